Background: an optimization exercise with open tools, aiming at small area, a short achievable clock period and few clock cycles per item. Do not read the settings as production practice. Where RTL was checked, it was by simulation tests only, not by an equivalence proof against the original. Runs are listed by start time; runs that overlapped did not see each other's results, and the first one shown may already differ from the original design. Some runs may be left out. An edit can pass the tests and still lose a function that they never use. The RTL of runs 2 to 9, 15 to 18, 21 and 22 was laid out without a check of its function. No activity file was given, so power comes from the tool's default toggle rates.

==> config.mk <==
export PLATFORM = sky130hd
export DESIGN_NAME = filter
export DESIGN_NICKNAME = filter
export VERILOG_FILES = /design/flow/design.v
export SDC_FILE = /design/flow/constraint.sdc
export NUM_CORES = 4
export LEC_CHECK = 0
export CAP_MARGIN = 20
export CORE_MARGIN = 2
export CORE_UTILIZATION = 40
export SLEW_MARGIN = 20
export SYNTH_MEMORY_MAX_BITS = 16384
==> constraint.sdc <==
create_clock -name core_clock -period 11.0 [get_ports {clk}]
set_input_delay 2.2000 -clock core_clock [delete_from_list [all_inputs] [get_ports {clk}]]
set_output_delay 2.2000 -clock core_clock [all_outputs]
set_load 0.01 [all_outputs]
==> design.v <==
`timescale 1ns / 1ps
module filter
	#(parameter DWIDTH = 16,
		parameter DDWIDTH = 2*DWIDTH,
		parameter L = 160,
		parameter L_LOG = 8,
		parameter M = 147,
		parameter M_LOG = 8,
		parameter CWIDTH = 4*L)
	(input clk,
		input rst,
		output req_in,
		input ack_in,
		input [0:DWIDTH-1] data_in,
		output req_out,
		input ack_out,
		output [0:DWIDTH-1] data_out);
	reg req_out_buf;
	assign req_out = req_out_buf;
	reg req_in_buf;
	assign req_in = req_in_buf;
	reg [0:L_LOG-1] l;
	reg signed [0:DWIDTH-1] in [0:3];
	reg signed [0:DWIDTH-1] h [0:2*L];
	reg signed [0:DDWIDTH-1] partial1;
	reg signed [0:DDWIDTH-1] partial2;
	reg signed [0:DDWIDTH-1] partial3;
	reg signed [0:DDWIDTH-1] partial4;
	reg signed [0:DDWIDTH-1] sum;
	assign data_out = sum >> 15;
	initial
	begin
		$readmemh("coefficients.hex", h);
	end
	always @(posedge clk)
	begin
		if (rst)
		begin
			req_in_buf <= 0;
			req_out_buf <= 0;
			sum <= 0;
			l <= 0;
			in[0] <= 0;
			in[1] <= 0;
			in[2] <= 0;
			in[3] <= 0;
			partial1 <= 0;
			partial2 <= 0;
			partial3 <= 0;
			partial4 <= 0;
		end
		else
		begin
			if (req_in && ack_in)
			begin
				in[0] <= data_in;
				in[1] <= in[0];
				in[2] <= in[1];
				in[3] <= in[2];
				req_in_buf <= 0;
			end
			if (req_out && ack_out)
			begin
				req_out_buf <= 0;
			end
			if (!req_in && !req_out && !ack_in && !ack_out)
			begin
				if( l < L - M )
				begin
					l <= l + M;
				end
				else
				begin
					l <= l - (L - M);
					req_in_buf <= 1;
				end
				req_out_buf <= 1;
				partial1 <= in[0] * h[l];       
				partial2 <= in[1] * h[l+L];     
				partial3 <= in[2] * h[L*2-l];   
				partial4 <= in[3] * h[L-l];     
				sum <= partial1 + partial2 + partial3 + partial4;
			end
		end
	end
endmodule
==> coefficients.hex <==
0000
0000
ffff
fffd
fffb
fff8
fff4
fff0
ffeb
ffe5
ffdf
ffd7
ffcf
ffc7
ffbd
ffb3
ffa8
ff9c
ff90
ff82
ff74
ff66
ff56
ff46
ff34
ff22
ff10
fefc
fee8
fed3
febd
fea7
fe8f
fe77
fe5f
fe45
fe2b
fe10
fdf4
fdd8
fdbb
fd9d
fd7f
fd60
fd40
fd20
fd00
fcde
fcbc
fc9a
fc77
fc53
fc30
fc0b
fbe6
fbc1
fb9c
fb76
fb4f
fb29
fb02
fadb
fab3
fa8c
fa64
fa3c
fa14
f9ec
f9c4
f99c
f974
f94c
f924
f8fd
f8d5
f8ae
f887
f860
f839
f813
f7ed
f7c8
f7a3
f77f
f75b
f738
f716
f6f4
f6d3
f6b3
f693
f675
f657
f63b
f61f
f604
f5eb
f5d2
f5bb
f5a5
f590
f57d
f56b
f55a
f54b
f53d
f531
f527
f51e
f516
f511
f50d
f50b
f50b
f50d
f511
f517
f51f
f528
f535
f543
f553
f566
f57b
f592
f5ac
f5c8
f5e6
f607
f62b
f651
f67a
f6a5
f6d3
f704
f737
f76d
f7a6
f7e2
f820
f862
f8a6
f8ee
f938
f985
f9d6
fa29
fa7f
fad9
fb35
fb95
fbf8
fc5e
fcc7
fd33
fda3
fe15
fe8b
ff04
ff81
0000
0083
0109
0192
021e
02ae
0341
03d7
0470
050d
05ad
064f
06f6
079f
084b
08fb
09ae
0a64
0b1c
0bd8
0c98
0d5a
0e1f
0ee7
0fb2
1080
1150
1224
12fa
13d4
14b0
158e
1670
1754
183a
1923
1a0f
1afd
1bed
1ce0
1dd5
1ecc
1fc6
20c1
21bf
22bf
23c0
24c4
25c9
26d1
27da
28e4
29f0
2afe
2c0d
2d1e
2e30
2f43
3057
316d
3283
339b
34b3
35cc
36e6
3800
391c
3a37
3b53
3c70
3d8c
3ea9
3fc6
40e3
4200
431c
4439
4555
4671
478c
48a7
49c1
4ada
4bf2
4d0a
4e21
4f36
504a
515d
526f
537f
548e
559b
56a7
57b0
58b8
59be
5ac2
5bc4
5cc4
5dc1
5ebc
5fb4
60ab
619e
628f
637d
6468
6550
6636
6718
67f7
68d3
69ab
6a81
6b52
6c21
6ceb
6db3
6e76
6f36
6ff1
70a9
715d
720d
72b9
7360
7404
74a3
753e
75d5
7667
76f4
777d
7802
7882
78fd
7974
79e6
7a53
7abb
7b1e
7b7d
7bd6
7c2b
7c7b
7cc5
7d0b
7d4c
7d87
7dbd
7def
7e1b
7e42
7e64
7e80
7e98
7eaa
7eb7
7ebf
7ec1
==> run.sh <==
#!/bin/bash
# synth_recipe.tcl (not shown) runs the flow's synth.tcl, then flattens the netlist and writes it again
# the make line also repeats each setting of config.mk as NAME=value (left out here)
make -C /OpenROAD-flow-scripts/flow DESIGN_CONFIG=/design/flow/config.mk WORK_HOME=/design/flow/orfs CLKGATE_MAP_FILE= SYNTH_SCRIPT=/design/flow/synth_recipe.tcl finish
==> impl_summary.txt, run 1 <==
----------------------------------------------------
[Power]
  Clock network power share ... 19.0%
  Net switching power ... ~0.0035 W
  Share of total power consumed by net switching ... 54.6%
  Worst IR drop on VDD ... 0.0000823 V
  P_int ... about 0.0029 W
  Reg power frac ... 16.5%
  Share of power burned in combinational logic ... roughly 65%
  Power density over cell area ... ~94 nW/µm²
  P_leak ... around 30 nW

[Critical path]
  Worst path slowest cell ... ha_1
  Most repeated library cell on the critical path ... fa_1
  CP max FO ... 37
  Highest cell delay on the worst timing path ... between 0.7 and 0.8 ns
  Crit path capture type ... flop
  Required time worst endpoint ... 11.45 ns
  Dominant delay contributor by cell family on the critical path ... adder cells
  Type of the setup path with the least slack ... reg2reg
  Arrival @ worst endpoint ... 10.89 ns
  Element type at the critical path start ... flop
  WP buf/inv ... 7

[Synthesis]
  Top_reg_cell synth ... dfxtp_1
  Post-synthesis cell count ... 7977
  Number of distinct library cells after synthesis ... 101
  Async S/R FF share, synth ... 0%
  Area share of the largest cell type after synthesis ... 33.8%
  Cell type with the highest aggregate area in the netlist ... fa_1
  Average cell area after synthesis ... 8.06 µm²
  Synth Warn # ... 2
  Synth Cell Area ... 64300 µm²
  Number of flops mapped to enable cells by yosys ... 0
  Yosys reg bits ... 230
  Largest cells by area after synthesis ... fa_1, ha_1, inv_1, dfxtp_1, nand2_1
  Sequential cell area fraction in the yosys report ... 7.16%

[Route]
  Detailed-route DRC error count ... 0
  Number of DRC violations after detailed-routing iteration 0 ... ~6300
  Aggregate routed wire length ... 246 mm
  Ratio of routed vias to standard cells ... slightly below 6
  Number of vias in the routed layout ... 58193
  Antenna-violating nets left ... 0
  Number of optimization iterations in the first detailed-route pass ... 9
  Per-cell routed wire length ... 25.1 µm

[Global routing]
  GR met2 Demand/Resource ... about half
  Wire length of the first global-routing pass ... between 300 and 400 mm
  Global routing usage on met1 ... 40.0%
  Total routing usage reported by global routing ... 30.3%
  Global route total overflow ... 0
  Vias in the first global route ... ~60000
  Antenna violations before repair ... 9
  Pin count of the biggest net entering global routing ... 127
  GR peak layer ... met2
  Met3 demand-to-capacity share in global routing ... 5.29%

[STA]
  Final cycle utilization of the critical path ... 94.9%
  Worst-case clock skew ... between 0.02 and 0.025 ns
  Remaining max-slew budget at the tightest pin ... 20.2%
  Setup repair after global routing missed its margin ... false
  Final Critical Period ... 10.44 ns
  Minimum hold slack ... 0.450 ns
  Achievable frequency ... 0.0958 GHz
  Final Hold Vio Count ... 0
  Actual slew at the worst max-slew pin ... 1.19 ns
  Slew Limit Fails ... 0
  Endpoints failing setup ... 0
  Accumulated negative setup slack ... 0 ns

[Job]
  Maximum Capacitance Violations ... 0

[Die]
  Overall die width ... 405 µm
  Initial cell density of the core ... 40.2%
  Ports placed on the boundary ... 38
  Core Rows ... 147
  Core Footprint ... 160000 µm²
  Die Outline Area ... 164000 µm²
  Vertical die dimension ... 405 µm

[Clock network]
  Maximum level of the CTS H-tree ... 2
  Number of buffers between clock root and the deepest sink ... 3
  Buffers inserted by post-CTS timing repair ... 0
  Cell chosen for the clock root ... clkbuf_16
  TritonCTS buffer count ... 34
  Clock edge transition at the registers on the reported setup and hold paths ... 0.06 ns
  Total clock sinks ... 230
  TritonCTS clock tree ... yes
  Latest clock arrival within the worst-skew pair ... approximately 0.59 ns

[Placement]
  DP Wirelength ... around 190 mm
  Number of buffers inserted by port buffering ... 37
  Final RePlAce weighted congestion ... 1.01

[Min path]
  Worst hold path class ... reg2reg

[Layout]
  Share of final-layout standard cells stronger than drive strength 1 ... roughly 5.5%
  Layout Nets ... roughly 9000
  End-of-flow core utilization ... 42.5%
  Number of inserted filler cells in the final layout ... 16241
  Layout overhead on the synthesized area ... 5.76%

[Status]
  Result of the run ... timing/DRC/antenna clean

----------------------------------------------------
[power by group through the flow]
stage	Sequential [W]	Clock (W)	Combinational [W]
floorplan	0.000941	0	0.00248
global placement	0.00107	0	0.00399
detailed placement	0.00107	0	0.00397
CTS	0.00105	0.00124	0.00399
global route	0.00106	0.00126	0.00435
finish	0.00106	0.00121	0.00412
[synthesized netlist by cell type, drive strengths merged, types with 12 or more instances]
library cell	number
a311oi	38
xnor2	128
nand2b	85
and3	39
a22o	12
xor2	58
dfxtp	230
nor4	14
o21ai	356
mux2i	43
nor2	369
o2111ai	13
buf	211
nand3	111
a21o	72
nand4	16
o221ai	33
nor2b	148
fa	1086
ha	401
o21a	18
o211ai	106
a2111oi	15
mux4	43
a31oi	95
nand2	1111
a22oi	20
o31ai	36
a211o	19
o22ai	42
a211oi	140
o311ai	47
or2	35
and2	385
inv	1236
or3	24
a221oi	31
a21boi	13
a21oi	487
clkbuf	358
nor3	92
[timing repair]
| action | in CTS | in global routing |
|---|---|---|
| gates resized for setup | 0 | 4 |
| hold buffers | 0 | 0 |
| hold endpoints to repair | 0 | 0 |
| endpoints found under the setup margin | 0 | 6 |
[per-stage QoR]
stage	area [µm²]	cells	power, W	worst slack (ns)
2_1_floorplan	64300	7977	0.00342	0.132
3_3_place_gp	66700	9737	0.00506	0.456
3_5_place_dp	66700	9737	0.00505	0.410
4_1_cts	68000	9799	0.00628	0.360
5_1_grt	68000	9800	0.00668	0.0884
6_report	68000	9802	0.00638	0.563
[final cells by class]
cell class	instances	area [µm²]	area share (%)
antenna	3	7.51	0.0110
multi-input combinational	5936	52800	77.6
inverter	1242	4660	6.86
timing repair buffer	243	2110	3.10
sequential	230	4620	6.80
tap	2086	2610	3.84
clock buffer	44	970	1.43
clock inverter	18	241	0.355
[metal layers]
layer  part of all wire (%)  up-vias
met1                     41    29491
li1                       -    25392
met5                  0.031        -
met3                    8.1      636
met2                     46     2662
met4                    5.2       12
[flip-flops by register name (all words and copies together) (netlist names), named ones only]
signal	flops
req_in_buf	1
sum	16
partial1	31
partial2	31
req_out_buf	1
l	8
partial3	31
in	64
partial4	31
[placed cells by master (no fill, tap or decap), types with 42 or more instances in the layout]
cell and n:
a21oi_1 483, buf_4 190, dfxtp_1 224, fa_1 1086
ha_1 397, xor2_1 58, nand2_1 1108, xnor2_1 121
mux4_2 43, and2_1 383, o311ai_0 44, o21ai_0 338
nor2_1 367, mux2i_1 43, inv_1 1232, nor2b_1 147
a21o_1 71, nand2b_1 85, nor3_1 91, nand3_1 111
o22ai_1 42, a211oi_1 134, a31oi_1 94, o211ai_1 106
[worst min-delay path, delay by kind of cell, from the launching register on]
family             cells  cell delay, ns
AOI/OAI and AO/OA      1            0.05
and+or+nand+nor        1            0.05
DFF                    1            0.31
[path summary, 6_finish.rpt]
| kind | slack [ns] | start | end | depth (start not counted) |
|---|---|---|---|---|
| setup / recovery | 0.56 | l[7] | partial2[23] | 33 |
| hold / removal | 0.45 | sum[17] | sum[17] | 2 |
| setup reg to reg | 0.56 | l[7] | partial2[23] | 33 |
| hold reg to reg | 0.45 | sum[17] | sum[17] | 2 |
[cell families after synthesis]
family                     count (synthesis)  share of synthesized area, %
and+or+nand+nor                         2457                          17.9
buffers and inverters                   1811                          11.0
AOI/OAI and AO/OA                       1706                          17.2
adders and majority gates               1492                          41.7
xor gates and xnor gates                 187                          2.65
DFF                                      230                          7.16
muxes                                     94                          2.32
Testbench counts, summed over its fixed seeds: cycles 63,992, items 32,000.
==> run 2: changes to the inputs <==
==> design.v (replaced) <==
`timescale 1ns / 1ps
module filter
	#(parameter DWIDTH = 16)
	(input clk,
		input rst,
		output req_in,
		input ack_in,
		input [0:DWIDTH-1] data_in,
		output req_out,
		input ack_out,
		output [0:DWIDTH-1] data_out);
	function [11:0] rom1;
		input [7:0] a;
		case (a)
			8'd0: rom1 = 12'd0;
			8'd1: rom1 = 12'd0;
			8'd2: rom1 = 12'd1;
			8'd3: rom1 = 12'd3;
			8'd4: rom1 = 12'd5;
			8'd5: rom1 = 12'd8;
			8'd6: rom1 = 12'd12;
			8'd7: rom1 = 12'd16;
			8'd8: rom1 = 12'd21;
			8'd9: rom1 = 12'd27;
			8'd10: rom1 = 12'd33;
			8'd11: rom1 = 12'd41;
			8'd12: rom1 = 12'd49;
			8'd13: rom1 = 12'd57;
			8'd14: rom1 = 12'd67;
			8'd15: rom1 = 12'd77;
			8'd16: rom1 = 12'd88;
			8'd17: rom1 = 12'd100;
			8'd18: rom1 = 12'd112;
			8'd19: rom1 = 12'd126;
			8'd20: rom1 = 12'd140;
			8'd21: rom1 = 12'd154;
			8'd22: rom1 = 12'd170;
			8'd23: rom1 = 12'd186;
			8'd24: rom1 = 12'd204;
			8'd25: rom1 = 12'd222;
			8'd26: rom1 = 12'd240;
			8'd27: rom1 = 12'd260;
			8'd28: rom1 = 12'd280;
			8'd29: rom1 = 12'd301;
			8'd30: rom1 = 12'd323;
			8'd31: rom1 = 12'd345;
			8'd32: rom1 = 12'd369;
			8'd33: rom1 = 12'd393;
			8'd34: rom1 = 12'd417;
			8'd35: rom1 = 12'd443;
			8'd36: rom1 = 12'd469;
			8'd37: rom1 = 12'd496;
			8'd38: rom1 = 12'd524;
			8'd39: rom1 = 12'd552;
			8'd40: rom1 = 12'd581;
			8'd41: rom1 = 12'd611;
			8'd42: rom1 = 12'd641;
			8'd43: rom1 = 12'd672;
			8'd44: rom1 = 12'd704;
			8'd45: rom1 = 12'd736;
			8'd46: rom1 = 12'd768;
			8'd47: rom1 = 12'd802;
			8'd48: rom1 = 12'd836;
			8'd49: rom1 = 12'd870;
			8'd50: rom1 = 12'd905;
			8'd51: rom1 = 12'd941;
			8'd52: rom1 = 12'd976;
			8'd53: rom1 = 12'd1013;
			8'd54: rom1 = 12'd1050;
			8'd55: rom1 = 12'd1087;
			8'd56: rom1 = 12'd1124;
			8'd57: rom1 = 12'd1162;
			8'd58: rom1 = 12'd1201;
			8'd59: rom1 = 12'd1239;
			8'd60: rom1 = 12'd1278;
			8'd61: rom1 = 12'd1317;
			8'd62: rom1 = 12'd1357;
			8'd63: rom1 = 12'd1396;
			8'd64: rom1 = 12'd1436;
			8'd65: rom1 = 12'd1476;
			8'd66: rom1 = 12'd1516;
			8'd67: rom1 = 12'd1556;
			8'd68: rom1 = 12'd1596;
			8'd69: rom1 = 12'd1636;
			8'd70: rom1 = 12'd1676;
			8'd71: rom1 = 12'd1716;
			8'd72: rom1 = 12'd1756;
			8'd73: rom1 = 12'd1795;
			8'd74: rom1 = 12'd1835;
			8'd75: rom1 = 12'd1874;
			8'd76: rom1 = 12'd1913;
			8'd77: rom1 = 12'd1952;
			8'd78: rom1 = 12'd1991;
			8'd79: rom1 = 12'd2029;
			8'd80: rom1 = 12'd2067;
			8'd81: rom1 = 12'd2104;
			8'd82: rom1 = 12'd2141;
			8'd83: rom1 = 12'd2177;
			8'd84: rom1 = 12'd2213;
			8'd85: rom1 = 12'd2248;
			8'd86: rom1 = 12'd2282;
			8'd87: rom1 = 12'd2316;
			8'd88: rom1 = 12'd2349;
			8'd89: rom1 = 12'd2381;
			8'd90: rom1 = 12'd2413;
			8'd91: rom1 = 12'd2443;
			8'd92: rom1 = 12'd2473;
			8'd93: rom1 = 12'd2501;
			8'd94: rom1 = 12'd2529;
			8'd95: rom1 = 12'd2556;
			8'd96: rom1 = 12'd2581;
			8'd97: rom1 = 12'd2606;
			8'd98: rom1 = 12'd2629;
			8'd99: rom1 = 12'd2651;
			8'd100: rom1 = 12'd2672;
			8'd101: rom1 = 12'd2691;
			8'd102: rom1 = 12'd2709;
			8'd103: rom1 = 12'd2726;
			8'd104: rom1 = 12'd2741;
			8'd105: rom1 = 12'd2755;
			8'd106: rom1 = 12'd2767;
			8'd107: rom1 = 12'd2777;
			8'd108: rom1 = 12'd2786;
			8'd109: rom1 = 12'd2794;
			8'd110: rom1 = 12'd2799;
			8'd111: rom1 = 12'd2803;
			8'd112: rom1 = 12'd2805;
			8'd113: rom1 = 12'd2805;
			8'd114: rom1 = 12'd2803;
			8'd115: rom1 = 12'd2799;
			8'd116: rom1 = 12'd2793;
			8'd117: rom1 = 12'd2785;
			8'd118: rom1 = 12'd2776;
			8'd119: rom1 = 12'd2763;
			8'd120: rom1 = 12'd2749;
			8'd121: rom1 = 12'd2733;
			8'd122: rom1 = 12'd2714;
			8'd123: rom1 = 12'd2693;
			8'd124: rom1 = 12'd2670;
			8'd125: rom1 = 12'd2644;
			8'd126: rom1 = 12'd2616;
			8'd127: rom1 = 12'd2586;
			8'd128: rom1 = 12'd2553;
			8'd129: rom1 = 12'd2517;
			8'd130: rom1 = 12'd2479;
			8'd131: rom1 = 12'd2438;
			8'd132: rom1 = 12'd2395;
			8'd133: rom1 = 12'd2349;
			8'd134: rom1 = 12'd2300;
			8'd135: rom1 = 12'd2249;
			8'd136: rom1 = 12'd2195;
			8'd137: rom1 = 12'd2138;
			8'd138: rom1 = 12'd2078;
			8'd139: rom1 = 12'd2016;
			8'd140: rom1 = 12'd1950;
			8'd141: rom1 = 12'd1882;
			8'd142: rom1 = 12'd1810;
			8'd143: rom1 = 12'd1736;
			8'd144: rom1 = 12'd1659;
			8'd145: rom1 = 12'd1578;
			8'd146: rom1 = 12'd1495;
			8'd147: rom1 = 12'd1409;
			8'd148: rom1 = 12'd1319;
			8'd149: rom1 = 12'd1227;
			8'd150: rom1 = 12'd1131;
			8'd151: rom1 = 12'd1032;
			8'd152: rom1 = 12'd930;
			8'd153: rom1 = 12'd825;
			8'd154: rom1 = 12'd717;
			8'd155: rom1 = 12'd605;
			8'd156: rom1 = 12'd491;
			8'd157: rom1 = 12'd373;
			8'd158: rom1 = 12'd252;
			8'd159: rom1 = 12'd127;
			8'd160: rom1 = 12'd0;
			default: rom1 = 12'd0;
		endcase
	endfunction
	function [14:0] rom2;
		input [7:0] a;
		case (a)
			8'd0: rom2 = 15'd0;
			8'd1: rom2 = 15'd131;
			8'd2: rom2 = 15'd265;
			8'd3: rom2 = 15'd402;
			8'd4: rom2 = 15'd542;
			8'd5: rom2 = 15'd686;
			8'd6: rom2 = 15'd833;
			8'd7: rom2 = 15'd983;
			8'd8: rom2 = 15'd1136;
			8'd9: rom2 = 15'd1293;
			8'd10: rom2 = 15'd1453;
			8'd11: rom2 = 15'd1615;
			8'd12: rom2 = 15'd1782;
			8'd13: rom2 = 15'd1951;
			8'd14: rom2 = 15'd2123;
			8'd15: rom2 = 15'd2299;
			8'd16: rom2 = 15'd2478;
			8'd17: rom2 = 15'd2660;
			8'd18: rom2 = 15'd2844;
			8'd19: rom2 = 15'd3032;
			8'd20: rom2 = 15'd3224;
			8'd21: rom2 = 15'd3418;
			8'd22: rom2 = 15'd3615;
			8'd23: rom2 = 15'd3815;
			8'd24: rom2 = 15'd4018;
			8'd25: rom2 = 15'd4224;
			8'd26: rom2 = 15'd4432;
			8'd27: rom2 = 15'd4644;
			8'd28: rom2 = 15'd4858;
			8'd29: rom2 = 15'd5076;
			8'd30: rom2 = 15'd5296;
			8'd31: rom2 = 15'd5518;
			8'd32: rom2 = 15'd5744;
			8'd33: rom2 = 15'd5972;
			8'd34: rom2 = 15'd6202;
			8'd35: rom2 = 15'd6435;
			8'd36: rom2 = 15'd6671;
			8'd37: rom2 = 15'd6909;
			8'd38: rom2 = 15'd7149;
			8'd39: rom2 = 15'd7392;
			8'd40: rom2 = 15'd7637;
			8'd41: rom2 = 15'd7884;
			8'd42: rom2 = 15'd8134;
			8'd43: rom2 = 15'd8385;
			8'd44: rom2 = 15'd8639;
			8'd45: rom2 = 15'd8895;
			8'd46: rom2 = 15'd9152;
			8'd47: rom2 = 15'd9412;
			8'd48: rom2 = 15'd9673;
			8'd49: rom2 = 15'd9937;
			8'd50: rom2 = 15'd10202;
			8'd51: rom2 = 15'd10468;
			8'd52: rom2 = 15'd10736;
			8'd53: rom2 = 15'd11006;
			8'd54: rom2 = 15'd11277;
			8'd55: rom2 = 15'd11550;
			8'd56: rom2 = 15'd11824;
			8'd57: rom2 = 15'd12099;
			8'd58: rom2 = 15'd12375;
			8'd59: rom2 = 15'd12653;
			8'd60: rom2 = 15'd12931;
			8'd61: rom2 = 15'd13211;
			8'd62: rom2 = 15'd13491;
			8'd63: rom2 = 15'd13772;
			8'd64: rom2 = 15'd14054;
			8'd65: rom2 = 15'd14336;
			8'd66: rom2 = 15'd14620;
			8'd67: rom2 = 15'd14903;
			8'd68: rom2 = 15'd15187;
			8'd69: rom2 = 15'd15472;
			8'd70: rom2 = 15'd15756;
			8'd71: rom2 = 15'd16041;
			8'd72: rom2 = 15'd16326;
			8'd73: rom2 = 15'd16611;
			8'd74: rom2 = 15'd16896;
			8'd75: rom2 = 15'd17180;
			8'd76: rom2 = 15'd17465;
			8'd77: rom2 = 15'd17749;
			8'd78: rom2 = 15'd18033;
			8'd79: rom2 = 15'd18316;
			8'd80: rom2 = 15'd18599;
			8'd81: rom2 = 15'd18881;
			8'd82: rom2 = 15'd19162;
			8'd83: rom2 = 15'd19442;
			8'd84: rom2 = 15'd19722;
			8'd85: rom2 = 15'd20001;
			8'd86: rom2 = 15'd20278;
			8'd87: rom2 = 15'd20554;
			8'd88: rom2 = 15'd20829;
			8'd89: rom2 = 15'd21103;
			8'd90: rom2 = 15'd21375;
			8'd91: rom2 = 15'd21646;
			8'd92: rom2 = 15'd21915;
			8'd93: rom2 = 15'd22183;
			8'd94: rom2 = 15'd22448;
			8'd95: rom2 = 15'd22712;
			8'd96: rom2 = 15'd22974;
			8'd97: rom2 = 15'd23234;
			8'd98: rom2 = 15'd23492;
			8'd99: rom2 = 15'd23748;
			8'd100: rom2 = 15'd24001;
			8'd101: rom2 = 15'd24252;
			8'd102: rom2 = 15'd24500;
			8'd103: rom2 = 15'd24747;
			8'd104: rom2 = 15'd24990;
			8'd105: rom2 = 15'd25231;
			8'd106: rom2 = 15'd25469;
			8'd107: rom2 = 15'd25704;
			8'd108: rom2 = 15'd25936;
			8'd109: rom2 = 15'd26166;
			8'd110: rom2 = 15'd26392;
			8'd111: rom2 = 15'd26615;
			8'd112: rom2 = 15'd26835;
			8'd113: rom2 = 15'd27051;
			8'd114: rom2 = 15'd27265;
			8'd115: rom2 = 15'd27474;
			8'd116: rom2 = 15'd27681;
			8'd117: rom2 = 15'd27883;
			8'd118: rom2 = 15'd28083;
			8'd119: rom2 = 15'd28278;
			8'd120: rom2 = 15'd28470;
			8'd121: rom2 = 15'd28657;
			8'd122: rom2 = 15'd28841;
			8'd123: rom2 = 15'd29021;
			8'd124: rom2 = 15'd29197;
			8'd125: rom2 = 15'd29369;
			8'd126: rom2 = 15'd29536;
			8'd127: rom2 = 15'd29700;
			8'd128: rom2 = 15'd29859;
			8'd129: rom2 = 15'd30014;
			8'd130: rom2 = 15'd30165;
			8'd131: rom2 = 15'd30311;
			8'd132: rom2 = 15'd30452;
			8'd133: rom2 = 15'd30589;
			8'd134: rom2 = 15'd30722;
			8'd135: rom2 = 15'd30850;
			8'd136: rom2 = 15'd30973;
			8'd137: rom2 = 15'd31092;
			8'd138: rom2 = 15'd31206;
			8'd139: rom2 = 15'd31315;
			8'd140: rom2 = 15'd31419;
			8'd141: rom2 = 15'd31518;
			8'd142: rom2 = 15'd31613;
			8'd143: rom2 = 15'd31702;
			8'd144: rom2 = 15'd31787;
			8'd145: rom2 = 15'd31867;
			8'd146: rom2 = 15'd31941;
			8'd147: rom2 = 15'd32011;
			8'd148: rom2 = 15'd32076;
			8'd149: rom2 = 15'd32135;
			8'd150: rom2 = 15'd32189;
			8'd151: rom2 = 15'd32239;
			8'd152: rom2 = 15'd32283;
			8'd153: rom2 = 15'd32322;
			8'd154: rom2 = 15'd32356;
			8'd155: rom2 = 15'd32384;
			8'd156: rom2 = 15'd32408;
			8'd157: rom2 = 15'd32426;
			8'd158: rom2 = 15'd32439;
			8'd159: rom2 = 15'd32447;
			8'd160: rom2 = 15'd32449;
			default: rom2 = 15'd0;
		endcase
	endfunction
	reg ph;                  
	reg [7:0] l;             
	reg shm;                 
	reg [11:0] c1;           
	reg [14:0] c2;           
	reg signed [30:0] m;     
	reg signed [15:0] x0, x1, x2, x3;
	reg [15:0] din;          
	reg dv;                  
	reg rqi, rqo, occ;       
	reg [15:0] out;
	assign req_in = rqi;
	assign req_out = rqo;
	assign data_out = out;
	wire mac_b = ~ph;
	wire en = ~(mac_b & (occ | (shm & ~dv)));
	wire consume = en & mac_b & shm;
	wire load = en & mac_b;
	wire [7:0] addr = ph ? (8'd160 - l) : l;
	wire signed [15:0] xa = ph ? x0 : x3;
	wire signed [15:0] xb = ph ? x1 : x2;
	wire signed [30:0] acc = mac_b ? m : 31'sd0;
	wire signed [30:0] res = acc + xb * $signed({1'b0, c2}) - xa * $signed({1'b0, c1});
	always @(posedge clk) begin
		if (rst | en) begin
			c1 <= rom1(addr);
			c2 <= rom2(addr);
		end
		if (rqi)
			din <= data_in;
		if (rst) begin
			ph <= 1'b0;
			l <= 8'd0;
			shm <= 1'b0;
			m <= 31'sd0;
			x0 <= 16'sd0;
			x1 <= 16'sd0;
			x2 <= 16'sd0;
			x3 <= 16'sd0;
			dv <= 1'b0;
			rqi <= 1'b0;
			rqo <= 1'b0;
			occ <= 1'b0;
			out <= 16'd0;
		end else begin
			if (en) begin
				ph <= ~ph;
				m <= res;
				if (ph) begin
					shm <= (l >= 8'd13);
					l <= (l < 8'd13) ? l + 8'd147 : l - 8'd13;
				end
			end
			if (load)
				out <= res[30:15];
			if (consume) begin
				x0 <= din;
				x1 <= x0;
				x2 <= x1;
				x3 <= x2;
			end
			if (rqi & ack_in)
				dv <= 1'b1;
			else if (consume)
				dv <= 1'b0;
			if (rqi)
				rqi <= ~ack_in;
			else
				rqi <= ~ack_in & (~dv | consume);
			if (load)
				occ <= 1'b1;
			else if (rqo & ack_out)
				occ <= 1'b0;
			if (rqo)
				rqo <= ~ack_out;
			else
				rqo <= ~ack_out & (occ | load);
		end
	end
endmodule
removed: coefficients.hex
==> run 2 against run 1 <==
Flip-flop and latch count down 62. Sequential share of layout area up 5.7 points. Utilization up 0.17 points. Final cell count down 57%. Largest cell class unchanged. First-iteration DRC count down 65%. Still clean on timing, DRC and antenna. Die area down 55%. Routed wire length down 62%. Clock-buffer cell count down 24.
==> impl_summary.txt, run 2 <==
----------------------------------------------------
[Placement]
  Placed standard-cell area ... 29900 µm² (-55%)
  Number of buffers inserted by port buffering ... 37 (unchanged)
  DP Wirelength ... 72.0 mm (-62%)
  Cell total after placement ... 4219 (-57%)
  Final RePlAce weighted congestion ... 1.04 (+2.4%)

[Clock network]
  TritonCTS clock tree ... yes
  Cts repair resizes ... 0 (unchanged)
  Clock edge transition at the registers on the reported setup and hold paths ... 0.07 ns (about the same)
  Maximum level of the CTS H-tree ... 4 (+2)
  Buffers inserted by post-CTS timing repair ... 0 (unchanged)
  TritonCTS buffer count ... 17 (-50%)
  Cell chosen for the clock root ... clkbuf_16
  Number of buffers between clock root and the deepest sink ... 2 (-1)
  Hold bufs inserted after CTS ... 0 (unchanged)
  Total clock sinks ... 168 (-27%)
  Latest clock arrival within the worst-skew pair ... 0.46 ns (-0.13 ns)

[Layout]
  Count of inserted antenna diode cells ... 0 (-3)
  Number of inserted filler cells in the final layout ... 7208 (-56%)
  Post-layout instance area ... 30500 µm² (-55%)
  End-of-flow core utilization ... 42.7% (+0.17 points)
  Largest reg by FF count ... m
  Layout Nets ... 3980 (-57%)
  Layout overhead on the synthesized area ... 5.60%
  Commonest cells after routing, fill and taps aside ... inv_1, nand2_1, fa_1
  Max reg flops ... 31 (-52%)
  Share of final-layout standard cells stronger than drive strength 1 ... 3.88% (-1.7 points)
  Non-filler cells, final ... 4251 (-57%)
  Most common cell after layout, fill and taps aside ... inv_1

[Route]
  Number of optimization iterations in the first detailed-route pass ... 7 (-2)
  Per-cell routed wire length ... 22.1 µm (-12%)
  Antenna-violating nets left ... 0 (unchanged)
  Number of DRC violations after detailed-routing iteration 0 ... 2209 (-65%)
  Ratio of routed vias to standard cells ... 5.62 (-5.3%)
  Aggregate routed wire length ... 93.9 mm (-62%)
  Detailed-route DRC error count ... 0 (unchanged)
  Number of vias in the routed layout ... 23891 (-59%)

[Critical path]
  CP max FO ... 37 (unchanged)
  Worst r2r dst ... m[29]
  Reg2reg path depth ... 23 (-30%)
  R2R Setup Slk ... 2.44 ns (+1.88 ns)
  Arrival @ worst endpoint ... 8.88 ns (-2.01 ns)
  Reg2reg start ... ph
  Element type at the critical path start ... flop
  Crit path capture type ... flop
  Type of the setup path with the least slack ... reg2reg
  Required time worst endpoint ... 11.32 ns (-0.13 ns)

[Synthesis]
  Sequential cell area fraction in the yosys report ... 13.1% (+6.0 points)
  Most numerous cell types in the synthesized netlist ... inv_1, nand2_1, fa_1, a21oi_1, and2_1
  Post-synthesis cell count ... 3407 (-57%)
  Cell type with the highest aggregate area in the netlist ... fa_1
  Async S/R FF share, synth ... 0% (unchanged)
  Most instantiated library cell after synthesis ... inv_1
  Number of distinct library cells after synthesis ... 82 (-19%)
  Number of flops mapped to enable cells by yosys ... 43 (+43)
  Synth Cell Area ... 28900 µm² (-55%)
  Synth Warn # ... 1 (-1)
  Top_reg_cell synth ... dfxtp_1
  Area share of the largest cell type after synthesis ... 35.7% (+1.9 points)
  Largest cells by area after synthesis ... fa_1, dfxtp_1, inv_1, nand2_1, ha_1
  Average cell area after synthesis ... 8.48 µm² (+5.2%)
  Yosys reg bits ... 168 (-27%)

[Global routing]
  Global route total overflow ... 0 (unchanged)
  Antenna violations before repair ... 0 (-9)
  Total routing usage reported by global routing ... 25.8% (-4.5 points)
  Vias in the first global route ... 24465 (-59%)
  Wire length of the first global-routing pass ... 147 mm (-61%)
  Pin count of the biggest net entering global routing ... 111 (-13%)

[STA]
  Final Hold Vio Count ... 0 (unchanged)
  Remaining max-slew budget at the tightest pin ... 16.4% (-3.9 points)
  Setup repair after global routing missed its margin ... false
  Endpoints failing setup ... 0 (unchanged)
  Achievable frequency ... 0.117 GHz (+22%)
  Final Critical Period ... 8.56 ns (-1.88 ns)
  Worst-case clock skew ... 0.0181 ns (-0.00629 ns)
  Final cycle utilization of the critical path ... 77.8% (-17 points)
  Accumulated negative setup slack ... 0 ns (unchanged)
  Slew Limit Fails ... 0 (unchanged)
  Actual slew at the worst max-slew pin ... 1.25 ns (+0.0641 ns)

[Status]
  Result of the run ... timing/DRC/antenna clean

[Die]
  Overall die width ... 273 µm (-33%)
  Ports placed on the boundary ... 38 (unchanged)
  Vertical die dimension ... 273 µm (-33%)
  Die Outline Area ... 74400 µm² (-55%)
  Core Footprint ... 71500 µm² (-55%)
  Core Rows ... 98 (-33%)
  Initial cell density of the core ... 40.4% (+0.23 points)

[Min path]
  Worst hold path class ... reg2reg
  End of the worst hold path ... m[26]
  Worst min-delay path startpoint ... m[26]
  Instance count along the most critical hold path ... 2 (unchanged)

[Job]
  Maximum Capacitance Violations ... 0 (unchanged)

----------------------------------------------------
-- run 2: cells by family after synthesis --
group                    count (synthesis)  share of synthesized area (%)
XOR/XNOR                                53                           1.75
multiplexers                            42                           1.65
AND/OR/NAND/NOR                       1082                           17.3
buffers and inverters                  781                           10.4
AO/OA/AOI/OAI                          609                           13.2
adder cells (fa/ha/maj)                672                           42.5
flip-flops                             168                           13.1
-- run 2: area by class of cell --
type	count	area, µm²	share of cell area [%]
multi-input combinational	2458	22200	72.6
sequential	168	3800	12.5
inverter	565	2120	6.95
tap	950	1190	3.90
timing repair buffer	78	679	2.23
clock buffer	20	447	1.46
clock inverter	12	114	0.373
-- run 2: stage by stage --
| stage | setup WS [ns] | hold slack [ns] |
|---|---|---|
| 4_1_cts | 2.40 | 0.453 |
| 2_1_floorplan | 2.90 | 0.427 |
| 3_3_place_gp | 2.51 | 0.435 |
| 5_1_grt | 1.98 | 0.473 |
| 6_report | 2.44 | 0.453 |
| 3_5_place_dp | 2.40 | 0.443 |
-- run 2: how the worst max path moves through the flow --
stage / from / end / slack (ns) / cells after the start
6_report: ph / m[29] / 2.44 / 23
5_1_grt: ph / out[14] / 1.98 / 25
4_1_cts: ph / m[29] / 2.40 / 23
3_5_place_dp: ph / m[29] / 2.40 / 23
3_3_place_gp: ph / m[29] / 2.51 / 25
2_1_floorplan: ph / m[29] / 2.90 / 28
-- run 2: per-layer routing --
metal,up-vias,part of all wire (%),global-route usage (%)
met2,1035,50,44.7
met5,-,0,0
met4,0,6.0,13.7
met3,288,6.1,2.84
li1,10613,-,-
met1,11955,38,31.6
-- run 2: critical path, cell delays in order, from the launching register on --
cell	delay, ns
dfxtp_4	0.69
mux2_2	0.54
and2_1	0.27
fa_1	0.75
inv_1	0.15
fa_1	0.49
inv_1	0.35
fa_1	0.52
fa_1	0.64
fa_1	0.45
fa_1	0.46
fa_1	0.49
inv_1	0.05
fa_1	0.47
inv_1	0.04
ha_1	0.38
nand4_1	0.14
nor2_1	0.08
a21o_1	0.18
a221oi_1	0.33
a21boi_1	0.17
o41ai_1	0.52
or3_1	0.20
a31oi_1	0.07
Power of run 2 is not shown: the default activity estimate is doubtful for this run.
==> run 3: changes to the inputs <==
--- a/design.v
+++ b/design.v
@@ -349,5 +349,5 @@
 	reg [11:0] c1;           
 	reg [14:0] c2;           
-	reg signed [30:0] m;     
+	reg [30:0] m;            
 	reg signed [15:0] x0, x1, x2, x3;
 	reg [15:0] din;          
@@ -363,8 +363,1332 @@
 	wire load = en & mac_b;
 	wire [7:0] addr = ph ? (8'd160 - l) : l;
-	wire signed [15:0] xa = ph ? x0 : x3;
-	wire signed [15:0] xb = ph ? x1 : x2;
-	wire signed [30:0] acc = mac_b ? m : 31'sd0;
-	wire signed [30:0] res = acc + xb * $signed({1'b0, c2}) - xa * $signed({1'b0, c1});
+	wire [15:0] u = ~(ph ? x0 : x3);
+	wire [15:0] xb = ph ? x1 : x2;
+	wire p0 = ~(xb[0] & c2[0]);
+	wire p1 = ~(xb[0] & c2[1]);
+	wire p2 = ~(xb[0] & c2[2]);
+	wire p3 = ~(xb[0] & c2[3]);
+	wire p4 = ~(xb[0] & c2[4]);
+	wire p5 = ~(xb[0] & c2[5]);
+	wire p6 = ~(xb[0] & c2[6]);
+	wire p7 = ~(xb[0] & c2[7]);
+	wire p8 = ~(xb[0] & c2[8]);
+	wire p9 = ~(xb[0] & c2[9]);
+	wire p10 = ~(xb[0] & c2[10]);
+	wire p11 = ~(xb[0] & c2[11]);
+	wire p12 = ~(xb[0] & c2[12]);
+	wire p13 = ~(xb[0] & c2[13]);
+	wire p14 = ~(xb[0] & c2[14]);
+	wire p15 = ~(xb[1] & c2[0]);
+	wire p16 = ~(xb[1] & c2[1]);
+	wire p17 = ~(xb[1] & c2[2]);
+	wire p18 = ~(xb[1] & c2[3]);
+	wire p19 = ~(xb[1] & c2[4]);
+	wire p20 = ~(xb[1] & c2[5]);
+	wire p21 = ~(xb[1] & c2[6]);
+	wire p22 = ~(xb[1] & c2[7]);
+	wire p23 = ~(xb[1] & c2[8]);
+	wire p24 = ~(xb[1] & c2[9]);
+	wire p25 = ~(xb[1] & c2[10]);
+	wire p26 = ~(xb[1] & c2[11]);
+	wire p27 = ~(xb[1] & c2[12]);
+	wire p28 = ~(xb[1] & c2[13]);
+	wire p29 = ~(xb[1] & c2[14]);
+	wire p30 = ~(xb[2] & c2[0]);
+	wire p31 = ~(xb[2] & c2[1]);
+	wire p32 = ~(xb[2] & c2[2]);
+	wire p33 = ~(xb[2] & c2[3]);
+	wire p34 = ~(xb[2] & c2[4]);
+	wire p35 = ~(xb[2] & c2[5]);
+	wire p36 = ~(xb[2] & c2[6]);
+	wire p37 = ~(xb[2] & c2[7]);
+	wire p38 = ~(xb[2] & c2[8]);
+	wire p39 = ~(xb[2] & c2[9]);
+	wire p40 = ~(xb[2] & c2[10]);
+	wire p41 = ~(xb[2] & c2[11]);
+	wire p42 = ~(xb[2] & c2[12]);
+	wire p43 = ~(xb[2] & c2[13]);
+	wire p44 = ~(xb[2] & c2[14]);
+	wire p45 = ~(xb[3] & c2[0]);
+	wire p46 = ~(xb[3] & c2[1]);
+	wire p47 = ~(xb[3] & c2[2]);
+	wire p48 = ~(xb[3] & c2[3]);
+	wire p49 = ~(xb[3] & c2[4]);
+	wire p50 = ~(xb[3] & c2[5]);
+	wire p51 = ~(xb[3] & c2[6]);
+	wire p52 = ~(xb[3] & c2[7]);
+	wire p53 = ~(xb[3] & c2[8]);
+	wire p54 = ~(xb[3] & c2[9]);
+	wire p55 = ~(xb[3] & c2[10]);
+	wire p56 = ~(xb[3] & c2[11]);
+	wire p57 = ~(xb[3] & c2[12]);
+	wire p58 = ~(xb[3] & c2[13]);
+	wire p59 = ~(xb[3] & c2[14]);
+	wire p60 = ~(xb[4] & c2[0]);
+	wire p61 = ~(xb[4] & c2[1]);
+	wire p62 = ~(xb[4] & c2[2]);
+	wire p63 = ~(xb[4] & c2[3]);
+	wire p64 = ~(xb[4] & c2[4]);
+	wire p65 = ~(xb[4] & c2[5]);
+	wire p66 = ~(xb[4] & c2[6]);
+	wire p67 = ~(xb[4] & c2[7]);
+	wire p68 = ~(xb[4] & c2[8]);
+	wire p69 = ~(xb[4] & c2[9]);
+	wire p70 = ~(xb[4] & c2[10]);
+	wire p71 = ~(xb[4] & c2[11]);
+	wire p72 = ~(xb[4] & c2[12]);
+	wire p73 = ~(xb[4] & c2[13]);
+	wire p74 = ~(xb[4] & c2[14]);
+	wire p75 = ~(xb[5] & c2[0]);
+	wire p76 = ~(xb[5] & c2[1]);
+	wire p77 = ~(xb[5] & c2[2]);
+	wire p78 = ~(xb[5] & c2[3]);
+	wire p79 = ~(xb[5] & c2[4]);
+	wire p80 = ~(xb[5] & c2[5]);
+	wire p81 = ~(xb[5] & c2[6]);
+	wire p82 = ~(xb[5] & c2[7]);
+	wire p83 = ~(xb[5] & c2[8]);
+	wire p84 = ~(xb[5] & c2[9]);
+	wire p85 = ~(xb[5] & c2[10]);
+	wire p86 = ~(xb[5] & c2[11]);
+	wire p87 = ~(xb[5] & c2[12]);
+	wire p88 = ~(xb[5] & c2[13]);
+	wire p89 = ~(xb[5] & c2[14]);
+	wire p90 = ~(xb[6] & c2[0]);
+	wire p91 = ~(xb[6] & c2[1]);
+	wire p92 = ~(xb[6] & c2[2]);
+	wire p93 = ~(xb[6] & c2[3]);
+	wire p94 = ~(xb[6] & c2[4]);
+	wire p95 = ~(xb[6] & c2[5]);
+	wire p96 = ~(xb[6] & c2[6]);
+	wire p97 = ~(xb[6] & c2[7]);
+	wire p98 = ~(xb[6] & c2[8]);
+	wire p99 = ~(xb[6] & c2[9]);
+	wire p100 = ~(xb[6] & c2[10]);
+	wire p101 = ~(xb[6] & c2[11]);
+	wire p102 = ~(xb[6] & c2[12]);
+	wire p103 = ~(xb[6] & c2[13]);
+	wire p104 = ~(xb[6] & c2[14]);
+	wire p105 = ~(xb[7] & c2[0]);
+	wire p106 = ~(xb[7] & c2[1]);
+	wire p107 = ~(xb[7] & c2[2]);
+	wire p108 = ~(xb[7] & c2[3]);
+	wire p109 = ~(xb[7] & c2[4]);
+	wire p110 = ~(xb[7] & c2[5]);
+	wire p111 = ~(xb[7] & c2[6]);
+	wire p112 = ~(xb[7] & c2[7]);
+	wire p113 = ~(xb[7] & c2[8]);
+	wire p114 = ~(xb[7] & c2[9]);
+	wire p115 = ~(xb[7] & c2[10]);
+	wire p116 = ~(xb[7] & c2[11]);
+	wire p117 = ~(xb[7] & c2[12]);
+	wire p118 = ~(xb[7] & c2[13]);
+	wire p119 = ~(xb[7] & c2[14]);
+	wire p120 = ~(xb[8] & c2[0]);
+	wire p121 = ~(xb[8] & c2[1]);
+	wire p122 = ~(xb[8] & c2[2]);
+	wire p123 = ~(xb[8] & c2[3]);
+	wire p124 = ~(xb[8] & c2[4]);
+	wire p125 = ~(xb[8] & c2[5]);
+	wire p126 = ~(xb[8] & c2[6]);
+	wire p127 = ~(xb[8] & c2[7]);
+	wire p128 = ~(xb[8] & c2[8]);
+	wire p129 = ~(xb[8] & c2[9]);
+	wire p130 = ~(xb[8] & c2[10]);
+	wire p131 = ~(xb[8] & c2[11]);
+	wire p132 = ~(xb[8] & c2[12]);
+	wire p133 = ~(xb[8] & c2[13]);
+	wire p134 = ~(xb[8] & c2[14]);
+	wire p135 = ~(xb[9] & c2[0]);
+	wire p136 = ~(xb[9] & c2[1]);
+	wire p137 = ~(xb[9] & c2[2]);
+	wire p138 = ~(xb[9] & c2[3]);
+	wire p139 = ~(xb[9] & c2[4]);
+	wire p140 = ~(xb[9] & c2[5]);
+	wire p141 = ~(xb[9] & c2[6]);
+	wire p142 = ~(xb[9] & c2[7]);
+	wire p143 = ~(xb[9] & c2[8]);
+	wire p144 = ~(xb[9] & c2[9]);
+	wire p145 = ~(xb[9] & c2[10]);
+	wire p146 = ~(xb[9] & c2[11]);
+	wire p147 = ~(xb[9] & c2[12]);
+	wire p148 = ~(xb[9] & c2[13]);
+	wire p149 = ~(xb[9] & c2[14]);
+	wire p150 = ~(xb[10] & c2[0]);
+	wire p151 = ~(xb[10] & c2[1]);
+	wire p152 = ~(xb[10] & c2[2]);
+	wire p153 = ~(xb[10] & c2[3]);
+	wire p154 = ~(xb[10] & c2[4]);
+	wire p155 = ~(xb[10] & c2[5]);
+	wire p156 = ~(xb[10] & c2[6]);
+	wire p157 = ~(xb[10] & c2[7]);
+	wire p158 = ~(xb[10] & c2[8]);
+	wire p159 = ~(xb[10] & c2[9]);
+	wire p160 = ~(xb[10] & c2[10]);
+	wire p161 = ~(xb[10] & c2[11]);
+	wire p162 = ~(xb[10] & c2[12]);
+	wire p163 = ~(xb[10] & c2[13]);
+	wire p164 = ~(xb[10] & c2[14]);
+	wire p165 = ~(xb[11] & c2[0]);
+	wire p166 = ~(xb[11] & c2[1]);
+	wire p167 = ~(xb[11] & c2[2]);
+	wire p168 = ~(xb[11] & c2[3]);
+	wire p169 = ~(xb[11] & c2[4]);
+	wire p170 = ~(xb[11] & c2[5]);
+	wire p171 = ~(xb[11] & c2[6]);
+	wire p172 = ~(xb[11] & c2[7]);
+	wire p173 = ~(xb[11] & c2[8]);
+	wire p174 = ~(xb[11] & c2[9]);
+	wire p175 = ~(xb[11] & c2[10]);
+	wire p176 = ~(xb[11] & c2[11]);
+	wire p177 = ~(xb[11] & c2[12]);
+	wire p178 = ~(xb[11] & c2[13]);
+	wire p179 = ~(xb[11] & c2[14]);
+	wire p180 = ~(xb[12] & c2[0]);
+	wire p181 = ~(xb[12] & c2[1]);
+	wire p182 = ~(xb[12] & c2[2]);
+	wire p183 = ~(xb[12] & c2[3]);
+	wire p184 = ~(xb[12] & c2[4]);
+	wire p185 = ~(xb[12] & c2[5]);
+	wire p186 = ~(xb[12] & c2[6]);
+	wire p187 = ~(xb[12] & c2[7]);
+	wire p188 = ~(xb[12] & c2[8]);
+	wire p189 = ~(xb[12] & c2[9]);
+	wire p190 = ~(xb[12] & c2[10]);
+	wire p191 = ~(xb[12] & c2[11]);
+	wire p192 = ~(xb[12] & c2[12]);
+	wire p193 = ~(xb[12] & c2[13]);
+	wire p194 = ~(xb[12] & c2[14]);
+	wire p195 = ~(xb[13] & c2[0]);
+	wire p196 = ~(xb[13] & c2[1]);
+	wire p197 = ~(xb[13] & c2[2]);
+	wire p198 = ~(xb[13] & c2[3]);
+	wire p199 = ~(xb[13] & c2[4]);
+	wire p200 = ~(xb[13] & c2[5]);
+	wire p201 = ~(xb[13] & c2[6]);
+	wire p202 = ~(xb[13] & c2[7]);
+	wire p203 = ~(xb[13] & c2[8]);
+	wire p204 = ~(xb[13] & c2[9]);
+	wire p205 = ~(xb[13] & c2[10]);
+	wire p206 = ~(xb[13] & c2[11]);
+	wire p207 = ~(xb[13] & c2[12]);
+	wire p208 = ~(xb[13] & c2[13]);
+	wire p209 = ~(xb[13] & c2[14]);
+	wire p210 = ~(xb[14] & c2[0]);
+	wire p211 = ~(xb[14] & c2[1]);
+	wire p212 = ~(xb[14] & c2[2]);
+	wire p213 = ~(xb[14] & c2[3]);
+	wire p214 = ~(xb[14] & c2[4]);
+	wire p215 = ~(xb[14] & c2[5]);
+	wire p216 = ~(xb[14] & c2[6]);
+	wire p217 = ~(xb[14] & c2[7]);
+	wire p218 = ~(xb[14] & c2[8]);
+	wire p219 = ~(xb[14] & c2[9]);
+	wire p220 = ~(xb[14] & c2[10]);
+	wire p221 = ~(xb[14] & c2[11]);
+	wire p222 = ~(xb[14] & c2[12]);
+	wire p223 = ~(xb[14] & c2[13]);
+	wire p224 = ~(xb[14] & c2[14]);
+	wire p225 = ~xb[15] | c2[0];
+	wire p226 = ~xb[15] | c2[1];
+	wire p227 = ~xb[15] | c2[2];
+	wire p228 = ~xb[15] | c2[3];
+	wire p229 = ~xb[15] | c2[4];
+	wire p230 = ~xb[15] | c2[5];
+	wire p231 = ~xb[15] | c2[6];
+	wire p232 = ~xb[15] | c2[7];
+	wire p233 = ~xb[15] | c2[8];
+	wire p234 = ~xb[15] | c2[9];
+	wire p235 = ~xb[15] | c2[10];
+	wire p236 = ~xb[15] | c2[11];
+	wire p237 = ~xb[15] | c2[12];
+	wire p238 = ~xb[15] | c2[13];
+	wire p239 = ~xb[15] | c2[14];
+	wire p240 = ~xb[15];
+	wire p241 = ~xb[15];
+	wire p242 = ~(u[0] & c1[0]);
+	wire p243 = ~(u[0] & c1[1]);
+	wire p244 = ~(u[0] & c1[2]);
+	wire p245 = ~(u[0] & c1[3]);
+	wire p246 = ~(u[0] & c1[4]);
+	wire p247 = ~(u[0] & c1[5]);
+	wire p248 = ~(u[0] & c1[6]);
+	wire p249 = ~(u[0] & c1[7]);
+	wire p250 = ~(u[0] & c1[8]);
+	wire p251 = ~(u[0] & c1[9]);
+	wire p252 = ~(u[0] & c1[10]);
+	wire p253 = ~(u[0] & c1[11]);
+	wire p254 = ~(u[1] & c1[0]);
+	wire p255 = ~(u[1] & c1[1]);
+	wire p256 = ~(u[1] & c1[2]);
+	wire p257 = ~(u[1] & c1[3]);
+	wire p258 = ~(u[1] & c1[4]);
+	wire p259 = ~(u[1] & c1[5]);
+	wire p260 = ~(u[1] & c1[6]);
+	wire p261 = ~(u[1] & c1[7]);
+	wire p262 = ~(u[1] & c1[8]);
+	wire p263 = ~(u[1] & c1[9]);
+	wire p264 = ~(u[1] & c1[10]);
+	wire p265 = ~(u[1] & c1[11]);
+	wire p266 = ~(u[2] & c1[0]);
+	wire p267 = ~(u[2] & c1[1]);
+	wire p268 = ~(u[2] & c1[2]);
+	wire p269 = ~(u[2] & c1[3]);
+	wire p270 = ~(u[2] & c1[4]);
+	wire p271 = ~(u[2] & c1[5]);
+	wire p272 = ~(u[2] & c1[6]);
+	wire p273 = ~(u[2] & c1[7]);
+	wire p274 = ~(u[2] & c1[8]);
+	wire p275 = ~(u[2] & c1[9]);
+	wire p276 = ~(u[2] & c1[10]);
+	wire p277 = ~(u[2] & c1[11]);
+	wire p278 = ~(u[3] & c1[0]);
+	wire p279 = ~(u[3] & c1[1]);
+	wire p280 = ~(u[3] & c1[2]);
+	wire p281 = ~(u[3] & c1[3]);
+	wire p282 = ~(u[3] & c1[4]);
+	wire p283 = ~(u[3] & c1[5]);
+	wire p284 = ~(u[3] & c1[6]);
+	wire p285 = ~(u[3] & c1[7]);
+	wire p286 = ~(u[3] & c1[8]);
+	wire p287 = ~(u[3] & c1[9]);
+	wire p288 = ~(u[3] & c1[10]);
+	wire p289 = ~(u[3] & c1[11]);
+	wire p290 = ~(u[4] & c1[0]);
+	wire p291 = ~(u[4] & c1[1]);
+	wire p292 = ~(u[4] & c1[2]);
+	wire p293 = ~(u[4] & c1[3]);
+	wire p294 = ~(u[4] & c1[4]);
+	wire p295 = ~(u[4] & c1[5]);
+	wire p296 = ~(u[4] & c1[6]);
+	wire p297 = ~(u[4] & c1[7]);
+	wire p298 = ~(u[4] & c1[8]);
+	wire p299 = ~(u[4] & c1[9]);
+	wire p300 = ~(u[4] & c1[10]);
+	wire p301 = ~(u[4] & c1[11]);
+	wire p302 = ~(u[5] & c1[0]);
+	wire p303 = ~(u[5] & c1[1]);
+	wire p304 = ~(u[5] & c1[2]);
+	wire p305 = ~(u[5] & c1[3]);
+	wire p306 = ~(u[5] & c1[4]);
+	wire p307 = ~(u[5] & c1[5]);
+	wire p308 = ~(u[5] & c1[6]);
+	wire p309 = ~(u[5] & c1[7]);
+	wire p310 = ~(u[5] & c1[8]);
+	wire p311 = ~(u[5] & c1[9]);
+	wire p312 = ~(u[5] & c1[10]);
+	wire p313 = ~(u[5] & c1[11]);
+	wire p314 = ~(u[6] & c1[0]);
+	wire p315 = ~(u[6] & c1[1]);
+	wire p316 = ~(u[6] & c1[2]);
+	wire p317 = ~(u[6] & c1[3]);
+	wire p318 = ~(u[6] & c1[4]);
+	wire p319 = ~(u[6] & c1[5]);
+	wire p320 = ~(u[6] & c1[6]);
+	wire p321 = ~(u[6] & c1[7]);
+	wire p322 = ~(u[6] & c1[8]);
+	wire p323 = ~(u[6] & c1[9]);
+	wire p324 = ~(u[6] & c1[10]);
+	wire p325 = ~(u[6] & c1[11]);
+	wire p326 = ~(u[7] & c1[0]);
+	wire p327 = ~(u[7] & c1[1]);
+	wire p328 = ~(u[7] & c1[2]);
+	wire p329 = ~(u[7] & c1[3]);
+	wire p330 = ~(u[7] & c1[4]);
+	wire p331 = ~(u[7] & c1[5]);
+	wire p332 = ~(u[7] & c1[6]);
+	wire p333 = ~(u[7] & c1[7]);
+	wire p334 = ~(u[7] & c1[8]);
+	wire p335 = ~(u[7] & c1[9]);
+	wire p336 = ~(u[7] & c1[10]);
+	wire p337 = ~(u[7] & c1[11]);
+	wire p338 = ~(u[8] & c1[0]);
+	wire p339 = ~(u[8] & c1[1]);
+	wire p340 = ~(u[8] & c1[2]);
+	wire p341 = ~(u[8] & c1[3]);
+	wire p342 = ~(u[8] & c1[4]);
+	wire p343 = ~(u[8] & c1[5]);
+	wire p344 = ~(u[8] & c1[6]);
+	wire p345 = ~(u[8] & c1[7]);
+	wire p346 = ~(u[8] & c1[8]);
+	wire p347 = ~(u[8] & c1[9]);
+	wire p348 = ~(u[8] & c1[10]);
+	wire p349 = ~(u[8] & c1[11]);
+	wire p350 = ~(u[9] & c1[0]);
+	wire p351 = ~(u[9] & c1[1]);
+	wire p352 = ~(u[9] & c1[2]);
+	wire p353 = ~(u[9] & c1[3]);
+	wire p354 = ~(u[9] & c1[4]);
+	wire p355 = ~(u[9] & c1[5]);
+	wire p356 = ~(u[9] & c1[6]);
+	wire p357 = ~(u[9] & c1[7]);
+	wire p358 = ~(u[9] & c1[8]);
+	wire p359 = ~(u[9] & c1[9]);
+	wire p360 = ~(u[9] & c1[10]);
+	wire p361 = ~(u[9] & c1[11]);
+	wire p362 = ~(u[10] & c1[0]);
+	wire p363 = ~(u[10] & c1[1]);
+	wire p364 = ~(u[10] & c1[2]);
+	wire p365 = ~(u[10] & c1[3]);
+	wire p366 = ~(u[10] & c1[4]);
+	wire p367 = ~(u[10] & c1[5]);
+	wire p368 = ~(u[10] & c1[6]);
+	wire p369 = ~(u[10] & c1[7]);
+	wire p370 = ~(u[10] & c1[8]);
+	wire p371 = ~(u[10] & c1[9]);
+	wire p372 = ~(u[10] & c1[10]);
+	wire p373 = ~(u[10] & c1[11]);
+	wire p374 = ~(u[11] & c1[0]);
+	wire p375 = ~(u[11] & c1[1]);
+	wire p376 = ~(u[11] & c1[2]);
+	wire p377 = ~(u[11] & c1[3]);
+	wire p378 = ~(u[11] & c1[4]);
+	wire p379 = ~(u[11] & c1[5]);
+	wire p380 = ~(u[11] & c1[6]);
+	wire p381 = ~(u[11] & c1[7]);
+	wire p382 = ~(u[11] & c1[8]);
+	wire p383 = ~(u[11] & c1[9]);
+	wire p384 = ~(u[11] & c1[10]);
+	wire p385 = ~(u[11] & c1[11]);
+	wire p386 = ~(u[12] & c1[0]);
+	wire p387 = ~(u[12] & c1[1]);
+	wire p388 = ~(u[12] & c1[2]);
+	wire p389 = ~(u[12] & c1[3]);
+	wire p390 = ~(u[12] & c1[4]);
+	wire p391 = ~(u[12] & c1[5]);
+	wire p392 = ~(u[12] & c1[6]);
+	wire p393 = ~(u[12] & c1[7]);
+	wire p394 = ~(u[12] & c1[8]);
+	wire p395 = ~(u[12] & c1[9]);
+	wire p396 = ~(u[12] & c1[10]);
+	wire p397 = ~(u[12] & c1[11]);
+	wire p398 = ~(u[13] & c1[0]);
+	wire p399 = ~(u[13] & c1[1]);
+	wire p400 = ~(u[13] & c1[2]);
+	wire p401 = ~(u[13] & c1[3]);
+	wire p402 = ~(u[13] & c1[4]);
+	wire p403 = ~(u[13] & c1[5]);
+	wire p404 = ~(u[13] & c1[6]);
+	wire p405 = ~(u[13] & c1[7]);
+	wire p406 = ~(u[13] & c1[8]);
+	wire p407 = ~(u[13] & c1[9]);
+	wire p408 = ~(u[13] & c1[10]);
+	wire p409 = ~(u[13] & c1[11]);
+	wire p410 = ~(u[14] & c1[0]);
+	wire p411 = ~(u[14] & c1[1]);
+	wire p412 = ~(u[14] & c1[2]);
+	wire p413 = ~(u[14] & c1[3]);
+	wire p414 = ~(u[14] & c1[4]);
+	wire p415 = ~(u[14] & c1[5]);
+	wire p416 = ~(u[14] & c1[6]);
+	wire p417 = ~(u[14] & c1[7]);
+	wire p418 = ~(u[14] & c1[8]);
+	wire p419 = ~(u[14] & c1[9]);
+	wire p420 = ~(u[14] & c1[10]);
+	wire p421 = ~(u[14] & c1[11]);
+	wire p422 = ~u[15] | c1[0];
+	wire p423 = ~u[15] | c1[1];
+	wire p424 = ~u[15] | c1[2];
+	wire p425 = ~u[15] | c1[3];
+	wire p426 = ~u[15] | c1[4];
+	wire p427 = ~u[15] | c1[5];
+	wire p428 = ~u[15] | c1[6];
+	wire p429 = ~u[15] | c1[7];
+	wire p430 = ~u[15] | c1[8];
+	wire p431 = ~u[15] | c1[9];
+	wire p432 = ~u[15] | c1[10];
+	wire p433 = ~u[15] | c1[11];
+	wire p434 = ~u[15];
+	wire p435 = ~u[15];
+	wire p436 = ~u[15];
+	wire p437 = ~u[15];
+	wire p438 = ~u[15];
+	wire p439 = ~c1[0];
+	wire p440 = ~c1[1];
+	wire p441 = ~c1[2];
+	wire p442 = ~c1[3];
+	wire p443 = ~c1[4];
+	wire p444 = ~c1[5];
+	wire p445 = ~c1[6];
+	wire p446 = ~c1[7];
+	wire p447 = ~c1[8];
+	wire p448 = ~c1[9];
+	wire p449 = ~c1[10];
+	wire p450 = ~c1[11];
+	wire fs0, fc0;
+	filter_fa u_fs0 (.a(m[0]), .b(p439), .ci(p0), .s(fs0), .co(fc0));
+	wire fs1, fc1;
+	filter_fa u_fs1 (.a(m[1]), .b(p440), .ci(p1), .s(fs1), .co(fc1));
+	wire fs2, fc2;
+	filter_fa u_fs2 (.a(p15), .b(p243), .ci(p254), .s(fs2), .co(fc2));
+	wire hs0, hc0;
+	filter_ha u_hs0 (.a(fc0), .b(fs1), .s(hs0), .c(hc0));
+	wire fs3, fc3;
+	filter_fa u_fs3 (.a(m[2]), .b(p441), .ci(p2), .s(fs3), .co(fc3));
+	wire fs4, fc4;
+	filter_fa u_fs4 (.a(p16), .b(p30), .ci(p244), .s(fs4), .co(fc4));
+	wire fs5, fc5;
+	filter_fa u_fs5 (.a(p255), .b(p266), .ci(fc1), .s(fs5), .co(fc5));
+	wire fs6, fc6;
+	filter_fa u_fs6 (.a(fc2), .b(fs3), .ci(fs4), .s(fs6), .co(fc6));
+	wire hs1, hc1;
+	filter_ha u_hs1 (.a(hc0), .b(fs5), .s(hs1), .c(hc1));
+	wire fs7, fc7;
+	filter_fa u_fs7 (.a(m[3]), .b(p442), .ci(p3), .s(fs7), .co(fc7));
+	wire fs8, fc8;
+	filter_fa u_fs8 (.a(p17), .b(p31), .ci(p45), .s(fs8), .co(fc8));
+	wire fs9, fc9;
+	filter_fa u_fs9 (.a(p245), .b(p256), .ci(p267), .s(fs9), .co(fc9));
+	wire fs10, fc10;
+	filter_fa u_fs10 (.a(p278), .b(fc3), .ci(fc4), .s(fs10), .co(fc10));
+	wire fs11, fc11;
+	filter_fa u_fs11 (.a(fs7), .b(fs8), .ci(fs9), .s(fs11), .co(fc11));
+	wire fs12, fc12;
+	filter_fa u_fs12 (.a(fc5), .b(fc6), .ci(fs10), .s(fs12), .co(fc12));
+	wire hs2, hc2;
+	filter_ha u_hs2 (.a(fs11), .b(hc1), .s(hs2), .c(hc2));
+	wire fs13, fc13;
+	filter_fa u_fs13 (.a(m[4]), .b(p443), .ci(p4), .s(fs13), .co(fc13));
+	wire fs14, fc14;
+	filter_fa u_fs14 (.a(p18), .b(p32), .ci(p46), .s(fs14), .co(fc14));
+	wire fs15, fc15;
+	filter_fa u_fs15 (.a(p60), .b(p246), .ci(p257), .s(fs15), .co(fc15));
+	wire fs16, fc16;
+	filter_fa u_fs16 (.a(p268), .b(p279), .ci(p290), .s(fs16), .co(fc16));
+	wire fs17, fc17;
+	filter_fa u_fs17 (.a(fc7), .b(fc8), .ci(fc9), .s(fs17), .co(fc17));
+	wire fs18, fc18;
+	filter_fa u_fs18 (.a(fs13), .b(fs14), .ci(fs15), .s(fs18), .co(fc18));
+	wire fs19, fc19;
+	filter_fa u_fs19 (.a(fs16), .b(fc10), .ci(fc11), .s(fs19), .co(fc19));
+	wire fs20, fc20;
+	filter_fa u_fs20 (.a(fs17), .b(fs18), .ci(hc2), .s(fs20), .co(fc20));
+	wire hs3, hc3;
+	filter_ha u_hs3 (.a(fc12), .b(fs19), .s(hs3), .c(hc3));
+	wire fs21, fc21;
+	filter_fa u_fs21 (.a(m[5]), .b(p444), .ci(p5), .s(fs21), .co(fc21));
+	wire fs22, fc22;
+	filter_fa u_fs22 (.a(p19), .b(p33), .ci(p47), .s(fs22), .co(fc22));
+	wire fs23, fc23;
+	filter_fa u_fs23 (.a(p61), .b(p75), .ci(p247), .s(fs23), .co(fc23));
+	wire fs24, fc24;
+	filter_fa u_fs24 (.a(p258), .b(p269), .ci(p280), .s(fs24), .co(fc24));
+	wire fs25, fc25;
+	filter_fa u_fs25 (.a(p291), .b(p302), .ci(fc13), .s(fs25), .co(fc25));
+	wire fs26, fc26;
+	filter_fa u_fs26 (.a(fc14), .b(fc15), .ci(fc16), .s(fs26), .co(fc26));
+	wire fs27, fc27;
+	filter_fa u_fs27 (.a(fs21), .b(fs22), .ci(fs23), .s(fs27), .co(fc27));
+	wire fs28, fc28;
+	filter_fa u_fs28 (.a(fs24), .b(fc17), .ci(fc18), .s(fs28), .co(fc28));
+	wire fs29, fc29;
+	filter_fa u_fs29 (.a(fs25), .b(fs26), .ci(fs27), .s(fs29), .co(fc29));
+	wire fs30, fc30;
+	filter_fa u_fs30 (.a(fc19), .b(fs28), .ci(fs29), .s(fs30), .co(fc30));
+	wire hs4, hc4;
+	filter_ha u_hs4 (.a(hc3), .b(fc20), .s(hs4), .c(hc4));
+	wire fs31, fc31;
+	filter_fa u_fs31 (.a(m[6]), .b(p445), .ci(p6), .s(fs31), .co(fc31));
+	wire fs32, fc32;
+	filter_fa u_fs32 (.a(p20), .b(p34), .ci(p48), .s(fs32), .co(fc32));
+	wire fs33, fc33;
+	filter_fa u_fs33 (.a(p62), .b(p76), .ci(p90), .s(fs33), .co(fc33));
+	wire fs34, fc34;
+	filter_fa u_fs34 (.a(p248), .b(p259), .ci(p270), .s(fs34), .co(fc34));
+	wire fs35, fc35;
+	filter_fa u_fs35 (.a(p281), .b(p292), .ci(p303), .s(fs35), .co(fc35));
+	wire fs36, fc36;
+	filter_fa u_fs36 (.a(p314), .b(fc21), .ci(fc22), .s(fs36), .co(fc36));
+	wire fs37, fc37;
+	filter_fa u_fs37 (.a(fc23), .b(fc24), .ci(fs31), .s(fs37), .co(fc37));
+	wire fs38, fc38;
+	filter_fa u_fs38 (.a(fs32), .b(fs33), .ci(fs34), .s(fs38), .co(fc38));
+	wire fs39, fc39;
+	filter_fa u_fs39 (.a(fs35), .b(fc25), .ci(fc26), .s(fs39), .co(fc39));
+	wire fs40, fc40;
+	filter_fa u_fs40 (.a(fc27), .b(fs36), .ci(fs37), .s(fs40), .co(fc40));
+	wire fs41, fc41;
+	filter_fa u_fs41 (.a(fs38), .b(fc28), .ci(fs39), .s(fs41), .co(fc41));
+	wire fs42, fc42;
+	filter_fa u_fs42 (.a(fc29), .b(fs40), .ci(fs41), .s(fs42), .co(fc42));
+	wire hs5, hc5;
+	filter_ha u_hs5 (.a(fc30), .b(hc4), .s(hs5), .c(hc5));
+	wire fs43, fc43;
+	filter_fa u_fs43 (.a(m[7]), .b(p446), .ci(p7), .s(fs43), .co(fc43));
+	wire fs44, fc44;
+	filter_fa u_fs44 (.a(p21), .b(p35), .ci(p49), .s(fs44), .co(fc44));
+	wire fs45, fc45;
+	filter_fa u_fs45 (.a(p63), .b(p77), .ci(p91), .s(fs45), .co(fc45));
+	wire fs46, fc46;
+	filter_fa u_fs46 (.a(p105), .b(p249), .ci(p260), .s(fs46), .co(fc46));
+	wire fs47, fc47;
+	filter_fa u_fs47 (.a(p271), .b(p282), .ci(p293), .s(fs47), .co(fc47));
+	wire fs48, fc48;
+	filter_fa u_fs48 (.a(p304), .b(p315), .ci(p326), .s(fs48), .co(fc48));
+	wire fs49, fc49;
+	filter_fa u_fs49 (.a(fc31), .b(fc32), .ci(fc33), .s(fs49), .co(fc49));
+	wire fs50, fc50;
+	filter_fa u_fs50 (.a(fc34), .b(fc35), .ci(fs43), .s(fs50), .co(fc50));
+	wire fs51, fc51;
+	filter_fa u_fs51 (.a(fs44), .b(fs45), .ci(fs46), .s(fs51), .co(fc51));
+	wire fs52, fc52;
+	filter_fa u_fs52 (.a(fs47), .b(fs48), .ci(fc36), .s(fs52), .co(fc52));
+	wire fs53, fc53;
+	filter_fa u_fs53 (.a(fc37), .b(fc38), .ci(fs49), .s(fs53), .co(fc53));
+	wire fs54, fc54;
+	filter_fa u_fs54 (.a(fs50), .b(fs51), .ci(fc39), .s(fs54), .co(fc54));
+	wire fs55, fc55;
+	filter_fa u_fs55 (.a(fs52), .b(fc40), .ci(fs53), .s(fs55), .co(fc55));
+	wire fs56, fc56;
+	filter_fa u_fs56 (.a(fs54), .b(fc41), .ci(fs55), .s(fs56), .co(fc56));
+	wire hs6, hc6;
+	filter_ha u_hs6 (.a(hc5), .b(fc42), .s(hs6), .c(hc6));
+	wire fs57, fc57;
+	filter_fa u_fs57 (.a(m[8]), .b(p447), .ci(p8), .s(fs57), .co(fc57));
+	wire fs58, fc58;
+	filter_fa u_fs58 (.a(p22), .b(p36), .ci(p50), .s(fs58), .co(fc58));
+	wire fs59, fc59;
+	filter_fa u_fs59 (.a(p64), .b(p78), .ci(p92), .s(fs59), .co(fc59));
+	wire fs60, fc60;
+	filter_fa u_fs60 (.a(p106), .b(p120), .ci(p250), .s(fs60), .co(fc60));
+	wire fs61, fc61;
+	filter_fa u_fs61 (.a(p261), .b(p272), .ci(p283), .s(fs61), .co(fc61));
+	wire fs62, fc62;
+	filter_fa u_fs62 (.a(p294), .b(p305), .ci(p316), .s(fs62), .co(fc62));
+	wire fs63, fc63;
+	filter_fa u_fs63 (.a(p327), .b(p338), .ci(fc43), .s(fs63), .co(fc63));
+	wire fs64, fc64;
+	filter_fa u_fs64 (.a(fc44), .b(fc45), .ci(fc46), .s(fs64), .co(fc64));
+	wire fs65, fc65;
+	filter_fa u_fs65 (.a(fc47), .b(fc48), .ci(fs57), .s(fs65), .co(fc65));
+	wire fs66, fc66;
+	filter_fa u_fs66 (.a(fs58), .b(fs59), .ci(fs60), .s(fs66), .co(fc66));
+	wire fs67, fc67;
+	filter_fa u_fs67 (.a(fs61), .b(fs62), .ci(fc49), .s(fs67), .co(fc67));
+	wire fs68, fc68;
+	filter_fa u_fs68 (.a(fc50), .b(fc51), .ci(fs63), .s(fs68), .co(fc68));
+	wire fs69, fc69;
+	filter_fa u_fs69 (.a(fs64), .b(fs65), .ci(fs66), .s(fs69), .co(fc69));
+	wire fs70, fc70;
+	filter_fa u_fs70 (.a(fc52), .b(fc53), .ci(fs67), .s(fs70), .co(fc70));
+	wire fs71, fc71;
+	filter_fa u_fs71 (.a(fs68), .b(fs69), .ci(fc54), .s(fs71), .co(fc71));
+	wire fs72, fc72;
+	filter_fa u_fs72 (.a(fc55), .b(fs70), .ci(fs71), .s(fs72), .co(fc72));
+	wire hs7, hc7;
+	filter_ha u_hs7 (.a(fc56), .b(hc6), .s(hs7), .c(hc7));
+	wire fs73, fc73;
+	filter_fa u_fs73 (.a(m[9]), .b(p448), .ci(p9), .s(fs73), .co(fc73));
+	wire fs74, fc74;
+	filter_fa u_fs74 (.a(p23), .b(p37), .ci(p51), .s(fs74), .co(fc74));
+	wire fs75, fc75;
+	filter_fa u_fs75 (.a(p65), .b(p79), .ci(p93), .s(fs75), .co(fc75));
+	wire fs76, fc76;
+	filter_fa u_fs76 (.a(p107), .b(p121), .ci(p135), .s(fs76), .co(fc76));
+	wire fs77, fc77;
+	filter_fa u_fs77 (.a(p251), .b(p262), .ci(p273), .s(fs77), .co(fc77));
+	wire fs78, fc78;
+	filter_fa u_fs78 (.a(p284), .b(p295), .ci(p306), .s(fs78), .co(fc78));
+	wire fs79, fc79;
+	filter_fa u_fs79 (.a(p317), .b(p328), .ci(p339), .s(fs79), .co(fc79));
+	wire fs80, fc80;
+	filter_fa u_fs80 (.a(p350), .b(fc57), .ci(fc58), .s(fs80), .co(fc80));
+	wire fs81, fc81;
+	filter_fa u_fs81 (.a(fc59), .b(fc60), .ci(fc61), .s(fs81), .co(fc81));
+	wire fs82, fc82;
+	filter_fa u_fs82 (.a(fc62), .b(fs73), .ci(fs74), .s(fs82), .co(fc82));
+	wire fs83, fc83;
+	filter_fa u_fs83 (.a(fs75), .b(fs76), .ci(fs77), .s(fs83), .co(fc83));
+	wire fs84, fc84;
+	filter_fa u_fs84 (.a(fs78), .b(fs79), .ci(fc63), .s(fs84), .co(fc84));
+	wire fs85, fc85;
+	filter_fa u_fs85 (.a(fc64), .b(fc65), .ci(fc66), .s(fs85), .co(fc85));
+	wire fs86, fc86;
+	filter_fa u_fs86 (.a(fs80), .b(fs81), .ci(fs82), .s(fs86), .co(fc86));
+	wire fs87, fc87;
+	filter_fa u_fs87 (.a(fs83), .b(fc67), .ci(fc68), .s(fs87), .co(fc87));
+	wire fs88, fc88;
+	filter_fa u_fs88 (.a(fs84), .b(fc69), .ci(fs85), .s(fs88), .co(fc88));
+	wire fs89, fc89;
+	filter_fa u_fs89 (.a(fs86), .b(fc70), .ci(fs87), .s(fs89), .co(fc89));
+	wire fs90, fc90;
+	filter_fa u_fs90 (.a(fs88), .b(fc71), .ci(fs89), .s(fs90), .co(fc90));
+	wire hs8, hc8;
+	filter_ha u_hs8 (.a(fc72), .b(hc7), .s(hs8), .c(hc8));
+	wire fs91, fc91;
+	filter_fa u_fs91 (.a(m[10]), .b(p449), .ci(p10), .s(fs91), .co(fc91));
+	wire fs92, fc92;
+	filter_fa u_fs92 (.a(p24), .b(p38), .ci(p52), .s(fs92), .co(fc92));
+	wire fs93, fc93;
+	filter_fa u_fs93 (.a(p66), .b(p80), .ci(p94), .s(fs93), .co(fc93));
+	wire fs94, fc94;
+	filter_fa u_fs94 (.a(p108), .b(p122), .ci(p136), .s(fs94), .co(fc94));
+	wire fs95, fc95;
+	filter_fa u_fs95 (.a(p150), .b(p252), .ci(p263), .s(fs95), .co(fc95));
+	wire fs96, fc96;
+	filter_fa u_fs96 (.a(p274), .b(p285), .ci(p296), .s(fs96), .co(fc96));
+	wire fs97, fc97;
+	filter_fa u_fs97 (.a(p307), .b(p318), .ci(p329), .s(fs97), .co(fc97));
+	wire fs98, fc98;
+	filter_fa u_fs98 (.a(p340), .b(p351), .ci(p362), .s(fs98), .co(fc98));
+	wire fs99, fc99;
+	filter_fa u_fs99 (.a(fc73), .b(fc74), .ci(fc75), .s(fs99), .co(fc99));
+	wire fs100, fc100;
+	filter_fa u_fs100 (.a(fc76), .b(fc77), .ci(fc78), .s(fs100), .co(fc100));
+	wire fs101, fc101;
+	filter_fa u_fs101 (.a(fc79), .b(fs91), .ci(fs92), .s(fs101), .co(fc101));
+	wire fs102, fc102;
+	filter_fa u_fs102 (.a(fs93), .b(fs94), .ci(fs95), .s(fs102), .co(fc102));
+	wire fs103, fc103;
+	filter_fa u_fs103 (.a(fs96), .b(fs97), .ci(fs98), .s(fs103), .co(fc103));
+	wire fs104, fc104;
+	filter_fa u_fs104 (.a(fc80), .b(fc81), .ci(fc82), .s(fs104), .co(fc104));
+	wire fs105, fc105;
+	filter_fa u_fs105 (.a(fc83), .b(fs99), .ci(fs100), .s(fs105), .co(fc105));
+	wire fs106, fc106;
+	filter_fa u_fs106 (.a(fs101), .b(fs102), .ci(fs103), .s(fs106), .co(fc106));
+	wire fs107, fc107;
+	filter_fa u_fs107 (.a(fc84), .b(fc85), .ci(fc86), .s(fs107), .co(fc107));
+	wire fs108, fc108;
+	filter_fa u_fs108 (.a(fs104), .b(fs105), .ci(fs106), .s(fs108), .co(fc108));
+	wire fs109, fc109;
+	filter_fa u_fs109 (.a(fc87), .b(fc88), .ci(fs107), .s(fs109), .co(fc109));
+	wire fs110, fc110;
+	filter_fa u_fs110 (.a(fs108), .b(fc89), .ci(fs109), .s(fs110), .co(fc110));
+	wire hs9, hc9;
+	filter_ha u_hs9 (.a(fc90), .b(fs110), .s(hs9), .c(hc9));
+	wire fs111, fc111;
+	filter_fa u_fs111 (.a(m[11]), .b(p450), .ci(p11), .s(fs111), .co(fc111));
+	wire fs112, fc112;
+	filter_fa u_fs112 (.a(p25), .b(p39), .ci(p53), .s(fs112), .co(fc112));
+	wire fs113, fc113;
+	filter_fa u_fs113 (.a(p67), .b(p81), .ci(p95), .s(fs113), .co(fc113));
+	wire fs114, fc114;
+	filter_fa u_fs114 (.a(p109), .b(p123), .ci(p137), .s(fs114), .co(fc114));
+	wire fs115, fc115;
+	filter_fa u_fs115 (.a(p151), .b(p165), .ci(p253), .s(fs115), .co(fc115));
+	wire fs116, fc116;
+	filter_fa u_fs116 (.a(p264), .b(p275), .ci(p286), .s(fs116), .co(fc116));
+	wire fs117, fc117;
+	filter_fa u_fs117 (.a(p297), .b(p308), .ci(p319), .s(fs117), .co(fc117));
+	wire fs118, fc118;
+	filter_fa u_fs118 (.a(p330), .b(p341), .ci(p352), .s(fs118), .co(fc118));
+	wire fs119, fc119;
+	filter_fa u_fs119 (.a(p363), .b(p374), .ci(fc91), .s(fs119), .co(fc119));
+	wire fs120, fc120;
+	filter_fa u_fs120 (.a(fc92), .b(fc93), .ci(fc94), .s(fs120), .co(fc120));
+	wire fs121, fc121;
+	filter_fa u_fs121 (.a(fc95), .b(fc96), .ci(fc97), .s(fs121), .co(fc121));
+	wire fs122, fc122;
+	filter_fa u_fs122 (.a(fc98), .b(fs111), .ci(fs112), .s(fs122), .co(fc122));
+	wire fs123, fc123;
+	filter_fa u_fs123 (.a(fs113), .b(fs114), .ci(fs115), .s(fs123), .co(fc123));
+	wire fs124, fc124;
+	filter_fa u_fs124 (.a(fs116), .b(fs117), .ci(fs118), .s(fs124), .co(fc124));
+	wire fs125, fc125;
+	filter_fa u_fs125 (.a(fc99), .b(fc100), .ci(fc101), .s(fs125), .co(fc125));
+	wire fs126, fc126;
+	filter_fa u_fs126 (.a(fc102), .b(fc103), .ci(fs119), .s(fs126), .co(fc126));
+	wire fs127, fc127;
+	filter_fa u_fs127 (.a(fs120), .b(fs121), .ci(fs122), .s(fs127), .co(fc127));
+	wire fs128, fc128;
+	filter_fa u_fs128 (.a(fs123), .b(fs124), .ci(fc104), .s(fs128), .co(fc128));
+	wire fs129, fc129;
+	filter_fa u_fs129 (.a(fc105), .b(fc106), .ci(fs125), .s(fs129), .co(fc129));
+	wire fs130, fc130;
+	filter_fa u_fs130 (.a(fs126), .b(fs127), .ci(fc107), .s(fs130), .co(fc130));
+	wire fs131, fc131;
+	filter_fa u_fs131 (.a(fs128), .b(fc108), .ci(fs129), .s(fs131), .co(fc131));
+	wire fs132, fc132;
+	filter_fa u_fs132 (.a(fs130), .b(fc109), .ci(fs131), .s(fs132), .co(fc132));
+	wire hs10, hc10;
+	filter_ha u_hs10 (.a(fc110), .b(fs132), .s(hs10), .c(hc10));
+	wire fs133, fc133;
+	filter_fa u_fs133 (.a(m[12]), .b(p12), .ci(p26), .s(fs133), .co(fc133));
+	wire fs134, fc134;
+	filter_fa u_fs134 (.a(p40), .b(p54), .ci(p68), .s(fs134), .co(fc134));
+	wire fs135, fc135;
+	filter_fa u_fs135 (.a(p82), .b(p96), .ci(p110), .s(fs135), .co(fc135));
+	wire fs136, fc136;
+	filter_fa u_fs136 (.a(p124), .b(p138), .ci(p152), .s(fs136), .co(fc136));
+	wire fs137, fc137;
+	filter_fa u_fs137 (.a(p166), .b(p180), .ci(p265), .s(fs137), .co(fc137));
+	wire fs138, fc138;
+	filter_fa u_fs138 (.a(p276), .b(p287), .ci(p298), .s(fs138), .co(fc138));
+	wire fs139, fc139;
+	filter_fa u_fs139 (.a(p309), .b(p320), .ci(p331), .s(fs139), .co(fc139));
+	wire fs140, fc140;
+	filter_fa u_fs140 (.a(p342), .b(p353), .ci(p364), .s(fs140), .co(fc140));
+	wire fs141, fc141;
+	filter_fa u_fs141 (.a(p375), .b(p386), .ci(fc111), .s(fs141), .co(fc141));
+	wire fs142, fc142;
+	filter_fa u_fs142 (.a(fc112), .b(fc113), .ci(fc114), .s(fs142), .co(fc142));
+	wire fs143, fc143;
+	filter_fa u_fs143 (.a(fc115), .b(fc116), .ci(fc117), .s(fs143), .co(fc143));
+	wire fs144, fc144;
+	filter_fa u_fs144 (.a(fc118), .b(fs133), .ci(fs134), .s(fs144), .co(fc144));
+	wire fs145, fc145;
+	filter_fa u_fs145 (.a(fs135), .b(fs136), .ci(fs137), .s(fs145), .co(fc145));
+	wire fs146, fc146;
+	filter_fa u_fs146 (.a(fs138), .b(fs139), .ci(fs140), .s(fs146), .co(fc146));
+	wire fs147, fc147;
+	filter_fa u_fs147 (.a(fc119), .b(fc120), .ci(fc121), .s(fs147), .co(fc147));
+	wire fs148, fc148;
+	filter_fa u_fs148 (.a(fc122), .b(fc123), .ci(fc124), .s(fs148), .co(fc148));
+	wire fs149, fc149;
+	filter_fa u_fs149 (.a(fs141), .b(fs142), .ci(fs143), .s(fs149), .co(fc149));
+	wire fs150, fc150;
+	filter_fa u_fs150 (.a(fs144), .b(fs145), .ci(fs146), .s(fs150), .co(fc150));
+	wire fs151, fc151;
+	filter_fa u_fs151 (.a(fc125), .b(fc126), .ci(fs147), .s(fs151), .co(fc151));
+	wire fs152, fc152;
+	filter_fa u_fs152 (.a(fc127), .b(fs148), .ci(fs149), .s(fs152), .co(fc152));
+	wire fs153, fc153;
+	filter_fa u_fs153 (.a(fs150), .b(fc128), .ci(fc129), .s(fs153), .co(fc153));
+	wire fs154, fc154;
+	filter_fa u_fs154 (.a(fs151), .b(fs152), .ci(fc130), .s(fs154), .co(fc154));
+	wire fs155, fc155;
+	filter_fa u_fs155 (.a(fs153), .b(fc131), .ci(fs154), .s(fs155), .co(fc155));
+	wire hs11, hc11;
+	filter_ha u_hs11 (.a(fc132), .b(hc10), .s(hs11), .c(hc11));
+	wire fs156, fc156;
+	filter_fa u_fs156 (.a(m[13]), .b(p13), .ci(p27), .s(fs156), .co(fc156));
+	wire fs157, fc157;
+	filter_fa u_fs157 (.a(p41), .b(p55), .ci(p69), .s(fs157), .co(fc157));
+	wire fs158, fc158;
+	filter_fa u_fs158 (.a(p83), .b(p97), .ci(p111), .s(fs158), .co(fc158));
+	wire fs159, fc159;
+	filter_fa u_fs159 (.a(p125), .b(p139), .ci(p153), .s(fs159), .co(fc159));
+	wire fs160, fc160;
+	filter_fa u_fs160 (.a(p167), .b(p181), .ci(p195), .s(fs160), .co(fc160));
+	wire fs161, fc161;
+	filter_fa u_fs161 (.a(p277), .b(p288), .ci(p299), .s(fs161), .co(fc161));
+	wire fs162, fc162;
+	filter_fa u_fs162 (.a(p310), .b(p321), .ci(p332), .s(fs162), .co(fc162));
+	wire fs163, fc163;
+	filter_fa u_fs163 (.a(p343), .b(p354), .ci(p365), .s(fs163), .co(fc163));
+	wire fs164, fc164;
+	filter_fa u_fs164 (.a(p376), .b(p387), .ci(p398), .s(fs164), .co(fc164));
+	wire fs165, fc165;
+	filter_fa u_fs165 (.a(fc133), .b(fc134), .ci(fc135), .s(fs165), .co(fc165));
+	wire fs166, fc166;
+	filter_fa u_fs166 (.a(fc136), .b(fc137), .ci(fc138), .s(fs166), .co(fc166));
+	wire fs167, fc167;
+	filter_fa u_fs167 (.a(fc139), .b(fc140), .ci(fs156), .s(fs167), .co(fc167));
+	wire fs168, fc168;
+	filter_fa u_fs168 (.a(fs157), .b(fs158), .ci(fs159), .s(fs168), .co(fc168));
+	wire fs169, fc169;
+	filter_fa u_fs169 (.a(fs160), .b(fs161), .ci(fs162), .s(fs169), .co(fc169));
+	wire fs170, fc170;
+	filter_fa u_fs170 (.a(fs163), .b(fs164), .ci(fc141), .s(fs170), .co(fc170));
+	wire fs171, fc171;
+	filter_fa u_fs171 (.a(fc142), .b(fc143), .ci(fc144), .s(fs171), .co(fc171));
+	wire fs172, fc172;
+	filter_fa u_fs172 (.a(fc145), .b(fc146), .ci(fs165), .s(fs172), .co(fc172));
+	wire fs173, fc173;
+	filter_fa u_fs173 (.a(fs166), .b(fs167), .ci(fs168), .s(fs173), .co(fc173));
+	wire fs174, fc174;
+	filter_fa u_fs174 (.a(fs169), .b(fc147), .ci(fc148), .s(fs174), .co(fc174));
+	wire fs175, fc175;
+	filter_fa u_fs175 (.a(fc149), .b(fs170), .ci(fc150), .s(fs175), .co(fc175));
+	wire fs176, fc176;
+	filter_fa u_fs176 (.a(fs171), .b(fs172), .ci(fs173), .s(fs176), .co(fc176));
+	wire fs177, fc177;
+	filter_fa u_fs177 (.a(fc151), .b(fc152), .ci(fs174), .s(fs177), .co(fc177));
+	wire fs178, fc178;
+	filter_fa u_fs178 (.a(fs175), .b(fs176), .ci(fc153), .s(fs178), .co(fc178));
+	wire fs179, fc179;
+	filter_fa u_fs179 (.a(fs177), .b(fc154), .ci(fs178), .s(fs179), .co(fc179));
+	wire hs12, hc12;
+	filter_ha u_hs12 (.a(fc155), .b(fs179), .s(hs12), .c(hc12));
+	wire fs180, fc180;
+	filter_fa u_fs180 (.a(m[14]), .b(p14), .ci(p28), .s(fs180), .co(fc180));
+	wire fs181, fc181;
+	filter_fa u_fs181 (.a(p42), .b(p56), .ci(p70), .s(fs181), .co(fc181));
+	wire fs182, fc182;
+	filter_fa u_fs182 (.a(p84), .b(p98), .ci(p112), .s(fs182), .co(fc182));
+	wire fs183, fc183;
+	filter_fa u_fs183 (.a(p126), .b(p140), .ci(p154), .s(fs183), .co(fc183));
+	wire fs184, fc184;
+	filter_fa u_fs184 (.a(p168), .b(p182), .ci(p196), .s(fs184), .co(fc184));
+	wire fs185, fc185;
+	filter_fa u_fs185 (.a(p210), .b(p289), .ci(p300), .s(fs185), .co(fc185));
+	wire fs186, fc186;
+	filter_fa u_fs186 (.a(p311), .b(p322), .ci(p333), .s(fs186), .co(fc186));
+	wire fs187, fc187;
+	filter_fa u_fs187 (.a(p344), .b(p355), .ci(p366), .s(fs187), .co(fc187));
+	wire fs188, fc188;
+	filter_fa u_fs188 (.a(p377), .b(p388), .ci(p399), .s(fs188), .co(fc188));
+	wire fs189, fc189;
+	filter_fa u_fs189 (.a(p410), .b(fc156), .ci(fc157), .s(fs189), .co(fc189));
+	wire fs190, fc190;
+	filter_fa u_fs190 (.a(fc158), .b(fc159), .ci(fc160), .s(fs190), .co(fc190));
+	wire fs191, fc191;
+	filter_fa u_fs191 (.a(fc161), .b(fc162), .ci(fc163), .s(fs191), .co(fc191));
+	wire fs192, fc192;
+	filter_fa u_fs192 (.a(fc164), .b(fs180), .ci(fs181), .s(fs192), .co(fc192));
+	wire fs193, fc193;
+	filter_fa u_fs193 (.a(fs182), .b(fs183), .ci(fs184), .s(fs193), .co(fc193));
+	wire fs194, fc194;
+	filter_fa u_fs194 (.a(fs185), .b(fs186), .ci(fs187), .s(fs194), .co(fc194));
+	wire fs195, fc195;
+	filter_fa u_fs195 (.a(fs188), .b(fc165), .ci(fc166), .s(fs195), .co(fc195));
+	wire fs196, fc196;
+	filter_fa u_fs196 (.a(fc167), .b(fc168), .ci(fc169), .s(fs196), .co(fc196));
+	wire fs197, fc197;
+	filter_fa u_fs197 (.a(fs189), .b(fs190), .ci(fs191), .s(fs197), .co(fc197));
+	wire fs198, fc198;
+	filter_fa u_fs198 (.a(fs192), .b(fs193), .ci(fs194), .s(fs198), .co(fc198));
+	wire fs199, fc199;
+	filter_fa u_fs199 (.a(fc170), .b(fc171), .ci(fc172), .s(fs199), .co(fc199));
+	wire fs200, fc200;
+	filter_fa u_fs200 (.a(fs195), .b(fc173), .ci(fs196), .s(fs200), .co(fc200));
+	wire fs201, fc201;
+	filter_fa u_fs201 (.a(fs197), .b(fs198), .ci(fc174), .s(fs201), .co(fc201));
+	wire fs202, fc202;
+	filter_fa u_fs202 (.a(fc175), .b(fs199), .ci(fc176), .s(fs202), .co(fc202));
+	wire fs203, fc203;
+	filter_fa u_fs203 (.a(fs200), .b(fc177), .ci(fs201), .s(fs203), .co(fc203));
+	wire fs204, fc204;
+	filter_fa u_fs204 (.a(fs202), .b(fc178), .ci(fs203), .s(fs204), .co(fc204));
+	wire hs13, hc13;
+	filter_ha u_hs13 (.a(fc179), .b(fs204), .s(hs13), .c(hc13));
+	wire fs205, fc205;
+	filter_fa u_fs205 (.a(m[15]), .b(p241), .ci(p438), .s(fs205), .co(fc205));
+	wire fs206, fc206;
+	filter_fa u_fs206 (.a(p29), .b(p43), .ci(p57), .s(fs206), .co(fc206));
+	wire fs207, fc207;
+	filter_fa u_fs207 (.a(p71), .b(p85), .ci(p99), .s(fs207), .co(fc207));
+	wire fs208, fc208;
+	filter_fa u_fs208 (.a(p113), .b(p127), .ci(p141), .s(fs208), .co(fc208));
+	wire fs209, fc209;
+	filter_fa u_fs209 (.a(p155), .b(p169), .ci(p183), .s(fs209), .co(fc209));
+	wire fs210, fc210;
+	filter_fa u_fs210 (.a(p197), .b(p211), .ci(p225), .s(fs210), .co(fc210));
+	wire fs211, fc211;
+	filter_fa u_fs211 (.a(p301), .b(p312), .ci(p323), .s(fs211), .co(fc211));
+	wire fs212, fc212;
+	filter_fa u_fs212 (.a(p334), .b(p345), .ci(p356), .s(fs212), .co(fc212));
+	wire fs213, fc213;
+	filter_fa u_fs213 (.a(p367), .b(p378), .ci(p389), .s(fs213), .co(fc213));
+	wire fs214, fc214;
+	filter_fa u_fs214 (.a(p400), .b(p411), .ci(p422), .s(fs214), .co(fc214));
+	wire fs215, fc215;
+	filter_fa u_fs215 (.a(fs205), .b(fc180), .ci(fc181), .s(fs215), .co(fc215));
+	wire fs216, fc216;
+	filter_fa u_fs216 (.a(fc182), .b(fc183), .ci(fc184), .s(fs216), .co(fc216));
+	wire fs217, fc217;
+	filter_fa u_fs217 (.a(fc185), .b(fc186), .ci(fc187), .s(fs217), .co(fc217));
+	wire fs218, fc218;
+	filter_fa u_fs218 (.a(fc188), .b(fs206), .ci(fs207), .s(fs218), .co(fc218));
+	wire fs219, fc219;
+	filter_fa u_fs219 (.a(fs208), .b(fs209), .ci(fs210), .s(fs219), .co(fc219));
+	wire fs220, fc220;
+	filter_fa u_fs220 (.a(fs211), .b(fs212), .ci(fs213), .s(fs220), .co(fc220));
+	wire fs221, fc221;
+	filter_fa u_fs221 (.a(fs214), .b(fc189), .ci(fc190), .s(fs221), .co(fc221));
+	wire fs222, fc222;
+	filter_fa u_fs222 (.a(fc191), .b(fc192), .ci(fc193), .s(fs222), .co(fc222));
+	wire fs223, fc223;
+	filter_fa u_fs223 (.a(fc194), .b(fs215), .ci(fs216), .s(fs223), .co(fc223));
+	wire fs224, fc224;
+	filter_fa u_fs224 (.a(fs217), .b(fs218), .ci(fs219), .s(fs224), .co(fc224));
+	wire fs225, fc225;
+	filter_fa u_fs225 (.a(fs220), .b(fc195), .ci(fc196), .s(fs225), .co(fc225));
+	wire fs226, fc226;
+	filter_fa u_fs226 (.a(fc197), .b(fs221), .ci(fc198), .s(fs226), .co(fc226));
+	wire fs227, fc227;
+	filter_fa u_fs227 (.a(fs222), .b(fs223), .ci(fs224), .s(fs227), .co(fc227));
+	wire fs228, fc228;
+	filter_fa u_fs228 (.a(fc199), .b(fc200), .ci(fs225), .s(fs228), .co(fc228));
+	wire fs229, fc229;
+	filter_fa u_fs229 (.a(fs226), .b(fs227), .ci(fc201), .s(fs229), .co(fc229));
+	wire fs230, fc230;
+	filter_fa u_fs230 (.a(fs228), .b(fc202), .ci(fc203), .s(fs230), .co(fc230));
+	wire fs231, fc231;
+	filter_fa u_fs231 (.a(fs229), .b(fc204), .ci(fs230), .s(fs231), .co(fc231));
+	wire fs232, fc232;
+	filter_fa u_fs232 (.a(m[16]), .b(p44), .ci(p58), .s(fs232), .co(fc232));
+	wire fs233, fc233;
+	filter_fa u_fs233 (.a(p72), .b(p86), .ci(p100), .s(fs233), .co(fc233));
+	wire fs234, fc234;
+	filter_fa u_fs234 (.a(p114), .b(p128), .ci(p142), .s(fs234), .co(fc234));
+	wire fs235, fc235;
+	filter_fa u_fs235 (.a(p156), .b(p170), .ci(p184), .s(fs235), .co(fc235));
+	wire fs236, fc236;
+	filter_fa u_fs236 (.a(p198), .b(p212), .ci(p226), .s(fs236), .co(fc236));
+	wire fs237, fc237;
+	filter_fa u_fs237 (.a(p313), .b(p324), .ci(p335), .s(fs237), .co(fc237));
+	wire fs238, fc238;
+	filter_fa u_fs238 (.a(p346), .b(p357), .ci(p368), .s(fs238), .co(fc238));
+	wire fs239, fc239;
+	filter_fa u_fs239 (.a(p379), .b(p390), .ci(p401), .s(fs239), .co(fc239));
+	wire fs240, fc240;
+	filter_fa u_fs240 (.a(p412), .b(p423), .ci(fc205), .s(fs240), .co(fc240));
+	wire fs241, fc241;
+	filter_fa u_fs241 (.a(fc206), .b(fc207), .ci(fc208), .s(fs241), .co(fc241));
+	wire fs242, fc242;
+	filter_fa u_fs242 (.a(fc209), .b(fc210), .ci(fc211), .s(fs242), .co(fc242));
+	wire fs243, fc243;
+	filter_fa u_fs243 (.a(fc212), .b(fc213), .ci(fc214), .s(fs243), .co(fc243));
+	wire fs244, fc244;
+	filter_fa u_fs244 (.a(fs232), .b(fs233), .ci(fs234), .s(fs244), .co(fc244));
+	wire fs245, fc245;
+	filter_fa u_fs245 (.a(fs235), .b(fs236), .ci(fs237), .s(fs245), .co(fc245));
+	wire fs246, fc246;
+	filter_fa u_fs246 (.a(fs238), .b(fs239), .ci(fs240), .s(fs246), .co(fc246));
+	wire fs247, fc247;
+	filter_fa u_fs247 (.a(fc215), .b(fc216), .ci(fc217), .s(fs247), .co(fc247));
+	wire fs248, fc248;
+	filter_fa u_fs248 (.a(fc218), .b(fc219), .ci(fc220), .s(fs248), .co(fc248));
+	wire fs249, fc249;
+	filter_fa u_fs249 (.a(fs241), .b(fs242), .ci(fs243), .s(fs249), .co(fc249));
+	wire fs250, fc250;
+	filter_fa u_fs250 (.a(fs244), .b(fs245), .ci(fs246), .s(fs250), .co(fc250));
+	wire fs251, fc251;
+	filter_fa u_fs251 (.a(fc221), .b(fc222), .ci(fc223), .s(fs251), .co(fc251));
+	wire fs252, fc252;
+	filter_fa u_fs252 (.a(fs247), .b(fc224), .ci(fs248), .s(fs252), .co(fc252));
+	wire fs253, fc253;
+	filter_fa u_fs253 (.a(fs249), .b(fs250), .ci(fc225), .s(fs253), .co(fc253));
+	wire fs254, fc254;
+	filter_fa u_fs254 (.a(fc226), .b(fs251), .ci(fc227), .s(fs254), .co(fc254));
+	wire fs255, fc255;
+	filter_fa u_fs255 (.a(fs252), .b(fc228), .ci(fs253), .s(fs255), .co(fc255));
+	wire fs256, fc256;
+	filter_fa u_fs256 (.a(fs254), .b(fc229), .ci(fs255), .s(fs256), .co(fc256));
+	wire hs14, hc14;
+	filter_ha u_hs14 (.a(fc230), .b(fs256), .s(hs14), .c(hc14));
+	wire fs257, fc257;
+	filter_fa u_fs257 (.a(m[17]), .b(p59), .ci(p73), .s(fs257), .co(fc257));
+	wire fs258, fc258;
+	filter_fa u_fs258 (.a(p87), .b(p101), .ci(p115), .s(fs258), .co(fc258));
+	wire fs259, fc259;
+	filter_fa u_fs259 (.a(p129), .b(p143), .ci(p157), .s(fs259), .co(fc259));
+	wire fs260, fc260;
+	filter_fa u_fs260 (.a(p171), .b(p185), .ci(p199), .s(fs260), .co(fc260));
+	wire fs261, fc261;
+	filter_fa u_fs261 (.a(p213), .b(p227), .ci(p325), .s(fs261), .co(fc261));
+	wire fs262, fc262;
+	filter_fa u_fs262 (.a(p336), .b(p347), .ci(p358), .s(fs262), .co(fc262));
+	wire fs263, fc263;
+	filter_fa u_fs263 (.a(p369), .b(p380), .ci(p391), .s(fs263), .co(fc263));
+	wire fs264, fc264;
+	filter_fa u_fs264 (.a(p402), .b(p413), .ci(p424), .s(fs264), .co(fc264));
+	wire fs265, fc265;
+	filter_fa u_fs265 (.a(fc232), .b(fc233), .ci(fc234), .s(fs265), .co(fc265));
+	wire fs266, fc266;
+	filter_fa u_fs266 (.a(fc235), .b(fc236), .ci(fc237), .s(fs266), .co(fc266));
+	wire fs267, fc267;
+	filter_fa u_fs267 (.a(fc238), .b(fc239), .ci(fs257), .s(fs267), .co(fc267));
+	wire fs268, fc268;
+	filter_fa u_fs268 (.a(fs258), .b(fs259), .ci(fs260), .s(fs268), .co(fc268));
+	wire fs269, fc269;
+	filter_fa u_fs269 (.a(fs261), .b(fs262), .ci(fs263), .s(fs269), .co(fc269));
+	wire fs270, fc270;
+	filter_fa u_fs270 (.a(fs264), .b(fc240), .ci(fc241), .s(fs270), .co(fc270));
+	wire fs271, fc271;
+	filter_fa u_fs271 (.a(fc242), .b(fc243), .ci(fc244), .s(fs271), .co(fc271));
+	wire fs272, fc272;
+	filter_fa u_fs272 (.a(fc245), .b(fs265), .ci(fs266), .s(fs272), .co(fc272));
+	wire fs273, fc273;
+	filter_fa u_fs273 (.a(fs267), .b(fs268), .ci(fs269), .s(fs273), .co(fc273));
+	wire fs274, fc274;
+	filter_fa u_fs274 (.a(fc246), .b(fc247), .ci(fc248), .s(fs274), .co(fc274));
+	wire fs275, fc275;
+	filter_fa u_fs275 (.a(fc249), .b(fs270), .ci(fs271), .s(fs275), .co(fc275));
+	wire fs276, fc276;
+	filter_fa u_fs276 (.a(fs272), .b(fs273), .ci(fc250), .s(fs276), .co(fc276));
+	wire fs277, fc277;
+	filter_fa u_fs277 (.a(fc251), .b(fc252), .ci(fs274), .s(fs277), .co(fc277));
+	wire fs278, fc278;
+	filter_fa u_fs278 (.a(fs275), .b(fs276), .ci(fc253), .s(fs278), .co(fc278));
+	wire fs279, fc279;
+	filter_fa u_fs279 (.a(fs277), .b(fc254), .ci(fc255), .s(fs279), .co(fc279));
+	wire fs280, fc280;
+	filter_fa u_fs280 (.a(fs278), .b(fc256), .ci(fs279), .s(fs280), .co(fc280));
+	wire fs281, fc281;
+	filter_fa u_fs281 (.a(m[18]), .b(p74), .ci(p88), .s(fs281), .co(fc281));
+	wire fs282, fc282;
+	filter_fa u_fs282 (.a(p102), .b(p116), .ci(p130), .s(fs282), .co(fc282));
+	wire fs283, fc283;
+	filter_fa u_fs283 (.a(p144), .b(p158), .ci(p172), .s(fs283), .co(fc283));
+	wire fs284, fc284;
+	filter_fa u_fs284 (.a(p186), .b(p200), .ci(p214), .s(fs284), .co(fc284));
+	wire fs285, fc285;
+	filter_fa u_fs285 (.a(p228), .b(p337), .ci(p348), .s(fs285), .co(fc285));
+	wire fs286, fc286;
+	filter_fa u_fs286 (.a(p359), .b(p370), .ci(p381), .s(fs286), .co(fc286));
+	wire fs287, fc287;
+	filter_fa u_fs287 (.a(p392), .b(p403), .ci(p414), .s(fs287), .co(fc287));
+	wire fs288, fc288;
+	filter_fa u_fs288 (.a(p425), .b(fc257), .ci(fc258), .s(fs288), .co(fc288));
+	wire fs289, fc289;
+	filter_fa u_fs289 (.a(fc259), .b(fc260), .ci(fc261), .s(fs289), .co(fc289));
+	wire fs290, fc290;
+	filter_fa u_fs290 (.a(fc262), .b(fc263), .ci(fc264), .s(fs290), .co(fc290));
+	wire fs291, fc291;
+	filter_fa u_fs291 (.a(fs281), .b(fs282), .ci(fs283), .s(fs291), .co(fc291));
+	wire fs292, fc292;
+	filter_fa u_fs292 (.a(fs284), .b(fs285), .ci(fs286), .s(fs292), .co(fc292));
+	wire fs293, fc293;
+	filter_fa u_fs293 (.a(fs287), .b(fc265), .ci(fc266), .s(fs293), .co(fc293));
+	wire fs294, fc294;
+	filter_fa u_fs294 (.a(fc267), .b(fc268), .ci(fc269), .s(fs294), .co(fc294));
+	wire fs295, fc295;
+	filter_fa u_fs295 (.a(fs288), .b(fs289), .ci(fs290), .s(fs295), .co(fc295));
+	wire fs296, fc296;
+	filter_fa u_fs296 (.a(fs291), .b(fs292), .ci(fc270), .s(fs296), .co(fc296));
+	wire fs297, fc297;
+	filter_fa u_fs297 (.a(fc271), .b(fc272), .ci(fs293), .s(fs297), .co(fc297));
+	wire fs298, fc298;
+	filter_fa u_fs298 (.a(fc273), .b(fs294), .ci(fs295), .s(fs298), .co(fc298));
+	wire fs299, fc299;
+	filter_fa u_fs299 (.a(fs296), .b(fc274), .ci(fc275), .s(fs299), .co(fc299));
+	wire fs300, fc300;
+	filter_fa u_fs300 (.a(fs297), .b(fs298), .ci(fc276), .s(fs300), .co(fc300));
+	wire fs301, fc301;
+	filter_fa u_fs301 (.a(fc277), .b(fs299), .ci(fs300), .s(fs301), .co(fc301));
+	wire fs302, fc302;
+	filter_fa u_fs302 (.a(fc278), .b(fs301), .ci(fc279), .s(fs302), .co(fc302));
+	wire fs303, fc303;
+	filter_fa u_fs303 (.a(m[19]), .b(p89), .ci(p103), .s(fs303), .co(fc303));
+	wire fs304, fc304;
+	filter_fa u_fs304 (.a(p117), .b(p131), .ci(p145), .s(fs304), .co(fc304));
+	wire fs305, fc305;
+	filter_fa u_fs305 (.a(p159), .b(p173), .ci(p187), .s(fs305), .co(fc305));
+	wire fs306, fc306;
+	filter_fa u_fs306 (.a(p201), .b(p215), .ci(p229), .s(fs306), .co(fc306));
+	wire fs307, fc307;
+	filter_fa u_fs307 (.a(p349), .b(p360), .ci(p371), .s(fs307), .co(fc307));
+	wire fs308, fc308;
+	filter_fa u_fs308 (.a(p382), .b(p393), .ci(p404), .s(fs308), .co(fc308));
+	wire fs309, fc309;
+	filter_fa u_fs309 (.a(p415), .b(p426), .ci(fc281), .s(fs309), .co(fc309));
+	wire fs310, fc310;
+	filter_fa u_fs310 (.a(fc282), .b(fc283), .ci(fc284), .s(fs310), .co(fc310));
+	wire fs311, fc311;
+	filter_fa u_fs311 (.a(fc285), .b(fc286), .ci(fc287), .s(fs311), .co(fc311));
+	wire fs312, fc312;
+	filter_fa u_fs312 (.a(fs303), .b(fs304), .ci(fs305), .s(fs312), .co(fc312));
+	wire fs313, fc313;
+	filter_fa u_fs313 (.a(fs306), .b(fs307), .ci(fs308), .s(fs313), .co(fc313));
+	wire fs314, fc314;
+	filter_fa u_fs314 (.a(fc288), .b(fc289), .ci(fc290), .s(fs314), .co(fc314));
+	wire fs315, fc315;
+	filter_fa u_fs315 (.a(fc291), .b(fc292), .ci(fs309), .s(fs315), .co(fc315));
+	wire fs316, fc316;
+	filter_fa u_fs316 (.a(fs310), .b(fs311), .ci(fs312), .s(fs316), .co(fc316));
+	wire fs317, fc317;
+	filter_fa u_fs317 (.a(fs313), .b(fc293), .ci(fc294), .s(fs317), .co(fc317));
+	wire fs318, fc318;
+	filter_fa u_fs318 (.a(fc295), .b(fs314), .ci(fs315), .s(fs318), .co(fc318));
+	wire fs319, fc319;
+	filter_fa u_fs319 (.a(fs316), .b(fc296), .ci(fc297), .s(fs319), .co(fc319));
+	wire fs320, fc320;
+	filter_fa u_fs320 (.a(fc298), .b(fs317), .ci(fs318), .s(fs320), .co(fc320));
+	wire fs321, fc321;
+	filter_fa u_fs321 (.a(fc299), .b(fs319), .ci(fs320), .s(fs321), .co(fc321));
+	wire fs322, fc322;
+	filter_fa u_fs322 (.a(fc300), .b(fs321), .ci(fc301), .s(fs322), .co(fc322));
+	wire fs323, fc323;
+	filter_fa u_fs323 (.a(m[20]), .b(p104), .ci(p118), .s(fs323), .co(fc323));
+	wire fs324, fc324;
+	filter_fa u_fs324 (.a(p132), .b(p146), .ci(p160), .s(fs324), .co(fc324));
+	wire fs325, fc325;
+	filter_fa u_fs325 (.a(p174), .b(p188), .ci(p202), .s(fs325), .co(fc325));
+	wire fs326, fc326;
+	filter_fa u_fs326 (.a(p216), .b(p230), .ci(p361), .s(fs326), .co(fc326));
+	wire fs327, fc327;
+	filter_fa u_fs327 (.a(p372), .b(p383), .ci(p394), .s(fs327), .co(fc327));
+	wire fs328, fc328;
+	filter_fa u_fs328 (.a(p405), .b(p416), .ci(p427), .s(fs328), .co(fc328));
+	wire fs329, fc329;
+	filter_fa u_fs329 (.a(fc303), .b(fc304), .ci(fc305), .s(fs329), .co(fc329));
+	wire fs330, fc330;
+	filter_fa u_fs330 (.a(fc306), .b(fc307), .ci(fc308), .s(fs330), .co(fc330));
+	wire fs331, fc331;
+	filter_fa u_fs331 (.a(fs323), .b(fs324), .ci(fs325), .s(fs331), .co(fc331));
+	wire fs332, fc332;
+	filter_fa u_fs332 (.a(fs326), .b(fs327), .ci(fs328), .s(fs332), .co(fc332));
+	wire fs333, fc333;
+	filter_fa u_fs333 (.a(fc309), .b(fc310), .ci(fc311), .s(fs333), .co(fc333));
+	wire fs334, fc334;
+	filter_fa u_fs334 (.a(fc312), .b(fc313), .ci(fs329), .s(fs334), .co(fc334));
+	wire fs335, fc335;
+	filter_fa u_fs335 (.a(fs330), .b(fs331), .ci(fs332), .s(fs335), .co(fc335));
+	wire fs336, fc336;
+	filter_fa u_fs336 (.a(fc314), .b(fc315), .ci(fs333), .s(fs336), .co(fc336));
+	wire fs337, fc337;
+	filter_fa u_fs337 (.a(fc316), .b(fs334), .ci(fs335), .s(fs337), .co(fc337));
+	wire fs338, fc338;
+	filter_fa u_fs338 (.a(fc317), .b(fc318), .ci(fs336), .s(fs338), .co(fc338));
+	wire fs339, fc339;
+	filter_fa u_fs339 (.a(fs337), .b(fc319), .ci(fs338), .s(fs339), .co(fc339));
+	wire fs340, fc340;
+	filter_fa u_fs340 (.a(fc320), .b(fs339), .ci(fc321), .s(fs340), .co(fc340));
+	wire fs341, fc341;
+	filter_fa u_fs341 (.a(m[21]), .b(p119), .ci(p133), .s(fs341), .co(fc341));
+	wire fs342, fc342;
+	filter_fa u_fs342 (.a(p147), .b(p161), .ci(p175), .s(fs342), .co(fc342));
+	wire fs343, fc343;
+	filter_fa u_fs343 (.a(p189), .b(p203), .ci(p217), .s(fs343), .co(fc343));
+	wire fs344, fc344;
+	filter_fa u_fs344 (.a(p231), .b(p373), .ci(p384), .s(fs344), .co(fc344));
+	wire fs345, fc345;
+	filter_fa u_fs345 (.a(p395), .b(p406), .ci(p417), .s(fs345), .co(fc345));
+	wire fs346, fc346;
+	filter_fa u_fs346 (.a(p428), .b(fc323), .ci(fc324), .s(fs346), .co(fc346));
+	wire fs347, fc347;
+	filter_fa u_fs347 (.a(fc325), .b(fc326), .ci(fc327), .s(fs347), .co(fc347));
+	wire fs348, fc348;
+	filter_fa u_fs348 (.a(fc328), .b(fs341), .ci(fs342), .s(fs348), .co(fc348));
+	wire fs349, fc349;
+	filter_fa u_fs349 (.a(fs343), .b(fs344), .ci(fs345), .s(fs349), .co(fc349));
+	wire fs350, fc350;
+	filter_fa u_fs350 (.a(fc329), .b(fc330), .ci(fc331), .s(fs350), .co(fc350));
+	wire fs351, fc351;
+	filter_fa u_fs351 (.a(fc332), .b(fs346), .ci(fs347), .s(fs351), .co(fc351));
+	wire fs352, fc352;
+	filter_fa u_fs352 (.a(fs348), .b(fs349), .ci(fc333), .s(fs352), .co(fc352));
+	wire fs353, fc353;
+	filter_fa u_fs353 (.a(fc334), .b(fc335), .ci(fs350), .s(fs353), .co(fc353));
+	wire fs354, fc354;
+	filter_fa u_fs354 (.a(fs351), .b(fs352), .ci(fc336), .s(fs354), .co(fc354));
+	wire fs355, fc355;
+	filter_fa u_fs355 (.a(fc337), .b(fs353), .ci(fc338), .s(fs355), .co(fc355));
+	wire fs356, fc356;
+	filter_fa u_fs356 (.a(fs354), .b(fc339), .ci(fs355), .s(fs356), .co(fc356));
+	wire fs357, fc357;
+	filter_fa u_fs357 (.a(m[22]), .b(p134), .ci(p148), .s(fs357), .co(fc357));
+	wire fs358, fc358;
+	filter_fa u_fs358 (.a(p162), .b(p176), .ci(p190), .s(fs358), .co(fc358));
+	wire fs359, fc359;
+	filter_fa u_fs359 (.a(p204), .b(p218), .ci(p232), .s(fs359), .co(fc359));
+	wire fs360, fc360;
+	filter_fa u_fs360 (.a(p385), .b(p396), .ci(p407), .s(fs360), .co(fc360));
+	wire fs361, fc361;
+	filter_fa u_fs361 (.a(p418), .b(p429), .ci(fc341), .s(fs361), .co(fc361));
+	wire fs362, fc362;
+	filter_fa u_fs362 (.a(fc342), .b(fc343), .ci(fc344), .s(fs362), .co(fc362));
+	wire fs363, fc363;
+	filter_fa u_fs363 (.a(fc345), .b(fs357), .ci(fs358), .s(fs363), .co(fc363));
+	wire fs364, fc364;
+	filter_fa u_fs364 (.a(fs359), .b(fs360), .ci(fc346), .s(fs364), .co(fc364));
+	wire fs365, fc365;
+	filter_fa u_fs365 (.a(fc347), .b(fc348), .ci(fc349), .s(fs365), .co(fc365));
+	wire fs366, fc366;
+	filter_fa u_fs366 (.a(fs361), .b(fs362), .ci(fs363), .s(fs366), .co(fc366));
+	wire fs367, fc367;
+	filter_fa u_fs367 (.a(fc350), .b(fc351), .ci(fs364), .s(fs367), .co(fc367));
+	wire fs368, fc368;
+	filter_fa u_fs368 (.a(fs365), .b(fs366), .ci(fc352), .s(fs368), .co(fc368));
+	wire fs369, fc369;
+	filter_fa u_fs369 (.a(fc353), .b(fs367), .ci(fs368), .s(fs369), .co(fc369));
+	wire fs370, fc370;
+	filter_fa u_fs370 (.a(fc354), .b(fs369), .ci(fc355), .s(fs370), .co(fc370));
+	wire fs371, fc371;
+	filter_fa u_fs371 (.a(m[23]), .b(p149), .ci(p163), .s(fs371), .co(fc371));
+	wire fs372, fc372;
+	filter_fa u_fs372 (.a(p177), .b(p191), .ci(p205), .s(fs372), .co(fc372));
+	wire fs373, fc373;
+	filter_fa u_fs373 (.a(p219), .b(p233), .ci(p397), .s(fs373), .co(fc373));
+	wire fs374, fc374;
+	filter_fa u_fs374 (.a(p408), .b(p419), .ci(p430), .s(fs374), .co(fc374));
+	wire fs375, fc375;
+	filter_fa u_fs375 (.a(fc357), .b(fc358), .ci(fc359), .s(fs375), .co(fc375));
+	wire fs376, fc376;
+	filter_fa u_fs376 (.a(fc360), .b(fs371), .ci(fs372), .s(fs376), .co(fc376));
+	wire fs377, fc377;
+	filter_fa u_fs377 (.a(fs373), .b(fs374), .ci(fc361), .s(fs377), .co(fc377));
+	wire fs378, fc378;
+	filter_fa u_fs378 (.a(fc362), .b(fc363), .ci(fs375), .s(fs378), .co(fc378));
+	wire fs379, fc379;
+	filter_fa u_fs379 (.a(fs376), .b(fc364), .ci(fc365), .s(fs379), .co(fc379));
+	wire fs380, fc380;
+	filter_fa u_fs380 (.a(fs377), .b(fc366), .ci(fs378), .s(fs380), .co(fc380));
+	wire fs381, fc381;
+	filter_fa u_fs381 (.a(fc367), .b(fs379), .ci(fs380), .s(fs381), .co(fc381));
+	wire fs382, fc382;
+	filter_fa u_fs382 (.a(fc368), .b(fs381), .ci(fc369), .s(fs382), .co(fc382));
+	wire fs383, fc383;
+	filter_fa u_fs383 (.a(m[24]), .b(p164), .ci(p178), .s(fs383), .co(fc383));
+	wire fs384, fc384;
+	filter_fa u_fs384 (.a(p192), .b(p206), .ci(p220), .s(fs384), .co(fc384));
+	wire fs385, fc385;
+	filter_fa u_fs385 (.a(p234), .b(p409), .ci(p420), .s(fs385), .co(fc385));
+	wire fs386, fc386;
+	filter_fa u_fs386 (.a(p431), .b(fc371), .ci(fc372), .s(fs386), .co(fc386));
+	wire fs387, fc387;
+	filter_fa u_fs387 (.a(fc373), .b(fc374), .ci(fs383), .s(fs387), .co(fc387));
+	wire fs388, fc388;
+	filter_fa u_fs388 (.a(fs384), .b(fs385), .ci(fc375), .s(fs388), .co(fc388));
+	wire fs389, fc389;
+	filter_fa u_fs389 (.a(fc376), .b(fs386), .ci(fs387), .s(fs389), .co(fc389));
+	wire fs390, fc390;
+	filter_fa u_fs390 (.a(fc377), .b(fc378), .ci(fs388), .s(fs390), .co(fc390));
+	wire fs391, fc391;
+	filter_fa u_fs391 (.a(fs389), .b(fc379), .ci(fc380), .s(fs391), .co(fc391));
+	wire fs392, fc392;
+	filter_fa u_fs392 (.a(fs390), .b(fs391), .ci(fc381), .s(fs392), .co(fc392));
+	wire fs393, fc393;
+	filter_fa u_fs393 (.a(m[25]), .b(p179), .ci(p193), .s(fs393), .co(fc393));
+	wire fs394, fc394;
+	filter_fa u_fs394 (.a(p207), .b(p221), .ci(p235), .s(fs394), .co(fc394));
+	wire fs395, fc395;
+	filter_fa u_fs395 (.a(p421), .b(p432), .ci(fc383), .s(fs395), .co(fc395));
+	wire fs396, fc396;
+	filter_fa u_fs396 (.a(fc384), .b(fc385), .ci(fs393), .s(fs396), .co(fc396));
+	wire fs397, fc397;
+	filter_fa u_fs397 (.a(fs394), .b(fc386), .ci(fc387), .s(fs397), .co(fc397));
+	wire fs398, fc398;
+	filter_fa u_fs398 (.a(fs395), .b(fs396), .ci(fc388), .s(fs398), .co(fc398));
+	wire fs399, fc399;
+	filter_fa u_fs399 (.a(fc389), .b(fs397), .ci(fs398), .s(fs399), .co(fc399));
+	wire fs400, fc400;
+	filter_fa u_fs400 (.a(fc390), .b(fs399), .ci(fc391), .s(fs400), .co(fc400));
+	wire fs401, fc401;
+	filter_fa u_fs401 (.a(m[26]), .b(p194), .ci(p208), .s(fs401), .co(fc401));
+	wire fs402, fc402;
+	filter_fa u_fs402 (.a(p222), .b(p236), .ci(p433), .s(fs402), .co(fc402));
+	wire fs403, fc403;
+	filter_fa u_fs403 (.a(fc393), .b(fc394), .ci(fs401), .s(fs403), .co(fc403));
+	wire fs404, fc404;
+	filter_fa u_fs404 (.a(fs402), .b(fc395), .ci(fc396), .s(fs404), .co(fc404));
+	wire fs405, fc405;
+	filter_fa u_fs405 (.a(fs403), .b(fc397), .ci(fs404), .s(fs405), .co(fc405));
+	wire fs406, fc406;
+	filter_fa u_fs406 (.a(fc398), .b(fs405), .ci(fc399), .s(fs406), .co(fc406));
+	wire fs407, fc407;
+	filter_fa u_fs407 (.a(m[27]), .b(p434), .ci(p209), .s(fs407), .co(fc407));
+	wire fs408, fc408;
+	filter_fa u_fs408 (.a(p223), .b(p237), .ci(fc401), .s(fs408), .co(fc408));
+	wire fs409, fc409;
+	filter_fa u_fs409 (.a(fc402), .b(fs407), .ci(fc403), .s(fs409), .co(fc409));
+	wire fs410, fc410;
+	filter_fa u_fs410 (.a(fs408), .b(fc404), .ci(fs409), .s(fs410), .co(fc410));
+	wire hs15, hc15;
+	filter_ha u_hs15 (.a(fc405), .b(fs410), .s(hs15), .c(hc15));
+	wire fs411, fc411;
+	filter_fa u_fs411 (.a(m[28]), .b(p435), .ci(p224), .s(fs411), .co(fc411));
+	wire fs412, fc412;
+	filter_fa u_fs412 (.a(p238), .b(fc407), .ci(fs411), .s(fs412), .co(fc412));
+	wire fs413, fc413;
+	filter_fa u_fs413 (.a(fc408), .b(fs412), .ci(fc409), .s(fs413), .co(fc413));
+	wire hs16, hc16;
+	filter_ha u_hs16 (.a(fc410), .b(fs413), .s(hs16), .c(hc16));
+	wire fs414, fc414;
+	filter_fa u_fs414 (.a(m[29]), .b(p436), .ci(p239), .s(fs414), .co(fc414));
+	wire fs415, fc415;
+	filter_fa u_fs415 (.a(fc411), .b(fs414), .ci(fc412), .s(fs415), .co(fc415));
+	wire hs17, hc17;
+	filter_ha u_hs17 (.a(fs415), .b(fc413), .s(hs17), .c(hc17));
+	wire fs416, fc416;
+	filter_fa u_fs416 (.a(m[30]), .b(p240), .ci(p437), .s(fs416), .co(fc416));
+	wire fs417, fc417;
+	filter_fa u_fs417 (.a(fs416), .b(fc414), .ci(fc415), .s(fs417), .co(fc417));
+	wire [30:0] rs = {hc17, hc16, hc15, fc406, fc400, fc392, fc382, fc370, fc356, fc340, fc322, fc302, fc280, hc14, fc231, hc13, hc12, hc11, fs155, hc9, hc8, fs90, fs72, fs56, fs42, fs30, fs20, fs12, fs6, fs2, p242};
+	wire [30:0] rc = {fs417, hs17, hs16, hs15, fs406, fs400, fs392, fs382, fs370, fs356, fs340, fs322, fs302, fs280, hs14, fs231, hs13, hs12, hs11, hs10, hs9, hs8, hs7, hs6, hs5, hs4, hs3, hs2, hs1, hs0, fs0};
+	wire [30:0] T = rs + rc;
 	always @(posedge clk) begin
 		if (rst | en) begin
@@ -378,5 +1702,5 @@
 			l <= 8'd0;
 			shm <= 1'b0;
-			m <= 31'sd0;
+			m <= 31'h38017ffe;
 			x0 <= 16'sd0;
 			x1 <= 16'sd0;
@@ -391,5 +1715,4 @@
 			if (en) begin
 				ph <= ~ph;
-				m <= res;
 				if (ph) begin
 					shm <= (l >= 8'd13);
@@ -397,6 +1720,10 @@
 				end
 			end
+			if (ph)
+				m <= T;
+			else if (en)
+				m <= 31'h7002fffd;
 			if (load)
-				out <= res[30:15];
+				out <= ~T[30:15];
 			if (consume) begin
 				x0 <= din;
@@ -424,2 +1751,10 @@
 	end
 endmodule
+module filter_fa(input a, input b, input ci, output s, output co);
+	assign s = a ^ b ^ ci;
+	assign co = (a & b) | (a & ci) | (b & ci);
+endmodule
+module filter_ha(input a, input b, output s, output c);
+	assign s = a ^ b;
+	assign c = a & b;
+endmodule
--- a/config.mk
+++ b/config.mk
@@ -10,3 +10,4 @@
 export CORE_UTILIZATION = 40
 export SLEW_MARGIN = 20
-export SYNTH_MEMORY_MAX_BITS = 16384
+export SYNTH_HIERARCHICAL = 1
+export SYNTH_MINIMUM_KEEP_SIZE = 0
==> run 3 against run 2 <==
Still clean. Clock-buffer cell count shrank 3. Final cell count down 20%. Global-route usage increased by 7.1 points. Flip-flop and latch count unchanged. Largest cell class unchanged.
==> impl_summary.txt, run 3 <==
----------------------------------------------------
[Synthesis]
  Compound-Gate Fraction of Synth Area ... 18.6% (+5.5 points)
  Xor and xnor fraction of the mapped netlist area ... 1.59% (-0.16 points)
  Number of distinct library cells after synthesis ... 98 (+20%)
  Async S/R FF share, synth ... 0% (unchanged)
  Synthesized-area fraction occupied by adder cells ... 38.4% (-4.1 points)
  Cell type with the highest aggregate area in the netlist ... fa_1
  Most numerous cell types in the synthesized netlist ... nand2_1, fa_1, a21oi_1, clkbuf_1, o21ai_0
  Number of flops mapped to enable cells by yosys ... 43 (unchanged)
  Post-synthesis cell count ... 2715 (-20%)
  Synth Warn # ... 7 (+6)
  Sequential cell area fraction in the yosys report ... 16.0% (+2.8 points)
  Simple-gate area share of the yosys netlist ... 18.7% (+1.3 points)
  Combinational family with the most area after synthesis ... adder cells
  Most instantiated library cell after synthesis ... nand2_1
  Area share of the largest cell type after synthesis ... 35.3% (-0.39 points)
  Synth Cell Area ... 23800 µm² (-18%)
  Top_reg_cell synth ... dfxtp_1
  Proportion of synthesized area in mux cells ... 2.08% (+0.43 points)
  Average cell area after synthesis ... 8.75 µm² (+3.2%)
  Yosys reg bits ... 168 (unchanged)
  Largest cells by area after synthesis ... fa_1, nand2_1, dfxtp_1, edfxtp_1, a21oi_1

[Route]
  Uppermost signal routing layer after detailed routing ... met4
  Number of vias in the routed layout ... 22075 (-7.6%)
  Detailed-route DRC error count ... 0 (unchanged)
  Ratio of routed vias to standard cells ... 6.51 (+16%)
  Aggregate routed wire length ... 100 mm (+6.7%)
  Number of optimization iterations in the first detailed-route pass ... 7 (unchanged)
  WL met1 ... 36.4 mm (+2.1%)
  Routed wl met2 ... 47.4 mm (+0.97%)
  Per-cell routed wire length ... 29.6 µm (+34%)
  Number of DRC violations after detailed-routing iteration 0 ... 2414 (+9.3%)
  Antenna-violating nets left ... 0 (unchanged)
  Met3 routed wirelength ... 9.01 mm (+58%)

[Die]
  Vertical die dimension ... 248 µm (-9.2%)
  Die Outline Area ... 61400 µm² (-18%)
  Core Footprint ... 58900 µm² (-18%)
  Ports placed on the boundary ... 38 (unchanged)
  Initial cell density of the core ... 40.3% (-0.077 points)
  Overall die width ... 248 µm (-9.2%)
  Core Rows ... 89 (-9.2%)

[Critical path]
  Type of the setup path with the least slack ... reg2reg
  Element type at the critical path start ... flop
  Worst path slowest cell ... buf_4
  Crit path capture type ... flop
  Startpoint of the worst setup timing path ... ph
  Required time worst endpoint ... 11.37 ns (+0.05 ns)
  Arrival @ worst endpoint ... 8.50 ns (-0.38 ns)
  Highest cell delay on the worst timing path ... 0.71 ns (-0.04 ns)
  Dominant delay contributor by cell family on the critical path ... adder cells
  WP buf/inv ... 3 (-1)
  Most repeated library cell on the critical path ... fa_1
  Reg2reg path depth ... 20 (-13%)
  Reg2reg start ... ph
  Number of stages on the worst setup path ... 20 (-13%)
  Cells along the critical path ... buf_4 -> mux2i_1 -> buf_4 -> inv_1 -> fa_1 -> fa_1 -> fa_1 -> fa_1 -> fa_1 -> fa_1 -> fa_1 -> fa_1 -> ha_1 -> nand2_1 -> nor3_1 -> nand3_1 -> a21oi_1 -> o21ai_0 -> a31o_2 -> a32o_1
  CP max FO ... 69 (+86%)

[Layout]
  Largest reg by FF count ... m
  Number of inserted filler cells in the final layout ... 5748 (-20%)
  Layout Nets ... 3105 (-22%)
  Layout overhead on the synthesized area ... 6.81%
  Max reg flops ... 31 (unchanged)
  Non-filler cells, final ... 3393 (-20%)
  Count of inserted antenna diode cells ... 0 (unchanged)
  Most common cell after layout, fill and taps aside ... nand2_1
  Share of final-layout standard cells stronger than drive strength 1 ... 7.25% (+3.4 points)
  Commonest cells after routing, fill and taps aside ... nand2_1, fa_1, a21oi_1

[STA]
  Achievable frequency ... 0.123 GHz (+5.2%)
  Final Hold Vio Count ... 0 (unchanged)
  Slew Limit Fails ... 0 (unchanged)
  Actual slew at the worst max-slew pin ... 1.13 ns (-0.122 ns)
  Worst-case clock skew ... 0.0150 ns (-0.00312 ns)
  Remaining max-slew budget at the tightest pin ... 24.7% (+8.3 points)
  Final Critical Period ... 8.13 ns (-0.426 ns)
  Setup repair after global routing missed its margin ... false
  Endpoints failing setup ... 0 (unchanged)
  Final cycle utilization of the critical path ... 73.9% (-3.9 points)
  Accumulated negative setup slack ... 0 ns (unchanged)

[Clock network]
  Clock edge transition at the registers on the reported setup and hold paths ... 0.08 ns (about the same)
  Cell chosen for the clock root ... clkbuf_16
  Number of buffers between clock root and the deepest sink ... 2 (unchanged)
  Buffers inserted by post-CTS timing repair ... 0 (unchanged)
  TritonCTS buffer count ... 17 (unchanged)
  Latest clock arrival within the worst-skew pair ... 0.47 ns (about the same)
  Cts repair resizes ... 0 (unchanged)
  Hold bufs inserted after CTS ... 0 (unchanged)
  TritonCTS clock tree ... yes
  Maximum level of the CTS H-tree ... 4 (unchanged)
  Total clock sinks ... 168 (unchanged)

[Placement]
  Final RePlAce weighted congestion ... 1.02 (-1.5%)
  Cell total after placement ... 3361 (-20%)
  DP Wirelength ... 73.6 mm (+2.2%)
  Number of buffers inserted by port buffering ... 37 (unchanged)

[Global routing]
  Vias in the first global route ... 22765 (-6.9%)
  Wire length of the first global-routing pass ... 149 mm (+1.2%)
  Total routing usage reported by global routing ... 32.9% (+7.1 points)
  Global route total overflow ... 0 (unchanged)
  Pin count of the biggest net entering global routing ... 85 (-23%)
  Antenna violations before repair ... 1 (+1)

[Min path]
  Worst hold path class ... reg2reg
  Instance count along the most critical hold path ... 2 (unchanged)
  Worst min-delay path startpoint ... out[3]

[Job]
  Maximum Capacitance Violations ... 0 (unchanged)

[Status]
  Result of the run ... timing/DRC/antenna clean

----------------------------------------------------
==> run 3: worst reg2reg max path: stages, from the launching register on <==
cell and delay (ns):
dfxtp_4 0.67, buf_4 0.75, mux2i_1 0.30, buf_4 0.23, inv_1 0.24, fa_1 0.45, fa_1 0.56, fa_1 0.46
fa_1 0.47, fa_1 0.54, fa_1 0.43, fa_1 0.40, fa_1 0.53, ha_1 0.45, nand2_1 0.14, nor3_1 0.28
nand3_1 0.11, a21oi_1 0.29, o21ai_0 0.23, a31o_2 0.28, a32o_1 0.23
==> run 3: cells by family after synthesis <==
group	after synthesis
AOI/OAI and AO/OA	682
xor gates and xnor gates	37
adders and majority gates	478
buffers and inverters	265
DFF	168
muxes	47
and+or+nand+nor	1038
==> run 3: final timing paths <==
| kind | to | slack [ns] |
|---|---|---|
| hold / removal | out[3] | 0.46 |
| setup / recovery | out[13] | 2.87 |
| hold reg to reg | out[3] | 0.46 |
| setup reg to reg | out[13] | 2.87 |
==> run 3: metrics by stage <==
| step | cell area, µm² | hold WS, ns | utilization, % | worst slack [ns] |
|---|---|---|---|---|
| floorplan | 23800 | 0.436 | - | 3.49 |
| global placement | 24600 | 0.438 | 41.8 | 2.74 |
| detailed placement | 24700 | 0.443 | 42.0 | 3.00 |
| CTS | 25400 | 0.459 | 43.1 | 2.94 |
| global route | 25400 | 0.472 | 43.1 | 2.53 |
| finish | 25400 | 0.460 | 43.1 | 2.87 |
==> run 3: cell type report <==
type	instances	area, µm²	share of cell area, %
repair buffers	99	857	3.38
flip-flops and latches	168	3800	15.0
multi-input cells	2282	19000	74.7
inverters	39	146	0.577
well taps	773	967	3.81
clock buffers	17	425	1.68
clock inverters	15	215	0.848
==> run 3: layer usage <==
layer,GRT usage [%],vias up
met5,0,-
met4,22.0,0
met3,6.09,412
met2,53.3,1506
met1,40.1,10995
li1,-,9162
==> run 3: Yosys stat by module, one instance, submodules excluded <==
module,cell area [µm²],times used,cells inside
filter,15200,1,2279
filter_fa,20.0,418,1
filter_ha,12.5,18,1
Power of run 3 is left out: the tool's default activity adds up to more than one toggle a clock period on the data nets, which glitch-free logic cannot reach.
## Run 4: large edit since run 3, in outline
design.v: 1760 -> 1266 lines; modules unchanged: 2
  filter: edited, 1751 -> 1257 lines, shown in part
==> module filter as of run 4, first 67 of 1257 lines <==
module filter
	#(parameter DWIDTH = 16)
	(input clk,
		input rst,
		output req_in,
		input ack_in,
		input [0:DWIDTH-1] data_in,
		output req_out,
		input ack_out,
		output [0:DWIDTH-1] data_out);
	function [20:0] rom1;
		input [7:0] a;
		case (a)
			8'd0: rom1 = 21'h0;
			8'd1: rom1 = 21'h0;
			8'd2: rom1 = 21'h124925;
			8'd3: rom1 = 21'h124929;
			8'd4: rom1 = 21'h12492d;
			8'd5: rom1 = 21'h124930;
			8'd6: rom1 = 21'h124948;
			8'd7: rom1 = 21'h124940;
			8'd8: rom1 = 21'h12496d;
			8'd9: rom1 = 21'h124989;
			8'd10: rom1 = 21'h124aa5;
			8'd11: rom1 = 21'h124a55;
			8'd12: rom1 = 21'h124a65;
			8'd13: rom1 = 21'h124a15;
			8'd14: rom1 = 21'h124b29;
			8'd15: rom1 = 21'h124b4d;
			8'd16: rom1 = 21'h124b70;
			8'd17: rom1 = 21'h124ca8;
			8'd18: rom1 = 21'h124c40;
			8'd19: rom1 = 21'h124c0e;
			8'd20: rom1 = 21'h125548;
			8'd21: rom1 = 21'h125596;
			8'd22: rom1 = 21'h125256;
			8'd23: rom1 = 21'h125216;
			8'd24: rom1 = 21'h125348;
			8'd25: rom1 = 21'h12538e;
			8'd26: rom1 = 21'h125040;
			8'd27: rom1 = 21'h125928;
			8'd28: rom1 = 21'h125970;
			8'd29: rom1 = 21'h125a4d;
			8'd30: rom1 = 21'h125b29;
			8'd31: rom1 = 21'h125b95;
			8'd32: rom1 = 21'h125c65;
			8'd33: rom1 = 21'h126555;
			8'd34: rom1 = 21'h1262a5;
			8'd35: rom1 = 21'h126209;
			8'd36: rom1 = 21'h12636d;
			8'd37: rom1 = 21'h126040;
			8'd38: rom1 = 21'h12a948;
			8'd39: rom1 = 21'h12aab0;
			8'd40: rom1 = 21'h12ab2d;
			8'd41: rom1 = 21'h12aca9;
			8'd42: rom1 = 21'h129525;
			8'd43: rom1 = 21'h129580;
			8'd44: rom1 = 21'h129200;
			8'd45: rom1 = 21'h129380;
			8'd46: rom1 = 21'h129000;
			8'd47: rom1 = 21'h129aa6;
			8'd48: rom1 = 21'h129b28;
			8'd49: rom1 = 21'h129cae;
			8'd50: rom1 = 21'h128555;
			8'd51: rom1 = 21'h12824d;
			8'd52: rom1 = 21'h128340;
			8'd53: rom1 = 21'h12806d;
==> run 4 against run 3 <==
The flow now stops in 1_2_yosys.
==> impl_summary.txt, run 4 <==
----------------------------------------------------
[Status]
  Last stage reached ... 1_2_yosys
  Tool error message ... ERROR: TCL interpreter returned an error: Source files actually used in the design:
  Result of the run ... stopped before the end

[Synthesis]
  Synth Warn # ... 1 (-6)

----------------------------------------------------
==> run 5: changes to the inputs <==
==> flow/run.sh (new file) <==
#!/bin/bash
# The standard layout (standard.sh: the standard flow's synthesis and ORFS flow, unchanged
# settings from config.mk), with repair_timing asked to leave more setup slack
# than config.mk's SETUP_SLACK_MARGIN may ask for.
set -euo pipefail
bash standard.sh SETUP_SLACK_MARGIN=${MARGIN:-7} finish > standard_flow.log 2>&1
==> standard.sh (new file) <==
#!/bin/bash
# synth_recipe.tcl (not shown) runs the flow's synth.tcl, then flattens the netlist and writes it again
# the make line also repeats each setting of config.mk as NAME=value (left out here)
make -C /OpenROAD-flow-scripts/flow DESIGN_CONFIG=/design/flow/config.mk WORK_HOME=/design/flow/orfs CLKGATE_MAP_FILE= SYNTH_SCRIPT=/design/flow/synth_recipe.tcl "${@:-finish}"
removed: run.sh
==> run 5 against run 4 <==
The run again fails in 1_2_yosys.
==> impl_summary.txt, run 5 <==
----------------------------------------------------
[Status]
  Result of the run ... stopped before the end
  Last stage reached ... 1_2_yosys
  Tool error message ... ERROR: TCL interpreter returned an error: Source files actually used in the design:

[Synthesis]
  Synth Warn # ... 1 (unchanged)

----------------------------------------------------
==> run 6: changes to the inputs <==
--- a/design.v
+++ b/design.v
@@ -10,338 +10,351 @@
 		input ack_out,
 		output [0:DWIDTH-1] data_out);
-	function [20:0] rom1;
+	function [13:0] rom1;
 		input [7:0] a;
 		case (a)
-			8'd0: rom1 = 21'h0;
-			8'd1: rom1 = 21'h0;
-			8'd2: rom1 = 21'h124925;
-			8'd3: rom1 = 21'h124929;
-			8'd4: rom1 = 21'h12492d;
-			8'd5: rom1 = 21'h124930;
-			8'd6: rom1 = 21'h124948;
-			8'd7: rom1 = 21'h124940;
-			8'd8: rom1 = 21'h12496d;
-			8'd9: rom1 = 21'h124989;
-			8'd10: rom1 = 21'h124aa5;
-			8'd11: rom1 = 21'h124a55;
-			8'd12: rom1 = 21'h124a65;
-			8'd13: rom1 = 21'h124a15;
-			8'd14: rom1 = 21'h124b29;
-			8'd15: rom1 = 21'h124b4d;
-			8'd16: rom1 = 21'h124b70;
-			8'd17: rom1 = 21'h124ca8;
-			8'd18: rom1 = 21'h124c40;
-			8'd19: rom1 = 21'h124c0e;
-			8'd20: rom1 = 21'h125548;
-			8'd21: rom1 = 21'h125596;
-			8'd22: rom1 = 21'h125256;
-			8'd23: rom1 = 21'h125216;
-			8'd24: rom1 = 21'h125348;
-			8'd25: rom1 = 21'h12538e;
-			8'd26: rom1 = 21'h125040;
-			8'd27: rom1 = 21'h125928;
-			8'd28: rom1 = 21'h125970;
-			8'd29: rom1 = 21'h125a4d;
-			8'd30: rom1 = 21'h125b29;
-			8'd31: rom1 = 21'h125b95;
-			8'd32: rom1 = 21'h125c65;
-			8'd33: rom1 = 21'h126555;
-			8'd34: rom1 = 21'h1262a5;
-			8'd35: rom1 = 21'h126209;
-			8'd36: rom1 = 21'h12636d;
-			8'd37: rom1 = 21'h126040;
-			8'd38: rom1 = 21'h12a948;
-			8'd39: rom1 = 21'h12aab0;
-			8'd40: rom1 = 21'h12ab2d;
-			8'd41: rom1 = 21'h12aca9;
-			8'd42: rom1 = 21'h129525;
-			8'd43: rom1 = 21'h129580;
-			8'd44: rom1 = 21'h129200;
-			8'd45: rom1 = 21'h129380;
-			8'd46: rom1 = 21'h129000;
-			8'd47: rom1 = 21'h129aa6;
-			8'd48: rom1 = 21'h129b28;
-			8'd49: rom1 = 21'h129cae;
-			8'd50: rom1 = 21'h128555;
-			8'd51: rom1 = 21'h12824d;
-			8'd52: rom1 = 21'h128340;
-			8'd53: rom1 = 21'h12806d;
-			8'd54: rom1 = 21'h12c996;
-			8'd55: rom1 = 21'h12ca01;
-			8'd56: rom1 = 21'h12cca8;
-			8'd57: rom1 = 21'h12d556;
-			8'd58: rom1 = 21'h12d265;
-			8'd59: rom1 = 21'h12d371;
-			8'd60: rom1 = 21'h12d00e;
-			8'd61: rom1 = 21'h12daad;
-			8'd62: rom1 = 21'h12db4d;
-			8'd63: rom1 = 21'h12dc68;
-			8'd64: rom1 = 21'h12e588;
-			8'd65: rom1 = 21'h12e328;
-			8'd66: rom1 = 21'h12e048;
-			8'd67: rom1 = 21'h132968;
-			8'd68: rom1 = 21'h132a08;
-			8'd69: rom1 = 21'h132ca8;
-			8'd70: rom1 = 21'h131548;
-			8'd71: rom1 = 21'h131268;
-			8'd72: rom1 = 21'h131388;
-			8'd73: rom1 = 21'h131929;
-			8'd74: rom1 = 21'h131a49;
-			8'd75: rom1 = 21'h131b66;
-			8'd76: rom1 = 21'h131c15;
-			8'd77: rom1 = 21'h130580;
-			8'd78: rom1 = 21'h130331;
-			8'd79: rom1 = 21'h13004d;
-			8'd80: rom1 = 21'h154969;
-			8'd81: rom1 = 21'h154a70;
-			8'd82: rom1 = 21'h154b8d;
-			8'd83: rom1 = 21'h155525;
-			8'd84: rom1 = 21'h1552ad;
-			8'd85: rom1 = 21'h155330;
-			8'd86: rom1 = 21'h155056;
-			8'd87: rom1 = 21'h155948;
-			8'd88: rom1 = 21'h155a4d;
-			8'd89: rom1 = 21'h155b4d;
-			8'd90: rom1 = 21'h155c4d;
-			8'd91: rom1 = 21'h156549;
-			8'd92: rom1 = 21'h156255;
-			8'd93: rom1 = 21'h15632d;
-			8'd94: rom1 = 21'h1560a5;
-			8'd95: rom1 = 21'h156008;
-			8'd96: rom1 = 21'h14a96d;
-			8'd97: rom1 = 21'h14aa4e;
-			8'd98: rom1 = 21'h14ab2d;
-			8'd99: rom1 = 21'h14ab89;
-			8'd100: rom1 = 21'h14ac40;
-			8'd101: rom1 = 21'h149529;
-			8'd102: rom1 = 21'h14956d;
-			8'd103: rom1 = 21'h1492ae;
-			8'd104: rom1 = 21'h14926d;
-			8'd105: rom1 = 21'h149329;
-			8'd106: rom1 = 21'h149341;
-			8'd107: rom1 = 21'h149395;
-			8'd108: rom1 = 21'h1490a6;
-			8'd109: rom1 = 21'h149056;
-			8'd110: rom1 = 21'h149041;
-			8'd111: rom1 = 21'h149069;
-			8'd112: rom1 = 21'h14906d;
-			8'd113: rom1 = 21'h14906d;
-			8'd114: rom1 = 21'h149069;
-			8'd115: rom1 = 21'h149041;
-			8'd116: rom1 = 21'h149055;
-			8'd117: rom1 = 21'h1490a5;
-			8'd118: rom1 = 21'h149370;
-			8'd119: rom1 = 21'h149349;
-			8'd120: rom1 = 21'h14920d;
-			8'd121: rom1 = 21'h14924d;
-			8'd122: rom1 = 21'h149596;
-			8'd123: rom1 = 21'h14952d;
-			8'd124: rom1 = 21'h14ac4e;
-			8'd125: rom1 = 21'h14ab68;
-			8'd126: rom1 = 21'h14aa70;
-			8'd127: rom1 = 21'h14a996;
-			8'd128: rom1 = 21'h156015;
-			8'd129: rom1 = 21'h15636d;
-			8'd130: rom1 = 21'h156241;
-			8'd131: rom1 = 21'h15652e;
-			8'd132: rom1 = 21'h155b89;
-			8'd133: rom1 = 21'h155a4d;
-			8'd134: rom1 = 21'h155008;
-			8'd135: rom1 = 21'h155355;
-			8'd136: rom1 = 21'h155569;
-			8'd137: rom1 = 21'h154b96;
-			8'd138: rom1 = 21'h15498e;
-			8'd139: rom1 = 21'h130380;
-			8'd140: rom1 = 21'h13058e;
-			8'd141: rom1 = 21'h131b96;
-			8'd142: rom1 = 21'h131966;
-			8'd143: rom1 = 21'h131330;
-			8'd144: rom1 = 21'h132c09;
-			8'd145: rom1 = 21'h132a56;
-			8'd146: rom1 = 21'h12e371;
-			8'd147: rom1 = 21'h12e525;
-			8'd148: rom1 = 21'h12dab1;
-			8'd149: rom1 = 21'h12d349;
-			8'd150: rom1 = 21'h12cc49;
-			8'd151: rom1 = 21'h12c930;
-			8'd152: rom1 = 21'h1282a6;
-			8'd153: rom1 = 21'h129a15;
-			8'd154: rom1 = 21'h12934d;
-			8'd155: rom1 = 21'h12ab8d;
-			8'd156: rom1 = 21'h126049;
-			8'd157: rom1 = 21'h125c6d;
-			8'd158: rom1 = 21'h125008;
-			8'd159: rom1 = 21'h124c01;
-			8'd160: rom1 = 21'h0;
-			default: rom1 = 21'h0;
+			8'd0: rom1 = 14'h0;
+			8'd1: rom1 = 14'h0;
+			8'd2: rom1 = 14'h3fff;
+			8'd3: rom1 = 14'h3ffd;
+			8'd4: rom1 = 14'h3ffb;
+			8'd5: rom1 = 14'h3ff8;
+			8'd6: rom1 = 14'h3ff4;
+			8'd7: rom1 = 14'h3ff0;
+			8'd8: rom1 = 14'h3feb;
+			8'd9: rom1 = 14'h3fe5;
+			8'd10: rom1 = 14'h3fdf;
+			8'd11: rom1 = 14'h3fd7;
+			8'd12: rom1 = 14'h3fcf;
+			8'd13: rom1 = 14'h3fc7;
+			8'd14: rom1 = 14'h3fbd;
+			8'd15: rom1 = 14'h3fb3;
+			8'd16: rom1 = 14'h3fa8;
+			8'd17: rom1 = 14'h3f9c;
+			8'd18: rom1 = 14'h3f90;
+			8'd19: rom1 = 14'h3f82;
+			8'd20: rom1 = 14'h3f74;
+			8'd21: rom1 = 14'h3f66;
+			8'd22: rom1 = 14'h3f56;
+			8'd23: rom1 = 14'h3f46;
+			8'd24: rom1 = 14'h3f34;
+			8'd25: rom1 = 14'h3f22;
+			8'd26: rom1 = 14'h3f10;
+			8'd27: rom1 = 14'h3efc;
+			8'd28: rom1 = 14'h3ee8;
+			8'd29: rom1 = 14'h3ed3;
+			8'd30: rom1 = 14'h3ebd;
+			8'd31: rom1 = 14'h3ea7;
+			8'd32: rom1 = 14'h3e8f;
+			8'd33: rom1 = 14'h3e77;
+			8'd34: rom1 = 14'h3e5f;
+			8'd35: rom1 = 14'h3e45;
+			8'd36: rom1 = 14'h3e2b;
+			8'd37: rom1 = 14'h3e10;
+			8'd38: rom1 = 14'h3df4;
+			8'd39: rom1 = 14'h3dd8;
+			8'd40: rom1 = 14'h3dbb;
+			8'd41: rom1 = 14'h3d9d;
+			8'd42: rom1 = 14'h3d7f;
+			8'd43: rom1 = 14'h3d60;
+			8'd44: rom1 = 14'h3d40;
+			8'd45: rom1 = 14'h3d20;
+			8'd46: rom1 = 14'h3d00;
+			8'd47: rom1 = 14'h3cde;
+			8'd48: rom1 = 14'h3cbc;
+			8'd49: rom1 = 14'h3c9a;
+			8'd50: rom1 = 14'h3c77;
+			8'd51: rom1 = 14'h3c53;
+			8'd52: rom1 = 14'h3c30;
+			8'd53: rom1 = 14'h3c0b;
+			8'd54: rom1 = 14'h3be6;
+			8'd55: rom1 = 14'h3bc1;
+			8'd56: rom1 = 14'h3b9c;
+			8'd57: rom1 = 14'h3b76;
+			8'd58: rom1 = 14'h3b4f;
+			8'd59: rom1 = 14'h3b29;
+			8'd60: rom1 = 14'h3b02;
+			8'd61: rom1 = 14'h3adb;
+			8'd62: rom1 = 14'h3ab3;
+			8'd63: rom1 = 14'h3a8c;
+			8'd64: rom1 = 14'h3a64;
+			8'd65: rom1 = 14'h3a3c;
+			8'd66: rom1 = 14'h3a14;
+			8'd67: rom1 = 14'h39ec;
+			8'd68: rom1 = 14'h39c4;
+			8'd69: rom1 = 14'h399c;
+			8'd70: rom1 = 14'h3974;
+			8'd71: rom1 = 14'h394c;
+			8'd72: rom1 = 14'h3924;
+			8'd73: rom1 = 14'h38fd;
+			8'd74: rom1 = 14'h38d5;
+			8'd75: rom1 = 14'h38ae;
+			8'd76: rom1 = 14'h3887;
+			8'd77: rom1 = 14'h3860;
+			8'd78: rom1 = 14'h3839;
+			8'd79: rom1 = 14'h3813;
+			8'd80: rom1 = 14'h37ed;
+			8'd81: rom1 = 14'h37c8;
+			8'd82: rom1 = 14'h37a3;
+			8'd83: rom1 = 14'h377f;
+			8'd84: rom1 = 14'h375b;
+			8'd85: rom1 = 14'h3738;
+			8'd86: rom1 = 14'h3716;
+			8'd87: rom1 = 14'h36f4;
+			8'd88: rom1 = 14'h36d3;
+			8'd89: rom1 = 14'h36b3;
+			8'd90: rom1 = 14'h3693;
+			8'd91: rom1 = 14'h3675;
+			8'd92: rom1 = 14'h3657;
+			8'd93: rom1 = 14'h363b;
+			8'd94: rom1 = 14'h361f;
+			8'd95: rom1 = 14'h3604;
+			8'd96: rom1 = 14'h35eb;
+			8'd97: rom1 = 14'h35d2;
+			8'd98: rom1 = 14'h35bb;
+			8'd99: rom1 = 14'h35a5;
+			8'd100: rom1 = 14'h3590;
+			8'd101: rom1 = 14'h357d;
+			8'd102: rom1 = 14'h356b;
+			8'd103: rom1 = 14'h355a;
+			8'd104: rom1 = 14'h354b;
+			8'd105: rom1 = 14'h353d;
+			8'd106: rom1 = 14'h3531;
+			8'd107: rom1 = 14'h3527;
+			8'd108: rom1 = 14'h351e;
+			8'd109: rom1 = 14'h3516;
+			8'd110: rom1 = 14'h3511;
+			8'd111: rom1 = 14'h350d;
+			8'd112: rom1 = 14'h350b;
+			8'd113: rom1 = 14'h350b;
+			8'd114: rom1 = 14'h350d;
+			8'd115: rom1 = 14'h3511;
+			8'd116: rom1 = 14'h3517;
+			8'd117: rom1 = 14'h351f;
+			8'd118: rom1 = 14'h3528;
+			8'd119: rom1 = 14'h3535;
+			8'd120: rom1 = 14'h3543;
+			8'd121: rom1 = 14'h3553;
+			8'd122: rom1 = 14'h3566;
+			8'd123: rom1 = 14'h357b;
+			8'd124: rom1 = 14'h3592;
+			8'd125: rom1 = 14'h35ac;
+			8'd126: rom1 = 14'h35c8;
+			8'd127: rom1 = 14'h35e6;
+			8'd128: rom1 = 14'h3607;
+			8'd129: rom1 = 14'h362b;
+			8'd130: rom1 = 14'h3651;
+			8'd131: rom1 = 14'h367a;
+			8'd132: rom1 = 14'h36a5;
+			8'd133: rom1 = 14'h36d3;
+			8'd134: rom1 = 14'h3704;
+			8'd135: rom1 = 14'h3737;
+			8'd136: rom1 = 14'h376d;
+			8'd137: rom1 = 14'h37a6;
+			8'd138: rom1 = 14'h37e2;
+			8'd139: rom1 = 14'h3820;
+			8'd140: rom1 = 14'h3862;
+			8'd141: rom1 = 14'h38a6;
+			8'd142: rom1 = 14'h38ee;
+			8'd143: rom1 = 14'h3938;
+			8'd144: rom1 = 14'h3985;
+			8'd145: rom1 = 14'h39d6;
+			8'd146: rom1 = 14'h3a29;
+			8'd147: rom1 = 14'h3a7f;
+			8'd148: rom1 = 14'h3ad9;
+			8'd149: rom1 = 14'h3b35;
+			8'd150: rom1 = 14'h3b95;
+			8'd151: rom1 = 14'h3bf8;
+			8'd152: rom1 = 14'h3c5e;
+			8'd153: rom1 = 14'h3cc7;
+			8'd154: rom1 = 14'h3d33;
+			8'd155: rom1 = 14'h3da3;
+			8'd156: rom1 = 14'h3e15;
+			8'd157: rom1 = 14'h3e8b;
+			8'd158: rom1 = 14'h3f04;
+			8'd159: rom1 = 14'h3f81;
+			8'd160: rom1 = 14'h0;
+			default: rom1 = 14'h0;
 		endcase
 	endfunction
-	function [23:0] rom2;
+	function [15:0] rom2;
 		input [7:0] a;
 		case (a)
-			8'd0: rom2 = 24'h0;
-			8'd1: rom2 = 24'h1c0d;
-			8'd2: rom2 = 24'h1071;
-			8'd3: rom2 = 24'h2c4e;
-			8'd4: rom2 = 24'he0a6;
-			8'd5: rom2 = 24'hdb66;
-			8'd6: rom2 = 24'hd201;
-			8'd7: rom2 = 24'hca55;
-			8'd8: rom2 = 24'h8540;
-			8'd9: rom2 = 24'h9069;
-			8'd10: rom2 = 24'hab69;
-			8'd11: rom2 = 24'h16265;
-			8'd12: rom2 = 24'h15956;
-			8'd13: rom2 = 24'h14ca5;
-			8'd14: rom2 = 24'h7026d;
-			8'd15: rom2 = 24'h7192d;
-			8'd16: rom2 = 24'h72b66;
-			8'd17: rom2 = 24'h6e588;
-			8'd18: rom2 = 24'h6d0a8;
-			8'd19: rom2 = 24'h6cab0;
-			8'd20: rom2 = 24'h69cb0;
-			8'd21: rom2 = 24'h692ae;
-			8'd22: rom2 = 24'h660a5;
-			8'd23: rom2 = 24'h65995;
-			8'd24: rom2 = 24'h64b4e;
-			8'd25: rom2 = 24'h41c00;
-			8'd26: rom2 = 24'h41240;
-			8'd27: rom2 = 24'h4e388;
-			8'd28: rom2 = 24'h4d92e;
-			8'd29: rom2 = 24'h4ca48;
-			8'd30: rom2 = 24'h49b40;
-			8'd31: rom2 = 24'h4ac66;
-			8'd32: rom2 = 24'h56540;
-			8'd33: rom2 = 24'h55248;
-			8'd34: rom2 = 24'hb032e;
-			8'd35: rom2 = 24'hb138d;
-			8'd36: rom2 = 24'hae065;
-			8'd37: rom2 = 24'had929;
-			8'd38: rom2 = 24'hac969;
-			8'd39: rom2 = 24'ha9980;
-			8'd40: rom2 = 24'haaa49;
-			8'd41: rom2 = 24'ha5a68;
-			8'd42: rom2 = 24'ha4a16;
-			8'd43: rom2 = 24'h381a01;
-			8'd44: rom2 = 24'h382b25;
-			8'd45: rom2 = 24'h38db25;
-			8'd46: rom2 = 24'h38ca00;
-			8'd47: rom2 = 24'h389a08;
-			8'd48: rom2 = 24'h38aa71;
-			8'd49: rom2 = 24'h395a41;
-			8'd50: rom2 = 24'h394aae;
-			8'd51: rom2 = 24'h371988;
-			8'd52: rom2 = 24'h372940;
-			8'd53: rom2 = 24'h36d926;
-			8'd54: rom2 = 24'h368069;
-			8'd55: rom2 = 24'h3690a6;
-			8'd56: rom2 = 24'h366340;
-			8'd57: rom2 = 24'h36520d;
-			8'd58: rom2 = 24'h340255;
-			8'd59: rom2 = 24'h341569;
-			8'd60: rom2 = 24'h34dc0d;
-			8'd61: rom2 = 24'h34ccad;
-			8'd62: rom2 = 24'h349b4d;
-			8'd63: rom2 = 24'h34aa68;
-			8'd64: rom2 = 24'h355996;
-			8'd65: rom2 = 24'h330000;
-			8'd66: rom2 = 24'h3310a8;
-			8'd67: rom2 = 24'h32e355;
-			8'd68: rom2 = 24'h32d24d;
-			8'd69: rom2 = 24'h328540;
-			8'd70: rom2 = 24'h32ac68;
-			8'd71: rom2 = 24'h325b71;
-			8'd72: rom2 = 24'h324a16;
-			8'd73: rom2 = 24'h20198d;
-			8'd74: rom2 = 24'h20e000;
-			8'd75: rom2 = 24'h20d0a8;
-			8'd76: rom2 = 24'h208331;
-			8'd77: rom2 = 24'h209249;
-			8'd78: rom2 = 24'h216541;
-			8'd79: rom2 = 24'h214c68;
-			8'd80: rom2 = 24'h271b95;
-			8'd81: rom2 = 24'h272a01;
-			8'd82: rom2 = 24'h26daae;
-			8'd83: rom2 = 24'h26c94e;
-			8'd84: rom2 = 24'h26906e;
-			8'd85: rom2 = 24'h266381;
-			8'd86: rom2 = 24'h265356;
-			8'd87: rom2 = 24'h24026e;
-			8'd88: rom2 = 24'h2412a9;
-			8'd89: rom2 = 24'h24e565;
-			8'd90: rom2 = 24'h24d525;
-			8'd91: rom2 = 24'h249c66;
-			8'd92: rom2 = 24'h24acad;
-			8'd93: rom2 = 24'h255b95;
-			8'd94: rom2 = 24'h254b40;
-			8'd95: rom2 = 24'h2b1b30;
-			8'd96: rom2 = 24'h2b2b26;
-			8'd97: rom2 = 24'h2ada0e;
-			8'd98: rom2 = 24'h2aca08;
-			8'd99: rom2 = 24'h2a9a08;
-			8'd100: rom2 = 24'h2aaa01;
-			8'd101: rom2 = 24'h2a5b28;
-			8'd102: rom2 = 24'h2a4b48;
-			8'd103: rom2 = 24'h581b6d;
-			8'd104: rom2 = 24'h582ca6;
-			8'd105: rom2 = 24'h58dc65;
-			8'd106: rom2 = 24'h58d529;
-			8'd107: rom2 = 24'h588570;
-			8'd108: rom2 = 24'h589240;
-			8'd109: rom2 = 24'h596356;
-			8'd110: rom2 = 24'h5950b0;
-			8'd111: rom2 = 24'h594955;
-			8'd112: rom2 = 24'h571a4d;
-			8'd113: rom2 = 24'h572b6d;
-			8'd114: rom2 = 24'h56dc01;
-			8'd115: rom2 = 24'h56d24e;
-			8'd116: rom2 = 24'h568381;
-			8'd117: rom2 = 24'h56996d;
-			8'd118: rom2 = 24'h56ab4d;
-			8'd119: rom2 = 24'h566556;
-			8'd120: rom2 = 24'h565356;
-			8'd121: rom2 = 24'h564941;
-			8'd122: rom2 = 24'h541b71;
-			8'd123: rom2 = 24'h5412a9;
-			8'd124: rom2 = 24'h54e069;
-			8'd125: rom2 = 24'h54db31;
-			8'd126: rom2 = 24'h54d580;
-			8'd127: rom2 = 24'h548008;
-			8'd128: rom2 = 24'h549b8d;
-			8'd129: rom2 = 24'h549326;
-			8'd130: rom2 = 24'h54aa49;
-			8'd131: rom2 = 24'h556595;
-			8'd132: rom2 = 24'h555948;
-			8'd133: rom2 = 24'h555529;
-			8'd134: rom2 = 24'h53000e;
-			8'd135: rom2 = 24'h531c0e;
-			8'd136: rom2 = 24'h531929;
-			8'd137: rom2 = 24'h531548;
-			8'd138: rom2 = 24'h532996;
-			8'd139: rom2 = 24'h52e24d;
-			8'd140: rom2 = 24'h52db2d;
-			8'd141: rom2 = 24'h52d0a6;
-			8'd142: rom2 = 24'h52d529;
-			8'd143: rom2 = 24'h52ca56;
-			8'd144: rom2 = 24'h52836d;
-			8'd145: rom2 = 24'h52852d;
-			8'd146: rom2 = 24'h529a09;
-			8'd147: rom2 = 24'h52906d;
-			8'd148: rom2 = 24'h529268;
-			8'd149: rom2 = 24'h52ac15;
-			8'd150: rom2 = 24'h52ab29;
-			8'd151: rom2 = 24'h52a965;
-			8'd152: rom2 = 24'h5260ad;
-			8'd153: rom2 = 24'h52620e;
-			8'd154: rom2 = 24'h526588;
-			8'd155: rom2 = 24'h525c00;
-			8'd156: rom2 = 24'h525cb0;
-			8'd157: rom2 = 24'h525b6e;
-			8'd158: rom2 = 24'h525b55;
-			8'd159: rom2 = 24'h525b25;
-			8'd160: rom2 = 24'h525a01;
-			default: rom2 = 24'h0;
+			8'd0: rom2 = 16'h0;
+			8'd1: rom2 = 16'h83;
+			8'd2: rom2 = 16'h109;
+			8'd3: rom2 = 16'h192;
+			8'd4: rom2 = 16'h21e;
+			8'd5: rom2 = 16'h2ae;
+			8'd6: rom2 = 16'h341;
+			8'd7: rom2 = 16'h3d7;
+			8'd8: rom2 = 16'h470;
+			8'd9: rom2 = 16'h50d;
+			8'd10: rom2 = 16'h5ad;
+			8'd11: rom2 = 16'h64f;
+			8'd12: rom2 = 16'h6f6;
+			8'd13: rom2 = 16'h79f;
+			8'd14: rom2 = 16'h84b;
+			8'd15: rom2 = 16'h8fb;
+			8'd16: rom2 = 16'h9ae;
+			8'd17: rom2 = 16'ha64;
+			8'd18: rom2 = 16'hb1c;
+			8'd19: rom2 = 16'hbd8;
+			8'd20: rom2 = 16'hc98;
+			8'd21: rom2 = 16'hd5a;
+			8'd22: rom2 = 16'he1f;
+			8'd23: rom2 = 16'hee7;
+			8'd24: rom2 = 16'hfb2;
+			8'd25: rom2 = 16'h1080;
+			8'd26: rom2 = 16'h1150;
+			8'd27: rom2 = 16'h1224;
+			8'd28: rom2 = 16'h12fa;
+			8'd29: rom2 = 16'h13d4;
+			8'd30: rom2 = 16'h14b0;
+			8'd31: rom2 = 16'h158e;
+			8'd32: rom2 = 16'h1670;
+			8'd33: rom2 = 16'h1754;
+			8'd34: rom2 = 16'h183a;
+			8'd35: rom2 = 16'h1923;
+			8'd36: rom2 = 16'h1a0f;
+			8'd37: rom2 = 16'h1afd;
+			8'd38: rom2 = 16'h1bed;
+			8'd39: rom2 = 16'h1ce0;
+			8'd40: rom2 = 16'h1dd5;
+			8'd41: rom2 = 16'h1ecc;
+			8'd42: rom2 = 16'h1fc6;
+			8'd43: rom2 = 16'h20c1;
+			8'd44: rom2 = 16'h21bf;
+			8'd45: rom2 = 16'h22bf;
+			8'd46: rom2 = 16'h23c0;
+			8'd47: rom2 = 16'h24c4;
+			8'd48: rom2 = 16'h25c9;
+			8'd49: rom2 = 16'h26d1;
+			8'd50: rom2 = 16'h27da;
+			8'd51: rom2 = 16'h28e4;
+			8'd52: rom2 = 16'h29f0;
+			8'd53: rom2 = 16'h2afe;
+			8'd54: rom2 = 16'h2c0d;
+			8'd55: rom2 = 16'h2d1e;
+			8'd56: rom2 = 16'h2e30;
+			8'd57: rom2 = 16'h2f43;
+			8'd58: rom2 = 16'h3057;
+			8'd59: rom2 = 16'h316d;
+			8'd60: rom2 = 16'h3283;
+			8'd61: rom2 = 16'h339b;
+			8'd62: rom2 = 16'h34b3;
+			8'd63: rom2 = 16'h35cc;
+			8'd64: rom2 = 16'h36e6;
+			8'd65: rom2 = 16'h3800;
+			8'd66: rom2 = 16'h391c;
+			8'd67: rom2 = 16'h3a37;
+			8'd68: rom2 = 16'h3b53;
+			8'd69: rom2 = 16'h3c70;
+			8'd70: rom2 = 16'h3d8c;
+			8'd71: rom2 = 16'h3ea9;
+			8'd72: rom2 = 16'h3fc6;
+			8'd73: rom2 = 16'h40e3;
+			8'd74: rom2 = 16'h4200;
+			8'd75: rom2 = 16'h431c;
+			8'd76: rom2 = 16'h4439;
+			8'd77: rom2 = 16'h4555;
+			8'd78: rom2 = 16'h4671;
+			8'd79: rom2 = 16'h478c;
+			8'd80: rom2 = 16'h48a7;
+			8'd81: rom2 = 16'h49c1;
+			8'd82: rom2 = 16'h4ada;
+			8'd83: rom2 = 16'h4bf2;
+			8'd84: rom2 = 16'h4d0a;
+			8'd85: rom2 = 16'h4e21;
+			8'd86: rom2 = 16'h4f36;
+			8'd87: rom2 = 16'h504a;
+			8'd88: rom2 = 16'h515d;
+			8'd89: rom2 = 16'h526f;
+			8'd90: rom2 = 16'h537f;
+			8'd91: rom2 = 16'h548e;
+			8'd92: rom2 = 16'h559b;
+			8'd93: rom2 = 16'h56a7;
+			8'd94: rom2 = 16'h57b0;
+			8'd95: rom2 = 16'h58b8;
+			8'd96: rom2 = 16'h59be;
+			8'd97: rom2 = 16'h5ac2;
+			8'd98: rom2 = 16'h5bc4;
+			8'd99: rom2 = 16'h5cc4;
+			8'd100: rom2 = 16'h5dc1;
+			8'd101: rom2 = 16'h5ebc;
+			8'd102: rom2 = 16'h5fb4;
+			8'd103: rom2 = 16'h60ab;
+			8'd104: rom2 = 16'h619e;
+			8'd105: rom2 = 16'h628f;
+			8'd106: rom2 = 16'h637d;
+			8'd107: rom2 = 16'h6468;
+			8'd108: rom2 = 16'h6550;
+			8'd109: rom2 = 16'h6636;
+			8'd110: rom2 = 16'h6718;
+			8'd111: rom2 = 16'h67f7;
+			8'd112: rom2 = 16'h68d3;
+			8'd113: rom2 = 16'h69ab;
+			8'd114: rom2 = 16'h6a81;
+			8'd115: rom2 = 16'h6b52;
+			8'd116: rom2 = 16'h6c21;
+			8'd117: rom2 = 16'h6ceb;
+			8'd118: rom2 = 16'h6db3;
+			8'd119: rom2 = 16'h6e76;
+			8'd120: rom2 = 16'h6f36;
+			8'd121: rom2 = 16'h6ff1;
+			8'd122: rom2 = 16'h70a9;
+			8'd123: rom2 = 16'h715d;
+			8'd124: rom2 = 16'h720d;
+			8'd125: rom2 = 16'h72b9;
+			8'd126: rom2 = 16'h7360;
+			8'd127: rom2 = 16'h7404;
+			8'd128: rom2 = 16'h74a3;
+			8'd129: rom2 = 16'h753e;
+			8'd130: rom2 = 16'h75d5;
+			8'd131: rom2 = 16'h7667;
+			8'd132: rom2 = 16'h76f4;
+			8'd133: rom2 = 16'h777d;
+			8'd134: rom2 = 16'h7802;
+			8'd135: rom2 = 16'h7882;
+			8'd136: rom2 = 16'h78fd;
+			8'd137: rom2 = 16'h7974;
+			8'd138: rom2 = 16'h79e6;
+			8'd139: rom2 = 16'h7a53;
+			8'd140: rom2 = 16'h7abb;
+			8'd141: rom2 = 16'h7b1e;
+			8'd142: rom2 = 16'h7b7d;
+			8'd143: rom2 = 16'h7bd6;
+			8'd144: rom2 = 16'h7c2b;
+			8'd145: rom2 = 16'h7c7b;
+			8'd146: rom2 = 16'h7cc5;
+			8'd147: rom2 = 16'h7d0b;
+			8'd148: rom2 = 16'h7d4c;
+			8'd149: rom2 = 16'h7d87;
+			8'd150: rom2 = 16'h7dbd;
+			8'd151: rom2 = 16'h7def;
+			8'd152: rom2 = 16'h7e1b;
+			8'd153: rom2 = 16'h7e42;
+			8'd154: rom2 = 16'h7e64;
+			8'd155: rom2 = 16'h7e80;
+			8'd156: rom2 = 16'h7e98;
+			8'd157: rom2 = 16'h7eaa;
+			8'd158: rom2 = 16'h7eb7;
+			8'd159: rom2 = 16'h7ebf;
+			8'd160: rom2 = 16'h7ec1;
+			default: rom2 = 16'h0;
 		endcase
 	endfunction
+	function [3*8-1:0] booth;
+		input [2*8-1:0] c;
+		integer k;
+		reg [2*8:0] b;
+		begin
+			b = {c, 1'b0};
+			for (k = 0; k < 8; k = k + 1) begin
+				booth[3*k] = b[2*k+1] ^ b[2*k];
+				booth[3*k+1] = (b[2*k+2] & ~b[2*k+1] & ~b[2*k]) | (~b[2*k+2] & b[2*k+1] & b[2*k]);
+				booth[3*k+2] = b[2*k+2];
+			end
+		end
+	endfunction
 	reg ph;                  
 	reg [7:0] l;             
@@ -362,4 +375,7 @@
 	wire shift = en & ~ph & sht;
 	wire [7:0] addr = ph ? (8'd160 - l) : l;
+	wire [13:0] c1 = rom1(addr);
+	wire [23:0] e1n = booth({c1[13], c1[13], c1});
+	wire [23:0] e2n = booth(rom2(addr));
 	wire [15:0] xa = r0;
 	wire [15:0] xb = r1;
@@ -652,5 +668,5 @@
 	filter_fa u_fs6 (.a(p128), .b(p144), .ci(fs4), .s(fs6), .co(fc6));
 	wire fs7, fc7;
-	filter_fa u_fs7 (.a(fc2), .b(fs5), .ci(fs6), .s(fs7), .co(fc7));
+	filter_fa u_fs7 (.a(fc2), .b(fs5), .ci(fc3), .s(fs7), .co(fc7));
 	wire fs8, fc8;
 	filter_fa u_fs8 (.a(fs[3]), .b(fc[3]), .ci(p3), .s(fs8), .co(fc8));
@@ -732,5 +748,5 @@
 	filter_fa u_fs46 (.a(fs41), .b(fs42), .ci(fs43), .s(fs46), .co(fc46));
 	wire fs47, fc47;
-	filter_fa u_fs47 (.a(fs44), .b(fc35), .ci(fc36), .s(fs47), .co(fc47));
+	filter_fa u_fs47 (.a(fc35), .b(fs44), .ci(fc36), .s(fs47), .co(fc47));
 	wire fs48, fc48;
 	filter_fa u_fs48 (.a(fs45), .b(fs46), .ci(fc37), .s(fs48), .co(fc48));
@@ -1187,11 +1203,11 @@
 	wire fs267, fc267;
 	filter_fa u_fs267 (.a(fc264), .b(fs266), .ci(fc265), .s(fs267), .co(fc267));
-	assign ts = {hc6, fc263, hc5, fc255, hc4, fc243, hc3, fc227, hc2, fc207, hc1, hc0, fs183, fc156, fc141, fc126, fc111, fc97, fc83, fc71, fc59, fc49, fc39, fc31, fc23, fc17, fc11, fc7, fc3, fs2, fs0};
+	assign ts = {hc6, fc263, hc5, fc255, hc4, fc243, hc3, fc227, hc2, fc207, hc1, hc0, fs183, fc156, fc141, fc126, fc111, fc97, fc83, fc71, fc59, fc49, fc39, fc31, fc23, fc17, fc11, fc7, fs6, fs2, fs0};
 	assign tc = {fs267, hs6, fs263, hs5, fs255, hs4, fs243, hs3, fs227, hs2, fs207, hs1, hs0, fs170, fs156, fs141, fs126, fs111, fs97, fs83, fs71, fs59, fs49, fs39, fs31, fs23, fs17, fs11, fs7, fs3, fs1};
 	wire [30:0] sum = cs_s + cs_c;
 	always @(posedge clk) begin
 		if (rst | en) begin
-			e1 <= rom1(addr);
-			e2 <= rom2(addr);
+			e1 <= e1n[21-1:0];
+			e2 <= e2n;
 		end
 		if (rqi)
==> run.sh (new file) <==
#!/bin/bash
# synth_recipe.tcl (not shown) runs the flow's synth.tcl, then flattens the netlist and writes it again
# the make line also repeats each setting of config.mk as NAME=value (left out here)
make -C /OpenROAD-flow-scripts/flow DESIGN_CONFIG=/design/flow/config.mk WORK_HOME=/design/flow/orfs CLKGATE_MAP_FILE= SYNTH_SCRIPT=/design/flow/synth_recipe.tcl finish
--- a/config.mk
+++ b/config.mk
@@ -11,3 +11,4 @@
 export SLEW_MARGIN = 20
 export SYNTH_HIERARCHICAL = 1
+export SYNTH_MEMORY_MAX_BITS = 16384
 export SYNTH_MINIMUM_KEEP_SIZE = 0
removed: flow/run.sh
removed: standard.sh
==> run 6 against run 5 <==
The run now finishes clean.
==> impl_summary.txt, run 6 <==
----------------------------------------------------
[Status]
  Result of the run ... timing/DRC/antenna clean

[STA]
  Final cycle utilization of the critical path ... 57.3%
  Final Hold Vio Count ... 0
  Worst-case clock skew ... 0.0236 ns
  Final Critical Period ... 6.31 ns
  Endpoints failing setup ... 0
  Setup repair after global routing missed its margin ... false
  Achievable frequency ... 0.159 GHz
  Actual slew at the worst max-slew pin ... ~1.2 ns
  Accumulated negative setup slack ... 0 ns
  Minimum hold slack ... 0.453 ns
  Remaining max-slew budget at the tightest pin ... 19.7%
  Slew Limit Fails ... 0

[Synthesis]
  Largest cells by area after synthesis ... fa_1, dfxtp_1, xnor2_1, edfxtp_1, nand2_1
  Async S/R FF share, synth ... 0%
  Synth Warn # ... 7 (+6)
  Top_reg_cell synth ... dfxtp_1
  Yosys reg bits ... 215
  Sequential cell area fraction in the yosys report ... about a fifth
  Number of flops mapped to enable cells by yosys ... 59
  Cell type with the highest aggregate area in the netlist ... fa_1
  Synth Cell Area ... 25500 µm²
  Number of distinct library cells after synthesis ... between 100 and 150
  Post-synthesis cell count ... around 3000
  Most numerous cell types in the synthesized netlist ... nand2_1, fa_1, xnor2_1, clkbuf_1, a21oi_1
  Area share of the largest cell type after synthesis ... 21.1%
  Most instantiated library cell after synthesis ... nand2_1
  Average cell area after synthesis ... roughly 8.6 µm²

[Clock network]
  Total clock sinks ... 215
  TritonCTS buffer count ... 27
  Cts repair resizes ... 0
  Hold bufs inserted after CTS ... 0
  Buffers inserted by post-CTS timing repair ... 0
  Cell chosen for the clock root ... clkbuf_16
  Maximum level of the CTS H-tree ... 1
  Latest clock arrival within the worst-skew pair ... about 0.59 ns
  TritonCTS clock tree ... yes
  Number of buffers between clock root and the deepest sink ... 3
  Clock edge transition at the registers on the reported setup and hold paths ... ~0.06 ns

[Job]
  Maximum Capacitance Violations ... 0

[Global routing]
  Global route total overflow ... 0
  Pin count of the biggest net entering global routing ... 167
  Wire length of the first global-routing pass ... roughly 150 mm
  Antenna violations before repair ... 1
  Total routing usage reported by global routing ... 30.2%
  Vias in the first global route ... 22574

[Critical path]
  Cells along the critical path ... buf_4 -> clkinv_1 -> ha_1 -> nor2b_1 -> xnor2_4 -> buf_4 -> inv_2 -> nor2_2 -> nand2_1 -> and3_1 -> o311ai_0 -> o311ai_1 -> nor2b_1 -> a21o_1
  CP max FO ... 51
  Highest cell delay on the worst timing path ... 0.67 ns
  Type of the setup path with the least slack ... reg2reg
  WP buf/inv ... 4
  Dominant delay contributor by cell family on the critical path ... simple AND/OR/NAND/NOR gates
  Crit path capture type ... flop
  Arrival @ worst endpoint ... 6.63 ns
  Element type at the critical path start ... flop
  Worst path slowest cell ... nor2_2
  Required time worst endpoint ... 11.32 ns

[Layout]
  Non-filler cells, final ... 3634
  Most common cell after layout, fill and taps aside ... nand2_1
  Layout Nets ... 3107
  Layout overhead on the synthesized area ... 5.80%
  Number of inserted filler cells in the final layout ... 6163
  Share of final-layout standard cells stronger than drive strength 1 ... 6.24%
  Registers with the highest flip-flop counts ... cs_c: 31 flops, cs_s: 31 flops, e2: 23 flops
  Commonest cells after routing, fill and taps aside ... nand2_1, fa_1, xnor2_1

[Die]
  Die Outline Area ... 65700 µm²
  Ports placed on the boundary ... 38
  Vertical die dimension ... between 200 and 300 µm
  Initial cell density of the core ... approximately two fifths
  Core Rows ... 92
  Core Footprint ... 63000 µm²
  Overall die width ... 256 µm

[Route]
  Number of optimization iterations in the first detailed-route pass ... 6
  Per-cell routed wire length ... ~28 µm
  Number of DRC violations after detailed-routing iteration 0 ... approximately 3000
  Aggregate routed wire length ... roughly 100 mm
  Antenna-violating nets left ... 0
  Number of vias in the routed layout ... around 23000
  Detailed-route DRC error count ... 0
  Ratio of routed vias to standard cells ... 6.44

[Min path]
  Worst hold path class ... reg2reg

[Placement]
  Final RePlAce weighted congestion ... 1.05
  Number of buffers inserted by port buffering ... 37
  DP Wirelength ... 71.1 mm
  Cell total after placement ... 3584

----------------------------------------------------
==> run 6: final cells by class <==
cell class              instances  area [µm²]  area share, %
flip-flops and latches        215        4900           18.2
clock buffers                  32         726           2.69
repair buffers                 99         858           3.19
diodes                          1        2.50        0.00929
inverters                      18        67.6          0.251
well taps                     846        1060           3.93
multi-input cells            2406       19100           71.0
clock inverters                17         203          0.752
==> run 6: kinds of logic after synthesis <==
| kind of cell | after synthesis | share of synthesized area (%) |
|---|---|---|
| AO/OA/AOI/OAI | 917 | 24.4 |
| AND/OR/NAND/NOR | 843 | 15.2 |
| buffers and inverters | 345 | 5.99 |
| adder cells (fa/ha/maj) | 320 | 23.6 |
| XOR/XNOR | 278 | 9.69 |
| flip-flops | 215 | 19.2 |
| multiplexers | 47 | 1.91 |
| other | 1 | 0.0147 |
==> run 6: worst paths after layout <==
check               from      to  slack [ns]  depth (start not counted)
setup / recovery    l[0]  e2[16]        4.69                         14
hold / removal    out[7]  out[7]        0.45                          2
setup reg to reg    l[0]  e2[16]        4.69                         14
hold reg to reg   out[7]  out[7]        0.45                          2
==> run 6: metal layers <==
layer  track usage, %  routed length, µm  vias to the layer above
li1                 -                  -                    10112
met2             48.8              47100                     1308
met5                0                  0                        -
met4             15.4               6010                        0
met1             38.9              40200                    11661
met3             4.89               8230                      322
==> run 6: stage by stage <==
step | instance area, µm² | worst slack, ns | util, %
CTS | 26900 | 5.03 | 42.8
global placement | 26000 | 4.98 | 41.3
global route | 26900 | 4.68 | 42.8
finish | 26900 | 4.69 | 42.8
detailed placement | 26000 | 5.06 | 41.3
floorplan | 25500 | 5.67 | -
==> run 6: tightest hold or removal path: stages, from the launching register on <==
cell	delay [ns]
dfxtp_1	0.31
nand2_1	0.05
a21oi_1	0.05
==> run 6: modules after synthesis, one instance, submodules excluded <==
module     flip-flops and latches  copies in the design  area (µm²)
filter                        215                     1       20000
filter_fa                       0                   268        20.0
filter_ha                       0                     7        12.5
Power of run 6 is left out for the same reason.
==> run 7: changes to the inputs <==
==> flow/run.sh (new file) <==
#!/bin/bash
# The standard layout (standard.sh: the standard flow's synthesis and ORFS flow, unchanged
# settings from config.mk), with repair_timing asked to leave more setup slack
# than config.mk's SETUP_SLACK_MARGIN may ask for.
set -euo pipefail
bash standard.sh SETUP_SLACK_MARGIN=${MARGIN:-7} finish > standard_flow.log 2>&1
==> standard.sh (new file) <==
#!/bin/bash
# synth_recipe.tcl (not shown) runs the flow's synth.tcl, then flattens the netlist and writes it again
# the make line also repeats each setting of config.mk as NAME=value (left out here)
make -C /OpenROAD-flow-scripts/flow DESIGN_CONFIG=/design/flow/config.mk WORK_HOME=/design/flow/orfs CLKGATE_MAP_FILE= SYNTH_SCRIPT=/design/flow/synth_recipe.tcl "${@:-finish}"
removed: run.sh
==> run 7 against run 6 <==
First-iteration DRC count grew 5.5%. Largest cell class unchanged. Routed wire length increased by 5.0%. Flip-flop and latch count unchanged.
==> impl_summary.txt, run 7 <==
----------------------------------------------------
[Status]
  Result of the run ... timing/DRC/antenna clean

[Global routing]
  Vias in the first global route ... 24176 (+7.1%)
  Antenna violations before repair ... 0 (-1)
  Pin count of the biggest net entering global routing ... 114 (-32%)
  Global route total overflow ... 0 (unchanged)
  Wire length of the first global-routing pass ... 159 mm (+5.1%)
  Total routing usage reported by global routing ... 31.7% (+1.5 points)

[Route]
  Per-cell routed wire length ... 28.2 µm (+0.78%)
  Aggregate routed wire length ... 107 mm (+5.0%)
  Number of optimization iterations in the first detailed-route pass ... 6 (unchanged)
  Number of DRC violations after detailed-routing iteration 0 ... 3152 (+5.5%)
  Number of vias in the routed layout ... 24525 (+4.8%)
  Antenna-violating nets left ... 0 (unchanged)
  Detailed-route DRC error count ... 0 (unchanged)
  Ratio of routed vias to standard cells ... 6.47 (+0.53%)

[Critical path]
  Required time worst endpoint ... 11.49 ns (+0.17 ns)
  Worst r2r dst ... cs_c[20]
  Reg2reg path depth ... 12 (-2)
  R2R Setup Slk ... 6.77 ns (+2.08 ns)
  Type of the setup path with the least slack ... reg2reg
  Reg2reg start ... e1[12]
  Crit path capture type ... flop
  Element type at the critical path start ... flop
  Arrival @ worst endpoint ... 4.72 ns (-1.91 ns)
  CP max FO ... 6 (-88%)

[STA]
  Final Critical Period ... 4.23 ns (-2.08 ns)
  Setup repair after global routing missed its margin ... true
  Actual slew at the worst max-slew pin ... 1.06 ns (-0.140 ns)
  Final cycle utilization of the critical path ... 38.4% (-19 points)
  Achievable frequency ... 0.236 GHz (+49%)
  Worst-case clock skew ... 0.0568 ns (+0.0332 ns)
  Endpoints failing setup ... 0 (unchanged)
  Slew Limit Fails ... 0 (unchanged)
  Remaining max-slew budget at the tightest pin ... 29.3% (+9.6 points)
  Final Hold Vio Count ... 0 (unchanged)
  Accumulated negative setup slack ... 0 ns (unchanged)

[Die]
  Overall die width ... 256 µm (unchanged)
  Vertical die dimension ... 256 µm (unchanged)
  Core Rows ... 92 (unchanged)
  Core Footprint ... 63000 µm² (unchanged)
  Initial cell density of the core ... 40.4% (unchanged)
  Die Outline Area ... 65700 µm² (unchanged)
  Ports placed on the boundary ... 38 (unchanged)

[Synthesis]
  Post-synthesis cell count ... 2966 (unchanged)
  Largest cells by area after synthesis ... fa_1, dfxtp_1, xnor2_1, edfxtp_1, nand2_1
  Area share of the largest cell type after synthesis ... 21.1% (unchanged)
  Synth Warn # ... 7 (unchanged)
  Number of distinct library cells after synthesis ... 106 (unchanged)
  Sequential cell area fraction in the yosys report ... 19.2% (unchanged)
  Synth Cell Area ... 25500 µm² (unchanged)
  Cell type with the highest aggregate area in the netlist ... fa_1
  Average cell area after synthesis ... 8.59 µm² (unchanged)
  Most instantiated library cell after synthesis ... nand2_1
  Number of flops mapped to enable cells by yosys ... 59 (unchanged)
  Most numerous cell types in the synthesized netlist ... nand2_1, fa_1, xnor2_1, clkbuf_1, a21oi_1
  Top_reg_cell synth ... dfxtp_1
  Yosys reg bits ... 215 (unchanged)
  Async S/R FF share, synth ... 0% (unchanged)

[Clock network]
  Number of buffers between clock root and the deepest sink ... 3 (unchanged)
  Hold bufs inserted after CTS ... 0 (unchanged)
  Maximum level of the CTS H-tree ... 1 (unchanged)
  Clock edge transition at the registers on the reported setup and hold paths ... 0.07 ns (about the same)
  Total clock sinks ... 215 (unchanged)
  Latest clock arrival within the worst-skew pair ... 0.62 ns (+0.03 ns)
  TritonCTS clock tree ... yes
  TritonCTS buffer count ... 29 (+7.4%)
  Cell chosen for the clock root ... clkbuf_16

[Min path]
  End of the worst hold path ... out[1]
  Worst hold path class ... reg2reg
  Worst min-delay path startpoint ... out[1]
  Instance count along the most critical hold path ... 2 (unchanged)

[Layout]
  Count of inserted antenna diode cells ... 0 (-1)
  Share of final-layout standard cells stronger than drive strength 1 ... 19.9% (+14 points)
  Layout overhead on the synthesized area ... 17.2%
  Registers with the highest flip-flop counts ... cs_c: 31 flops, cs_s: 31 flops, e2: 23 flops
  Number of inserted filler cells in the final layout ... 5915 (-4.0%)
  Most common cell after layout, fill and taps aside ... nand2_1
  Commonest cells after routing, fill and taps aside ... nand2_1, xnor2_1, a21oi_1
  Layout Nets ... 3259 (+4.9%)

[Placement]
  Number of buffers inserted by port buffering ... 37 (unchanged)
  Final RePlAce weighted congestion ... 1.05 (+0.23%)
  DP Wirelength ... 70.6 mm (-0.69%)

[Job]
  Maximum Capacitance Violations ... 0 (unchanged)

----------------------------------------------------
## run 7: cell counts after synthesis
No cell type changed its count.
## run 7: critical path, stage by stage, from the launching register on
cell,delay (ns)
edfxtp_1,0.42
buf_12,0.16
a22oi_2,0.23
xnor2_2,0.10
fa_2,0.40
fa_1,0.52
fa_2,0.40
fa_2,0.34
fa_1,0.47
fa_2,0.36
fa_1,0.53
nand2_1,0.06
a21oi_1,0.16
## run 7: how the worst max path moves through the flow
stage	from	end	slack [ns]	cells past startpoint
floorplan	ph	cs_c[20]	6.41	18
global placement	l[0]	e2[7]	4.95	14
detailed placement	l[0]	e2[4]	4.97	14
CTS	e2[9]	cs_c[20]	6.78	12
global route	r0[4]	cs_c[20]	6.68	11
finish	e1[12]	cs_c[20]	6.77	12
## run 7: kinds of logic (layout without fill, tap and decap cells)
kind of cell    count (synthesis)  in the layout  synth area share [%]
mux                            47             48                  1.91
fa+ha+maj                     320            320                  23.6
buf+inv                       345            319                  5.99
compound gates                917            918                  24.4
simple gates                  843            843                  15.2
flops                         215            215                  19.2
xor+xnor                      278            278                  9.69
other cells                     1              1                0.0147
## run 7: layout make-up
cell class / instances / area, µm² / area share [%]
Tap cell: 846 / 1060 / 3.55
Multi-Input combinational cell: 2408 / 20100 / 67.4
Sequential cell: 215 / 4990 / 16.7
Inverter: 18 / 86.3 / 0.289
Clock buffer: 38 / 769 / 2.58
Clock inverter: 16 / 220 / 0.738
Timing Repair Buffer: 247 / 2590 / 8.67
## run 7: per-stage QoR
stage	worst slack, ns	hold slack [ns]	utilization, %	std cells	cell area, µm²
2_1_floorplan	6.41	0.445	-	2966	25600
3_3_place_gp	4.95	0.440	41.5	3591	26100
3_5_place_dp	4.97	0.446	41.5	3592	26100
4_1_cts	6.78	0.456	46.2	3768	29100
5_1_grt	6.68	0.489	47.4	3788	29800
6_report	6.77	0.458	47.4	3788	29800
## run 7: metal layers
layer  vias up  track usage, %  wire [µm]
li1      10418               -          -
met1     12249            43.1      43000
met2      1536            47.5      46300
met3       322            6.86      11100
met4         0            15.5       6310
met5         -               0          0
## run 7: timing repair
item | 4_1_cts | 5_1_grt
setup endpoints to repair | 107 | 54
resized for setup | 210 | 144
buffers inserted | 117 | 18
cloned | 5 | 1
pin swaps | 64 | 52
endpoints found under the hold margin | 0 | 0
## run 7: modules after synthesis (local to each module, per instance)
module | cell area (µm²) | copies in the design | cells | flops+latches
filter_ha | 12.5 | 7 | 1 | 0
filter_fa | 20.0 | 268 | 1 | 0
filter | 20000 | 1 | 2691 | 215
Power of run 7 is left out for the same reason.
==> run 8: too many edits to list; what changed since run 7 <==
design.v: 1282 -> 1214 lines; modules unchanged: 2
  filter: edited, 1273 -> 1205 lines, shown in part
==> module filter, changes in run 8, first 54 of 951 lines <==
@@ -357,5 +357,8 @@
 	endfunction
 	reg ph;                  
+	reg first;               
 	reg [7:0] l;             
+	reg [7:0] a1, a2_n;      
+	reg rst_r;               
 	reg sht;                 
 	reg [21-1:0] e1;
@@ -363,22 +366,24 @@
 	reg [15:0] r0, r1, r2, r3;
 	reg [30:0] cs_s, cs_c;
+	reg [30:0] acc;
 	reg [15:0] din;          
 	reg dv;                  
-	reg rqi, rqo, occ;       
+	reg rqi, rqo;            
+	reg rqi_n, rqo_n;        
+	reg occ;                 
 	reg [15:0] out;
 	assign req_in = rqi;
 	assign req_out = rqo;
 	assign data_out = out;
-	wire en = ~(ph ? occ : (sht & ~dv));
-	wire load = en & ph;
+	wire en = ~(ph ? (occ & ~first) : (sht & ~dv));
+	wire load = en & ph & ~first;
 	wire shift = en & ~ph & sht;
-	wire [7:0] addr = ph ? (8'd160 - l) : l;
-	wire [13:0] c1 = rom1(addr);
+	wire [7:0] l_next = (l < 8'd13) ? l + 8'd147 : l - 8'd13;
+	wire [7:0] a_next = ph ? l_next : 8'd160 - l;
+	wire [13:0] c1 = rom1(a1);
 	wire [23:0] e1n = booth({c1[13], c1[13], c1});
-	wire [23:0] e2n = booth(rom2(addr));
+	wire [23:0] e2n = booth(rom2(~a2_n));
 	wire [15:0] xa = r0;
 	wire [15:0] xb = r1;
-	wire [30:0] fs = ph ? 31'h2aac0000 : cs_s;
-	wire [30:0] fc = ph ? 31'h0 : cs_c;
 	wire [30:0] ts, tc;
 	wire p0 = (e1[0] & xa[0]) ^ e1[2];
@@ -653,586 +658,495 @@
 	wire p269 = e2[23];
 	wire fs0, fc0;
-	filter_fa u_fs0 (.a(p17), .b(p143), .ci(fs[0]), .s(fs0), .co(fc0));
+	filter_fa u_fs0 (.a(p17), .b(p143), .ci(p0), .s(fs0), .co(fc0));
+	wire hs0, hc0;
+	filter_ha u_hs0 (.a(p1), .b(p127), .s(hs0), .c(hc0));
 	wire fs1, fc1;
-	filter_fa u_fs1 (.a(fc[0]), .b(p0), .ci(p126), .s(fs1), .co(fc1));
+	filter_fa u_fs1 (.a(p35), .b(p161), .ci(p2), .s(fs1), .co(fc1));
 	wire fs2, fc2;
-	filter_fa u_fs2 (.a(fs[1]), .b(fc[1]), .ci(p1), .s(fs2), .co(fc2));
==> flow/run.sh (replaced) <==
#!/bin/bash
# The standard layout (standard.sh: the standard flow's synthesis and ORFS flow with the
# settings of config.mk), with repair_timing asked for more setup slack than
# config.mk's SETUP_SLACK_MARGIN may ask for. The make output goes to
# standard_flow.log; ORFS's own logs stay under orfs/logs.
set -euo pipefail
MARGIN=$(cat flow/margin)
bash standard.sh SETUP_SLACK_MARGIN=$MARGIN finish > standard_flow.log 2>&1
==> flow/margin (new file) <==
7.5
==> run 8 against run 7 <==
Routed wire length is 7.9% lower. Non-clock buffer count increased by 89. Global-route usage shrank 4.7 points. Flip-flop and latch count is 64 higher. Synthesized cell count up 3.5%. Area after synthesis increased by 8.0%. Final area rose by 16%.
==> impl_summary.txt, run 8 <==
----------------------------------------------------
[Critical path]
  Arrival @ worst endpoint ... 4.47 ns (-0.25 ns)
  Highest cell delay on the worst timing path ... 0.53 ns (about the same)
  Cells along the critical path ... buf_6 -> a22oi_2 -> xnor2_2 -> fa_2 -> fa_2 -> fa_2 -> fa_2 -> fa_1 -> fa_1 -> ha_2
  Worst path slowest cell ... fa_1
  Type of the setup path with the least slack ... reg2reg
  Element type at the critical path start ... flop
  CP max FO ... 4 (-2)
  Required time worst endpoint ... 11.29 ns (-0.20 ns)
  Most repeated library cell on the critical path ... fa_2
  Crit path capture type ... flop

[Clock network]
  Hold bufs inserted after CTS ... 0 (unchanged)
  Cell chosen for the clock root ... clkbuf_16
  Latest clock arrival within the worst-skew pair ... 0.57 ns (-0.05 ns)
  TritonCTS clock tree ... yes
  Number of buffers between clock root and the deepest sink ... 3 (unchanged)
  Total clock sinks ... 279 (+30%)
  Clock edge transition at the registers on the reported setup and hold paths ... 0.06 ns (about the same)
  TritonCTS buffer count ... 36 (+24%)
  Maximum level of the CTS H-tree ... 2 (+1)

[Synthesis]
  Most numerous cell types in the synthesized netlist ... nand2_1, xnor2_1, clkbuf_1, fa_1, a22oi_1
  Largest cells by area after synthesis ... fa_1, edfxtp_1, dfxtp_1, xnor2_1, a22oi_1
  Number of flops mapped to enable cells by yosys ... 152 (+160%)
  Number of distinct library cells after synthesis ... 95 (-10%)
  Yosys reg bits ... 279 (+30%)
  Top_reg_cell synth ... edfxtp_1
  Synth Warn # ... 7 (unchanged)
  Async S/R FF share, synth ... 0% (unchanged)
  Synth Cell Area ... 27500 µm² (+8.0%)
  Average cell area after synthesis ... 8.97 µm² (+4.4%)
  Most instantiated library cell after synthesis ... nand2_1
  Post-synthesis cell count ... 3069 (+3.5%)
  Cell type with the highest aggregate area in the netlist ... fa_1
  Sequential cell area fraction in the yosys report ... 25.8% (+6.6 points)
  Area share of the largest cell type after synthesis ... 17.4% (-3.7 points)

[STA]
  Final Hold Vio Count ... 0 (unchanged)
  Actual slew at the worst max-slew pin ... 1.03 ns (-0.0255 ns)
  Worst-case clock skew ... 0.0288 ns (-0.0280 ns)
  Accumulated negative setup slack ... 0 ns (unchanged)
  Slew Limit Fails ... 0 (unchanged)
  Achievable frequency ... 0.239 GHz (+1.2%)
  Final cycle utilization of the critical path ... 38.0% (-0.45 points)
  Remaining max-slew budget at the tightest pin ... 30.6% (+1.3 points)
  Final Critical Period ... 4.18 ns (-0.0490 ns)
  Endpoints failing setup ... 0 (unchanged)
  Setup repair after global routing missed its margin ... true

[Layout]
  Number of inserted filler cells in the final layout ... 6102 (+3.2%)
  Non-filler cells, final ... 4040 (+6.7%)
  End-of-flow core utilization ... 50.7% (+3.3 points)
  Registers with the highest flip-flop counts ... acc: 31 flops, cs_c: 31 flops, cs_s: 31 flops
  Layout Nets ... 3485 (+6.9%)
  Layout overhead on the synthesized area ... 25.9%
  Commonest cells after routing, fill and taps aside ... nand2_1, xnor2_1, buf_4
  Most common cell after layout, fill and taps aside ... nand2_1
  Share of final-layout standard cells stronger than drive strength 1 ... 27.2% (+7.3 points)
  Post-layout instance area ... 34600 µm² (+16%)
  Count of inserted antenna diode cells ... 0 (unchanged)

[Die]
  Core Rows ... 96 (+4.3%)
  Ports placed on the boundary ... 38 (unchanged)
  Core Footprint ... 68300 µm² (+8.5%)
  Vertical die dimension ... 266 µm (+3.9%)
  Die Outline Area ... 70900 µm² (+7.9%)
  Overall die width ... 266 µm (+3.9%)
  Initial cell density of the core ... 40.3% (-0.19 points)

[Job]
  Maximum Capacitance Violations ... 0 (unchanged)

[Global routing]
  Pin count of the biggest net entering global routing ... 111 (-2.6%)
  Vias in the first global route ... 24781 (+2.5%)
  Antenna violations before repair ... 1 (+1)
  Global route total overflow ... 0 (unchanged)
  Total routing usage reported by global routing ... 27.0% (-4.7 points)
  Wire length of the first global-routing pass ... 149 mm (-6.6%)

[Placement]
  Cell total after placement ... 3709 (+3.3%)
  Final RePlAce weighted congestion ... 0.965 (-7.9%)
  DP Wirelength ... 62.3 mm (-12%)
  Placed standard-cell area ... 28700 µm² (+9.6%)
  Number of buffers inserted by port buffering ... 37 (unchanged)

[Route]
  Number of vias in the routed layout ... 25176 (+2.7%)
  Per-cell routed wire length ... 24.3 µm (-14%)
  Detailed-route DRC error count ... 0 (unchanged)
  Number of DRC violations after detailed-routing iteration 0 ... 3238 (+2.7%)
  Ratio of routed vias to standard cells ... 6.23 (-3.7%)
  Antenna-violating nets left ... 0 (unchanged)
  Number of optimization iterations in the first detailed-route pass ... 6 (unchanged)
  Aggregate routed wire length ... 98.3 mm (-7.9%)

[Min path]
  Worst hold path class ... reg2reg

[Status]
  Result of the run ... timing/DRC/antenna clean

----------------------------------------------------
[run 8: cell types whose count changed in the layout (fill, tap and decap cells not counted), moves of 43 or more]
| cell | change |
|---|---|
| nand2_1 | -90 |
| nor2b_1 | -50 |
| edfxtp_1 | +93 |
| inv_1 | +131 |
| buf_6 | +43 |
[run 8: repair_timing]
item	4_1_cts	5_1_grt
buffers inserted	210	38
gates resized for setup	379	189
pin swaps	167	171
endpoints found under the hold margin	0	0
setup endpoints to repair	134	85
gates cloned	13	4
[run 8: kinds of logic after synthesis]
| logic type | synth area share (%) |
|---|---|
| buffers and inverters | 6.88 |
| and+or+nand+nor | 11.9 |
| adders and majority gates | 21.8 |
| AOI/OAI and AO/OA | 22.2 |
| muxes | 2.23 |
| DFF | 25.8 |
| xor gates and xnor gates | 9.16 |
| other | 0.0136 |
[run 8: per-module statistics from Yosys (local to each module, per instance)]
module | times used | cells inside | flip-flops and latches | area (µm²)
filter | 1 | 2838 | 279 | 23100
filter_fa | 208 | 1 | 0 | 20.0
filter_ha | 23 | 1 | 0 | 12.5
[run 8: cell type report]
class / count / area [µm²] / area share, %
multi-input combinational: 2311 / 20700 / 59.9
sequential: 279 / 7220 / 20.9
timing repair buffer: 336 / 3610 / 10.4
tap: 882 / 1100 / 3.19
clock buffer: 48 / 1030 / 2.97
inverter: 162 / 679 / 1.96
clock inverter: 18 / 186 / 0.538
timing repair inverter: 4 / 52.6 / 0.152
[run 8: worst max-delay path, delay by kind of cell (launching register included)]
family / cells / cell delay [ns]
xor+xnor: 1 / 0.16
buf+inv: 1 / 0.19
fa+ha+maj: 7 / 2.85
compound gates: 1 / 0.23
flops: 1 / 0.50
[run 8: routing by layer]
metal	wire length, µm	vias up	share of wire (%)	global-route usage (%)
li1	-	10994	-	-
met1	39500	12317	40	35.9
met2	44500	1565	45	42.2
met3	10300	300	10	6.25
met4	4060	0	4.1	11.2
met5	0	-	0	0
[run 8: per-stage QoR]
step / hold slack, ns / worst slack (ns)
after floorplan: 0.409 / 6.52
after global placement: 0.436 / 5.26
after detailed placement: 0.440 / 5.33
after CTS: 0.451 / 6.85
after global routing: 0.469 / 6.76
final: 0.450 / 6.82
[run 8: path summary, 6_finish.rpt]
path / to / cells after the start / slack [ns] / startpoint
max: cs_c[16] / 10 / 6.82 / e1[0]
min: out[0] / 2 / 0.45 / out[0]
max reg2reg: cs_c[16] / 10 / 6.82 / e1[0]
min reg2reg: out[0] / 2 / 0.45 / out[0]
Power of run 8 is left out for the same reason.
==> run 9: changes to the inputs <==
==> run.sh (new file) <==
#!/bin/bash
# synth_recipe.tcl (not shown) runs the flow's synth.tcl, then flattens the netlist and writes it again
# the make line also repeats each setting of config.mk as NAME=value (left out here)
make -C /OpenROAD-flow-scripts/flow DESIGN_CONFIG=/design/flow/config.mk WORK_HOME=/design/flow/orfs CLKGATE_MAP_FILE= SYNTH_SCRIPT=/design/flow/synth_recipe.tcl finish
--- a/config.mk
+++ b/config.mk
@@ -9,4 +9,5 @@
 export CORE_MARGIN = 2
 export CORE_UTILIZATION = 40
+export SETUP_SLACK_MARGIN = 5
 export SLEW_MARGIN = 20
 export SYNTH_HIERARCHICAL = 1
removed: flow/run.sh
removed: flow/margin
removed: standard.sh
==> run 9 against run 8 <==
Still clean on timing, DRC and antenna. Area after synthesis unchanged. Final cell count decreased by 6.5%. Utilization decreased by 7.9 points. Via count decreased by 7.4%. Synthesized cell count unchanged. Setup slack got worse by 1.7 ns. Die area unchanged. Clock skew increased by 0.00098 ns. Sequential share of layout area increased by 3.5 points. Critical endpoint is now c1[6]. Largest cell class unchanged.
==> impl_summary.txt, run 9 <==
----------------------------------------------------
[Critical path]
  Dominant delay contributor by cell family on the critical path ... simple AND/OR/NAND/NOR gates
  CP max FO ... 51 (+47)
  Arrival @ worst endpoint ... 6.27 ns (+1.80 ns)
  Worst path slowest cell ... nor2_1
  Worst r2r dst ... out[14]
  Crit path to ... c1[6]
  Type of the setup path with the least slack ... in2reg
  WP buf/inv ... 4 (+3)
  Number of stages on the worst setup path ... 12 (+2)
  Reg2reg path depth ... 14 (+4)
  R2R Setup Slk ... 5.87 ns (-0.95 ns)
  Required time worst endpoint ... 11.43 ns (+0.14 ns)
  Element type at the critical path start ... input port
  Reg2reg start ... ph
  Crit path capture type ... flop
  Highest cell delay on the worst timing path ... 0.61 ns (+0.08 ns)
  Most repeated library cell on the critical path ... buf_4
  Startpoint of the worst setup timing path ... rst
  Cells along the critical path ... clkdlybuf4s50_1 -> buf_4 -> a31o_2 -> nor3_2 -> buf_4 -> inv_1 -> ha_1 -> nor2_1 -> o21ai_0 -> a221o_1 -> a21o_1 -> or4_1

[Synthesis]
  Synth Cell Area ... 27500 µm² (unchanged)
  Top_reg_cell synth ... edfxtp_1
  Post-synthesis cell count ... 3069 (unchanged)
  Yosys reg bits ... 279 (unchanged)
  Async S/R FF share, synth ... 0% (unchanged)
  Average cell area after synthesis ... 8.97 µm² (unchanged)
  Cell type with the highest aggregate area in the netlist ... fa_1
  Number of distinct library cells after synthesis ... 95 (unchanged)
  Number of flops mapped to enable cells by yosys ... 152 (unchanged)
  Synth Warn # ... 7 (unchanged)
  Most instantiated library cell after synthesis ... nand2_1
  Sequential cell area fraction in the yosys report ... 25.8% (unchanged)
  Largest cells by area after synthesis ... fa_1, edfxtp_1, dfxtp_1, xnor2_1, a22oi_1
  Area share of the largest cell type after synthesis ... 17.4% (unchanged)
  Most numerous cell types in the synthesized netlist ... nand2_1, xnor2_1, clkbuf_1, fa_1, a22oi_1

[STA]
  Achievable frequency ... 0.171 GHz (-28%)
  Endpoints failing setup ... 0 (unchanged)
  Final Critical Period ... 5.84 ns (+1.66 ns)
  Final cycle utilization of the critical path ... 53.1% (+15 points)
  Worst-case clock skew ... 0.0298 ns (+0.000984 ns)
  Accumulated negative setup slack ... 0 ns (unchanged)
  Final Hold Vio Count ... 0 (unchanged)
  Remaining max-slew budget at the tightest pin ... 25.5% (-5.1 points)
  Slew Limit Fails ... 0 (unchanged)
  Setup repair after global routing missed its margin ... false
  Actual slew at the worst max-slew pin ... 1.12 ns (+0.0829 ns)

[Global routing]
  Met3 demand-to-capacity share in global routing ... 3.07% (-3.2 points)
  GR met2 Demand/Resource ... 38.4% (-3.8 points)
  Global routing usage on met1 ... 30.4% (-5.5 points)
  Total routing usage reported by global routing ... 23.2% (-3.7 points)
  GR peak layer ... met2
  Vias in the first global route ... 22976 (-7.3%)
  Global route total overflow ... 0 (unchanged)
  Pin count of the biggest net entering global routing ... 95 (-14%)
  Wire length of the first global-routing pass ... 131 mm (-12%)
  Antenna violations before repair ... 0 (-1)

[Die]
  Die Outline Area ... 70900 µm² (unchanged)
  Core Rows ... 96 (unchanged)
  Vertical die dimension ... 266 µm (unchanged)
  Initial cell density of the core ... 40.3% (unchanged)
  Overall die width ... 266 µm (unchanged)
  Core Footprint ... 68300 µm² (unchanged)
  Ports placed on the boundary ... 38 (unchanged)

[Clock network]
  Clock edge transition at the registers on the reported setup and hold paths ... 0.06 ns (about the same)
  Cts repair resizes ... 0 (-100%)
  Maximum level of the CTS H-tree ... 2 (unchanged)
  Latest clock arrival within the worst-skew pair ... 0.56 ns (about the same)
  Total clock sinks ... 279 (unchanged)
  Number of buffers between clock root and the deepest sink ... 3 (unchanged)
  TritonCTS buffer count ... 36 (unchanged)
  Buffers inserted by post-CTS timing repair ... 0 (-100%)
  Hold bufs inserted after CTS ... 0 (unchanged)
  Cell chosen for the clock root ... clkbuf_16
  TritonCTS clock tree ... yes

[Route]
  Number of DRC violations after detailed-routing iteration 0 ... 2355 (-27%)
  Per-cell routed wire length ... 22.3 µm (-8.4%)
  Detailed-route DRC error count ... 0 (unchanged)
  Antenna-violating nets left ... 0 (unchanged)
  Number of optimization iterations in the first detailed-route pass ... 6 (unchanged)
  Number of vias in the routed layout ... 23313 (-7.4%)
  Ratio of routed vias to standard cells ... 6.17 (-1.0%)
  Aggregate routed wire length ... 84.2 mm (-14%)

[Layout]
  Layout Nets ... 3224 (-7.5%)
  Share of final-layout standard cells stronger than drive strength 1 ... 5.18% (-22 points)
  Commonest cells after routing, fill and taps aside ... nand2_1, xnor2_1, fa_1
  End-of-flow core utilization ... 42.8% (-7.9 points)
  Most common cell after layout, fill and taps aside ... nand2_1
  Layout overhead on the synthesized area ... 6.33%
  Count of inserted antenna diode cells ... 0 (unchanged)
  Registers with the highest flip-flop counts ... acc: 31 flops, cs_c: 31 flops, cs_s: 31 flops

[Placement]
  Number of buffers inserted by port buffering ... 37 (unchanged)
  Final RePlAce weighted congestion ... 0.963 (-0.24%)
  DP Wirelength ... 59.3 mm (-4.9%)

[Job]
  Maximum Capacitance Violations ... 0 (unchanged)

[Status]
  Result of the run ... timing/DRC/antenna clean

[Min path]
  Worst hold path class ... reg2reg

----------------------------------------------------
## run 9: worst min-delay path by stage
stage | from | endpoint | slack (ns) | cells past startpoint
after global routing | c1[12] | e1[20] | 0.46 | 0
after floorplan | c1[0] | e1[0] | 0.41 | 0
after global placement | c1[12] | e1[20] | 0.44 | 0
after CTS | c1[12] | e1[20] | 0.46 | 0
final | c1[12] | e1[20] | 0.45 | 0
after detailed placement | c1[12] | e1[20] | 0.44 | 0
## run 9: cell families (layout without fill, tap and decap cells)
| family | Yosys count | count (layout) | share of synthesized area, % |
|---|---|---|---|
| AOI/OAI and AO/OA | 913 | 913 | 22.2 |
| and+or+nand+nor | 721 | 721 | 11.9 |
| buffers and inverters | 480 | 308 | 6.88 |
| adders and majority gates | 337 | 337 | 21.8 |
| xor gates and xnor gates | 287 | 287 | 9.16 |
| DFF | 279 | 279 | 25.8 |
| muxes | 51 | 51 | 2.23 |
| other | 1 | 1 | 0.0136 |
## run 9: area by class of cell
class                           instances  area (µm²)
Clock buffer                           47         995
Clock inverter                         19         191
Fill cell                            6559       39100
Inverter                              162         618
Multi-Input combinational cell       2310       18500
Sequential cell                       279        7120
Tap cell                              882        1100
Timing Repair Buffer                   80         701
## run 9: per-stage QoR
step,instances,cell area (µm²),hold WS [ns],setup slack [ns]
2_1_floorplan,3069,27500,0.409,6.03
3_3_place_gp,3712,28100,0.442,4.77
3_5_place_dp,3712,28100,0.443,4.76
4_1_cts,3778,29200,0.456,5.36
5_1_grt,3779,29300,0.457,5.13
6_report,3779,29300,0.454,5.16
## run 9: metal layers
metal  vias to the layer above  share of wire, %
met3                       226               6.2
met4                         0               4.2
met1                     11552                42
li1                      10459                 -
met2                      1076                48
met5                         -                 0
## run 9: per-module statistics from Yosys (local to each module, per instance)
module,cell area (µm²),times used,cells inside,flops+latches
filter_ha,12.5,23,1,0
filter,23100,1,2838,279
filter_fa,20.0,208,1,0
Power of run 9 is left out for the same reason.
==> run 10: changes to the inputs <==
--- a/design.v
+++ b/design.v
@@ -360,5 +360,5 @@
 	reg first;               
 	reg [7:0] l;             
-	reg [7:0] a1, a2_n;      
+	reg [7:0] a1_n, a2_n;    
 	reg rst_r;               
 	reg sht;                 
@@ -382,5 +382,5 @@
 	wire [7:0] l_next = (l < 8'd13) ? l + 8'd147 : l - 8'd13;
 	wire [7:0] a_next = ph ? l_next : 8'd160 - l;
-	wire [13:0] c1 = rom1(a1);
+	wire [13:0] c1 = rom1(~a1_n);
 	wire [23:0] e1n = booth({c1[13], c1[13], c1});
 	wire [23:0] e2n = booth(rom2(~a2_n));
@@ -1173,5 +1173,5 @@
 			first <= 1'b1;
 			l <= 8'd0;
-			a1 <= 8'd0;
+			a1_n <= 8'hff;
 			a2_n <= 8'hff;
 			sht <= 1'b0;
@@ -1185,5 +1185,5 @@
 			if (en) begin
 				ph <= ~ph;
-				a1 <= a_next;
+				a1_n <= ~a_next;
 				a2_n <= ~a_next;
 				if (ph) begin
==> flow/run.sh (new file) <==
#!/bin/bash
# The standard layout (standard.sh: the standard flow's synthesis and ORFS flow with the
# settings of config.mk), with repair_timing asked for more setup slack than
# config.mk's SETUP_SLACK_MARGIN may ask for. The make output goes to
# standard_flow.log; ORFS's own logs stay under orfs/logs.
set -euo pipefail
MARGIN=$(cat flow/margin)
bash standard.sh SETUP_SLACK_MARGIN=$MARGIN finish > standard_flow.log 2>&1
==> flow/margin (new file) <==
7.5
==> standard.sh (new file) <==
#!/bin/bash
# synth_recipe.tcl (not shown) runs the flow's synth.tcl, then flattens the netlist and writes it again
# the make line also repeats each setting of config.mk as NAME=value (left out here)
make -C /OpenROAD-flow-scripts/flow DESIGN_CONFIG=/design/flow/config.mk WORK_HOME=/design/flow/orfs CLKGATE_MAP_FILE= SYNTH_SCRIPT=/design/flow/synth_recipe.tcl "${@:-finish}"
--- a/config.mk
+++ b/config.mk
@@ -9,5 +9,4 @@
 export CORE_MARGIN = 2
 export CORE_UTILIZATION = 40
-export SETUP_SLACK_MARGIN = 5
 export SLEW_MARGIN = 20
 export SYNTH_HIERARCHICAL = 1
removed: run.sh
==> run 10 against run 9 <==
Clock-buffer cell count fell by 10. Via count fell by 2.3%. Die area fell by 6.3%. Critical path depth fell by 2. Non-clock buffer count rose by 147. Setup slack improved by 1.7 ns. Fmax rose by 41%. Synthesized cell count fell by 8.7%. Utilization rose by 4.9 points. Sequential share of layout area fell by 2.1 points. Clock skew rose by 0.0081 ns.
==> impl_summary.txt, run 10 <==
----------------------------------------------------
[Global routing]
  Pin count of the biggest net entering global routing ... 107 (+13%)
  Wire length of the first global-routing pass ... 142 mm (+8.2%)
  Antenna violations before repair ... 3 (+3)
  Total routing usage reported by global routing ... 27.8% (+4.5 points)
  Global route total overflow ... 0 (unchanged)
  Vias in the first global route ... 22169 (-3.5%)

[STA]
  Actual slew at the worst max-slew pin ... 1.05 ns (-0.0655 ns)
  Slew Limit Fails ... 0 (unchanged)
  Endpoints failing setup ... 0 (unchanged)
  Accumulated negative setup slack ... 0 ns (unchanged)
  Achievable frequency ... 0.242 GHz (+41%)
  Final Critical Period ... 4.13 ns (-1.71 ns)
  Remaining max-slew budget at the tightest pin ... 29.8% (+4.4 points)
  Final cycle utilization of the critical path ... 37.5% (-16 points)
  Worst-case clock skew ... 0.0378 ns (+0.00807 ns)
  Final Hold Vio Count ... 0 (unchanged)
  Setup repair after global routing missed its margin ... true
  Minimum hold slack ... 0.452 ns (-0.00205 ns)

[Critical path]
  WP buf/inv ... 1 (-3)
  Arrival @ worst endpoint ... 4.45 ns (-1.82 ns)
  Startpoint of the worst setup timing path ... e1[6]
  Worst path slowest cell ... fa_1
  Dominant delay contributor by cell family on the critical path ... adder cells
  Most repeated library cell on the critical path ... fa_2
  Worst r2r dst ... cs_c[18]
  Reg2reg path depth ... 10 (-4)
  Element type at the critical path start ... flop
  Cells along the critical path ... buf_12 -> a22oi_2 -> xnor2_2 -> fa_1 -> fa_1 -> fa_2 -> fa_2 -> fa_1 -> fa_2 -> fa_2
  Type of the setup path with the least slack ... reg2reg
  Required time worst endpoint ... 11.32 ns (-0.11 ns)
  R2R Setup Slk ... 6.87 ns (+1.00 ns)
  Reg2reg start ... e1[6]
  Highest cell delay on the worst timing path ... 0.60 ns (about the same)
  CP max FO ... 9 (-82%)
  Crit path capture type ... flop

[Layout]
  Number of inserted filler cells in the final layout ... 5915 (-9.8%)
  Layout overhead on the synthesized area ... 18.6%
  Layout Nets ... 3106 (-3.7%)
  Commonest cells after routing, fill and taps aside ... nand2_1, xnor2_1, nor2_1
  Area occupied by registers ... 6800 µm² (-4.4%)
  Total area of multi-input combinational cells ... 18800 µm² (+1.2%)
  Registers with the highest flip-flop counts ... acc: 31 flops, cs_c: 31 flops, cs_s: 31 flops
  Share of final-layout standard cells stronger than drive strength 1 ... 21.9% (+17 points)
  Most common cell after layout, fill and taps aside ... nand2_1
  Post-layout instance area ... 30500 µm² (+4.4%)
  End-of-flow core utilization ... 47.7% (+4.9 points)

[Route]
  Per-cell routed wire length ... 26.1 µm (+17%)
  Aggregate routed wire length ... 95.0 mm (+13%)
  Number of DRC violations after detailed-routing iteration 0 ... 2850 (+21%)
  Met3 routed wirelength ... 10.8 mm (+110%)
  WL met1 ... 40.3 mm (+15%)
  Detailed-route DRC error count ... 0 (unchanged)
  Number of optimization iterations in the first detailed-route pass ... 6 (unchanged)
  Routed wl met2 ... 40.1 mm (-0.83%)
  Number of vias in the routed layout ... 22770 (-2.3%)
  Uppermost signal routing layer after detailed routing ... met5
  Antenna-violating nets left ... 0 (unchanged)
  Ratio of routed vias to standard cells ... 6.24 (+1.2%)

[Synthesis]
  Average cell area after synthesis ... 9.19 µm² (+2.5%)
  Area share of the largest cell type after synthesis ... 18.6% (+1.2 points)
  Number of flops mapped to enable cells by yosys ... 152 (unchanged)
  Async S/R FF share, synth ... 0% (unchanged)
  Cell type with the highest aggregate area in the netlist ... fa_1
  Post-synthesis cell count ... 2802 (-8.7%)
  Sequential cell area fraction in the yosys report ... 26.0% (+0.13 points)
  Number of distinct library cells after synthesis ... 85 (-11%)
  Yosys reg bits ... 258 (-7.5%)
  Synth Warn # ... 7 (unchanged)
  Top_reg_cell synth ... edfxtp_1
  Most numerous cell types in the synthesized netlist ... xnor2_1, fa_1, nand2_1, clkbuf_1, nor2_1
  Synth Cell Area ... 25800 µm² (-6.4%)
  Most instantiated library cell after synthesis ... xnor2_1
  Largest cells by area after synthesis ... fa_1, edfxtp_1, xnor2_1, dfxtp_1, a22oi_1

[Die]
  Overall die width ... 258 µm (-3.2%)
  Vertical die dimension ... 258 µm (-3.2%)
  Ports placed on the boundary ... 38 (unchanged)
  Initial cell density of the core ... 40.2% (about the same)
  Core Rows ... 93 (-3.1%)
  Core Footprint ... 64000 µm² (-6.4%)
  Die Outline Area ... 66400 µm² (-6.3%)

[Clock network]
  TritonCTS buffer count ... 29 (-19%)
  Clock edge transition at the registers on the reported setup and hold paths ... 0.06 ns (about the same)
  Total clock sinks ... 258 (-7.5%)
  TritonCTS clock tree ... yes
  Latest clock arrival within the worst-skew pair ... 0.58 ns (+0.02 ns)
  Maximum level of the CTS H-tree ... 1 (-1)
  Cell chosen for the clock root ... clkbuf_16
  Number of buffers between clock root and the deepest sink ... 3 (unchanged)

[Status]
  Result of the run ... timing/DRC/antenna clean

[Min path]
  Worst min-delay path startpoint ... out[4]
  End of the worst hold path ... out[4]
  Worst hold path class ... reg2reg
  Instance count along the most critical hold path ... 2 (+2)

[Placement]
  Number of buffers inserted by port buffering ... 37 (unchanged)
  Placed standard-cell area ... 26800 µm² (-4.6%)
  Final RePlAce weighted congestion ... 0.952 (-1.1%)
  DP Wirelength ... 65.0 mm (+9.6%)

[Job]
  Maximum Capacitance Violations ... 0 (unchanged)

----------------------------------------------------
## run 10: cell count changes after synthesis, sizes merged, moves of 11 or more
cell and change:
nand2 -99, a21oi -51, nor2 +47, o21ai -43, a221oi +26, dfxtp -21
ha -17, a211oi -16, clkbuf -15, a22o +12, nand3 -12, buf -11
## run 10: routing by layer
layer / up-vias / global-route usage, %
met5: - / 0
met4: 4 / 9.09
met3: 257 / 6.66
met2: 1420 / 41.2
met1: 11263 / 39.6
li1: 9826 / -
## run 10: area by class of cell
type / count / area share, %
multi-input combinational: 2102 / 61.4
sequential: 258 / 22.3
timing repair buffer: 227 / 7.69
tap: 855 / 3.50
clock buffer: 37 / 2.51
inverter: 150 / 1.95
clock inverter: 17 / 0.639
antenna: 1 / 0.00819
## run 10: kinds of logic after synthesis
group	count (synthesis)	share of synthesized area [%]
AO/OA/AOI/OAI	811	21.7
XOR/XNOR	289	9.86
adder cells (fa/ha/maj)	319	22.5
buffers and inverters	442	6.90
flip-flops	258	26.0
multiplexers	53	2.35
other	1	0.0146
AND/OR/NAND/NOR	629	10.7
## run 10: how the worst max path moves through the flow
| stage | endpoint | slack (ns) | cells past startpoint |
|---|---|---|---|
| after global placement | cs_c[17] | 6.44 | 9 |
| after global routing | cs_c[18] | 6.78 | 10 |
| final | cs_c[18] | 6.87 | 10 |
| after detailed placement | cs_c[18] | 6.41 | 7 |
| after CTS | cs_c[18] | 6.89 | 9 |
| after floorplan | cs_c[17] | 6.93 | 11 |
## run 10: repair_timing
action / in CTS / in global routing
gates resized for setup: 228 / 121
gates cloned: 2 / 0
hold buffers: 0 / 0
setup endpoints to repair: 142 / 74
pin swaps: 98 / 77
setup buffers: 121 / 16
## run 10: per-stage QoR
stage | std cells | setup slack, ns
2_1_floorplan | 2802 | 6.93
3_3_place_gp | 3453 | 6.44
3_5_place_dp | 3453 | 6.41
4_1_cts | 3630 | 6.89
5_1_grt | 3646 | 6.78
6_report | 3647 | 6.87
## run 10: tightest hold or removal path, delay by kind of cell, from the launching register on
| kind | cells | cell delay, ns |
|---|---|---|
| AO/OA/AOI/OAI | 1 | 0.05 |
| flip-flops | 1 | 0.31 |
| AND/OR/NAND/NOR | 1 | 0.05 |
## run 10: per-module statistics from Yosys, one instance, submodules excluded
module | area [µm²] | cells
filter | 21300 | 2571
filter_ha | 12.5 | 1
filter_fa | 20.0 | 1
Testbench counts for the RTL of run 10, summed over its fixed seeds: cycles 64,000, items 32,000.
Power of run 10 is left out for the same reason.
==> run 11: changes to the inputs <==
==> flow/margin (replaced) <==
7
==> run 11 against run 10 <==
Critical path depth up 1. First-iteration DRC count shrank 12%. Global-route usage decreased by 2.2 points. Largest cell class unchanged. Critical endpoint is now cs_c[16]. Sequential share of layout area grew 0.88 points. Highest routed layer is now met4. Critical path type unchanged. Utilization shrank 1.8 points. Clock-buffer cell count grew 12. Non-clock buffer count fell by 28. Final cell count decreased by 0.69%.
==> impl_summary.txt, run 11 <==
----------------------------------------------------
[Min path]
  Worst min-delay path startpoint ... out[2]
  Worst hold path class ... reg2reg
  End of the worst hold path ... out[2]
  Instance count along the most critical hold path ... 2 (unchanged)

[Route]
  Antenna-violating nets left ... 0 (unchanged)
  Number of DRC violations after detailed-routing iteration 0 ... 2511 (-12%)
  Number of optimization iterations in the first detailed-route pass ... 6 (unchanged)
  Detailed-route DRC error count ... 0 (unchanged)
  Aggregate routed wire length ... 87.6 mm (-7.8%)
  Number of vias in the routed layout ... 22203 (-2.5%)
  Per-cell routed wire length ... 24.2 µm (-7.2%)
  Ratio of routed vias to standard cells ... 6.13 (-1.8%)

[Global routing]
  Global route total overflow ... 0 (unchanged)
  Antenna violations before repair ... 2 (-1)
  Wire length of the first global-routing pass ... 133 mm (-6.2%)
  Vias in the first global route ... 21760 (-1.8%)
  Pin count of the biggest net entering global routing ... 93 (-13%)
  Total routing usage reported by global routing ... 25.6% (-2.2 points)

[Die]
  Die Outline Area ... 66400 µm² (unchanged)
  Initial cell density of the core ... 40.2% (unchanged)
  Core Footprint ... 64000 µm² (unchanged)
  Core Rows ... 93 (unchanged)
  Ports placed on the boundary ... 38 (unchanged)
  Overall die width ... 258 µm (unchanged)
  Vertical die dimension ... 258 µm (unchanged)

[Clock network]
  Total clock sinks ... 258 (unchanged)
  TritonCTS clock tree ... yes
  TritonCTS buffer count ... 30 (+3.4%)
  Maximum level of the CTS H-tree ... 1 (unchanged)
  Number of buffers between clock root and the deepest sink ... 3 (unchanged)
  Cell chosen for the clock root ... clkbuf_16
  Clock edge transition at the registers on the reported setup and hold paths ... 0.06 ns (about the same)
  Hold bufs inserted after CTS ... 0 (unchanged)
  Latest clock arrival within the worst-skew pair ... 0.62 ns (+0.04 ns)

[Layout]
  Number of inserted filler cells in the final layout ... 6056 (+2.4%)
  Layout Nets ... 3079 (-0.87%)
  Non-filler cells, final ... 3622 (-0.69%)
  Share of final-layout standard cells stronger than drive strength 1 ... 15.5% (-6.4 points)
  Layout overhead on the synthesized area ... 14.0%
  Registers with the highest flip-flop counts ... acc: 31 flops, cs_c: 31 flops, cs_s: 31 flops
  Post-layout instance area ... 29400 µm² (-3.9%)
  Commonest cells after routing, fill and taps aside ... nand2_1, xnor2_1, nor2_1

[Critical path]
  Required time worst endpoint ... 11.33 ns (about the same)
  Type of the setup path with the least slack ... reg2reg
  Highest cell delay on the worst timing path ... 0.53 ns (-0.07 ns)
  CP max FO ... 9 (unchanged)
  Arrival @ worst endpoint ... 4.59 ns (+0.14 ns)
  Reg2reg start ... e1[9]
  Reg2reg path depth ... 11 (+1)
  Most repeated library cell on the critical path ... fa_2
  Element type at the critical path start ... flop
  Cells along the critical path ... buf_12 -> buf_4 -> a22oi_2 -> xnor2_2 -> fa_2 -> fa_2 -> fa_2 -> fa_2 -> fa_1 -> fa_1 -> ha_2
  Crit path capture type ... flop
  Worst r2r dst ... cs_c[16]
  Worst path slowest cell ... fa_1
  R2R Setup Slk ... 6.74 ns (-0.13 ns)

[Synthesis]
  Average cell area after synthesis ... 9.19 µm² (unchanged)
  Async S/R FF share, synth ... 0% (unchanged)
  Number of flops mapped to enable cells by yosys ... 152 (unchanged)
  Synth Warn # ... 7 (unchanged)
  Sequential cell area fraction in the yosys report ... 26.0% (unchanged)
  Synth Cell Area ... 25800 µm² (unchanged)
  Area share of the largest cell type after synthesis ... 18.6% (unchanged)
  Number of distinct library cells after synthesis ... 85 (unchanged)
  Cell type with the highest aggregate area in the netlist ... fa_1
  Most instantiated library cell after synthesis ... xnor2_1
  Top_reg_cell synth ... edfxtp_1
  Yosys reg bits ... 258 (unchanged)
  Post-synthesis cell count ... 2802 (unchanged)
  Most numerous cell types in the synthesized netlist ... xnor2_1, fa_1, nand2_1, clkbuf_1, nor2_1
  Largest cells by area after synthesis ... fa_1, edfxtp_1, xnor2_1, dfxtp_1, a22oi_1

[STA]
  Final Hold Vio Count ... 0 (unchanged)
  Setup repair after global routing missed its margin ... true
  Accumulated negative setup slack ... 0 ns (unchanged)
  Final cycle utilization of the critical path ... 38.7% (+1.1 points)
  Slew Limit Fails ... 0 (unchanged)
  Final Critical Period ... 4.26 ns (+0.126 ns)
  Endpoints failing setup ... 0 (unchanged)
  Remaining max-slew budget at the tightest pin ... 30.1% (+0.29 points)
  Achievable frequency ... 0.235 GHz (-3.0%)
  Worst-case clock skew ... 0.0500 ns (+0.0122 ns)
  Actual slew at the worst max-slew pin ... 1.03 ns (-0.0175 ns)

[Placement]
  Number of buffers inserted by port buffering ... 37 (unchanged)
  Cell total after placement ... 3435 (-0.52%)
  Placed standard-cell area ... 26400 µm² (-1.2%)
  DP Wirelength ... 61.5 mm (-5.3%)
  Final RePlAce weighted congestion ... 1.05 (+10%)

[Job]
  Maximum Capacitance Violations ... 0 (unchanged)

[Status]
  Result of the run ... timing/DRC/antenna clean

----------------------------------------------------
==> run 11: cell counts after synthesis <==
No cell type changed its count.
==> run 11: worst max-delay path by stage <==
stage / from / end
after floorplan: e1[17] / cs_c[18]
after global placement: e1[5] / cs_c[16]
after detailed placement: e1[2] / cs_c[16]
after CTS: e1[9] / cs_c[18]
after global routing: e1[1] / cs_c[18]
final: e1[9] / cs_c[16]
==> run 11: stage by stage <==
step	utilization, %	setup WS (ns)	hold slack [ns]
2_1_floorplan	-	6.93	0.440
3_3_place_gp	41.3	6.42	0.445
3_5_place_dp	41.3	6.39	0.449
4_1_cts	45.4	6.82	0.458
5_1_grt	45.9	6.65	0.473
6_report	45.9	6.74	0.454
==> run 11: Yosys stat by module (local to each module, per instance) <==
module,area [µm²],flops+latches,cells
filter,21300,258,2571
filter_fa,20.0,0,1
filter_ha,12.5,0,1
==> run 11: routing by layer <==
metal  global-route usage [%]  wire length, µm  up-vias
met5                        0                0        -
met4                     10.8             4180        0
li1                         -                -     9763
met2                     40.4            39200     1221
met1                     34.3            35800    10962
met3                     4.96             8440      257
==> run 11: final cells by class <==
class                   count  area, µm²  area share [%]
repair buffers            199       2010            6.86
multi-input cells        2102      17900            61.1
well taps                 855       1070            3.64
flip-flops and latches    258       6800            23.2
clock buffers              49        905            3.08
diodes                      2       5.00          0.0170
inverters                 150        571            1.94
clock inverters             7       67.6           0.230
==> run 11: logic make-up after synthesis <==
family / synth area share, %
flip-flops: 26.0
adder cells (fa/ha/maj): 22.5
other: 0.0146
buffers and inverters: 6.90
AND/OR/NAND/NOR: 10.7
XOR/XNOR: 9.86
multiplexers: 2.35
AO/OA/AOI/OAI: 21.7
==> run 11: what timing repair did <==
item                                    in CTS  in global routing
gates resized for setup                    121                 58
pin swaps                                   22                 33
endpoints found under the hold margin        0                  0
setup buffers                              123                  6
endpoints found under the setup margin      55                 59
==> run 11: critical path: cells and delay by family, from the launching register on <==
| family | cells | cell delay (ns) |
|---|---|---|
| AO/OA/AOI/OAI | 1 | 0.20 |
| XOR/XNOR | 1 | 0.16 |
| adder cells (fa/ha/maj) | 7 | 2.86 |
| buffers and inverters | 2 | 0.31 |
| flip-flops | 1 | 0.44 |
Power of run 11 is left out for the same reason.
==> run 12: changes to the inputs <==
--- a/design.v
+++ b/design.v
@@ -366,5 +366,5 @@
 	reg [24-1:0] e2;
 	reg [15:0] r0, r1, r2, r3;
-	reg [30:0] cs_s, cs_c;
+	reg [30:0] cs0, cs1, cs2;
 	reg [30:0] acc;
 	reg [15:0] din;          
@@ -387,5 +387,5 @@
 	wire [15:0] xa = r0;
 	wire [15:0] xb = r1;
-	wire [30:0] ts, tc;
+	wire [30:0] t0, t1, t2;
 	wire p0 = (e1[0] & xa[0]) ^ e1[2];
 	wire p1 = ((e1[0] & xa[1]) | (e1[1] & xa[0])) ^ e1[2];
@@ -658,472 +658,417 @@
 	wire p268 = ~(((e2[21] & xb[15]) | (e2[22] & xb[15])) ^ e2[23]);
 	wire p269 = e2[23];
-	wire fs0, fc0;
-	filter_fa u_fs0 (.a(p17), .b(p143), .ci(p0), .s(fs0), .co(fc0));
 	wire hs0, hc0;
-	filter_ha u_hs0 (.a(p1), .b(p127), .s(hs0), .c(hc0));
+	filter_ha u_hs0 (.a(p17), .b(p143), .s(hs0), .c(hc0));
+	wire fs0, fc0;
+	filter_fa u_fs0 (.a(p35), .b(p161), .ci(p2), .s(fs0), .co(fc0));
+	wire hs1, hc1;
+	filter_ha u_hs1 (.a(p18), .b(p128), .s(hs1), .c(hc1));
 	wire fs1, fc1;
-	filter_fa u_fs1 (.a(p35), .b(p161), .ci(p2), .s(fs1), .co(fc1));
+	filter_fa u_fs1 (.a(p3), .b(p19), .ci(p129), .s(fs1), .co(fc1));
+	wire hs2, hc2;
+	filter_ha u_hs2 (.a(p145), .b(hc1), .s(hs2), .c(hc2));
 	wire fs2, fc2;
-	filter_fa u_fs2 (.a(p18), .b(p128), .ci(p144), .s(fs2), .co(fc2));
-	wire hs1, hc1;
-	filter_ha u_hs1 (.a(hc0), .b(fs1), .s(hs1), .c(hc1));
+	filter_fa u_fs2 (.a(p53), .b(p179), .ci(p4), .s(fs2), .co(fc2));
 	wire fs3, fc3;
-	filter_fa u_fs3 (.a(p3), .b(p19), .ci(p129), .s(fs3), .co(fc3));
+	filter_fa u_fs3 (.a(p20), .b(p36), .ci(p130), .s(fs3), .co(fc3));
 	wire fs4, fc4;
-	filter_fa u_fs4 (.a(p145), .b(fc1), .ci(fc2), .s(fs4), .co(fc4));
-	wire hs2, hc2;
-	filter_ha u_hs2 (.a(fs3), .b(hc1), .s(hs2), .c(hc2));
+	filter_fa u_fs4 (.a(p146), .b(p162), .ci(hc2), .s(fs4), .co(fc4));
+	wire hs3, hc3;
+	filter_ha u_hs3 (.a(fc1), .b(fs2), .s(hs3), .c(hc3));
 	wire fs5, fc5;
-	filter_fa u_fs5 (.a(p53), .b(p179), .ci(p4), .s(fs5), .co(fc5));
+	filter_fa u_fs5 (.a(p5), .b(p21), .ci(p37), .s(fs5), .co(fc5));
 	wire fs6, fc6;
-	filter_fa u_fs6 (.a(p20), .b(p36), .ci(p130), .s(fs6), .co(fc6));
+	filter_fa u_fs6 (.a(p131), .b(p147), .ci(p163), .s(fs6), .co(fc6));
 	wire fs7, fc7;
-	filter_fa u_fs7 (.a(p146), .b(p162), .ci(fc3), .s(fs7), .co(fc7));
+	filter_fa u_fs7 (.a(fc2), .b(fc3), .ci(fs5), .s(fs7), .co(fc7));
+	wire hs4, hc4;
+	filter_ha u_hs4 (.a(fs6), .b(hc3), .s(hs4), .c(hc4));
 	wire fs8, fc8;
-	filter_fa u_fs8 (.a(fs5), .b(fs6), .ci(fc4), .s(fs8), .co(fc8));
-	wire hs3, hc3;
-	filter_ha u_hs3 (.a(hc2), .b(fs7), .s(hs3), .c(hc3));
+	filter_fa u_fs8 (.a(p71), .b(p197), .ci(p6), .s(fs8), .co(fc8));
 	wire fs9, fc9;
-	filter_fa u_fs9 (.a(p5), .b(p21), .ci(p37), .s(fs9), .co(fc9));
+	filter_fa u_fs9 (.a(p22), .b(p38), .ci(p54), .s(fs9), .co(fc9));
 	wire fs10, fc10;
-	filter_fa u_fs10 (.a(p131), .b(p147), .ci(p163), .s(fs10), .co(fc10));
+	filter_fa u_fs10 (.a(p132), .b(p148), .ci(p164), .s(fs10), .co(fc10));
 	wire fs11, fc11;
-	filter_fa u_fs11 (.a(fc5), .b(fc6), .ci(fs9), .s(fs11), .co(fc11));
+	filter_fa u_fs11 (.a(p180), .b(fc5), .ci(fc6), .s(fs11), .co(fc11));
 	wire fs12, fc12;
-	filter_fa u_fs12 (.a(fs10), .b(fc7), .ci(fs11), .s(fs12), .co(fc12));
-	wire hs4, hc4;
-	filter_ha u_hs4 (.a(hc3), .b(fc8), .s(hs4), .c(hc4));
+	filter_fa u_fs12 (.a(fs8), .b(fs9), .ci(fs10), .s(fs12), .co(fc12));
+	wire hs5, hc5;
+	filter_ha u_hs5 (.a(hc4), .b(fc7), .s(hs5), .c(hc5));
 	wire fs13, fc13;
-	filter_fa u_fs13 (.a(p71), .b(p197), .ci(p6), .s(fs13), .co(fc13));
+	filter_fa u_fs13 (.a(p7), .b(p23), .ci(p39), .s(fs13), .co(fc13));
 	wire fs14, fc14;
-	filter_fa u_fs14 (.a(p22), .b(p38), .ci(p54), .s(fs14), .co(fc14));
+	filter_fa u_fs14 (.a(p55), .b(p133), .ci(p149), .s(fs14), .co(fc14));
 	wire fs15, fc15;
-	filter_fa u_fs15 (.a(p132), .b(p148), .ci(p164), .s(fs15), .co(fc15));
+	filter_fa u_fs15 (.a(p165), .b(p181), .ci(fc8), .s(fs15), .co(fc15));
 	wire fs16, fc16;
-	filter_fa u_fs16 (.a(p180), .b(fc9), .ci(fc10), .s(fs16), .co(fc16));
+	filter_fa u_fs16 (.a(fc9), .b(fc10), .ci(fs13), .s(fs16), .co(fc16));
 	wire fs17, fc17;
-	filter_fa u_fs17 (.a(fs13), .b(fs14), .ci(fs15), .s(fs17), .co(fc17));
+	filter_fa u_fs17 (.a(fs14), .b(fc11), .ci(fc12), .s(fs17), .co(fc17));
+	wire hs6, hc6;
+	filter_ha u_hs6 (.a(fs15), .b(fs16), .s(hs6), .c(hc6));
 	wire fs18, fc18;
-	filter_fa u_fs18 (.a(fc11), .b(fs16), .ci(fs17), .s(fs18), .co(fc18));
-	wire hs5, hc5;
-	filter_ha u_hs5 (.a(fc12), .b(fs18), .s(hs5), .c(hc5));
+	filter_fa u_fs18 (.a(p89), .b(p215), .ci(p8), .s(fs18), .co(fc18));
 	wire fs19, fc19;
-	filter_fa u_fs19 (.a(p7), .b(p23), .ci(p39), .s(fs19), .co(fc19));
+	filter_fa u_fs19 (.a(p24), .b(p40), .ci(p56), .s(fs19), .co(fc19));
 	wire fs20, fc20;
-	filter_fa u_fs20 (.a(p55), .b(p133), .ci(p149), .s(fs20), .co(fc20));
+	filter_fa u_fs20 (.a(p72), .b(p134), .ci(p150), .s(fs20), .co(fc20));
 	wire fs21, fc21;
-	filter_fa u_fs21 (.a(p165), .b(p181), .ci(fc13), .s(fs21), .co(fc21));
+	filter_fa u_fs21 (.a(p166), .b(p182), .ci(p198), .s(fs21), .co(fc21));
 	wire fs22, fc22;
-	filter_fa u_fs22 (.a(fc14), .b(fc15), .ci(fs19), .s(fs22), .co(fc22));
+	filter_fa u_fs22 (.a(fc13), .b(fc14), .ci(fs18), .s(fs22), .co(fc22));
 	wire fs23, fc23;
-	filter_fa u_fs23 (.a(fs20), .b(fc16), .ci(fc17), .s(fs23), .co(fc23));
+	filter_fa u_fs23 (.a(fs19), .b(fs20), .ci(fs21), .s(fs23), .co(fc23));
 	wire fs24, fc24;
-	filter_fa u_fs24 (.a(fs21), .b(fs22), .ci(fc18), .s(fs24), .co(fc24));
-	wire hs6, hc6;
-	filter_ha u_hs6 (.a(fs23), .b(hc5), .s(hs6), .c(hc6));
+	filter_fa u_fs24 (.a(fc15), .b(fc16), .ci(fs22), .s(fs24), .co(fc24));
+	wire hs7, hc7;
+	filter_ha u_hs7 (.a(fs23), .b(hc6), .s(hs7), .c(hc7));
 	wire fs25, fc25;
-	filter_fa u_fs25 (.a(p89), .b(p215), .ci(p8), .s(fs25), .co(fc25));
+	filter_fa u_fs25 (.a(p9), .b(p25), .ci(p41), .s(fs25), .co(fc25));
 	wire fs26, fc26;
-	filter_fa u_fs26 (.a(p24), .b(p40), .ci(p56), .s(fs26), .co(fc26));
+	filter_fa u_fs26 (.a(p57), .b(p73), .ci(p135), .s(fs26), .co(fc26));
 	wire fs27, fc27;
-	filter_fa u_fs27 (.a(p72), .b(p134), .ci(p150), .s(fs27), .co(fc27));
+	filter_fa u_fs27 (.a(p151), .b(p167), .ci(p183), .s(fs27), .co(fc27));
 	wire fs28, fc28;
-	filter_fa u_fs28 (.a(p166), .b(p182), .ci(p198), .s(fs28), .co(fc28));
+	filter_fa u_fs28 (.a(p199), .b(fc18), .ci(fc19), .s(fs28), .co(fc28));
 	wire fs29, fc29;
-	filter_fa u_fs29 (.a(fc19), .b(fc20), .ci(fs25), .s(fs29), .co(fc29));
+	filter_fa u_fs29 (.a(fc20), .b(fc21), .ci(fs25), .s(fs29), .co(fc29));
 	wire fs30, fc30;
-	filter_fa u_fs30 (.a(fs26), .b(fs27), .ci(fs28), .s(fs30), .co(fc30));
+	filter_fa u_fs30 (.a(fs26), .b(fs27), .ci(fc22), .s(fs30), .co(fc30));
 	wire fs31, fc31;
-	filter_fa u_fs31 (.a(fc21), .b(fc22), .ci(fs29), .s(fs31), .co(fc31));
+	filter_fa u_fs31 (.a(fc23), .b(fs28), .ci(fs29), .s(fs31), .co(fc31));
+	wire hs8, hc8;
+	filter_ha u_hs8 (.a(hc7), .b(fc24), .s(hs8), .c(hc8));
 	wire fs32, fc32;
-	filter_fa u_fs32 (.a(fs30), .b(fc23), .ci(fs31), .s(fs32), .co(fc32));
-	wire hs7, hc7;
-	filter_ha u_hs7 (.a(fc24), .b(hc6), .s(hs7), .c(hc7));
+	filter_fa u_fs32 (.a(p107), .b(p233), .ci(p10), .s(fs32), .co(fc32));
 	wire fs33, fc33;
-	filter_fa u_fs33 (.a(p9), .b(p25), .ci(p41), .s(fs33), .co(fc33));
+	filter_fa u_fs33 (.a(p26), .b(p42), .ci(p58), .s(fs33), .co(fc33));
 	wire fs34, fc34;
-	filter_fa u_fs34 (.a(p57), .b(p73), .ci(p135), .s(fs34), .co(fc34));
+	filter_fa u_fs34 (.a(p74), .b(p90), .ci(p136), .s(fs34), .co(fc34));
 	wire fs35, fc35;
-	filter_fa u_fs35 (.a(p151), .b(p167), .ci(p183), .s(fs35), .co(fc35));
+	filter_fa u_fs35 (.a(p152), .b(p168), .ci(p184), .s(fs35), .co(fc35));
 	wire fs36, fc36;
-	filter_fa u_fs36 (.a(p199), .b(fc25), .ci(fc26), .s(fs36), .co(fc36));
+	filter_fa u_fs36 (.a(p200), .b(p216), .ci(fc25), .s(fs36), .co(fc36));
 	wire fs37, fc37;
-	filter_fa u_fs37 (.a(fc27), .b(fc28), .ci(fs33), .s(fs37), .co(fc37));
+	filter_fa u_fs37 (.a(fc26), .b(fc27), .ci(fs32), .s(fs37), .co(fc37));
 	wire fs38, fc38;
-	filter_fa u_fs38 (.a(fs34), .b(fs35), .ci(fc29), .s(fs38), .co(fc38));
+	filter_fa u_fs38 (.a(fs33), .b(fs34), .ci(fs35), .s(fs38), .co(fc38));
 	wire fs39, fc39;
-	filter_fa u_fs39 (.a(fc30), .b(fs36), .ci(fs37), .s(fs39), .co(fc39));
+	filter_fa u_fs39 (.a(fc28), .b(fc29), .ci(fs36), .s(fs39), .co(fc39));
 	wire fs40, fc40;
-	filter_fa u_fs40 (.a(fc31), .b(fs38), .ci(fs39), .s(fs40), .co(fc40));
-	wire hs8, hc8;
-	filter_ha u_hs8 (.a(fc32), .b(fs40), .s(hs8), .c(hc8));
+	filter_fa u_fs40 (.a(fs37), .b(fs38), .ci(fc30), .s(fs40), .co(fc40));
+	wire hs9, hc9;
+	filter_ha u_hs9 (.a(fc31), .b(fs39), .s(hs9), .c(hc9));
 	wire fs41, fc41;
-	filter_fa u_fs41 (.a(p107), .b(p233), .ci(p10), .s(fs41), .co(fc41));
+	filter_fa u_fs41 (.a(p11), .b(p27), .ci(p43), .s(fs41), .co(fc41));
 	wire fs42, fc42;
-	filter_fa u_fs42 (.a(p26), .b(p42), .ci(p58), .s(fs42), .co(fc42));
+	filter_fa u_fs42 (.a(p59), .b(p75), .ci(p91), .s(fs42), .co(fc42));
 	wire fs43, fc43;
-	filter_fa u_fs43 (.a(p74), .b(p90), .ci(p136), .s(fs43), .co(fc43));
+	filter_fa u_fs43 (.a(p137), .b(p153), .ci(p169), .s(fs43), .co(fc43));
 	wire fs44, fc44;
-	filter_fa u_fs44 (.a(p152), .b(p168), .ci(p184), .s(fs44), .co(fc44));
+	filter_fa u_fs44 (.a(p185), .b(p201), .ci(p217), .s(fs44), .co(fc44));
 	wire fs45, fc45;
-	filter_fa u_fs45 (.a(p200), .b(p216), .ci(fc33), .s(fs45), .co(fc45));
+	filter_fa u_fs45 (.a(fc32), .b(fc33), .ci(fc34), .s(fs45), .co(fc45));
 	wire fs46, fc46;
-	filter_fa u_fs46 (.a(fc34), .b(fc35), .ci(fs41), .s(fs46), .co(fc46));
+	filter_fa u_fs46 (.a(fc35), .b(fs41), .ci(fs42), .s(fs46), .co(fc46));
 	wire fs47, fc47;
-	filter_fa u_fs47 (.a(fs42), .b(fs43), .ci(fs44), .s(fs47), .co(fc47));
+	filter_fa u_fs47 (.a(fs43), .b(fs44), .ci(fc36), .s(fs47), .co(fc47));
 	wire fs48, fc48;
-	filter_fa u_fs48 (.a(fc36), .b(fc37), .ci(fs45), .s(fs48), .co(fc48));
+	filter_fa u_fs48 (.a(fc37), .b(fc38), .ci(fs45), .s(fs48), .co(fc48));
 	wire fs49, fc49;
-	filter_fa u_fs49 (.a(fs46), .b(fs47), .ci(fc38), .s(fs49), .co(fc49));
+	filter_fa u_fs49 (.a(fs46), .b(fc39), .ci(fs47), .s(fs49), .co(fc49));
+	wire hs10, hc10;
+	filter_ha u_hs10 (.a(fs48), .b(hc9), .s(hs10), .c(hc10));
 	wire fs50, fc50;
-	filter_fa u_fs50 (.a(fc39), .b(fs48), .ci(fs49), .s(fs50), .co(fc50));
-	wire hs9, hc9;
-	filter_ha u_hs9 (.a(fc40), .b(hc8), .s(hs9), .c(hc9));
+	filter_fa u_fs50 (.a(p125), .b(p251), .ci(p12), .s(fs50), .co(fc50));
 	wire fs51, fc51;
-	filter_fa u_fs51 (.a(p11), .b(p27), .ci(p43), .s(fs51), .co(fc51));
+	filter_fa u_fs51 (.a(p28), .b(p44), .ci(p60), .s(fs51), .co(fc51));
 	wire fs52, fc52;
-	filter_fa u_fs52 (.a(p59), .b(p75), .ci(p91), .s(fs52), .co(fc52));
+	filter_fa u_fs52 (.a(p76), .b(p92), .ci(p108), .s(fs52), .co(fc52));
 	wire fs53, fc53;
-	filter_fa u_fs53 (.a(p137), .b(p153), .ci(p169), .s(fs53), .co(fc53));
+	filter_fa u_fs53 (.a(p138), .b(p154), .ci(p170), .s(fs53), .co(fc53));
 	wire fs54, fc54;
-	filter_fa u_fs54 (.a(p185), .b(p201), .ci(p217), .s(fs54), .co(fc54));
+	filter_fa u_fs54 (.a(p186), .b(p202), .ci(p218), .s(fs54), .co(fc54));
 	wire fs55, fc55;
-	filter_fa u_fs55 (.a(fc41), .b(fc42), .ci(fc43), .s(fs55), .co(fc55));
+	filter_fa u_fs55 (.a(p234), .b(fc41), .ci(fc42), .s(fs55), .co(fc55));
 	wire fs56, fc56;
-	filter_fa u_fs56 (.a(fc44), .b(fs51), .ci(fs52), .s(fs56), .co(fc56));
+	filter_fa u_fs56 (.a(fc43), .b(fc44), .ci(fs50), .s(fs56), .co(fc56));
 	wire fs57, fc57;
-	filter_fa u_fs57 (.a(fs53), .b(fs54), .ci(fc45), .s(fs57), .co(fc57));
+	filter_fa u_fs57 (.a(fs51), .b(fs52), .ci(fs53), .s(fs57), .co(fc57));
 	wire fs58, fc58;
-	filter_fa u_fs58 (.a(fc46), .b(fc47), .ci(fs55), .s(fs58), .co(fc58));
+	filter_fa u_fs58 (.a(fs54), .b(fc45), .ci(fc46), .s(fs58), .co(fc58));
 	wire fs59, fc59;
-	filter_fa u_fs59 (.a(fs56), .b(fc48), .ci(fs57), .s(fs59), .co(fc59));
+	filter_fa u_fs59 (.a(fs55), .b(fs56), .ci(fs57), .s(fs59), .co(fc59));
 	wire fs60, fc60;
-	filter_fa u_fs60 (.a(fs58), .b(fc49), .ci(fs59), .s(fs60), .co(fc60));
-	wire hs10, hc10;
-	filter_ha u_hs10 (.a(fc50), .b(fs60), .s(hs10), .c(hc10));
+	filter_fa u_fs60 (.a(fc47), .b(fc48), .ci(fs58), .s(fs60), .co(fc60));
+	wire hs11, hc11;
+	filter_ha u_hs11 (.a(fs59), .b(fc49), .s(hs11), .c(hc11));
 	wire fs61, fc61;
-	filter_fa u_fs61 (.a(p125), .b(p251), .ci(p12), .s(fs61), .co(fc61));
+	filter_fa u_fs61 (.a(p13), .b(p29), .ci(p45), .s(fs61), .co(fc61));
 	wire fs62, fc62;
-	filter_fa u_fs62 (.a(p28), .b(p44), .ci(p60), .s(fs62), .co(fc62));
+	filter_fa u_fs62 (.a(p61), .b(p77), .ci(p93), .s(fs62), .co(fc62));
 	wire fs63, fc63;
-	filter_fa u_fs63 (.a(p76), .b(p92), .ci(p108), .s(fs63), .co(fc63));
+	filter_fa u_fs63 (.a(p109), .b(p139), .ci(p155), .s(fs63), .co(fc63));
 	wire fs64, fc64;
-	filter_fa u_fs64 (.a(p138), .b(p154), .ci(p170), .s(fs64), .co(fc64));
+	filter_fa u_fs64 (.a(p171), .b(p187), .ci(p203), .s(fs64), .co(fc64));
 	wire fs65, fc65;
-	filter_fa u_fs65 (.a(p186), .b(p202), .ci(p218), .s(fs65), .co(fc65));
+	filter_fa u_fs65 (.a(p219), .b(p235), .ci(fc50), .s(fs65), .co(fc65));
 	wire fs66, fc66;
-	filter_fa u_fs66 (.a(p234), .b(fc51), .ci(fc52), .s(fs66), .co(fc66));
+	filter_fa u_fs66 (.a(fc51), .b(fc52), .ci(fc53), .s(fs66), .co(fc66));
 	wire fs67, fc67;
-	filter_fa u_fs67 (.a(fc53), .b(fc54), .ci(fs61), .s(fs67), .co(fc67));
+	filter_fa u_fs67 (.a(fc54), .b(fs61), .ci(fs62), .s(fs67), .co(fc67));
 	wire fs68, fc68;
-	filter_fa u_fs68 (.a(fs62), .b(fs63), .ci(fs64), .s(fs68), .co(fc68));
+	filter_fa u_fs68 (.a(fs63), .b(fs64), .ci(fc55), .s(fs68), .co(fc68));
 	wire fs69, fc69;
-	filter_fa u_fs69 (.a(fs65), .b(fc55), .ci(fc56), .s(fs69), .co(fc69));
+	filter_fa u_fs69 (.a(fc56), .b(fc57), .ci(fs65), .s(fs69), .co(fc69));
 	wire fs70, fc70;
-	filter_fa u_fs70 (.a(fs66), .b(fs67), .ci(fs68), .s(fs70), .co(fc70));
+	filter_fa u_fs70 (.a(fs66), .b(fs67), .ci(fc58), .s(fs70), .co(fc70));
 	wire fs71, fc71;
-	filter_fa u_fs71 (.a(fc57), .b(fc58), .ci(fs69), .s(fs71), .co(fc71));
+	filter_fa u_fs71 (.a(fs68), .b(fc59), .ci(fs69), .s(fs71), .co(fc71));
+	wire hs12, hc12;
+	filter_ha u_hs12 (.a(fc60), .b(fs70), .s(hs12), .c(hc12));
 	wire fs72, fc72;
-	filter_fa u_fs72 (.a(fs70), .b(fc59), .ci(fs71), .s(fs72), .co(fc72));
-	wire hs11, hc11;
-	filter_ha u_hs11 (.a(fc60), .b(fs72), .s(hs11), .c(hc11));
+	filter_fa u_fs72 (.a(p269), .b(p14), .ci(p30), .s(fs72), .co(fc72));
 	wire fs73, fc73;
-	filter_fa u_fs73 (.a(p13), .b(p29), .ci(p45), .s(fs73), .co(fc73));
+	filter_fa u_fs73 (.a(p46), .b(p62), .ci(p78), .s(fs73), .co(fc73));
 	wire fs74, fc74;
-	filter_fa u_fs74 (.a(p61), .b(p77), .ci(p93), .s(fs74), .co(fc74));
+	filter_fa u_fs74 (.a(p94), .b(p110), .ci(p140), .s(fs74), .co(fc74));
 	wire fs75, fc75;
-	filter_fa u_fs75 (.a(p109), .b(p139), .ci(p155), .s(fs75), .co(fc75));
+	filter_fa u_fs75 (.a(p156), .b(p172), .ci(p188), .s(fs75), .co(fc75));
 	wire fs76, fc76;
-	filter_fa u_fs76 (.a(p171), .b(p187), .ci(p203), .s(fs76), .co(fc76));
+	filter_fa u_fs76 (.a(p204), .b(p220), .ci(p236), .s(fs76), .co(fc76));
 	wire fs77, fc77;
-	filter_fa u_fs77 (.a(p219), .b(p235), .ci(fc61), .s(fs77), .co(fc77));
+	filter_fa u_fs77 (.a(p252), .b(fc61), .ci(fc62), .s(fs77), .co(fc77));
 	wire fs78, fc78;
-	filter_fa u_fs78 (.a(fc62), .b(fc63), .ci(fc64), .s(fs78), .co(fc78));
+	filter_fa u_fs78 (.a(fc63), .b(fc64), .ci(fs72), .s(fs78), .co(fc78));
 	wire fs79, fc79;
-	filter_fa u_fs79 (.a(fc65), .b(fs73), .ci(fs74), .s(fs79), .co(fc79));
+	filter_fa u_fs79 (.a(fs73), .b(fs74), .ci(fs75), .s(fs79), .co(fc79));
 	wire fs80, fc80;
-	filter_fa u_fs80 (.a(fs75), .b(fs76), .ci(fc66), .s(fs80), .co(fc80));
+	filter_fa u_fs80 (.a(fs76), .b(fc65), .ci(fc66), .s(fs80), .co(fc80));
 	wire fs81, fc81;
-	filter_fa u_fs81 (.a(fc67), .b(fc68), .ci(fs77), .s(fs81), .co(fc81));
+	filter_fa u_fs81 (.a(fc67), .b(fs77), .ci(fs78), .s(fs81), .co(fc81));
 	wire fs82, fc82;
-	filter_fa u_fs82 (.a(fs78), .b(fs79), .ci(fc69), .s(fs82), .co(fc82));
+	filter_fa u_fs82 (.a(fs79), .b(fc68), .ci(fc69), .s(fs82), .co(fc82));
 	wire fs83, fc83;
-	filter_fa u_fs83 (.a(fs80), .b(fc70), .ci(fs81), .s(fs83), .co(fc83));
+	filter_fa u_fs83 (.a(fs80), .b(fs81), .ci(fc70), .s(fs83), .co(fc83));
+	wire hs13, hc13;
+	filter_ha u_hs13 (.a(fc71), .b(fs82), .s(hs13), .c(hc13));
 	wire fs84, fc84;
-	filter_fa u_fs84 (.a(fc71), .b(fs82), .ci(fs83), .s(fs84), .co(fc84));
-	wire hs12, hc12;
-	filter_ha u_hs12 (.a(fc72), .b(fs84), .s(hs12), .c(hc12));
+	filter_fa u_fs84 (.a(p15), .b(p31), .ci(p47), .s(fs84), .co(fc84));
 	wire fs85, fc85;
-	filter_fa u_fs85 (.a(p269), .b(p14), .ci(p30), .s(fs85), .co(fc85));
+	filter_fa u_fs85 (.a(p63), .b(p79), .ci(p95), .s(fs85), .co(fc85));
 	wire fs86, fc86;
-	filter_fa u_fs86 (.a(p46), .b(p62), .ci(p78), .s(fs86), .co(fc86));
+	filter_fa u_fs86 (.a(p111), .b(p141), .ci(p157), .s(fs86), .co(fc86));
 	wire fs87, fc87;
-	filter_fa u_fs87 (.a(p94), .b(p110), .ci(p140), .s(fs87), .co(fc87));
+	filter_fa u_fs87 (.a(p173), .b(p189), .ci(p205), .s(fs87), .co(fc87));
 	wire fs88, fc88;
-	filter_fa u_fs88 (.a(p156), .b(p172), .ci(p188), .s(fs88), .co(fc88));
+	filter_fa u_fs88 (.a(p221), .b(p237), .ci(p253), .s(fs88), .co(fc88));
 	wire fs89, fc89;
-	filter_fa u_fs89 (.a(p204), .b(p220), .ci(p236), .s(fs89), .co(fc89));
+	filter_fa u_fs89 (.a(fc72), .b(fc73), .ci(fc74), .s(fs89), .co(fc89));
 	wire fs90, fc90;
-	filter_fa u_fs90 (.a(p252), .b(fc73), .ci(fc74), .s(fs90), .co(fc90));
+	filter_fa u_fs90 (.a(fc75), .b(fc76), .ci(fs84), .s(fs90), .co(fc90));
 	wire fs91, fc91;
-	filter_fa u_fs91 (.a(fc75), .b(fc76), .ci(fs85), .s(fs91), .co(fc91));
+	filter_fa u_fs91 (.a(fs85), .b(fs86), .ci(fs87), .s(fs91), .co(fc91));
 	wire fs92, fc92;
-	filter_fa u_fs92 (.a(fs86), .b(fs87), .ci(fs88), .s(fs92), .co(fc92));
+	filter_fa u_fs92 (.a(fs88), .b(fc77), .ci(fc78), .s(fs92), .co(fc92));
 	wire fs93, fc93;
-	filter_fa u_fs93 (.a(fs89), .b(fc77), .ci(fc78), .s(fs93), .co(fc93));
+	filter_fa u_fs93 (.a(fc79), .b(fs89), .ci(fs90), .s(fs93), .co(fc93));
 	wire fs94, fc94;
-	filter_fa u_fs94 (.a(fc79), .b(fs90), .ci(fs91), .s(fs94), .co(fc94));
+	filter_fa u_fs94 (.a(fs91), .b(fc80), .ci(fc81), .s(fs94), .co(fc94));
 	wire fs95, fc95;
-	filter_fa u_fs95 (.a(fs92), .b(fc80), .ci(fc81), .s(fs95), .co(fc95));
+	filter_fa u_fs95 (.a(fs92), .b(fs93), .ci(fc82), .s(fs95), .co(fc95));
+	wire hs14, hc14;
+	filter_ha u_hs14 (.a(fs94), .b(hc13), .s(hs14), .c(hc14));
 	wire fs96, fc96;
-	filter_fa u_fs96 (.a(fs93), .b(fs94), .ci(fc82), .s(fs96), .co(fc96));
+	filter_fa u_fs96 (.a(p16), .b(p32), .ci(p48), .s(fs96), .co(fc96));
 	wire fs97, fc97;
-	filter_fa u_fs97 (.a(fc83), .b(fs95), .ci(fs96), .s(fs97), .co(fc97));
-	wire hs13, hc13;
-	filter_ha u_hs13 (.a(fc84), .b(hc12), .s(hs13), .c(hc13));
+	filter_fa u_fs97 (.a(p64), .b(p80), .ci(p96), .s(fs97), .co(fc97));
 	wire fs98, fc98;
-	filter_fa u_fs98 (.a(p15), .b(p31), .ci(p47), .s(fs98), .co(fc98));
+	filter_fa u_fs98 (.a(p112), .b(p142), .ci(p158), .s(fs98), .co(fc98));
 	wire fs99, fc99;
-	filter_fa u_fs99 (.a(p63), .b(p79), .ci(p95), .s(fs99), .co(fc99));
+	filter_fa u_fs99 (.a(p174), .b(p190), .ci(p206), .s(fs99), .co(fc99));
 	wire fs100, fc100;
-	filter_fa u_fs100 (.a(p111), .b(p141), .ci(p157), .s(fs100), .co(fc100));
+	filter_fa u_fs100 (.a(p222), .b(p238), .ci(p254), .s(fs100), .co(fc100));
 	wire fs101, fc101;
-	filter_fa u_fs101 (.a(p173), .b(p189), .ci(p205), .s(fs101), .co(fc101));
+	filter_fa u_fs101 (.a(fc84), .b(fc85), .ci(fc86), .s(fs101), .co(fc101));
 	wire fs102, fc102;
-	filter_fa u_fs102 (.a(p221), .b(p237), .ci(p253), .s(fs102), .co(fc102));
+	filter_fa u_fs102 (.a(fc87), .b(fc88), .ci(fs96), .s(fs102), .co(fc102));
 	wire fs103, fc103;
-	filter_fa u_fs103 (.a(fc85), .b(fc86), .ci(fc87), .s(fs103), .co(fc103));
+	filter_fa u_fs103 (.a(fs97), .b(fs98), .ci(fs99), .s(fs103), .co(fc103));
 	wire fs104, fc104;
-	filter_fa u_fs104 (.a(fc88), .b(fc89), .ci(fs98), .s(fs104), .co(fc104));
+	filter_fa u_fs104 (.a(fs100), .b(fc89), .ci(fc90), .s(fs104), .co(fc104));
 	wire fs105, fc105;
-	filter_fa u_fs105 (.a(fs99), .b(fs100), .ci(fs101), .s(fs105), .co(fc105));
+	filter_fa u_fs105 (.a(fc91), .b(fs101), .ci(fs102), .s(fs105), .co(fc105));
 	wire fs106, fc106;
-	filter_fa u_fs106 (.a(fs102), .b(fc90), .ci(fc91), .s(fs106), .co(fc106));
+	filter_fa u_fs106 (.a(fs103), .b(fc92), .ci(fc93), .s(fs106), .co(fc106));
 	wire fs107, fc107;
-	filter_fa u_fs107 (.a(fc92), .b(fs103), .ci(fs104), .s(fs107), .co(fc107));
+	filter_fa u_fs107 (.a(fs104), .b(fs105), .ci(fc94), .s(fs107), .co(fc107));
+	wire hs15, hc15;
+	filter_ha u_hs15 (.a(fs106), .b(fc95), .s(hs15), .c(hc15));
 	wire fs108, fc108;
-	filter_fa u_fs108 (.a(fs105), .b(fc93), .ci(fc94), .s(fs108), .co(fc108));
+	filter_fa u_fs108 (.a(p33), .b(p49), .ci(p65), .s(fs108), .co(fc108));
 	wire fs109, fc109;
-	filter_fa u_fs109 (.a(fs106), .b(fs107), .ci(fc95), .s(fs109), .co(fc109));
+	filter_fa u_fs109 (.a(p81), .b(p97), .ci(p113), .s(fs109), .co(fc109));
 	wire fs110, fc110;
-	filter_fa u_fs110 (.a(fs108), .b(fc96), .ci(fs109), .s(fs110), .co(fc110));
-	wire hs14, hc14;
-	filter_ha u_hs14 (.a(fc97), .b(fs110), .s(hs14), .c(hc14));
+	filter_fa u_fs110 (.a(p159), .b(p175), .ci(p191), .s(fs110), .co(fc110));
 	wire fs111, fc111;
-	filter_fa u_fs111 (.a(p16), .b(p32), .ci(p48), .s(fs111), .co(fc111));
+	filter_fa u_fs111 (.a(p207), .b(p223), .ci(p239), .s(fs111), .co(fc111));
 	wire fs112, fc112;
-	filter_fa u_fs112 (.a(p64), .b(p80), .ci(p96), .s(fs112), .co(fc112));
+	filter_fa u_fs112 (.a(p255), .b(fc96), .ci(fc97), .s(fs112), .co(fc112));
 	wire fs113, fc113;
-	filter_fa u_fs113 (.a(p112), .b(p142), .ci(p158), .s(fs113), .co(fc113));
+	filter_fa u_fs113 (.a(fc98), .b(fc99), .ci(fc100), .s(fs113), .co(fc113));
 	wire fs114, fc114;
-	filter_fa u_fs114 (.a(p174), .b(p190), .ci(p206), .s(fs114), .co(fc114));
+	filter_fa u_fs114 (.a(fs108), .b(fs109), .ci(fs110), .s(fs114), .co(fc114));
 	wire fs115, fc115;
-	filter_fa u_fs115 (.a(p222), .b(p238), .ci(p254), .s(fs115), .co(fc115));
+	filter_fa u_fs115 (.a(fs111), .b(fc101), .ci(fc102), .s(fs115), .co(fc115));
 	wire fs116, fc116;
-	filter_fa u_fs116 (.a(fc98), .b(fc99), .ci(fc100), .s(fs116), .co(fc116));
+	filter_fa u_fs116 (.a(fc103), .b(fs112), .ci(fs113), .s(fs116), .co(fc116));
 	wire fs117, fc117;
-	filter_fa u_fs117 (.a(fc101), .b(fc102), .ci(fs111), .s(fs117), .co(fc117));
+	filter_fa u_fs117 (.a(fs114), .b(fc104), .ci(fc105), .s(fs117), .co(fc117));
 	wire fs118, fc118;
-	filter_fa u_fs118 (.a(fs112), .b(fs113), .ci(fs114), .s(fs118), .co(fc118));
+	filter_fa u_fs118 (.a(fs115), .b(fs116), .ci(fc106), .s(fs118), .co(fc118));
+	wire hs16, hc16;
+	filter_ha u_hs16 (.a(fs117), .b(fc107), .s(hs16), .c(hc16));
 	wire fs119, fc119;
-	filter_fa u_fs119 (.a(fs115), .b(fc103), .ci(fc104), .s(fs119), .co(fc119));
+	filter_fa u_fs119 (.a(p34), .b(p50), .ci(p66), .s(fs119), .co(fc119));
 	wire fs120, fc120;
-	filter_fa u_fs120 (.a(fc105), .b(fs116), .ci(fs117), .s(fs120), .co(fc120));
+	filter_fa u_fs120 (.a(p82), .b(p98), .ci(p114), .s(fs120), .co(fc120));
 	wire fs121, fc121;
-	filter_fa u_fs121 (.a(fs118), .b(fc106), .ci(fc107), .s(fs121), .co(fc121));
+	filter_fa u_fs121 (.a(p160), .b(p176), .ci(p192), .s(fs121), .co(fc121));
 	wire fs122, fc122;
-	filter_fa u_fs122 (.a(fs119), .b(fs120), .ci(fc108), .s(fs122), .co(fc122));
+	filter_fa u_fs122 (.a(p208), .b(p224), .ci(p240), .s(fs122), .co(fc122));
 	wire fs123, fc123;
-	filter_fa u_fs123 (.a(fs121), .b(fc109), .ci(fs122), .s(fs123), .co(fc123));
-	wire hs15, hc15;
-	filter_ha u_hs15 (.a(fc110), .b(fs123), .s(hs15), .c(hc15));
+	filter_fa u_fs123 (.a(p256), .b(fc108), .ci(fc109), .s(fs123), .co(fc123));
 	wire fs124, fc124;
-	filter_fa u_fs124 (.a(p33), .b(p49), .ci(p65), .s(fs124), .co(fc124));
+	filter_fa u_fs124 (.a(fc110), .b(fc111), .ci(fs119), .s(fs124), .co(fc124));
 	wire fs125, fc125;
-	filter_fa u_fs125 (.a(p81), .b(p97), .ci(p113), .s(fs125), .co(fc125));
+	filter_fa u_fs125 (.a(fs120), .b(fs121), .ci(fs122), .s(fs125), .co(fc125));
 	wire fs126, fc126;
-	filter_fa u_fs126 (.a(p159), .b(p175), .ci(p191), .s(fs126), .co(fc126));
+	filter_fa u_fs126 (.a(fc112), .b(fc113), .ci(fc114), .s(fs126), .co(fc126));
 	wire fs127, fc127;
-	filter_fa u_fs127 (.a(p207), .b(p223), .ci(p239), .s(fs127), .co(fc127));
+	filter_fa u_fs127 (.a(fs123), .b(fs124), .ci(fs125), .s(fs127), .co(fc127));
 	wire fs128, fc128;
-	filter_fa u_fs128 (.a(p255), .b(fc111), .ci(fc112), .s(fs128), .co(fc128));
+	filter_fa u_fs128 (.a(fc115), .b(fc116), .ci(fs126), .s(fs128), .co(fc128));
 	wire fs129, fc129;
-	filter_fa u_fs129 (.a(fc113), .b(fc114), .ci(fc115), .s(fs129), .co(fc129));
+	filter_fa u_fs129 (.a(fs127), .b(fc117), .ci(fs128), .s(fs129), .co(fc129));
 	wire fs130, fc130;
-	filter_fa u_fs130 (.a(fs124), .b(fs125), .ci(fs126), .s(fs130), .co(fc130));
+	filter_fa u_fs130 (.a(p51), .b(p67), .ci(p83), .s(fs130), .co(fc130));
 	wire fs131, fc131;
-	filter_fa u_fs131 (.a(fs127), .b(fc116), .ci(fc117), .s(fs131), .co(fc131));
+	filter_fa u_fs131 (.a(p99), .b(p115), .ci(p177), .s(fs131), .co(fc131));
 	wire fs132, fc132;
-	filter_fa u_fs132 (.a(fc118), .b(fs128), .ci(fs129), .s(fs132), .co(fc132));
+	filter_fa u_fs132 (.a(p193), .b(p209), .ci(p225), .s(fs132), .co(fc132));
 	wire fs133, fc133;
-	filter_fa u_fs133 (.a(fs130), .b(fc119), .ci(fc120), .s(fs133), .co(fc133));
+	filter_fa u_fs133 (.a(p241), .b(p257), .ci(fc119), .s(fs133), .co(fc133));
 	wire fs134, fc134;
-	filter_fa u_fs134 (.a(fs131), .b(fs132), .ci(fc121), .s(fs134), .co(fc134));
+	filter_fa u_fs134 (.a(fc120), .b(fc121), .ci(fc122), .s(fs134), .co(fc134));
 	wire fs135, fc135;
-	filter_fa u_fs135 (.a(fs133), .b(fc122), .ci(fs134), .s(fs135), .co(fc135));
-	wire hs16, hc16;
-	filter_ha u_hs16 (.a(fc123), .b(fs135), .s(hs16), .c(hc16));
+	filter_fa u_fs135 (.a(fs130), .b(fs131), .ci(fs132), .s(fs135), .co(fc135));
 	wire fs136, fc136;
-	filter_fa u_fs136 (.a(p34), .b(p50), .ci(p66), .s(fs136), .co(fc136));
+	filter_fa u_fs136 (.a(fc123), .b(fc124), .ci(fc125), .s(fs136), .co(fc136));
 	wire fs137, fc137;
-	filter_fa u_fs137 (.a(p82), .b(p98), .ci(p114), .s(fs137), .co(fc137));
+	filter_fa u_fs137 (.a(fs133), .b(fs134), .ci(fs135), .s(fs137), .co(fc137));
 	wire fs138, fc138;
-	filter_fa u_fs138 (.a(p160), .b(p176), .ci(p192), .s(fs138), .co(fc138));
+	filter_fa u_fs138 (.a(fc126), .b(fc127), .ci(fs136), .s(fs138), .co(fc138));
+	wire hs17, hc17;
+	filter_ha u_hs17 (.a(fs137), .b(fc128), .s(hs17), .c(hc17));
 	wire fs139, fc139;
-	filter_fa u_fs139 (.a(p208), .b(p224), .ci(p240), .s(fs139), .co(fc139));
+	filter_fa u_fs139 (.a(p52), .b(p68), .ci(p84), .s(fs139), .co(fc139));
 	wire fs140, fc140;
-	filter_fa u_fs140 (.a(p256), .b(fc124), .ci(fc125), .s(fs140), .co(fc140));
+	filter_fa u_fs140 (.a(p100), .b(p116), .ci(p178), .s(fs140), .co(fc140));
 	wire fs141, fc141;
-	filter_fa u_fs141 (.a(fc126), .b(fc127), .ci(fs136), .s(fs141), .co(fc141));
+	filter_fa u_fs141 (.a(p194), .b(p210), .ci(p226), .s(fs141), .co(fc141));
 	wire fs142, fc142;
-	filter_fa u_fs142 (.a(fs137), .b(fs138), .ci(fs139), .s(fs142), .co(fc142));
+	filter_fa u_fs142 (.a(p242), .b(p258), .ci(fc130), .s(fs142), .co(fc142));
 	wire fs143, fc143;
-	filter_fa u_fs143 (.a(fc128), .b(fc129), .ci(fc130), .s(fs143), .co(fc143));
+	filter_fa u_fs143 (.a(fc131), .b(fc132), .ci(fs139), .s(fs143), .co(fc143));
 	wire fs144, fc144;
-	filter_fa u_fs144 (.a(fs140), .b(fs141), .ci(fs142), .s(fs144), .co(fc144));
+	filter_fa u_fs144 (.a(fs140), .b(fs141), .ci(fc133), .s(fs144), .co(fc144));
 	wire fs145, fc145;
-	filter_fa u_fs145 (.a(fc131), .b(fc132), .ci(fs143), .s(fs145), .co(fc145));
+	filter_fa u_fs145 (.a(fc134), .b(fc135), .ci(fs142), .s(fs145), .co(fc145));
 	wire fs146, fc146;
-	filter_fa u_fs146 (.a(fs144), .b(fc133), .ci(fs145), .s(fs146), .co(fc146));
+	filter_fa u_fs146 (.a(fs143), .b(fc136), .ci(fs144), .s(fs146), .co(fc146));
 	wire fs147, fc147;
-	filter_fa u_fs147 (.a(fc134), .b(fs146), .ci(fc135), .s(fs147), .co(fc147));
+	filter_fa u_fs147 (.a(fc137), .b(fs145), .ci(fc138), .s(fs147), .co(fc147));
 	wire fs148, fc148;
-	filter_fa u_fs148 (.a(p51), .b(p67), .ci(p83), .s(fs148), .co(fc148));
+	filter_fa u_fs148 (.a(p69), .b(p85), .ci(p101), .s(fs148), .co(fc148));
 	wire fs149, fc149;
-	filter_fa u_fs149 (.a(p99), .b(p115), .ci(p177), .s(fs149), .co(fc149));
+	filter_fa u_fs149 (.a(p117), .b(p195), .ci(p211), .s(fs149), .co(fc149));
 	wire fs150, fc150;
-	filter_fa u_fs150 (.a(p193), .b(p209), .ci(p225), .s(fs150), .co(fc150));
+	filter_fa u_fs150 (.a(p227), .b(p243), .ci(p259), .s(fs150), .co(fc150));
 	wire fs151, fc151;
-	filter_fa u_fs151 (.a(p241), .b(p257), .ci(fc136), .s(fs151), .co(fc151));
+	filter_fa u_fs151 (.a(fc139), .b(fc140), .ci(fc141), .s(fs151), .co(fc151));
 	wire fs152, fc152;
-	filter_fa u_fs152 (.a(fc137), .b(fc138), .ci(fc139), .s(fs152), .co(fc152));
+	filter_fa u_fs152 (.a(fs148), .b(fs149), .ci(fs150), .s(fs152), .co(fc152));
 	wire fs153, fc153;
-	filter_fa u_fs153 (.a(fs148), .b(fs149), .ci(fs150), .s(fs153), .co(fc153));
+	filter_fa u_fs153 (.a(fc142), .b(fc143), .ci(fs151), .s(fs153), .co(fc153));
 	wire fs154, fc154;
-	filter_fa u_fs154 (.a(fc140), .b(fc141), .ci(fc142), .s(fs154), .co(fc154));
+	filter_fa u_fs154 (.a(fs152), .b(fc144), .ci(fc145), .s(fs154), .co(fc154));
+	wire hs18, hc18;
+	filter_ha u_hs18 (.a(fs153), .b(fc146), .s(hs18), .c(hc18));
 	wire fs155, fc155;
-	filter_fa u_fs155 (.a(fs151), .b(fs152), .ci(fs153), .s(fs155), .co(fc155));
+	filter_fa u_fs155 (.a(p70), .b(p86), .ci(p102), .s(fs155), .co(fc155));
 	wire fs156, fc156;
-	filter_fa u_fs156 (.a(fc143), .b(fc144), .ci(fs154), .s(fs156), .co(fc156));
+	filter_fa u_fs156 (.a(p118), .b(p196), .ci(p212), .s(fs156), .co(fc156));
 	wire fs157, fc157;
-	filter_fa u_fs157 (.a(fs155), .b(fc145), .ci(fs156), .s(fs157), .co(fc157));
-	wire hs17, hc17;
-	filter_ha u_hs17 (.a(fc146), .b(fs157), .s(hs17), .c(hc17));
+	filter_fa u_fs157 (.a(p228), .b(p244), .ci(p260), .s(fs157), .co(fc157));
 	wire fs158, fc158;
-	filter_fa u_fs158 (.a(p52), .b(p68), .ci(p84), .s(fs158), .co(fc158));
+	filter_fa u_fs158 (.a(fc148), .b(fc149), .ci(fc150), .s(fs158), .co(fc158));
 	wire fs159, fc159;
-	filter_fa u_fs159 (.a(p100), .b(p116), .ci(p178), .s(fs159), .co(fc159));
+	filter_fa u_fs159 (.a(fs155), .b(fs156), .ci(fs157), .s(fs159), .co(fc159));
 	wire fs160, fc160;
-	filter_fa u_fs160 (.a(p194), .b(p210), .ci(p226), .s(fs160), .co(fc160));
+	filter_fa u_fs160 (.a(fc151), .b(fc152), .ci(fs158), .s(fs160), .co(fc160));
 	wire fs161, fc161;
-	filter_fa u_fs161 (.a(p242), .b(p258), .ci(fc148), .s(fs161), .co(fc161));
+	filter_fa u_fs161 (.a(fs159), .b(fc153), .ci(fs160), .s(fs161), .co(fc161));
 	wire fs162, fc162;
-	filter_fa u_fs162 (.a(fc149), .b(fc150), .ci(fs158), .s(fs162), .co(fc162));
+	filter_fa u_fs162 (.a(p87), .b(p103), .ci(p119), .s(fs162), .co(fc162));
 	wire fs163, fc163;
-	filter_fa u_fs163 (.a(fs159), .b(fs160), .ci(fc151), .s(fs163), .co(fc163));
+	filter_fa u_fs163 (.a(p213), .b(p229), .ci(p245), .s(fs163), .co(fc163));
 	wire fs164, fc164;
-	filter_fa u_fs164 (.a(fc152), .b(fc153), .ci(fs161), .s(fs164), .co(fc164));
+	filter_fa u_fs164 (.a(p261), .b(fc155), .ci(fc156), .s(fs164), .co(fc164));
 	wire fs165, fc165;
-	filter_fa u_fs165 (.a(fs162), .b(fc154), .ci(fs163), .s(fs165), .co(fc165));
+	filter_fa u_fs165 (.a(fc157), .b(fs162), .ci(fs163), .s(fs165), .co(fc165));
 	wire fs166, fc166;
-	filter_fa u_fs166 (.a(fc155), .b(fs164), .ci(fc156), .s(fs166), .co(fc166));
+	filter_fa u_fs166 (.a(fc158), .b(fc159), .ci(fs164), .s(fs166), .co(fc166));
+	wire hs19, hc19;
+	filter_ha u_hs19 (.a(fs165), .b(fc160), .s(hs19), .c(hc19));
 	wire fs167, fc167;
-	filter_fa u_fs167 (.a(fs165), .b(fs166), .ci(fc157), .s(fs167), .co(fc167));
+	filter_fa u_fs167 (.a(p88), .b(p104), .ci(p120), .s(fs167), .co(fc167));
 	wire fs168, fc168;
-	filter_fa u_fs168 (.a(p69), .b(p85), .ci(p101), .s(fs168), .co(fc168));
+	filter_fa u_fs168 (.a(p214), .b(p230), .ci(p246), .s(fs168), .co(fc168));
 	wire fs169, fc169;
-	filter_fa u_fs169 (.a(p117), .b(p195), .ci(p211), .s(fs169), .co(fc169));
+	filter_fa u_fs169 (.a(p262), .b(fc162), .ci(fc163), .s(fs169), .co(fc169));
 	wire fs170, fc170;
-	filter_fa u_fs170 (.a(p227), .b(p243), .ci(p259), .s(fs170), .co(fc170));
+	filter_fa u_fs170 (.a(fs167), .b(fs168), .ci(fc164), .s(fs170), .co(fc170));
 	wire fs171, fc171;
-	filter_fa u_fs171 (.a(fc158), .b(fc159), .ci(fc160), .s(fs171), .co(fc171));
+	filter_fa u_fs171 (.a(fc165), .b(fs169), .ci(fc166), .s(fs171), .co(fc171));
 	wire fs172, fc172;
-	filter_fa u_fs172 (.a(fs168), .b(fs169), .ci(fs170), .s(fs172), .co(fc172));
+	filter_fa u_fs172 (.a(p105), .b(p121), .ci(p231), .s(fs172), .co(fc172));
 	wire fs173, fc173;
-	filter_fa u_fs173 (.a(fc161), .b(fc162), .ci(fs171), .s(fs173), .co(fc173));
+	filter_fa u_fs173 (.a(p247), .b(p263), .ci(fc167), .s(fs173), .co(fc173));
 	wire fs174, fc174;
-	filter_fa u_fs174 (.a(fs172), .b(fc163), .ci(fc164), .s(fs174), .co(fc174));
+	filter_fa u_fs174 (.a(fc168), .b(fs172), .ci(fc169), .s(fs174), .co(fc174));
+	wire hs20, hc20;
+	filter_ha u_hs20 (.a(fs173), .b(fc170), .s(hs20), .c(hc20));
 	wire fs175, fc175;
-	filter_fa u_fs175 (.a(fs173), .b(fc165), .ci(fs174), .s(fs175), .co(fc175));
-	wire hs18, hc18;
-	filter_ha u_hs18 (.a(fc166), .b(fs175), .s(hs18), .c(hc18));
+	filter_fa u_fs175 (.a(p106), .b(p122), .ci(p232), .s(fs175), .co(fc175));
 	wire fs176, fc176;
-	filter_fa u_fs176 (.a(p70), .b(p86), .ci(p102), .s(fs176), .co(fc176));
+	filter_fa u_fs176 (.a(p248), .b(p264), .ci(fc172), .s(fs176), .co(fc176));
 	wire fs177, fc177;
-	filter_fa u_fs177 (.a(p118), .b(p196), .ci(p212), .s(fs177), .co(fc177));
+	filter_fa u_fs177 (.a(fs175), .b(fc173), .ci(fs176), .s(fs177), .co(fc177));
 	wire fs178, fc178;
-	filter_fa u_fs178 (.a(p228), .b(p244), .ci(p260), .s(fs178), .co(fc178));
-	wire fs179, fc179;
-	filter_fa u_fs179 (.a(fc168), .b(fc169), .ci(fc170), .s(fs179), .co(fc179));
-	wire fs180, fc180;
-	filter_fa u_fs180 (.a(fs176), .b(fs177), .ci(fs178), .s(fs180), .co(fc180));
-	wire fs181, fc181;
-	filter_fa u_fs181 (.a(fc171), .b(fc172), .ci(fs179), .s(fs181), .co(fc181));
-	wire fs182, fc182;
-	filter_fa u_fs182 (.a(fs180), .b(fc173), .ci(fs181), .s(fs182), .co(fc182));
-	wire fs183, fc183;
-	filter_fa u_fs183 (.a(fc174), .b(fs182), .ci(fc175), .s(fs183), .co(fc183));
-	wire fs184, fc184;
-	filter_fa u_fs184 (.a(p87), .b(p103), .ci(p119), .s(fs184), .co(fc184));
-	wire fs185, fc185;
-	filter_fa u_fs185 (.a(p213), .b(p229), .ci(p245), .s(fs185), .co(fc185));
-	wire fs186, fc186;
-	filter_fa u_fs186 (.a(p261), .b(fc176), .ci(fc177), .s(fs186), .co(fc186));
-	wire fs187, fc187;
-	filter_fa u_fs187 (.a(fc178), .b(fs184), .ci(fs185), .s(fs187), .co(fc187));
-	wire fs188, fc188;
-	filter_fa u_fs188 (.a(fc179), .b(fc180), .ci(fs186), .s(fs188), .co(fc188));
-	wire fs189, fc189;
-	filter_fa u_fs189 (.a(fs187), .b(fc181), .ci(fs188), .s(fs189), .co(fc189));
-	wire hs19, hc19;
-	filter_ha u_hs19 (.a(fc182), .b(fs189), .s(hs19), .c(hc19));
-	wire fs190, fc190;
-	filter_fa u_fs190 (.a(p88), .b(p104), .ci(p120), .s(fs190), .co(fc190));
-	wire fs191, fc191;
-	filter_fa u_fs191 (.a(p214), .b(p230), .ci(p246), .s(fs191), .co(fc191));
-	wire fs192, fc192;
-	filter_fa u_fs192 (.a(p262), .b(fc184), .ci(fc185), .s(fs192), .co(fc192));
-	wire fs193, fc193;
-	filter_fa u_fs193 (.a(fs190), .b(fs191), .ci(fc186), .s(fs193), .co(fc193));
-	wire fs194, fc194;
-	filter_fa u_fs194 (.a(fc187), .b(fs192), .ci(fc188), .s(fs194), .co(fc194));
-	wire fs195, fc195;
-	filter_fa u_fs195 (.a(fs193), .b(fc189), .ci(fs194), .s(fs195), .co(fc195));
-	wire fs196, fc196;
-	filter_fa u_fs196 (.a(p105), .b(p121), .ci(p231), .s(fs196), .co(fc196));
-	wire fs197, fc197;
-	filter_fa u_fs197 (.a(p247), .b(p263), .ci(fc190), .s(fs197), .co(fc197));
-	wire fs198, fc198;
-	filter_fa u_fs198 (.a(fc191), .b(fs196), .ci(fc192), .s(fs198), .co(fc198));
-	wire fs199, fc199;
-	filter_fa u_fs199 (.a(fs197), .b(fc193), .ci(fs198), .s(fs199), .co(fc199));
-	wire hs20, hc20;
-	filter_ha u_hs20 (.a(fc194), .b(fs199), .s(hs20), .c(hc20));
-	wire fs200, fc200;
-	filter_fa u_fs200 (.a(p106), .b(p122), .ci(p232), .s(fs200), .co(fc200));
-	wire fs201, fc201;
-	filter_fa u_fs201 (.a(p248), .b(p264), .ci(fc196), .s(fs201), .co(fc201));
-	wire fs202, fc202;
-	filter_fa u_fs202 (.a(fs200), .b(fc197), .ci(fs201), .s(fs202), .co(fc202));
-	wire fs203, fc203;
-	filter_fa u_fs203 (.a(fc198), .b(fs202), .ci(fc199), .s(fs203), .co(fc203));
-	wire fs204, fc204;
-	filter_fa u_fs204 (.a(p123), .b(p249), .ci(p265), .s(fs204), .co(fc204));
-	wire fs205, fc205;
-	filter_fa u_fs205 (.a(fc200), .b(fs204), .ci(fc201), .s(fs205), .co(fc205));
+	filter_fa u_fs178 (.a(p123), .b(p249), .ci(p265), .s(fs178), .co(fc178));
 	wire hs21, hc21;
-	filter_ha u_hs21 (.a(fc202), .b(fs205), .s(hs21), .c(hc21));
-	wire fs206, fc206;
-	filter_fa u_fs206 (.a(p124), .b(p250), .ci(p266), .s(fs206), .co(fc206));
-	wire fs207, fc207;
-	filter_fa u_fs207 (.a(fc204), .b(fs206), .ci(fc205), .s(fs207), .co(fc207));
-	wire hs22, hc22;
-	filter_ha u_hs22 (.a(p267), .b(fc206), .s(hs22), .c(hc22));
-	assign ts = {p268, fc207, hc21, fc203, hc20, fc195, hc19, fc183, hc18, fc167, hc17, fc147, hc16, hc15, hc14, hc13, fs97, hc11, hc10, hc9, fs50, hc7, fs32, fs24, hc4, fs12, fs8, fs4, fs2, fc0, p126};
-	assign tc = {hc22, hs22, fs207, hs21, fs203, hs20, fs195, hs19, fs183, hs18, fs167, hs17, fs147, hs16, hs15, hs14, hs13, hs12, hs11, hs10, hs9, hs8, hs7, hs6, hs5, hs4, hs3, hs2, hs1, hs0, fs0};
+	filter_ha u_hs21 (.a(fc175), .b(fs178), .s(hs21), .c(hc21));
+	wire fs179, fc179;
+	filter_fa u_fs179 (.a(p124), .b(p250), .ci(p266), .s(fs179), .co(fc179));
+	assign t0 = {p268, p267, fc178, fc176, fc174, fs174, fs170, fs166, fc154, fs154, fs146, fs138, fc118, fs118, hc14, fc83, hc12, fs71, hc10, fc40, hc8, fs30, fc17, hc5, fs11, fc4, fs3, fc0, p144, p1, p0};
+	assign t1 = {1'b0, fc179, hc21, fc177, hc20, fc171, hc19, fc161, hc18, fc147, hc17, fc129, hc16, hc15, fs107, fs95, fs83, hc11, fs60, fs49, fs40, fs31, fs24, fs17, fs12, fs7, fs4, fs1, fs0, p127, p126};
+	assign t2 = {1'b0, 1'b0, fs179, hs21, fs177, hs20, fs171, hs19, fs161, hs18, fs147, hs17, fs129, hs16, hs15, hs14, hs13, hs12, hs11, hs10, hs9, hs8, hs7, hs6, hs5, hs4, hs3, hs2, hs1, hc0, hs0};
 	wire [30:0] ag = ph ? acc : 31'h2aac0000;
-	wire [30:0] as = ag ^ cs_s ^ cs_c;
-	wire [30:0] ac = (ag & cs_s) | (ag & cs_c) | (cs_s & cs_c);
-	wire [30:0] sum = as + {ac[29:0], 1'b0};
+	wire [30:0] as = cs0 ^ cs1 ^ cs2;
+	wire [30:0] ac = {(cs0[29:0] & cs1[29:0]) | (cs0[29:0] & cs2[29:0]) | (cs1[29:0] & cs2[29:0]), 1'b0};
+	wire [30:0] bs = ag ^ as ^ ac;
+	wire [30:0] bc = {(ag[29:0] & as[29:0]) | (ag[29:0] & ac[29:0]) | (as[29:0] & ac[29:0]), 1'b0};
+	wire [30:0] sum = bs + bc;
 	wire rqi_next = ~rqi_n ? ~ack_in : (~ack_in & (~dv | shift));
 	wire occ_next = load | (occ & ~(~rqo_n & ack_out));
@@ -1133,6 +1078,7 @@
 			e1 <= e1n[21-1:0];
 			e2 <= e2n;
-			cs_s <= ts;
-			cs_c <= tc;
+			cs0 <= t0;
+			cs1 <= t1;
+			cs2 <= t2;
 		end
 		if (~ph)
==> flow/margin (replaced) <==
7.5
--- a/config.mk
+++ b/config.mk
@@ -6,4 +6,5 @@
 export NUM_CORES = 4
 export LEC_CHECK = 0
+export ABC_AREA = 1
 export CAP_MARGIN = 20
 export CORE_MARGIN = 2
==> run 12 against run 11 <==
Sequential share of layout area increased by 0.97 points. Largest cell class unchanged. Critical path depth down 1. First-iteration DRC count is 22% higher.
==> impl_summary.txt, run 12 <==
----------------------------------------------------
[Status]
  Result of the run ... timing/DRC/antenna clean

[Die]
  Overall die width ... 263 µm (+2.1%)
  Die Outline Area ... 69300 µm² (+4.3%)
  Core Rows ... 95 (+2.2%)
  Initial cell density of the core ... 40.2% (about the same)
  Core Footprint ... 66800 µm² (+4.4%)
  Ports placed on the boundary ... 38 (unchanged)
  Vertical die dimension ... 263 µm (+2.1%)

[Global routing]
  Antenna violations before repair ... 0 (-2)
  Wire length of the first global-routing pass ... 145 mm (+9.4%)
  Vias in the first global route ... 24380 (+12%)
  Global route total overflow ... 0 (unchanged)
  Total routing usage reported by global routing ... 27.1% (+1.5 points)
  Pin count of the biggest net entering global routing ... 183 (+97%)

[Job]
  Maximum Capacitance Violations ... 0 (unchanged)

[STA]
  Slew Limit Fails ... 0 (unchanged)
  Setup repair after global routing missed its margin ... true
  Worst-case setup margin in the final layout ... 7.21 ns (+0.465 ns)
  Accumulated negative setup slack ... 0 ns (unchanged)
  Final Critical Period ... 3.79 ns (-0.465 ns)
  Remaining max-slew budget at the tightest pin ... 31.7% (+1.6 points)
  Final cycle utilization of the critical path ... 34.5% (-4.2 points)
  Final Hold Vio Count ... 0 (unchanged)
  Worst-case clock skew ... 0.0269 ns (-0.0231 ns)
  Endpoints failing setup ... 0 (unchanged)
  Achievable frequency ... 0.264 GHz (+12%)
  Actual slew at the worst max-slew pin ... 1.02 ns (-0.0128 ns)

[Critical path]
  Element type at the critical path start ... flop
  Startpoint of the worst setup timing path ... e1[3]
  Crit path capture type ... flop
  Reg2reg start ... e1[3]
  Crit path to ... cs2[17]
  Reg2reg path depth ... 10 (-1)
  CP max FO ... 5 (-4)
  Type of the setup path with the least slack ... reg2reg
  R2R Setup Slk ... 7.21 ns (+0.46 ns)
  Worst r2r dst ... cs2[17]
  Arrival @ worst endpoint ... 4.11 ns (-0.48 ns)
  Required time worst endpoint ... 11.32 ns (about the same)

[Route]
  Number of vias in the routed layout ... 25233 (+14%)
  Detailed-route DRC error count ... 0 (unchanged)
  Per-cell routed wire length ... 22.6 µm (-6.7%)
  Antenna-violating nets left ... 0 (unchanged)
  Aggregate routed wire length ... 97.7 mm (+12%)
  Number of DRC violations after detailed-routing iteration 0 ... 3055 (+22%)
  Ratio of routed vias to standard cells ... 5.83 (-4.9%)
  Number of optimization iterations in the first detailed-route pass ... 6 (unchanged)

[Placement]
  Cell total after placement ... 4075 (+19%)
  Setup Slack @ Placement ... 6.85 ns (+0.456 ns)
  DP Wirelength ... 69.1 mm (+12%)
  Number of buffers inserted by port buffering ... 37 (unchanged)
  Final RePlAce weighted congestion ... 1.02 (-2.4%)

[Clock network]
  Hold bufs inserted after CTS ... 0 (unchanged)
  Clock edge transition at the registers on the reported setup and hold paths ... 0.06 ns (about the same)
  Maximum level of the CTS H-tree ... 1 (unchanged)
  TritonCTS clock tree ... yes
  Latest clock arrival within the worst-skew pair ... 0.59 ns (-0.03 ns)
  TritonCTS buffer count ... 31 (+3.3%)
  Cell chosen for the clock root ... clkbuf_16
  Number of buffers between clock root and the deepest sink ... 3 (unchanged)
  Total clock sinks ... 286 (+11%)

[Synthesis]
  Async S/R FF share, synth ... 0% (unchanged)
  Number of distinct library cells after synthesis ... 49 (-42%)
  Yosys reg bits ... 286 (+11%)
  Most numerous cell types in the synthesized netlist ... nand2_1, inv_1, xor2_1, fa_1, o22ai_1
  Synth Cell Area ... 26900 µm² (+4.3%)
  Most instantiated library cell after synthesis ... nand2_1
  Largest cells by area after synthesis ... edfxtp_1, fa_1, nand2_1, xor2_1, dfxtp_1
  Post-synthesis cell count ... 3335 (+19%)
  Area share of the largest cell type after synthesis ... 20.1% (+1.5 points)
  Sequential cell area fraction in the yosys report ... 28.0% (+2.1 points)
  Cell type with the highest aggregate area in the netlist ... edfxtp_1
  Synth Warn # ... 7 (unchanged)
  Top_reg_cell synth ... edfxtp_1
  Number of flops mapped to enable cells by yosys ... 180 (+18%)
  Average cell area after synthesis ... 8.06 µm² (-12%)

[Layout]
  Count of inserted antenna diode cells ... 0 (-2)
  End-of-flow core utilization ... 47.0% (+1.2 points)
  Commonest cells after routing, fill and taps aside ... nand2_1, inv_1, xor2_1
  Layout overhead on the synthesized area ... 17.0%
  Most common cell after layout, fill and taps aside ... nand2_1
  Non-filler cells, final ... 4329 (+20%)
  Layout Nets ... 3773 (+23%)
  Registers with the highest flip-flop counts ... acc: 31 flops, cs0: 31 flops, cs1: 30 flops
  Share of final-layout standard cells stronger than drive strength 1 ... 15.6% (+0.12 points)

[Min path]
  Worst hold path class ... reg2reg

----------------------------------------------------
## run 12: cell count changes after synthesis, sizes merged, moves of 47 or more
cell	before	now
xnor2	254	21
a311oi	50	0
clkbuf	227	86
nand3	39	211
xor2	35	243
a22oi	199	5
o22ai	12	215
mux2i	47	0
inv	150	378
nand2	236	792
## run 12: per-stage QoR
step	cell area (µm²)	hold WS [ns]
5_1_grt	31400	0.517
6_report	31400	0.484
3_5_place_dp	27700	0.470
4_1_cts	30500	0.483
2_1_floorplan	27100	0.441
3_3_place_gp	27700	0.468
## run 12: how the worst min path moves through the flow
stage,cells after the start,endpoint,from,slack [ns]
after detailed placement,2,rqo_n,rqo_n,0.47
final,2,rqo_n,rqo_n,0.48
after CTS,2,rqo_n,rqo_n,0.48
after global routing,2,r1[11],r2[11],0.52
after floorplan,2,rqo_n,rqo_n,0.44
after global placement,2,rqo_n,rqo_n,0.47
## run 12: logic make-up after synthesis
kind of cell / after synthesis / synth area share [%]
simple gates: 1241 / 18.8
buf+inv: 591 / 8.94
xor+xnor: 264 / 8.61
fa+ha+maj: 322 / 21.7
other cells: 1 / 0.0140
flops: 286 / 28.0
compound gates: 630 / 14.0
## run 12: critical path, cell delays in order (launching register included)
cell        delay, ns
edfxtp_1         0.45
clkinvlp_4       0.22
buf_4            0.18
o22ai_2          0.16
xor2_1           0.11
fa_1             0.60
fa_2             0.49
fa_2             0.36
fa_2             0.36
fa_2             0.34
ha_2             0.26
## run 12: cell type report
type	instances	area, µm²
timing repair inverter	5	37.5
fill	6411	35400
clock inverter	16	115
timing repair buffer	254	2260
tap	873	1090
multi-input combinational	2458	17800
inverter	395	1710
clock buffer	42	858
sequential	286	7580
## run 12: Yosys stat by module (local to each module, per instance)
module | cell area, µm² | cells inside | copies in the design
filter_fa | 20.0 | 1 | 180
filter_ha | 12.5 | 1 | 22
filter | 23000 | 3133 | 1
## run 12: repair_timing
action	in CTS	in global routing
pin swaps	60	71
buffers inserted	153	38
setup endpoints to repair	168	142
gates resized for setup	187	120
gates cloned	4	1
## run 12: per-layer routing
metal,global-route usage [%],up-vias,part of all wire [%]
met1,34.2,11952,38
met4,16.0,0,7.6
met5,0,-,0
met3,3.77,467,8.9
li1,-,11192,-
met2,44.4,1622,46
Testbench counts for the RTL of run 12, summed over its fixed seeds: cycles 64,000, items 32,000.
Power of run 12 is left out for the same reason.
==> run 13: changes to the inputs <==
==> flow/margin (replaced) <==
7
==> run 13 against run 12 <==
Still clean. Setup slack worse by 0.12 ns. Utilization fell by 2.0 points. Final cell count fell by 1.1%. Clock skew down 0.013 ns. Routed wire length rose by 1.5%. Sequential share of layout area up 0.94 points. Fmax decreased by 3.1%. Global-route usage is 0.68 points higher. Via count down 2.5%. Die area unchanged. First-iteration DRC count decreased by 1.9%.
==> impl_summary.txt, run 13 <==
----------------------------------------------------
[Status]
  Result of the run ... timing/DRC/antenna clean

[Die]
  Overall die width ... 263 µm (unchanged)
  Core Rows ... 95 (unchanged)
  Die Outline Area ... 69300 µm² (unchanged)
  Core Footprint ... 66800 µm² (unchanged)
  Vertical die dimension ... 263 µm (unchanged)
  Ports placed on the boundary ... 38 (unchanged)
  Initial cell density of the core ... 40.2% (unchanged)

[Synthesis]
  Yosys reg bits ... 286 (unchanged)
  Number of distinct library cells after synthesis ... 49 (unchanged)
  Post-synthesis cell count ... 3335 (unchanged)
  Xor and xnor fraction of the mapped netlist area ... 8.61% (unchanged)
  Number of flops mapped to enable cells by yosys ... 180 (unchanged)
  Top_reg_cell synth ... edfxtp_1
  Cell type with the highest aggregate area in the netlist ... edfxtp_1
  Largest cells by area after synthesis ... edfxtp_1, fa_1, nand2_1, xor2_1, dfxtp_1
  Synth Cell Area ... 26900 µm² (unchanged)
  Sequential cell area fraction in the yosys report ... 28.0% (unchanged)
  Async S/R FF share, synth ... 0% (unchanged)
  Synth Warn # ... 7 (unchanged)
  Average cell area after synthesis ... 8.06 µm² (unchanged)
  Compound-Gate Fraction of Synth Area ... 14.0% (unchanged)
  Most instantiated library cell after synthesis ... nand2_1
  Simple-gate area share of the yosys netlist ... 18.8% (unchanged)
  Combinational family with the most area after synthesis ... adder cells
  Proportion of synthesized area in mux cells ... 0% (unchanged)
  Area share of the largest cell type after synthesis ... 20.1% (unchanged)
  Synthesized-area fraction occupied by adder cells ... 21.7% (unchanged)
  Most numerous cell types in the synthesized netlist ... nand2_1, inv_1, xor2_1, fa_1, o22ai_1

[Min path]
  End of the worst hold path ... rqo_n
  Instance count along the most critical hold path ... 2 (unchanged)
  Worst hold path class ... reg2reg
  Worst min-delay path startpoint ... rqo_n

[Placement]
  Setup Slack @ Placement ... 6.84 ns (-0.00805 ns)
  Final RePlAce weighted congestion ... 1.01 (-1.6%)
  Number of buffers inserted by port buffering ... 37 (unchanged)
  DP Wirelength ... 72.7 mm (+5.3%)
  Cell total after placement ... 4076 (+0.025%)

[Critical path]
  R2R Setup Slk ... 7.09 ns (-0.12 ns)
  Arrival @ worst endpoint ... 4.24 ns (+0.13 ns)
  Element type at the critical path start ... flop
  Worst r2r dst ... cs2[16]
  Type of the setup path with the least slack ... reg2reg
  Required time worst endpoint ... 11.33 ns (about the same)
  CP max FO ... 13 (+8)
  Reg2reg path depth ... 9 (-1)
  Reg2reg start ... r0[3]
  Crit path capture type ... flop

[Clock network]
  Total clock sinks ... 286 (unchanged)
  Hold bufs inserted after CTS ... 0 (unchanged)
  Maximum level of the CTS H-tree ... 1 (unchanged)
  Clock edge transition at the registers on the reported setup and hold paths ... 0.06 ns (about the same)
  TritonCTS clock tree ... yes
  TritonCTS buffer count ... 29 (-6.5%)
  Cell chosen for the clock root ... clkbuf_16
  Number of buffers between clock root and the deepest sink ... 3 (unchanged)
  Latest clock arrival within the worst-skew pair ... 0.59 ns (about the same)

[STA]
  Endpoints failing setup ... 0 (unchanged)
  Actual slew at the worst max-slew pin ... 1.01 ns (-0.00738 ns)
  Final Hold Vio Count ... 0 (unchanged)
  Final Critical Period ... 3.91 ns (+0.120 ns)
  Accumulated negative setup slack ... 0 ns (unchanged)
  Achievable frequency ... 0.256 GHz (-3.1%)
  Remaining max-slew budget at the tightest pin ... 32.4% (+0.66 points)
  Worst-case setup margin in the final layout ... 7.09 ns (-0.120 ns)
  Final cycle utilization of the critical path ... 35.6% (+1.1 points)
  Setup repair after global routing missed its margin ... true
  Slew Limit Fails ... 0 (unchanged)
  Worst-case clock skew ... 0.0144 ns (-0.0125 ns)

[Route]
  Per-cell routed wire length ... 23.2 µm (+2.6%)
  Ratio of routed vias to standard cells ... 5.75 (-1.4%)
  Number of optimization iterations in the first detailed-route pass ... 7 (+1)
  Antenna-violating nets left ... 0 (unchanged)
  Number of DRC violations after detailed-routing iteration 0 ... 2998 (-1.9%)
  Detailed-route DRC error count ... 0 (unchanged)
  Number of vias in the routed layout ... 24608 (-2.5%)
  Aggregate routed wire length ... 99.1 mm (+1.5%)

[Layout]
  Registers with the highest flip-flop counts ... acc: 31 flops, cs0: 31 flops, cs1: 30 flops
  Most common cell after layout, fill and taps aside ... nand2_1
  Commonest cells after routing, fill and taps aside ... nand2_1, inv_1, xor2_1
  Count of inserted antenna diode cells ... 0 (unchanged)
  Share of final-layout standard cells stronger than drive strength 1 ... 9.71% (-5.9 points)
  Layout Nets ... 3727 (-1.2%)
  Layout overhead on the synthesized area ... 12.0%
  Number of inserted filler cells in the final layout ... 6679 (+4.2%)
  Non-filler cells, final ... 4281 (-1.1%)

[Global routing]
  Vias in the first global route ... 23577 (-3.3%)
  Pin count of the biggest net entering global routing ... 171 (-6.6%)
  Total routing usage reported by global routing ... 27.8% (+0.68 points)
  Antenna violations before repair ... 0 (unchanged)
  Wire length of the first global-routing pass ... 147 mm (+1.2%)
  Global route total overflow ... 0 (unchanged)

[Job]
  Maximum Capacitance Violations ... 0 (unchanged)

----------------------------------------------------
==> run 13: cell types whose count changed in the layout (fill, tap and decap cells not counted), sizes merged, moves of 2 or more <==
cell / delta
clkbuf: -4
clkinv: -5
dlygate4sd2: -18
inv: +5
clkinvlp: -2
buf: -43
clkdlybuf4s50: +18
==> run 13: worst max-delay path, cell delays in order (launching register included) <==
cell and delay [ns]:
dfxtp_1 0.42, inv_1 0.29, o22ai_1 0.31, xor2_1 0.27, fa_1 0.46, fa_2 0.41, fa_1 0.41, fa_1 0.42
fa_1 0.38, ha_1 0.27
==> run 13: worst max-delay path by stage <==
stage,from,to,cells past startpoint
after floorplan,e1[8],cs2[16],9
after global placement,r1[0],cs2[16],9
after detailed placement,r1[11],cs2[16],9
after CTS,e1[17],cs2[16],7
after global routing,r0[3],cs2[16],9
final,r0[3],cs2[16],9
==> run 13: metrics by stage <==
stage / util [%] / hold slack, ns / cell area [µm²]
after global routing: 45.1 / 0.528 / 30100
after floorplan: - / 0.441 / 26900
final: 45.1 / 0.490 / 30100
after detailed placement: 41.4 / 0.483 / 27600
after CTS: 43.4 / 0.495 / 29000
after global placement: 41.4 / 0.484 / 27600
==> run 13: logic make-up after synthesis <==
| group | after synthesis |
|---|---|
| AOI/OAI and AO/OA | 630 |
| other | 1 |
| xor gates and xnor gates | 264 |
| and+or+nand+nor | 1241 |
| DFF | 286 |
| buffers and inverters | 591 |
| adders and majority gates | 322 |
==> run 13: metal layers <==
| metal | track usage [%] | part of all wire, % | wire length, µm | vias up |
|---|---|---|---|---|
| met5 | 0 | 0 | 0 | - |
| met4 | 16.3 | 7.0 | 6970 | 0 |
| met3 | 3.32 | 8.0 | 7900 | 361 |
| met2 | 45.3 | 46 | 45400 | 1358 |
| met1 | 35.6 | 39 | 38800 | 11787 |
| li1 | - | - | - | 11102 |
==> run 13: final cells by class <==
| class | count | area [µm²] | share of cell area (%) |
|---|---|---|---|
| clock buffer | 38 | 801 | 2.66 |
| clock inverter | 16 | 153 | 0.507 |
| inverter | 395 | 1650 | 5.48 |
| multi-input combinational | 2458 | 17000 | 56.4 |
| sequential | 286 | 7540 | 25.1 |
| tap | 873 | 1090 | 3.63 |
| timing repair buffer | 211 | 1850 | 6.15 |
| timing repair inverter | 4 | 27.5 | 0.0915 |
==> run 13: what timing repair did <==
action | 4_1_cts | 5_1_grt
endpoints found under the setup margin | 9 | 40
buffers inserted | 33 | 114
resized for setup | 16 | 57
cloned | 0 | 4
pin swaps | 0 | 7
==> run 13: per-module statistics from Yosys, one instance, submodules excluded <==
module | copies in the design | cells | cell area (µm²)
filter_ha | 22 | 1 | 12.5
filter | 1 | 3133 | 23000
filter_fa | 180 | 1 | 20.0
Power of run 13 is left out for the same reason.
==> run 14: changes to the inputs <==
--- a/config.mk
+++ b/config.mk
@@ -6,5 +6,4 @@
 export NUM_CORES = 4
 export LEC_CHECK = 0
-export ABC_AREA = 1
 export CAP_MARGIN = 20
 export CORE_MARGIN = 2
==> run 14 against run 13 <==
Final cell count fell by 14%. Utilization is 0.61 points lower. Final area fell by 1.2%. Clock skew grew 0.017 ns. Setup slack got worse by 0.065 ns. Global-route usage is 2.2 points lower. Sequential share of layout area is 0.41 points higher. Register-to-register slack got worse by 0.07 ns. Area after synthesis rose by 0.15%. Fmax is 1.6% lower. Critical path type unchanged. Critical endpoint is now out[14].
==> impl_summary.txt, run 14 <==
----------------------------------------------------
[Status]
  Result of the run ... timing/DRC/antenna clean

[Critical path]
  Type of the setup path with the least slack ... reg2reg
  CP max FO ... 3 (-10)
  Reg2reg path depth ... 16 (+7)
  Element type at the critical path start ... flop
  Reg2reg start ... cs2[1]
  Worst r2r dst ... out[14]
  Cells along the critical path ... inv_2 -> fa_1 -> fa_1 -> inv_1 -> ha_2 -> inv_2 -> fa_2 -> and2b_1 -> o2111ai_2 -> a2111oi_4 -> buf_4 -> o21ai_2 -> or2_1 -> a31oi_1 -> xor2_1 -> a22o_1
  Required time worst endpoint ... 11.44 ns (+0.11 ns)
  Worst path slowest cell ... fa_1
  R2R Setup Slk ... 7.02 ns (-0.07 ns)
  Arrival @ worst endpoint ... 4.41 ns (+0.17 ns)
  Highest cell delay on the worst timing path ... 0.54 ns (+0.08 ns)
  Crit path capture type ... flop

[Placement]
  Number of buffers inserted by port buffering ... 37 (unchanged)
  Final RePlAce weighted congestion ... 1.02 (+1.7%)
  DP Wirelength ... 63.3 mm (-13%)
  Cell total after placement ... 3535 (-13%)

[Layout]
  End-of-flow core utilization ... 44.4% (-0.61 points)
  Share of final-layout standard cells stronger than drive strength 1 ... 10.5% (+0.82 points)
  Most common cell after layout, fill and taps aside ... nand2_1
  Non-filler cells, final ... 3702 (-14%)
  Commonest cells after routing, fill and taps aside ... nand2_1, xnor2_1, fa_1
  Layout overhead on the synthesized area ... 10.5%
  Number of inserted filler cells in the final layout ... 6398 (-4.2%)
  Count of inserted antenna diode cells ... 0 (unchanged)
  Layout Nets ... 3146 (-16%)
  Registers with the highest flip-flop counts ... acc: 31 flops, cs0: 31 flops, cs1: 30 flops

[Synthesis]
  Number of distinct library cells after synthesis ... 89 (+82%)
  Largest cells by area after synthesis ... edfxtp_1, fa_1, xnor2_1, dfxtp_1, a22oi_1
  Synth Cell Area ... 26900 µm² (+0.15%)
  Top_reg_cell synth ... edfxtp_1
  Yosys reg bits ... 286 (unchanged)
  Sequential cell area fraction in the yosys report ... 28.0% (-0.043 points)
  Average cell area after synthesis ... 9.35 µm² (+16%)
  Cell type with the highest aggregate area in the netlist ... edfxtp_1
  Async S/R FF share, synth ... 0% (unchanged)
  Synth Warn # ... 7 (unchanged)
  Number of flops mapped to enable cells by yosys ... 180 (unchanged)
  Most numerous cell types in the synthesized netlist ... nand2_1, xnor2_1, fa_1, clkbuf_1, a22oi_1
  Area share of the largest cell type after synthesis ... 20.1% (-0.031 points)
  Most instantiated library cell after synthesis ... nand2_1
  Post-synthesis cell count ... 2878 (-14%)

[Route]
  Number of vias in the routed layout ... 22690 (-7.8%)
  Number of DRC violations after detailed-routing iteration 0 ... 2790 (-6.9%)
  Detailed-route DRC error count ... 0 (unchanged)
  Ratio of routed vias to standard cells ... 6.13 (+6.6%)
  Aggregate routed wire length ... 90.3 mm (-8.9%)
  Per-cell routed wire length ... 24.4 µm (+5.4%)
  Antenna-violating nets left ... 0 (unchanged)
  Number of optimization iterations in the first detailed-route pass ... 6 (-1)

[Clock network]
  TritonCTS buffer count ... 34 (+17%)
  Total clock sinks ... 286 (unchanged)
  Cell chosen for the clock root ... clkbuf_16
  Latest clock arrival within the worst-skew pair ... 0.56 ns (-0.03 ns)
  TritonCTS clock tree ... yes
  Number of buffers between clock root and the deepest sink ... 3 (unchanged)
  Hold bufs inserted after CTS ... 0 (unchanged)
  Clock edge transition at the registers on the reported setup and hold paths ... 0.06 ns (about the same)
  Maximum level of the CTS H-tree ... 2 (+1)

[Global routing]
  GR peak layer ... met2
  Antenna violations before repair ... 1 (+1)
  Global route total overflow ... 0 (unchanged)
  Pin count of the biggest net entering global routing ... 142 (-17%)
  GR met2 Demand/Resource ... 39.7% (-5.5 points)
  Wire length of the first global-routing pass ... 138 mm (-6.3%)
  Total routing usage reported by global routing ... 25.6% (-2.2 points)
  Met3 demand-to-capacity share in global routing ... 5.39% (+2.1 points)
  Vias in the first global route ... 22342 (-5.2%)
  Global routing usage on met1 ... 33.3% (-2.3 points)

[STA]
  Setup repair after global routing missed its margin ... true
  Minimum hold slack ... 0.455 ns (-0.0350 ns)
  Remaining max-slew budget at the tightest pin ... 23.8% (-8.6 points)
  Achievable frequency ... 0.251 GHz (-1.6%)
  Final Hold Vio Count ... 0 (unchanged)
  Final Critical Period ... 3.98 ns (+0.0654 ns)
  Worst-case clock skew ... 0.0314 ns (+0.0170 ns)
  Endpoints failing setup ... 0 (unchanged)
  Actual slew at the worst max-slew pin ... 1.13 ns (+0.117 ns)
  Final cycle utilization of the critical path ... 36.2% (+0.59 points)
  Slew Limit Fails ... 0 (unchanged)
  Accumulated negative setup slack ... 0 ns (unchanged)

[Min path]
  Worst min-delay path startpoint ... out[0]
  Instance count along the most critical hold path ... 2 (unchanged)
  End of the worst hold path ... out[0]
  Worst hold path class ... reg2reg

[Die]
  Core Rows ... 95 (unchanged)
  Die Outline Area ... 69400 µm² (+0.15%)
  Initial cell density of the core ... 40.2% (about the same)
  Core Footprint ... 66900 µm² (+0.18%)
  Vertical die dimension ... 263 µm (about the same)
  Ports placed on the boundary ... 38 (unchanged)
  Overall die width ... 263 µm (about the same)

[Job]
  Maximum Capacitance Violations ... 0 (unchanged)

----------------------------------------------------
run 14: cell count changes after synthesis, moves of 177 or more:
| cell | previous run | this run |
|---|---|---|
| o22ai_1 | 215 | 8 |
| xor2_1 | 243 | 40 |
| nand3_1 | 211 | 34 |
| a22oi_1 | 5 | 205 |
| xnor2_1 | 21 | 250 |
| inv_1 | 368 | 165 |
| nand2_1 | 787 | 259 |
run 14: area by class of cell:
type	count	area [µm²]	share of cell area, %
multi-input cells	2129	17600	59.2
repair buffers	183	1790	6.00
clock buffers	41	888	2.99
flip-flops and latches	286	7580	25.5
well taps	873	1090	3.67
clock inverters	20	153	0.513
inverters	170	651	2.19
run 14: worst max-delay path by stage:
stage	start	endpoint
2_1_floorplan	e1[8]	cs2[16]
3_3_place_gp	ph	out[15]
3_5_place_dp	ph	out[15]
4_1_cts	a1_n[0]	e2[13]
5_1_grt	ph	out[10]
6_report	cs2[1]	out[14]
run 14: timing repair:
item	CTS	global route
resized for setup	26	27
buffers inserted	62	44
endpoints found under the setup margin	135	124
pin swaps	2	9
run 14: metrics by stage:
| step | instance area, µm² | setup WS, ns |
|---|---|---|
| after detailed placement | 27500 | 6.57 |
| after CTS | 29200 | 7.00 |
| after global placement | 27500 | 6.58 |
| final | 29700 | 7.02 |
| after floorplan | 26900 | 7.02 |
| after global routing | 29700 | 6.91 |
run 14: worst max-delay path, delay by kind of cell (launching register included):
| kind | cells | cell delay, ns |
|---|---|---|
| fa+ha+maj | 4 | 1.51 |
| compound gates | 5 | 1.06 |
| simple gates | 2 | 0.48 |
| buf+inv | 4 | 0.36 |
| flops | 1 | 0.34 |
| xor+xnor | 1 | 0.10 |
run 14: logic make-up (layout without fill, tap and decap cells):
logic type | after synthesis | in the layout | synth area share, %
AO/OA/AOI/OAI | 830 | 830 | 21.1
AND/OR/NAND/NOR | 629 | 629 | 10.4
buffers and inverters | 463 | 414 | 6.97
adder cells (fa/ha/maj) | 322 | 322 | 21.6
XOR/XNOR | 290 | 290 | 9.44
flip-flops | 286 | 286 | 28.0
multiplexers | 57 | 57 | 2.52
other | 1 | 1 | 0.0139
run 14: Yosys stat by module (local to each module, per instance):
module	cells inside	copies in the design	cell area, µm²	flops+latches
filter_ha	1	22	12.5	0
filter	2676	1	23000	286
filter_fa	1	180	20.0	0
run 14: metal layers:
layer / share of wire, % / up-vias
met3: 9.7 / 348
met5: 0.014 / -
met2: 44 / 1311
met4: 6.0 / 2
met1: 40 / 11065
li1: - / 9964
Power of run 14 is left out for the same reason.
==> run 15: changes to the inputs <==
--- a/design.v
+++ b/design.v
@@ -366,5 +366,6 @@
 	reg [24-1:0] e2;
 	reg [15:0] r0, r1, r2, r3;
-	reg [30:0] cs0, cs1, cs2;
+	reg [30:0] cs0, cs1;
+	reg [20:11] cs2;       
 	reg [30:0] acc;
 	reg [15:0] din;          
@@ -387,5 +388,8 @@
 	wire [15:0] xa = r0;
 	wire [15:0] xb = r1;
-	wire [30:0] t0, t1, t2;
+	wire [30:0] t0, t1;
+	wire [20:11] t2;
+	wire [30:0] ag;
+	wire [30:0] as, ac, bs, bc;
 	wire p0 = (e1[0] & xa[0]) ^ e1[2];
 	wire p1 = ((e1[0] & xa[1]) | (e1[1] & xa[0])) ^ e1[2];
@@ -658,416 +662,512 @@
 	wire p268 = ~(((e2[21] & xb[15]) | (e2[22] & xb[15])) ^ e2[23]);
 	wire p269 = e2[23];
-	wire hs0, hc0;
-	filter_ha u_hs0 (.a(p17), .b(p143), .s(hs0), .c(hc0));
 	wire fs0, fc0;
-	filter_fa u_fs0 (.a(p35), .b(p161), .ci(p2), .s(fs0), .co(fc0));
-	wire hs1, hc1;
-	filter_ha u_hs1 (.a(p18), .b(p128), .s(hs1), .c(hc1));
+	filter_fa u_fs0 (.a(p17), .b(p143), .ci(p0), .s(fs0), .co(fc0));
+	wire hs0, hc0;
+	filter_ha u_hs0 (.a(p1), .b(p127), .s(hs0), .c(hc0));
 	wire fs1, fc1;
-	filter_fa u_fs1 (.a(p3), .b(p19), .ci(p129), .s(fs1), .co(fc1));
-	wire hs2, hc2;
-	filter_ha u_hs2 (.a(p145), .b(hc1), .s(hs2), .c(hc2));
+	filter_fa u_fs1 (.a(p35), .b(p161), .ci(p2), .s(fs1), .co(fc1));
 	wire fs2, fc2;
-	filter_fa u_fs2 (.a(p53), .b(p179), .ci(p4), .s(fs2), .co(fc2));
+	filter_fa u_fs2 (.a(p18), .b(p128), .ci(p144), .s(fs2), .co(fc2));
+	wire hs1, hc1;
+	filter_ha u_hs1 (.a(hc0), .b(fs1), .s(hs1), .c(hc1));
 	wire fs3, fc3;
-	filter_fa u_fs3 (.a(p20), .b(p36), .ci(p130), .s(fs3), .co(fc3));
+	filter_fa u_fs3 (.a(p3), .b(p19), .ci(p129), .s(fs3), .co(fc3));
 	wire fs4, fc4;
-	filter_fa u_fs4 (.a(p146), .b(p162), .ci(hc2), .s(fs4), .co(fc4));
-	wire hs3, hc3;
-	filter_ha u_hs3 (.a(fc1), .b(fs2), .s(hs3), .c(hc3));
+	filter_fa u_fs4 (.a(p145), .b(fc1), .ci(fc2), .s(fs4), .co(fc4));
+	wire hs2, hc2;
+	filter_ha u_hs2 (.a(fs3), .b(hc1), .s(hs2), .c(hc2));
 	wire fs5, fc5;
-	filter_fa u_fs5 (.a(p5), .b(p21), .ci(p37), .s(fs5), .co(fc5));
+	filter_fa u_fs5 (.a(p53), .b(p179), .ci(p4), .s(fs5), .co(fc5));
 	wire fs6, fc6;
-	filter_fa u_fs6 (.a(p131), .b(p147), .ci(p163), .s(fs6), .co(fc6));
+	filter_fa u_fs6 (.a(p20), .b(p36), .ci(p130), .s(fs6), .co(fc6));
 	wire fs7, fc7;
-	filter_fa u_fs7 (.a(fc2), .b(fc3), .ci(fs5), .s(fs7), .co(fc7));
-	wire hs4, hc4;
-	filter_ha u_hs4 (.a(fs6), .b(hc3), .s(hs4), .c(hc4));
+	filter_fa u_fs7 (.a(p146), .b(p162), .ci(fc3), .s(fs7), .co(fc7));
 	wire fs8, fc8;
-	filter_fa u_fs8 (.a(p71), .b(p197), .ci(p6), .s(fs8), .co(fc8));
+	filter_fa u_fs8 (.a(fs5), .b(fs6), .ci(fc4), .s(fs8), .co(fc8));
+	wire hs3, hc3;
+	filter_ha u_hs3 (.a(hc2), .b(fs7), .s(hs3), .c(hc3));
 	wire fs9, fc9;
-	filter_fa u_fs9 (.a(p22), .b(p38), .ci(p54), .s(fs9), .co(fc9));
+	filter_fa u_fs9 (.a(p5), .b(p21), .ci(p37), .s(fs9), .co(fc9));
 	wire fs10, fc10;
-	filter_fa u_fs10 (.a(p132), .b(p148), .ci(p164), .s(fs10), .co(fc10));
+	filter_fa u_fs10 (.a(p131), .b(p147), .ci(p163), .s(fs10), .co(fc10));
 	wire fs11, fc11;
-	filter_fa u_fs11 (.a(p180), .b(fc5), .ci(fc6), .s(fs11), .co(fc11));
+	filter_fa u_fs11 (.a(fc5), .b(fc6), .ci(fs9), .s(fs11), .co(fc11));
 	wire fs12, fc12;
-	filter_fa u_fs12 (.a(fs8), .b(fs9), .ci(fs10), .s(fs12), .co(fc12));
-	wire hs5, hc5;
-	filter_ha u_hs5 (.a(hc4), .b(fc7), .s(hs5), .c(hc5));
+	filter_fa u_fs12 (.a(fs10), .b(fc7), .ci(fs11), .s(fs12), .co(fc12));
+	wire hs4, hc4;
+	filter_ha u_hs4 (.a(hc3), .b(fc8), .s(hs4), .c(hc4));
 	wire fs13, fc13;
-	filter_fa u_fs13 (.a(p7), .b(p23), .ci(p39), .s(fs13), .co(fc13));
+	filter_fa u_fs13 (.a(p71), .b(p197), .ci(p6), .s(fs13), .co(fc13));
 	wire fs14, fc14;
-	filter_fa u_fs14 (.a(p55), .b(p133), .ci(p149), .s(fs14), .co(fc14));
+	filter_fa u_fs14 (.a(p22), .b(p38), .ci(p54), .s(fs14), .co(fc14));
 	wire fs15, fc15;
-	filter_fa u_fs15 (.a(p165), .b(p181), .ci(fc8), .s(fs15), .co(fc15));
+	filter_fa u_fs15 (.a(p132), .b(p148), .ci(p164), .s(fs15), .co(fc15));
 	wire fs16, fc16;
-	filter_fa u_fs16 (.a(fc9), .b(fc10), .ci(fs13), .s(fs16), .co(fc16));
+	filter_fa u_fs16 (.a(p180), .b(fc9), .ci(fc10), .s(fs16), .co(fc16));
 	wire fs17, fc17;
-	filter_fa u_fs17 (.a(fs14), .b(fc11), .ci(fc12), .s(fs17), .co(fc17));
-	wire hs6, hc6;
-	filter_ha u_hs6 (.a(fs15), .b(fs16), .s(hs6), .c(hc6));
+	filter_fa u_fs17 (.a(fs13), .b(fs14), .ci(fs15), .s(fs17), .co(fc17));
 	wire fs18, fc18;
-	filter_fa u_fs18 (.a(p89), .b(p215), .ci(p8), .s(fs18), .co(fc18));
+	filter_fa u_fs18 (.a(fc11), .b(fs16), .ci(fs17), .s(fs18), .co(fc18));
+	wire hs5, hc5;
+	filter_ha u_hs5 (.a(fc12), .b(fs18), .s(hs5), .c(hc5));
 	wire fs19, fc19;
-	filter_fa u_fs19 (.a(p24), .b(p40), .ci(p56), .s(fs19), .co(fc19));
+	filter_fa u_fs19 (.a(p7), .b(p23), .ci(p39), .s(fs19), .co(fc19));
 	wire fs20, fc20;
-	filter_fa u_fs20 (.a(p72), .b(p134), .ci(p150), .s(fs20), .co(fc20));
+	filter_fa u_fs20 (.a(p55), .b(p133), .ci(p149), .s(fs20), .co(fc20));
 	wire fs21, fc21;
-	filter_fa u_fs21 (.a(p166), .b(p182), .ci(p198), .s(fs21), .co(fc21));
+	filter_fa u_fs21 (.a(p165), .b(p181), .ci(fc13), .s(fs21), .co(fc21));
 	wire fs22, fc22;
-	filter_fa u_fs22 (.a(fc13), .b(fc14), .ci(fs18), .s(fs22), .co(fc22));
+	filter_fa u_fs22 (.a(fc14), .b(fc15), .ci(fs19), .s(fs22), .co(fc22));
 	wire fs23, fc23;
-	filter_fa u_fs23 (.a(fs19), .b(fs20), .ci(fs21), .s(fs23), .co(fc23));
+	filter_fa u_fs23 (.a(fs20), .b(fc16), .ci(fc17), .s(fs23), .co(fc23));
 	wire fs24, fc24;
-	filter_fa u_fs24 (.a(fc15), .b(fc16), .ci(fs22), .s(fs24), .co(fc24));
-	wire hs7, hc7;
-	filter_ha u_hs7 (.a(fs23), .b(hc6), .s(hs7), .c(hc7));
+	filter_fa u_fs24 (.a(fs21), .b(fs22), .ci(fc18), .s(fs24), .co(fc24));
+	wire hs6, hc6;
+	filter_ha u_hs6 (.a(fs23), .b(hc5), .s(hs6), .c(hc6));
 	wire fs25, fc25;
-	filter_fa u_fs25 (.a(p9), .b(p25), .ci(p41), .s(fs25), .co(fc25));
+	filter_fa u_fs25 (.a(p89), .b(p215), .ci(p8), .s(fs25), .co(fc25));
 	wire fs26, fc26;
-	filter_fa u_fs26 (.a(p57), .b(p73), .ci(p135), .s(fs26), .co(fc26));
+	filter_fa u_fs26 (.a(p24), .b(p40), .ci(p56), .s(fs26), .co(fc26));
 	wire fs27, fc27;
-	filter_fa u_fs27 (.a(p151), .b(p167), .ci(p183), .s(fs27), .co(fc27));
+	filter_fa u_fs27 (.a(p72), .b(p134), .ci(p150), .s(fs27), .co(fc27));
 	wire fs28, fc28;
-	filter_fa u_fs28 (.a(p199), .b(fc18), .ci(fc19), .s(fs28), .co(fc28));
+	filter_fa u_fs28 (.a(p166), .b(p182), .ci(p198), .s(fs28), .co(fc28));
 	wire fs29, fc29;
-	filter_fa u_fs29 (.a(fc20), .b(fc21), .ci(fs25), .s(fs29), .co(fc29));
+	filter_fa u_fs29 (.a(fc19), .b(fc20), .ci(fs25), .s(fs29), .co(fc29));
 	wire fs30, fc30;
-	filter_fa u_fs30 (.a(fs26), .b(fs27), .ci(fc22), .s(fs30), .co(fc30));
+	filter_fa u_fs30 (.a(fs26), .b(fs27), .ci(fs28), .s(fs30), .co(fc30));
 	wire fs31, fc31;
-	filter_fa u_fs31 (.a(fc23), .b(fs28), .ci(fs29), .s(fs31), .co(fc31));
-	wire hs8, hc8;
-	filter_ha u_hs8 (.a(hc7), .b(fc24), .s(hs8), .c(hc8));
+	filter_fa u_fs31 (.a(fc21), .b(fc22), .ci(fs29), .s(fs31), .co(fc31));
 	wire fs32, fc32;
-	filter_fa u_fs32 (.a(p107), .b(p233), .ci(p10), .s(fs32), .co(fc32));
+	filter_fa u_fs32 (.a(fs30), .b(fc23), .ci(fs31), .s(fs32), .co(fc32));
+	wire hs7, hc7;
+	filter_ha u_hs7 (.a(fc24), .b(hc6), .s(hs7), .c(hc7));
 	wire fs33, fc33;
-	filter_fa u_fs33 (.a(p26), .b(p42), .ci(p58), .s(fs33), .co(fc33));
+	filter_fa u_fs33 (.a(p9), .b(p25), .ci(p41), .s(fs33), .co(fc33));
 	wire fs34, fc34;
-	filter_fa u_fs34 (.a(p74), .b(p90), .ci(p136), .s(fs34), .co(fc34));
+	filter_fa u_fs34 (.a(p57), .b(p73), .ci(p135), .s(fs34), .co(fc34));
 	wire fs35, fc35;
-	filter_fa u_fs35 (.a(p152), .b(p168), .ci(p184), .s(fs35), .co(fc35));
+	filter_fa u_fs35 (.a(p151), .b(p167), .ci(p183), .s(fs35), .co(fc35));
 	wire fs36, fc36;
-	filter_fa u_fs36 (.a(p200), .b(p216), .ci(fc25), .s(fs36), .co(fc36));
+	filter_fa u_fs36 (.a(p199), .b(fc25), .ci(fc26), .s(fs36), .co(fc36));
 	wire fs37, fc37;
-	filter_fa u_fs37 (.a(fc26), .b(fc27), .ci(fs32), .s(fs37), .co(fc37));
+	filter_fa u_fs37 (.a(fc27), .b(fc28), .ci(fs33), .s(fs37), .co(fc37));
 	wire fs38, fc38;
-	filter_fa u_fs38 (.a(fs33), .b(fs34), .ci(fs35), .s(fs38), .co(fc38));
+	filter_fa u_fs38 (.a(fs34), .b(fs35), .ci(fc29), .s(fs38), .co(fc38));
 	wire fs39, fc39;
-	filter_fa u_fs39 (.a(fc28), .b(fc29), .ci(fs36), .s(fs39), .co(fc39));
+	filter_fa u_fs39 (.a(fc30), .b(fs36), .ci(fs37), .s(fs39), .co(fc39));
 	wire fs40, fc40;
-	filter_fa u_fs40 (.a(fs37), .b(fs38), .ci(fc30), .s(fs40), .co(fc40));
-	wire hs9, hc9;
-	filter_ha u_hs9 (.a(fc31), .b(fs39), .s(hs9), .c(hc9));
+	filter_fa u_fs40 (.a(fc31), .b(fs38), .ci(fs39), .s(fs40), .co(fc40));
+	wire hs8, hc8;
+	filter_ha u_hs8 (.a(fc32), .b(fs40), .s(hs8), .c(hc8));
 	wire fs41, fc41;
-	filter_fa u_fs41 (.a(p11), .b(p27), .ci(p43), .s(fs41), .co(fc41));
+	filter_fa u_fs41 (.a(p107), .b(p233), .ci(p10), .s(fs41), .co(fc41));
 	wire fs42, fc42;
-	filter_fa u_fs42 (.a(p59), .b(p75), .ci(p91), .s(fs42), .co(fc42));
+	filter_fa u_fs42 (.a(p26), .b(p42), .ci(p58), .s(fs42), .co(fc42));
 	wire fs43, fc43;
-	filter_fa u_fs43 (.a(p137), .b(p153), .ci(p169), .s(fs43), .co(fc43));
+	filter_fa u_fs43 (.a(p74), .b(p90), .ci(p136), .s(fs43), .co(fc43));
 	wire fs44, fc44;
-	filter_fa u_fs44 (.a(p185), .b(p201), .ci(p217), .s(fs44), .co(fc44));
+	filter_fa u_fs44 (.a(p152), .b(p168), .ci(p184), .s(fs44), .co(fc44));
 	wire fs45, fc45;
-	filter_fa u_fs45 (.a(fc32), .b(fc33), .ci(fc34), .s(fs45), .co(fc45));
+	filter_fa u_fs45 (.a(p200), .b(p216), .ci(fc33), .s(fs45), .co(fc45));
 	wire fs46, fc46;
-	filter_fa u_fs46 (.a(fc35), .b(fs41), .ci(fs42), .s(fs46), .co(fc46));
+	filter_fa u_fs46 (.a(fc34), .b(fc35), .ci(fs41), .s(fs46), .co(fc46));
 	wire fs47, fc47;
-	filter_fa u_fs47 (.a(fs43), .b(fs44), .ci(fc36), .s(fs47), .co(fc47));
+	filter_fa u_fs47 (.a(fs42), .b(fs43), .ci(fs44), .s(fs47), .co(fc47));
 	wire fs48, fc48;
-	filter_fa u_fs48 (.a(fc37), .b(fc38), .ci(fs45), .s(fs48), .co(fc48));
+	filter_fa u_fs48 (.a(fc36), .b(fc37), .ci(fs45), .s(fs48), .co(fc48));
 	wire fs49, fc49;
-	filter_fa u_fs49 (.a(fs46), .b(fc39), .ci(fs47), .s(fs49), .co(fc49));
-	wire hs10, hc10;
-	filter_ha u_hs10 (.a(fs48), .b(hc9), .s(hs10), .c(hc10));
+	filter_fa u_fs49 (.a(fs46), .b(fs47), .ci(fc38), .s(fs49), .co(fc49));
 	wire fs50, fc50;
-	filter_fa u_fs50 (.a(p125), .b(p251), .ci(p12), .s(fs50), .co(fc50));
+	filter_fa u_fs50 (.a(fc39), .b(fs48), .ci(fs49), .s(fs50), .co(fc50));
+	wire hs9, hc9;
+	filter_ha u_hs9 (.a(fc40), .b(hc8), .s(hs9), .c(hc9));
 	wire fs51, fc51;
-	filter_fa u_fs51 (.a(p28), .b(p44), .ci(p60), .s(fs51), .co(fc51));
+	filter_fa u_fs51 (.a(p11), .b(p27), .ci(p43), .s(fs51), .co(fc51));
 	wire fs52, fc52;
-	filter_fa u_fs52 (.a(p76), .b(p92), .ci(p108), .s(fs52), .co(fc52));
+	filter_fa u_fs52 (.a(p59), .b(p75), .ci(p91), .s(fs52), .co(fc52));
 	wire fs53, fc53;
-	filter_fa u_fs53 (.a(p138), .b(p154), .ci(p170), .s(fs53), .co(fc53));
+	filter_fa u_fs53 (.a(p137), .b(p153), .ci(p169), .s(fs53), .co(fc53));
 	wire fs54, fc54;
-	filter_fa u_fs54 (.a(p186), .b(p202), .ci(p218), .s(fs54), .co(fc54));
+	filter_fa u_fs54 (.a(p185), .b(p201), .ci(p217), .s(fs54), .co(fc54));
 	wire fs55, fc55;
-	filter_fa u_fs55 (.a(p234), .b(fc41), .ci(fc42), .s(fs55), .co(fc55));
+	filter_fa u_fs55 (.a(fc41), .b(fc42), .ci(fc43), .s(fs55), .co(fc55));
 	wire fs56, fc56;
-	filter_fa u_fs56 (.a(fc43), .b(fc44), .ci(fs50), .s(fs56), .co(fc56));
+	filter_fa u_fs56 (.a(fc44), .b(fs51), .ci(fs52), .s(fs56), .co(fc56));
 	wire fs57, fc57;
-	filter_fa u_fs57 (.a(fs51), .b(fs52), .ci(fs53), .s(fs57), .co(fc57));
+	filter_fa u_fs57 (.a(fs53), .b(fs54), .ci(fc45), .s(fs57), .co(fc57));
 	wire fs58, fc58;
-	filter_fa u_fs58 (.a(fs54), .b(fc45), .ci(fc46), .s(fs58), .co(fc58));
+	filter_fa u_fs58 (.a(fc46), .b(fc47), .ci(fs55), .s(fs58), .co(fc58));
 	wire fs59, fc59;
-	filter_fa u_fs59 (.a(fs55), .b(fs56), .ci(fs57), .s(fs59), .co(fc59));
+	filter_fa u_fs59 (.a(fs56), .b(fc48), .ci(fs57), .s(fs59), .co(fc59));
 	wire fs60, fc60;
-	filter_fa u_fs60 (.a(fc47), .b(fc48), .ci(fs58), .s(fs60), .co(fc60));
-	wire hs11, hc11;
-	filter_ha u_hs11 (.a(fs59), .b(fc49), .s(hs11), .c(hc11));
+	filter_fa u_fs60 (.a(fs58), .b(fc49), .ci(fs59), .s(fs60), .co(fc60));
 	wire fs61, fc61;
-	filter_fa u_fs61 (.a(p13), .b(p29), .ci(p45), .s(fs61), .co(fc61));
+	filter_fa u_fs61 (.a(p125), .b(p251), .ci(p12), .s(fs61), .co(fc61));
 	wire fs62, fc62;
-	filter_fa u_fs62 (.a(p61), .b(p77), .ci(p93), .s(fs62), .co(fc62));
+	filter_fa u_fs62 (.a(p28), .b(p44), .ci(p60), .s(fs62), .co(fc62));
 	wire fs63, fc63;
-	filter_fa u_fs63 (.a(p109), .b(p139), .ci(p155), .s(fs63), .co(fc63));
+	filter_fa u_fs63 (.a(p76), .b(p92), .ci(p108), .s(fs63), .co(fc63));
 	wire fs64, fc64;
-	filter_fa u_fs64 (.a(p171), .b(p187), .ci(p203), .s(fs64), .co(fc64));
+	filter_fa u_fs64 (.a(p138), .b(p154), .ci(p170), .s(fs64), .co(fc64));
 	wire fs65, fc65;
-	filter_fa u_fs65 (.a(p219), .b(p235), .ci(fc50), .s(fs65), .co(fc65));
+	filter_fa u_fs65 (.a(p186), .b(p202), .ci(p218), .s(fs65), .co(fc65));
 	wire fs66, fc66;
-	filter_fa u_fs66 (.a(fc51), .b(fc52), .ci(fc53), .s(fs66), .co(fc66));
+	filter_fa u_fs66 (.a(p234), .b(fc51), .ci(fc52), .s(fs66), .co(fc66));
 	wire fs67, fc67;
-	filter_fa u_fs67 (.a(fc54), .b(fs61), .ci(fs62), .s(fs67), .co(fc67));
+	filter_fa u_fs67 (.a(fc53), .b(fc54), .ci(fs61), .s(fs67), .co(fc67));
 	wire fs68, fc68;
-	filter_fa u_fs68 (.a(fs63), .b(fs64), .ci(fc55), .s(fs68), .co(fc68));
+	filter_fa u_fs68 (.a(fs62), .b(fs63), .ci(fs64), .s(fs68), .co(fc68));
 	wire fs69, fc69;
-	filter_fa u_fs69 (.a(fc56), .b(fc57), .ci(fs65), .s(fs69), .co(fc69));
+	filter_fa u_fs69 (.a(fs65), .b(fc55), .ci(fc56), .s(fs69), .co(fc69));
 	wire fs70, fc70;
-	filter_fa u_fs70 (.a(fs66), .b(fs67), .ci(fc58), .s(fs70), .co(fc70));
+	filter_fa u_fs70 (.a(fs66), .b(fs67), .ci(fs68), .s(fs70), .co(fc70));
 	wire fs71, fc71;
-	filter_fa u_fs71 (.a(fs68), .b(fc59), .ci(fs69), .s(fs71), .co(fc71));
-	wire hs12, hc12;
-	filter_ha u_hs12 (.a(fc60), .b(fs70), .s(hs12), .c(hc12));
+	filter_fa u_fs71 (.a(fc57), .b(fc58), .ci(fs69), .s(fs71), .co(fc71));
+	wire hs10, hc10;
+	filter_ha u_hs10 (.a(fs70), .b(fc59), .s(hs10), .c(hc10));
 	wire fs72, fc72;
-	filter_fa u_fs72 (.a(p269), .b(p14), .ci(p30), .s(fs72), .co(fc72));
+	filter_fa u_fs72 (.a(p13), .b(p29), .ci(p45), .s(fs72), .co(fc72));
 	wire fs73, fc73;
-	filter_fa u_fs73 (.a(p46), .b(p62), .ci(p78), .s(fs73), .co(fc73));
+	filter_fa u_fs73 (.a(p61), .b(p77), .ci(p93), .s(fs73), .co(fc73));
 	wire fs74, fc74;
-	filter_fa u_fs74 (.a(p94), .b(p110), .ci(p140), .s(fs74), .co(fc74));
+	filter_fa u_fs74 (.a(p109), .b(p139), .ci(p155), .s(fs74), .co(fc74));
 	wire fs75, fc75;
-	filter_fa u_fs75 (.a(p156), .b(p172), .ci(p188), .s(fs75), .co(fc75));
+	filter_fa u_fs75 (.a(p171), .b(p187), .ci(p203), .s(fs75), .co(fc75));
 	wire fs76, fc76;
-	filter_fa u_fs76 (.a(p204), .b(p220), .ci(p236), .s(fs76), .co(fc76));
+	filter_fa u_fs76 (.a(p219), .b(p235), .ci(fc61), .s(fs76), .co(fc76));
 	wire fs77, fc77;
-	filter_fa u_fs77 (.a(p252), .b(fc61), .ci(fc62), .s(fs77), .co(fc77));
+	filter_fa u_fs77 (.a(fc62), .b(fc63), .ci(fc64), .s(fs77), .co(fc77));
 	wire fs78, fc78;
-	filter_fa u_fs78 (.a(fc63), .b(fc64), .ci(fs72), .s(fs78), .co(fc78));
+	filter_fa u_fs78 (.a(fc65), .b(fs72), .ci(fs73), .s(fs78), .co(fc78));
 	wire fs79, fc79;
-	filter_fa u_fs79 (.a(fs73), .b(fs74), .ci(fs75), .s(fs79), .co(fc79));
+	filter_fa u_fs79 (.a(fs74), .b(fs75), .ci(fc66), .s(fs79), .co(fc79));
 	wire fs80, fc80;
-	filter_fa u_fs80 (.a(fs76), .b(fc65), .ci(fc66), .s(fs80), .co(fc80));
+	filter_fa u_fs80 (.a(fc67), .b(fc68), .ci(fs76), .s(fs80), .co(fc80));
 	wire fs81, fc81;
-	filter_fa u_fs81 (.a(fc67), .b(fs77), .ci(fs78), .s(fs81), .co(fc81));
+	filter_fa u_fs81 (.a(fs77), .b(fs78), .ci(fc69), .s(fs81), .co(fc81));
 	wire fs82, fc82;
-	filter_fa u_fs82 (.a(fs79), .b(fc68), .ci(fc69), .s(fs82), .co(fc82));
+	filter_fa u_fs82 (.a(fs79), .b(fc70), .ci(fs80), .s(fs82), .co(fc82));
+	wire hs11, hc11;
+	filter_ha u_hs11 (.a(fc71), .b(fs81), .s(hs11), .c(hc11));
 	wire fs83, fc83;
-	filter_fa u_fs83 (.a(fs80), .b(fs81), .ci(fc70), .s(fs83), .co(fc83));
-	wire hs13, hc13;
-	filter_ha u_hs13 (.a(fc71), .b(fs82), .s(hs13), .c(hc13));
+	filter_fa u_fs83 (.a(p269), .b(p14), .ci(p30), .s(fs83), .co(fc83));
 	wire fs84, fc84;
-	filter_fa u_fs84 (.a(p15), .b(p31), .ci(p47), .s(fs84), .co(fc84));
+	filter_fa u_fs84 (.a(p46), .b(p62), .ci(p78), .s(fs84), .co(fc84));
 	wire fs85, fc85;
-	filter_fa u_fs85 (.a(p63), .b(p79), .ci(p95), .s(fs85), .co(fc85));
+	filter_fa u_fs85 (.a(p94), .b(p110), .ci(p140), .s(fs85), .co(fc85));
 	wire fs86, fc86;
-	filter_fa u_fs86 (.a(p111), .b(p141), .ci(p157), .s(fs86), .co(fc86));
+	filter_fa u_fs86 (.a(p156), .b(p172), .ci(p188), .s(fs86), .co(fc86));
 	wire fs87, fc87;
-	filter_fa u_fs87 (.a(p173), .b(p189), .ci(p205), .s(fs87), .co(fc87));
+	filter_fa u_fs87 (.a(p204), .b(p220), .ci(p236), .s(fs87), .co(fc87));
 	wire fs88, fc88;
-	filter_fa u_fs88 (.a(p221), .b(p237), .ci(p253), .s(fs88), .co(fc88));
+	filter_fa u_fs88 (.a(p252), .b(fc72), .ci(fc73), .s(fs88), .co(fc88));
 	wire fs89, fc89;
-	filter_fa u_fs89 (.a(fc72), .b(fc73), .ci(fc74), .s(fs89), .co(fc89));
+	filter_fa u_fs89 (.a(fc74), .b(fc75), .ci(fs83), .s(fs89), .co(fc89));
 	wire fs90, fc90;
-	filter_fa u_fs90 (.a(fc75), .b(fc76), .ci(fs84), .s(fs90), .co(fc90));
+	filter_fa u_fs90 (.a(fs84), .b(fs85), .ci(fs86), .s(fs90), .co(fc90));
 	wire fs91, fc91;
-	filter_fa u_fs91 (.a(fs85), .b(fs86), .ci(fs87), .s(fs91), .co(fc91));
+	filter_fa u_fs91 (.a(fs87), .b(fc76), .ci(fc77), .s(fs91), .co(fc91));
 	wire fs92, fc92;
-	filter_fa u_fs92 (.a(fs88), .b(fc77), .ci(fc78), .s(fs92), .co(fc92));
+	filter_fa u_fs92 (.a(fc78), .b(fs88), .ci(fs89), .s(fs92), .co(fc92));
 	wire fs93, fc93;
-	filter_fa u_fs93 (.a(fc79), .b(fs89), .ci(fs90), .s(fs93), .co(fc93));
+	filter_fa u_fs93 (.a(fs90), .b(fc79), .ci(fc80), .s(fs93), .co(fc93));
 	wire fs94, fc94;
-	filter_fa u_fs94 (.a(fs91), .b(fc80), .ci(fc81), .s(fs94), .co(fc94));
+	filter_fa u_fs94 (.a(fs91), .b(fs92), .ci(fc81), .s(fs94), .co(fc94));
+	wire hs12, hc12;
+	filter_ha u_hs12 (.a(fc82), .b(fs93), .s(hs12), .c(hc12));
 	wire fs95, fc95;
-	filter_fa u_fs95 (.a(fs92), .b(fs93), .ci(fc82), .s(fs95), .co(fc95));
-	wire hs14, hc14;
-	filter_ha u_hs14 (.a(fs94), .b(hc13), .s(hs14), .c(hc14));
+	filter_fa u_fs95 (.a(p15), .b(p31), .ci(p47), .s(fs95), .co(fc95));
 	wire fs96, fc96;
-	filter_fa u_fs96 (.a(p16), .b(p32), .ci(p48), .s(fs96), .co(fc96));
+	filter_fa u_fs96 (.a(p63), .b(p79), .ci(p95), .s(fs96), .co(fc96));
 	wire fs97, fc97;
-	filter_fa u_fs97 (.a(p64), .b(p80), .ci(p96), .s(fs97), .co(fc97));
+	filter_fa u_fs97 (.a(p111), .b(p141), .ci(p157), .s(fs97), .co(fc97));
 	wire fs98, fc98;
-	filter_fa u_fs98 (.a(p112), .b(p142), .ci(p158), .s(fs98), .co(fc98));
+	filter_fa u_fs98 (.a(p173), .b(p189), .ci(p205), .s(fs98), .co(fc98));
 	wire fs99, fc99;
-	filter_fa u_fs99 (.a(p174), .b(p190), .ci(p206), .s(fs99), .co(fc99));
+	filter_fa u_fs99 (.a(p221), .b(p237), .ci(p253), .s(fs99), .co(fc99));
 	wire fs100, fc100;
-	filter_fa u_fs100 (.a(p222), .b(p238), .ci(p254), .s(fs100), .co(fc100));
+	filter_fa u_fs100 (.a(fc83), .b(fc84), .ci(fc85), .s(fs100), .co(fc100));
 	wire fs101, fc101;
-	filter_fa u_fs101 (.a(fc84), .b(fc85), .ci(fc86), .s(fs101), .co(fc101));
+	filter_fa u_fs101 (.a(fc86), .b(fc87), .ci(fs95), .s(fs101), .co(fc101));
 	wire fs102, fc102;
-	filter_fa u_fs102 (.a(fc87), .b(fc88), .ci(fs96), .s(fs102), .co(fc102));
+	filter_fa u_fs102 (.a(fs96), .b(fs97), .ci(fs98), .s(fs102), .co(fc102));
 	wire fs103, fc103;
-	filter_fa u_fs103 (.a(fs97), .b(fs98), .ci(fs99), .s(fs103), .co(fc103));
+	filter_fa u_fs103 (.a(fs99), .b(fc88), .ci(fc89), .s(fs103), .co(fc103));
 	wire fs104, fc104;
-	filter_fa u_fs104 (.a(fs100), .b(fc89), .ci(fc90), .s(fs104), .co(fc104));
+	filter_fa u_fs104 (.a(fc90), .b(fs100), .ci(fs101), .s(fs104), .co(fc104));
 	wire fs105, fc105;
-	filter_fa u_fs105 (.a(fc91), .b(fs101), .ci(fs102), .s(fs105), .co(fc105));
+	filter_fa u_fs105 (.a(fs102), .b(fc91), .ci(fc92), .s(fs105), .co(fc105));
 	wire fs106, fc106;
-	filter_fa u_fs106 (.a(fs103), .b(fc92), .ci(fc93), .s(fs106), .co(fc106));
+	filter_fa u_fs106 (.a(fs103), .b(fs104), .ci(fc93), .s(fs106), .co(fc106));
+	wire hs13, hc13;
+	filter_ha u_hs13 (.a(fs105), .b(hc12), .s(hs13), .c(hc13));
 	wire fs107, fc107;
-	filter_fa u_fs107 (.a(fs104), .b(fs105), .ci(fc94), .s(fs107), .co(fc107));
-	wire hs15, hc15;
-	filter_ha u_hs15 (.a(fs106), .b(fc95), .s(hs15), .c(hc15));
+	filter_fa u_fs107 (.a(p16), .b(p32), .ci(p48), .s(fs107), .co(fc107));
 	wire fs108, fc108;
-	filter_fa u_fs108 (.a(p33), .b(p49), .ci(p65), .s(fs108), .co(fc108));
+	filter_fa u_fs108 (.a(p64), .b(p80), .ci(p96), .s(fs108), .co(fc108));
 	wire fs109, fc109;
-	filter_fa u_fs109 (.a(p81), .b(p97), .ci(p113), .s(fs109), .co(fc109));
+	filter_fa u_fs109 (.a(p112), .b(p142), .ci(p158), .s(fs109), .co(fc109));
 	wire fs110, fc110;
-	filter_fa u_fs110 (.a(p159), .b(p175), .ci(p191), .s(fs110), .co(fc110));
+	filter_fa u_fs110 (.a(p174), .b(p190), .ci(p206), .s(fs110), .co(fc110));
 	wire fs111, fc111;
-	filter_fa u_fs111 (.a(p207), .b(p223), .ci(p239), .s(fs111), .co(fc111));
+	filter_fa u_fs111 (.a(p222), .b(p238), .ci(p254), .s(fs111), .co(fc111));
 	wire fs112, fc112;
-	filter_fa u_fs112 (.a(p255), .b(fc96), .ci(fc97), .s(fs112), .co(fc112));
+	filter_fa u_fs112 (.a(fc95), .b(fc96), .ci(fc97), .s(fs112), .co(fc112));
 	wire fs113, fc113;
-	filter_fa u_fs113 (.a(fc98), .b(fc99), .ci(fc100), .s(fs113), .co(fc113));
+	filter_fa u_fs113 (.a(fc98), .b(fc99), .ci(fs107), .s(fs113), .co(fc113));
 	wire fs114, fc114;
 	filter_fa u_fs114 (.a(fs108), .b(fs109), .ci(fs110), .s(fs114), .co(fc114));
 	wire fs115, fc115;
-	filter_fa u_fs115 (.a(fs111), .b(fc101), .ci(fc102), .s(fs115), .co(fc115));
+	filter_fa u_fs115 (.a(fs111), .b(fc100), .ci(fc101), .s(fs115), .co(fc115));
 	wire fs116, fc116;
-	filter_fa u_fs116 (.a(fc103), .b(fs112), .ci(fs113), .s(fs116), .co(fc116));
+	filter_fa u_fs116 (.a(fc102), .b(fs112), .ci(fs113), .s(fs116), .co(fc116));
 	wire fs117, fc117;
-	filter_fa u_fs117 (.a(fs114), .b(fc104), .ci(fc105), .s(fs117), .co(fc117));
+	filter_fa u_fs117 (.a(fs114), .b(fc103), .ci(fc104), .s(fs117), .co(fc117));
 	wire fs118, fc118;
-	filter_fa u_fs118 (.a(fs115), .b(fs116), .ci(fc106), .s(fs118), .co(fc118));
-	wire hs16, hc16;
-	filter_ha u_hs16 (.a(fs117), .b(fc107), .s(hs16), .c(hc16));
+	filter_fa u_fs118 (.a(fs115), .b(fs116), .ci(fc105), .s(fs118), .co(fc118));
+	wire hs14, hc14;
+	filter_ha u_hs14 (.a(fs117), .b(fc106), .s(hs14), .c(hc14));
 	wire fs119, fc119;
-	filter_fa u_fs119 (.a(p34), .b(p50), .ci(p66), .s(fs119), .co(fc119));
+	filter_fa u_fs119 (.a(p33), .b(p49), .ci(p65), .s(fs119), .co(fc119));
 	wire fs120, fc120;
-	filter_fa u_fs120 (.a(p82), .b(p98), .ci(p114), .s(fs120), .co(fc120));
+	filter_fa u_fs120 (.a(p81), .b(p97), .ci(p113), .s(fs120), .co(fc120));
 	wire fs121, fc121;
-	filter_fa u_fs121 (.a(p160), .b(p176), .ci(p192), .s(fs121), .co(fc121));
+	filter_fa u_fs121 (.a(p159), .b(p175), .ci(p191), .s(fs121), .co(fc121));
 	wire fs122, fc122;
-	filter_fa u_fs122 (.a(p208), .b(p224), .ci(p240), .s(fs122), .co(fc122));
+	filter_fa u_fs122 (.a(p207), .b(p223), .ci(p239), .s(fs122), .co(fc122));
 	wire fs123, fc123;
-	filter_fa u_fs123 (.a(p256), .b(fc108), .ci(fc109), .s(fs123), .co(fc123));
+	filter_fa u_fs123 (.a(p255), .b(fc107), .ci(fc108), .s(fs123), .co(fc123));
 	wire fs124, fc124;
-	filter_fa u_fs124 (.a(fc110), .b(fc111), .ci(fs119), .s(fs124), .co(fc124));
+	filter_fa u_fs124 (.a(fc109), .b(fc110), .ci(fc111), .s(fs124), .co(fc124));
 	wire fs125, fc125;
-	filter_fa u_fs125 (.a(fs120), .b(fs121), .ci(fs122), .s(fs125), .co(fc125));
+	filter_fa u_fs125 (.a(fs119), .b(fs120), .ci(fs121), .s(fs125), .co(fc125));
 	wire fs126, fc126;
-	filter_fa u_fs126 (.a(fc112), .b(fc113), .ci(fc114), .s(fs126), .co(fc126));
+	filter_fa u_fs126 (.a(fs122), .b(fc112), .ci(fc113), .s(fs126), .co(fc126));
 	wire fs127, fc127;
-	filter_fa u_fs127 (.a(fs123), .b(fs124), .ci(fs125), .s(fs127), .co(fc127));
+	filter_fa u_fs127 (.a(fc114), .b(fs123), .ci(fs124), .s(fs127), .co(fc127));
 	wire fs128, fc128;
-	filter_fa u_fs128 (.a(fc115), .b(fc116), .ci(fs126), .s(fs128), .co(fc128));
+	filter_fa u_fs128 (.a(fs125), .b(fc115), .ci(fc116), .s(fs128), .co(fc128));
 	wire fs129, fc129;
-	filter_fa u_fs129 (.a(fs127), .b(fc117), .ci(fs128), .s(fs129), .co(fc129));
+	filter_fa u_fs129 (.a(fs126), .b(fs127), .ci(fc117), .s(fs129), .co(fc129));
+	wire hs15, hc15;
+	filter_ha u_hs15 (.a(fs128), .b(fc118), .s(hs15), .c(hc15));
 	wire fs130, fc130;
-	filter_fa u_fs130 (.a(p51), .b(p67), .ci(p83), .s(fs130), .co(fc130));
+	filter_fa u_fs130 (.a(p34), .b(p50), .ci(p66), .s(fs130), .co(fc130));
 	wire fs131, fc131;
-	filter_fa u_fs131 (.a(p99), .b(p115), .ci(p177), .s(fs131), .co(fc131));
+	filter_fa u_fs131 (.a(p82), .b(p98), .ci(p114), .s(fs131), .co(fc131));
 	wire fs132, fc132;
-	filter_fa u_fs132 (.a(p193), .b(p209), .ci(p225), .s(fs132), .co(fc132));
+	filter_fa u_fs132 (.a(p160), .b(p176), .ci(p192), .s(fs132), .co(fc132));
 	wire fs133, fc133;
-	filter_fa u_fs133 (.a(p241), .b(p257), .ci(fc119), .s(fs133), .co(fc133));
+	filter_fa u_fs133 (.a(p208), .b(p224), .ci(p240), .s(fs133), .co(fc133));
 	wire fs134, fc134;
-	filter_fa u_fs134 (.a(fc120), .b(fc121), .ci(fc122), .s(fs134), .co(fc134));
+	filter_fa u_fs134 (.a(p256), .b(fc119), .ci(fc120), .s(fs134), .co(fc134));
 	wire fs135, fc135;
-	filter_fa u_fs135 (.a(fs130), .b(fs131), .ci(fs132), .s(fs135), .co(fc135));
+	filter_fa u_fs135 (.a(fc121), .b(fc122), .ci(fs130), .s(fs135), .co(fc135));
 	wire fs136, fc136;
-	filter_fa u_fs136 (.a(fc123), .b(fc124), .ci(fc125), .s(fs136), .co(fc136));
+	filter_fa u_fs136 (.a(fs131), .b(fs132), .ci(fs133), .s(fs136), .co(fc136));
 	wire fs137, fc137;
-	filter_fa u_fs137 (.a(fs133), .b(fs134), .ci(fs135), .s(fs137), .co(fc137));
+	filter_fa u_fs137 (.a(fc123), .b(fc124), .ci(fc125), .s(fs137), .co(fc137));
 	wire fs138, fc138;
-	filter_fa u_fs138 (.a(fc126), .b(fc127), .ci(fs136), .s(fs138), .co(fc138));
-	wire hs17, hc17;
-	filter_ha u_hs17 (.a(fs137), .b(fc128), .s(hs17), .c(hc17));
+	filter_fa u_fs138 (.a(fs134), .b(fs135), .ci(fs136), .s(fs138), .co(fc138));
 	wire fs139, fc139;
-	filter_fa u_fs139 (.a(p52), .b(p68), .ci(p84), .s(fs139), .co(fc139));
+	filter_fa u_fs139 (.a(fc126), .b(fc127), .ci(fs137), .s(fs139), .co(fc139));
 	wire fs140, fc140;
-	filter_fa u_fs140 (.a(p100), .b(p116), .ci(p178), .s(fs140), .co(fc140));
+	filter_fa u_fs140 (.a(fs138), .b(fc128), .ci(fs139), .s(fs140), .co(fc140));
 	wire fs141, fc141;
-	filter_fa u_fs141 (.a(p194), .b(p210), .ci(p226), .s(fs141), .co(fc141));
+	filter_fa u_fs141 (.a(p51), .b(p67), .ci(p83), .s(fs141), .co(fc141));
 	wire fs142, fc142;
-	filter_fa u_fs142 (.a(p242), .b(p258), .ci(fc130), .s(fs142), .co(fc142));
+	filter_fa u_fs142 (.a(p99), .b(p115), .ci(p177), .s(fs142), .co(fc142));
 	wire fs143, fc143;
-	filter_fa u_fs143 (.a(fc131), .b(fc132), .ci(fs139), .s(fs143), .co(fc143));
+	filter_fa u_fs143 (.a(p193), .b(p209), .ci(p225), .s(fs143), .co(fc143));
 	wire fs144, fc144;
-	filter_fa u_fs144 (.a(fs140), .b(fs141), .ci(fc133), .s(fs144), .co(fc144));
+	filter_fa u_fs144 (.a(p241), .b(p257), .ci(fc130), .s(fs144), .co(fc144));
 	wire fs145, fc145;
-	filter_fa u_fs145 (.a(fc134), .b(fc135), .ci(fs142), .s(fs145), .co(fc145));
+	filter_fa u_fs145 (.a(fc131), .b(fc132), .ci(fc133), .s(fs145), .co(fc145));
 	wire fs146, fc146;
-	filter_fa u_fs146 (.a(fs143), .b(fc136), .ci(fs144), .s(fs146), .co(fc146));
+	filter_fa u_fs146 (.a(fs141), .b(fs142), .ci(fs143), .s(fs146), .co(fc146));
 	wire fs147, fc147;
-	filter_fa u_fs147 (.a(fc137), .b(fs145), .ci(fc138), .s(fs147), .co(fc147));
+	filter_fa u_fs147 (.a(fc134), .b(fc135), .ci(fc136), .s(fs147), .co(fc147));
 	wire fs148, fc148;
-	filter_fa u_fs148 (.a(p69), .b(p85), .ci(p101), .s(fs148), .co(fc148));
+	filter_fa u_fs148 (.a(fs144), .b(fs145), .ci(fs146), .s(fs148), .co(fc148));
 	wire fs149, fc149;
-	filter_fa u_fs149 (.a(p117), .b(p195), .ci(p211), .s(fs149), .co(fc149));
+	filter_fa u_fs149 (.a(fc137), .b(fc138), .ci(fs147), .s(fs149), .co(fc149));
+	wire hs16, hc16;
+	filter_ha u_hs16 (.a(fs148), .b(fc139), .s(hs16), .c(hc16));
 	wire fs150, fc150;
-	filter_fa u_fs150 (.a(p227), .b(p243), .ci(p259), .s(fs150), .co(fc150));
+	filter_fa u_fs150 (.a(p52), .b(p68), .ci(p84), .s(fs150), .co(fc150));
 	wire fs151, fc151;
-	filter_fa u_fs151 (.a(fc139), .b(fc140), .ci(fc141), .s(fs151), .co(fc151));
+	filter_fa u_fs151 (.a(p100), .b(p116), .ci(p178), .s(fs151), .co(fc151));
 	wire fs152, fc152;
-	filter_fa u_fs152 (.a(fs148), .b(fs149), .ci(fs150), .s(fs152), .co(fc152));
+	filter_fa u_fs152 (.a(p194), .b(p210), .ci(p226), .s(fs152), .co(fc152));
 	wire fs153, fc153;
-	filter_fa u_fs153 (.a(fc142), .b(fc143), .ci(fs151), .s(fs153), .co(fc153));
+	filter_fa u_fs153 (.a(p242), .b(p258), .ci(fc141), .s(fs153), .co(fc153));
 	wire fs154, fc154;
-	filter_fa u_fs154 (.a(fs152), .b(fc144), .ci(fc145), .s(fs154), .co(fc154));
-	wire hs18, hc18;
-	filter_ha u_hs18 (.a(fs153), .b(fc146), .s(hs18), .c(hc18));
+	filter_fa u_fs154 (.a(fc142), .b(fc143), .ci(fs150), .s(fs154), .co(fc154));
 	wire fs155, fc155;
-	filter_fa u_fs155 (.a(p70), .b(p86), .ci(p102), .s(fs155), .co(fc155));
+	filter_fa u_fs155 (.a(fs151), .b(fs152), .ci(fc144), .s(fs155), .co(fc155));
 	wire fs156, fc156;
-	filter_fa u_fs156 (.a(p118), .b(p196), .ci(p212), .s(fs156), .co(fc156));
+	filter_fa u_fs156 (.a(fc145), .b(fc146), .ci(fs153), .s(fs156), .co(fc156));
 	wire fs157, fc157;
-	filter_fa u_fs157 (.a(p228), .b(p244), .ci(p260), .s(fs157), .co(fc157));
+	filter_fa u_fs157 (.a(fs154), .b(fc147), .ci(fs155), .s(fs157), .co(fc157));
 	wire fs158, fc158;
-	filter_fa u_fs158 (.a(fc148), .b(fc149), .ci(fc150), .s(fs158), .co(fc158));
+	filter_fa u_fs158 (.a(fc148), .b(fs156), .ci(fc149), .s(fs158), .co(fc158));
 	wire fs159, fc159;
-	filter_fa u_fs159 (.a(fs155), .b(fs156), .ci(fs157), .s(fs159), .co(fc159));
+	filter_fa u_fs159 (.a(p69), .b(p85), .ci(p101), .s(fs159), .co(fc159));
 	wire fs160, fc160;
-	filter_fa u_fs160 (.a(fc151), .b(fc152), .ci(fs158), .s(fs160), .co(fc160));
+	filter_fa u_fs160 (.a(p117), .b(p195), .ci(p211), .s(fs160), .co(fc160));
 	wire fs161, fc161;
-	filter_fa u_fs161 (.a(fs159), .b(fc153), .ci(fs160), .s(fs161), .co(fc161));
+	filter_fa u_fs161 (.a(p227), .b(p243), .ci(p259), .s(fs161), .co(fc161));
 	wire fs162, fc162;
-	filter_fa u_fs162 (.a(p87), .b(p103), .ci(p119), .s(fs162), .co(fc162));
+	filter_fa u_fs162 (.a(fc150), .b(fc151), .ci(fc152), .s(fs162), .co(fc162));
 	wire fs163, fc163;
-	filter_fa u_fs163 (.a(p213), .b(p229), .ci(p245), .s(fs163), .co(fc163));
+	filter_fa u_fs163 (.a(fs159), .b(fs160), .ci(fs161), .s(fs163), .co(fc163));
 	wire fs164, fc164;
-	filter_fa u_fs164 (.a(p261), .b(fc155), .ci(fc156), .s(fs164), .co(fc164));
+	filter_fa u_fs164 (.a(fc153), .b(fc154), .ci(fs162), .s(fs164), .co(fc164));
 	wire fs165, fc165;
-	filter_fa u_fs165 (.a(fc157), .b(fs162), .ci(fs163), .s(fs165), .co(fc165));
+	filter_fa u_fs165 (.a(fs163), .b(fc155), .ci(fc156), .s(fs165), .co(fc165));
 	wire fs166, fc166;
-	filter_fa u_fs166 (.a(fc158), .b(fc159), .ci(fs164), .s(fs166), .co(fc166));
-	wire hs19, hc19;
-	filter_ha u_hs19 (.a(fs165), .b(fc160), .s(hs19), .c(hc19));
+	filter_fa u_fs166 (.a(fs164), .b(fc157), .ci(fs165), .s(fs166), .co(fc166));
 	wire fs167, fc167;
-	filter_fa u_fs167 (.a(p88), .b(p104), .ci(p120), .s(fs167), .co(fc167));
+	filter_fa u_fs167 (.a(p70), .b(p86), .ci(p102), .s(fs167), .co(fc167));
 	wire fs168, fc168;
-	filter_fa u_fs168 (.a(p214), .b(p230), .ci(p246), .s(fs168), .co(fc168));
+	filter_fa u_fs168 (.a(p118), .b(p196), .ci(p212), .s(fs168), .co(fc168));
 	wire fs169, fc169;
-	filter_fa u_fs169 (.a(p262), .b(fc162), .ci(fc163), .s(fs169), .co(fc169));
+	filter_fa u_fs169 (.a(p228), .b(p244), .ci(p260), .s(fs169), .co(fc169));
 	wire fs170, fc170;
-	filter_fa u_fs170 (.a(fs167), .b(fs168), .ci(fc164), .s(fs170), .co(fc170));
+	filter_fa u_fs170 (.a(fc159), .b(fc160), .ci(fc161), .s(fs170), .co(fc170));
 	wire fs171, fc171;
-	filter_fa u_fs171 (.a(fc165), .b(fs169), .ci(fc166), .s(fs171), .co(fc171));
+	filter_fa u_fs171 (.a(fs167), .b(fs168), .ci(fs169), .s(fs171), .co(fc171));
 	wire fs172, fc172;
-	filter_fa u_fs172 (.a(p105), .b(p121), .ci(p231), .s(fs172), .co(fc172));
+	filter_fa u_fs172 (.a(fc162), .b(fc163), .ci(fs170), .s(fs172), .co(fc172));
 	wire fs173, fc173;
-	filter_fa u_fs173 (.a(p247), .b(p263), .ci(fc167), .s(fs173), .co(fc173));
+	filter_fa u_fs173 (.a(fs171), .b(fc164), .ci(fs172), .s(fs173), .co(fc173));
+	wire hs17, hc17;
+	filter_ha u_hs17 (.a(fc165), .b(fs173), .s(hs17), .c(hc17));
 	wire fs174, fc174;
-	filter_fa u_fs174 (.a(fc168), .b(fs172), .ci(fc169), .s(fs174), .co(fc174));
-	wire hs20, hc20;
-	filter_ha u_hs20 (.a(fs173), .b(fc170), .s(hs20), .c(hc20));
+	filter_fa u_fs174 (.a(p87), .b(p103), .ci(p119), .s(fs174), .co(fc174));
 	wire fs175, fc175;
-	filter_fa u_fs175 (.a(p106), .b(p122), .ci(p232), .s(fs175), .co(fc175));
+	filter_fa u_fs175 (.a(p213), .b(p229), .ci(p245), .s(fs175), .co(fc175));
 	wire fs176, fc176;
-	filter_fa u_fs176 (.a(p248), .b(p264), .ci(fc172), .s(fs176), .co(fc176));
+	filter_fa u_fs176 (.a(p261), .b(fc167), .ci(fc168), .s(fs176), .co(fc176));
 	wire fs177, fc177;
-	filter_fa u_fs177 (.a(fs175), .b(fc173), .ci(fs176), .s(fs177), .co(fc177));
+	filter_fa u_fs177 (.a(fc169), .b(fs174), .ci(fs175), .s(fs177), .co(fc177));
 	wire fs178, fc178;
-	filter_fa u_fs178 (.a(p123), .b(p249), .ci(p265), .s(fs178), .co(fc178));
-	wire hs21, hc21;
-	filter_ha u_hs21 (.a(fc175), .b(fs178), .s(hs21), .c(hc21));
+	filter_fa u_fs178 (.a(fc170), .b(fc171), .ci(fs176), .s(fs178), .co(fc178));
 	wire fs179, fc179;
-	filter_fa u_fs179 (.a(p124), .b(p250), .ci(p266), .s(fs179), .co(fc179));
-	assign t0 = {p268, p267, fc178, fc176, fc174, fs174, fs170, fs166, fc154, fs154, fs146, fs138, fc118, fs118, hc14, fc83, hc12, fs71, hc10, fc40, hc8, fs30, fc17, hc5, fs11, fc4, fs3, fc0, p144, p1, p0};
-	assign t1 = {1'b0, fc179, hc21, fc177, hc20, fc171, hc19, fc161, hc18, fc147, hc17, fc129, hc16, hc15, fs107, fs95, fs83, hc11, fs60, fs49, fs40, fs31, fs24, fs17, fs12, fs7, fs4, fs1, fs0, p127, p126};
-	assign t2 = {1'b0, 1'b0, fs179, hs21, fs177, hs20, fs171, hs19, fs161, hs18, fs147, hs17, fs129, hs16, hs15, hs14, hs13, hs12, hs11, hs10, hs9, hs8, hs7, hs6, hs5, hs4, hs3, hs2, hs1, hc0, hs0};
-	wire [30:0] ag = ph ? acc : 31'h2aac0000;
-	wire [30:0] as = cs0 ^ cs1 ^ cs2;
-	wire [30:0] ac = {(cs0[29:0] & cs1[29:0]) | (cs0[29:0] & cs2[29:0]) | (cs1[29:0] & cs2[29:0]), 1'b0};
-	wire [30:0] bs = ag ^ as ^ ac;
-	wire [30:0] bc = {(ag[29:0] & as[29:0]) | (ag[29:0] & ac[29:0]) | (as[29:0] & ac[29:0]), 1'b0};
+	filter_fa u_fs179 (.a(fs177), .b(fc172), .ci(fs178), .s(fs179), .co(fc179));
+	wire hs18, hc18;
+	filter_ha u_hs18 (.a(fc173), .b(fs179), .s(hs18), .c(hc18));
+	wire fs180, fc180;
+	filter_fa u_fs180 (.a(p88), .b(p104), .ci(p120), .s(fs180), .co(fc180));
+	wire fs181, fc181;
+	filter_fa u_fs181 (.a(p214), .b(p230), .ci(p246), .s(fs181), .co(fc181));
+	wire fs182, fc182;
+	filter_fa u_fs182 (.a(p262), .b(fc174), .ci(fc175), .s(fs182), .co(fc182));
+	wire fs183, fc183;
+	filter_fa u_fs183 (.a(fs180), .b(fs181), .ci(fc176), .s(fs183), .co(fc183));
+	wire fs184, fc184;
+	filter_fa u_fs184 (.a(fc177), .b(fs182), .ci(fc178), .s(fs184), .co(fc184));
+	wire fs185, fc185;
+	filter_fa u_fs185 (.a(fs183), .b(fc179), .ci(fs184), .s(fs185), .co(fc185));
+	wire fs186, fc186;
+	filter_fa u_fs186 (.a(p105), .b(p121), .ci(p231), .s(fs186), .co(fc186));
+	wire fs187, fc187;
+	filter_fa u_fs187 (.a(p247), .b(p263), .ci(fc180), .s(fs187), .co(fc187));
+	wire fs188, fc188;
+	filter_fa u_fs188 (.a(fc181), .b(fs186), .ci(fc182), .s(fs188), .co(fc188));
+	wire fs189, fc189;
+	filter_fa u_fs189 (.a(fs187), .b(fc183), .ci(fs188), .s(fs189), .co(fc189));
+	wire hs19, hc19;
+	filter_ha u_hs19 (.a(fc184), .b(fs189), .s(hs19), .c(hc19));
+	wire fs190, fc190;
+	filter_fa u_fs190 (.a(p106), .b(p122), .ci(p232), .s(fs190), .co(fc190));
+	wire fs191, fc191;
+	filter_fa u_fs191 (.a(p248), .b(p264), .ci(fc186), .s(fs191), .co(fc191));
+	wire fs192, fc192;
+	filter_fa u_fs192 (.a(fs190), .b(fc187), .ci(fs191), .s(fs192), .co(fc192));
+	wire fs193, fc193;
+	filter_fa u_fs193 (.a(fc188), .b(fs192), .ci(fc189), .s(fs193), .co(fc193));
+	wire fs194, fc194;
+	filter_fa u_fs194 (.a(p123), .b(p249), .ci(p265), .s(fs194), .co(fc194));
+	wire fs195, fc195;
+	filter_fa u_fs195 (.a(fc190), .b(fs194), .ci(fc191), .s(fs195), .co(fc195));
+	wire hs20, hc20;
+	filter_ha u_hs20 (.a(fc192), .b(fs195), .s(hs20), .c(hc20));
+	wire fs196, fc196;
+	filter_fa u_fs196 (.a(p124), .b(p250), .ci(p266), .s(fs196), .co(fc196));
+	wire fs197, fc197;
+	filter_fa u_fs197 (.a(fc194), .b(fs196), .ci(fc195), .s(fs197), .co(fc197));
+	wire hs21, hc21;
+	filter_ha u_hs21 (.a(p267), .b(fc196), .s(hs21), .c(hc21));
+	assign t0 = {p268, fc197, hc20, fc193, hc19, fc185, hc18, hc17, fc166, fc158, fs157, fs149, fc129, fs129, hc13, fc94, hc11, fs82, fs71, fc50, fs50, hc7, fs32, fs24, hc4, fs12, fs8, fs4, fs2, fc0, p126};
+	assign t1 = {hc21, hs21, fs197, hs20, fs193, hs19, fs185, hs18, hs17, fs166, hc16, fc140, hc15, hc14, fs118, fs106, fs94, hc10, fc60, hc9, hs9, hs8, hs7, hs6, hs5, hs4, hs3, hs2, hs1, hs0, fs0};
+	assign t2 = {fs158, hs16, fs140, hs15, hs14, hs13, hs12, hs11, hs10, fs60};
+	filter_ha u_a0 (.a(cs0[0]), .b(cs1[0]), .s(as[0]), .c(ac[1]));
+	filter_ha u_a1 (.a(cs0[1]), .b(cs1[1]), .s(as[1]), .c(ac[2]));
+	filter_ha u_a2 (.a(cs0[2]), .b(cs1[2]), .s(as[2]), .c(ac[3]));
+	filter_ha u_a3 (.a(cs0[3]), .b(cs1[3]), .s(as[3]), .c(ac[4]));
+	filter_ha u_a4 (.a(cs0[4]), .b(cs1[4]), .s(as[4]), .c(ac[5]));
+	filter_ha u_a5 (.a(cs0[5]), .b(cs1[5]), .s(as[5]), .c(ac[6]));
+	filter_ha u_a6 (.a(cs0[6]), .b(cs1[6]), .s(as[6]), .c(ac[7]));
+	filter_ha u_a7 (.a(cs0[7]), .b(cs1[7]), .s(as[7]), .c(ac[8]));
+	filter_ha u_a8 (.a(cs0[8]), .b(cs1[8]), .s(as[8]), .c(ac[9]));
+	filter_ha u_a9 (.a(cs0[9]), .b(cs1[9]), .s(as[9]), .c(ac[10]));
+	filter_ha u_a10 (.a(cs0[10]), .b(cs1[10]), .s(as[10]), .c(ac[11]));
+	filter_fa u_a11 (.a(cs0[11]), .b(cs1[11]), .ci(cs2[11]), .s(as[11]), .co(ac[12]));
+	filter_fa u_a12 (.a(cs0[12]), .b(cs1[12]), .ci(cs2[12]), .s(as[12]), .co(ac[13]));
+	filter_fa u_a13 (.a(cs0[13]), .b(cs1[13]), .ci(cs2[13]), .s(as[13]), .co(ac[14]));
+	filter_fa u_a14 (.a(cs0[14]), .b(cs1[14]), .ci(cs2[14]), .s(as[14]), .co(ac[15]));
+	filter_fa u_a15 (.a(cs0[15]), .b(cs1[15]), .ci(cs2[15]), .s(as[15]), .co(ac[16]));
+	filter_fa u_a16 (.a(cs0[16]), .b(cs1[16]), .ci(cs2[16]), .s(as[16]), .co(ac[17]));
+	filter_fa u_a17 (.a(cs0[17]), .b(cs1[17]), .ci(cs2[17]), .s(as[17]), .co(ac[18]));
+	filter_fa u_a18 (.a(cs0[18]), .b(cs1[18]), .ci(cs2[18]), .s(as[18]), .co(ac[19]));
+	filter_fa u_a19 (.a(cs0[19]), .b(cs1[19]), .ci(cs2[19]), .s(as[19]), .co(ac[20]));
+	filter_fa u_a20 (.a(cs0[20]), .b(cs1[20]), .ci(cs2[20]), .s(as[20]), .co(ac[21]));
+	filter_ha u_a21 (.a(cs0[21]), .b(cs1[21]), .s(as[21]), .c(ac[22]));
+	filter_ha u_a22 (.a(cs0[22]), .b(cs1[22]), .s(as[22]), .c(ac[23]));
+	filter_ha u_a23 (.a(cs0[23]), .b(cs1[23]), .s(as[23]), .c(ac[24]));
+	filter_ha u_a24 (.a(cs0[24]), .b(cs1[24]), .s(as[24]), .c(ac[25]));
+	filter_ha u_a25 (.a(cs0[25]), .b(cs1[25]), .s(as[25]), .c(ac[26]));
+	filter_ha u_a26 (.a(cs0[26]), .b(cs1[26]), .s(as[26]), .c(ac[27]));
+	filter_ha u_a27 (.a(cs0[27]), .b(cs1[27]), .s(as[27]), .c(ac[28]));
+	filter_ha u_a28 (.a(cs0[28]), .b(cs1[28]), .s(as[28]), .c(ac[29]));
+	filter_ha u_a29 (.a(cs0[29]), .b(cs1[29]), .s(as[29]), .c(ac[30]));
+	assign as[30] = cs0[30] ^ cs1[30];
+	assign ac[0] = 1'b0;
+	filter_fa u_b0 (.a(ag[0]), .b(as[0]), .ci(ac[0]), .s(bs[0]), .co(bc[1]));
+	filter_fa u_b1 (.a(ag[1]), .b(as[1]), .ci(ac[1]), .s(bs[1]), .co(bc[2]));
+	filter_fa u_b2 (.a(ag[2]), .b(as[2]), .ci(ac[2]), .s(bs[2]), .co(bc[3]));
+	filter_fa u_b3 (.a(ag[3]), .b(as[3]), .ci(ac[3]), .s(bs[3]), .co(bc[4]));
+	filter_fa u_b4 (.a(ag[4]), .b(as[4]), .ci(ac[4]), .s(bs[4]), .co(bc[5]));
+	filter_fa u_b5 (.a(ag[5]), .b(as[5]), .ci(ac[5]), .s(bs[5]), .co(bc[6]));
+	filter_fa u_b6 (.a(ag[6]), .b(as[6]), .ci(ac[6]), .s(bs[6]), .co(bc[7]));
+	filter_fa u_b7 (.a(ag[7]), .b(as[7]), .ci(ac[7]), .s(bs[7]), .co(bc[8]));
+	filter_fa u_b8 (.a(ag[8]), .b(as[8]), .ci(ac[8]), .s(bs[8]), .co(bc[9]));
+	filter_fa u_b9 (.a(ag[9]), .b(as[9]), .ci(ac[9]), .s(bs[9]), .co(bc[10]));
+	filter_fa u_b10 (.a(ag[10]), .b(as[10]), .ci(ac[10]), .s(bs[10]), .co(bc[11]));
+	filter_fa u_b11 (.a(ag[11]), .b(as[11]), .ci(ac[11]), .s(bs[11]), .co(bc[12]));
+	filter_fa u_b12 (.a(ag[12]), .b(as[12]), .ci(ac[12]), .s(bs[12]), .co(bc[13]));
+	filter_fa u_b13 (.a(ag[13]), .b(as[13]), .ci(ac[13]), .s(bs[13]), .co(bc[14]));
+	filter_fa u_b14 (.a(ag[14]), .b(as[14]), .ci(ac[14]), .s(bs[14]), .co(bc[15]));
+	filter_fa u_b15 (.a(ag[15]), .b(as[15]), .ci(ac[15]), .s(bs[15]), .co(bc[16]));
+	filter_fa u_b16 (.a(ag[16]), .b(as[16]), .ci(ac[16]), .s(bs[16]), .co(bc[17]));
+	filter_fa u_b17 (.a(ag[17]), .b(as[17]), .ci(ac[17]), .s(bs[17]), .co(bc[18]));
+	filter_fa u_b18 (.a(ag[18]), .b(as[18]), .ci(ac[18]), .s(bs[18]), .co(bc[19]));
+	filter_fa u_b19 (.a(ag[19]), .b(as[19]), .ci(ac[19]), .s(bs[19]), .co(bc[20]));
+	filter_fa u_b20 (.a(ag[20]), .b(as[20]), .ci(ac[20]), .s(bs[20]), .co(bc[21]));
+	filter_fa u_b21 (.a(ag[21]), .b(as[21]), .ci(ac[21]), .s(bs[21]), .co(bc[22]));
+	filter_fa u_b22 (.a(ag[22]), .b(as[22]), .ci(ac[22]), .s(bs[22]), .co(bc[23]));
+	filter_fa u_b23 (.a(ag[23]), .b(as[23]), .ci(ac[23]), .s(bs[23]), .co(bc[24]));
+	filter_fa u_b24 (.a(ag[24]), .b(as[24]), .ci(ac[24]), .s(bs[24]), .co(bc[25]));
+	filter_fa u_b25 (.a(ag[25]), .b(as[25]), .ci(ac[25]), .s(bs[25]), .co(bc[26]));
+	filter_fa u_b26 (.a(ag[26]), .b(as[26]), .ci(ac[26]), .s(bs[26]), .co(bc[27]));
+	filter_fa u_b27 (.a(ag[27]), .b(as[27]), .ci(ac[27]), .s(bs[27]), .co(bc[28]));
+	filter_fa u_b28 (.a(ag[28]), .b(as[28]), .ci(ac[28]), .s(bs[28]), .co(bc[29]));
+	filter_fa u_b29 (.a(ag[29]), .b(as[29]), .ci(ac[29]), .s(bs[29]), .co(bc[30]));
+	assign bs[30] = ag[30] ^ as[30] ^ ac[30];
+	assign bc[0] = 1'b0;
+	assign ag = ph ? acc : 31'h2aac0000;
 	wire [30:0] sum = bs + bc;
 	wire rqi_next = ~rqi_n ? ~ack_in : (~ack_in & (~dv | shift));
--- a/config.mk
+++ b/config.mk
@@ -6,4 +6,5 @@
 export NUM_CORES = 4
 export LEC_CHECK = 0
+export ABC_AREA = 1
 export CAP_MARGIN = 20
 export CORE_MARGIN = 2
==> run 15 against run 14 <==
Routed wire length grew 11%. Utilization grew 0.97 points. Synthesized cell count grew 13%. Hold slack gained 0.043 ns. First-iteration DRC count grew 6.7%. Sequential share of layout area shrank 1.6 points. Clock-buffer cell count grew 1. Die area shrank 3.1%. Area after synthesis shrank 3.2%. Global-route usage grew 3.5 points. Final cell count grew 12%.
==> impl_summary.txt, run 15 <==
----------------------------------------------------
[Status]
  Result of the run ... timing/DRC/antenna clean

[Layout]
  Share of final-layout standard cells stronger than drive strength 1 ... 9.41% (-1.1 points)
  Number of inserted filler cells in the final layout ... 6449 (+0.80%)
  Layout Nets ... 3618 (+15%)
  Most common cell after layout, fill and taps aside ... nand2_1
  Count of inserted antenna diode cells ... 0 (unchanged)
  Layout overhead on the synthesized area ... 12.4%
  Commonest cells after routing, fill and taps aside ... nand2_1, xor2_1, inv_1
  Registers with the highest flip-flop counts ... acc: 31 flops, cs0: 31 flops, cs1: 31 flops

[Global routing]
  Pin count of the biggest net entering global routing ... 141 (-0.70%)
  Global route total overflow ... 0 (unchanged)
  Vias in the first global route ... 23305 (+4.3%)
  Total routing usage reported by global routing ... 29.1% (+3.5 points)
  Wire length of the first global-routing pass ... 148 mm (+7.1%)
  Antenna violations before repair ... 1 (unchanged)

[Route]
  Antenna-violating nets left ... 0 (unchanged)
  Per-cell routed wire length ... 24.1 µm (-1.4%)
  Aggregate routed wire length ... 99.8 mm (+11%)
  Number of vias in the routed layout ... 24317 (+7.2%)
  Number of DRC violations after detailed-routing iteration 0 ... 2976 (+6.7%)
  Detailed-route DRC error count ... 0 (unchanged)
  Number of optimization iterations in the first detailed-route pass ... 7 (+1)
  Ratio of routed vias to standard cells ... 5.86 (-4.4%)

[Synthesis]
  Sequential cell area fraction in the yosys report ... 26.8% (-1.2 points)
  Most numerous cell types in the synthesized netlist ... nand2_1, inv_1, xor2_1, fa_1
  Cell type with the highest aggregate area in the netlist ... edfxtp_1
  Area share of the largest cell type after synthesis ... 18.7% (-1.4 points)
  Yosys reg bits ... 268 (-6.3%)
  Synth Warn # ... 7 (unchanged)
  Number of flops mapped to enable cells by yosys ... 162 (-10%)
  Async S/R FF share, synth ... 0% (unchanged)
  Most instantiated library cell after synthesis ... nand2_1
  Average cell area after synthesis ... 8.04 µm² (-14%)
  Number of distinct library cells after synthesis ... 51 (-43%)
  Largest cells by area after synthesis ... edfxtp_1, fa_1, nand2_1, xor2_1, dfxtp_1
  Post-synthesis cell count ... 3242 (+13%)
  Synth Cell Area ... 26100 µm² (-3.2%)
  Top_reg_cell synth ... edfxtp_1

[Die]
  Core Rows ... 93 (-2.1%)
  Core Footprint ... 64500 µm² (-3.7%)
  Die Outline Area ... 67200 µm² (-3.1%)
  Ports placed on the boundary ... 38 (unchanged)
  Overall die width ... 259 µm (-1.6%)
  Vertical die dimension ... 259 µm (-1.6%)
  Initial cell density of the core ... 40.4% (+0.20 points)

[STA]
  Slew Limit Fails ... 0 (unchanged)
  Accumulated negative setup slack ... 0 ns (unchanged)
  Achievable frequency ... 0.248 GHz (-1.2%)
  Actual slew at the worst max-slew pin ... 1.01 ns (-0.123 ns)
  Final cycle utilization of the critical path ... 36.6% (+0.45 points)
  Final Hold Vio Count ... 0 (unchanged)
  Worst-case clock skew ... 0.0353 ns (+0.00387 ns)
  Setup repair after global routing missed its margin ... true
  Final Critical Period ... 4.03 ns (+0.0492 ns)
  Remaining max-slew budget at the tightest pin ... 32.5% (+8.7 points)
  Endpoints failing setup ... 0 (unchanged)

[Clock network]
  Total clock sinks ... 268 (-6.3%)
  TritonCTS buffer count ... 30 (-12%)
  Latest clock arrival within the worst-skew pair ... 0.59 ns (+0.03 ns)
  Maximum level of the CTS H-tree ... 1 (-1)
  Clock edge transition at the registers on the reported setup and hold paths ... 0.07 ns (about the same)
  TritonCTS clock tree ... yes
  Cell chosen for the clock root ... clkbuf_16
  Number of buffers between clock root and the deepest sink ... 3 (unchanged)

[Placement]
  DP Wirelength ... 72.3 mm (+14%)
  Final RePlAce weighted congestion ... 1.02 (-0.96%)
  Number of buffers inserted by port buffering ... 37 (unchanged)

[Job]
  Maximum Capacitance Violations ... 0 (unchanged)

[Critical path]
  Element type at the critical path start ... flop
  Crit path capture type ... flop
  Reg2reg start ... e1[12]
  Type of the setup path with the least slack ... reg2reg
  Arrival @ worst endpoint ... 4.33 ns (-0.08 ns)
  CP max FO ... 7 (+4)
  Startpoint of the worst setup timing path ... e1[12]
  Required time worst endpoint ... 11.31 ns (-0.13 ns)

[Min path]
  Worst min-delay path startpoint ... l[7]
  Worst hold path class ... reg2reg

----------------------------------------------------
## run 15: changes by cell type after synthesis, moves of 98 or more
cell	previous run	this run
xor2_1	40	247
nand2_1	259	787
a22oi_1	205	6
o22ai_1	8	212
nand3_1	34	212
clkbuf_1	208	88
inv_1	165	263
xnor2_1	250	17
## run 15: worst max-delay path, cell delays in order (launching register included)
cell and delay [ns]:
edfxtp_1 0.51, clkinvlp_4 0.29, o22ai_1 0.26, xor2_1 0.26, fa_1 0.50, fa_2 0.40
fa_1 0.57, fa_1 0.47, fa_1 0.47
## run 15: stage by stage
stage	setup WS, ns	cells	hold WS, ns	utilization, %	instance area [µm²]
detailed placement	6.86	3967	0.479	41.7	26900
global placement	6.86	3967	0.467	41.7	26900
floorplan	7.19	3243	0.441	-	26100
finish	6.97	4148	0.498	45.4	29300
CTS	7.00	4066	0.497	44.0	28400
global route	6.89	4148	0.530	45.4	29300
## run 15: worst paths after layout
path                            endpoint  slack, ns  cells past startpoint
worst min register to register      l[7]       0.50                      2
worst max-delay path             cs2[18]       6.97                      8
worst max register to register   cs2[18]       6.97                      8
worst min-delay path                l[7]       0.50                      2
## run 15: Yosys stat by module (local to each module, per instance)
module	copies in the design	flip-flops and latches	cell area, µm²	cells
filter_ha	42	0	12.5	1
filter_fa	238	0	20.0	1
filter	1	268	20800	2962
## run 15: area by class of cell
cell class / instances / area [µm²] / area share [%]
Clock buffer: 42 / 898 / 3.07
Tap cell: 855 / 1070 / 3.65
Timing Repair Buffer: 187 / 1710 / 5.86
Timing Repair inverter: 5 / 37.5 / 0.128
Sequential cell: 268 / 7000 / 23.9
Multi-Input combinational cell: 2489 / 17200 / 58.9
Inverter: 288 / 1220 / 4.16
Clock inverter: 14 / 103 / 0.350
## run 15: kinds of logic (layout without fill, tap and decap cells)
group	Yosys count	count (layout)	synth area share (%)
other cells	1	2	0.0144
simple gates	1238	1238	19.4
buf+inv	486	536	7.41
flops	268	268	26.8
fa+ha+maj	329	329	22.7
compound gates	656	656	14.8
xor+xnor	264	264	8.88
## run 15: repair_timing
item | 4_1_cts | 5_1_grt
hold buffers | 0 | 0
gates resized for setup | 18 | 61
gates cloned | 0 | 5
buffers inserted | 43 | 76
pin swaps | 0 | 19
setup endpoints to repair | 15 | 19
## run 15: routing by layer
metal / GRT usage [%] / share of wire, % / up-vias
li1: - / - / 10888
met1: 36.7 / 38 / 11613
met2: 46.8 / 45 / 1437
met3: 4.23 / 8.7 / 377
met4: 18.9 / 8.0 / 2
met5: 0 / 0.010 / -
Power of run 15 is left out for the same reason.
==> run 16: changes to the inputs <==
--- a/design.v
+++ b/design.v
@@ -358,9 +358,9 @@
 	endfunction
 	reg ph;                  
-	reg first;               
+	reg vr, vt, vd;          
 	reg [7:0] l;             
+	reg pend;                
 	reg [7:0] a1_n, a2_n;    
 	reg rst_r;               
-	reg sht;                 
 	reg [21-1:0] e1;
 	reg [24-1:0] e2;
@@ -373,14 +373,16 @@
 	reg rqi, rqo;            
 	reg rqi_n, rqo_n;        
-	reg occ;                 
-	reg [15:0] out;
+	reg [15:0] q0, q1, q2;   
+	reg [1:0] cnt;           
 	assign req_in = rqi;
 	assign req_out = rqo;
-	assign data_out = out;
-	wire en = ~(ph ? (occ & ~first) : (sht & ~dv));
-	wire load = en & ph & ~first;
-	wire shift = en & ~ph & sht;
+	assign data_out = q0;
+	wire take = ~rqi_n & ack_in;
+	wire go = ({1'b0, cnt} + vd + vt <= 3'd2) & (~pend | dv | take);
+	wire shift = ~ph & vr & pend;
+	wire push = ph & vd;
+	wire pop = ~rqo_n & ack_out;
 	wire [7:0] l_next = (l < 8'd13) ? l + 8'd147 : l - 8'd13;
-	wire [7:0] a_next = ph ? l_next : 8'd160 - l;
+	wire [7:0] a_next = ph ? l : 8'd160 - l;
 	wire [13:0] c1 = rom1(~a1_n);
 	wire [23:0] e1n = booth({c1[13], c1[13], c1});
@@ -1171,19 +1173,19 @@
 	assign ag = ph ? acc : 31'h2aac0000;
 	wire [30:0] sum = bs + bc;
+	wire [15:0] y = sum[30:15];
 	wire rqi_next = ~rqi_n ? ~ack_in : (~ack_in & (~dv | shift));
-	wire occ_next = load | (occ & ~(~rqo_n & ack_out));
-	wire rqo_next = ~rqo_n ? ~ack_out : (~ack_out & (occ | load));
+	wire rqo_next = ~rqo_n ? ~ack_out : (~ack_out & ((cnt != 2'd0) | push));
 	always @(posedge clk) begin
-		if (en) begin
-			e1 <= e1n[21-1:0];
-			e2 <= e2n;
-			cs0 <= t0;
-			cs1 <= t1;
-			cs2 <= t2;
-		end
+		e1 <= e1n[21-1:0];
+		e2 <= e2n;
+		cs0 <= t0;
+		cs1 <= t1;
+		cs2 <= t2;
 		if (~ph)
 			acc <= sum;
 		if (~rqi_n)
 			din <= data_in;
+		a1_n <= ~a_next;
+		a2_n <= ~a_next;
 		rst_r <= rst;
 		if (rst_r) begin
@@ -1192,34 +1194,51 @@
 			r2 <= 16'd0;
 			r3 <= 16'd0;
-			out <= 16'd0;
-		end else begin
-			if (en) begin
-				if (ph) begin
-					r0 <= r3;
-					r1 <= r2;
-					r2 <= r0;
-					r3 <= r1;
-				end else if (sht) begin
-					r0 <= din;
-					r1 <= r2;
-					r2 <= r3;
-					r3 <= r1;
-				end else begin
-					r0 <= r2;
-					r1 <= r3;
-					r2 <= r1;
-					r3 <= r0;
-				end
+		end else if (ph) begin
+			if (vt) begin
+				r0 <= r3;
+				r1 <= r2;
+				r2 <= r0;
+				r3 <= r1;
 			end
-			if (load)
-				out <= sum[30:15];
+		end else if (vt) begin
+			if (shift) begin
+				r0 <= din;
+				r1 <= r2;
+				r2 <= r3;
+				r3 <= r1;
+			end else begin
+				r0 <= r2;
+				r1 <= r3;
+				r2 <= r1;
+				r3 <= r0;
+			end
+		end else if (shift) begin
+			r0 <= din;
+			r1 <= r0;
+			r2 <= r1;
+			r3 <= r2;
+		end
+		if (pop) begin
+			q0 <= (cnt[1] | ~push) ? q1 : y;
+			q1 <= (cnt == 2'd3 | ~push) ? q2 : y;
+			if (cnt == 2'd3)
+				q2 <= y;
+		end else if (push) begin
+			if (cnt == 2'd0)
+				q0 <= y;
+			if (cnt == 2'd1)
+				q1 <= y;
+			if (cnt == 2'd2)
+				q2 <= y;
 		end
 		if (rst) begin
 			ph <= 1'b0;
-			first <= 1'b1;
+			vr <= 1'b1;
+			vt <= 1'b0;
+			vd <= 1'b0;
 			l <= 8'd0;
+			pend <= 1'b0;
 			a1_n <= 8'hff;
 			a2_n <= 8'hff;
-			sht <= 1'b0;
 			dv <= 1'b0;
 			rqi <= 1'b0;
@@ -1227,17 +1246,19 @@
 			rqo <= 1'b0;
 			rqo_n <= 1'b1;
-			occ <= 1'b1;
+			q0 <= 16'd0;
+			cnt <= 2'd1;
 		end else begin
-			if (en) begin
-				ph <= ~ph;
-				a1_n <= ~a_next;
-				a2_n <= ~a_next;
-				if (ph) begin
-					first <= 1'b0;
-					sht <= (l >= 8'd13);
+			ph <= ~ph;
+			if (ph) begin
+				vr <= go;
+				vd <= vt;
+			end else begin
+				vt <= vr;
+				if (vr) begin
 					l <= l_next;
+					pend <= (l >= 8'd13);
 				end
 			end
-			if (~rqi_n & ack_in)
+			if (take)
 				dv <= 1'b1;
 			else if (shift)
@@ -1245,5 +1266,5 @@
 			rqi <= rqi_next;
 			rqi_n <= ~rqi_next;
-			occ <= occ_next;
+			cnt <= cnt + push - pop;
 			rqo <= rqo_next;
 			rqo_n <= ~rqo_next;
==> run 16 against run 15 <==
Area after synthesis increased by 2.6%. Register-to-register slack improved by 0.05 ns. Critical endpoint is now cs2[16]. Routed wire length decreased by 3.0%. Non-clock buffer count decreased by 102. Final cell count increased by 1.3%. Via count increased by 1.2%.
==> impl_summary.txt, run 16 <==
----------------------------------------------------
[Die]
  Initial cell density of the core ... 40.5% (+0.11 points)
  Ports placed on the boundary ... 38 (unchanged)
  Die Outline Area ... 68900 µm² (+2.6%)
  Core Rows ... 94 (+1.1%)
  Core Footprint ... 66000 µm² (+2.4%)
  Vertical die dimension ... 263 µm (+1.3%)
  Overall die width ... 263 µm (+1.3%)

[Critical path]
  Element type at the critical path start ... flop
  Required time worst endpoint ... 11.43 ns (+0.12 ns)
  Most repeated library cell on the critical path ... fa_1
  Crit path capture type ... flop
  Arrival @ worst endpoint ... 4.40 ns (+0.07 ns)
  Type of the setup path with the least slack ... reg2reg
  Worst path slowest cell ... dfxtp_1
  CP max FO ... 11 (+4)
  Cells along the critical path ... clkinv_2 -> o22ai_1 -> xor2_1 -> fa_1 -> fa_1 -> fa_1 -> fa_1 -> fa_1 -> ha_1
  Highest cell delay on the worst timing path ... 0.69 ns (+0.12 ns)

[STA]
  Accumulated negative setup slack ... 0 ns (unchanged)
  Remaining max-slew budget at the tightest pin ... 26.8% (-5.7 points)
  Final cycle utilization of the critical path ... 36.1% (-0.48 points)
  Actual slew at the worst max-slew pin ... 1.10 ns (+0.0876 ns)
  Final Hold Vio Count ... 0 (unchanged)
  Minimum hold slack ... 0.450 ns (-0.0482 ns)
  Slew Limit Fails ... 0 (unchanged)
  Endpoints failing setup ... 0 (unchanged)
  Final Critical Period ... 3.97 ns (-0.0532 ns)
  Achievable frequency ... 0.252 GHz (+1.3%)
  Worst-case clock skew ... 0.0272 ns (-0.00806 ns)
  Setup repair after global routing missed its margin ... true

[Layout]
  Layout Nets ... 3667 (+1.4%)
  Commonest cells after routing, fill and taps aside ... nand2_1, inv_1, xor2_1
  Most common cell after layout, fill and taps aside ... nand2_1
  Share of final-layout standard cells stronger than drive strength 1 ... 6.32% (-3.1 points)
  End-of-flow core utilization ... 43.9% (-1.5 points)
  Non-filler cells, final ... 4203 (+1.3%)
  Registers with the highest flip-flop counts ... acc: 31 flops, cs0: 31 flops, cs1: 31 flops
  Layout overhead on the synthesized area ... 8.40%
  Number of inserted filler cells in the final layout ... 6745 (+4.6%)
  Count of inserted antenna diode cells ... 0 (unchanged)

[Route]
  Number of optimization iterations in the first detailed-route pass ... 6 (-1)
  Ratio of routed vias to standard cells ... 5.86 (-0.12%)
  Number of vias in the routed layout ... 24610 (+1.2%)
  Aggregate routed wire length ... 96.9 mm (-3.0%)
  Detailed-route DRC error count ... 0 (unchanged)
  Antenna-violating nets left ... 0 (unchanged)
  Number of DRC violations after detailed-routing iteration 0 ... 2912 (-2.2%)
  Per-cell routed wire length ... 23.0 µm (-4.2%)

[Clock network]
  Latest clock arrival within the worst-skew pair ... 0.56 ns (-0.03 ns)
  TritonCTS clock tree ... yes
  TritonCTS buffer count ... 37 (+23%)
  Number of buffers between clock root and the deepest sink ... 3 (unchanged)
  Total clock sinks ... 303 (+13%)
  Maximum level of the CTS H-tree ... 2 (+1)
  Cell chosen for the clock root ... clkbuf_16
  Clock edge transition at the registers on the reported setup and hold paths ... 0.06 ns (about the same)

[Placement]
  Final RePlAce weighted congestion ... 1.07 (+5.3%)
  DP Wirelength ... 71.5 mm (-1.0%)
  Number of buffers inserted by port buffering ... 37 (unchanged)
  Cell total after placement ... 4122 (+3.9%)

[Synthesis]
  Post-synthesis cell count ... 3388 (+4.5%)
  Async S/R FF share, synth ... 0% (unchanged)
  Synth Cell Area ... 26700 µm² (+2.6%)
  Simple-gate area share of the yosys netlist ... 18.4% (-0.98 points)
  Xor and xnor fraction of the mapped netlist area ... 8.65% (-0.23 points)
  Synthesized-area fraction occupied by adder cells ... 22.4% (-0.27 points)
  Combinational family with the most area after synthesis ... adder cells
  Yosys reg bits ... 303 (+13%)
  Largest cells by area after synthesis ... fa_1, dfxtp_1, nand2_1, edfxtp_1, xor2_1
  Top_reg_cell synth ... dfxtp_1
  Most numerous cell types in the synthesized netlist ... nand2_1, inv_1, xor2_1, fa_1, o22ai_1
  Cell type with the highest aggregate area in the netlist ... fa_1
  Average cell area after synthesis ... 7.89 µm² (-1.8%)
  Most instantiated library cell after synthesis ... nand2_1
  Synth Warn # ... 7 (unchanged)
  Number of flops mapped to enable cells by yosys ... 79 (-51%)
  Area share of the largest cell type after synthesis ... 18.0% (-0.70 points)
  Sequential cell area fraction in the yosys report ... 25.6% (-1.2 points)
  Proportion of synthesized area in mux cells ... 0.0842% (+0.084 points)
  Number of distinct library cells after synthesis ... 55 (+7.8%)
  Compound-Gate Fraction of Synth Area ... 16.6% (+1.8 points)

[Global routing]
  Total routing usage reported by global routing ... 27.4% (-1.7 points)
  Pin count of the biggest net entering global routing ... 75 (-47%)
  Wire length of the first global-routing pass ... 147 mm (-0.44%)
  Antenna violations before repair ... 0 (-1)
  Global route total overflow ... 0 (unchanged)
  Vias in the first global route ... 24003 (+3.0%)

[Job]
  Maximum Capacitance Violations ... 0 (unchanged)

[Status]
  Result of the run ... timing/DRC/antenna clean

[Min path]
  Worst hold path class ... reg2reg

----------------------------------------------------
==> run 16: per-module statistics from Yosys, one instance, submodules excluded <==
module	flops+latches	copies in the design
filter_fa	0	238
filter	303	1
filter_ha	0	42
==> run 16: critical path, delay by kind of cell (launching register included) <==
family | cells | cell delay (ns)
compound gates | 1 | 0.29
buf+inv | 1 | 0.39
flops | 1 | 0.69
xor+xnor | 1 | 0.12
fa+ha+maj | 6 | 2.37
==> run 16: layout make-up <==
class                      instances  area (µm²)  area share (%)
multi-input combinational       2547       17800            61.4
sequential                       303        6870            23.7
inverter                         338        1330            4.57
tap                              864        1080            3.73
clock buffer                      47         993            3.43
timing repair buffer              85         758            2.62
clock inverter                    19         165           0.570
==> run 16: path summary, 6_finish.rpt <==
check	startpoint	end	slack (ns)	cells after the start
setup / recovery	r1[0]	cs2[16]	7.03	9
hold / removal	l[0]	a1_n[0]	0.45	1
setup reg to reg	r1[0]	cs2[16]	7.03	9
hold reg to reg	l[0]	a1_n[0]	0.45	1
==> run 16: metrics by stage <==
step	instance area [µm²]	worst slack [ns]
finish	29000	7.03
global placement	27600	6.44
global route	29000	6.94
floorplan	26700	7.03
detailed placement	27600	6.21
CTS	28800	7.00
==> run 16: metal layers <==
metal | vias up | global-route usage (%) | part of all wire, %
met5 | - | 0 | 0
met4 | 0 | 15.6 | 6.6
met3 | 368 | 5.68 | 10
met2 | 1455 | 42.1 | 43
met1 | 11653 | 35.9 | 41
li1 | 11134 | - | -
==> run 16: cells by family after synthesis <==
group | Yosys count
other | 1
and+or+nand+nor | 1207
adders and majority gates | 335
AOI/OAI and AO/OA | 736
buffers and inverters | 540
muxes | 2
DFF | 303
xor gates and xnor gates | 264
==> run 16: what timing repair did <==
action                     in CTS  in global routing
buffers inserted                0                 14
setup endpoints to repair      55                103
pin swaps                       1                  0
gates resized for setup        15                 19
hold endpoints to repair        0                  0
hold buffers                    0                  0
cloned                          1                  0
Power of run 16 is left out for the same reason.
==> run 17: changes to the inputs <==
==> flow/margin (replaced) <==
8
==> run 17 against run 16 <==
Synthesized cell count stayed put. Sequential share of layout area decreased by 2.8 points. Via count rose by 5.0%. Critical path depth is 1 higher. Utilization increased by 7.3 points. Hold slack worse by 0.0057 ns. Die area did not move. Clock-buffer cell count shrank 2. Critical path type unchanged. Largest cell class unchanged. Fmax rose by 14%. Register-to-register slack better by 0.49 ns.
==> impl_summary.txt, run 17 <==
----------------------------------------------------
[Placement]
  Final RePlAce weighted congestion ... 1.04 (-2.4%)
  Number of buffers inserted by port buffering ... 37 (unchanged)
  DP Wirelength ... 71.8 mm (+0.35%)
  Placed standard-cell area ... 28400 µm² (+2.9%)

[STA]
  Setup repair after global routing missed its margin ... true
  Final cycle utilization of the critical path ... 31.6% (-4.5 points)
  Achievable frequency ... 0.287 GHz (+14%)
  Remaining max-slew budget at the tightest pin ... 22.7% (-4.1 points)
  Final Critical Period ... 3.48 ns (-0.492 ns)
  Slew Limit Fails ... 0 (unchanged)
  Endpoints failing setup ... 0 (unchanged)
  Actual slew at the worst max-slew pin ... 1.16 ns (+0.0614 ns)
  Worst-case clock skew ... 0.0439 ns (+0.0167 ns)
  Accumulated negative setup slack ... 0 ns (unchanged)
  Final Hold Vio Count ... 0 (unchanged)
  Minimum hold slack ... 0.444 ns (-0.00568 ns)

[Min path]
  Worst hold path class ... reg2reg
  End of the worst hold path ... l[7]
  Instance count along the most critical hold path ... 1 (unchanged)
  Worst min-delay path startpoint ... l[7]

[Route]
  Antenna-violating nets left ... 0 (unchanged)
  Number of optimization iterations in the first detailed-route pass ... 8 (+2)
  Number of vias in the routed layout ... 25834 (+5.0%)
  Number of DRC violations after detailed-routing iteration 0 ... 3043 (+4.5%)
  Ratio of routed vias to standard cells ... 5.93 (+1.4%)
  Detailed-route DRC error count ... 0 (unchanged)
  Aggregate routed wire length ... 106 mm (+9.2%)
  Per-cell routed wire length ... 24.3 µm (+5.5%)

[Clock network]
  Total clock sinks ... 303 (unchanged)
  Clock edge transition at the registers on the reported setup and hold paths ... 0.06 ns (about the same)
  Cell chosen for the clock root ... clkbuf_16
  Maximum level of the CTS H-tree ... 2 (unchanged)
  Hold bufs inserted after CTS ... 0 (unchanged)
  TritonCTS clock tree ... yes
  TritonCTS buffer count ... 35 (-5.4%)
  Latest clock arrival within the worst-skew pair ... 0.57 ns (about the same)
  Number of buffers between clock root and the deepest sink ... 3 (unchanged)

[Critical path]
  Reg2reg path depth ... 10 (+1)
  Crit path capture type ... flop
  Element type at the critical path start ... flop
  R2R Setup Slk ... 7.52 ns (+0.49 ns)
  CP max FO ... 6 (-5)
  Type of the setup path with the least slack ... reg2reg
  Required time worst endpoint ... 11.49 ns (+0.06 ns)
  Worst r2r dst ... cs2[17]
  Reg2reg start ... r0[8]
  Arrival @ worst endpoint ... 3.97 ns (-0.43 ns)

[Synthesis]
  Sequential cell area fraction in the yosys report ... 25.6% (unchanged)
  Post-synthesis cell count ... 3388 (unchanged)
  Cell type with the highest aggregate area in the netlist ... fa_1
  Async S/R FF share, synth ... 0% (unchanged)
  Number of flops mapped to enable cells by yosys ... 79 (unchanged)
  Top_reg_cell synth ... dfxtp_1
  Number of distinct library cells after synthesis ... 55 (unchanged)
  Average cell area after synthesis ... 7.89 µm² (unchanged)
  Synth Warn # ... 7 (unchanged)
  Synth Cell Area ... 26700 µm² (unchanged)
  Area share of the largest cell type after synthesis ... 18.0% (unchanged)
  Most numerous cell types in the synthesized netlist ... nand2_1, inv_1, xor2_1, fa_1, o22ai_1
  Yosys reg bits ... 303 (unchanged)
  Largest cells by area after synthesis ... fa_1, dfxtp_1, nand2_1, edfxtp_1, xor2_1
  Most instantiated library cell after synthesis ... nand2_1

[Layout]
  Registers with the highest flip-flop counts ... acc: 31 flops, cs0: 31 flops, cs1: 31 flops
  Number of inserted filler cells in the final layout ... 6120 (-9.3%)
  Share of final-layout standard cells stronger than drive strength 1 ... 28.0% (+22 points)
  Most common cell after layout, fill and taps aside ... nand2_1
  Post-layout instance area ... 33800 µm² (+17%)
  Commonest cells after routing, fill and taps aside ... nand2_1, inv_1, xor2_1
  Layout Nets ... 3819 (+4.1%)
  Layout overhead on the synthesized area ... 26.4%
  End-of-flow core utilization ... 51.2% (+7.3 points)
  Count of inserted antenna diode cells ... 0 (unchanged)

[Die]
  Vertical die dimension ... 263 µm (unchanged)
  Ports placed on the boundary ... 38 (unchanged)
  Initial cell density of the core ... 40.5% (unchanged)
  Die Outline Area ... 68900 µm² (unchanged)
  Core Footprint ... 66000 µm² (unchanged)
  Overall die width ... 263 µm (unchanged)
  Core Rows ... 94 (unchanged)

[Global routing]
  Vias in the first global route ... 24765 (+3.2%)
  Antenna violations before repair ... 1 (+1)
  Global route total overflow ... 0 (unchanged)
  Pin count of the biggest net entering global routing ... 74 (-1.3%)
  Total routing usage reported by global routing ... 29.1% (+1.7 points)
  Wire length of the first global-routing pass ... 155 mm (+5.6%)

[Status]
  Result of the run ... timing/DRC/antenna clean

[Job]
  Maximum Capacitance Violations ... 0 (unchanged)

----------------------------------------------------
[run 17: cell count changes in the layout (fill, tap and decap cells not counted), sizes merged]
cell | previous run | this run
clkinvlp | 11 | 16
buf | 48 | 209
o21bai | 6 | 8
clkdlybuf4s50 | 37 | 18
bufinv | 2 | 1
clkbuf | 47 | 46
clkinv | 22 | 30
inv | 322 | 315
o21ai | 153 | 155
[run 17: cell type report]
class                   instances  area (µm²)  area share (%)
inverters                     338        1720            5.10
multi-input cells            2551       20600            61.0
flip-flops and latches        303        7050            20.9
repair buffers                228        2180            6.45
clock inverters                17         140           0.415
well taps                     864        1080            3.20
repair inverters                7        63.8           0.189
clock buffers                  45         933            2.76
[run 17: cell families after synthesis]
family / count (synthesis) / synth area share (%)
AO/OA/AOI/OAI: 736 / 16.6
XOR/XNOR: 264 / 8.65
adder cells (fa/ha/maj): 335 / 22.4
buffers and inverters: 540 / 8.14
flip-flops: 303 / 25.6
multiplexers: 2 / 0.0842
other: 1 / 0.0140
AND/OR/NAND/NOR: 1207 / 18.4
[run 17: stage by stage]
| step | setup slack (ns) | instances |
|---|---|---|
| detailed placement | 6.79 | 4115 |
| global placement | 6.82 | 4115 |
| CTS | 7.62 | 4311 |
| finish | 7.52 | 4353 |
| floorplan | 7.67 | 3389 |
| global route | 7.48 | 4353 |
[run 17: repair_timing]
item,CTS,global route
setup buffers,126,37
resized for setup,545,236
setup endpoints to repair,295,210
pin swaps,101,151
gates cloned,8,5
[run 17: worst max-delay path by stage]
stage	start	endpoint	cells past startpoint
after detailed placement	ack_out	q1[2]	6
after global routing	r0[8]	cs2[17]	10
after global placement	ack_out	q2[1]	6
after floorplan	ack_out	q1[0]	5
after CTS	r0[7]	cs2[18]	10
final	r0[8]	cs2[17]	10
[run 17: worst max-delay path: stages (launching register included)]
cell and delay (ns):
dfxtp_4 0.37, inv_8 0.06, buf_4 0.17, o22ai_2 0.21
xor2_1 0.25, fa_1 0.54, fa_2 0.39, fa_2 0.40
fa_2 0.36, fa_2 0.34, ha_2 0.32
[run 17: per-module statistics from Yosys (local to each module, per instance)]
module / times used / cells inside
filter: 1 / 3108
filter_fa: 238 / 1
filter_ha: 42 / 1
[run 17: per-layer routing]
layer	global-route usage, %	wire, µm	vias to the layer above
li1	-	-	11439
met1	40.2	43500	12496
met2	44.2	45900	1587
met3	6.11	11400	310
met4	12.0	4950	2
met5	0	3	-
Power of run 17 is left out for the same reason.
==> run 18: changes to the inputs <==
==> flow/margin (replaced) <==
7.5
==> run 18 against run 17 <==
Utilization is 3.2 points lower. Critical path type unchanged. Sequential share of layout area rose by 1.2 points. Synthesized cell count did not move. Hold slack improved by 0.00083 ns.
==> impl_summary.txt, run 18 <==
----------------------------------------------------
[Status]
  Result of the run ... timing/DRC/antenna clean

[Critical path]
  Reg2reg start ... r0[8]
  R2R Setup Slk ... 7.36 ns (-0.16 ns)
  Worst r2r dst ... cs2[17]
  Reg2reg path depth ... 11 (+1)
  Arrival @ worst endpoint ... 4.09 ns (+0.12 ns)
  Crit path capture type ... flop
  Element type at the critical path start ... flop
  CP max FO ... 7 (+1)
  Type of the setup path with the least slack ... reg2reg
  Required time worst endpoint ... 11.45 ns (-0.04 ns)

[Synthesis]
  Average cell area after synthesis ... 7.89 µm² (unchanged)
  Synth Warn # ... 7 (unchanged)
  Yosys reg bits ... 303 (unchanged)
  Cell type with the highest aggregate area in the netlist ... fa_1
  Sequential cell area fraction in the yosys report ... 25.6% (unchanged)
  Async S/R FF share, synth ... 0% (unchanged)
  Largest cells by area after synthesis ... fa_1, dfxtp_1, nand2_1, edfxtp_1, xor2_1
  Post-synthesis cell count ... 3388 (unchanged)
  Area share of the largest cell type after synthesis ... 18.0% (unchanged)
  Number of distinct library cells after synthesis ... 55 (unchanged)
  Most instantiated library cell after synthesis ... nand2_1
  Top_reg_cell synth ... dfxtp_1
  Number of flops mapped to enable cells by yosys ... 79 (unchanged)
  Synth Cell Area ... 26700 µm² (unchanged)
  Most numerous cell types in the synthesized netlist ... nand2_1, inv_1, xor2_1, fa_1, o22ai_1

[STA]
  Worst-case clock skew ... 0.0318 ns (-0.0121 ns)
  Achievable frequency ... 0.275 GHz (-4.4%)
  Accumulated negative setup slack ... 0 ns (unchanged)
  Slew Limit Fails ... 0 (unchanged)
  Final Hold Vio Count ... 0 (unchanged)
  Minimum hold slack ... 0.445 ns (+0.000831 ns)
  Actual slew at the worst max-slew pin ... 0.975 ns (-0.183 ns)
  Remaining max-slew budget at the tightest pin ... 35.0% (+12 points)
  Worst-case setup margin in the final layout ... 7.36 ns (-0.159 ns)
  Final Critical Period ... 3.64 ns (+0.159 ns)
  Final cycle utilization of the critical path ... 33.1% (+1.4 points)
  Endpoints failing setup ... 0 (unchanged)
  Setup repair after global routing missed its margin ... true

[Clock network]
  Maximum level of the CTS H-tree ... 2 (unchanged)
  TritonCTS clock tree ... yes
  Total clock sinks ... 303 (unchanged)
  Hold bufs inserted after CTS ... 0 (unchanged)
  TritonCTS buffer count ... 36 (+2.9%)
  Clock edge transition at the registers on the reported setup and hold paths ... 0.06 ns (about the same)
  Number of buffers between clock root and the deepest sink ... 3 (unchanged)
  Cell chosen for the clock root ... clkbuf_16
  Latest clock arrival within the worst-skew pair ... 0.57 ns (about the same)

[Global routing]
  Pin count of the biggest net entering global routing ... 75 (+1.4%)
  Total routing usage reported by global routing ... 28.9% (-0.24 points)
  Wire length of the first global-routing pass ... 154 mm (-0.92%)
  Vias in the first global route ... 25103 (+1.4%)
  Global route total overflow ... 0 (unchanged)
  Antenna violations before repair ... 2 (+1)

[Layout]
  Share of final-layout standard cells stronger than drive strength 1 ... 17.4% (-11 points)
  Most common cell after layout, fill and taps aside ... nand2_1
  Layout overhead on the synthesized area ... 18.5%
  Registers with the highest flip-flop counts ... acc: 31 flops, cs0: 31 flops, cs1: 31 flops
  Commonest cells after routing, fill and taps aside ... nand2_1, inv_1, xor2_1
  Total area of multi-input combinational cells ... 18500 µm² (-10%)
  Number of inserted filler cells in the final layout ... 6361 (+3.9%)
  Area occupied by registers ... 7000 µm² (-0.80%)
  Layout Nets ... 3841 (+0.58%)

[Placement]
  Number of buffers inserted by port buffering ... 37 (unchanged)
  DP Wirelength ... 72.9 mm (+1.5%)
  Setup Slack @ Placement ... 6.42 ns (-0.367 ns)
  Final RePlAce weighted congestion ... 1.03 (-1.6%)

[Route]
  Ratio of routed vias to standard cells ... 5.86 (-1.2%)
  Aggregate routed wire length ... 104 mm (-1.5%)
  Per-cell routed wire length ... 23.8 µm (-2.1%)
  Detailed-route DRC error count ... 0 (unchanged)
  Antenna-violating nets left ... 0 (unchanged)
  Number of optimization iterations in the first detailed-route pass ... 7 (-1)
  Number of DRC violations after detailed-routing iteration 0 ... 3167 (+4.1%)
  Number of vias in the routed layout ... 25671 (-0.63%)

[Die]
  Die Outline Area ... 68900 µm² (unchanged)
  Core Rows ... 94 (unchanged)
  Core Footprint ... 66000 µm² (unchanged)
  Overall die width ... 263 µm (unchanged)
  Ports placed on the boundary ... 38 (unchanged)
  Vertical die dimension ... 263 µm (unchanged)
  Initial cell density of the core ... 40.5% (unchanged)

[Min path]
  Worst hold path class ... reg2reg
  Worst min-delay path startpoint ... e2[22]
  End of the worst hold path ... cs0[30]
  Instance count along the most critical hold path ... 1 (unchanged)

[Job]
  Maximum Capacitance Violations ... 0 (unchanged)

----------------------------------------------------
run 18: cell counts after synthesis:
Identical to the previous run, type by type.
run 18: final cells by class:
| cell class | count | share of cell area (%) |
|---|---|---|
| clock buffer | 48 | 3.25 |
| sequential | 303 | 22.1 |
| multi-input combinational | 2548 | 58.3 |
| clock inverter | 18 | 0.561 |
| antenna | 1 | 0.00790 |
| inverter | 338 | 4.75 |
| timing repair inverter | 8 | 0.174 |
| timing repair buffer | 251 | 7.50 |
| tap | 864 | 3.41 |
run 18: metal layers:
layer	vias up	wire length [µm]	GRT usage [%]
met5	-	0	0
met4	0	7820	18.2
met3	520	10500	5.92
met2	1645	46500	46.1
met1	12010	39400	35.7
li1	11496	-	-
run 18: critical path, stage by stage, from the launching register on:
cell and delay [ns]:
dfxtp_4 0.37, clkinvlp_4 0.25, buf_6 0.21, buf_6 0.11, o22ai_4 0.17, xor2_2 0.18
fa_2 0.50, fa_2 0.37, fa_2 0.40, fa_2 0.38, fa_2 0.37, ha_4 0.22
run 18: how the worst max path moves through the flow:
stage / cells after the start / to / startpoint
floorplan: 9 / q0[11] / ack_out
global placement: 9 / q0[2] / ack_out
detailed placement: 9 / q0[2] / ack_out
CTS: 10 / cs2[16] / e1[7]
global route: 8 / cs2[18] / r1[15]
finish: 11 / cs2[17] / r0[8]
run 18: timing repair:
item | 4_1_cts | 5_1_grt
hold endpoints to repair | 0 | 0
cloned | 8 | 2
setup endpoints to repair | 176 | 101
pin swaps | 31 | 44
buffers inserted | 136 | 43
resized for setup | 218 | 135
run 18: kinds of logic after synthesis:
group	count (synthesis)	synth area share (%)
compound gates	736	16.6
xor+xnor	264	8.65
fa+ha+maj	335	22.4
buf+inv	540	8.14
flops	303	25.6
mux	2	0.0842
other cells	1	0.0140
simple gates	1207	18.4
run 18: stage by stage:
step           instances  util (%)  instance area (µm²)
5_1_grt             4378      48.0                31700
3_5_place_dp        4123      41.8                27600
3_3_place_gp        4123      41.8                27600
6_report            4379      48.0                31700
2_1_floorplan       3389         -                26800
4_1_cts             4333      46.5                30700
run 18: modules after synthesis, one instance, submodules excluded:
module     cells  area [µm²]  flops+latches
filter      3108       21400            303
filter_ha      1        12.5              0
filter_fa      1        20.0              0
Power of run 18 is left out for the same reason.
==> run 19: too many edits to list; what changed since run 18 <==
design.v: 1281 -> 1325 lines; modules unchanged: 2
  filter: edited, 1272 -> 1316 lines, shown in part
==> module filter, changes in run 19, first 56 of 813 lines <==
@@ -360,11 +360,13 @@
 	reg [7:0] l;             
 	reg pend;                
-	reg [7:0] a1_n, a2_n;    
+	reg [7:0] a1_n, a2_x;    
 	reg rst_r;               
 	reg [21-1:0] e1;
 	reg [24-1:0] e2;
 	reg [15:0] r0, r1, r2, r3;
-	reg [30:0] cs0, cs1;
-	reg [20:11] cs2;       
+	reg [30:0] cs0;
+	reg [30:0] cs1;
+	reg [16:0] cs2;
+	reg [5:0] cs3;
 	reg [30:0] acc;
 	reg [15:0] din;          
@@ -386,11 +388,13 @@
 	wire [13:0] c1 = rom1(~a1_n);
 	wire [23:0] e1n = booth({c1[13], c1[13], c1});
-	wire [23:0] e2n = booth(rom2(~a2_n));
+	wire [23:0] e2n = booth(rom2(a2_x ^ 8'ha5));
 	wire [15:0] xa = r0;
 	wire [15:0] xb = r1;
-	wire [30:0] t0, t1;
-	wire [20:11] t2;
+	wire [30:0] t0;
+	wire [30:0] t1;
+	wire [16:0] t2;
+	wire [5:0] t3;
 	wire [30:0] ag;
-	wire [30:0] as, ac, bs, bc;
+	wire [30:0] bs, bc;
 	wire p0 = (e1[0] & xa[0]) ^ e1[2];
 	wire p1 = ((e1[0] & xa[1]) | (e1[1] & xa[0])) ^ e1[2];
@@ -725,6 +729,4 @@
 	wire fs24, fc24;
 	filter_fa u_fs24 (.a(fs21), .b(fs22), .ci(fc18), .s(fs24), .co(fc24));
-	wire hs6, hc6;
-	filter_ha u_hs6 (.a(fs23), .b(hc5), .s(hs6), .c(hc6));
 	wire fs25, fc25;
 	filter_fa u_fs25 (.a(p89), .b(p215), .ci(p8), .s(fs25), .co(fc25));
@@ -741,433 +743,474 @@
 	wire fs31, fc31;
 	filter_fa u_fs31 (.a(fc21), .b(fc22), .ci(fs29), .s(fs31), .co(fc31));
+	wire hs6, hc6;
+	filter_ha u_hs6 (.a(fs30), .b(fc23), .s(hs6), .c(hc6));
 	wire fs32, fc32;
-	filter_fa u_fs32 (.a(fs30), .b(fc23), .ci(fs31), .s(fs32), .co(fc32));
-	wire hs7, hc7;
-	filter_ha u_hs7 (.a(fc24), .b(hc6), .s(hs7), .c(hc7));
+	filter_fa u_fs32 (.a(p9), .b(p25), .ci(p41), .s(fs32), .co(fc32));
 	wire fs33, fc33;
-	filter_fa u_fs33 (.a(p9), .b(p25), .ci(p41), .s(fs33), .co(fc33));
+	filter_fa u_fs33 (.a(p57), .b(p73), .ci(p135), .s(fs33), .co(fc33));
 	wire fs34, fc34;
==> flow/margin (replaced) <==
8
==> run 19 against run 18 <==
Flip-flop and latch count increased by 17. Register-to-register slack improved by 0.37 ns. Fmax increased by 11%. Sequential share of layout area decreased by 1.1 points. Setup slack improved by 0.37 ns. Still clean. Clock skew decreased by 0.014 ns. Via count increased by 5.8%. Final area increased by 11%. Final cell count increased by 6.6%. Area after synthesis increased by 3.6%. Largest cell class unchanged.
==> impl_summary.txt, run 19 <==
----------------------------------------------------
[Synthesis]
  Synth Warn # ... 7 (unchanged)
  Number of flops mapped to enable cells by yosys ... 79 (unchanged)
  Number of distinct library cells after synthesis ... 48 (-13%)
  Area share of the largest cell type after synthesis ... 17.4% (-0.56 points)
  Async S/R FF share, synth ... 0% (unchanged)
  Most numerous cell types in the synthesized netlist ... nand2_1, inv_1, xor2_1, dfxtp_1, fa_1
  Post-synthesis cell count ... 3540 (+4.5%)
  Sequential cell area fraction in the yosys report ... 26.0% (+0.33 points)
  Yosys reg bits ... 320 (+5.6%)
  Top_reg_cell synth ... dfxtp_1
  Synth Cell Area ... 27700 µm² (+3.6%)
  Largest cells by area after synthesis ... dfxtp_1, fa_1, nand2_1, edfxtp_1, xor2_1
  Most instantiated library cell after synthesis ... nand2_1
  Average cell area after synthesis ... 7.83 µm² (-0.83%)
  Cell type with the highest aggregate area in the netlist ... dfxtp_1

[STA]
  Remaining max-slew budget at the tightest pin ... 32.2% (-2.8 points)
  Accumulated negative setup slack ... 0 ns (unchanged)
  Endpoints failing setup ... 0 (unchanged)
  Achievable frequency ... 0.306 GHz (+11%)
  Minimum hold slack ... 0.467 ns (+0.0224 ns)
  Worst-case clock skew ... 0.0175 ns (-0.0143 ns)
  Final Hold Vio Count ... 0 (unchanged)
  Final Critical Period ... 3.27 ns (-0.372 ns)
  Setup repair after global routing missed its margin ... true
  Final cycle utilization of the critical path ... 29.7% (-3.4 points)
  Actual slew at the worst max-slew pin ... 1.02 ns (+0.0425 ns)
  Slew Limit Fails ... 0 (unchanged)

[Global routing]
  Vias in the first global route ... 25885 (+3.1%)
  Global route total overflow ... 0 (unchanged)
  Wire length of the first global-routing pass ... 157 mm (+2.2%)
  Total routing usage reported by global routing ... 28.6% (-0.29 points)
  Antenna violations before repair ... 0 (-2)
  Pin count of the biggest net entering global routing ... 77 (+2.7%)

[Layout]
  Count of inserted antenna diode cells ... 0 (-1)
  Layout Nets ... 4073 (+6.0%)
  Area occupied by registers ... 7410 µm² (+5.9%)
  Most common cell after layout, fill and taps aside ... nand2_1
  Number of inserted filler cells in the final layout ... 6298 (-0.99%)
  Registers with the highest flip-flop counts ... acc: 31 flops, cs0: 31 flops, cs1: 31 flops
  Total area of multi-input combinational cells ... 20500 µm² (+11%)
  Layout overhead on the synthesized area ... 27.5%
  Commonest cells after routing, fill and taps aside ... nand2_1, inv_1, buf_4
  Share of final-layout standard cells stronger than drive strength 1 ... 27.3% (+10 points)

[Clock network]
  Latest clock arrival within the worst-skew pair ... 0.58 ns (about the same)
  TritonCTS buffer count ... 38 (+5.6%)
  Total clock sinks ... 320 (+5.6%)
  Clock edge transition at the registers on the reported setup and hold paths ... 0.06 ns (about the same)
  Cell chosen for the clock root ... clkbuf_16
  TritonCTS clock tree ... yes
  Maximum level of the CTS H-tree ... 2 (unchanged)
  Number of buffers between clock root and the deepest sink ... 3 (unchanged)
  Hold bufs inserted after CTS ... 0 (unchanged)

[Die]
  Core Footprint ... 68600 µm² (+3.9%)
  Ports placed on the boundary ... 38 (unchanged)
  Initial cell density of the core ... 40.4% (-0.13 points)
  Overall die width ... 267 µm (+1.8%)
  Core Rows ... 96 (+2.1%)
  Die Outline Area ... 71400 µm² (+3.6%)
  Vertical die dimension ... 267 µm (+1.8%)

[Route]
  Number of vias in the routed layout ... 27156 (+5.8%)
  Per-cell routed wire length ... 22.8 µm (-4.0%)
  Number of DRC violations after detailed-routing iteration 0 ... 3455 (+9.1%)
  Ratio of routed vias to standard cells ... 5.82 (-0.76%)
  Aggregate routed wire length ... 107 mm (+2.3%)
  Detailed-route DRC error count ... 0 (unchanged)
  Antenna-violating nets left ... 0 (unchanged)
  Number of optimization iterations in the first detailed-route pass ... 10 (+3)

[Critical path]
  Type of the setup path with the least slack ... reg2reg
  R2R Setup Slk ... 7.73 ns (+0.37 ns)
  CP max FO ... 6 (-1)
  Crit path capture type ... flop
  Required time worst endpoint ... 11.33 ns (-0.12 ns)
  Arrival @ worst endpoint ... 3.60 ns (-0.49 ns)
  Element type at the critical path start ... flop

[Min path]
  Worst hold path class ... reg2reg

[Placement]
  DP Wirelength ... 68.4 mm (-6.1%)
  Number of buffers inserted by port buffering ... 37 (unchanged)
  Final RePlAce weighted congestion ... 0.983 (-4.3%)

[Job]
  Maximum Capacitance Violations ... 0 (unchanged)

[Status]
  Result of the run ... timing/DRC/antenna clean

----------------------------------------------------
run 19: cell types whose count changed after synthesis, sizes merged, moves of 5 or more:
cell | before | now
nand3 | 169 | 197
dfxtp | 224 | 241
nor2 | 233 | 223
buf | 107 | 122
a21oi | 183 | 170
o211ai | 69 | 63
a221oi | 31 | 48
inv | 321 | 329
ha | 95 | 107
a22oi | 16 | 21
nand2 | 768 | 844
nand4 | 12 | 22
run 19: kinds of logic (layout without fill, tap and decap cells):
family,Yosys count,after routing,share of synthesized area (%)
mux,2,2,0.0813
simple gates,1313,1313,19.3
flops,320,320,26.0
compound gates,731,731,16.0
fa+ha+maj,346,346,22.1
buf+inv,561,758,8.12
xor+xnor,266,266,8.41
other cells,1,1,0.0135
run 19: layout make-up:
type,instances,share of cell area (%)
multi-input cells,2659,58.1
repair buffers,326,9.09
flip-flops and latches,320,21.0
repair inverters,15,0.283
clock inverters,20,0.489
well taps,931,3.30
inverters,347,4.54
clock buffers,50,3.20
run 19: worst paths after layout:
| kind | start | endpoint | depth (start not counted) |
|---|---|---|---|
| worst max-delay path | ph | acc[16] | 16 |
| worst min-delay path | l[0] | a2_x[0] | 1 |
| worst max register to register | ph | acc[16] | 16 |
| worst min register to register | l[0] | a2_x[0] | 1 |
run 19: per-layer routing:
| metal | up-vias | track usage (%) | part of all wire (%) |
|---|---|---|---|
| met3 | 387 | 5.95 | 11 |
| met4 | 0 | 11.8 | 4.9 |
| li1 | 12097 | - | - |
| met2 | 1697 | 43.4 | 43 |
| met5 | - | 0 | 0 |
| met1 | 12975 | 39.5 | 41 |
run 19: stage by stage:
step | cells | area [µm²] | worst slack [ns] | util [%]
3_5_place_dp | 4328 | 28900 | 6.61 | 42.1
3_3_place_gp | 4328 | 28900 | 6.66 | 42.1
6_report | 4668 | 35300 | 7.73 | 51.5
2_1_floorplan | 3540 | 28100 | 7.71 | -
4_1_cts | 4606 | 33400 | 7.72 | 48.7
5_1_grt | 4668 | 35300 | 7.61 | 51.5
run 19: modules after synthesis, one instance, submodules excluded:
| module | cells inside | flip-flops and latches |
|---|---|---|
| filter_fa | 1 | 0 |
| filter | 3270 | 320 |
| filter_ha | 1 | 0 |
run 19: critical path, cell delays in order, from the launching register on:
cell and delay [ns]:
dfxtp_4 0.35, buf_12 0.14, buf_8 0.13, nand2_4 0.05, inv_2 0.04, fa_1 0.56, fa_2 0.47, ha_4 0.33
nand2_4 0.08, inv_4 0.06, nand2_4 0.06, nor3_4 0.19, nand2_1 0.09, nand2_2 0.11, xor2_4 0.10, buf_4 0.14
buf_6 0.11
run 19: timing repair:
item                       CTS  global route
setup endpoints to repair  301           216
hold endpoints to repair     0             0
gates cloned                15             4
buffers inserted           193            58
resized for setup          529           309
pin swaps                  122           116
Testbench counts for the RTL of run 19, summed over its fixed seeds: cycles 64,000, items 32,000.
Power of run 19 is left out for the same reason.
==> run 20: changes to the inputs <==
==> flow/margin (replaced) <==
7.5
==> run 20 against run 19 <==
Setup slack lost 0.17 ns. Highest routed layer is now met5. First-iteration DRC count down 17%. Global-route usage fell by 2.2 points. Register-to-register slack got worse by 0.16 ns. Clock skew increased by 0.0020 ns. Critical endpoint is now q0[14]. Critical path type is now in2reg. Final cell count down 5.6%. Critical path depth fell by 4.
==> impl_summary.txt, run 20 <==
----------------------------------------------------
[Synthesis]
  Area share of the largest cell type after synthesis ... 17.4% (unchanged)
  Number of distinct library cells after synthesis ... 48 (unchanged)
  Number of flops mapped to enable cells by yosys ... 79 (unchanged)
  Sequential cell area fraction in the yosys report ... 26.0% (unchanged)
  Cell type with the highest aggregate area in the netlist ... dfxtp_1
  Average cell area after synthesis ... 7.83 µm² (unchanged)
  Yosys reg bits ... 320 (unchanged)
  Async S/R FF share, synth ... 0% (unchanged)
  Most instantiated library cell after synthesis ... nand2_1
  Top_reg_cell synth ... dfxtp_1
  Post-synthesis cell count ... 3540 (unchanged)
  Most numerous cell types in the synthesized netlist ... nand2_1, inv_1, xor2_1, dfxtp_1, fa_1
  Synth Cell Area ... 27700 µm² (unchanged)
  Largest cells by area after synthesis ... dfxtp_1, fa_1, nand2_1, edfxtp_1, xor2_1
  Synth Warn # ... 7 (unchanged)

[Layout]
  Share of final-layout standard cells stronger than drive strength 1 ... 6.71% (-21 points)
  Number of inserted filler cells in the final layout ... 6925 (+10%)
  Layout Nets ... 3814 (-6.4%)
  Most common cell after layout, fill and taps aside ... nand2_1
  Commonest cells after routing, fill and taps aside ... nand2_1, inv_1, xor2_1
  Layout overhead on the synthesized area ... 9.32%
  Registers with the highest flip-flop counts ... acc: 31 flops, cs0: 31 flops, cs1: 31 flops

[Placement]
  DP Wirelength ... 68.7 mm (+0.40%)
  Final RePlAce weighted congestion ... 0.988 (+0.55%)
  Number of buffers inserted by port buffering ... 37 (unchanged)

[STA]
  Final cycle utilization of the critical path ... 31.3% (+1.6 points)
  Final Hold Vio Count ... 0 (unchanged)
  Remaining max-slew budget at the tightest pin ... 23.9% (-8.3 points)
  Final Critical Period ... 3.44 ns (+0.172 ns)
  Actual slew at the worst max-slew pin ... 1.14 ns (+0.121 ns)
  Accumulated negative setup slack ... 0 ns (unchanged)
  Slew Limit Fails ... 0 (unchanged)
  Endpoints failing setup ... 0 (unchanged)
  Setup repair after global routing missed its margin ... true
  Achievable frequency ... 0.291 GHz (-5.0%)
  Worst-case clock skew ... 0.0195 ns (+0.00199 ns)

[Status]
  Result of the run ... timing/DRC/antenna clean

[Critical path]
  Dominant delay contributor by cell family on the critical path ... buffers and inverters
  Highest cell delay on the worst timing path ... 0.48 ns (-0.08 ns)
  Crit path capture type ... flop
  WP buf/inv ... 7 (+1)
  Element type at the critical path start ... input port
  Cells along the critical path ... clkdlybuf4s50_1 -> inv_1 -> nor2_4 -> inv_2 -> ha_4 -> nor2_4 -> buf_4 -> buf_12 -> clkinvlp_4 -> buf_4 -> nand2_1 -> a21oi_1
  Required time worst endpoint ... 11.42 ns (+0.09 ns)
  Worst path slowest cell ... clkdlybuf4s50_1
  CP max FO ... 7 (+1)
  Arrival @ worst endpoint ... 3.86 ns (+0.26 ns)
  Type of the setup path with the least slack ... in2reg

[Route]
  Aggregate routed wire length ... 94.7 mm (-11%)
  Antenna-violating nets left ... 0 (unchanged)
  Number of vias in the routed layout ... 25205 (-7.2%)
  Number of optimization iterations in the first detailed-route pass ... 6 (-4)
  Detailed-route DRC error count ... 0 (unchanged)
  Per-cell routed wire length ... 21.5 µm (-6.0%)
  Ratio of routed vias to standard cells ... 5.72 (-1.7%)
  Number of DRC violations after detailed-routing iteration 0 ... 2883 (-17%)

[Die]
  Core Footprint ... 68600 µm² (unchanged)
  Overall die width ... 267 µm (unchanged)
  Die Outline Area ... 71400 µm² (unchanged)
  Core Rows ... 96 (unchanged)
  Vertical die dimension ... 267 µm (unchanged)
  Ports placed on the boundary ... 38 (unchanged)
  Initial cell density of the core ... 40.4% (unchanged)

[Job]
  Maximum Capacitance Violations ... 0 (unchanged)

[Global routing]
  Total routing usage reported by global routing ... 26.4% (-2.2 points)
  Wire length of the first global-routing pass ... 146 mm (-7.2%)
  Pin count of the biggest net entering global routing ... 96 (+25%)
  Vias in the first global route ... 24622 (-4.9%)
  Global route total overflow ... 0 (unchanged)
  Antenna violations before repair ... 3 (+3)

[Clock network]
  Number of buffers between clock root and the deepest sink ... 3 (unchanged)
  Latest clock arrival within the worst-skew pair ... 0.56 ns (-0.02 ns)
  Clock edge transition at the registers on the reported setup and hold paths ... 0.06 ns (about the same)
  Hold bufs inserted after CTS ... 0 (unchanged)
  TritonCTS clock tree ... yes
  TritonCTS buffer count ... 35 (-7.9%)
  Cell chosen for the clock root ... clkbuf_16
  Total clock sinks ... 320 (unchanged)
  Maximum level of the CTS H-tree ... 2 (unchanged)

[Min path]
  Worst hold path class ... reg2reg

----------------------------------------------------
-- run 20: final cells by class --
type                            instances  area [µm²]  share of cell area [%]
Multi-Input combinational cell       2659       18500                    61.1
Sequential cell                       320        7220                    23.8
Inverter                              347        1350                    4.46
Tap cell                              931        1160                    3.85
Clock buffer                           47        1000                    3.32
Timing Repair Buffer                   84         736                    2.43
Clock inverter                         17         292                   0.963
Timing Repair inverter                  1        7.51                  0.0248
Antenna cell                            2        5.00                  0.0165
-- run 20: metrics by stage --
stage / utilization, % / instance area, µm² / setup slack, ns / hold slack (ns) / cells
after floorplan: - / 27700 / 7.54 / 0.408 / 3540
after global placement: 41.7 / 28600 / 6.55 / 0.441 / 4324
after detailed placement: 41.7 / 28600 / 6.51 / 0.440 / 4324
after CTS: 43.8 / 30000 / 7.20 / 0.460 / 4399
after global routing: 44.2 / 30300 / 7.49 / 0.478 / 4407
final: 44.2 / 30300 / 7.56 / 0.459 / 4408
-- run 20: worst paths after layout --
path	from	to	slack [ns]	depth (start not counted)
hold reg to reg	q0[12]	q0[12]	0.46	2
hold / removal	q0[12]	q0[12]	0.46	2
setup / recovery	ack_out	q0[14]	7.56	12
setup reg to reg	e2[0]	cs2[9]	7.57	7
-- run 20: logic make-up after synthesis --
group	count (synthesis)	share of synthesized area, %
simple gates	1313	19.3
compound gates	731	16.0
buf+inv	561	8.12
fa+ha+maj	346	22.1
flops	320	26.0
xor+xnor	266	8.41
mux	2	0.0813
other cells	1	0.0135
-- run 20: per-module statistics from Yosys, one instance, submodules excluded --
module,copies in the design,flip-flops and latches,cells inside
filter_ha,33,0,1
filter_fa,237,0,1
filter,1,320,3270
-- run 20: tightest hold or removal path: stages (launching register included) --
cell	delay [ns]
dfxtp_1	0.30
nand2_1	0.06
a21oi_1	0.05
-- run 20: metal layers --
layer	part of all wire (%)	track usage, %
met2	45	42.3
met3	8.1	4.30
met1	41	34.3
met4	5.7	13.4
met5	0.014	0
-- run 20: repair_timing --
| action | in CTS | in global routing |
|---|---|---|
| cloned | 1 | 0 |
| pin swaps | 2 | 9 |
| setup endpoints to repair | 182 | 121 |
| gates resized for setup | 43 | 58 |
| buffers inserted | 10 | 7 |
Power of run 20 is left out for the same reason.
==> run 21: changes to the inputs <==
--- a/design.v
+++ b/design.v
@@ -377,9 +377,10 @@
 	reg [15:0] q0, q1, q2;   
 	reg [1:0] cnt;           
+	reg popd;                
 	assign req_in = rqi;
 	assign req_out = rqo;
 	assign data_out = q0;
 	wire take = ~rqi_n & ack_in;
-	wire go = ({1'b0, cnt} + vd + vt <= 3'd2) & (~pend | dv | take);
+	wire go = ({1'b0, cnt} - popd + vd + vt <= 3'd2) & (~pend | dv | take);
 	wire shift = ~ph & vr & pend;
 	wire push = ph & vd;
@@ -1218,5 +1219,6 @@
 	wire [15:0] y = sum[30:15];
 	wire rqi_next = ~rqi_n ? ~ack_in : (~ack_in & (~dv | shift));
-	wire rqo_next = ~rqo_n ? ~ack_out : (~ack_out & ((cnt != 2'd0) | push));
+	wire [1:0] left = cnt - popd;    
+	wire rqo_next = ~rqo_n ? ~ack_out : (~ack_out & ((left != 2'd0) | push));
 	always @(posedge clk) begin
 		e1 <= e1n[21-1:0];
@@ -1263,5 +1265,5 @@
 			r3 <= r2;
 		end
-		if (pop) begin
+		if (popd) begin
 			q0 <= (cnt[1] | ~push) ? q1 : y;
 			q1 <= (cnt == 2'd3 | ~push) ? q2 : y;
@@ -1292,4 +1294,5 @@
 			q0 <= 16'd0;
 			cnt <= 2'd1;
+			popd <= 1'b0;
 		end else begin
 			ph <= ~ph;
@@ -1310,5 +1313,6 @@
 			rqi <= rqi_next;
 			rqi_n <= ~rqi_next;
-			cnt <= cnt + push - pop;
+			cnt <= cnt + push - popd;
+			popd <= pop;
 			rqo <= rqo_next;
 			rqo_n <= ~rqo_next;
==> run 21 against run 20 <==
Final cell count is 0.32% higher. Routed wire length rose by 2.5%. Via count decreased by 0.14%. Hold slack worse by 0.016 ns. Clock-buffer cell count grew 1. Critical path type is now reg2out. Sequential share of layout area is 0.053 points lower. Flip-flop and latch count grew 1. Setup slack worse by 0.011 ns. Clock skew is 0.018 ns higher. Utilization up 0.066 points. Global-route usage increased by 0.49 points. Final area rose by 0.50%. Still clean.
==> impl_summary.txt, run 21 <==
----------------------------------------------------
[Status]
  Result of the run ... timing/DRC/antenna clean

[Clock network]
  Latest clock arrival within the worst-skew pair ... 0.58 ns (+0.02 ns)
  Clock edge transition at the registers on the reported setup and hold paths ... 0.06 ns (about the same)
  TritonCTS buffer count ... 37 (+5.7%)
  TritonCTS clock tree ... yes
  Total clock sinks ... 321 (+0.31%)
  Number of buffers between clock root and the deepest sink ... 3 (unchanged)
  Cell chosen for the clock root ... clkbuf_16
  Maximum level of the CTS H-tree ... 2 (unchanged)

[Critical path]
  CP max FO ... 2 (-5)
  Cells along the critical path ... clkdlybuf4s15_2
  Type of the setup path with the least slack ... reg2out
  Crit path capture type ... primary output
  Reg2reg start ... e2[8]
  Required time worst endpoint ... 8.80 ns (-2.62 ns)
  Dominant delay contributor by cell family on the critical path ... flip-flops
  Worst path slowest cell ... dfxtp_1
  Highest cell delay on the worst timing path ... 0.39 ns (-0.09 ns)
  Element type at the critical path start ... flop
  WP buf/inv ... 1 (-6)
  Startpoint of the worst setup timing path ... q0[10]
  Arrival @ worst endpoint ... 1.25 ns (-2.61 ns)

[Synthesis]
  Synth Warn # ... 7 (unchanged)
  Number of flops mapped to enable cells by yosys ... 79 (unchanged)
  Cell type with the highest aggregate area in the netlist ... dfxtp_1
  Most numerous cell types in the synthesized netlist ... nand2_1, inv_1, xor2_1, dfxtp_1, fa_1
  Top_reg_cell synth ... dfxtp_1
  Synth Cell Area ... 27900 µm² (+0.61%)
  Async S/R FF share, synth ... 0% (unchanged)
  Largest cells by area after synthesis ... dfxtp_1, fa_1, nand2_1, edfxtp_1, xor2_1
  Average cell area after synthesis ... 7.85 µm² (+0.36%)
  Sequential cell area fraction in the yosys report ... 25.9% (-0.087 points)
  Yosys reg bits ... 321 (+0.31%)
  Post-synthesis cell count ... 3549 (+0.25%)
  Most instantiated library cell after synthesis ... nand2_1
  Area share of the largest cell type after synthesis ... 17.4% (-0.034 points)
  Number of distinct library cells after synthesis ... 57 (+19%)

[Route]
  Antenna-violating nets left ... 0 (unchanged)
  Per-cell routed wire length ... 21.9 µm (+2.2%)
  Number of DRC violations after detailed-routing iteration 0 ... 2606 (-9.6%)
  Number of optimization iterations in the first detailed-route pass ... 6 (unchanged)
  Aggregate routed wire length ... 97.1 mm (+2.5%)
  Detailed-route DRC error count ... 0 (unchanged)
  Number of vias in the routed layout ... 25170 (-0.14%)
  Ratio of routed vias to standard cells ... 5.69 (-0.46%)

[Global routing]
  Vias in the first global route ... 24446 (-0.71%)
  Antenna violations before repair ... 1 (-2)
  Wire length of the first global-routing pass ... 148 mm (+1.7%)
  Global route total overflow ... 0 (unchanged)
  Total routing usage reported by global routing ... 26.8% (+0.49 points)
  Pin count of the biggest net entering global routing ... 78 (-19%)

[Placement]
  Final RePlAce weighted congestion ... 0.982 (-0.69%)
  Number of buffers inserted by port buffering ... 37 (unchanged)
  Cell total after placement ... 4338 (+0.32%)
  Setup Slack @ Placement ... 6.29 ns (-0.219 ns)
  DP Wirelength ... 70.1 mm (+2.1%)

[STA]
  Setup repair after global routing missed its margin ... true
  Remaining max-slew budget at the tightest pin ... 22.2% (-1.6 points)
  Slew Limit Fails ... 0 (unchanged)
  Final Critical Period ... 3.45 ns (+0.0111 ns)
  Endpoints failing setup ... 0 (unchanged)
  Worst-case setup margin in the final layout ... 7.55 ns (-0.0111 ns)
  Final Hold Vio Count ... 0 (unchanged)
  Final cycle utilization of the critical path ... 31.4% (+0.10 points)
  Worst-case clock skew ... 0.0375 ns (+0.0180 ns)
  Accumulated negative setup slack ... 0 ns (unchanged)
  Achievable frequency ... 0.290 GHz (-0.32%)
  Actual slew at the worst max-slew pin ... 1.17 ns (+0.0272 ns)

[Layout]
  Layout Nets ... 3827 (+0.34%)
  Non-filler cells, final ... 4422 (+0.32%)
  Share of final-layout standard cells stronger than drive strength 1 ... 7.22% (+0.52 points)
  Registers with the highest flip-flop counts ... acc: 31 flops, cs0: 31 flops, cs1: 31 flops
  Most common cell after layout, fill and taps aside ... nand2_1
  Layout overhead on the synthesized area ... 9.20%
  Commonest cells after routing, fill and taps aside ... nand2_1, inv_1, xor2_1

[Die]
  Core Rows ... 96 (unchanged)
  Ports placed on the boundary ... 38 (unchanged)
  Die Outline Area ... 71800 µm² (+0.60%)
  Overall die width ... 268 µm (+0.30%)
  Initial cell density of the core ... 40.5% (+0.11 points)
  Vertical die dimension ... 268 µm (+0.30%)
  Core Footprint ... 68800 µm² (+0.35%)

[Min path]
  Worst min-delay path startpoint ... rqo_n
  Worst hold path class ... reg2reg

[Job]
  Maximum Capacitance Violations ... 0 (unchanged)

----------------------------------------------------
==> run 21: cell types whose count changed after synthesis, moves of 4 or more <==
| cell | before | now |
|---|---|---|
| a221oi_1 | 47 | 43 |
| a22oi_1 | 21 | 17 |
| buf_1 | 56 | 50 |
| buf_2 | 54 | 60 |
| buf_4 | 5 | 10 |
| buf_6 | 7 | 11 |
| clkbuf_1 | 91 | 80 |
| inv_1 | 318 | 333 |
| nor2_1 | 212 | 173 |
| nor3_1 | 9 | 16 |
| o211ai_1 | 63 | 58 |
| o21ai_0 | 144 | 160 |
==> run 21: worst paths after layout <==
path,endpoint,slack [ns],cells past startpoint
worst max-delay path,data_out[5],7.55,1
worst min-delay path,popd,0.44,1
worst max register to register,cs3[0],7.60,5
worst min register to register,popd,0.44,1
==> run 21: kinds of logic (layout without fill, tap and decap cells) <==
logic type / Yosys count / count (layout) / synth area share [%]
fa+ha+maj: 346 / 346 / 22.0
buf+inv: 574 / 515 / 8.43
simple gates: 1298 / 1298 / 19.2
mux: 2 / 2 / 0.0808
xor+xnor: 265 / 265 / 8.33
other cells: 1 / 2 / 0.0135
flops: 321 / 321 / 25.9
compound gates: 742 / 742 / 16.1
==> run 21: modules after synthesis, one instance, submodules excluded <==
module	times used	area [µm²]	flops+latches
filter	1	22700	321
filter_ha	33	12.5	0
filter_fa	237	20.0	0
==> run 21: worst reg2reg max path, stage by stage (launching register included) <==
cell and delay [ns]:
dfxtp_1 1.09, xor2_1 0.23, fa_1 0.55, fa_1 0.41, fa_1 0.49, fa_1 0.53
==> run 21: per-stage QoR <==
step | utilization (%) | hold WS (ns) | cell area, µm²
CTS | 43.8 | 0.444 | 30100
global route | 44.2 | 0.456 | 30400
floorplan | - | 0.399 | 27900
detailed placement | 41.7 | 0.435 | 28700
global placement | 41.7 | 0.437 | 28700
finish | 44.2 | 0.443 | 30400
==> run 21: repair_timing <==
action | CTS | global route
gates cloned | 2 | 2
hold buffers | 0 | 0
buffers inserted | 4 | 7
gates resized for setup | 66 | 60
pin swaps | 1 | 16
endpoints found under the setup margin | 113 | 85
==> run 21: layout make-up <==
cell class              count  area (µm²)
fillers                  6970       38400
flip-flops and latches    321        7240
clock inverters            20         164
repair inverters            2        22.5
well taps                 931        1160
multi-input cells        2654       18600
inverters                 362        1420
diodes                      1        2.50
repair buffers             83         807
clock buffers              48        1030
==> run 21: routing by layer <==
layer  wire, µm  vias up  track usage (%)
met2      41800     1273             40.7
met3       9050      205             5.15
met5          0        -                0
met1      43300    12042             38.6
li1           -    11650                -
met4       2870        0             8.17
Power of run 21 is left out for the same reason.
==> run 22: changes to the inputs <==
--- a/design.v
+++ b/design.v
@@ -361,5 +361,5 @@
 	reg [7:0] l;             
 	reg pend;                
-	reg [7:0] a1_n, a2_x;    
+	reg [7:0] a_n;           
 	reg rst_r;               
 	reg [21-1:0] e1;
@@ -388,7 +388,7 @@
 	wire [7:0] l_next = (l < 8'd13) ? l + 8'd147 : l - 8'd13;
 	wire [7:0] a_next = ph ? l : 8'd160 - l;
-	wire [13:0] c1 = rom1(~a1_n);
+	wire [13:0] c1 = rom1(~a_n);
 	wire [23:0] e1n = booth({c1[13], c1[13], c1});
-	wire [23:0] e2n = booth(rom2(a2_x ^ 8'ha5));
+	wire [23:0] e2n = booth(rom2(~a_n));
 	wire [15:0] xa = r0;
 	wire [15:0] xb = r1;
@@ -1232,6 +1232,5 @@
 		if (~rqi_n)
 			din <= data_in;
-		a1_n <= ~a_next;
-		a2_x <= a_next ^ 8'ha5;
+		a_n <= ~a_next;
 		rst_r <= rst;
 		if (rst_r) begin
@@ -1285,6 +1284,5 @@
 			l <= 8'd0;
 			pend <= 1'b0;
-			a1_n <= 8'hff;
-			a2_x <= 8'ha5;
+			a_n <= 8'hff;
 			dv <= 1'b0;
 			rqi <= 1'b0;
==> run 22 against run 21 <==
Non-clock buffer count is 4 higher. First-iteration DRC count is 7.1% higher. Global-route usage is 2.0 points higher. Via count is 2.0% lower. Die area is 3.1% lower. Clock skew is 0.012 ns lower. Highest routed layer unchanged.
==> impl_summary.txt, run 22 <==
----------------------------------------------------
[STA]
  Setup repair after global routing missed its margin ... true
  Actual slew at the worst max-slew pin ... 1.18 ns (+0.0198 ns)
  Worst-case clock skew ... 0.0252 ns (-0.0124 ns)
  Slew Limit Fails ... 0 (unchanged)
  Endpoints failing setup ... 0 (unchanged)
  Remaining max-slew budget at the tightest pin ... 20.7% (-1.5 points)
  Achievable frequency ... 0.289 GHz (-0.23%)
  Final Hold Vio Count ... 0 (unchanged)
  Accumulated negative setup slack ... 0 ns (unchanged)
  Final cycle utilization of the critical path ... 31.4% (+0.072 points)
  Final Critical Period ... 3.46 ns (+0.00797 ns)

[Min path]
  Worst hold path class ... reg2reg
  Instance count along the most critical hold path ... 1 (unchanged)
  Worst min-delay path startpoint ... rqo_n
  End of the worst hold path ... popd

[Status]
  Result of the run ... timing/DRC/antenna clean

[Critical path]
  Cells along the critical path ... clkdlybuf4s15_1
  Crit path capture type ... primary output
  Worst r2r dst ... cs2[9]
  Required time worst endpoint ... 8.80 ns (about the same)
  Element type at the critical path start ... flop
  Type of the setup path with the least slack ... reg2out
  Reg2reg start ... e1[17]
  R2R Setup Slk ... 7.57 ns (-0.03 ns)
  Arrival @ worst endpoint ... 1.26 ns (about the same)
  Worst path slowest cell ... dfxtp_1
  Reg2reg path depth ... 5 (unchanged)
  Highest cell delay on the worst timing path ... 0.36 ns (-0.03 ns)
  CP max FO ... 2 (unchanged)
  WP buf/inv ... 1 (unchanged)
  Dominant delay contributor by cell family on the critical path ... flip-flops

[Layout]
  Count of inserted antenna diode cells ... 0 (-1)
  Most common cell after layout, fill and taps aside ... nand2_1
  Layout Nets ... 3665 (-4.2%)
  Layout overhead on the synthesized area ... 8.41%
  Commonest cells after routing, fill and taps aside ... nand2_1, inv_1, xor2_1
  Share of final-layout standard cells stronger than drive strength 1 ... 7.15% (-0.071 points)
  Registers with the highest flip-flop counts ... acc: 31 flops, cs0: 31 flops, cs1: 31 flops

[Die]
  Core Rows ... 95 (-1.0%)
  Vertical die dimension ... 264 µm (-1.6%)
  Core Footprint ... 67000 µm² (-2.6%)
  Ports placed on the boundary ... 38 (unchanged)
  Initial cell density of the core ... 40.3% (-0.25 points)
  Die Outline Area ... 69600 µm² (-3.1%)
  Overall die width ... 264 µm (-1.6%)

[Placement]
  Number of buffers inserted by port buffering ... 37 (unchanged)
  Final RePlAce weighted congestion ... 1.07 (+8.8%)
  DP Wirelength ... 74.1 mm (+5.7%)

[Synthesis]
  Largest cells by area after synthesis ... fa_1, dfxtp_1, nand2_1, edfxtp_1, xor2_1
  Synth Warn # ... 7 (unchanged)
  Top_reg_cell synth ... dfxtp_1
  Synth Cell Area ... 27000 µm² (-3.2%)
  Number of flops mapped to enable cells by yosys ... 79 (unchanged)
  Sequential cell area fraction in the yosys report ... 26.4% (+0.56 points)
  Yosys reg bits ... 317 (-1.2%)
  Area share of the largest cell type after synthesis ... 17.8% (+0.42 points)
  Number of distinct library cells after synthesis ... 55 (-3.5%)
  Cell type with the highest aggregate area in the netlist ... fa_1
  Async S/R FF share, synth ... 0% (unchanged)
  Post-synthesis cell count ... 3396 (-4.3%)
  Most numerous cell types in the synthesized netlist ... nand2_1, inv_1, xor2_1, fa_1, dfxtp_1
  Average cell area after synthesis ... 7.95 µm² (+1.2%)
  Most instantiated library cell after synthesis ... nand2_1

[Job]
  Maximum Capacitance Violations ... 0 (unchanged)

[Route]
  Aggregate routed wire length ... 101 mm (+4.1%)
  Number of vias in the routed layout ... 24673 (-2.0%)
  Number of DRC violations after detailed-routing iteration 0 ... 2792 (+7.1%)
  Ratio of routed vias to standard cells ... 5.85 (+2.8%)
  Number of optimization iterations in the first detailed-route pass ... 6 (unchanged)
  Per-cell routed wire length ... 24.0 µm (+9.2%)
  Detailed-route DRC error count ... 0 (unchanged)
  Antenna-violating nets left ... 0 (unchanged)

[Clock network]
  Number of buffers between clock root and the deepest sink ... 3 (unchanged)
  Cell chosen for the clock root ... clkbuf_16
  Clock edge transition at the registers on the reported setup and hold paths ... 0.06 ns (about the same)
  Hold bufs inserted after CTS ... 0 (unchanged)
  Maximum level of the CTS H-tree ... 2 (unchanged)
  TritonCTS clock tree ... yes
  Latest clock arrival within the worst-skew pair ... 0.56 ns (-0.02 ns)
  Total clock sinks ... 317 (-1.2%)
  TritonCTS buffer count ... 35 (-5.4%)

[Global routing]
  Met3 demand-to-capacity share in global routing ... 4.30% (-0.85 points)
  GR peak layer ... met2
  Vias in the first global route ... 23976 (-1.9%)
  GR met2 Demand/Resource ... 46.0% (+5.3 points)
  Wire length of the first global-routing pass ... 153 mm (+3.0%)
  Antenna violations before repair ... 0 (-1)
  Global routing usage on met1 ... 36.8% (-1.8 points)
  Global route total overflow ... 0 (unchanged)
  Total routing usage reported by global routing ... 28.8% (+2.0 points)
  Pin count of the biggest net entering global routing ... 63 (-19%)

----------------------------------------------------
-- run 22: cell types whose count changed after synthesis, sizes merged, moves of 4 or more --
| cell | previous run | this run |
|---|---|---|
| a21oi | 172 | 182 |
| ha | 106 | 88 |
| o211ai | 59 | 55 |
| or2 | 14 | 9 |
| nand3 | 200 | 172 |
| nand2 | 850 | 772 |
| xor2 | 246 | 242 |
| nand4 | 22 | 15 |
| o21ai | 171 | 164 |
| clkbuf | 81 | 85 |
| buf | 131 | 118 |
| dfxtp | 242 | 238 |
-- run 22: stage by stage --
stage / instance area (µm²) / hold slack, ns / cells / utilization, % / setup slack (ns)
4_1_cts: 29000 / 0.434 / 4204 / 43.2 / 7.50
3_5_place_dp: 27800 / 0.426 / 4136 / 41.5 / 7.07
5_1_grt: 29300 / 0.454 / 4216 / 43.6 / 7.45
3_3_place_gp: 27800 / 0.423 / 4136 / 41.5 / 7.10
6_report: 29300 / 0.435 / 4216 / 43.6 / 7.54
2_1_floorplan: 27000 / 0.396 / 3396 / - / 7.53
-- run 22: Yosys stat by module, one instance, submodules excluded --
module | cells | flip-flops and latches | cell area (µm²) | times used
filter | 3126 | 317 | 21800 | 1
filter_ha | 1 | 0 | 12.5 | 33
filter_fa | 1 | 0 | 20.0 | 237
-- run 22: kinds of logic (layout without fill, tap and decap cells) --
family,count (synthesis),after routing,share of synthesized area [%]
AOI/OAI and AO/OA,744,744,16.6
DFF,317,317,26.4
and+or+nand+nor,1179,1179,18.0
other,1,1,0.0139
adders and majority gates,328,328,21.9
muxes,1,1,0.0417
xor gates and xnor gates,263,263,8.54
buffers and inverters,563,510,8.45
-- run 22: repair_timing --
action                     CTS  global route
cloned                       0             0
hold endpoints to repair     0             0
pin swaps                    0             1
setup buffers                5            12
setup endpoints to repair  120           113
gates resized for setup     31            50
-- run 22: how the worst max path moves through the flow --
stage | from | to | depth (start not counted)
finish | q0[15] | data_out[0] | 1
global route | cs0[16] | q0[11] | 14
CTS | cs0[14] | q1[1] | 12
detailed placement | ph | q1[13] | 13
global placement | ph | q1[13] | 13
floorplan | ph | q1[1] | 16
-- run 22: routing by layer --
layer / wire [µm] / up-vias
li1: - / 11143
met1: 39800 / 11776
met2: 45600 / 1394
met3: 8000 / 360
met4: 7580 / 0
met5: 0 / -
-- run 22: cell type report --
type                       instances  area, µm²
sequential                       317       7160
fill                            6884      37800
tap                              873       1090
timing repair buffer              87        761
clock inverter                    17        128
clock buffer                      46        991
inverter                         360       1400
multi-input combinational       2516      17700
Power of run 22 is left out for the same reason.
==> run 23: changes to the inputs <==
--- a/design.v
+++ b/design.v
@@ -1228,6 +1228,5 @@
 		cs2 <= t2;
 		cs3 <= t3;
-		if (~ph)
-			acc <= sum;
+		acc <= sum;              
 		if (~rqi_n)
 			din <= data_in;
==> flow/margin (replaced) <==
7.75
==> run 23 against run 22 <==
Still clean. Synthesized cell count increased by 0.62%. Register-to-register slack improved by 0.16 ns. Non-clock buffer count increased by 97. Utilization increased by 3.2 points. Hold slack improved by 0.0048 ns. Final area increased by 5.4%. Critical endpoint is now cs2[9]. Largest cell class unchanged.
==> impl_summary.txt, run 23 <==
----------------------------------------------------
[Status]
  Result of the run ... timing/DRC/antenna clean

[STA]
  Final Critical Period ... 3.27 ns (-0.189 ns)
  Final Hold Vio Count ... 0 (unchanged)
  Actual slew at the worst max-slew pin ... 1.19 ns (+0.00288 ns)
  Endpoints failing setup ... 0 (unchanged)
  Final cycle utilization of the critical path ... 29.7% (-1.7 points)
  Setup repair after global routing missed its margin ... true
  Achievable frequency ... 0.306 GHz (+5.8%)
  Remaining max-slew budget at the tightest pin ... 20.5% (-0.19 points)
  Slew Limit Fails ... 0 (unchanged)
  Worst-case clock skew ... 0.0295 ns (+0.00430 ns)
  Accumulated negative setup slack ... 0 ns (unchanged)

[Layout]
  End-of-flow core utilization ... 46.8% (+3.2 points)
  Count of inserted antenna diode cells ... 0 (unchanged)
  Registers with the highest flip-flop counts ... acc: 31 flops, cs0: 31 flops, cs1: 31 flops
  Most common cell after layout, fill and taps aside ... nand2_1
  Total area of multi-input combinational cells ... 18300 µm² (+3.5%)
  Share of final-layout standard cells stronger than drive strength 1 ... 16.2% (+9.1 points)
  Non-filler cells, final ... 4326 (+2.6%)
  Layout Nets ... 3782 (+3.2%)
  Commonest cells after routing, fill and taps aside ... nand2_1, inv_1, xor2_1
  Number of inserted filler cells in the final layout ... 6593 (-4.2%)
  Area occupied by registers ... 6940 µm² (-3.1%)
  Layout overhead on the synthesized area ... 15.5%
  Post-layout instance area ... 30800 µm² (+5.4%)

[Placement]
  DP Wirelength ... 74.6 mm (+0.67%)
  Number of buffers inserted by port buffering ... 37 (unchanged)
  Placed standard-cell area ... 27500 µm² (-0.98%)
  Final RePlAce weighted congestion ... 1.07 (-0.14%)
  Cell total after placement ... 4150 (+0.34%)

[Critical path]
  WP buf/inv ... 3 (+2)
  CP max FO ... 6 (+4)
  Arrival @ worst endpoint ... 3.70 ns (+2.44 ns)
  R2R Setup Slk ... 7.73 ns (+0.16 ns)
  Number of stages on the worst setup path ... 9 (+8)
  Highest cell delay on the worst timing path ... 0.52 ns (+0.16 ns)
  Worst path slowest cell ... fa_1
  Cells along the critical path ... clkinvlp_4 -> buf_4 -> buf_4 -> o22ai_1 -> xor2_1 -> fa_1 -> fa_1 -> fa_1 -> fa_1
  Most repeated library cell on the critical path ... fa_1
  Required time worst endpoint ... 11.43 ns (+2.63 ns)
  Reg2reg start ... e1[4]
  Worst r2r dst ... cs2[9]
  Dominant delay contributor by cell family on the critical path ... adder cells
  Element type at the critical path start ... flop
  Crit path capture type ... flop
  Reg2reg path depth ... 9 (+4)
  Type of the setup path with the least slack ... reg2reg
  Startpoint of the worst setup timing path ... e1[4]

[Synthesis]
  Number of distinct library cells after synthesis ... 56 (+1.8%)
  Average cell area after synthesis ... 7.81 µm² (-1.7%)
  Synth Cell Area ... 26700 µm² (-1.1%)
  Synth Warn # ... 7 (unchanged)
  Post-synthesis cell count ... 3417 (+0.62%)
  Most instantiated library cell after synthesis ... nand2_1
  Cell type with the highest aggregate area in the netlist ... dfxtp_1
  Most numerous cell types in the synthesized netlist ... nand2_1, inv_1, dfxtp_1, xor2_1, o22ai_1
  Number of flops mapped to enable cells by yosys ... 48 (-39%)
  Async S/R FF share, synth ... 0% (unchanged)
  Top_reg_cell synth ... dfxtp_1
  Sequential cell area fraction in the yosys report ... 25.6% (-0.86 points)
  Yosys reg bits ... 317 (unchanged)
  Largest cells by area after synthesis ... dfxtp_1, fa_1, nand2_1, xor2_1, o22ai_1
  Area share of the largest cell type after synthesis ... 20.2% (+2.4 points)

[Global routing]
  Vias in the first global route ... 24255 (+1.2%)
  Total routing usage reported by global routing ... 29.0% (+0.14 points)
  Global route total overflow ... 0 (unchanged)
  Antenna violations before repair ... 0 (unchanged)
  Pin count of the biggest net entering global routing ... 97 (+54%)
  Wire length of the first global-routing pass ... 153 mm (about the same)

[Clock network]
  TritonCTS clock tree ... yes
  TritonCTS buffer count ... 36 (+2.9%)
  Latest clock arrival within the worst-skew pair ... 0.56 ns (about the same)
  Number of buffers between clock root and the deepest sink ... 3 (unchanged)
  Clock edge transition at the registers on the reported setup and hold paths ... 0.06 ns (about the same)
  Total clock sinks ... 317 (unchanged)
  Cell chosen for the clock root ... clkbuf_16
  Maximum level of the CTS H-tree ... 2 (unchanged)

[Die]
  Die Outline Area ... 68800 µm² (-1.1%)
  Core Rows ... 94 (-1.1%)
  Overall die width ... 262 µm (-0.56%)
  Core Footprint ... 65900 µm² (-1.8%)
  Vertical die dimension ... 262 µm (-0.56%)
  Initial cell density of the core ... 40.5% (+0.25 points)
  Ports placed on the boundary ... 38 (unchanged)

[Route]
  Detailed-route DRC error count ... 0 (unchanged)
  Met3 routed wirelength ... 8.60 mm (+7.5%)
  Antenna-violating nets left ... 0 (unchanged)
  Per-cell routed wire length ... 23.9 µm (-0.36%)
  WL met1 ... 40.2 mm (+0.88%)
  Number of optimization iterations in the first detailed-route pass ... 10 (+4)
  Number of DRC violations after detailed-routing iteration 0 ... 2991 (+7.1%)
  Number of vias in the routed layout ... 25121 (+1.8%)
  Aggregate routed wire length ... 103 mm (+2.2%)
  Uppermost signal routing layer after detailed routing ... met4
  Routed wl met2 ... 47.3 mm (+3.6%)
  Ratio of routed vias to standard cells ... 5.81 (-0.77%)

[Min path]
  Worst min-delay path startpoint ... rqo_n
  Worst hold path class ... reg2reg
  End of the worst hold path ... popd
  Instance count along the most critical hold path ... 1 (unchanged)

[Job]
  Maximum Capacitance Violations ... 0 (unchanged)

----------------------------------------------------
-- run 23: cell count changes after synthesis, moves of 12 or more --
cell	delta
a221oi_1	-44
a22oi_1	-12
dfxtp_1	+31
edfxtp_1	-31
o21ai_0	+28
a21oi_1	-59
a31oi_1	+42
nand2_1	+14
o22ai_1	+13
o211ai_1	+14
-- run 23: per-layer routing --
metal,up-vias,GRT usage (%)
met5,-,0
met4,0,17.5
met3,372,3.89
met2,1453,46.8
met1,11937,36.9
li1,11359,-
-- run 23: what timing repair did --
action | in CTS | in global routing
gates resized for setup | 221 | 198
hold endpoints to repair | 0 | 0
setup endpoints to repair | 166 | 115
pin swaps | 19 | 51
hold buffers | 0 | 0
buffers inserted | 38 | 72
-- run 23: modules after synthesis, one instance, submodules excluded --
module / flops+latches / cells inside / area, µm² / copies in the design
filter: 317 / 3147 / 21500 / 1
filter_fa: 0 / 1 / 20.0 / 237
filter_ha: 0 / 1 / 12.5 / 33
-- run 23: cell families (layout without fill, tap and decap cells) --
| group | after synthesis | count (layout) | share of synthesized area [%] |
|---|---|---|---|
| mux | 1 | 1 | 0.0422 |
| simple gates | 1205 | 1205 | 18.7 |
| flops | 317 | 317 | 25.6 |
| other cells | 1 | 1 | 0.0141 |
| compound gates | 737 | 737 | 16.4 |
| xor+xnor | 266 | 266 | 8.73 |
| buf+inv | 562 | 607 | 8.39 |
| fa+ha+maj | 328 | 328 | 22.1 |
-- run 23: final cells by class --
type | count | area share, %
Multi-Input combinational cell | 2538 | 59.5
Sequential cell | 317 | 22.5
Timing Repair Buffer | 184 | 5.45
Inverter | 357 | 5.01
Clock buffer | 53 | 3.57
Tap cell | 864 | 3.51
Clock inverter | 13 | 0.442
-- run 23: how the worst max path moves through the flow --
stage | end | slack, ns
finish | cs2[9] | 7.73
CTS | cs1[23] | 7.71
detailed placement | q1[12] | 7.06
floorplan | q1[1] | 7.77
global route | q0[1] | 7.64
global placement | q0[12] | 7.10
-- run 23: stage by stage --
| step | hold slack (ns) | worst slack (ns) |
|---|---|---|
| 5_1_grt | 0.447 | 7.64 |
| 3_3_place_gp | 0.421 | 7.10 |
| 6_report | 0.440 | 7.73 |
| 3_5_place_dp | 0.427 | 7.06 |
| 2_1_floorplan | 0.396 | 7.77 |
| 4_1_cts | 0.438 | 7.71 |
Testbench counts for the RTL of run 23, summed over its fixed seeds: cycles 64,000, items 32,000.
Power of run 23 is left out for the same reason.
==> run 24: changes to the inputs <==
==> flow/margin (replaced) <==
7.5
==> run 24 against run 23 <==
Hold slack about the same. Critical path type is now reg2out. Critical endpoint is now data_out[5]. Critical path depth shrank 8. Via count shrank 2.0%.
==> impl_summary.txt, run 24 <==
----------------------------------------------------
[Die]
  Vertical die dimension ... 262 µm (unchanged)
  Core Rows ... 94 (unchanged)
  Initial cell density of the core ... 40.5% (unchanged)
  Die Outline Area ... 68800 µm² (unchanged)
  Overall die width ... 262 µm (unchanged)
  Ports placed on the boundary ... 38 (unchanged)
  Core Footprint ... 65900 µm² (unchanged)

[Critical path]
  Cells along the critical path ... dlygate4sd2_1
  Reg2reg path depth ... 7 (-2)
  Arrival @ worst endpoint ... 1.25 ns (-2.45 ns)
  Type of the setup path with the least slack ... reg2out
  WP buf/inv ... 1 (-2)
  Required time worst endpoint ... 8.80 ns (-2.63 ns)
  Worst path slowest cell ... dfxtp_1
  Element type at the critical path start ... flop
  CP max FO ... 2 (-4)
  Number of stages on the worst setup path ... 1 (-8)
  Dominant delay contributor by cell family on the critical path ... flip-flops
  Crit path capture type ... primary output
  Highest cell delay on the worst timing path ... 0.40 ns (-0.12 ns)

[Synthesis]
  Xor and xnor fraction of the mapped netlist area ... 8.73% (unchanged)
  Synth Cell Area ... 26700 µm² (unchanged)
  Synth Warn # ... 7 (unchanged)
  Number of distinct library cells after synthesis ... 56 (unchanged)
  Combinational family with the most area after synthesis ... adder cells
  Largest cells by area after synthesis ... dfxtp_1, fa_1, nand2_1, xor2_1, o22ai_1
  Sequential cell area fraction in the yosys report ... 25.6% (unchanged)
  Proportion of synthesized area in mux cells ... 0.0422% (unchanged)
  Average cell area after synthesis ... 7.81 µm² (unchanged)
  Top_reg_cell synth ... dfxtp_1
  Async S/R FF share, synth ... 0% (unchanged)
  Simple-gate area share of the yosys netlist ... 18.7% (unchanged)
  Cell type with the highest aggregate area in the netlist ... dfxtp_1
  Area share of the largest cell type after synthesis ... 20.2% (unchanged)
  Most numerous cell types in the synthesized netlist ... nand2_1, inv_1, dfxtp_1, xor2_1, o22ai_1
  Yosys reg bits ... 317 (unchanged)
  Compound-Gate Fraction of Synth Area ... 16.4% (unchanged)
  Post-synthesis cell count ... 3417 (unchanged)
  Number of flops mapped to enable cells by yosys ... 48 (unchanged)
  Synthesized-area fraction occupied by adder cells ... 22.1% (unchanged)
  Most instantiated library cell after synthesis ... nand2_1

[Route]
  Detailed-route DRC error count ... 0 (unchanged)
  Antenna-violating nets left ... 0 (unchanged)
  Number of optimization iterations in the first detailed-route pass ... 9 (-1)
  Number of DRC violations after detailed-routing iteration 0 ... 3102 (+3.7%)
  Aggregate routed wire length ... 98.9 mm (-4.3%)
  Per-cell routed wire length ... 23.4 µm (-2.0%)
  Ratio of routed vias to standard cells ... 5.83 (+0.40%)
  Number of vias in the routed layout ... 24616 (-2.0%)

[Layout]
  Commonest cells after routing, fill and taps aside ... nand2_1, inv_1, dfxtp_1
  Layout Nets ... 3678 (-2.7%)
  Share of final-layout standard cells stronger than drive strength 1 ... 7.45% (-8.8 points)
  Most common cell after layout, fill and taps aside ... nand2_1
  Layout overhead on the synthesized area ... 8.72%
  Number of inserted filler cells in the final layout ... 6692 (+1.5%)
  Post-layout instance area ... 29000 µm² (-5.9%)
  End-of-flow core utilization ... 44.0% (-2.8 points)
  Registers with the highest flip-flop counts ... acc: 31 flops, cs0: 31 flops, cs1: 31 flops

[Clock network]
  TritonCTS clock tree ... yes
  TritonCTS buffer count ... 35 (-2.8%)
  Total clock sinks ... 317 (unchanged)
  Maximum level of the CTS H-tree ... 2 (unchanged)
  Cell chosen for the clock root ... clkbuf_16
  Hold bufs inserted after CTS ... 0 (unchanged)
  Clock edge transition at the registers on the reported setup and hold paths ... 0.06 ns (about the same)
  Number of buffers between clock root and the deepest sink ... 3 (unchanged)
  Latest clock arrival within the worst-skew pair ... 0.56 ns (about the same)

[Global routing]
  Global route total overflow ... 0 (unchanged)
  Vias in the first global route ... 23944 (-1.3%)
  Wire length of the first global-routing pass ... 149 mm (-2.5%)
  Antenna violations before repair ... 1 (+1)
  Pin count of the biggest net entering global routing ... 79 (-19%)
  Total routing usage reported by global routing ... 28.0% (-0.93 points)

[STA]
  Achievable frequency ... 0.290 GHz (-5.3%)
  Worst-case clock skew ... 0.0248 ns (-0.00462 ns)
  Remaining max-slew budget at the tightest pin ... 24.9% (+4.3 points)
  Slew Limit Fails ... 0 (unchanged)
  Final Hold Vio Count ... 0 (unchanged)
  Accumulated negative setup slack ... 0 ns (unchanged)
  Setup repair after global routing missed its margin ... true
  Endpoints failing setup ... 0 (unchanged)
  Final cycle utilization of the critical path ... 31.4% (+1.7 points)
  Worst-case setup margin in the final layout ... 7.55 ns (-0.184 ns)
  Final Critical Period ... 3.45 ns (+0.184 ns)
  Actual slew at the worst max-slew pin ... 1.12 ns (-0.0649 ns)

[Placement]
  Final RePlAce weighted congestion ... 1.10 (+3.4%)
  Setup Slack @ Placement ... 7.09 ns (+0.0262 ns)
  Placed standard-cell area ... 27500 µm² (-0.15%)
  DP Wirelength ... 72.6 mm (-2.8%)
  Number of buffers inserted by port buffering ... 37 (unchanged)

[Min path]
  Instance count along the most critical hold path ... 1 (unchanged)
  Worst hold path class ... reg2reg

[Job]
  Maximum Capacitance Violations ... 0 (unchanged)

[Status]
  Result of the run ... timing/DRC/antenna clean

----------------------------------------------------
run 24: cell counts after synthesis:
No cell type changed its count.
run 24: kinds of logic after synthesis:
| group | count (synthesis) |
|---|---|
| flops | 317 |
| other cells | 1 |
| buf+inv | 562 |
| simple gates | 1205 |
| xor+xnor | 266 |
| compound gates | 737 |
| fa+ha+maj | 328 |
| mux | 1 |
run 24: final timing paths:
| check | from | to | slack (ns) |
|---|---|---|---|
| max | q0[10] | data_out[5] | 7.55 |
| min | rqo_n | popd | 0.44 |
| max reg2reg | r0[11] | cs2[6] | 7.56 |
| min reg2reg | rqo_n | popd | 0.44 |
run 24: what timing repair did:
action                     CTS  global route
setup buffers                5             8
gates resized for setup     28            60
pin swaps                    0             2
setup endpoints to repair   98            99
run 24: metrics by stage:
step	hold slack [ns]	std cells
finish	0.440	4222
global route	0.479	4221
CTS	0.439	4213
detailed placement	0.430	4144
global placement	0.418	4144
floorplan	0.396	3417
run 24: metal layers:
metal	GRT usage, %	wire, µm	up-vias
met3	5.51	8770	371
met1	35.6	39000	11655
met2	44.0	43900	1439
li1	-	-	11151
met5	0	0	-
met4	17.3	7240	0
run 24: per-module statistics from Yosys, one instance, submodules excluded:
module / cell area, µm² / flops+latches / copies in the design
filter_fa: 20.0 / 0 / 237
filter_ha: 12.5 / 0 / 33
filter: 21500 / 317 / 1
run 24: cell type report:
class | count | area, µm² | share of cell area (%)
multi-input combinational | 2538 | 17800 | 61.4
sequential | 317 | 6850 | 23.6
inverter | 357 | 1400 | 4.82
tap | 864 | 1080 | 3.73
clock buffer | 45 | 1020 | 3.51
timing repair buffer | 81 | 706 | 2.43
clock inverter | 19 | 155 | 0.535
antenna | 1 | 2.50 | 0.00863
Power of run 24 is left out for the same reason.
==> run 25: changes to the inputs <==
--- a/config.mk
+++ b/config.mk
@@ -7,8 +7,10 @@
 export LEC_CHECK = 0
 export ABC_AREA = 1
-export CAP_MARGIN = 20
+export CAP_MARGIN = 10
 export CORE_MARGIN = 2
 export CORE_UTILIZATION = 40
-export SLEW_MARGIN = 20
+export CTS_CLUSTER_DIAMETER = 80
+export CTS_CLUSTER_SIZE = 20
+export SLEW_MARGIN = 10
 export SYNTH_HIERARCHICAL = 1
 export SYNTH_MEMORY_MAX_BITS = 16384
==> run 25 against run 24 <==
Flip-flop and latch count stayed put. Critical path type is now reg2reg. Final area is 1.7% lower. Largest cell class unchanged. Register-to-register slack lost 0.04 ns.
==> impl_summary.txt, run 25 <==
----------------------------------------------------
[Synthesis]
  Number of distinct library cells after synthesis ... 56 (unchanged)
  Number of flops mapped to enable cells by yosys ... 48 (unchanged)
  Most numerous cell types in the synthesized netlist ... nand2_1, inv_1, dfxtp_1, xor2_1, o22ai_1
  Post-synthesis cell count ... 3417 (unchanged)
  Yosys reg bits ... 317 (unchanged)
  Sequential cell area fraction in the yosys report ... 25.6% (unchanged)
  Synth Warn # ... 7 (unchanged)
  Async S/R FF share, synth ... 0% (unchanged)
  Synth Cell Area ... 26700 µm² (unchanged)
  Largest cells by area after synthesis ... dfxtp_1, fa_1, nand2_1, xor2_1, o22ai_1
  Top_reg_cell synth ... dfxtp_1
  Cell type with the highest aggregate area in the netlist ... dfxtp_1
  Area share of the largest cell type after synthesis ... 20.2% (unchanged)
  Average cell area after synthesis ... 7.81 µm² (unchanged)
  Most instantiated library cell after synthesis ... nand2_1

[Die]
  Vertical die dimension ... 262 µm (unchanged)
  Ports placed on the boundary ... 38 (unchanged)
  Overall die width ... 262 µm (unchanged)
  Core Footprint ... 65900 µm² (unchanged)
  Core Rows ... 94 (unchanged)
  Initial cell density of the core ... 40.5% (unchanged)
  Die Outline Area ... 68800 µm² (unchanged)

[Critical path]
  CP max FO ... 11 (+9)
  Crit path capture type ... flop
  Type of the setup path with the least slack ... reg2reg
  Reg2reg start ... r0[0]
  Worst r2r dst ... cs3[0]
  Arrival @ worst endpoint ... 3.89 ns (+2.64 ns)
  Element type at the critical path start ... flop
  R2R Setup Slk ... 7.52 ns (-0.04 ns)
  Required time worst endpoint ... 11.42 ns (+2.62 ns)
  Reg2reg path depth ... 7 (unchanged)

[Min path]
  Worst min-delay path startpoint ... rqo_n
  Instance count along the most critical hold path ... 1 (unchanged)
  Worst hold path class ... reg2reg
  End of the worst hold path ... popd

[Layout]
  Layout overhead on the synthesized area ... 6.87%
  Commonest cells after routing, fill and taps aside ... nand2_1, inv_1, dfxtp_1
  Number of inserted filler cells in the final layout ... 6786 (+1.4%)
  Count of inserted antenna diode cells ... 0 (-1)
  Registers with the highest flip-flop counts ... acc: 31 flops, cs0: 31 flops, cs1: 31 flops
  Layout Nets ... 3668 (-0.27%)
  End-of-flow core utilization ... 43.3% (-0.75 points)
  Share of final-layout standard cells stronger than drive strength 1 ... 6.45% (-1.0 points)
  Non-filler cells, final ... 4199 (-0.54%)
  Most common cell after layout, fill and taps aside ... nand2_1

[Clock network]
  TritonCTS clock tree ... yes
  TritonCTS buffer count ... 22 (-37%)
  Latest clock arrival within the worst-skew pair ... 0.57 ns (about the same)
  Cell chosen for the clock root ... clkbuf_16
  Number of buffers between clock root and the deepest sink ... 3 (unchanged)
  Hold bufs inserted after CTS ... 0 (unchanged)
  Maximum level of the CTS H-tree ... 1 (-1)
  Clock edge transition at the registers on the reported setup and hold paths ... 0.09 ns (+0.03 ns)
  Total clock sinks ... 317 (unchanged)

[STA]
  Final Hold Vio Count ... 0 (unchanged)
  Accumulated negative setup slack ... 0 ns (unchanged)
  Minimum hold slack ... 0.446 ns (+0.00617 ns)
  Setup repair after global routing missed its margin ... true
  Worst-case clock skew ... 0.0305 ns (+0.00561 ns)
  Achievable frequency ... 0.288 GHz (-0.62%)
  Slew Limit Fails ... 0 (unchanged)
  Actual slew at the worst max-slew pin ... 1.17 ns (+0.0441 ns)
  Remaining max-slew budget at the tightest pin ... 22.1% (-2.8 points)
  Final Critical Period ... 3.48 ns (+0.0215 ns)
  Endpoints failing setup ... 0 (unchanged)
  Final cycle utilization of the critical path ... 31.6% (+0.20 points)

[Route]
  Aggregate routed wire length ... 98.3 mm (-0.58%)
  Ratio of routed vias to standard cells ... 5.82 (-0.20%)
  Antenna-violating nets left ... 0 (unchanged)
  Detailed-route DRC error count ... 0 (unchanged)
  Number of DRC violations after detailed-routing iteration 0 ... 2979 (-4.0%)
  Per-cell routed wire length ... 23.4 µm (about the same)
  Number of optimization iterations in the first detailed-route pass ... 8 (-1)
  Number of vias in the routed layout ... 24432 (-0.75%)

[Global routing]
  Antenna violations before repair ... 1 (unchanged)
  Global route total overflow ... 0 (unchanged)
  Total routing usage reported by global routing ... 27.9% (-0.14 points)
  Wire length of the first global-routing pass ... 149 mm (-0.19%)
  Vias in the first global route ... 23962 (+0.075%)
  Pin count of the biggest net entering global routing ... 79 (unchanged)

[Status]
  Result of the run ... timing/DRC/antenna clean

[Placement]
  Final RePlAce weighted congestion ... 1.10 (unchanged)
  DP Wirelength ... 72.5 mm (about the same)
  Cell total after placement ... 4144 (unchanged)
  Number of buffers inserted by port buffering ... 37 (unchanged)

[Job]
  Maximum Capacitance Violations ... 0 (unchanged)

----------------------------------------------------
## run 25: cell counts after synthesis
Identical to the previous run, type by type.
## run 25: kinds of logic after synthesis
logic type               count (synthesis)  synth area share (%)
buffers and inverters                  562                  8.39
multiplexers                             1                0.0422
AND/OR/NAND/NOR                       1205                  18.7
flip-flops                             317                  25.6
XOR/XNOR                               266                  8.73
AO/OA/AOI/OAI                          737                  16.4
adder cells (fa/ha/maj)                328                  22.1
other                                    1                0.0141
## run 25: how the worst max path moves through the flow
stage	start	endpoint	slack, ns	cells after the start
finish	r0[0]	cs3[0]	7.52	7
global route	cs0[15]	q0[10]	7.44	16
CTS	r1[12]	cs3[5]	7.51	7
detailed placement	rst	vd	7.07	5
global placement	rst	vd	7.12	5
floorplan	ph	q1[1]	7.50	16
## run 25: Yosys stat by module (local to each module, per instance)
| module | cells | area [µm²] | flip-flops and latches | copies in the design |
|---|---|---|---|---|
| filter_fa | 1 | 20.0 | 0 | 237 |
| filter_ha | 1 | 12.5 | 0 | 33 |
| filter | 3147 | 21500 | 317 | 1 |
## run 25: layer usage
metal  track usage (%)  share of wire, %  up-vias
met4              17.6               7.5        0
met5                 0                 0        -
li1                  -                 -    11118
met3              4.89               8.8      359
met1              35.7                39    11632
met2              43.6                44     1323
## run 25: final cells by class
cell class / instances / area [µm²] / area share [%]
multi-input cells: 2538 / 17800 / 62.3
clock buffers: 30 / 612 / 2.15
repair buffers: 84 / 741 / 2.60
clock inverters: 9 / 82.6 / 0.290
flip-flops and latches: 317 / 6850 / 24.0
well taps: 864 / 1080 / 3.79
inverters: 357 / 1390 / 4.86
## run 25: through the flow
stage               cell area (µm²)  worst slack (ns)
global route                  28500              7.44
finish                        28500              7.52
detailed placement            27500              7.07
global placement              27500              7.12
CTS                           28200              7.51
floorplan                     26700              7.50
## run 25: timing repair
action | in CTS | in global routing
pin swaps | 0 | 1
setup endpoints to repair | 103 | 96
resized for setup | 36 | 42
buffers inserted | 5 | 11
## run 25: worst max-delay path, cell delays in order (launching register included)
cell and delay (ns):
dfxtp_1 0.66, inv_1 0.31, o22ai_1 0.26, xor2_1 0.22
fa_1 0.47, fa_1 0.41, fa_1 0.55, fa_1 0.44
Power of run 25 is left out for the same reason.
==> run 26: changes to the inputs <==
--- a/config.mk
+++ b/config.mk
@@ -10,6 +10,4 @@
 export CORE_MARGIN = 2
 export CORE_UTILIZATION = 40
-export CTS_CLUSTER_DIAMETER = 80
-export CTS_CLUSTER_SIZE = 20
 export SLEW_MARGIN = 10
 export SYNTH_HIERARCHICAL = 1
==> run 26 against run 25 <==
Critical path depth shrank 6. Clock skew shrank 0.0036 ns. Final area rose by 1.4%. Final cell count up 0.48%. Fmax rose by 0.40%. Setup slack better by 0.014 ns. Flip-flop and latch count unchanged. Hold slack worse by 0.0011 ns. Area after synthesis did not move. Via count about the same. Routed wire length rose by 0.61%. First-iteration DRC count decreased by 4.7%.
==> impl_summary.txt, run 26 <==
----------------------------------------------------
[Status]
  Result of the run ... timing/DRC/antenna clean

[STA]
  Slew Limit Fails ... 0 (unchanged)
  Endpoints failing setup ... 0 (unchanged)
  Final Critical Period ... 3.46 ns (-0.0137 ns)
  Remaining max-slew budget at the tightest pin ... 22.5% (+0.36 points)
  Achievable frequency ... 0.289 GHz (+0.40%)
  Accumulated negative setup slack ... 0 ns (unchanged)
  Final Hold Vio Count ... 0 (unchanged)
  Setup repair after global routing missed its margin ... true
  Final cycle utilization of the critical path ... 31.5% (-0.12 points)
  Actual slew at the worst max-slew pin ... 1.16 ns (-0.00806 ns)
  Worst-case clock skew ... 0.0269 ns (-0.00357 ns)

[Clock network]
  Hold bufs inserted after CTS ... 0 (unchanged)
  Cell chosen for the clock root ... clkbuf_16
  TritonCTS buffer count ... 35 (+59%)
  Maximum level of the CTS H-tree ... 2 (+1)
  Latest clock arrival within the worst-skew pair ... 0.56 ns (about the same)
  Total clock sinks ... 317 (unchanged)
  TritonCTS clock tree ... yes
  Number of buffers between clock root and the deepest sink ... 3 (unchanged)
  Clock edge transition at the registers on the reported setup and hold paths ... 0.06 ns (-0.03 ns)

[Synthesis]
  Yosys reg bits ... 317 (unchanged)
  Async S/R FF share, synth ... 0% (unchanged)
  Average cell area after synthesis ... 7.81 µm² (unchanged)
  Area share of the largest cell type after synthesis ... 20.2% (unchanged)
  Cell type with the highest aggregate area in the netlist ... dfxtp_1
  Largest cells by area after synthesis ... dfxtp_1, fa_1, nand2_1, xor2_1, o22ai_1
  Most instantiated library cell after synthesis ... nand2_1
  Most numerous cell types in the synthesized netlist ... nand2_1, inv_1, dfxtp_1, xor2_1, o22ai_1
  Synth Warn # ... 7 (unchanged)
  Sequential cell area fraction in the yosys report ... 25.6% (unchanged)
  Number of distinct library cells after synthesis ... 56 (unchanged)
  Top_reg_cell synth ... dfxtp_1
  Number of flops mapped to enable cells by yosys ... 48 (unchanged)
  Synth Cell Area ... 26700 µm² (unchanged)
  Post-synthesis cell count ... 3417 (unchanged)

[Die]
  Overall die width ... 262 µm (unchanged)
  Die Outline Area ... 68800 µm² (unchanged)
  Ports placed on the boundary ... 38 (unchanged)
  Initial cell density of the core ... 40.5% (unchanged)
  Vertical die dimension ... 262 µm (unchanged)
  Core Rows ... 94 (unchanged)
  Core Footprint ... 65900 µm² (unchanged)

[Route]
  Aggregate routed wire length ... 98.9 mm (+0.61%)
  Number of DRC violations after detailed-routing iteration 0 ... 2839 (-4.7%)
  Antenna-violating nets left ... 0 (unchanged)
  Number of optimization iterations in the first detailed-route pass ... 6 (-2)
  Per-cell routed wire length ... 23.4 µm (+0.13%)
  Number of vias in the routed layout ... 24431 (-0.0041%)
  Detailed-route DRC error count ... 0 (unchanged)
  Ratio of routed vias to standard cells ... 5.79 (-0.48%)

[Global routing]
  Total routing usage reported by global routing ... 28.2% (+0.26 points)
  Antenna violations before repair ... 1 (unchanged)
  Wire length of the first global-routing pass ... 149 mm (+0.53%)
  Global route total overflow ... 0 (unchanged)
  Pin count of the biggest net entering global routing ... 79 (unchanged)
  Vias in the first global route ... 24093 (+0.55%)

[Placement]
  Number of buffers inserted by port buffering ... 37 (unchanged)
  DP Wirelength ... 72.5 mm (unchanged)
  Placed standard-cell area ... 27500 µm² (unchanged)
  Final RePlAce weighted congestion ... 1.10 (unchanged)

[Critical path]
  Type of the setup path with the least slack ... reg2out
  Dominant delay contributor by cell family on the critical path ... flip-flops
  CP max FO ... 2 (-9)
  Cells along the critical path ... dlygate4sd2_1
  Number of stages on the worst setup path ... 1 (-6)
  Reg2reg path depth ... 5 (-2)
  Worst path slowest cell ... dfxtp_1
  Element type at the critical path start ... flop
  Required time worst endpoint ... 8.80 ns (-2.62 ns)
  WP buf/inv ... 1 (unchanged)
  Highest cell delay on the worst timing path ... 0.41 ns (-0.25 ns)
  Arrival @ worst endpoint ... 1.26 ns (-2.63 ns)
  Crit path capture type ... primary output

[Layout]
  Share of final-layout standard cells stronger than drive strength 1 ... 6.89% (+0.44 points)
  Commonest cells after routing, fill and taps aside ... nand2_1, inv_1, dfxtp_1
  Number of inserted filler cells in the final layout ... 6741 (-0.66%)
  Most common cell after layout, fill and taps aside ... nand2_1
  Layout Nets ... 3676 (+0.22%)
  Post-layout instance area ... 28900 µm² (+1.4%)
  Registers with the highest flip-flop counts ... acc: 31 flops, cs0: 31 flops, cs1: 31 flops
  Layout overhead on the synthesized area ... 8.40%

[Job]
  Maximum Capacitance Violations ... 0 (unchanged)

[Min path]
  Worst hold path class ... reg2reg
  Instance count along the most critical hold path ... 1 (unchanged)

----------------------------------------------------
-- run 26: timing repair --
item	CTS	global route
endpoints found under the hold margin	0	0
resized for setup	28	53
endpoints found under the setup margin	99	108
pin swaps	0	3
cloned	0	0
buffers inserted	5	6
-- run 26: stage by stage --
step / cells / hold slack, ns / setup slack (ns) / util, %
after global placement: 4144 / 0.418 / 7.12 / 41.7
final: 4219 / 0.445 / 7.54 / 43.9
after global routing: 4218 / 0.476 / 7.46 / 43.9
after CTS: 4212 / 0.442 / 7.50 / 43.5
after detailed placement: 4144 / 0.433 / 7.07 / 41.7
after floorplan: 3417 / 0.396 / 7.50 / -
-- run 26: final timing paths --
| check | from | to | slack [ns] |
|---|---|---|---|
| worst max register to register | e1[14] | cs2[12] | 7.56 |
| worst min-delay path | rqo_n | popd | 0.45 |
| worst min register to register | rqo_n | popd | 0.45 |
| worst max-delay path | q0[10] | data_out[5] | 7.54 |
-- run 26: logic make-up (layout without fill, tap and decap cells) --
family | count (synthesis) | in the layout | share of synthesized area (%)
AOI/OAI and AO/OA | 737 | 737 | 16.4
DFF | 317 | 317 | 25.6
adders and majority gates | 328 | 328 | 22.1
other | 1 | 2 | 0.0141
buffers and inverters | 562 | 499 | 8.39
xor gates and xnor gates | 266 | 266 | 8.73
muxes | 1 | 1 | 0.0422
and+or+nand+nor | 1205 | 1205 | 18.7
-- run 26: metal layers --
metal | track usage [%] | routed length (µm) | vias to the layer above
li1 | - | - | 11141
met1 | 35.7 | 39300 | 11639
met2 | 43.8 | 43800 | 1281
met3 | 5.64 | 8380 | 370
met4 | 18.0 | 7480 | 0
met5 | 0 | 0 | -
-- run 26: final cells by class --
class                   count  area [µm²]  share of cell area, %
flip-flops and latches    317        6840                   23.7
repair buffers             79         691                   2.39
diodes                      1        2.50                0.00865
multi-input cells        2538       17800                   61.5
clock buffers              49         992                   3.43
inverters                 357        1400                   4.83
well taps                 864        1080                   3.74
clock inverters            14         125                  0.433
-- run 26: Yosys stat by module, one instance, submodules excluded --
module     flip-flops and latches  times used
filter                        317           1
filter_fa                       0         237
filter_ha                       0          33
Power of run 26 is left out for the same reason.

==> static timing again, ports no longer ideal <==
Ports are ideal in the flow. The routed layouts listed here were re-timed in OpenROAD.
Step 1: set_driving_cell puts a clkbuf_16 on clk and a buf_2 on each other input, an assumption about the parent block.
Step 2 adds t to the input delays and takes it off the output delays; t is the mean of the earliest and latest rising clock arrival at the registers after step 1. Input paths then give back, and output paths get back, about the clock's delay inside the block.
Slacks: ideal / step 1 / step 2; pairs: ideal / step 1.
run	shift t [ns]	slack for setup (ns)	worst setup path at the end	latest minus earliest clock arrival (ns)	worst slew at a driven data input, ns
run 1	0.666	0.563 / 0.563 / 0.563	register to register	0.027 / 0.026	0.18
run 2	0.500	2.440 / 2.440 / 2.440	register to register	0.018 / 0.018	0.04
run 3	0.510	2.866 / 2.866 / 2.866	register to register	0.015 / 0.015	0.05
run 6	0.642	4.692 / 4.692 / 4.692	register to register	0.023 / 0.024	0.06
run 7	0.647	6.771 / 6.771 / 6.760	input to register	0.060 / 0.061	0.06
run 8	0.617	6.820 / 6.820 / 6.237	input to register	0.032 / 0.031	0.06
run 9	0.609	5.162 / 5.202 / 4.592	input to register	0.030 / 0.031	0.04
run 10	0.619	6.870 / 6.870 / 6.870	register to register	0.038 / 0.038	0.08
run 11	0.653	6.744 / 6.744 / 6.744	register to register	0.051 / 0.051	0.05
run 12	0.635	7.209 / 7.209 / 7.119	input to register	0.028 / 0.027	0.05
run 13	0.639	7.089 / 7.089 / 7.089	register to register	0.015 / 0.015	0.04
run 14	0.607	7.023 / 7.023 / 7.023	register to register	0.032 / 0.032	0.07
run 15	0.641	6.974 / 6.974 / 6.974	register to register	0.036 / 0.035	0.07
run 16	0.601	7.027 / 7.027 / 6.693	input to register	0.028 / 0.028	0.05
run 17	0.599	7.519 / 7.519 / 7.398	input to register	0.044 / 0.044	0.12
run 18	0.613	7.361 / 7.361 / 7.184	input to register	0.032 / 0.033	0.04
run 19	0.633	7.732 / 7.687 / 7.379	input to register	0.021 / 0.021	0.03
run 20	0.613	7.561 / 7.425 / 6.812	input to register	0.020 / 0.020	0.19
run 21	0.630	7.549 / 7.482 / 7.030	input to register	0.038 / 0.038	0.05
run 22	0.605	7.541 / 7.482 / 7.159	input to register	0.025 / 0.025	0.05
run 23	0.609	7.730 / 7.684 / 7.249	input to register	0.030 / 0.029	0.04
run 24	0.608	7.546 / 7.486 / 7.048	input to register	0.025 / 0.026	0.04
run 25	0.613	7.525 / 7.505 / 7.109	input to register	0.032 / 0.031	0.04
run 26	0.606	7.538 / 7.476 / 7.096	input to register	0.026 / 0.026	0.04
After both steps every run listed still meets setup and hold. For run 20, which loses most, drivers alone change the setup slack by -0.136 ns; drivers and shift together by -0.749 ns.
